Background: an optimization exercise with open tools, aiming at small area. Do not read the settings as production practice. Only simulation tests tie the RTL to the original design; equivalence was not proved. The runs stand in the order in which they began. Some may have run side by side, so a run need not build on the results above it, and the first need not be the original design. The series may have gaps, and a smaller design here may also do less where the tests do not look. Power and IR drop assume default switching activity.

==> flow/design.v <==
module twiddle_rom #(
    parameter DATA_WIDTH = 12,
    parameter ADDR_WIDTH = 8
)(
    input  wire                      clk,
    input  wire [ADDR_WIDTH-1:0]     addr_forward,
    input  wire [ADDR_WIDTH-1:0]     addr_backward,
    input  wire [6:0]                addr_pwm,
    output reg  [DATA_WIDTH-1:0]     data_forward,
    output reg  [DATA_WIDTH-1:0]     data_backward,
    output reg  [DATA_WIDTH-1:0]     data_pwm
);
    function [DATA_WIDTH-1:0] rom_forward_lo(input [6:0] a);
        case (a)
            7'd0: rom_forward_lo = 12'd1;
            7'd1: rom_forward_lo = 12'd3328;
            7'd2: rom_forward_lo = 12'd1729;
            7'd3: rom_forward_lo = 12'd1600;
            7'd4: rom_forward_lo = 12'd2580;
            7'd5: rom_forward_lo = 12'd749;
            7'd6: rom_forward_lo = 12'd3289;
            7'd7: rom_forward_lo = 12'd40;
            7'd8: rom_forward_lo = 12'd2642;
            7'd9: rom_forward_lo = 12'd687;
            7'd10: rom_forward_lo = 12'd630;
            7'd11: rom_forward_lo = 12'd2699;
            7'd12: rom_forward_lo = 12'd1897;
            7'd13: rom_forward_lo = 12'd1432;
            7'd14: rom_forward_lo = 12'd848;
            7'd15: rom_forward_lo = 12'd2481;
            7'd16: rom_forward_lo = 12'd1062;
            7'd17: rom_forward_lo = 12'd2267;
            7'd18: rom_forward_lo = 12'd1919;
            7'd19: rom_forward_lo = 12'd1410;
            7'd20: rom_forward_lo = 12'd193;
            7'd21: rom_forward_lo = 12'd3136;
            7'd22: rom_forward_lo = 12'd797;
            7'd23: rom_forward_lo = 12'd2532;
            7'd24: rom_forward_lo = 12'd2786;
            7'd25: rom_forward_lo = 12'd543;
            7'd26: rom_forward_lo = 12'd3260;
            7'd27: rom_forward_lo = 12'd69;
            7'd28: rom_forward_lo = 12'd569;
            7'd29: rom_forward_lo = 12'd2760;
            7'd30: rom_forward_lo = 12'd1746;
            7'd31: rom_forward_lo = 12'd1583;
            7'd32: rom_forward_lo = 12'd296;
            7'd33: rom_forward_lo = 12'd3033;
            7'd34: rom_forward_lo = 12'd2447;
            7'd35: rom_forward_lo = 12'd882;
            7'd36: rom_forward_lo = 12'd1339;
            7'd37: rom_forward_lo = 12'd1990;
            7'd38: rom_forward_lo = 12'd1476;
            7'd39: rom_forward_lo = 12'd1853;
            7'd40: rom_forward_lo = 12'd3046;
            7'd41: rom_forward_lo = 12'd283;
            7'd42: rom_forward_lo = 12'd56;
            7'd43: rom_forward_lo = 12'd3273;
            7'd44: rom_forward_lo = 12'd2240;
            7'd45: rom_forward_lo = 12'd1089;
            7'd46: rom_forward_lo = 12'd1333;
            7'd47: rom_forward_lo = 12'd1996;
            7'd48: rom_forward_lo = 12'd1426;
            7'd49: rom_forward_lo = 12'd1903;
            7'd50: rom_forward_lo = 12'd2094;
            7'd51: rom_forward_lo = 12'd1235;
            7'd52: rom_forward_lo = 12'd535;
            7'd53: rom_forward_lo = 12'd2794;
            7'd54: rom_forward_lo = 12'd2882;
            7'd55: rom_forward_lo = 12'd447;
            7'd56: rom_forward_lo = 12'd2393;
            7'd57: rom_forward_lo = 12'd936;
            7'd58: rom_forward_lo = 12'd2879;
            7'd59: rom_forward_lo = 12'd450;
            7'd60: rom_forward_lo = 12'd1974;
            7'd61: rom_forward_lo = 12'd1355;
            7'd62: rom_forward_lo = 12'd821;
            7'd63: rom_forward_lo = 12'd2508;
            7'd64: rom_forward_lo = 12'd289;
            7'd65: rom_forward_lo = 12'd3040;
            7'd66: rom_forward_lo = 12'd331;
            7'd67: rom_forward_lo = 12'd2998;
            7'd68: rom_forward_lo = 12'd3253;
            7'd69: rom_forward_lo = 12'd76;
            7'd70: rom_forward_lo = 12'd1756;
            7'd71: rom_forward_lo = 12'd1573;
            7'd72: rom_forward_lo = 12'd1197;
            7'd73: rom_forward_lo = 12'd2132;
            7'd74: rom_forward_lo = 12'd2304;
            7'd75: rom_forward_lo = 12'd1025;
            7'd76: rom_forward_lo = 12'd2277;
            7'd77: rom_forward_lo = 12'd1052;
            7'd78: rom_forward_lo = 12'd2055;
            7'd79: rom_forward_lo = 12'd1274;
            7'd80: rom_forward_lo = 12'd650;
            7'd81: rom_forward_lo = 12'd2679;
            7'd82: rom_forward_lo = 12'd1977;
            7'd83: rom_forward_lo = 12'd1352;
            7'd84: rom_forward_lo = 12'd2513;
            7'd85: rom_forward_lo = 12'd816;
            7'd86: rom_forward_lo = 12'd632;
            7'd87: rom_forward_lo = 12'd2697;
            7'd88: rom_forward_lo = 12'd2865;
            7'd89: rom_forward_lo = 12'd464;
            7'd90: rom_forward_lo = 12'd33;
            7'd91: rom_forward_lo = 12'd3296;
            7'd92: rom_forward_lo = 12'd1320;
            7'd93: rom_forward_lo = 12'd2009;
            7'd94: rom_forward_lo = 12'd1915;
            7'd95: rom_forward_lo = 12'd1414;
            7'd96: rom_forward_lo = 12'd2319;
            7'd97: rom_forward_lo = 12'd1010;
            7'd98: rom_forward_lo = 12'd1435;
            7'd99: rom_forward_lo = 12'd1894;
            7'd100: rom_forward_lo = 12'd807;
            7'd101: rom_forward_lo = 12'd2522;
            7'd102: rom_forward_lo = 12'd452;
            7'd103: rom_forward_lo = 12'd2877;
            7'd104: rom_forward_lo = 12'd1438;
            7'd105: rom_forward_lo = 12'd1891;
            7'd106: rom_forward_lo = 12'd2868;
            7'd107: rom_forward_lo = 12'd461;
            7'd108: rom_forward_lo = 12'd1534;
            7'd109: rom_forward_lo = 12'd1795;
            7'd110: rom_forward_lo = 12'd2402;
            7'd111: rom_forward_lo = 12'd927;
            7'd112: rom_forward_lo = 12'd2647;
            7'd113: rom_forward_lo = 12'd682;
            7'd114: rom_forward_lo = 12'd2617;
            7'd115: rom_forward_lo = 12'd712;
            7'd116: rom_forward_lo = 12'd1481;
            7'd117: rom_forward_lo = 12'd1848;
            7'd118: rom_forward_lo = 12'd648;
            7'd119: rom_forward_lo = 12'd2681;
            7'd120: rom_forward_lo = 12'd2474;
            7'd121: rom_forward_lo = 12'd855;
            7'd122: rom_forward_lo = 12'd3110;
            7'd123: rom_forward_lo = 12'd219;
            7'd124: rom_forward_lo = 12'd1227;
            7'd125: rom_forward_lo = 12'd2102;
            7'd126: rom_forward_lo = 12'd910;
            7'd127: rom_forward_lo = 12'd2419;
            default: rom_forward_lo = 12'd0;
        endcase
    endfunction
    function [DATA_WIDTH-1:0] rom_forward_hi(input [6:0] a);
        case (a)
            7'd0: rom_forward_hi = 12'd17;
            7'd1: rom_forward_hi = 12'd3312;
            7'd2: rom_forward_hi = 12'd2761;
            7'd3: rom_forward_hi = 12'd568;
            7'd4: rom_forward_hi = 12'd583;
            7'd5: rom_forward_hi = 12'd2746;
            7'd6: rom_forward_hi = 12'd2649;
            7'd7: rom_forward_hi = 12'd680;
            7'd8: rom_forward_hi = 12'd1637;
            7'd9: rom_forward_hi = 12'd1692;
            7'd10: rom_forward_hi = 12'd723;
            7'd11: rom_forward_hi = 12'd2606;
            7'd12: rom_forward_hi = 12'd2288;
            7'd13: rom_forward_hi = 12'd1041;
            7'd14: rom_forward_hi = 12'd1100;
            7'd15: rom_forward_hi = 12'd2229;
            7'd16: rom_forward_hi = 12'd1409;
            7'd17: rom_forward_hi = 12'd1920;
            7'd18: rom_forward_hi = 12'd2662;
            7'd19: rom_forward_hi = 12'd667;
            7'd20: rom_forward_hi = 12'd3281;
            7'd21: rom_forward_hi = 12'd48;
            7'd22: rom_forward_hi = 12'd233;
            7'd23: rom_forward_hi = 12'd3096;
            7'd24: rom_forward_hi = 12'd756;
            7'd25: rom_forward_hi = 12'd2573;
            7'd26: rom_forward_hi = 12'd2156;
            7'd27: rom_forward_hi = 12'd1173;
            7'd28: rom_forward_hi = 12'd3015;
            7'd29: rom_forward_hi = 12'd314;
            7'd30: rom_forward_hi = 12'd3050;
            7'd31: rom_forward_hi = 12'd279;
            7'd32: rom_forward_hi = 12'd1703;
            7'd33: rom_forward_hi = 12'd1626;
            7'd34: rom_forward_hi = 12'd1651;
            7'd35: rom_forward_hi = 12'd1678;
            7'd36: rom_forward_hi = 12'd2789;
            7'd37: rom_forward_hi = 12'd540;
            7'd38: rom_forward_hi = 12'd1789;
            7'd39: rom_forward_hi = 12'd1540;
            7'd40: rom_forward_hi = 12'd1847;
            7'd41: rom_forward_hi = 12'd1482;
            7'd42: rom_forward_hi = 12'd952;
            7'd43: rom_forward_hi = 12'd2377;
            7'd44: rom_forward_hi = 12'd1461;
            7'd45: rom_forward_hi = 12'd1868;
            7'd46: rom_forward_hi = 12'd2687;
            7'd47: rom_forward_hi = 12'd642;
            7'd48: rom_forward_hi = 12'd939;
            7'd49: rom_forward_hi = 12'd2390;
            7'd50: rom_forward_hi = 12'd2308;
            7'd51: rom_forward_hi = 12'd1021;
            7'd52: rom_forward_hi = 12'd2437;
            7'd53: rom_forward_hi = 12'd892;
            7'd54: rom_forward_hi = 12'd2388;
            7'd55: rom_forward_hi = 12'd941;
            7'd56: rom_forward_hi = 12'd733;
            7'd57: rom_forward_hi = 12'd2596;
            7'd58: rom_forward_hi = 12'd2337;
            7'd59: rom_forward_hi = 12'd992;
            7'd60: rom_forward_hi = 12'd268;
            7'd61: rom_forward_hi = 12'd3061;
            7'd62: rom_forward_hi = 12'd641;
            7'd63: rom_forward_hi = 12'd2688;
            7'd64: rom_forward_hi = 12'd1584;
            7'd65: rom_forward_hi = 12'd1745;
            7'd66: rom_forward_hi = 12'd2298;
            7'd67: rom_forward_hi = 12'd1031;
            7'd68: rom_forward_hi = 12'd2037;
            7'd69: rom_forward_hi = 12'd1292;
            7'd70: rom_forward_hi = 12'd3220;
            7'd71: rom_forward_hi = 12'd109;
            7'd72: rom_forward_hi = 12'd375;
            7'd73: rom_forward_hi = 12'd2954;
            7'd74: rom_forward_hi = 12'd2549;
            7'd75: rom_forward_hi = 12'd780;
            7'd76: rom_forward_hi = 12'd2090;
            7'd77: rom_forward_hi = 12'd1239;
            7'd78: rom_forward_hi = 12'd1645;
            7'd79: rom_forward_hi = 12'd1684;
            7'd80: rom_forward_hi = 12'd1063;
            7'd81: rom_forward_hi = 12'd2266;
            7'd82: rom_forward_hi = 12'd319;
            7'd83: rom_forward_hi = 12'd3010;
            7'd84: rom_forward_hi = 12'd2773;
            7'd85: rom_forward_hi = 12'd556;
            7'd86: rom_forward_hi = 12'd757;
            7'd87: rom_forward_hi = 12'd2572;
            7'd88: rom_forward_hi = 12'd2099;
            7'd89: rom_forward_hi = 12'd1230;
            7'd90: rom_forward_hi = 12'd561;
            7'd91: rom_forward_hi = 12'd2768;
            7'd92: rom_forward_hi = 12'd2466;
            7'd93: rom_forward_hi = 12'd863;
            7'd94: rom_forward_hi = 12'd2594;
            7'd95: rom_forward_hi = 12'd735;
            7'd96: rom_forward_hi = 12'd2804;
            7'd97: rom_forward_hi = 12'd525;
            7'd98: rom_forward_hi = 12'd1092;
            7'd99: rom_forward_hi = 12'd2237;
            7'd100: rom_forward_hi = 12'd403;
            7'd101: rom_forward_hi = 12'd2926;
            7'd102: rom_forward_hi = 12'd1026;
            7'd103: rom_forward_hi = 12'd2303;
            7'd104: rom_forward_hi = 12'd1143;
            7'd105: rom_forward_hi = 12'd2186;
            7'd106: rom_forward_hi = 12'd2150;
            7'd107: rom_forward_hi = 12'd1179;
            7'd108: rom_forward_hi = 12'd2775;
            7'd109: rom_forward_hi = 12'd554;
            7'd110: rom_forward_hi = 12'd886;
            7'd111: rom_forward_hi = 12'd2443;
            7'd112: rom_forward_hi = 12'd1722;
            7'd113: rom_forward_hi = 12'd1607;
            7'd114: rom_forward_hi = 12'd1212;
            7'd115: rom_forward_hi = 12'd2117;
            7'd116: rom_forward_hi = 12'd1874;
            7'd117: rom_forward_hi = 12'd1455;
            7'd118: rom_forward_hi = 12'd1029;
            7'd119: rom_forward_hi = 12'd2300;
            7'd120: rom_forward_hi = 12'd2110;
            7'd121: rom_forward_hi = 12'd1219;
            7'd122: rom_forward_hi = 12'd2935;
            7'd123: rom_forward_hi = 12'd394;
            7'd124: rom_forward_hi = 12'd885;
            7'd125: rom_forward_hi = 12'd2444;
            7'd126: rom_forward_hi = 12'd2154;
            7'd127: rom_forward_hi = 12'd1175;
            default: rom_forward_hi = 12'd0;
        endcase
    endfunction
    function [DATA_WIDTH-1:0] rom_backward_lo(input [6:0] a);
        case (a)
            7'd0: rom_backward_lo = 12'd1;
            7'd1: rom_backward_lo = 12'd3328;
            7'd2: rom_backward_lo = 12'd1600;
            7'd3: rom_backward_lo = 12'd1729;
            7'd4: rom_backward_lo = 12'd40;
            7'd5: rom_backward_lo = 12'd3289;
            7'd6: rom_backward_lo = 12'd749;
            7'd7: rom_backward_lo = 12'd2580;
            7'd8: rom_backward_lo = 12'd2481;
            7'd9: rom_backward_lo = 12'd848;
            7'd10: rom_backward_lo = 12'd1432;
            7'd11: rom_backward_lo = 12'd1897;
            7'd12: rom_backward_lo = 12'd2699;
            7'd13: rom_backward_lo = 12'd630;
            7'd14: rom_backward_lo = 12'd687;
            7'd15: rom_backward_lo = 12'd2642;
            7'd16: rom_backward_lo = 12'd1583;
            7'd17: rom_backward_lo = 12'd1746;
            7'd18: rom_backward_lo = 12'd2760;
            7'd19: rom_backward_lo = 12'd569;
            7'd20: rom_backward_lo = 12'd69;
            7'd21: rom_backward_lo = 12'd3260;
            7'd22: rom_backward_lo = 12'd543;
            7'd23: rom_backward_lo = 12'd2786;
            7'd24: rom_backward_lo = 12'd2532;
            7'd25: rom_backward_lo = 12'd797;
            7'd26: rom_backward_lo = 12'd3136;
            7'd27: rom_backward_lo = 12'd193;
            7'd28: rom_backward_lo = 12'd1410;
            7'd29: rom_backward_lo = 12'd1919;
            7'd30: rom_backward_lo = 12'd2267;
            7'd31: rom_backward_lo = 12'd1062;
            7'd32: rom_backward_lo = 12'd2508;
            7'd33: rom_backward_lo = 12'd821;
            7'd34: rom_backward_lo = 12'd1355;
            7'd35: rom_backward_lo = 12'd1974;
            7'd36: rom_backward_lo = 12'd450;
            7'd37: rom_backward_lo = 12'd2879;
            7'd38: rom_backward_lo = 12'd936;
            7'd39: rom_backward_lo = 12'd2393;
            7'd40: rom_backward_lo = 12'd447;
            7'd41: rom_backward_lo = 12'd2882;
            7'd42: rom_backward_lo = 12'd2794;
            7'd43: rom_backward_lo = 12'd535;
            7'd44: rom_backward_lo = 12'd1235;
            7'd45: rom_backward_lo = 12'd2094;
            7'd46: rom_backward_lo = 12'd1903;
            7'd47: rom_backward_lo = 12'd1426;
            7'd48: rom_backward_lo = 12'd1996;
            7'd49: rom_backward_lo = 12'd1333;
            7'd50: rom_backward_lo = 12'd1089;
            7'd51: rom_backward_lo = 12'd2240;
            7'd52: rom_backward_lo = 12'd3273;
            7'd53: rom_backward_lo = 12'd56;
            7'd54: rom_backward_lo = 12'd283;
            7'd55: rom_backward_lo = 12'd3046;
            7'd56: rom_backward_lo = 12'd1853;
            7'd57: rom_backward_lo = 12'd1476;
            7'd58: rom_backward_lo = 12'd1990;
            7'd59: rom_backward_lo = 12'd1339;
            7'd60: rom_backward_lo = 12'd882;
            7'd61: rom_backward_lo = 12'd2447;
            7'd62: rom_backward_lo = 12'd3033;
            7'd63: rom_backward_lo = 12'd296;
            7'd64: rom_backward_lo = 12'd2419;
            7'd65: rom_backward_lo = 12'd910;
            7'd66: rom_backward_lo = 12'd2102;
            7'd67: rom_backward_lo = 12'd1227;
            7'd68: rom_backward_lo = 12'd219;
            7'd69: rom_backward_lo = 12'd3110;
            7'd70: rom_backward_lo = 12'd855;
            7'd71: rom_backward_lo = 12'd2474;
            7'd72: rom_backward_lo = 12'd2681;
            7'd73: rom_backward_lo = 12'd648;
            7'd74: rom_backward_lo = 12'd1848;
            7'd75: rom_backward_lo = 12'd1481;
            7'd76: rom_backward_lo = 12'd712;
            7'd77: rom_backward_lo = 12'd2617;
            7'd78: rom_backward_lo = 12'd682;
            7'd79: rom_backward_lo = 12'd2647;
            7'd80: rom_backward_lo = 12'd927;
            7'd81: rom_backward_lo = 12'd2402;
            7'd82: rom_backward_lo = 12'd1795;
            7'd83: rom_backward_lo = 12'd1534;
            7'd84: rom_backward_lo = 12'd461;
            7'd85: rom_backward_lo = 12'd2868;
            7'd86: rom_backward_lo = 12'd1891;
            7'd87: rom_backward_lo = 12'd1438;
            7'd88: rom_backward_lo = 12'd2877;
            7'd89: rom_backward_lo = 12'd452;
            7'd90: rom_backward_lo = 12'd2522;
            7'd91: rom_backward_lo = 12'd807;
            7'd92: rom_backward_lo = 12'd1894;
            7'd93: rom_backward_lo = 12'd1435;
            7'd94: rom_backward_lo = 12'd1010;
            7'd95: rom_backward_lo = 12'd2319;
            7'd96: rom_backward_lo = 12'd1414;
            7'd97: rom_backward_lo = 12'd1915;
            7'd98: rom_backward_lo = 12'd2009;
            7'd99: rom_backward_lo = 12'd1320;
            7'd100: rom_backward_lo = 12'd3296;
            7'd101: rom_backward_lo = 12'd33;
            7'd102: rom_backward_lo = 12'd464;
            7'd103: rom_backward_lo = 12'd2865;
            7'd104: rom_backward_lo = 12'd2697;
            7'd105: rom_backward_lo = 12'd632;
            7'd106: rom_backward_lo = 12'd816;
            7'd107: rom_backward_lo = 12'd2513;
            7'd108: rom_backward_lo = 12'd1352;
            7'd109: rom_backward_lo = 12'd1977;
            7'd110: rom_backward_lo = 12'd2679;
            7'd111: rom_backward_lo = 12'd650;
            7'd112: rom_backward_lo = 12'd1274;
            7'd113: rom_backward_lo = 12'd2055;
            7'd114: rom_backward_lo = 12'd1052;
            7'd115: rom_backward_lo = 12'd2277;
            7'd116: rom_backward_lo = 12'd1025;
            7'd117: rom_backward_lo = 12'd2304;
            7'd118: rom_backward_lo = 12'd2132;
            7'd119: rom_backward_lo = 12'd1197;
            7'd120: rom_backward_lo = 12'd1573;
            7'd121: rom_backward_lo = 12'd1756;
            7'd122: rom_backward_lo = 12'd76;
            7'd123: rom_backward_lo = 12'd3253;
            7'd124: rom_backward_lo = 12'd2998;
            7'd125: rom_backward_lo = 12'd331;
            7'd126: rom_backward_lo = 12'd3040;
            7'd127: rom_backward_lo = 12'd289;
            default: rom_backward_lo = 12'd0;
        endcase
    endfunction
    function [DATA_WIDTH-1:0] rom_backward_hi(input [6:0] a);
        case (a)
            7'd0: rom_backward_hi = 12'd1175;
            7'd1: rom_backward_hi = 12'd2154;
            7'd2: rom_backward_hi = 12'd2444;
            7'd3: rom_backward_hi = 12'd885;
            7'd4: rom_backward_hi = 12'd394;
            7'd5: rom_backward_hi = 12'd2935;
            7'd6: rom_backward_hi = 12'd1219;
            7'd7: rom_backward_hi = 12'd2110;
            7'd8: rom_backward_hi = 12'd2300;
            7'd9: rom_backward_hi = 12'd1029;
            7'd10: rom_backward_hi = 12'd1455;
            7'd11: rom_backward_hi = 12'd1874;
            7'd12: rom_backward_hi = 12'd2117;
            7'd13: rom_backward_hi = 12'd1212;
            7'd14: rom_backward_hi = 12'd1607;
            7'd15: rom_backward_hi = 12'd1722;
            7'd16: rom_backward_hi = 12'd2443;
            7'd17: rom_backward_hi = 12'd886;
            7'd18: rom_backward_hi = 12'd554;
            7'd19: rom_backward_hi = 12'd2775;
            7'd20: rom_backward_hi = 12'd1179;
            7'd21: rom_backward_hi = 12'd2150;
            7'd22: rom_backward_hi = 12'd2186;
            7'd23: rom_backward_hi = 12'd1143;
            7'd24: rom_backward_hi = 12'd2303;
            7'd25: rom_backward_hi = 12'd1026;
            7'd26: rom_backward_hi = 12'd2926;
            7'd27: rom_backward_hi = 12'd403;
            7'd28: rom_backward_hi = 12'd2237;
            7'd29: rom_backward_hi = 12'd1092;
            7'd30: rom_backward_hi = 12'd525;
            7'd31: rom_backward_hi = 12'd2804;
            7'd32: rom_backward_hi = 12'd735;
            7'd33: rom_backward_hi = 12'd2594;
            7'd34: rom_backward_hi = 12'd863;
            7'd35: rom_backward_hi = 12'd2466;
            7'd36: rom_backward_hi = 12'd2768;
            7'd37: rom_backward_hi = 12'd561;
            7'd38: rom_backward_hi = 12'd1230;
            7'd39: rom_backward_hi = 12'd2099;
            7'd40: rom_backward_hi = 12'd2572;
            7'd41: rom_backward_hi = 12'd757;
            7'd42: rom_backward_hi = 12'd556;
            7'd43: rom_backward_hi = 12'd2773;
            7'd44: rom_backward_hi = 12'd3010;
            7'd45: rom_backward_hi = 12'd319;
            7'd46: rom_backward_hi = 12'd2266;
            7'd47: rom_backward_hi = 12'd1063;
            7'd48: rom_backward_hi = 12'd1684;
            7'd49: rom_backward_hi = 12'd1645;
            7'd50: rom_backward_hi = 12'd1239;
            7'd51: rom_backward_hi = 12'd2090;
            7'd52: rom_backward_hi = 12'd780;
            7'd53: rom_backward_hi = 12'd2549;
            7'd54: rom_backward_hi = 12'd2954;
            7'd55: rom_backward_hi = 12'd375;
            7'd56: rom_backward_hi = 12'd109;
            7'd57: rom_backward_hi = 12'd3220;
            7'd58: rom_backward_hi = 12'd1292;
            7'd59: rom_backward_hi = 12'd2037;
            7'd60: rom_backward_hi = 12'd1031;
            7'd61: rom_backward_hi = 12'd2298;
            7'd62: rom_backward_hi = 12'd1745;
            7'd63: rom_backward_hi = 12'd1584;
            7'd64: rom_backward_hi = 12'd2688;
            7'd65: rom_backward_hi = 12'd641;
            7'd66: rom_backward_hi = 12'd3061;
            7'd67: rom_backward_hi = 12'd268;
            7'd68: rom_backward_hi = 12'd992;
            7'd69: rom_backward_hi = 12'd2337;
            7'd70: rom_backward_hi = 12'd2596;
            7'd71: rom_backward_hi = 12'd733;
            7'd72: rom_backward_hi = 12'd941;
            7'd73: rom_backward_hi = 12'd2388;
            7'd74: rom_backward_hi = 12'd892;
            7'd75: rom_backward_hi = 12'd2437;
            7'd76: rom_backward_hi = 12'd1021;
            7'd77: rom_backward_hi = 12'd2308;
            7'd78: rom_backward_hi = 12'd2390;
            7'd79: rom_backward_hi = 12'd939;
            7'd80: rom_backward_hi = 12'd642;
            7'd81: rom_backward_hi = 12'd2687;
            7'd82: rom_backward_hi = 12'd1868;
            7'd83: rom_backward_hi = 12'd1461;
            7'd84: rom_backward_hi = 12'd2377;
            7'd85: rom_backward_hi = 12'd952;
            7'd86: rom_backward_hi = 12'd1482;
            7'd87: rom_backward_hi = 12'd1847;
            7'd88: rom_backward_hi = 12'd1540;
            7'd89: rom_backward_hi = 12'd1789;
            7'd90: rom_backward_hi = 12'd540;
            7'd91: rom_backward_hi = 12'd2789;
            7'd92: rom_backward_hi = 12'd1678;
            7'd93: rom_backward_hi = 12'd1651;
            7'd94: rom_backward_hi = 12'd1626;
            7'd95: rom_backward_hi = 12'd1703;
            7'd96: rom_backward_hi = 12'd279;
            7'd97: rom_backward_hi = 12'd3050;
            7'd98: rom_backward_hi = 12'd314;
            7'd99: rom_backward_hi = 12'd3015;
            7'd100: rom_backward_hi = 12'd1173;
            7'd101: rom_backward_hi = 12'd2156;
            7'd102: rom_backward_hi = 12'd2573;
            7'd103: rom_backward_hi = 12'd756;
            7'd104: rom_backward_hi = 12'd3096;
            7'd105: rom_backward_hi = 12'd233;
            7'd106: rom_backward_hi = 12'd48;
            7'd107: rom_backward_hi = 12'd3281;
            7'd108: rom_backward_hi = 12'd667;
            7'd109: rom_backward_hi = 12'd2662;
            7'd110: rom_backward_hi = 12'd1920;
            7'd111: rom_backward_hi = 12'd1409;
            7'd112: rom_backward_hi = 12'd2229;
            7'd113: rom_backward_hi = 12'd1100;
            7'd114: rom_backward_hi = 12'd1041;
            7'd115: rom_backward_hi = 12'd2288;
            7'd116: rom_backward_hi = 12'd2606;
            7'd117: rom_backward_hi = 12'd723;
            7'd118: rom_backward_hi = 12'd1692;
            7'd119: rom_backward_hi = 12'd1637;
            7'd120: rom_backward_hi = 12'd680;
            7'd121: rom_backward_hi = 12'd2649;
            7'd122: rom_backward_hi = 12'd2746;
            7'd123: rom_backward_hi = 12'd583;
            7'd124: rom_backward_hi = 12'd568;
            7'd125: rom_backward_hi = 12'd2761;
            7'd126: rom_backward_hi = 12'd3312;
            7'd127: rom_backward_hi = 12'd17;
            default: rom_backward_hi = 12'd0;
        endcase
    endfunction
    function [DATA_WIDTH-1:0] rom_pwm_lo(input [5:0] a);
        case (a)
            6'd0: rom_pwm_lo = 12'd17;
            6'd1: rom_pwm_lo = 12'd3312;
            6'd2: rom_pwm_lo = 12'd2761;
            6'd3: rom_pwm_lo = 12'd568;
            6'd4: rom_pwm_lo = 12'd583;
            6'd5: rom_pwm_lo = 12'd2746;
            6'd6: rom_pwm_lo = 12'd2649;
            6'd7: rom_pwm_lo = 12'd680;
            6'd8: rom_pwm_lo = 12'd1637;
            6'd9: rom_pwm_lo = 12'd1692;
            6'd10: rom_pwm_lo = 12'd723;
            6'd11: rom_pwm_lo = 12'd2606;
            6'd12: rom_pwm_lo = 12'd2288;
            6'd13: rom_pwm_lo = 12'd1041;
            6'd14: rom_pwm_lo = 12'd1100;
            6'd15: rom_pwm_lo = 12'd2229;
            6'd16: rom_pwm_lo = 12'd1409;
            6'd17: rom_pwm_lo = 12'd1920;
            6'd18: rom_pwm_lo = 12'd2662;
            6'd19: rom_pwm_lo = 12'd667;
            6'd20: rom_pwm_lo = 12'd3281;
            6'd21: rom_pwm_lo = 12'd48;
            6'd22: rom_pwm_lo = 12'd233;
            6'd23: rom_pwm_lo = 12'd3096;
            6'd24: rom_pwm_lo = 12'd756;
            6'd25: rom_pwm_lo = 12'd2573;
            6'd26: rom_pwm_lo = 12'd2156;
            6'd27: rom_pwm_lo = 12'd1173;
            6'd28: rom_pwm_lo = 12'd3015;
            6'd29: rom_pwm_lo = 12'd314;
            6'd30: rom_pwm_lo = 12'd3050;
            6'd31: rom_pwm_lo = 12'd279;
            6'd32: rom_pwm_lo = 12'd1703;
            6'd33: rom_pwm_lo = 12'd1626;
            6'd34: rom_pwm_lo = 12'd1651;
            6'd35: rom_pwm_lo = 12'd1678;
            6'd36: rom_pwm_lo = 12'd2789;
            6'd37: rom_pwm_lo = 12'd540;
            6'd38: rom_pwm_lo = 12'd1789;
            6'd39: rom_pwm_lo = 12'd1540;
            6'd40: rom_pwm_lo = 12'd1847;
            6'd41: rom_pwm_lo = 12'd1482;
            6'd42: rom_pwm_lo = 12'd952;
            6'd43: rom_pwm_lo = 12'd2377;
            6'd44: rom_pwm_lo = 12'd1461;
            6'd45: rom_pwm_lo = 12'd1868;
            6'd46: rom_pwm_lo = 12'd2687;
            6'd47: rom_pwm_lo = 12'd642;
            6'd48: rom_pwm_lo = 12'd939;
            6'd49: rom_pwm_lo = 12'd2390;
            6'd50: rom_pwm_lo = 12'd2308;
            6'd51: rom_pwm_lo = 12'd1021;
            6'd52: rom_pwm_lo = 12'd2437;
            6'd53: rom_pwm_lo = 12'd892;
            6'd54: rom_pwm_lo = 12'd2388;
            6'd55: rom_pwm_lo = 12'd941;
            6'd56: rom_pwm_lo = 12'd733;
            6'd57: rom_pwm_lo = 12'd2596;
            6'd58: rom_pwm_lo = 12'd2337;
            6'd59: rom_pwm_lo = 12'd992;
            6'd60: rom_pwm_lo = 12'd268;
            6'd61: rom_pwm_lo = 12'd3061;
            6'd62: rom_pwm_lo = 12'd641;
            6'd63: rom_pwm_lo = 12'd2688;
            default: rom_pwm_lo = 12'd0;
        endcase
    endfunction
    function [DATA_WIDTH-1:0] rom_pwm_hi(input [5:0] a);
        case (a)
            6'd0: rom_pwm_hi = 12'd1584;
            6'd1: rom_pwm_hi = 12'd1745;
            6'd2: rom_pwm_hi = 12'd2298;
            6'd3: rom_pwm_hi = 12'd1031;
            6'd4: rom_pwm_hi = 12'd2037;
            6'd5: rom_pwm_hi = 12'd1292;
            6'd6: rom_pwm_hi = 12'd3220;
            6'd7: rom_pwm_hi = 12'd109;
            6'd8: rom_pwm_hi = 12'd375;
            6'd9: rom_pwm_hi = 12'd2954;
            6'd10: rom_pwm_hi = 12'd2549;
            6'd11: rom_pwm_hi = 12'd780;
            6'd12: rom_pwm_hi = 12'd2090;
            6'd13: rom_pwm_hi = 12'd1239;
            6'd14: rom_pwm_hi = 12'd1645;
            6'd15: rom_pwm_hi = 12'd1684;
            6'd16: rom_pwm_hi = 12'd1063;
            6'd17: rom_pwm_hi = 12'd2266;
            6'd18: rom_pwm_hi = 12'd319;
            6'd19: rom_pwm_hi = 12'd3010;
            6'd20: rom_pwm_hi = 12'd2773;
            6'd21: rom_pwm_hi = 12'd556;
            6'd22: rom_pwm_hi = 12'd757;
            6'd23: rom_pwm_hi = 12'd2572;
            6'd24: rom_pwm_hi = 12'd2099;
            6'd25: rom_pwm_hi = 12'd1230;
            6'd26: rom_pwm_hi = 12'd561;
            6'd27: rom_pwm_hi = 12'd2768;
            6'd28: rom_pwm_hi = 12'd2466;
            6'd29: rom_pwm_hi = 12'd863;
            6'd30: rom_pwm_hi = 12'd2594;
            6'd31: rom_pwm_hi = 12'd735;
            6'd32: rom_pwm_hi = 12'd2804;
            6'd33: rom_pwm_hi = 12'd525;
            6'd34: rom_pwm_hi = 12'd1092;
            6'd35: rom_pwm_hi = 12'd2237;
            6'd36: rom_pwm_hi = 12'd403;
            6'd37: rom_pwm_hi = 12'd2926;
            6'd38: rom_pwm_hi = 12'd1026;
            6'd39: rom_pwm_hi = 12'd2303;
            6'd40: rom_pwm_hi = 12'd1143;
            6'd41: rom_pwm_hi = 12'd2186;
            6'd42: rom_pwm_hi = 12'd2150;
            6'd43: rom_pwm_hi = 12'd1179;
            6'd44: rom_pwm_hi = 12'd2775;
            6'd45: rom_pwm_hi = 12'd554;
            6'd46: rom_pwm_hi = 12'd886;
            6'd47: rom_pwm_hi = 12'd2443;
            6'd48: rom_pwm_hi = 12'd1722;
            6'd49: rom_pwm_hi = 12'd1607;
            6'd50: rom_pwm_hi = 12'd1212;
            6'd51: rom_pwm_hi = 12'd2117;
            6'd52: rom_pwm_hi = 12'd1874;
            6'd53: rom_pwm_hi = 12'd1455;
            6'd54: rom_pwm_hi = 12'd1029;
            6'd55: rom_pwm_hi = 12'd2300;
            6'd56: rom_pwm_hi = 12'd2110;
            6'd57: rom_pwm_hi = 12'd1219;
            6'd58: rom_pwm_hi = 12'd2935;
            6'd59: rom_pwm_hi = 12'd394;
            6'd60: rom_pwm_hi = 12'd885;
            6'd61: rom_pwm_hi = 12'd2444;
            6'd62: rom_pwm_hi = 12'd2154;
            6'd63: rom_pwm_hi = 12'd1175;
            default: rom_pwm_hi = 12'd0;
        endcase
    endfunction
    wire [DATA_WIDTH-1:0] fwd_lo = rom_forward_lo(addr_forward[6:0]);
    wire [DATA_WIDTH-1:0] fwd_hi = rom_forward_hi(addr_forward[6:0]);
    wire [DATA_WIDTH-1:0] bwd_lo = rom_backward_lo(addr_backward[6:0]);
    wire [DATA_WIDTH-1:0] bwd_hi = rom_backward_hi(addr_backward[6:0]);
    wire [DATA_WIDTH-1:0] pwm_lo = rom_pwm_lo(addr_pwm[5:0]);
    wire [DATA_WIDTH-1:0] pwm_hi = rom_pwm_hi(addr_pwm[5:0]);
    always @(posedge clk) begin
        data_forward  <= addr_forward[7] ? fwd_hi : fwd_lo;
        data_backward <= addr_backward[7] ? bwd_hi : bwd_lo;
        data_pwm      <= addr_pwm[6] ? pwm_hi : pwm_lo;
    end
endmodule
==> flow/run.sh <==
#!/bin/bash
# synth_recipe.tcl (not shown) runs the flow's synth.tcl, then flattens the netlist and writes it again
# the make line also repeats each setting of config.mk as NAME=value (left out here)
make -C /OpenROAD-flow-scripts/flow DESIGN_CONFIG=/design/flow/config.mk WORK_HOME=/design/flow/orfs CLKGATE_MAP_FILE= SYNTH_SCRIPT=/design/flow/synth_recipe.tcl finish
==> flow/config.mk <==
export PLATFORM = sky130hd
export DESIGN_NAME = twiddle_rom
export DESIGN_NICKNAME = twiddle_rom
export VERILOG_FILES = /design/flow/design.v
export SDC_FILE = /design/flow/constraint.sdc
export NUM_CORES = 4
export LEC_CHECK = 0
export CAP_MARGIN = 20
export CORE_MARGIN = 2
export CORE_UTILIZATION = 25
export SLEW_MARGIN = 20
==> flow/constraint.sdc <==
create_clock -name core_clock -period 5.0 [get_ports {clk}]
set_input_delay 1.0000 -clock core_clock [delete_from_list [all_inputs] [get_ports {clk}]]
set_output_delay 1.0000 -clock core_clock [all_outputs]
set_load 0.01 [all_outputs]
==> results of run 1 <==
## report_power, final
group          internal [mW]  switching (mW)
Clock                  0.201           0.191
Combinational          0.453           0.870
Sequential             0.329          0.0177
## registers in the layout (all words and copies together) (netlist names)
name,flops
data_backward,12
data_forward,12
data_pwm,12
## critical path: cells and delay by family
family                     cells  cell delay [ps]
and+or+nand+nor                2              710
AOI/OAI and AO/OA              4             1190
adders and majority gates      1              340
buffers and inverters          3              980
## layout make-up
cell class | count | area (sq um) | share of cell area [%]
Multi-Input combinational cell | 1471 | 9160 | 76.6
Sequential cell | 36 | 721 | 6.02
Clock buffer | 7 | 143 | 1.19
Timing Repair Buffer | 129 | 1090 | 9.14
Antenna cell | 1 | 2.50 | 0.0209
Clock inverter | 1 | 7.51 | 0.0627
Tap cell | 585 | 732 | 6.12
Inverter | 27 | 101 | 0.847
## layer usage
metal | track usage, % | part of all wire (%) | vias up
met2 | 36.3 | 42 | 1410
met5 | 0 | 0 | -
met4 | 12.6 | 6.6 | 0
li1 | - | - | 6489
met3 | 5.73 | 13 | 332
met1 | 32.8 | 38 | 6982
## cells in the mapped netlist (all sizes together) (13+ instances only)
| cell | n |
|---|---|
| o21ai | 173 |
| a21oi | 169 |
| nand2 | 162 |
| nor2 | 162 |
| buf | 116 |
| clkbuf | 99 |
| nand3 | 71 |
| nor3 | 66 |
| ha | 60 |
| nand2b | 52 |
| a211oi | 47 |
| o211ai | 45 |
| a31oi | 41 |
| dfxtp | 36 |
| nor2b | 33 |
| o311ai | 28 |
| o31ai | 26 |
| a311oi | 24 |
| o221ai | 22 |
| inv | 20 |
| a211o | 19 |
| o22ai | 18 |
| a221oi | 17 |
| and2 | 15 |
| o2111ai | 14 |
| mux2i | 13 |
## metrics by stage
| stage | setup slack (ps) | instance area (sq um) | hold WS (ps) |
|---|---|---|---|
| 2_1_floorplan | 1670 | 11000 | 1230 |
| 3_3_place_gp | 954 | 11800 | 1620 |
| 3_5_place_dp | 998 | 11800 | 1620 |
| 4_1_cts | 1340 | 12000 | 1260 |
| 5_1_grt | 975 | 12000 | 1310 |
| 6_report | 1000 | 12000 | 1310 |
## path summary, 6_finish.rpt
check	startpoint	slack, ps	endpoint
setup / recovery	addr_forward[0]	1000	data_forward[11]
hold / removal	addr_forward[4]	1310	data_forward[5]
## logic make-up after synthesis
| family | count (synthesis) | share of synthesized area (%) |
|---|---|---|
| compound gates | 754 | 46.1 |
| simple gates | 626 | 27.1 |
| buf+inv | 242 | 9.85 |
| fa+ha+maj | 60 | 6.85 |
| flops | 36 | 6.57 |
| mux | 22 | 2.73 |
| xor+xnor | 9 | 0.787 |
==> notes.md, run 1 <==
vias per cell=6.74; RSZ-0062 raised after global routing=no; hold crit path type=in -> reg; Hold-fix buffers, CTS=0; Core Util, Final=between 20 and 30%; area share of the largest cell type after synthesis=7.81%; H-tree levels=2; die footprint=0.0455 sq mm; final setup violation count=0; Clk Tree Root Cell=clkbuf_16; Clock Pin Slew Worst Setup and Hold Paths=~80 ps; Mapped Cells=1749; antenna violations before repair=1; cts repair resizes=0; Worst Setup End Kind=register; dpl hpwl=roughly 39000 um; DRT antenna net count=0; Worst EP arrival=4250 ps; Post-synth top flop=dfxtp_1; status=complete, no violations; Avg Cell Area, Syn=~6.3 sq um; power after layout=2.06 mW; period utilization=about four fifths; WS Path Type=in -> reg; CORE AREA=0.0432 sq mm; first-pass GRT wire length=86300 um; Syn-to-layout area delta=9.12%; largest cells by area after synthesis=o21ai_0 7.8%, a21oi_1 7.7%, ha_1 6.8%; asr flop ratio synth=0%; Yosys top cell by area=o21ai_0; Initial Util=25.4%; gr ovfl total=0; Worst path slowest cell=a2111oi_0; cell row count=76; initial DRC count=about 2700; Final Max Slew Viols=0; synth unique cells=81; most frequent cells in the layout=171 x o21ai_0, 168 x a21oi_1, 162 x nand2_1; max capacitance violation total=0; Placed Cells incl. Taps=roughly 2200; Worst Path Required=5250 ps; Mapped Area=0.0110 sq mm; vias in the first global route=13600; final hold vios=0; final net count=1754; CTS tree=done; drt drc=0; WL/cell=25.5 um; setup tns final=0 ps; Final min period=approximately 4000 ps; largest net degree at the start of global routing=131; Seq cells post-synth=36; Syn Nets=1833; Slew headroom=34.3%; CTS Buf Count=5; final cell count without fillers=roughly 2300; Max IR drop VDD=0.117 mV; Tot GR Track Use=24.5%; RePlAce Congestion=around 1.1; fmax=250 MHz; Worst Setup Start Kind=input port; number of fill cells=roughly 4900; commonest non-fill, non-tap cell in the layout=o21ai_0; Critical Path Fanout Max=29; sequential area share after synthesis=6.57%; WL final=57600 um; Worst path max stage delay=820 ps; die height=between 200 and 250 um; routed vias=approximately 15000; WHS Path Cells=3; PortBufs=59; number of enable flip-flop cells after synthesis=0; clk sink count=36; first-pass iteration count of the detailed router=9; CTS max path bufs=2; P per Cell Area=approximately 170 mW/mm^2; Ys Warns=1; Slew @ Worst Pin=a little under 1000 ps; I/O pins=60; worst path cell trace=clkdlybuf4s50_1 > inv_1 > ha_1 > buf_4 > nand2b_1 > nor2_1 > a211oi_1 > a2111oi_0 > a31oi_1 > a2bb2oi_1; leak pwr=4.17 nW; DIE WIDTH=around 210 um; Post-CTS Setup Inserts=0; share of post-route cells with drive strength above 1=7.42%
==> run 2: changes to the inputs <==
==> flow/design.v (replaced) <==
module twiddle_rom #(
    parameter DATA_WIDTH = 12,
    parameter ADDR_WIDTH = 8
)(
    input  wire                      clk,
    input  wire [ADDR_WIDTH-1:0]     addr_forward,
    input  wire [ADDR_WIDTH-1:0]     addr_backward,
    input  wire [6:0]                addr_pwm,
    output wire [DATA_WIDTH-1:0]     data_forward,
    output wire [DATA_WIDTH-1:0]     data_backward,
    output wire [DATA_WIDTH-1:0]     data_pwm
);
    reg [7:0] ra_f, ra_b;
    reg [6:0] ra_p;
    always @(posedge clk) begin
        ra_f <= addr_forward;
        ra_b <= addr_backward;
        ra_p <= addr_pwm;
    end
    wire [11:0] xf, xb, xp;
    wire tf_new_n100, tf_new_n101, tf_new_n102, tf_new_n103, tf_new_n104, tf_new_n105, tf_new_n106, tf_new_n107;
    wire tf_new_n108, tf_new_n109, tf_new_n110, tf_new_n111, tf_new_n112, tf_new_n113, tf_new_n114, tf_new_n115;
    wire tf_new_n116, tf_new_n117, tf_new_n118, tf_new_n119, tf_new_n120, tf_new_n121, tf_new_n122, tf_new_n123;
    wire tf_new_n124, tf_new_n125, tf_new_n126, tf_new_n127, tf_new_n128, tf_new_n129, tf_new_n130, tf_new_n131;
    wire tf_new_n132, tf_new_n133, tf_new_n134, tf_new_n135, tf_new_n136, tf_new_n138, tf_new_n139, tf_new_n140;
    wire tf_new_n141, tf_new_n142, tf_new_n143, tf_new_n144, tf_new_n145, tf_new_n146, tf_new_n147, tf_new_n148;
    wire tf_new_n149, tf_new_n150, tf_new_n151, tf_new_n152, tf_new_n153, tf_new_n154, tf_new_n155, tf_new_n156;
    wire tf_new_n157, tf_new_n158, tf_new_n159, tf_new_n160, tf_new_n161, tf_new_n162, tf_new_n163, tf_new_n164;
    wire tf_new_n165, tf_new_n166, tf_new_n167, tf_new_n168, tf_new_n169, tf_new_n170, tf_new_n171, tf_new_n172;
    wire tf_new_n173, tf_new_n174, tf_new_n176, tf_new_n177, tf_new_n178, tf_new_n179, tf_new_n180, tf_new_n181;
    wire tf_new_n182, tf_new_n183, tf_new_n184, tf_new_n185, tf_new_n186, tf_new_n187, tf_new_n188, tf_new_n189;
    wire tf_new_n190, tf_new_n191, tf_new_n192, tf_new_n193, tf_new_n194, tf_new_n195, tf_new_n196, tf_new_n197;
    wire tf_new_n198, tf_new_n199, tf_new_n20, tf_new_n200, tf_new_n201, tf_new_n203, tf_new_n204, tf_new_n205;
    wire tf_new_n206, tf_new_n207, tf_new_n208, tf_new_n209, tf_new_n21, tf_new_n210, tf_new_n211, tf_new_n212;
    wire tf_new_n213, tf_new_n214, tf_new_n215, tf_new_n216, tf_new_n217, tf_new_n218, tf_new_n219, tf_new_n22;
    wire tf_new_n220, tf_new_n221, tf_new_n222, tf_new_n223, tf_new_n224, tf_new_n225, tf_new_n226, tf_new_n228;
    wire tf_new_n229, tf_new_n23, tf_new_n230, tf_new_n231, tf_new_n232, tf_new_n233, tf_new_n234, tf_new_n235;
    wire tf_new_n236, tf_new_n237, tf_new_n238, tf_new_n239, tf_new_n24, tf_new_n240, tf_new_n241, tf_new_n242;
    wire tf_new_n243, tf_new_n244, tf_new_n245, tf_new_n247, tf_new_n248, tf_new_n249, tf_new_n25, tf_new_n250;
    wire tf_new_n251, tf_new_n252, tf_new_n253, tf_new_n254, tf_new_n255, tf_new_n256, tf_new_n257, tf_new_n258;
    wire tf_new_n259, tf_new_n26, tf_new_n260, tf_new_n261, tf_new_n262, tf_new_n263, tf_new_n265, tf_new_n266;
    wire tf_new_n267, tf_new_n268, tf_new_n269, tf_new_n27, tf_new_n270, tf_new_n271, tf_new_n272, tf_new_n273;
    wire tf_new_n274, tf_new_n275, tf_new_n276, tf_new_n278, tf_new_n279, tf_new_n28, tf_new_n280, tf_new_n281;
    wire tf_new_n282, tf_new_n283, tf_new_n284, tf_new_n285, tf_new_n286, tf_new_n287, tf_new_n288, tf_new_n289;
    wire tf_new_n29, tf_new_n290, tf_new_n291, tf_new_n292, tf_new_n293, tf_new_n294, tf_new_n295, tf_new_n297;
    wire tf_new_n298, tf_new_n299, tf_new_n30, tf_new_n300, tf_new_n301, tf_new_n302, tf_new_n303, tf_new_n304;
    wire tf_new_n305, tf_new_n306, tf_new_n307, tf_new_n308, tf_new_n309, tf_new_n31, tf_new_n310, tf_new_n311;
    wire tf_new_n312, tf_new_n314, tf_new_n315, tf_new_n316, tf_new_n317, tf_new_n318, tf_new_n319, tf_new_n32;
    wire tf_new_n320, tf_new_n321, tf_new_n322, tf_new_n323, tf_new_n324, tf_new_n326, tf_new_n327, tf_new_n328;
    wire tf_new_n329, tf_new_n33, tf_new_n330, tf_new_n331, tf_new_n332, tf_new_n333, tf_new_n334, tf_new_n335;
    wire tf_new_n336, tf_new_n337, tf_new_n338, tf_new_n339, tf_new_n34, tf_new_n35, tf_new_n36, tf_new_n37;
    wire tf_new_n38, tf_new_n39, tf_new_n40, tf_new_n41, tf_new_n42, tf_new_n43, tf_new_n44, tf_new_n45;
    wire tf_new_n46, tf_new_n47, tf_new_n48, tf_new_n49, tf_new_n50, tf_new_n51, tf_new_n52, tf_new_n53;
    wire tf_new_n54, tf_new_n55, tf_new_n56, tf_new_n57, tf_new_n58, tf_new_n59, tf_new_n60, tf_new_n61;
    wire tf_new_n62, tf_new_n63, tf_new_n64, tf_new_n65, tf_new_n66, tf_new_n67, tf_new_n68, tf_new_n69;
    wire tf_new_n70, tf_new_n71, tf_new_n72, tf_new_n73, tf_new_n74, tf_new_n75, tf_new_n76, tf_new_n77;
    wire tf_new_n78, tf_new_n79, tf_new_n80, tf_new_n81, tf_new_n82, tf_new_n83, tf_new_n84, tf_new_n85;
    wire tf_new_n86, tf_new_n87, tf_new_n88, tf_new_n89, tf_new_n90, tf_new_n91, tf_new_n93, tf_new_n94;
    wire tf_new_n95, tf_new_n96, tf_new_n97, tf_new_n98, tf_new_n99, tb_new_n100, tb_new_n101, tb_new_n102;
    wire tb_new_n103, tb_new_n104, tb_new_n105, tb_new_n106, tb_new_n107, tb_new_n108, tb_new_n109, tb_new_n110;
    wire tb_new_n111, tb_new_n112, tb_new_n113, tb_new_n114, tb_new_n115, tb_new_n116, tb_new_n117, tb_new_n118;
    wire tb_new_n119, tb_new_n120, tb_new_n121, tb_new_n122, tb_new_n123, tb_new_n124, tb_new_n125, tb_new_n126;
    wire tb_new_n127, tb_new_n128, tb_new_n129, tb_new_n130, tb_new_n131, tb_new_n132, tb_new_n133, tb_new_n134;
    wire tb_new_n135, tb_new_n137, tb_new_n138, tb_new_n139, tb_new_n140, tb_new_n141, tb_new_n142, tb_new_n143;
    wire tb_new_n144, tb_new_n145, tb_new_n146, tb_new_n147, tb_new_n148, tb_new_n149, tb_new_n150, tb_new_n151;
    wire tb_new_n152, tb_new_n153, tb_new_n154, tb_new_n155, tb_new_n156, tb_new_n157, tb_new_n158, tb_new_n159;
    wire tb_new_n160, tb_new_n161, tb_new_n162, tb_new_n163, tb_new_n164, tb_new_n165, tb_new_n167, tb_new_n168;
    wire tb_new_n169, tb_new_n170, tb_new_n171, tb_new_n172, tb_new_n173, tb_new_n174, tb_new_n175, tb_new_n176;
    wire tb_new_n177, tb_new_n178, tb_new_n179, tb_new_n180, tb_new_n181, tb_new_n182, tb_new_n183, tb_new_n184;
    wire tb_new_n185, tb_new_n186, tb_new_n187, tb_new_n188, tb_new_n189, tb_new_n190, tb_new_n192, tb_new_n193;
    wire tb_new_n194, tb_new_n195, tb_new_n196, tb_new_n197, tb_new_n198, tb_new_n199, tb_new_n20, tb_new_n200;
    wire tb_new_n201, tb_new_n202, tb_new_n203, tb_new_n204, tb_new_n205, tb_new_n206, tb_new_n207, tb_new_n208;
    wire tb_new_n209, tb_new_n21, tb_new_n210, tb_new_n211, tb_new_n212, tb_new_n213, tb_new_n215, tb_new_n216;
    wire tb_new_n217, tb_new_n218, tb_new_n219, tb_new_n22, tb_new_n220, tb_new_n221, tb_new_n222, tb_new_n223;
    wire tb_new_n224, tb_new_n225, tb_new_n226, tb_new_n227, tb_new_n228, tb_new_n229, tb_new_n23, tb_new_n230;
    wire tb_new_n231, tb_new_n232, tb_new_n233, tb_new_n234, tb_new_n235, tb_new_n237, tb_new_n238, tb_new_n239;
    wire tb_new_n24, tb_new_n240, tb_new_n241, tb_new_n242, tb_new_n243, tb_new_n244, tb_new_n245, tb_new_n246;
    wire tb_new_n247, tb_new_n248, tb_new_n249, tb_new_n25, tb_new_n250, tb_new_n251, tb_new_n252, tb_new_n253;
    wire tb_new_n254, tb_new_n255, tb_new_n256, tb_new_n257, tb_new_n258, tb_new_n26, tb_new_n260, tb_new_n261;
    wire tb_new_n262, tb_new_n263, tb_new_n264, tb_new_n265, tb_new_n266, tb_new_n267, tb_new_n268, tb_new_n269;
    wire tb_new_n27, tb_new_n270, tb_new_n271, tb_new_n272, tb_new_n273, tb_new_n274, tb_new_n276, tb_new_n277;
    wire tb_new_n278, tb_new_n279, tb_new_n28, tb_new_n280, tb_new_n281, tb_new_n282, tb_new_n283, tb_new_n284;
    wire tb_new_n285, tb_new_n286, tb_new_n287, tb_new_n288, tb_new_n289, tb_new_n29, tb_new_n290, tb_new_n291;
    wire tb_new_n292, tb_new_n293, tb_new_n294, tb_new_n295, tb_new_n296, tb_new_n298, tb_new_n299, tb_new_n30;
    wire tb_new_n300, tb_new_n301, tb_new_n302, tb_new_n303, tb_new_n304, tb_new_n305, tb_new_n306, tb_new_n307;
    wire tb_new_n308, tb_new_n309, tb_new_n31, tb_new_n310, tb_new_n311, tb_new_n312, tb_new_n314, tb_new_n315;
    wire tb_new_n316, tb_new_n317, tb_new_n318, tb_new_n319, tb_new_n32, tb_new_n320, tb_new_n321, tb_new_n322;
    wire tb_new_n323, tb_new_n324, tb_new_n325, tb_new_n326, tb_new_n327, tb_new_n329, tb_new_n33, tb_new_n330;
    wire tb_new_n331, tb_new_n332, tb_new_n333, tb_new_n334, tb_new_n335, tb_new_n336, tb_new_n337, tb_new_n338;
    wire tb_new_n339, tb_new_n34, tb_new_n340, tb_new_n341, tb_new_n342, tb_new_n35, tb_new_n36, tb_new_n37;
    wire tb_new_n38, tb_new_n39, tb_new_n40, tb_new_n41, tb_new_n42, tb_new_n43, tb_new_n44, tb_new_n45;
    wire tb_new_n46, tb_new_n47, tb_new_n48, tb_new_n49, tb_new_n50, tb_new_n51, tb_new_n52, tb_new_n53;
    wire tb_new_n54, tb_new_n55, tb_new_n56, tb_new_n57, tb_new_n58, tb_new_n59, tb_new_n60, tb_new_n61;
    wire tb_new_n62, tb_new_n63, tb_new_n64, tb_new_n65, tb_new_n66, tb_new_n67, tb_new_n68, tb_new_n69;
    wire tb_new_n70, tb_new_n71, tb_new_n72, tb_new_n73, tb_new_n74, tb_new_n75, tb_new_n76, tb_new_n77;
    wire tb_new_n78, tb_new_n79, tb_new_n80, tb_new_n81, tb_new_n82, tb_new_n83, tb_new_n84, tb_new_n85;
    wire tb_new_n86, tb_new_n87, tb_new_n88, tb_new_n89, tb_new_n90, tb_new_n91, tb_new_n92, tb_new_n93;
    wire tb_new_n94, tb_new_n95, tb_new_n97, tb_new_n98, tb_new_n99, tp_new_n100, tp_new_n101, tp_new_n102;
    wire tp_new_n103, tp_new_n104, tp_new_n105, tp_new_n106, tp_new_n107, tp_new_n108, tp_new_n109, tp_new_n110;
    wire tp_new_n112, tp_new_n113, tp_new_n114, tp_new_n115, tp_new_n116, tp_new_n117, tp_new_n118, tp_new_n119;
    wire tp_new_n120, tp_new_n121, tp_new_n122, tp_new_n123, tp_new_n124, tp_new_n125, tp_new_n127, tp_new_n128;
    wire tp_new_n129, tp_new_n130, tp_new_n131, tp_new_n132, tp_new_n133, tp_new_n134, tp_new_n135, tp_new_n136;
    wire tp_new_n137, tp_new_n139, tp_new_n140, tp_new_n141, tp_new_n142, tp_new_n143, tp_new_n144, tp_new_n145;
    wire tp_new_n146, tp_new_n147, tp_new_n148, tp_new_n149, tp_new_n150, tp_new_n151, tp_new_n152, tp_new_n154;
    wire tp_new_n155, tp_new_n156, tp_new_n157, tp_new_n158, tp_new_n159, tp_new_n160, tp_new_n161, tp_new_n162;
    wire tp_new_n164, tp_new_n165, tp_new_n166, tp_new_n167, tp_new_n169, tp_new_n170, tp_new_n171, tp_new_n172;
    wire tp_new_n173, tp_new_n174, tp_new_n175, tp_new_n176, tp_new_n178, tp_new_n179, tp_new_n180, tp_new_n181;
    wire tp_new_n182, tp_new_n183, tp_new_n185, tp_new_n186, tp_new_n187, tp_new_n188, tp_new_n189, tp_new_n19;
    wire tp_new_n190, tp_new_n191, tp_new_n192, tp_new_n20, tp_new_n21, tp_new_n22, tp_new_n23, tp_new_n24;
    wire tp_new_n25, tp_new_n26, tp_new_n27, tp_new_n28, tp_new_n29, tp_new_n30, tp_new_n31, tp_new_n32;
    wire tp_new_n33, tp_new_n34, tp_new_n35, tp_new_n36, tp_new_n37, tp_new_n38, tp_new_n39, tp_new_n40;
    wire tp_new_n41, tp_new_n42, tp_new_n43, tp_new_n44, tp_new_n45, tp_new_n46, tp_new_n47, tp_new_n48;
    wire tp_new_n49, tp_new_n50, tp_new_n51, tp_new_n52, tp_new_n53, tp_new_n54, tp_new_n55, tp_new_n57;
    wire tp_new_n58, tp_new_n59, tp_new_n60, tp_new_n61, tp_new_n62, tp_new_n63, tp_new_n64, tp_new_n65;
    wire tp_new_n66, tp_new_n67, tp_new_n68, tp_new_n69, tp_new_n70, tp_new_n71, tp_new_n72, tp_new_n73;
    wire tp_new_n74, tp_new_n75, tp_new_n76, tp_new_n77, tp_new_n78, tp_new_n79, tp_new_n80, tp_new_n81;
    wire tp_new_n82, tp_new_n83, tp_new_n84, tp_new_n85, tp_new_n86, tp_new_n87, tp_new_n88, tp_new_n90;
    wire tp_new_n91, tp_new_n92, tp_new_n93, tp_new_n94, tp_new_n95, tp_new_n96, tp_new_n97, tp_new_n98;
    assign tf_new_n20 = (~(ra_f[6]));
    assign tf_new_n21 = (~(ra_f[2]));
    assign tf_new_n22 = (~(ra_f[1])&~(tf_new_n21));
    assign tf_new_n23 = (~(ra_f[3])&~(tf_new_n20)&~(tf_new_n22));
    assign tf_new_n24 = (~(ra_f[1]));
    assign tf_new_n25 = (~(ra_f[5]));
    assign tf_new_n26 = (~(tf_new_n24)&~(tf_new_n25));
    assign tf_new_n27 = (~(ra_f[2])&~(tf_new_n26));
    assign tf_new_n28 = (~(tf_new_n27));
    assign tf_new_n29 = (~(ra_f[5])&~(tf_new_n20));
    assign tf_new_n30 = (~(tf_new_n29));
    assign tf_new_n31 = (~(tf_new_n24)&~(tf_new_n20)) | (~(ra_f[5]));
    assign tf_new_n32 = (~(tf_new_n30)) | (~(tf_new_n31));
    assign tf_new_n33 = (~(ra_f[1])&~(ra_f[5]));
    assign tf_new_n34 = (~(tf_new_n33));
    assign tf_new_n35 = (~(tf_new_n32)) | (~(ra_f[2])) | (~(tf_new_n34));
    assign tf_new_n36 = (~(tf_new_n35)&~(tf_new_n23)) | (~(ra_f[3])&~(tf_new_n23)) | (~(tf_new_n28)&~(tf_new_n23));
    assign tf_new_n37 = (~(tf_new_n25)&~(tf_new_n20));
    assign tf_new_n38 = (~(tf_new_n37)&~(ra_f[3])) | (~(tf_new_n21)&~(ra_f[3]));
    assign tf_new_n39 = (~(tf_new_n24)&~(tf_new_n20));
    assign tf_new_n40 = (~(ra_f[1])&~(ra_f[6]));
    assign tf_new_n41 = (~(tf_new_n40)&~(tf_new_n39));
    assign tf_new_n42 = (~(tf_new_n41)&~(tf_new_n21)) | (~(ra_f[5])&~(tf_new_n21));
    assign tf_new_n43 = (~(ra_f[6])&~(tf_new_n24));
    assign tf_new_n44 = (~(ra_f[2])&~(tf_new_n43));
    assign tf_new_n45 = (~(tf_new_n44)&~(tf_new_n42)) | (~(tf_new_n38));
    assign tf_new_n46 = (~(tf_new_n40));
    assign tf_new_n47 = (~(ra_f[5])&~(tf_new_n46));
    assign tf_new_n48 = (~(tf_new_n47));
    assign tf_new_n49 = (~(tf_new_n42)) | (~(tf_new_n48));
    assign tf_new_n50 = (~(ra_f[5])&~(ra_f[6]));
    assign tf_new_n51 = (~(tf_new_n50)&~(tf_new_n37));
    assign tf_new_n52 = (~(tf_new_n51));
    assign tf_new_n53 = (~(ra_f[2])&~(tf_new_n39));
    assign tf_new_n54 = (~(tf_new_n52)) | (~(tf_new_n53));
    assign tf_new_n55 = (~(tf_new_n49)) | (~(ra_f[3])) | (~(tf_new_n54));
    assign tf_new_n56 = (~(tf_new_n55)) | (~(ra_f[4])) | (~(tf_new_n45));
    assign tf_new_n57 = (~(ra_f[4])&~(tf_new_n36)) | (~(tf_new_n56));
    assign tf_new_n58 = (~(ra_f[3]));
    assign tf_new_n59 = (~(tf_new_n52)&~(tf_new_n58)) | (~(tf_new_n22)&~(tf_new_n58));
    assign tf_new_n60 = (~(tf_new_n22)&~(tf_new_n52)) | (~(tf_new_n59));
    assign tf_new_n61 = (~(ra_f[4]));
    assign tf_new_n62 = (~(tf_new_n37));
    assign tf_new_n63 = (~(tf_new_n21)&~(tf_new_n20));
    assign tf_new_n64 = (~(ra_f[5])&~(tf_new_n24));
    assign tf_new_n65 = (~(tf_new_n64));
    assign tf_new_n66 = (~(tf_new_n62)&~(tf_new_n63)) | (~(tf_new_n65)&~(tf_new_n63));
    assign tf_new_n67 = (~(tf_new_n22)&~(tf_new_n66));
    assign tf_new_n68 = (~(tf_new_n67)&~(tf_new_n61)) | (~(tf_new_n58)&~(tf_new_n61));
    assign tf_new_n69 = (~(ra_f[7]));
    assign tf_new_n70 = (~(tf_new_n50));
    assign tf_new_n71 = (~(tf_new_n24)&~(tf_new_n21));
    assign tf_new_n72 = (~(tf_new_n71));
    assign tf_new_n73 = (~(tf_new_n70)&~(tf_new_n72));
    assign tf_new_n74 = (~(tf_new_n25)&~(tf_new_n43));
    assign tf_new_n75 = (~(tf_new_n74)&~(tf_new_n73)) | (~(ra_f[2])&~(tf_new_n73));
    assign tf_new_n76 = (~(ra_f[2])&~(tf_new_n24));
    assign tf_new_n77 = (~(ra_f[2])&~(tf_new_n25));
    assign tf_new_n78 = (~(ra_f[2])&~(ra_f[6]));
    assign tf_new_n79 = (~(tf_new_n78)&~(tf_new_n77));
    assign tf_new_n80 = (~(tf_new_n79));
    assign tf_new_n81 = (~(tf_new_n76)&~(tf_new_n80));
    assign tf_new_n82 = (~(ra_f[4])&~(tf_new_n58));
    assign tf_new_n83 = (~(tf_new_n75)) | (~(tf_new_n81)) | (~(tf_new_n82));
    assign tf_new_n84 = (~(tf_new_n21)&~(tf_new_n25));
    assign tf_new_n85 = (~(ra_f[2])&~(ra_f[5]));
    assign tf_new_n86 = (~(tf_new_n85)&~(tf_new_n46)&~(tf_new_n84));
    assign tf_new_n87 = (~(tf_new_n50)&~(tf_new_n72));
    assign tf_new_n88 = (~(ra_f[3])&~(ra_f[4]));
    assign tf_new_n89 = (~(tf_new_n88));
    assign tf_new_n90 = (~(tf_new_n86)&~(tf_new_n87)&~(tf_new_n89)) | (~(tf_new_n69)) | (~(tf_new_n83));
    assign tf_new_n91 = (~(tf_new_n60)&~(tf_new_n90)) | (~(tf_new_n68)&~(tf_new_n90));
    assign xf[0] = (~(tf_new_n57)&~(tf_new_n91)) | (~(ra_f[7])&~(tf_new_n91));
    assign tf_new_n93 = (~(tf_new_n21)&~(tf_new_n37));
    assign tf_new_n94 = (~(tf_new_n93));
    assign tf_new_n95 = (~(ra_f[3])&~(tf_new_n71));
    assign tf_new_n96 = (~(tf_new_n33)&~(tf_new_n26));
    assign tf_new_n97 = (~(tf_new_n96));
    assign tf_new_n98 = (~(tf_new_n97)) | (~(tf_new_n80));
    assign tf_new_n99 = (~(ra_f[3])&~(tf_new_n61));
    assign tf_new_n100 = (~(tf_new_n31)&~(tf_new_n61)) | (~(ra_f[2])&~(tf_new_n61));
    assign tf_new_n101 = (~(ra_f[2])&~(tf_new_n20));
    assign tf_new_n102 = (~(tf_new_n65)) | (~(tf_new_n101));
    assign tf_new_n103 = (~(tf_new_n100)&~(tf_new_n99)) | (~(tf_new_n102)&~(tf_new_n99));
    assign tf_new_n104 = (~(tf_new_n98)&~(tf_new_n103)) | (~(tf_new_n94)&~(tf_new_n103)) | (~(tf_new_n95)&~(tf_new_n103));
    assign tf_new_n105 = (~(tf_new_n78)&~(tf_new_n85));
    assign tf_new_n106 = (~(tf_new_n50)&~(tf_new_n105));
    assign tf_new_n107 = (~(tf_new_n21)&~(tf_new_n43)&~(tf_new_n51));
    assign tf_new_n108 = (~(tf_new_n34)&~(tf_new_n89)&~(tf_new_n107)) | (~(tf_new_n106)&~(tf_new_n89)&~(tf_new_n107));
    assign tf_new_n109 = (~(tf_new_n82));
    assign tf_new_n110 = (~(tf_new_n26));
    assign tf_new_n111 = (~(ra_f[1])&~(tf_new_n50));
    assign tf_new_n112 = (~(tf_new_n77)&~(tf_new_n44));
    assign tf_new_n113 = (~(ra_f[1])&~(tf_new_n112)) | (~(tf_new_n37)&~(tf_new_n112));
    assign tf_new_n114 = (~(tf_new_n113));
    assign tf_new_n115 = (~(tf_new_n111)&~(tf_new_n114));
    assign tf_new_n116 = (~(ra_f[1])&~(tf_new_n20));
    assign tf_new_n117 = (~(tf_new_n116));
    assign tf_new_n118 = (~(ra_f[2])&~(tf_new_n115)) | (~(tf_new_n110)&~(tf_new_n115)) | (~(tf_new_n117)&~(tf_new_n115));
    assign tf_new_n119 = (~(tf_new_n109)&~(tf_new_n118)) | (~(ra_f[7]));
    assign tf_new_n120 = (~(tf_new_n63));
    assign tf_new_n121 = (~(tf_new_n29)&~(tf_new_n28)) | (~(tf_new_n33)&~(tf_new_n120));
    assign tf_new_n122 = (~(tf_new_n121)) | (~(ra_f[3]));
    assign tf_new_n123 = (~(tf_new_n78));
    assign tf_new_n124 = (~(tf_new_n26)&~(tf_new_n123)) | (~(tf_new_n34)) | (~(tf_new_n95));
    assign tf_new_n125 = (~(tf_new_n122)) | (~(tf_new_n61)) | (~(tf_new_n124));
    assign tf_new_n126 = (~(tf_new_n25)&~(tf_new_n40));
    assign tf_new_n127 = (~(tf_new_n126));
    assign tf_new_n128 = (~(tf_new_n48)&~(tf_new_n93)) | (~(tf_new_n48)&~(tf_new_n97)) | (~(tf_new_n21)&~(tf_new_n93)) | (~(tf_new_n127)&~(tf_new_n93)) | (~(tf_new_n21)&~(tf_new_n97)) | (~(tf_new_n127)&~(tf_new_n97));
    assign tf_new_n129 = (~(tf_new_n58)&~(tf_new_n61));
    assign tf_new_n130 = (~(tf_new_n129));
    assign tf_new_n131 = (~(tf_new_n99));
    assign tf_new_n132 = (~(tf_new_n84));
    assign tf_new_n133 = (~(ra_f[6])&~(tf_new_n132));
    assign tf_new_n134 = (~(tf_new_n53)&~(tf_new_n131)&~(tf_new_n133));
    assign tf_new_n135 = (~(ra_f[7])&~(tf_new_n134));
    assign tf_new_n136 = (~(tf_new_n130)&~(tf_new_n128)) | (~(tf_new_n135)) | (~(tf_new_n125));
    assign xf[1] = (~(tf_new_n108)&~(tf_new_n104)&~(tf_new_n119)) | (~(tf_new_n136));
    assign tf_new_n138 = (~(tf_new_n21)&~(tf_new_n34));
    assign tf_new_n139 = (~(tf_new_n63)&~(tf_new_n138));
    assign tf_new_n140 = (~(tf_new_n95));
    assign tf_new_n141 = (~(tf_new_n58)) | (~(tf_new_n25));
    assign tf_new_n142 = (~(tf_new_n140)) | (~(tf_new_n141));
    assign tf_new_n143 = (~(tf_new_n142)) | (~(tf_new_n139));
    assign tf_new_n144 = (~(tf_new_n41));
    assign tf_new_n145 = (~(tf_new_n77));
    assign tf_new_n146 = (~(tf_new_n145)&~(tf_new_n144));
    assign tf_new_n147 = (~(tf_new_n30)&~(tf_new_n115)) | (~(tf_new_n42)&~(tf_new_n115));
    assign tf_new_n148 = (~(tf_new_n58)&~(tf_new_n147)) | (~(tf_new_n143)&~(tf_new_n146));
    assign tf_new_n149 = (~(tf_new_n148)) | (~(tf_new_n61));
    assign tf_new_n150 = (~(tf_new_n41)) | (~(ra_f[5]));
    assign tf_new_n151 = (~(tf_new_n21)&~(tf_new_n143)) | (~(tf_new_n70)&~(tf_new_n143)) | (~(tf_new_n150)&~(tf_new_n143));
    assign tf_new_n152 = (~(tf_new_n76));
    assign tf_new_n153 = (~(tf_new_n29)&~(tf_new_n152));
    assign tf_new_n154 = (~(tf_new_n116)&~(tf_new_n132));
    assign tf_new_n155 = (~(tf_new_n153)&~(tf_new_n154)) | (~(ra_f[3]));
    assign tf_new_n156 = (~(tf_new_n155)) | (~(ra_f[4]));
    assign tf_new_n157 = (~(tf_new_n151)&~(tf_new_n156)) | (~(tf_new_n149));
    assign tf_new_n158 = (~(tf_new_n30)&~(tf_new_n21)) | (~(tf_new_n24)&~(tf_new_n21));
    assign tf_new_n159 = (~(tf_new_n158));
    assign tf_new_n160 = (~(ra_f[2])&~(tf_new_n74));
    assign tf_new_n161 = (~(tf_new_n160)) | (~(tf_new_n70));
    assign tf_new_n162 = (~(tf_new_n159)&~(tf_new_n58)) | (~(tf_new_n161)&~(tf_new_n58));
    assign tf_new_n163 = (~(tf_new_n71)&~(tf_new_n93));
    assign tf_new_n164 = (~(tf_new_n50)&~(tf_new_n163));
    assign tf_new_n165 = (~(tf_new_n30)&~(ra_f[2])) | (~(tf_new_n24)&~(ra_f[2]));
    assign tf_new_n166 = (~(ra_f[3])&~(tf_new_n165)&~(tf_new_n164));
    assign tf_new_n167 = (~(tf_new_n61)&~(tf_new_n162)&~(tf_new_n166));
    assign tf_new_n168 = (~(tf_new_n21)&~(tf_new_n40)&~(tf_new_n51));
    assign tf_new_n169 = (~(tf_new_n89)&~(tf_new_n160)&~(tf_new_n168));
    assign tf_new_n170 = (~(tf_new_n22)&~(tf_new_n76));
    assign tf_new_n171 = (~(tf_new_n170));
    assign tf_new_n172 = (~(tf_new_n39)&~(tf_new_n84));
    assign tf_new_n173 = (~(tf_new_n171)&~(tf_new_n109)) | (~(tf_new_n172)&~(tf_new_n109));
    assign tf_new_n174 = (~(tf_new_n69)&~(tf_new_n169)&~(tf_new_n173)&~(tf_new_n167));
    assign xf[2] = (~(tf_new_n157)&~(tf_new_n174)) | (~(tf_new_n69)&~(tf_new_n174));
    assign tf_new_n176 = (~(tf_new_n62)&~(tf_new_n21)) | (~(tf_new_n65)&~(tf_new_n21));
    assign tf_new_n177 = (~(tf_new_n53));
    assign tf_new_n178 = (~(tf_new_n33)&~(tf_new_n177)) | (~(ra_f[3])) | (~(tf_new_n139));
    assign tf_new_n179 = (~(ra_f[3])&~(tf_new_n165)&~(tf_new_n176)) | (~(ra_f[4])) | (~(tf_new_n178));
    assign tf_new_n180 = (~(tf_new_n25)&~(tf_new_n120));
    assign tf_new_n181 = (~(tf_new_n97)&~(tf_new_n180)) | (~(ra_f[2])&~(tf_new_n180));
    assign tf_new_n182 = (~(tf_new_n181)) | (~(tf_new_n61));
    assign tf_new_n183 = (~(tf_new_n182)) | (~(tf_new_n109));
    assign tf_new_n184 = (~(tf_new_n116)&~(tf_new_n26)) | (~(tf_new_n21));
    assign tf_new_n185 = (~(tf_new_n39)&~(tf_new_n184)) | (~(tf_new_n59));
    assign tf_new_n186 = (~(tf_new_n177)&~(tf_new_n141)) | (~(tf_new_n185)) | (~(tf_new_n183));
    assign tf_new_n187 = (~(tf_new_n40)&~(tf_new_n85)&~(tf_new_n37));
    assign tf_new_n188 = (~(tf_new_n64)&~(tf_new_n140));
    assign tf_new_n189 = (~(tf_new_n188));
    assign tf_new_n190 = (~(ra_f[3])&~(tf_new_n20));
    assign tf_new_n191 = (~(ra_f[2])&~(tf_new_n65)) | (~(tf_new_n190));
    assign tf_new_n192 = (~(tf_new_n58)&~(tf_new_n187)) | (~(tf_new_n61)) | (~(tf_new_n191)) | (~(tf_new_n189));
    assign tf_new_n193 = (~(tf_new_n21)&~(tf_new_n41));
    assign tf_new_n194 = (~(tf_new_n193));
    assign tf_new_n195 = (~(tf_new_n79)&~(tf_new_n97));
    assign tf_new_n196 = (~(tf_new_n195));
    assign tf_new_n197 = (~(tf_new_n25)&~(tf_new_n194)) | (~(tf_new_n196));
    assign tf_new_n198 = (~(tf_new_n44)) | (~(tf_new_n34));
    assign tf_new_n199 = (~(tf_new_n73)&~(tf_new_n69)) | (~(ra_f[4])&~(tf_new_n69));
    assign tf_new_n200 = (~(tf_new_n131)&~(tf_new_n198)) | (~(tf_new_n199));
    assign tf_new_n201 = (~(tf_new_n197)&~(tf_new_n200)) | (~(tf_new_n129)&~(tf_new_n200));
    assign xf[3] = (~(tf_new_n186)&~(tf_new_n192)) | (~(tf_new_n186)&~(tf_new_n201)) | (~(tf_new_n69)&~(tf_new_n192)) | (~(tf_new_n179)&~(tf_new_n192)) | (~(tf_new_n69)&~(tf_new_n201)) | (~(tf_new_n179)&~(tf_new_n201));
    assign tf_new_n203 = (~(tf_new_n116)&~(tf_new_n94)) | (~(tf_new_n129));
    assign tf_new_n204 = (~(tf_new_n62)&~(tf_new_n203)) | (~(tf_new_n48)&~(tf_new_n203)) | (~(tf_new_n53)&~(tf_new_n203));
    assign tf_new_n205 = (~(tf_new_n58)&~(tf_new_n138));
    assign tf_new_n206 = (~(tf_new_n51)) | (~(tf_new_n44));
    assign tf_new_n207 = (~(tf_new_n194)) | (~(tf_new_n205)) | (~(tf_new_n206));
    assign tf_new_n208 = (~(tf_new_n40)&~(tf_new_n132));
    assign tf_new_n209 = (~(tf_new_n78)&~(tf_new_n208));
    assign tf_new_n210 = (~(tf_new_n209)) | (~(tf_new_n58)) | (~(tf_new_n28));
    assign tf_new_n211 = (~(tf_new_n207)) | (~(tf_new_n210)) | (~(tf_new_n61));
    assign tf_new_n212 = (~(tf_new_n105)&~(tf_new_n96));
    assign tf_new_n213 = (~(tf_new_n48)&~(tf_new_n21)) | (~(tf_new_n127)&~(tf_new_n21));
    assign tf_new_n214 = (~(tf_new_n212)&~(tf_new_n213)) | (~(tf_new_n99));
    assign tf_new_n215 = (~(tf_new_n211)) | (~(tf_new_n69)) | (~(tf_new_n214));
    assign tf_new_n216 = (~(tf_new_n132)&~(tf_new_n41));
    assign tf_new_n217 = (~(ra_f[3])&~(tf_new_n73)&~(tf_new_n216));
    assign tf_new_n218 = (~(tf_new_n217));
    assign tf_new_n219 = (~(tf_new_n62)&~(tf_new_n218)) | (~(tf_new_n53)&~(tf_new_n218));
    assign tf_new_n220 = (~(tf_new_n58)&~(tf_new_n43)&~(tf_new_n71)&~(tf_new_n93));
    assign tf_new_n221 = (~(tf_new_n21)&~(tf_new_n29));
    assign tf_new_n222 = (~(tf_new_n46)&~(tf_new_n221)) | (~(tf_new_n46)&~(tf_new_n65)) | (~(tf_new_n85)&~(tf_new_n221)) | (~(tf_new_n85)&~(tf_new_n65));
    assign tf_new_n223 = (~(tf_new_n222)) | (~(tf_new_n31)) | (~(tf_new_n82));
    assign tf_new_n224 = (~(tf_new_n70)&~(tf_new_n170)) | (~(tf_new_n25)&~(tf_new_n41));
    assign tf_new_n225 = (~(tf_new_n224)&~(tf_new_n69)) | (~(tf_new_n88)&~(tf_new_n69));
    assign tf_new_n226 = (~(tf_new_n61)&~(tf_new_n220)&~(tf_new_n219)) | (~(tf_new_n223)) | (~(tf_new_n225));
    assign xf[4] = (~(tf_new_n204)&~(tf_new_n215)) | (~(tf_new_n226));
    assign tf_new_n228 = (~(tf_new_n38));
    assign tf_new_n229 = (~(tf_new_n111));
    assign tf_new_n230 = (~(tf_new_n25)&~(tf_new_n116));
    assign tf_new_n231 = (~(tf_new_n230));
    assign tf_new_n232 = (~(ra_f[5])&~(tf_new_n144)) | (~(tf_new_n231));
    assign tf_new_n233 = (~(tf_new_n21)&(tf_new_n181)) | (~(tf_new_n232)&(tf_new_n181));
    assign tf_new_n234 = (~(tf_new_n58)&~(tf_new_n233)) | (~(tf_new_n228)&~(tf_new_n229)) | (~(tf_new_n69));
    assign tf_new_n235 = (~(tf_new_n43)&~(tf_new_n180)) | (~(tf_new_n110));
    assign tf_new_n236 = (~(tf_new_n63)&~(ra_f[3])) | (~(tf_new_n34)&~(ra_f[3]));
    assign tf_new_n237 = (~(tf_new_n32)&~(tf_new_n235)&~(tf_new_n69)) | (~(tf_new_n32)&~(ra_f[3])&~(tf_new_n69)) | (~(tf_new_n236)&~(tf_new_n235)&~(tf_new_n69)) | (~(tf_new_n236)&~(ra_f[3])&~(tf_new_n69));
    assign tf_new_n238 = (~(ra_f[4])&~(tf_new_n237));
    assign tf_new_n239 = (~(tf_new_n234)) | (~(tf_new_n238));
    assign tf_new_n240 = (~(tf_new_n168)) | (~(tf_new_n69));
    assign tf_new_n241 = (~(tf_new_n65)) | (~(ra_f[2])) | (~(tf_new_n20)) | (~(ra_f[7]));
    assign tf_new_n242 = (~(tf_new_n46)&~(tf_new_n145)) | (~(tf_new_n129)) | (~(tf_new_n241)) | (~(tf_new_n240));
    assign tf_new_n243 = (~(tf_new_n44)&~(tf_new_n69)&~(tf_new_n64)) | (~(tf_new_n70)&~(tf_new_n69)&~(tf_new_n64));
    assign tf_new_n244 = (~(tf_new_n221));
    assign tf_new_n245 = (~(tf_new_n244)&~(ra_f[7])) | (~(tf_new_n229)&~(ra_f[7]));
    assign xf[5] = (~(tf_new_n131)&~(tf_new_n243)&~(tf_new_n245)) | (~(tf_new_n242)) | (~(tf_new_n239));
    assign tf_new_n247 = (~(tf_new_n112));
    assign tf_new_n248 = (~(ra_f[2])&~(tf_new_n41));
    assign tf_new_n249 = (~(tf_new_n25)&~(tf_new_n63)&~(tf_new_n248)) | (~(ra_f[3])) | (~(tf_new_n30));
    assign tf_new_n250 = (~(ra_f[3])&~(tf_new_n247)&~(tf_new_n216)) | (~(ra_f[7])) | (~(tf_new_n249));
    assign tf_new_n251 = (~(tf_new_n231)&~(ra_f[2])) | (~(tf_new_n30)&~(ra_f[2])) | (~(tf_new_n34)&~(ra_f[2]));
    assign tf_new_n252 = (~(tf_new_n76)&~(tf_new_n101)&~(tf_new_n154));
    assign tf_new_n253 = (~(tf_new_n252)&~(ra_f[7])) | (~(tf_new_n205)&~(ra_f[7]));
    assign tf_new_n254 = (~(tf_new_n251)&~(tf_new_n218)) | (~(tf_new_n253));
    assign tf_new_n255 = (~(tf_new_n254)) | (~(ra_f[4])) | (~(tf_new_n250));
    assign tf_new_n256 = (~(tf_new_n101));
    assign tf_new_n257 = (~(tf_new_n24)&~(tf_new_n52)) | (~(tf_new_n256));
    assign tf_new_n258 = (~(tf_new_n257)) | (~(ra_f[3]));
    assign tf_new_n259 = (~(tf_new_n258)&~(ra_f[7])) | (~(tf_new_n189)&~(ra_f[7]));
    assign tf_new_n260 = (~(tf_new_n20)&~(tf_new_n51)&~(tf_new_n58)) | (~(tf_new_n20)&~(tf_new_n22)&~(tf_new_n58)) | (~(tf_new_n77)&~(tf_new_n51)&~(tf_new_n58)) | (~(tf_new_n77)&~(tf_new_n22)&~(tf_new_n58));
    assign tf_new_n261 = (~(tf_new_n105));
    assign tf_new_n262 = (~(tf_new_n261)) | (~(tf_new_n24));
    assign tf_new_n263 = (~(tf_new_n236)&~(tf_new_n69)&~(tf_new_n260)) | (~(tf_new_n262)&~(tf_new_n69)&~(tf_new_n260));
    assign xf[6] = (~(ra_f[4])&~(tf_new_n259)&~(tf_new_n263)) | (~(tf_new_n255));
    assign tf_new_n265 = (~(tf_new_n206)) | (~(tf_new_n99));
    assign tf_new_n266 = (~(tf_new_n75)) | (~(tf_new_n54)) | (~(tf_new_n129));
    assign tf_new_n267 = (~(tf_new_n89)&~(tf_new_n153)&~(tf_new_n158));
    assign tf_new_n268 = (~(tf_new_n82)&~(tf_new_n267)) | (~(tf_new_n229)&~(tf_new_n267));
    assign tf_new_n269 = (~(tf_new_n138)&~(tf_new_n180)&~(tf_new_n265)) | (~(tf_new_n266)) | (~(tf_new_n268));
    assign tf_new_n270 = (~(ra_f[6])&~(tf_new_n171)) | (~(tf_new_n205));
    assign tf_new_n271 = (~(tf_new_n84)&~(tf_new_n261)) | (~(tf_new_n58)) | (~(tf_new_n46));
    assign tf_new_n272 = (~(tf_new_n270)) | (~(ra_f[4])) | (~(tf_new_n271));
    assign tf_new_n273 = (~(tf_new_n221)&~(tf_new_n89)) | (~(tf_new_n31)&~(tf_new_n89));
    assign tf_new_n274 = (~(ra_f[2])&~(tf_new_n96)) | (~(tf_new_n273));
    assign tf_new_n275 = (~(tf_new_n44)&~(tf_new_n109)) | (~(tf_new_n65)&~(tf_new_n109));
    assign tf_new_n276 = (~(tf_new_n159)&~(tf_new_n69)) | (~(tf_new_n275)&~(tf_new_n69));
    assign xf[7] = (~(tf_new_n276)&~(tf_new_n269)) | (~(tf_new_n276)&~(tf_new_n69)) | (~(tf_new_n272)&~(tf_new_n269)) | (~(tf_new_n274)&~(tf_new_n269)) | (~(tf_new_n272)&~(tf_new_n69)) | (~(tf_new_n274)&~(tf_new_n69));
    assign tf_new_n278 = (~(tf_new_n97)&~(tf_new_n193)&~(tf_new_n228)) | (~(tf_new_n21)&~(tf_new_n193)&~(tf_new_n228));
    assign tf_new_n279 = (~(tf_new_n70)) | (~(ra_f[3]));
    assign tf_new_n280 = (~(tf_new_n163)&~(tf_new_n279)) | (~(tf_new_n177)&~(tf_new_n279));
    assign tf_new_n281 = (~(ra_f[7])&~(tf_new_n280)&~(tf_new_n278));
    assign tf_new_n282 = (~(tf_new_n77)&~(tf_new_n53));
    assign tf_new_n283 = (~(tf_new_n20)&~(tf_new_n282)) | (~(tf_new_n65)&~(tf_new_n282));
    assign tf_new_n284 = (~(ra_f[2])&~(ra_f[3])&~(tf_new_n283)) | (~(tf_new_n31)&~(ra_f[3])&~(tf_new_n283));
    assign tf_new_n285 = (~(tf_new_n58)&~(tf_new_n27)&~(tf_new_n87));
    assign tf_new_n286 = (~(tf_new_n69)&~(tf_new_n285)&~(tf_new_n284));
    assign tf_new_n287 = (~(tf_new_n256)) | (~(tf_new_n58)) | (~(tf_new_n25));
    assign tf_new_n288 = (~(tf_new_n21)&~(tf_new_n70));
    assign tf_new_n289 = (~(tf_new_n58)&~(tf_new_n288)&~(tf_new_n208));
    assign tf_new_n290 = (~(tf_new_n289)) | (~(tf_new_n198));
    assign tf_new_n291 = (~(tf_new_n290)&~(ra_f[7])) | (~(tf_new_n287)&~(ra_f[7]));
    assign tf_new_n292 = (~(tf_new_n106)&~(tf_new_n216)) | (~(ra_f[3]));
    assign tf_new_n293 = (~(tf_new_n22)&~(tf_new_n69)) | (~(tf_new_n190)&~(tf_new_n69));
    assign tf_new_n294 = (~(tf_new_n292)) | (~(tf_new_n293));
    assign tf_new_n295 = (~(tf_new_n294)) | (~(tf_new_n61));
    assign xf[8] = (~(tf_new_n61)&~(tf_new_n281)&~(tf_new_n286)) | (~(tf_new_n291)&~(tf_new_n295));
    assign tf_new_n297 = (~(tf_new_n229)) | (~(tf_new_n44));
    assign tf_new_n298 = (~(tf_new_n297)) | (~(tf_new_n236));
    assign tf_new_n299 = (~(tf_new_n24)&~(tf_new_n120)) | (~(tf_new_n209));
    assign tf_new_n300 = (~(tf_new_n299)&~(tf_new_n69)) | (~(ra_f[3])&~(tf_new_n69));
    assign tf_new_n301 = (~(tf_new_n232)&~(tf_new_n247)) | (~(ra_f[2])&~(tf_new_n247));
    assign tf_new_n302 = (~(tf_new_n145)&~(tf_new_n41));
    assign tf_new_n303 = (~(ra_f[3])&~(tf_new_n301)) | (~(tf_new_n279)&~(tf_new_n302));
    assign tf_new_n304 = ((tf_new_n303)&(tf_new_n69)) | ((tf_new_n298)&(tf_new_n300));
    assign tf_new_n305 = (~(ra_f[2])&~(tf_new_n58)&~(tf_new_n212)) | (~(tf_new_n117)&~(tf_new_n58)&~(tf_new_n212));
    assign tf_new_n306 = (~(tf_new_n101)&~(tf_new_n133)&~(tf_new_n189));
    assign tf_new_n307 = (~(ra_f[7])&~(tf_new_n305)&~(tf_new_n306));
    assign tf_new_n308 = (~(tf_new_n25)&~(tf_new_n41)) | (~(tf_new_n71)&~(tf_new_n221));
    assign tf_new_n309 = (~(tf_new_n58)&~(tf_new_n248));
    assign tf_new_n310 = (~(tf_new_n110)&~(ra_f[3])) | (~(tf_new_n63)&~(ra_f[3]));
    assign tf_new_n311 = (~(tf_new_n308)&~(tf_new_n196)&~(tf_new_n69)) | (~(tf_new_n308)&~(tf_new_n310)&~(tf_new_n69)) | (~(tf_new_n309)&~(tf_new_n196)&~(tf_new_n69)) | (~(tf_new_n309)&~(tf_new_n310)&~(tf_new_n69));
    assign tf_new_n312 = (~(tf_new_n61)&~(tf_new_n311)&~(tf_new_n307));
    assign xf[9] = (~(tf_new_n304)&~(tf_new_n312)) | (~(tf_new_n61)&~(tf_new_n312));
    assign tf_new_n314 = (~(tf_new_n165)&~(tf_new_n182)) | (~(ra_f[3]));
    assign tf_new_n315 = (~(tf_new_n230)&~(tf_new_n81)) | (~(tf_new_n26)&~(tf_new_n244));
    assign tf_new_n316 = (~(tf_new_n315)) | (~(tf_new_n88));
    assign tf_new_n317 = (~(tf_new_n34)&~(tf_new_n63)) | (~(ra_f[4]));
    assign tf_new_n318 = (~(tf_new_n37)&~(tf_new_n317)) | (~(ra_f[7])) | (~(tf_new_n316)) | (~(tf_new_n314));
    assign tf_new_n319 = (~(tf_new_n49)) | (~(ra_f[3])) | (~(tf_new_n152)) | (~(tf_new_n123));
    assign tf_new_n320 = (~(ra_f[3])&~(tf_new_n107)&~(tf_new_n113)) | (~(tf_new_n61)) | (~(tf_new_n319));
    assign tf_new_n321 = (~(tf_new_n96)&~(tf_new_n244)) | (~(ra_f[3]));
    assign tf_new_n322 = (~(tf_new_n94)&~(tf_new_n61)) | (~(tf_new_n95)&~(tf_new_n61)) | (~(tf_new_n184)&~(tf_new_n61));
    assign tf_new_n323 = (~(tf_new_n113)&~(tf_new_n321)) | (~(tf_new_n322));
    assign tf_new_n324 = (~(tf_new_n320)) | (~(tf_new_n69)) | (~(tf_new_n323));
    assign xf[10] = (~(tf_new_n318)) | (~(tf_new_n324));
    assign tf_new_n326 = (~(tf_new_n172)&~(tf_new_n193));
    assign tf_new_n327 = (~(tf_new_n40)&~(tf_new_n282)) | (~(tf_new_n100));
    assign tf_new_n328 = (~(ra_f[4])&~(tf_new_n138)&~(tf_new_n326)) | (~(ra_f[3])) | (~(tf_new_n327));
    assign tf_new_n329 = (~(tf_new_n96)&~(ra_f[2])) | (~(tf_new_n46)&~(ra_f[2]));
    assign tf_new_n330 = (~(tf_new_n61)&~(tf_new_n44)&~(tf_new_n176)) | (~(tf_new_n329)&~(tf_new_n182));
    assign tf_new_n331 = (~(tf_new_n330)&~(tf_new_n69)) | (~(tf_new_n58)&~(tf_new_n69));
    assign tf_new_n332 = (~(tf_new_n248)&~(tf_new_n42));
    assign tf_new_n333 = (~(tf_new_n288)&~(tf_new_n109)&~(tf_new_n332));
    assign tf_new_n334 = (~(tf_new_n120)&~(tf_new_n138)) | (~(ra_f[5])&~(tf_new_n138));
    assign tf_new_n335 = (~(tf_new_n46)) | (~(tf_new_n58)) | (~(ra_f[4]));
    assign tf_new_n336 = (~(tf_new_n335)&~(tf_new_n334)) | (~(tf_new_n130)&~(tf_new_n282));
    assign tf_new_n337 = (~(ra_f[2])&~(tf_new_n126)) | (~(tf_new_n172));
    assign tf_new_n338 = (~(tf_new_n89)&~(tf_new_n337)) | (~(tf_new_n69));
    assign tf_new_n339 = (~(tf_new_n336)&~(tf_new_n338)&~(tf_new_n333));
    assign xf[11] = (~(tf_new_n331)&~(tf_new_n339)) | (~(tf_new_n328)&~(tf_new_n339));
    assign tb_new_n20 = (~(ra_b[4]));
    assign tb_new_n21 = (~(ra_b[3]));
    assign tb_new_n22 = (~(ra_b[6]));
    assign tb_new_n23 = (~(ra_b[5]));
    assign tb_new_n24 = (~(ra_b[7]));
    assign tb_new_n25 = (~(ra_b[1])&~(tb_new_n24));
    assign tb_new_n26 = (~(tb_new_n25));
    assign tb_new_n27 = (~(ra_b[2])&~(ra_b[7]));
    assign tb_new_n28 = (~(ra_b[2]));
    assign tb_new_n29 = (~(tb_new_n28)&~(tb_new_n24));
    assign tb_new_n30 = (~(tb_new_n27)&~(tb_new_n29));
    assign tb_new_n31 = (~(tb_new_n30));
    assign tb_new_n32 = (~(tb_new_n31)) | (~(ra_b[1]));
    assign tb_new_n33 = (~(tb_new_n32)) | (~(tb_new_n23)) | (~(tb_new_n26));
    assign tb_new_n34 = (~(ra_b[1]));
    assign tb_new_n35 = (~(tb_new_n34)&~(tb_new_n31));
    assign tb_new_n36 = (~(ra_b[1])&~(ra_b[7]));
    assign tb_new_n37 = (~(tb_new_n23)&~(tb_new_n36));
    assign tb_new_n38 = (~(tb_new_n37));
    assign tb_new_n39 = (~(tb_new_n38)&~(tb_new_n35));
    assign tb_new_n40 = (~(tb_new_n39));
    assign tb_new_n41 = (~(tb_new_n40)&~(tb_new_n22)) | (~(tb_new_n33)&~(tb_new_n22));
    assign tb_new_n42 = (~(ra_b[2])&~(tb_new_n24));
    assign tb_new_n43 = (~(ra_b[2])&~(tb_new_n34));
    assign tb_new_n44 = (~(tb_new_n23)&~(tb_new_n43));
    assign tb_new_n45 = (~(tb_new_n44));
    assign tb_new_n46 = (~(tb_new_n42)&~(tb_new_n45));
    assign tb_new_n47 = (~(tb_new_n34)&~(tb_new_n28));
    assign tb_new_n48 = (~(ra_b[1])&~(ra_b[2]));
    assign tb_new_n49 = (~(ra_b[5])&~(tb_new_n48));
    assign tb_new_n50 = (~(tb_new_n49));
    assign tb_new_n51 = (~(tb_new_n47)&~(tb_new_n50)) | (~(tb_new_n22));
    assign tb_new_n52 = (~(tb_new_n51)&~(tb_new_n46)) | (~(tb_new_n21));
    assign tb_new_n53 = (~(tb_new_n48)&~(tb_new_n25));
    assign tb_new_n54 = (~(tb_new_n42)&~(tb_new_n53));
    assign tb_new_n55 = (~(ra_b[7])&~(tb_new_n28));
    assign tb_new_n56 = (~(tb_new_n55)&~(tb_new_n23)) | (~(ra_b[1])&~(tb_new_n23));
    assign tb_new_n57 = (~(tb_new_n56));
    assign tb_new_n58 = (~(tb_new_n54)&~(tb_new_n57));
    assign tb_new_n59 = (~(tb_new_n26)&~(tb_new_n22)&~(tb_new_n58)) | (~(tb_new_n49)&~(tb_new_n22)&~(tb_new_n58));
    assign tb_new_n60 = (~(tb_new_n36));
    assign tb_new_n61 = (~(ra_b[2])&~(ra_b[5]));
    assign tb_new_n62 = (~(tb_new_n34)&~(tb_new_n24)) | (~(tb_new_n61));
    assign tb_new_n63 = (~(tb_new_n23)&~(tb_new_n55));
    assign tb_new_n64 = (~(tb_new_n63));
    assign tb_new_n65 = (~(tb_new_n64)) | (~(tb_new_n62));
    assign tb_new_n66 = (~(tb_new_n65)&~(ra_b[6])) | (~(tb_new_n60)&~(ra_b[6]));
    assign tb_new_n67 = (~(tb_new_n21)&~(tb_new_n66)&~(tb_new_n59)) | (~(tb_new_n52)&~(tb_new_n41));
    assign tb_new_n68 = (~(tb_new_n48));
    assign tb_new_n69 = (~(tb_new_n23)&~(tb_new_n68));
    assign tb_new_n70 = (~(tb_new_n69));
    assign tb_new_n71 = (~(tb_new_n28)&~(tb_new_n23));
    assign tb_new_n72 = (~(tb_new_n71));
    assign tb_new_n73 = (~(tb_new_n24)&~(tb_new_n72));
    assign tb_new_n74 = (~(tb_new_n73));
    assign tb_new_n75 = (~(tb_new_n74)) | (~(tb_new_n22)) | (~(tb_new_n70));
    assign tb_new_n76 = (~(ra_b[5])&~(tb_new_n34));
    assign tb_new_n77 = (~(tb_new_n76));
    assign tb_new_n78 = (~(tb_new_n55)&~(tb_new_n77));
    assign tb_new_n79 = (~(ra_b[1])&~(tb_new_n28));
    assign tb_new_n80 = (~(ra_b[5])&~(tb_new_n24));
    assign tb_new_n81 = (~(tb_new_n80));
    assign tb_new_n82 = (~(tb_new_n34)&~(tb_new_n23));
    assign tb_new_n83 = (~(tb_new_n82));
    assign tb_new_n84 = (~(tb_new_n42)&~(tb_new_n83));
    assign tb_new_n85 = (~(tb_new_n84));
    assign tb_new_n86 = (~(tb_new_n54)) | (~(ra_b[5]));
    assign tb_new_n87 = (~(tb_new_n79)&~(tb_new_n81)) | (~(ra_b[6])) | (~(tb_new_n86)) | (~(tb_new_n85));
    assign tb_new_n88 = (~(tb_new_n78)&~(tb_new_n75)) | (~(tb_new_n87));
    assign tb_new_n89 = (~(tb_new_n88)) | (~(tb_new_n21));
    assign tb_new_n90 = (~(tb_new_n47));
    assign tb_new_n91 = (~(ra_b[6])&~(tb_new_n25));
    assign tb_new_n92 = (~(tb_new_n70)) | (~(tb_new_n90)) | (~(tb_new_n91));
    assign tb_new_n93 = (~(tb_new_n36)) | (~(tb_new_n28));
    assign tb_new_n94 = (~(tb_new_n93)&~(tb_new_n21)) | (~(ra_b[6])&~(tb_new_n21));
    assign tb_new_n95 = (~(tb_new_n92)&~(tb_new_n20)) | (~(tb_new_n94)&~(tb_new_n20));
    assign xb[0] = (~(tb_new_n89)&~(tb_new_n67)) | (~(tb_new_n89)&~(tb_new_n20)) | (~(tb_new_n95)&~(tb_new_n67)) | (~(tb_new_n95)&~(tb_new_n20));
    assign tb_new_n97 = (~(tb_new_n34)&~(tb_new_n42));
    assign tb_new_n98 = (~(ra_b[5])&~(tb_new_n79));
    assign tb_new_n99 = (~(tb_new_n98));
    assign tb_new_n100 = (~(tb_new_n97)&~(tb_new_n99));
    assign tb_new_n101 = (~(tb_new_n42)) | (~(ra_b[1]));
    assign tb_new_n102 = (~(tb_new_n101)&~(tb_new_n22)) | (~(tb_new_n37)&~(tb_new_n22));
    assign tb_new_n103 = (~(tb_new_n102)) | (~(tb_new_n70));
    assign tb_new_n104 = (~(tb_new_n100)&~(tb_new_n103));
    assign tb_new_n105 = (~(tb_new_n34)&~(tb_new_n24));
    assign tb_new_n106 = (~(tb_new_n23)&~(tb_new_n48)&~(tb_new_n105));
    assign tb_new_n107 = (~(tb_new_n30)&~(tb_new_n106)) | (~(tb_new_n30)&~(tb_new_n90)) | (~(tb_new_n23)&~(tb_new_n106)) | (~(tb_new_n23)&~(tb_new_n90));
    assign tb_new_n108 = (~(ra_b[6])&~(tb_new_n107)) | (~(ra_b[3]));
    assign tb_new_n109 = (~(tb_new_n27));
    assign tb_new_n110 = (~(tb_new_n82)) | (~(tb_new_n109));
    assign tb_new_n111 = (~(tb_new_n68)) | (~(tb_new_n24));
    assign tb_new_n112 = (~(tb_new_n47)&~(tb_new_n111)) | (~(tb_new_n23));
    assign tb_new_n113 = (~(tb_new_n23)&~(tb_new_n54)) | (~(tb_new_n50));
    assign tb_new_n114 = (~(tb_new_n42)&~(tb_new_n77));
    assign tb_new_n115 = (~(tb_new_n22)&~(tb_new_n114));
    assign tb_new_n116 = (~(tb_new_n22)&~(tb_new_n113)) | (~(tb_new_n22)&~(tb_new_n115)) | (~(tb_new_n110)&~(tb_new_n113)) | (~(tb_new_n112)&~(tb_new_n113)) | (~(tb_new_n110)&~(tb_new_n115)) | (~(tb_new_n112)&~(tb_new_n115));
    assign tb_new_n117 = (~(ra_b[3])&~(tb_new_n116)) | (~(tb_new_n104)&~(tb_new_n108));
    assign tb_new_n118 = (~(tb_new_n23)&~(tb_new_n42));
    assign tb_new_n119 = (~(tb_new_n26)&~(tb_new_n118)) | (~(tb_new_n23)&~(tb_new_n118)) | (~(tb_new_n109)&~(tb_new_n118));
    assign tb_new_n120 = (~(ra_b[5])&~(tb_new_n28));
    assign tb_new_n121 = (~(tb_new_n36)&~(tb_new_n105));
    assign tb_new_n122 = (~(tb_new_n121));
    assign tb_new_n123 = (~(tb_new_n28)&~(tb_new_n122));
    assign tb_new_n124 = (~(ra_b[1])&~(ra_b[5]));
    assign tb_new_n125 = (~(tb_new_n22)&~(tb_new_n124));
    assign tb_new_n126 = (~(tb_new_n120)&~(tb_new_n123)) | (~(tb_new_n125));
    assign tb_new_n127 = (~(ra_b[6])&~(tb_new_n119)) | (~(ra_b[3])) | (~(tb_new_n126));
    assign tb_new_n128 = (~(tb_new_n42));
    assign tb_new_n129 = (~(tb_new_n23)&~(tb_new_n48));
    assign tb_new_n130 = (~(tb_new_n128)) | (~(tb_new_n129));
    assign tb_new_n131 = (~(tb_new_n130)&~(tb_new_n22)) | (~(tb_new_n81)&~(tb_new_n22));
    assign tb_new_n132 = (~(tb_new_n43)&~(tb_new_n81));
    assign tb_new_n133 = (~(ra_b[6])&~(tb_new_n132)&~(tb_new_n58));
    assign tb_new_n134 = (~(tb_new_n131)&~(tb_new_n133)) | (~(tb_new_n21));
    assign tb_new_n135 = (~(tb_new_n134)&~(ra_b[4])) | (~(tb_new_n127)&~(ra_b[4]));
    assign xb[1] = (~(ra_b[4])&~(tb_new_n135)) | (~(tb_new_n117)&~(tb_new_n135));
    assign tb_new_n137 = (~(tb_new_n61));
    assign tb_new_n138 = (~(ra_b[5])&~(ra_b[7]));
    assign tb_new_n139 = (~(tb_new_n138));
    assign tb_new_n140 = (~(tb_new_n137)) | (~(tb_new_n139));
    assign tb_new_n141 = (~(tb_new_n122)) | (~(tb_new_n140));
    assign tb_new_n142 = (~(tb_new_n80)&~(tb_new_n78));
    assign tb_new_n143 = (~(tb_new_n25)&~(tb_new_n130)) | (~(tb_new_n142));
    assign tb_new_n144 = (~(tb_new_n141)&~(tb_new_n143)) | (~(tb_new_n141)&~(tb_new_n22)) | (~(tb_new_n102)&~(tb_new_n143)) | (~(tb_new_n102)&~(tb_new_n22));
    assign tb_new_n145 = (~(tb_new_n72)) | (~(tb_new_n139));
    assign tb_new_n146 = (~(tb_new_n145)&~(ra_b[6])) | (~(tb_new_n53)&~(ra_b[6]));
    assign tb_new_n147 = (~(tb_new_n27)&~(tb_new_n38)) | (~(tb_new_n115));
    assign tb_new_n148 = (~(tb_new_n147)) | (~(ra_b[3]));
    assign tb_new_n149 = (~(ra_b[3])&~(tb_new_n144)) | (~(tb_new_n146)&~(tb_new_n148));
    assign tb_new_n150 = (~(tb_new_n109)) | (~(tb_new_n23));
    assign tb_new_n151 = (~(tb_new_n36)&~(tb_new_n150));
    assign tb_new_n152 = (~(ra_b[6])&~(tb_new_n151));
    assign tb_new_n153 = (~(tb_new_n23)&~(tb_new_n79));
    assign tb_new_n154 = (~(tb_new_n32)) | (~(tb_new_n153));
    assign tb_new_n155 = (~(tb_new_n154)&~(tb_new_n21)) | (~(tb_new_n152)&~(tb_new_n21));
    assign tb_new_n156 = (~(tb_new_n55));
    assign tb_new_n157 = (~(tb_new_n22)&~(tb_new_n80));
    assign tb_new_n158 = (~(tb_new_n156)&~(tb_new_n83)) | (~(tb_new_n157));
    assign tb_new_n159 = (~(tb_new_n155)) | (~(tb_new_n158));
    assign tb_new_n160 = (~(tb_new_n30)&~(ra_b[5])) | (~(tb_new_n60)&~(ra_b[5]));
    assign tb_new_n161 = (~(tb_new_n106)&~(tb_new_n160));
    assign tb_new_n162 = (~(ra_b[6])&~(tb_new_n161));
    assign tb_new_n163 = (~(tb_new_n22)&~(tb_new_n73));
    assign tb_new_n164 = (~(tb_new_n77)&~(tb_new_n162)) | (~(tb_new_n70)&~(tb_new_n162)) | (~(tb_new_n163)&~(tb_new_n162));
    assign tb_new_n165 = (~(tb_new_n164)&~(ra_b[4])) | (~(tb_new_n21)&~(ra_b[4]));
    assign xb[2] = (~(ra_b[4])&~(tb_new_n165)) | (~(ra_b[4])&~(tb_new_n159)) | (~(tb_new_n149)&~(tb_new_n165)) | (~(tb_new_n149)&~(tb_new_n159));
    assign tb_new_n167 = (~(tb_new_n34)&~(tb_new_n55));
    assign tb_new_n168 = (~(tb_new_n167));
    assign tb_new_n169 = (~(tb_new_n168)) | (~(tb_new_n23));
    assign tb_new_n170 = (~(tb_new_n54)&~(tb_new_n169));
    assign tb_new_n171 = (~(tb_new_n26)&~(tb_new_n170)) | (~(tb_new_n44)&~(tb_new_n170));
    assign tb_new_n172 = (~(tb_new_n22)&~(tb_new_n171)) | (~(tb_new_n155));
    assign tb_new_n173 = (~(tb_new_n99)&~(tb_new_n122));
    assign tb_new_n174 = (~(tb_new_n173));
    assign tb_new_n175 = (~(tb_new_n23)&~(tb_new_n31));
    assign tb_new_n176 = (~(tb_new_n22)&~(tb_new_n175));
    assign tb_new_n177 = (~(tb_new_n176)) | (~(tb_new_n174));
    assign tb_new_n178 = (~(tb_new_n80)&~(tb_new_n98)&~(tb_new_n46));
    assign tb_new_n179 = (~(ra_b[6])&~(tb_new_n178)) | (~(tb_new_n177));
    assign tb_new_n180 = (~(tb_new_n179)&~(tb_new_n20)) | (~(tb_new_n21)&~(tb_new_n20));
    assign tb_new_n181 = (~(tb_new_n153));
    assign tb_new_n182 = (~(tb_new_n32)) | (~(tb_new_n21)) | (~(tb_new_n23)) | (~(tb_new_n68));
    assign tb_new_n183 = (~(tb_new_n140)) | (~(ra_b[3])) | (~(tb_new_n93));
    assign tb_new_n184 = (~(tb_new_n182)) | (~(tb_new_n181)) | (~(tb_new_n183));
    assign tb_new_n185 = (~(ra_b[5])&~(tb_new_n55));
    assign tb_new_n186 = (~(tb_new_n124)&~(tb_new_n167));
    assign tb_new_n187 = (~(tb_new_n185)&~(tb_new_n186)) | (~(tb_new_n21));
    assign tb_new_n188 = (~(tb_new_n140));
    assign tb_new_n189 = (~(tb_new_n188)&~(tb_new_n22)) | (~(ra_b[1])&~(tb_new_n22)) | (~(ra_b[3])&~(tb_new_n22));
    assign tb_new_n190 = (~(tb_new_n187)&~(tb_new_n184)&~(ra_b[4])) | (~(tb_new_n187)&~(tb_new_n22)&~(ra_b[4])) | (~(tb_new_n189)&~(tb_new_n184)&~(ra_b[4])) | (~(tb_new_n189)&~(tb_new_n22)&~(ra_b[4]));
    assign xb[3] = (~(tb_new_n180)&~(tb_new_n190)) | (~(tb_new_n172)&~(tb_new_n190));
    assign tb_new_n192 = (~(tb_new_n56)&~(ra_b[6])) | (~(tb_new_n128)&~(ra_b[6]));
    assign tb_new_n193 = (~(ra_b[5])&~(tb_new_n123)) | (~(tb_new_n192));
    assign tb_new_n194 = (~(tb_new_n22)&~(tb_new_n79));
    assign tb_new_n195 = (~(ra_b[5])&~(tb_new_n36)) | (~(tb_new_n194));
    assign tb_new_n196 = (~(tb_new_n193)) | (~(tb_new_n21)) | (~(tb_new_n195));
    assign tb_new_n197 = (~(tb_new_n124));
    assign tb_new_n198 = (~(tb_new_n105)&~(tb_new_n181)) | (~(tb_new_n27)&~(tb_new_n197));
    assign tb_new_n199 = (~(tb_new_n150)&~(tb_new_n122)) | (~(tb_new_n25)&~(tb_new_n45));
    assign tb_new_n200 = (~(tb_new_n199)&~(tb_new_n21)) | (~(tb_new_n22)&~(tb_new_n21));
    assign tb_new_n201 = (~(tb_new_n22)&~(tb_new_n198)) | (~(tb_new_n200));
    assign tb_new_n202 = (~(tb_new_n201)&~(tb_new_n20)) | (~(tb_new_n196)&~(tb_new_n20));
    assign tb_new_n203 = (~(tb_new_n138)&~(tb_new_n49));
    assign tb_new_n204 = (~(tb_new_n203)) | (~(tb_new_n22));
    assign tb_new_n205 = (~(tb_new_n26)&~(tb_new_n204)) | (~(tb_new_n118)&~(tb_new_n204));
    assign tb_new_n206 = (~(tb_new_n118));
    assign tb_new_n207 = (~(tb_new_n121)&~(tb_new_n206));
    assign tb_new_n208 = (~(tb_new_n22)&~(tb_new_n132)&~(tb_new_n207));
    assign tb_new_n209 = (~(tb_new_n205)&~(tb_new_n208)) | (~(tb_new_n21));
    assign tb_new_n210 = (~(tb_new_n207)&~(tb_new_n170)) | (~(ra_b[6]));
    assign tb_new_n211 = (~(tb_new_n207));
    assign tb_new_n212 = (~(tb_new_n211)) | (~(tb_new_n22)) | (~(tb_new_n62));
    assign tb_new_n213 = (~(tb_new_n210)&~(ra_b[4])) | (~(tb_new_n212)&~(ra_b[4])) | (~(ra_b[3])&~(ra_b[4]));
    assign xb[4] = (~(tb_new_n213)&~(tb_new_n202)) | (~(tb_new_n209)&~(tb_new_n202));
    assign tb_new_n215 = (~(tb_new_n32)) | (~(tb_new_n98));
    assign tb_new_n216 = (~(tb_new_n29));
    assign tb_new_n217 = (~(tb_new_n109)) | (~(tb_new_n34));
    assign tb_new_n218 = (~(tb_new_n216)) | (~(tb_new_n217)) | (~(ra_b[5]));
    assign tb_new_n219 = (~(tb_new_n215)&~(ra_b[6])) | (~(tb_new_n218)&~(ra_b[6]));
    assign tb_new_n220 = (~(tb_new_n34)&~(tb_new_n29));
    assign tb_new_n221 = (~(tb_new_n23)&~(tb_new_n220));
    assign tb_new_n222 = (~(tb_new_n221));
    assign tb_new_n223 = (~(tb_new_n122)) | (~(tb_new_n120));
    assign tb_new_n224 = (~(ra_b[6])&~(ra_b[4])&~(tb_new_n219)) | (~(tb_new_n222)&~(ra_b[4])&~(tb_new_n219)) | (~(tb_new_n223)&~(ra_b[4])&~(tb_new_n219));
    assign tb_new_n225 = (~(tb_new_n25)&~(tb_new_n42)&~(tb_new_n50));
    assign tb_new_n226 = (~(ra_b[6])&~(tb_new_n82)&~(tb_new_n73)&~(tb_new_n225));
    assign tb_new_n227 = (~(tb_new_n157));
    assign tb_new_n228 = (~(ra_b[1])&~(tb_new_n227)) | (~(tb_new_n27)&~(tb_new_n227));
    assign tb_new_n229 = (~(tb_new_n20)&~(tb_new_n228)&~(tb_new_n226));
    assign tb_new_n230 = (~(ra_b[6])&~(tb_new_n56));
    assign tb_new_n231 = (~(tb_new_n230));
    assign tb_new_n232 = (~(tb_new_n103)&~(tb_new_n170)) | (~(tb_new_n185)&~(tb_new_n231)) | (~(tb_new_n20));
    assign tb_new_n233 = (~(tb_new_n76)&~(tb_new_n63)) | (~(ra_b[6])) | (~(tb_new_n168));
    assign tb_new_n234 = (~(ra_b[6])&~(tb_new_n137)&~(tb_new_n121)) | (~(ra_b[4])) | (~(tb_new_n233));
    assign tb_new_n235 = (~(tb_new_n232)) | (~(tb_new_n21)) | (~(tb_new_n234));
    assign xb[5] = (~(tb_new_n21)&~(tb_new_n229)&~(tb_new_n224)) | (~(tb_new_n235));
    assign tb_new_n237 = (~(tb_new_n35));
    assign tb_new_n238 = (~(tb_new_n237)) | (~(tb_new_n60)) | (~(tb_new_n98));
    assign tb_new_n239 = (~(tb_new_n111)) | (~(ra_b[5]));
    assign tb_new_n240 = (~(tb_new_n238)&~(tb_new_n22)) | (~(tb_new_n239)&~(tb_new_n22));
    assign tb_new_n241 = (~(tb_new_n114)&~(tb_new_n231)) | (~(tb_new_n21));
    assign tb_new_n242 = (~(tb_new_n174)&~(tb_new_n22)) | (~(tb_new_n64)&~(tb_new_n22));
    assign tb_new_n243 = (~(ra_b[6])&~(tb_new_n132));
    assign tb_new_n244 = (~(tb_new_n243)) | (~(tb_new_n130));
    assign tb_new_n245 = (~(tb_new_n244)) | (~(ra_b[3]));
    assign tb_new_n246 = (~(tb_new_n241)&~(tb_new_n240)) | (~(tb_new_n242)&~(tb_new_n245));
    assign tb_new_n247 = (~(tb_new_n246)) | (~(tb_new_n20));
    assign tb_new_n248 = (~(tb_new_n29)&~(tb_new_n99));
    assign tb_new_n249 = (~(tb_new_n175)&~(tb_new_n248)) | (~(tb_new_n34)&~(tb_new_n248));
    assign tb_new_n250 = (~(ra_b[6])&~(tb_new_n249));
    assign tb_new_n251 = (~(ra_b[6])&~(tb_new_n21)&~(tb_new_n84)&~(tb_new_n250)) | (~(tb_new_n225)&~(tb_new_n21)&~(tb_new_n84)&~(tb_new_n250));
    assign tb_new_n252 = (~(tb_new_n43));
    assign tb_new_n253 = (~(tb_new_n112)) | (~(tb_new_n22));
    assign tb_new_n254 = (~(tb_new_n252)&~(tb_new_n253)) | (~(tb_new_n37)&~(tb_new_n253));
    assign tb_new_n255 = (~(tb_new_n56)) | (~(tb_new_n93));
    assign tb_new_n256 = (~(tb_new_n255)) | (~(ra_b[6])) | (~(tb_new_n62));
    assign tb_new_n257 = (~(tb_new_n256)) | (~(tb_new_n21));
    assign tb_new_n258 = (~(tb_new_n257)&~(tb_new_n254)) | (~(ra_b[4]));
    assign xb[6] = (~(tb_new_n251)&~(tb_new_n258)) | (~(tb_new_n247));
    assign tb_new_n260 = (~(tb_new_n192)) | (~(tb_new_n188));
    assign tb_new_n261 = (~(tb_new_n30)&~(tb_new_n45)) | (~(tb_new_n105)&~(tb_new_n150)) | (~(ra_b[6]));
    assign tb_new_n262 = (~(tb_new_n261)) | (~(tb_new_n260)) | (~(ra_b[3]));
    assign tb_new_n263 = (~(ra_b[7])&~(tb_new_n23));
    assign tb_new_n264 = (~(ra_b[7])&~(tb_new_n263)) | (~(tb_new_n61)&~(tb_new_n263));
    assign tb_new_n265 = (~(tb_new_n194)&~(tb_new_n152)&~(ra_b[3])) | (~(tb_new_n194)&~(tb_new_n45)&~(ra_b[3])) | (~(tb_new_n264)&~(tb_new_n152)&~(ra_b[3])) | (~(tb_new_n264)&~(tb_new_n45)&~(ra_b[3]));
    assign tb_new_n266 = (~(ra_b[4])&~(tb_new_n265));
    assign tb_new_n267 = (~(tb_new_n220));
    assign tb_new_n268 = (~(tb_new_n121)&~(ra_b[6])) | (~(tb_new_n129)&~(ra_b[6]));
    assign tb_new_n269 = (~(tb_new_n139)) | (~(tb_new_n79));
    assign tb_new_n270 = ((ra_b[6])&(tb_new_n267)&(tb_new_n269)) | ((tb_new_n33)&(tb_new_n268));
    assign tb_new_n271 = (~(tb_new_n270)) | (~(tb_new_n21));
    assign tb_new_n272 = (~(tb_new_n50)&~(tb_new_n122)) | (~(tb_new_n110)) | (~(tb_new_n176));
    assign tb_new_n273 = (~(tb_new_n169)) | (~(tb_new_n22));
    assign tb_new_n274 = (~(tb_new_n84)&~(tb_new_n273)) | (~(ra_b[3])) | (~(tb_new_n272));
    assign xb[7] = (~(tb_new_n271)&~(tb_new_n262)) | (~(tb_new_n271)&~(tb_new_n266)) | (~(tb_new_n274)&~(tb_new_n262)) | (~(ra_b[4])&~(tb_new_n262)) | (~(tb_new_n274)&~(tb_new_n266)) | (~(ra_b[4])&~(tb_new_n266));
    assign tb_new_n276 = (~(tb_new_n54));
    assign tb_new_n277 = (~(tb_new_n237)) | (~(tb_new_n276)) | (~(tb_new_n23));
    assign tb_new_n278 = (~(tb_new_n163));
    assign tb_new_n279 = (~(tb_new_n71)&~(tb_new_n278)) | (~(tb_new_n34)&~(tb_new_n278));
    assign tb_new_n280 = (~(tb_new_n124)&~(tb_new_n216)) | (~(ra_b[2])&~(tb_new_n26));
    assign tb_new_n281 = (~(ra_b[6])&~(tb_new_n138)&~(tb_new_n280));
    assign tb_new_n282 = (~(tb_new_n279)&~(tb_new_n281)) | (~(tb_new_n277)&~(tb_new_n281));
    assign tb_new_n283 = (~(tb_new_n25)) | (~(tb_new_n23));
    assign tb_new_n284 = (~(tb_new_n28)&~(ra_b[5])) | (~(tb_new_n283));
    assign tb_new_n285 = (~(tb_new_n284)&~(tb_new_n58)) | (~(tb_new_n22));
    assign tb_new_n286 = (~(tb_new_n83)&~(tb_new_n30));
    assign tb_new_n287 = (~(tb_new_n22)&~(tb_new_n286));
    assign tb_new_n288 = (~(tb_new_n60)&~(tb_new_n72)) | (~(tb_new_n142)) | (~(tb_new_n287));
    assign tb_new_n289 = (~(tb_new_n285)) | (~(ra_b[3])) | (~(tb_new_n288));
    assign tb_new_n290 = (~(ra_b[3])&~(tb_new_n282)) | (~(tb_new_n289));
    assign tb_new_n291 = (~(tb_new_n290)) | (~(tb_new_n20));
    assign tb_new_n292 = (~(tb_new_n276)&~(tb_new_n204)) | (~(ra_b[5])&~(tb_new_n204)) | (~(tb_new_n90)&~(tb_new_n204));
    assign tb_new_n293 = (~(tb_new_n22)&~(tb_new_n203)) | (~(tb_new_n21));
    assign tb_new_n294 = (~(tb_new_n74)) | (~(tb_new_n91));
    assign tb_new_n295 = (~(tb_new_n114)&~(tb_new_n294)) | (~(tb_new_n63)&~(tb_new_n227)) | (~(ra_b[3]));
    assign tb_new_n296 = (~(tb_new_n292)&~(tb_new_n293)) | (~(tb_new_n295));
    assign xb[8] = (~(tb_new_n20)&~(tb_new_n296)) | (~(tb_new_n291));
    assign tb_new_n298 = (~(tb_new_n109)&~(tb_new_n188)) | (~(tb_new_n34)&~(tb_new_n188));
    assign tb_new_n299 = (~(tb_new_n248)&~(tb_new_n278)) | (~(tb_new_n298)&~(tb_new_n75));
    assign tb_new_n300 = (~(tb_new_n299)) | (~(tb_new_n21));
    assign tb_new_n301 = (~(tb_new_n76)) | (~(tb_new_n27));
    assign tb_new_n302 = (~(tb_new_n287)) | (~(tb_new_n301));
    assign tb_new_n303 = (~(tb_new_n80)&~(tb_new_n118)) | (~(tb_new_n91));
    assign tb_new_n304 = (~(tb_new_n302)) | (~(ra_b[3])) | (~(tb_new_n303));
    assign tb_new_n305 = (~(tb_new_n300)&~(tb_new_n20)) | (~(tb_new_n304)&~(tb_new_n20));
    assign tb_new_n306 = (~(tb_new_n85)&~(tb_new_n22)) | (~(tb_new_n86)&~(tb_new_n22)) | (~(tb_new_n197)&~(tb_new_n22));
    assign tb_new_n307 = (~(tb_new_n140)) | (~(ra_b[6]));
    assign tb_new_n308 = (~(tb_new_n211)) | (~(tb_new_n22)) | (~(tb_new_n137)) | (~(tb_new_n283));
    assign tb_new_n309 = (~(tb_new_n308)) | (~(tb_new_n307));
    assign tb_new_n310 = (~(tb_new_n306)&~(tb_new_n309)) | (~(ra_b[3]));
    assign tb_new_n311 = (~(tb_new_n36)&~(tb_new_n80)&~(tb_new_n286)) | (~(tb_new_n22));
    assign tb_new_n312 = (~(tb_new_n22)&~(tb_new_n151)&~(tb_new_n286)) | (~(tb_new_n21)) | (~(tb_new_n311));
    assign xb[9] = (~(tb_new_n20)&~(tb_new_n305)) | (~(tb_new_n310)&~(tb_new_n305)) | (~(tb_new_n312)&~(tb_new_n305));
    assign tb_new_n314 = (~(tb_new_n47)&~(tb_new_n206)) | (~(ra_b[6]));
    assign tb_new_n315 = (~(tb_new_n23)&~(tb_new_n32)) | (~(tb_new_n22)) | (~(tb_new_n238));
    assign tb_new_n316 = (~(tb_new_n315)&~(ra_b[4])) | (~(tb_new_n314)&~(ra_b[4]));
    assign tb_new_n317 = (~(ra_b[5])&~(tb_new_n54)) | (~(tb_new_n36)&~(tb_new_n72)) | (~(tb_new_n22));
    assign tb_new_n318 = (~(tb_new_n156)&~(tb_new_n83)) | (~(tb_new_n26)) | (~(tb_new_n125));
    assign tb_new_n319 = (~(tb_new_n317)) | (~(ra_b[4])) | (~(tb_new_n318));
    assign tb_new_n320 = (~(tb_new_n319)) | (~(tb_new_n21));
    assign tb_new_n321 = (~(tb_new_n222)) | (~(tb_new_n301));
    assign tb_new_n322 = (~(tb_new_n63)&~(tb_new_n273)) | (~(tb_new_n20));
    assign tb_new_n323 = (~(ra_b[6])&~(tb_new_n322)) | (~(tb_new_n86)&~(tb_new_n322)) | (~(tb_new_n321)&~(tb_new_n322));
    assign tb_new_n324 = (~(tb_new_n175)&~(tb_new_n253)) | (~(tb_new_n252)&~(tb_new_n253));
    assign tb_new_n325 = (~(tb_new_n267)) | (~(tb_new_n217));
    assign tb_new_n326 = (~(tb_new_n325)&~(tb_new_n22)&~(tb_new_n298)) | (~(ra_b[5])&~(tb_new_n22)&~(tb_new_n298));
    assign tb_new_n327 = (~(tb_new_n20)&~(tb_new_n324)&~(tb_new_n326));
    assign xb[10] = (~(tb_new_n21)&~(tb_new_n323)&~(tb_new_n327)) | (~(tb_new_n320)&~(tb_new_n316));
    assign tb_new_n329 = (~(tb_new_n122)) | (~(tb_new_n71));
    assign tb_new_n330 = (~(tb_new_n55)&~(tb_new_n99)) | (~(tb_new_n329));
    assign tb_new_n331 = (~(tb_new_n330)) | (~(ra_b[6]));
    assign tb_new_n332 = (~(ra_b[6])&~(tb_new_n97)&~(tb_new_n124)&~(tb_new_n175)) | (~(tb_new_n331));
    assign tb_new_n333 = (~(ra_b[5])&~(tb_new_n325)) | (~(ra_b[6]));
    assign tb_new_n334 = (~(tb_new_n153)&~(tb_new_n333)) | (~(tb_new_n168)&~(tb_new_n333));
    assign tb_new_n335 = (~(tb_new_n40)&~(tb_new_n21)&~(tb_new_n334)) | (~(tb_new_n22)&~(tb_new_n21)&~(tb_new_n334)) | (~(tb_new_n197)&~(tb_new_n21)&~(tb_new_n334));
    assign tb_new_n336 = (~(tb_new_n21)&~(tb_new_n335)) | (~(tb_new_n332)&~(tb_new_n335));
    assign tb_new_n337 = (~(tb_new_n238)) | (~(tb_new_n22)) | (~(tb_new_n329));
    assign tb_new_n338 = (~(tb_new_n337)&~(ra_b[3])) | (~(tb_new_n307)&~(ra_b[3])) | (~(tb_new_n318)&~(ra_b[3]));
    assign tb_new_n339 = (~(tb_new_n223)) | (~(tb_new_n230));
    assign tb_new_n340 = (~(tb_new_n105)&~(tb_new_n64)) | (~(ra_b[6])) | (~(tb_new_n150));
    assign tb_new_n341 = (~(tb_new_n339)) | (~(tb_new_n340)) | (~(ra_b[3]));
    assign tb_new_n342 = (~(tb_new_n341)) | (~(ra_b[4]));
    assign xb[11] = (~(ra_b[4])&~(tb_new_n336)) | (~(tb_new_n338)&~(tb_new_n342));
    assign tp_new_n19 = (~(ra_p[4]));
    assign tp_new_n20 = (~(ra_p[2]));
    assign tp_new_n21 = (~(ra_p[1]));
    assign tp_new_n22 = (~(ra_p[6]));
    assign tp_new_n23 = (~(tp_new_n21)&~(tp_new_n22));
    assign tp_new_n24 = (~(tp_new_n23));
    assign tp_new_n25 = (~(tp_new_n20)&~(tp_new_n24));
    assign tp_new_n26 = (~(tp_new_n25));
    assign tp_new_n27 = (~(tp_new_n20)&~(tp_new_n22));
    assign tp_new_n28 = (~(ra_p[2])&~(ra_p[6]));
    assign tp_new_n29 = (~(tp_new_n28)&~(tp_new_n27));
    assign tp_new_n30 = (~(ra_p[5]));
    assign tp_new_n31 = (~(tp_new_n21)&~(tp_new_n30));
    assign tp_new_n32 = (~(tp_new_n31));
    assign tp_new_n33 = (~(tp_new_n29));
    assign tp_new_n34 = (~(tp_new_n33)) | (~(ra_p[5]));
    assign tp_new_n35 = (~(tp_new_n34)) | (~(tp_new_n32));
    assign tp_new_n36 = (~(ra_p[6])&~(tp_new_n21));
    assign tp_new_n37 = (~(ra_p[5])&~(tp_new_n36));
    assign tp_new_n38 = (~(tp_new_n29)&~(tp_new_n35)&~(tp_new_n19)) | (~(tp_new_n29)&~(tp_new_n26)&~(tp_new_n19)) | (~(tp_new_n37)&~(tp_new_n35)&~(tp_new_n19)) | (~(tp_new_n37)&~(tp_new_n26)&~(tp_new_n19));
    assign tp_new_n39 = (~(ra_p[6])&~(tp_new_n20));
    assign tp_new_n40 = (~(tp_new_n39));
    assign tp_new_n41 = (~(ra_p[5])&~(tp_new_n20));
    assign tp_new_n42 = (~(tp_new_n41));
    assign tp_new_n43 = (~(tp_new_n23)&~(tp_new_n42));
    assign tp_new_n44 = (~(tp_new_n31)&~(tp_new_n43)) | (~(tp_new_n40)&~(tp_new_n43));
    assign tp_new_n45 = (~(ra_p[4])&~(tp_new_n44)) | (~(ra_p[3]));
    assign tp_new_n46 = (~(tp_new_n30)&~(tp_new_n22));
    assign tp_new_n47 = (~(tp_new_n31)&~(tp_new_n46)) | (~(tp_new_n26));
    assign tp_new_n48 = (~(ra_p[2])&~(ra_p[5]));
    assign tp_new_n49 = (~(tp_new_n36)) | (~(tp_new_n48));
    assign tp_new_n50 = (~(ra_p[3])&~(tp_new_n19));
    assign tp_new_n51 = (~(ra_p[3])&~(ra_p[4]));
    assign tp_new_n52 = (~(tp_new_n51));
    assign tp_new_n53 = (~(ra_p[2])&~(tp_new_n22));
    assign tp_new_n54 = (~(tp_new_n53)&~(tp_new_n23)&~(tp_new_n52));
    assign tp_new_n55 = (~(tp_new_n47)&~(tp_new_n54)) | (~(tp_new_n49)&~(tp_new_n54)) | (~(tp_new_n50)&~(tp_new_n54));
    assign xp[0] = (~(tp_new_n45)&~(tp_new_n38)) | (~(tp_new_n55));
    assign tp_new_n57 = (~(ra_p[1])&~(tp_new_n22));
    assign tp_new_n58 = (~(ra_p[1])&~(ra_p[2]));
    assign tp_new_n59 = (~(tp_new_n30)&~(tp_new_n58));
    assign tp_new_n60 = (~(tp_new_n59));
    assign tp_new_n61 = (~(tp_new_n57)&~(tp_new_n60)) | (~(tp_new_n50));
    assign tp_new_n62 = (~(ra_p[1])&~(ra_p[6]));
    assign tp_new_n63 = (~(tp_new_n62));
    assign tp_new_n64 = (~(tp_new_n63)&~(ra_p[5])) | (~(tp_new_n20)&~(ra_p[5]));
    assign tp_new_n65 = (~(tp_new_n57));
    assign tp_new_n66 = (~(tp_new_n37));
    assign tp_new_n67 = (~(tp_new_n21)&~(tp_new_n20));
    assign tp_new_n68 = (~(tp_new_n58)&~(tp_new_n67));
    assign tp_new_n69 = (~(tp_new_n68));
    assign tp_new_n70 = (~(tp_new_n66)&~(tp_new_n69));
    assign tp_new_n71 = (~(tp_new_n70)) | (~(tp_new_n65));
    assign tp_new_n72 = (~(tp_new_n71)&~(tp_new_n52)) | (~(tp_new_n34)&~(tp_new_n52));
    assign tp_new_n73 = (~(tp_new_n67)&~(ra_p[4])) | (~(ra_p[5])&~(ra_p[4]));
    assign tp_new_n74 = (~(ra_p[5])&~(tp_new_n62)&~(tp_new_n39));
    assign tp_new_n75 = (~(tp_new_n74)) | (~(tp_new_n24));
    assign tp_new_n76 = (~(tp_new_n58));
    assign tp_new_n77 = (~(tp_new_n76)) | (~(tp_new_n22));
    assign tp_new_n78 = (~(tp_new_n77)) | (~(ra_p[5]));
    assign tp_new_n79 = (~(tp_new_n75)) | (~(tp_new_n73)) | (~(tp_new_n78));
    assign tp_new_n80 = (~(ra_p[3]));
    assign tp_new_n81 = (~(ra_p[1])&~(tp_new_n20));
    assign tp_new_n82 = (~(tp_new_n81));
    assign tp_new_n83 = (~(ra_p[1])&~(ra_p[5]));
    assign tp_new_n84 = (~(tp_new_n83));
    assign tp_new_n85 = (~(tp_new_n22)&~(tp_new_n84));
    assign tp_new_n86 = (~(tp_new_n82)&~(tp_new_n85)) | (~(tp_new_n46)&~(tp_new_n85));
    assign tp_new_n87 = (~(tp_new_n86)&~(tp_new_n80)) | (~(ra_p[4])&~(tp_new_n80)) | (~(tp_new_n42)&~(tp_new_n80));
    assign tp_new_n88 = (~(tp_new_n79)&~(tp_new_n72)) | (~(tp_new_n87)&~(tp_new_n72));
    assign xp[1] = (~(tp_new_n61)&~(tp_new_n64)) | (~(tp_new_n88));
    assign tp_new_n90 = (~(ra_p[6])&~(tp_new_n31));
    assign tp_new_n91 = (~(tp_new_n19)&~(tp_new_n67));
    assign tp_new_n92 = (~(tp_new_n46)&~(tp_new_n90)) | (~(tp_new_n91));
    assign tp_new_n93 = (~(tp_new_n28)&~(tp_new_n83)) | (~(tp_new_n76));
    assign tp_new_n94 = (~(tp_new_n93)&~(tp_new_n80)) | (~(tp_new_n19)&~(tp_new_n80));
    assign tp_new_n95 = (~(tp_new_n74)&~(tp_new_n61));
    assign tp_new_n96 = (~(ra_p[5])&~(tp_new_n81));
    assign tp_new_n97 = (~(tp_new_n96));
    assign tp_new_n98 = (~(tp_new_n97)&~(tp_new_n25)) | (~(tp_new_n29)&~(tp_new_n60));
    assign xp[2] = (~(tp_new_n92)&~(tp_new_n98)&~(tp_new_n95)) | (~(tp_new_n92)&~(tp_new_n51)&~(tp_new_n95)) | (~(tp_new_n94)&~(tp_new_n98)&~(tp_new_n95)) | (~(tp_new_n94)&~(tp_new_n51)&~(tp_new_n95));
    assign tp_new_n100 = (~(tp_new_n80)&~(tp_new_n19));
    assign tp_new_n101 = (~(tp_new_n63)) | (~(ra_p[5]));
    assign tp_new_n102 = (~(tp_new_n58)&~(tp_new_n101));
    assign tp_new_n103 = (~(tp_new_n26)&~(tp_new_n37)) | (~(tp_new_n102)&~(tp_new_n37));
    assign tp_new_n104 = (~(tp_new_n80)&~(tp_new_n62)&~(tp_new_n48)&~(tp_new_n46));
    assign tp_new_n105 = (~(tp_new_n19)&~(tp_new_n103)) | (~(tp_new_n100)&~(tp_new_n104));
    assign tp_new_n106 = (~(tp_new_n48)&~(tp_new_n39)) | (~(ra_p[1])) | (~(tp_new_n51));
    assign tp_new_n107 = (~(tp_new_n53));
    assign tp_new_n108 = (~(ra_p[5])&~(tp_new_n39));
    assign tp_new_n109 = (~(tp_new_n59)&~(tp_new_n108)) | (~(tp_new_n107));
    assign tp_new_n110 = (~(tp_new_n109)) | (~(tp_new_n50)) | (~(tp_new_n84));
    assign xp[3] = (~(tp_new_n105)) | (~(tp_new_n106)) | (~(tp_new_n110));
    assign tp_new_n112 = (~(tp_new_n21)) | (~(ra_p[5]));
    assign tp_new_n113 = (~(tp_new_n34)) | (~(tp_new_n112));
    assign tp_new_n114 = (~(tp_new_n24)&~(tp_new_n113)&~(tp_new_n19)) | (~(tp_new_n24)&~(tp_new_n65)&~(tp_new_n19)) | (~(tp_new_n96)&~(tp_new_n113)&~(tp_new_n19)) | (~(tp_new_n96)&~(tp_new_n65)&~(tp_new_n19));
    assign tp_new_n115 = (~(tp_new_n48)&~(tp_new_n83));
    assign tp_new_n116 = (~(tp_new_n36)&~(tp_new_n57));
    assign tp_new_n117 = (~(tp_new_n116)) | (~(ra_p[5]));
    assign tp_new_n118 = (~(tp_new_n115)&~(tp_new_n77)) | (~(tp_new_n117));
    assign tp_new_n119 = (~(ra_p[4])&~(tp_new_n118)) | (~(tp_new_n80));
    assign tp_new_n120 = (~(tp_new_n119)&~(tp_new_n114));
    assign tp_new_n121 = (~(tp_new_n91)) | (~(tp_new_n42)) | (~(tp_new_n77));
    assign tp_new_n122 = (~(ra_p[1])&~(tp_new_n29));
    assign tp_new_n123 = (~(tp_new_n107)) | (~(tp_new_n31));
    assign tp_new_n124 = (~(tp_new_n115)&~(tp_new_n122)) | (~(tp_new_n112)) | (~(tp_new_n123));
    assign tp_new_n125 = (~(tp_new_n124)&~(tp_new_n80)) | (~(tp_new_n19)&~(tp_new_n80));
    assign xp[4] = (~(tp_new_n121)&~(tp_new_n120)) | (~(tp_new_n125)&~(tp_new_n120));
    assign tp_new_n127 = (~(tp_new_n39)&~(tp_new_n62)) | (~(tp_new_n97));
    assign tp_new_n128 = (~(tp_new_n22)&~(tp_new_n82)) | (~(ra_p[5]));
    assign tp_new_n129 = (~(tp_new_n128)&~(tp_new_n80)) | (~(tp_new_n66)&~(tp_new_n80)) | (~(tp_new_n19)&~(tp_new_n80));
    assign tp_new_n130 = (~(tp_new_n19)&~(tp_new_n127)) | (~(tp_new_n129));
    assign tp_new_n131 = (~(tp_new_n65)) | (~(tp_new_n30));
    assign tp_new_n132 = (~(tp_new_n131)&~(tp_new_n53)) | (~(tp_new_n19)&~(tp_new_n53));
    assign tp_new_n133 = (~(tp_new_n46));
    assign tp_new_n134 = (~(tp_new_n58)&~(tp_new_n133));
    assign tp_new_n135 = (~(tp_new_n32)) | (~(tp_new_n84));
    assign tp_new_n136 = (~(tp_new_n81)&~(tp_new_n135)) | (~(tp_new_n107));
    assign tp_new_n137 = (~(tp_new_n136)) | (~(tp_new_n50));
    assign xp[5] = (~(ra_p[3])&~(tp_new_n132)&~(tp_new_n134)) | (~(tp_new_n137)) | (~(tp_new_n130));
    assign tp_new_n139 = (~(tp_new_n21)&~(tp_new_n39)) | (~(tp_new_n102));
    assign tp_new_n140 = (~(ra_p[5])&~(tp_new_n58)&~(tp_new_n53));
    assign tp_new_n141 = (~(tp_new_n140));
    assign tp_new_n142 = (~(tp_new_n139)) | (~(ra_p[4])) | (~(tp_new_n141));
    assign tp_new_n143 = (~(tp_new_n27)) | (~(tp_new_n84));
    assign tp_new_n144 = (~(tp_new_n46)&~(tp_new_n76)) | (~(tp_new_n143));
    assign tp_new_n145 = (~(tp_new_n144)) | (~(tp_new_n19));
    assign tp_new_n146 = (~(tp_new_n22)&~(tp_new_n82));
    assign tp_new_n147 = (~(ra_p[5])&~(tp_new_n146));
    assign tp_new_n148 = (~(tp_new_n46)&~(tp_new_n147));
    assign tp_new_n149 = (~(tp_new_n148)) | (~(tp_new_n73));
    assign tp_new_n150 = (~(tp_new_n134));
    assign tp_new_n151 = (~(tp_new_n60)&~(tp_new_n19)) | (~(tp_new_n22)&~(tp_new_n19));
    assign tp_new_n152 = (~(tp_new_n150)&~(tp_new_n80)) | (~(tp_new_n151)&~(tp_new_n80));
    assign xp[6] = ((tp_new_n80)&(tp_new_n142)&(tp_new_n145)) | ((tp_new_n149)&(tp_new_n152));
    assign tp_new_n154 = (~(tp_new_n30)&~(tp_new_n146));
    assign tp_new_n155 = (~(tp_new_n64)&~(tp_new_n154)) | (~(tp_new_n50)) | (~(tp_new_n123));
    assign tp_new_n156 = (~(tp_new_n21)&~(tp_new_n39)) | (~(tp_new_n147));
    assign tp_new_n157 = (~(tp_new_n32)&~(tp_new_n39)) | (~(tp_new_n51)) | (~(tp_new_n156));
    assign tp_new_n158 = (~(tp_new_n135)&~(tp_new_n69)) | (~(ra_p[6])&~(tp_new_n69));
    assign tp_new_n159 = (~(ra_p[5])&~(tp_new_n82));
    assign tp_new_n160 = (~(tp_new_n69)&~(tp_new_n159)) | (~(tp_new_n22)&~(tp_new_n159));
    assign tp_new_n161 = (~(tp_new_n160)&~(tp_new_n80)) | (~(ra_p[4])&~(tp_new_n80));
    assign tp_new_n162 = (~(ra_p[4])&~(tp_new_n158)) | (~(tp_new_n161));
    assign xp[7] = (~(tp_new_n162)) | (~(tp_new_n155)) | (~(tp_new_n157));
    assign tp_new_n164 = (~(tp_new_n30)&~(tp_new_n113)&~(ra_p[4])) | (~(tp_new_n30)&~(tp_new_n65)&~(ra_p[4])) | (~(tp_new_n53)&~(tp_new_n113)&~(ra_p[4])) | (~(tp_new_n53)&~(tp_new_n65)&~(ra_p[4]));
    assign tp_new_n165 = (~(tp_new_n67)&~(tp_new_n60)) | (~(ra_p[4]));
    assign tp_new_n166 = (~(tp_new_n43)&~(tp_new_n165)) | (~(ra_p[3]));
    assign tp_new_n167 = (~(tp_new_n86)&~(tp_new_n51)) | (~(tp_new_n86)&~(tp_new_n146)) | (~(tp_new_n141)&~(tp_new_n51)) | (~(tp_new_n50)&~(tp_new_n51)) | (~(tp_new_n141)&~(tp_new_n146)) | (~(tp_new_n50)&~(tp_new_n146));
    assign xp[8] = (~(tp_new_n166)&~(tp_new_n164)) | (~(tp_new_n167));
    assign tp_new_n169 = (~(ra_p[1])&~(tp_new_n29)) | (~(tp_new_n113));
    assign tp_new_n170 = (~(tp_new_n169)) | (~(tp_new_n75)) | (~(tp_new_n100));
    assign tp_new_n171 = (~(tp_new_n116)&~(tp_new_n52)) | (~(tp_new_n96)&~(tp_new_n52));
    assign tp_new_n172 = (~(tp_new_n150)) | (~(tp_new_n171));
    assign tp_new_n173 = (~(tp_new_n141)) | (~(tp_new_n112));
    assign tp_new_n174 = (~(tp_new_n173)) | (~(tp_new_n40)) | (~(tp_new_n50));
    assign tp_new_n175 = (~(tp_new_n39)&~(tp_new_n81)) | (~(tp_new_n101));
    assign tp_new_n176 = (~(tp_new_n175)) | (~(ra_p[3])) | (~(tp_new_n19)) | (~(tp_new_n107));
    assign xp[9] = (~(tp_new_n170)) | (~(tp_new_n172)) | (~(tp_new_n174)) | (~(tp_new_n176));
    assign tp_new_n178 = (~(tp_new_n27)&~(tp_new_n131)) | (~(tp_new_n28)&~(tp_new_n112));
    assign tp_new_n179 = (~(tp_new_n102));
    assign tp_new_n180 = (~(tp_new_n63)&~(tp_new_n159)) | (~(tp_new_n48)&~(tp_new_n159));
    assign tp_new_n181 = (~(tp_new_n180)&~(tp_new_n80)) | (~(tp_new_n179)&~(tp_new_n80));
    assign tp_new_n182 = (~(tp_new_n84)&~(tp_new_n27));
    assign tp_new_n183 = (~(tp_new_n19)&~(tp_new_n46)&~(tp_new_n182));
    assign xp[10] = (~(tp_new_n51)&~(tp_new_n100)&~(tp_new_n183)&~(tp_new_n181)) | (~(tp_new_n178)&~(tp_new_n100)&~(tp_new_n183)&~(tp_new_n181));
    assign tp_new_n185 = (~(tp_new_n49)) | (~(ra_p[4]));
    assign tp_new_n186 = (~(tp_new_n97)&~(tp_new_n185)) | (~(tp_new_n78)&~(tp_new_n185));
    assign tp_new_n187 = (~(tp_new_n135)&~(tp_new_n122)) | (~(tp_new_n19));
    assign tp_new_n188 = (~(tp_new_n187)) | (~(tp_new_n80));
    assign tp_new_n189 = (~(ra_p[1])&~(tp_new_n179)) | (~(tp_new_n33)&~(tp_new_n179));
    assign tp_new_n190 = (~(ra_p[4])&~(tp_new_n70)&~(tp_new_n189));
    assign tp_new_n191 = (~(tp_new_n39)&~(tp_new_n81)&~(tp_new_n101));
    assign tp_new_n192 = (~(tp_new_n19)&~(tp_new_n85)&~(tp_new_n140)&~(tp_new_n191));
    assign xp[11] = (~(tp_new_n80)&~(tp_new_n192)&~(tp_new_n190)) | (~(tp_new_n186)&~(tp_new_n188));
    function [11:0] cneg(input [11:0] x, input j);
        reg [11:0] c;
        integer i;
        begin
            c = 12'd0;
            c[2] = ~x[1];
            for (i = 3; i < 9; i = i + 1) c[i] = c[i-1] & ~x[i-1];
            c[9]  = ~x[8] | c[8];
            c[10] = ~x[9] & c[9];
            c[11] = ~x[10] | c[10];
            cneg[0] = x[0] ^ j;
            cneg[1] = x[1];
            for (i = 2; i < 8; i = i + 1) cneg[i] = x[i] ^ (j & ~c[i]);
            cneg[8]  = x[8] ^ (j & c[8]);
            cneg[9]  = x[9] ^ (j & ~c[9]);
            cneg[10] = x[10] ^ (j & c[10]);
            cneg[11] = x[11] ^ (j & c[11]);
        end
    endfunction
    assign data_forward  = cneg(xf, ra_f[0]);
    assign data_backward = cneg(xb, ra_b[0]);
    assign data_pwm      = cneg(xp, ra_p[0]);
endmodule
--- a/flow/config.mk
+++ b/flow/config.mk
@@ -5,6 +5,7 @@
 export SDC_FILE = /design/flow/constraint.sdc
 export NUM_CORES = 4
 export LEC_CHECK = 0
+export ABC_AREA = 1
 export CAP_MARGIN = 20
 export CORE_MARGIN = 2
 export CORE_UTILIZATION = 25
==> run 2 against run 1 <==
  * Flip-flop and latch count decreased by 13
  * Clock power fell by 51%
  * Die area decreased by 47%
  * Synthesized cell count down 39%
  * Total power decreased by 40%
  * Sequential share of layout area grew 0.67 points
  * Final area shrank 42%
  * Non-clock buffer count is 23 lower
  * Largest power group unchanged
==> notes.md, run 2 <==
status=complete, no violations; fmax=218 MHz (-13%); Slew headroom=56.0% (+22 points); I/O pins=60 (unchanged); cts repair resizes=0 (unchanged); commonest non-fill, non-tap cell in the layout=nand2_1; Worst Path Required=4000 ps (-1250 ps); net load switching power=0.614 mW (-43%); Max IR drop VDD=0.111 mV (-5.0%); Yosys top cell by area=nand2_1; Initial Util=25.5% (+0.074 points); asr flop ratio synth=0% (unchanged); final setup violation count=0 (unchanged); Mapped Area=0.00577 sq mm (-47%); RePlAce Congestion=1.10 (+1.5%); routed wire length on met3=3140 um (-59%); wl on met1=10800 um (-51%); PortBufs=59 (unchanged); most common cell in the netlist=nand2_1; Placed Cells incl. Taps=1407 (-37%); sw frac=49.7% (-2.6 points); initial DRC count=1217 (-55%); Min-Delay Endpoint=ra_b[1]; Worst EP arrival=3590 ps (-660 ps); WS Path Type=reg -> out; Avg Cell Area, Syn=5.45 sq um (-13%); Clk pwr share=15.8% (-3.2 points); WL/cell=20.4 um (-20%); Post-synth top flop=dfxtp_1; most frequent cells in the layout=268 x nand2_1, 117 x nor2_1, 111 x nand3_1; Reg area=463 sq um (-36%); Slew @ Worst Pin=655 ps (-326 ps); Final Max Slew Viols=0 (unchanged); antenna violations before repair=1 (unchanged); routed vias=8311 (-45%); Synth top cells by count=268 x nand2_1, 117 x nor2_1, 111 x nand3_1; setup tns final=0 ps (unchanged); dpl hpwl=22300 um (-42%); Post-CTS Setup Inserts=0 (unchanged); Tot GR Track Use=23.6% (-0.89 points); period utilization=91.8% (+12 points); WL final=28900 um (-50%); worst hold path startpoint=addr_backward[1]; H-tree levels=1 (-1); die footprint=0.0243 sq mm (-47%); Clock Pin Slew Worst Setup and Hold Paths=70 ps (about the same); cell row count=55 (-28%); number of fill cells=2560 (-47%); CORE AREA=0.0226 sq mm (-48%); max capacitance violation total=0 (unchanged); Worst path slowest cell=clkdlybuf4s50_1; number of enable flip-flop cells after synthesis=0 (unchanged); Hold-fix buffers, CTS=0 (unchanged); sequential area share after synthesis=7.98% (+1.4 points); leak pwr=3.25 nW (-22%); synth unique cells=53 (-35%); CTS max path bufs=2 (unchanged); Seq pwr share=16.7% (about the same); worst path cell trace=inv_2 > ha_1 > inv_1 > nand3_1 > nand2_1 > inv_1 > o21ai_0 > nand2_1 > nand2_1 > nand2_1 > nand2_2 > nand4_1 > nor2_2 > nand3_1 > nor2_1 > xor2_1 > clkdlybuf4s50_1; final cell count without fillers=1412 (-37%); RSZ-0062 raised after global routing=no; Seq cells post-synth=23 (-36%); largest net degree at the start of global routing=39 (-70%); vias per cell=5.89 (-13%); Pint=0.620 mW (-37%); gr ovfl total=0 (unchanged); DR WL met2=12600 um (-47%); Syn-to-layout area delta=20.0%; P per Cell Area=178 mW/mm^2 (+3.4%); Final min period=4590 ps (+594 ps); vias in the first global route=7895 (-42%); delay-heaviest family, CP=simple AND/OR/NAND/NOR gates; Mapped Cells=1059 (-39%); CTS Buf Count=3 (-2); Ys Warns=1 (unchanged); first-pass GRT wire length=45000 um (-48%); share of post-route cells with drive strength above 1=7.73% (+0.31 points); CP Buf/Inv Count=4 (+1); combinational power share=67.5% (+3.3 points); Top Metal Used=met4; top flop regs=ra_b x8, ra_f x8, ra_p x7; DRT antenna net count=0 (unchanged); CP dominant cell by count=nand2_1; hold crit path type=in -> reg; Syn Nets=1124 (-39%); clk sink count=23 (-36%); die height=156 um (-27%); first-pass iteration count of the detailed router=8 (-1); Worst Setup End Kind=primary output; drt drc=0 (unchanged); final hold vios=0 (unchanged); Clk Tree Root Cell=clkbuf_16; Worst path max stage delay=570 ps (-250 ps); Worst Setup Start Kind=register; largest cells by area after synthesis=nand2_1 17%, nand3_1 9.6%, o21ai_0 8.9%; area share of the largest cell type after synthesis=17.4% (+9.6 points); multi-input logic area=0.00460 sq mm (-50%); WHS Path Cells=1 (-2); Critical Path Fanout Max=10 (-66%); final net count=1192 (-32%); DIE WIDTH=156 um (-27%); CTS tree=done
## run 2: cell count changes in the layout (fill, tap and decap cells not counted), sizes merged, moves of 43 or more
cell	delta
a211oi	-43
a21oi	-105
inv	+101
nand2	+110
o21ai	-69
nand2b	-52
nor3	-52
## run 2: cell families (layout without fill, tap and decap cells)
logic type	count (synthesis)	after routing	share of synthesized area, %
simple gates	545	545	40.4
compound gates	253	253	25.9
buf+inv	168	235	12.3
fa+ha+maj	41	41	9.03
xor+xnor	29	29	4.40
flops	23	23	7.98
other cells	0	1	0
## run 2: per-layer routing
layer / up-vias / global-route usage (%)
li1: 3719 / -
met1: 3729 / 30.0
met2: 678 / 37.4
met3: 185 / 3.36
met4: 0 / 15.0
met5: - / 0
## run 2: power groups by stage
| stage | Clock (mW) | Combinational [mW] | Sequential, mW |
|---|---|---|---|
| after floorplan | 0 | 0.476 | 0.209 |
| after global placement | 0 | 0.839 | 0.210 |
| after detailed placement | 0 | 0.803 | 0.210 |
| after CTS | 0.211 | 0.806 | 0.206 |
| after global routing | 0.220 | 0.894 | 0.209 |
| final | 0.194 | 0.833 | 0.207 |
## run 2: per-stage QoR
| step | power [mW] | hold slack, ps | util [%] | worst slack (ps) | instance area (sq um) |
|---|---|---|---|---|---|
| final | 1.23 | 1160 | 30.6 | 408 | 6920 |
| after global routing | 1.32 | 1150 | 30.6 | 101 | 6920 |
| after CTS | 1.22 | 1150 | 30.5 | 275 | 6910 |
| after detailed placement | 1.01 | 1450 | 30.2 | 588 | 6830 |
| after global placement | 1.05 | 1450 | 30.2 | 413 | 6830 |
| after floorplan | 0.684 | 1030 | - | 1640 | 5770 |
## run 2: area by class of cell
| class | instances | share of cell area [%] |
|---|---|---|
| Tap cell | 285 | 5.15 |
| Inverter | 125 | 6.82 |
| Antenna cell | 1 | 0.0362 |
| Timing Repair Buffer | 106 | 13.6 |
| Clock buffer | 3 | 1.08 |
| Sequential cell | 23 | 6.69 |
| Clock inverter | 1 | 0.108 |
| Multi-Input combinational cell | 868 | 66.5 |
## run 2: how the worst max path moves through the flow
stage	slack (ps)	cells past startpoint	endpoint	from
floorplan	1640	15	data_forward[10]	ra_f[6]
global placement	410	17	data_backward[8]	ra_b[1]
detailed placement	590	17	data_backward[8]	ra_b[1]
CTS	270	17	data_backward[8]	ra_b[1]
global route	100	20	data_backward[11]	ra_b[2]
finish	410	17	data_backward[8]	ra_b[2]
==> run 3: changes to the inputs <==
==> flow/flow/run.sh (new file) <==
#!/bin/bash
# Own flow: the standard layout (standard.sh) with two changes:
#  1. Yosys's ABC call maps the logic for area (abc_map.script: strash; dch; map -a) instead
#     of ORFS's script, which also buffers and resizes; OpenROAD repairs timing later.
#  2. Port buffers are sky130_fd_sc_hd__buf_1 (every port still gets one).
# Everything else, including the synthesis script itself, is the standard flow's.
set -euo pipefail
W=$(pwd)
{
  echo "proc abc {args} {"
  echo "  set i [lsearch -exact \$args -script]"
  echo "  if {\$i >= 0} { lset args [expr {\$i + 1}] $W/flow/abc_map.script }"
  echo "  yosys abc {*}\$args"
  echo "}"
  cat "$W/synth_recipe.tcl"
} > "$W/flow_synth.tcl"
bash "$W/standard.sh" "SYNTH_SCRIPT=$W/flow_synth.tcl" \
  "BUFFER_PORTS_ARGS=-buffer_cell sky130_fd_sc_hd__buf_1" finish > "$W/orfs_make.log" 2>&1
==> flow/flow/abc_map.script (new file) <==
strash
dch
map -a
topo
==> flow/standard.sh (new file) <==
#!/bin/bash
# synth_recipe.tcl (not shown) runs the flow's synth.tcl, then flattens the netlist and writes it again
# the make line also repeats each setting of config.mk as NAME=value (left out here)
make -C /OpenROAD-flow-scripts/flow DESIGN_CONFIG=/design/flow/config.mk WORK_HOME=/design/flow/orfs CLKGATE_MAP_FILE= SYNTH_SCRIPT=/design/flow/synth_recipe.tcl "${@:-finish}"
--- a/flow/config.mk
+++ b/flow/config.mk
@@ -8,5 +8,5 @@
 export ABC_AREA = 1
 export CAP_MARGIN = 20
 export CORE_MARGIN = 2
-export CORE_UTILIZATION = 25
+export CORE_UTILIZATION = 40
 export SLEW_MARGIN = 20
removed: flow/run.sh
==> run 3 against run 2 <==
  * Global-route usage rose by 13 points
  * Sequential share of layout area rose by 0.65 points
  * Largest power group unchanged
  * Combinational power fell by 9.2%
  * First-iteration DRC count rose by 34%
  * Synthesized area fell by 8.7%
  * Still clean on timing, DRC and antenna
==> notes.md, run 3 <==
dpl hpwl=20600 um (-7.5%); Worst EP arrival=3750 ps (+160 ps); sequential area share after synthesis=8.74% (+0.76 points); Initial Util=41.4% (+16 points); DRT antenna net count=0 (unchanged); number of enable flip-flop cells after synthesis=0 (unchanged); DIE WIDTH=119 um (-24%); antenna violations before repair=0 (-1); final setup violation count=0 (unchanged); most common cell in the netlist=nor2_1; cell row count=41 (-25%); # diodes=0 (-1); P per Cell Area=183 mW/mm^2 (+2.4%); synth unique cells=37 (-30%); Worst path max stage delay=430 ps (-140 ps); vias per cell=6.65 (+13%); Worst Setup End Kind=primary output; Ys Warns=1 (unchanged); share of post-route cells with drive strength above 1=8.90% (+1.2 points); Slew @ Worst Pin=725 ps (+69.2 ps); Avg Cell Area, Syn=5.67 sq um (+4.2%); Syn Nets=993 (-12%); WS Path Type=reg -> out; Max IR drop VDD=0.160 mV (+44%); Yosys top cell by area=nor2_1; Final Max Slew Viols=0 (unchanged); clk sink count=23 (unchanged); leak pwr=2.41 nW (-26%); commonest non-fill, non-tap cell in the layout=nor2_1; CORE AREA=0.0127 sq mm (-44%); worst hold path startpoint=addr_forward[6]; Slew headroom=51.2% (-4.8 points); gr ovfl total=0 (unchanged); period utilization=95.0% (+3.1 points); H-tree levels=1 (unchanged); Mapped Cells=928 (-12%); CTS Buf Count=3 (unchanged); Post-synth top flop=dfxtp_1; multi-input logic area=0.00433 sq mm (-5.8%); Worst Path Required=4000 ps (about the same); Worst Setup Start Kind=register; asr flop ratio synth=0% (unchanged); Adder-Cell Fraction of Synth Area=9.88% (+0.86 points); die height=119 um (-24%); status=complete, no violations; Synth top cells by count=185 x nor2_1, 135 x clkinv_1, 111 x nand2_1; number of fill cells=1353 (-47%); routed vias=8167 (-1.7%); Compound-Gate Fraction of Synth Area=36.9% (+11 points); die footprint=0.0141 sq mm (-42%); WL/cell=21.8 um (+6.9%); initial DRC count=1631 (+34%); Finished Cell Area=0.00632 sq mm (-8.6%); Critical Path Fanout Max=8 (-2); PortBufs=59 (unchanged); Final min period=4750 ps (+156 ps); area share of the largest cell type after synthesis=13.2% (-4.3 points); Syn-to-layout area delta=20.1% (about the same); Hold-fix buffers, CTS=0 (unchanged); Min-Delay Endpoint=ra_f[6]; Placed Area=0.00612 sq mm (-10%); Mapped Area=0.00527 sq mm (-8.7%); largest cells by area after synthesis=nor2_1 13%, clkinv_1 9.6%, ha_1 9.5%; fraction of the mapped netlist area in simple logic gates=29.3% (-11 points); setup tns final=0 ps (unchanged); top flop regs=ra_b x8, ra_f x8, ra_p x7; CP dominant cell by count=nand2_1; Seq cells post-synth=23 (unchanged); final hold vios=0 (unchanged); Clock Pin Slew Worst Setup and Hold Paths=80 ps (about the same); CTS tree=done; vias in the first global route=7262 (-8.0%); WL final=26800 um (-7.0%); drt drc=0 (unchanged); RSZ-0062 raised after global routing=no; first-pass GRT wire length=40600 um (-9.7%); final net count=1122 (-5.9%); CTS max path bufs=2 (unchanged); Worst path slowest cell=dfxtp_2; fmax=211 MHz (-3.3%); Tot GR Track Use=36.1% (+13 points); max capacitance violation total=0 (unchanged); I/O pins=60 (unchanged); first-pass iteration count of the detailed router=8 (unchanged); largest net degree at the start of global routing=31 (-21%); Synth Area in XOR/XNOR=5.49% (+1.1 points); most frequent cells in the layout=180 x nor2_1, 129 x clkinv_1, 111 x nand2_1; Clk Tree Root Cell=clkbuf_16; worst path cell trace=clkinvlp_4 > buf_4 > ha_1 > clkinv_1 > o21ai_0 > a21oi_1 > o21ai_0 > o21ai_0 > nand2_1 > nor2_1 > nand2_1 > nor3b_2 > nand2_1 > nand2_1 > nand2_1 > nor2_1 > a21oi_1 > xnor2_1 > buf_1; Reg area=464 sq um (+0.27%); fraction of synthesized area in multiplexers=0% (unchanged); main combinational cell family by area after synthesis=compound AO/OA/AOI/OAI gates; hold crit path type=in -> reg; WHS Path Cells=1 (unchanged); RePlAce Congestion=1.11 (+0.58%)
==> run 3: through the flow <==
step	total power, mW	setup WS (ps)	utilization (%)	hold slack (ps)	cells
finish	1.16	252	49.7	815	1228
global route	1.21	1.60	49.7	804	1228
floorplan	0.656	522	-	1030	928
detailed placement	0.912	343	48.1	1090	1214
global placement	0.934	447	48.1	1090	1214
CTS	1.11	30.6	48.7	806	1218
==> run 3: power breakdown <==
group	internal (mW)	total (mW)	leakage [nW]	switching, mW
Sequential	0.194	0.209	0.194	0.0152
Combinational	0.247	0.756	2.18	0.510
Clock	0.109	0.190	0.0371	0.0811
==> run 3: area by class of cell <==
type | count | share of cell area [%]
Clock buffer | 3 | 1.19
Multi-Input combinational cell | 770 | 68.5
Sequential cell | 23 | 7.34
Timing Repair Buffer | 124 | 11.2
Tap cell | 172 | 3.40
Inverter | 135 | 8.19
Clock inverter | 1 | 0.119
==> run 3: how the worst max path moves through the flow <==
stage	startpoint	cells after the start	slack, ps	end
after floorplan	ra_b[6]	16	520	data_backward[11]
after global placement	ra_p[1]	17	450	data_pwm[11]
after detailed placement	ra_b[2]	19	340	data_backward[11]
after CTS	ra_b[7]	19	30	data_backward[11]
after global routing	ra_f[5]	18	2	data_forward[11]
final	ra_b[7]	19	250	data_backward[11]
==> run 3: critical path: cells and delay by family, from the launching register on <==
family,cells,cell delay (ps)
and+or+nand+nor,8,970
AOI/OAI and AO/OA,5,910
buffers and inverters,4,660
DFF,1,430
adders and majority gates,1,350
xor gates and xnor gates,1,160
==> run 3: per-layer routing <==
metal  vias up  GRT usage (%)  wire length [um]
met1      3555           48.5             10200
li1       3575              -                 -
met5         -           3.68                65
met2       842           51.7             10500
met3       193           15.7              4660
met4         2           10.7              1410
==> run 3: logic make-up after synthesis <==
kind of cell / after synthesis
AND/OR/NAND/NOR: 379
AO/OA/AOI/OAI: 317
buffers and inverters: 135
adder cells (fa/ha/maj): 41
XOR/XNOR: 33
flip-flops: 23
==> run 3: timing repair <==
action,CTS,global route
resized for setup,0,21
buffers inserted,0,10
endpoints found under the setup margin,0,8
==> run 4: too many edits to list; what changed since run 3 <==
flow/design.v: 961 -> 911 lines; modules unchanged: 0
  twiddle_rom: edited, 961 -> 911 lines, shown in part
==> module twiddle_rom, changes in run 4, first 19 of 1760 lines <==
@@ -18,924 +18,874 @@
         ra_p <= addr_pwm;
     end
     wire [11:0] xf, xb, xp;
-    wire tf_new_n100, tf_new_n101, tf_new_n102, tf_new_n103, tf_new_n104, tf_new_n105, tf_new_n106, tf_new_n107;
-    wire tf_new_n108, tf_new_n109, tf_new_n110, tf_new_n111, tf_new_n112, tf_new_n113, tf_new_n114, tf_new_n115;
-    wire tf_new_n116, tf_new_n117, tf_new_n118, tf_new_n119, tf_new_n120, tf_new_n121, tf_new_n122, tf_new_n123;
-    wire tf_new_n124, tf_new_n125, tf_new_n126, tf_new_n127, tf_new_n128, tf_new_n129, tf_new_n130, tf_new_n131;
-    wire tf_new_n132, tf_new_n133, tf_new_n134, tf_new_n135, tf_new_n136, tf_new_n138, tf_new_n139, tf_new_n140;
+    wire tf_new_n100, tf_new_n101, tf_new_n102, tf_new_n103, tf_new_n105, tf_new_n106, tf_new_n107, tf_new_n108;
+    wire tf_new_n109, tf_new_n110, tf_new_n111, tf_new_n112, tf_new_n113, tf_new_n114, tf_new_n115, tf_new_n116;
+    wire tf_new_n117, tf_new_n118, tf_new_n119, tf_new_n120, tf_new_n121, tf_new_n122, tf_new_n123, tf_new_n124;
+    wire tf_new_n125, tf_new_n126, tf_new_n127, tf_new_n128, tf_new_n129, tf_new_n130, tf_new_n131, tf_new_n132;
+    wire tf_new_n133, tf_new_n134, tf_new_n135, tf_new_n136, tf_new_n137, tf_new_n138, tf_new_n139, tf_new_n140;
     wire tf_new_n141, tf_new_n142, tf_new_n143, tf_new_n144, tf_new_n145, tf_new_n146, tf_new_n147, tf_new_n148;
-    wire tf_new_n149, tf_new_n150, tf_new_n151, tf_new_n152, tf_new_n153, tf_new_n154, tf_new_n155, tf_new_n156;
-    wire tf_new_n157, tf_new_n158, tf_new_n159, tf_new_n160, tf_new_n161, tf_new_n162, tf_new_n163, tf_new_n164;
-    wire tf_new_n165, tf_new_n166, tf_new_n167, tf_new_n168, tf_new_n169, tf_new_n170, tf_new_n171, tf_new_n172;
-    wire tf_new_n173, tf_new_n174, tf_new_n176, tf_new_n177, tf_new_n178, tf_new_n179, tf_new_n180, tf_new_n181;
==> flow/flow/run.sh (replaced) <==
#!/bin/bash
# Own flow: the standard layout (standard.sh) with these changes:
#  1. Yosys's ABC call maps the logic with flow/abc_map.script (strash; dch; map -D 1500)
#     instead of ORFS's script, which also buffers and resizes; OpenROAD repairs timing later.
#  2. ADDER_MAP_FILE is empty, so synthesis does not extract half/full adders ahead of ABC.
#  3. Port buffers are sky130_fd_sc_hd__buf_1 (every port still gets one).
# Everything else, including the synthesis script itself, is the standard flow's.
set -euo pipefail
W=$(pwd)
{
  echo "proc abc {args} {"
  echo "  set i [lsearch -exact \$args -script]"
  echo "  if {\$i >= 0} { lset args [expr {\$i + 1}] $W/flow/abc_map.script }"
  echo "  yosys abc {*}\$args"
  echo "}"
  cat "$W/synth_recipe.tcl"
} > "$W/flow_synth.tcl"
bash "$W/standard.sh" "SYNTH_SCRIPT=$W/flow_synth.tcl" "ADDER_MAP_FILE=" \
  "BUFFER_PORTS_ARGS=-buffer_cell sky130_fd_sc_hd__buf_1" finish > "$W/orfs_make.log" 2>&1
==> flow/flow/abc_map.script (replaced) <==
strash
dch
map -D 1500
topo
--- a/flow/config.mk
+++ b/flow/config.mk
@@ -9,4 +9,6 @@
 export CAP_MARGIN = 20
 export CORE_MARGIN = 2
 export CORE_UTILIZATION = 40
+export GPL_TIMING_DRIVEN = 0
+export SETUP_SLACK_MARGIN = 0.05
 export SLEW_MARGIN = 20
==> run 4 against run 3 <==
  * Critical path type unchanged
  * Largest cell class unchanged
  * Combinational power decreased by about 20%
  * Total power decreased by 11%
  * Sequential share of layout area increased by 1.6 points
  * Die area decreased by 10%
==> notes.md, run 4 <==
DRT antenna net count=0 (unchanged); Seq cells post-synth=23 (unchanged); Syn-to-layout area delta=12.3%; final hold vios=0 (unchanged); Worst path max stage delay=620 ps (+190 ps); sw frac=52.4% (about the same); sequential area share after synthesis=9.75% (+1.0 points); worst hold path startpoint=addr_forward[6]; H-tree levels=1 (unchanged); I/O pins=60 (unchanged); wl on met1=8190 um (-19%); Avg Cell Area, Syn=5.27 sq um (-7.1%); die footprint=0.0127 sq mm (-10%); final cell count without fillers=1106 (-9.9%); clk sink count=23 (unchanged); most frequent cells in the layout=189 x nand2_1, 149 x nor2_1, 110 x clkinv_1; Mapped Cells=896 (-3.4%); first-pass iteration count of the detailed router=12 (+4); CP Buf/Inv Count=2 (-2); first-pass GRT wire length=36600 um (-9.9%); Seq pwr share=23.5% (+5.4 points); WS Path Type=reg -> out; RSZ-0062 raised after global routing=no; Pint=0.488 mW (-11%); Syn Nets=920 (-7.4%); most common cell in the netlist=nand2_1; WL/cell=21.2 um (-2.9%); Worst EP arrival=3780 ps (+30 ps); status=complete, no violations; combinational power share=59.1% (-6.4 points); largest net degree at the start of global routing=30 (-3.2%); largest cells by area after synthesis=nand2_1 15%, nor2_1 12%, dfxtp_1 9.8%; Final min period=4780 ps (+30.5 ps); Yosys top cell by area=nand2_1; Worst Path Required=4000 ps (about the same); Core Util, Final=46.3% (-3.5 points); Slew @ Worst Pin=829 ps (+105 ps); fraction of synthesized area in multiplexers=0% (unchanged); DR WL met2=10500 um (about the same); main combinational cell family by area after synthesis=simple AND/OR/NAND/NOR gates; CP dominant cell by count=nand2_1; Ys Warns=1 (unchanged); Worst Setup Start Kind=register; PortBufs=59 (unchanged); dpl hpwl=17400 um (-15%); Max IR drop VDD=0.148 mV (-7.5%); gr ovfl total=0 (unchanged); vias in the first global route=6761 (-6.9%); Tot GR Track Use=36.0% (-0.12 points); leak pwr=1.99 nW (-17%); CTS max path bufs=2 (unchanged); Critical Path Fanout Max=11 (+3); # diodes=0 (unchanged); Clock Pin Slew Worst Setup and Hold Paths=70 ps (about the same); CTS tree=done; net load switching power=0.538 mW (-11%); delay-heaviest family, CP=simple AND/OR/NAND/NOR gates; die height=113 um (-5.1%); Worst path slowest cell=dfxtp_1; antenna violations before repair=0 (unchanged); CORE AREA=0.0115 sq mm (-9.9%); synth unique cells=39 (+5.4%); Adder-Cell Fraction of Synth Area=0% (-9.9 points); P per Cell Area=194 mW/mm^2 (+6.0%); Placed Cells incl. Taps=1098 (-9.6%); RePlAce Congestion=1.09 (-1.8%); fmax=209 MHz (-0.64%); Worst Setup End Kind=primary output; Slew headroom=44.6% (-6.6 points); routed wire length on met3=3040 um (-35%); Synth top cells by count=191 x nand2_1, 151 x nor2_1, 117 x clkinv_1; fraction of the mapped netlist area in simple logic gates=40.7% (+11 points); Initial Util=41.2% (-0.22 points); DIE WIDTH=113 um (-5.1%); vias per cell=6.73 (+1.2%); Synth Area in XOR/XNOR=5.38% (-0.11 points); hold crit path type=in -> reg; top flop regs=ra_b x8, ra_f x8, ra_p x7; Final Max Slew Viols=0 (unchanged); Clk Tree Root Cell=clkbuf_16; cell row count=39 (-4.9%); Compound-Gate Fraction of Synth Area=34.9% (-2.1 points); number of enable flip-flop cells after synthesis=0 (unchanged); commonest non-fill, non-tap cell in the layout=nand2_1; Crit. Startpoint=ra_b[1]; Post-synth top flop=dfxtp_1; CTS Buf Count=3 (unchanged); final setup violation count=0 (unchanged); routed vias=7441 (-8.9%); share of post-route cells with drive strength above 1=3.53% (-5.4 points); worst path cell trace=clkinv_1 > nand2_1 > nand2_1 > nor2_1 > a211oi_1 > nand3_1 > o311ai_0 > nand4_1 > nand2_1 > nor2_1 > nand3_1 > o31ai_1 > buf_1; asr flop ratio synth=0% (unchanged); max capacitance violation total=0 (unchanged); area share of the largest cell type after synthesis=15.2% (+2.0 points); Mapped Area=0.00472 sq mm (-10%); Top Metal Used=met4; drt drc=0 (unchanged); final net count=988 (-12%); period utilization=95.6% (+0.61 points); Clk pwr share=17.4% (+0.9 points); WL final=23500 um (-13%); initial DRC count=1356 (-17%)
==> run 4: cell types whose count changed after synthesis, moves of 6 or more <==
cell	before	now
o21ai_0	92	71
nand4_1	6	14
nand3_1	44	75
nand2_1	111	191
a21oi_1	99	74
nor2_1	185	151
clkinv_1	135	117
ha_1	40	0
xnor2_1	19	13
==> run 4: power groups by stage <==
stage	registers [mW]	clock network (mW)	logic [mW]
after floorplan	0.223	0	0.395
after global placement	0.242	0	0.589
after detailed placement	0.240	0	0.570
after CTS	0.236	0.183	0.572
after global routing	0.242	0.189	0.655
final	0.241	0.179	0.607
==> run 4: through the flow <==
step                setup TNS, ps  hold WS [ps]  power, mW  area, sq um  setup WS (ps)
global route                    0           816       1.09         5300           45.8
detailed placement          -1220          1090      0.809         5120           -342
floorplan                       0          1030      0.619         4720           1050
CTS                             0           821      0.991         5220           39.3
finish                          0           824       1.03         5300            222
global placement            -2570          1090      0.831         5120           -496
==> run 4: layout make-up <==
class                           instances  area, sq um
Multi-Input combinational cell        756         3860
Tap cell                              143          179
Clock buffer                            4         78.8
Sequential cell                        23          477
Fill cell                            1223         6160
Inverter                              117          457
Timing Repair Buffer                   63          251
==> run 4: kinds of logic (layout without fill, tap and decap cells) <==
family	Yosys count	count (layout)
AO/OA/AOI/OAI	263	263
AND/OR/NAND/NOR	464	464
XOR/XNOR	29	29
buffers and inverters	117	184
flip-flops	23	23
==> run 4: final timing paths <==
kind	slack, ps	cells past startpoint	endpoint
max	220	13	data_backward[8]
min	820	1	ra_f[6]
==> run 4: metal layers <==
| metal | vias up | track usage [%] |
|---|---|---|
| met4 | 0 | 17.6 |
| met1 | 3217 | 44.9 |
| met2 | 709 | 58.9 |
| met5 | - | 0 |
| met3 | 190 | 7.56 |
| li1 | 3325 | - |
==> run 4: what timing repair did <==
item / in CTS / in global routing
setup buffers: 0 / 4
hold buffers: 0 / 0
resized for setup: 8 / 19
setup endpoints to repair: 15 / 14
==> run 5: changes to the inputs <==
--- a/flow/config.mk
+++ b/flow/config.mk
@@ -8,7 +8,7 @@
 export ABC_AREA = 1
 export CAP_MARGIN = 20
 export CORE_MARGIN = 2
-export CORE_UTILIZATION = 40
+export CORE_UTILIZATION = 55
 export GPL_TIMING_DRIVEN = 0
 export SETUP_SLACK_MARGIN = 0.05
 export SLEW_MARGIN = 20
==> run 5 against run 4 <==
  * Still clean on timing, DRC and antenna
  * Sequential power about the same
  * Final area shrank 2.0%
  * Maximum frequency fell by 1.1%
  * Synthesized cell count unchanged
  * Critical endpoint is now data_forward[11]
==> notes.md, run 5 <==
RePlAce Congestion=1.22 (+12%); antenna violations before repair=0 (unchanged); max capacitance violation total=0 (unchanged); Tot GR Track Use=43.8% (+7.7 points); Slew headroom=40.3% (-4.3 points); most common cell in the netlist=nand2_1; setup tns final=0 ps (unchanged); Final Max Slew Viols=0 (unchanged); Ys Warns=1 (unchanged); WS Path Type=reg -> out; largest net degree at the start of global routing=30 (unchanged); die footprint=0.00934 sq mm (-26%); Initial Util=57.2% (+16 points); cell row count=33 (-15%); area share of the largest cell type after synthesis=15.2% (unchanged); Worst path slowest cell=dfxtp_1; Placed Area=0.00507 sq mm (-0.93%); fmax=207 MHz (-1.1%); Fin Hold WS=799 ps (-25.0 ps); CP dominant cell by count=nand2_1; most frequent cells in the layout=188 x nand2_1, 150 x nor2_1, 107 x clkinv_1; vias in the first global route=6829 (+1.0%); Finished Cell Area=0.00520 sq mm (-2.0%); multi-input logic area=0.00385 sq mm (-0.36%); Syn Nets=920 (unchanged); CORE AREA=0.00826 sq mm (-28%); Worst Setup End Kind=primary output; Final min period=4830 ps (+52.6 ps); Synth top cells by count=191 x nand2_1, 151 x nor2_1, 117 x clkinv_1; commonest non-fill, non-tap cell in the layout=nand2_1; final net count=985 (-0.30%); Reg area=478 sq um (+0.26%); final setup violation count=0 (unchanged); period utilization=96.6% (+1.1 points); gr ovfl total=0 (unchanged); Max IR drop VDD=0.146 mV (-0.72%); Hold-fix buffers, CTS=0 (unchanged); hold crit path type=in -> reg; CP Buf/Inv Count=2 (unchanged); Yosys top cell by area=nand2_1; CTS Buf Count=3 (unchanged); PortBufs=59 (unchanged); status=complete, no violations; Critical Path Fanout Max=21 (+10); dpl hpwl=15700 um (-9.8%); number of fill cells=855 (-30%); Worst Setup Start Kind=register; Mapped Cells=896 (unchanged); power after layout=0.963 mW (-6.2%); synth unique cells=39 (unchanged); vias per cell=7.17 (+6.6%); leak pwr=1.95 nW (-2.2%); DRT antenna net count=0 (unchanged); CTS max path bufs=2 (unchanged); first-pass iteration count of the detailed router=14 (+2); # diodes=0 (unchanged); Clk Tree Root Cell=clkbuf_8; drt drc=0 (unchanged); Slew @ Worst Pin=894 ps (+65.0 ps); Post-CTS Setup Inserts=0 (unchanged); Worst EP arrival=3830 ps (+50 ps); Syn-to-layout area delta=10.1%; Avg Cell Area, Syn=5.27 sq um (unchanged); I/O pins=60 (unchanged); H-tree levels=1 (unchanged); P per Cell Area=185 mW/mm^2 (-4.3%); delay-heaviest family, CP=simple AND/OR/NAND/NOR gates; die height=96.7 um (-14%); Seq cells post-synth=23 (unchanged); sequential area share after synthesis=9.75% (unchanged); first-pass GRT wire length=34300 um (-6.2%); DIE WIDTH=96.7 um (-14%); top flop regs=ra_b x8, ra_f x8, ra_p x7; share of post-route cells with drive strength above 1=3.96% (+0.43 points); routed vias=7639 (+2.7%); CTS tree=done; worst path cell trace=clkinv_1 > nor2_1 > nand2_1 > a22oi_1 > o21a_1 > nor3b_1 > nand4_1 > a21oi_1 > o21bai_1 > nand2_1 > buf_1; largest cells by area after synthesis=nand2_1 15%, nor2_1 12%, dfxtp_1 9.8%; Worst path max stage delay=920 ps (+300 ps); number of enable flip-flop cells after synthesis=0 (unchanged); asr flop ratio synth=0% (unchanged); Worst Path Required=4000 ps (about the same); RSZ-0062 raised after global routing=yes; final hold vios=0 (unchanged); Post-synth top flop=dfxtp_1; Clock Pin Slew Worst Setup and Hold Paths=110 ps (+40 ps); WL final=21400 um (-8.8%); WL/cell=20.1 um (-5.3%); initial DRC count=1834 (+35%); clk sink count=23 (unchanged); Mapped Area=0.00472 sq mm (unchanged)
## run 5: cell counts after synthesis
No cell type changed its count.
## run 5: through the flow
stage | util (%) | instances | worst slack (ps)
after detailed placement | 61.5 | 1060 | -92.2
final | 63.0 | 1065 | 169
after floorplan | - | 896 | 1050
after CTS | 62.2 | 1064 | 57.2
after global routing | 63.0 | 1065 | 6.25
after global placement | 61.5 | 1060 | -153
## run 5: path summary, 6_finish.rpt
path | from | to | slack [ps] | depth (start not counted)
setup / recovery | ra_f[4] | data_forward[11] | 170 | 11
hold / removal | addr_backward[5] | ra_b[5] | 800 | 1
## run 5: what timing repair did
action                     CTS  global route
gates resized for setup      8            23
hold endpoints to repair     0             0
setup endpoints to repair   13            17
cloned                       0             1
## run 5: report_power, final
group | total [mW] | switching, mW | internal, mW
clock network | 0.130 | 0.0731 | 0.0566
logic | 0.593 | 0.408 | 0.184
registers | 0.241 | 0.0476 | 0.193
## run 5: final cells by class
| class | instances | area share, % |
|---|---|---|
| Clock buffer | 3 | 0.794 |
| Clock inverter | 1 | 0.144 |
| Inverter | 117 | 8.98 |
| Multi-Input combinational cell | 756 | 74.0 |
| Sequential cell | 23 | 9.19 |
| Tap cell | 105 | 2.53 |
| Timing Repair Buffer | 59 | 4.26 |
| Timing Repair inverter | 1 | 0.0963 |
## run 5: cells by family after synthesis
kind of cell | Yosys count | synth area share (%)
AO/OA/AOI/OAI | 263 | 34.9
XOR/XNOR | 29 | 5.38
buffers and inverters | 117 | 9.30
flip-flops | 23 | 9.75
AND/OR/NAND/NOR | 464 | 40.7
## run 5: per-layer routing
| metal | global-route usage, % | routed length [um] | vias to the layer above | share of wire, % |
|---|---|---|---|---|
| li1 | - | - | 3309 | - |
| met1 | 57.6 | 7460 | 3250 | 35 |
| met2 | 63.1 | 8250 | 829 | 39 |
| met3 | 17.8 | 4040 | 247 | 19 |
| met4 | 17.2 | 1560 | 4 | 7.3 |
| met5 | 4.95 | 90 | - | 0.42 |
==> run 6: changes to the inputs <==
==> flow/design.v (replaced) <==
module twiddle_rom #(
    parameter DATA_WIDTH = 12,
    parameter ADDR_WIDTH = 8
)(
    input  wire                      clk,
    input  wire [ADDR_WIDTH-1:0]     addr_forward,
    input  wire [ADDR_WIDTH-1:0]     addr_backward,
    input  wire [6:0]                addr_pwm,
    output wire [DATA_WIDTH-1:0]     data_forward,
    output wire [DATA_WIDTH-1:0]     data_backward,
    output wire [DATA_WIDTH-1:0]     data_pwm
);
    reg [7:0] ra_f, ra_b;
    reg [6:0] ra_p;
    always @(posedge clk) begin
        ra_f <= addr_forward;
        ra_b <= addr_backward;
        ra_p <= addr_pwm;
    end
    wire [11:0] xf, xb, xp;
    wire tf_new_n100, tf_new_n101, tf_new_n102, tf_new_n103, tf_new_n104, tf_new_n105, tf_new_n106, tf_new_n107;
    wire tf_new_n108, tf_new_n109, tf_new_n110, tf_new_n111, tf_new_n112, tf_new_n113, tf_new_n114, tf_new_n115;
    wire tf_new_n116, tf_new_n117, tf_new_n118, tf_new_n119, tf_new_n120, tf_new_n121, tf_new_n122, tf_new_n123;
    wire tf_new_n124, tf_new_n125, tf_new_n126, tf_new_n127, tf_new_n128, tf_new_n129, tf_new_n130, tf_new_n131;
    wire tf_new_n132, tf_new_n133, tf_new_n134, tf_new_n135, tf_new_n136, tf_new_n137, tf_new_n138, tf_new_n139;
    wire tf_new_n140, tf_new_n142, tf_new_n143, tf_new_n144, tf_new_n145, tf_new_n146, tf_new_n147, tf_new_n148;
    wire tf_new_n149, tf_new_n150, tf_new_n151, tf_new_n152, tf_new_n153, tf_new_n154, tf_new_n155, tf_new_n156;
    wire tf_new_n157, tf_new_n158, tf_new_n159, tf_new_n160, tf_new_n161, tf_new_n162, tf_new_n163, tf_new_n164;
    wire tf_new_n165, tf_new_n166, tf_new_n167, tf_new_n168, tf_new_n169, tf_new_n170, tf_new_n171, tf_new_n172;
    wire tf_new_n173, tf_new_n175, tf_new_n176, tf_new_n177, tf_new_n178, tf_new_n179, tf_new_n180, tf_new_n181;
    wire tf_new_n182, tf_new_n183, tf_new_n184, tf_new_n185, tf_new_n186, tf_new_n187, tf_new_n188, tf_new_n189;
    wire tf_new_n190, tf_new_n191, tf_new_n192, tf_new_n193, tf_new_n194, tf_new_n195, tf_new_n196, tf_new_n197;
    wire tf_new_n199, tf_new_n20, tf_new_n200, tf_new_n201, tf_new_n202, tf_new_n203, tf_new_n204, tf_new_n205;
    wire tf_new_n206, tf_new_n207, tf_new_n208, tf_new_n209, tf_new_n21, tf_new_n210, tf_new_n211, tf_new_n212;
    wire tf_new_n213, tf_new_n215, tf_new_n216, tf_new_n217, tf_new_n218, tf_new_n219, tf_new_n22, tf_new_n220;
    wire tf_new_n221, tf_new_n222, tf_new_n223, tf_new_n224, tf_new_n225, tf_new_n226, tf_new_n227, tf_new_n228;
    wire tf_new_n229, tf_new_n23, tf_new_n231, tf_new_n232, tf_new_n233, tf_new_n234, tf_new_n235, tf_new_n236;
    wire tf_new_n237, tf_new_n238, tf_new_n239, tf_new_n24, tf_new_n240, tf_new_n241, tf_new_n242, tf_new_n243;
    wire tf_new_n244, tf_new_n245, tf_new_n246, tf_new_n247, tf_new_n248, tf_new_n249, tf_new_n25, tf_new_n250;
    wire tf_new_n251, tf_new_n252, tf_new_n254, tf_new_n255, tf_new_n256, tf_new_n257, tf_new_n258, tf_new_n259;
    wire tf_new_n26, tf_new_n260, tf_new_n261, tf_new_n262, tf_new_n263, tf_new_n264, tf_new_n265, tf_new_n266;
    wire tf_new_n268, tf_new_n269, tf_new_n27, tf_new_n270, tf_new_n271, tf_new_n272, tf_new_n273, tf_new_n274;
    wire tf_new_n275, tf_new_n276, tf_new_n277, tf_new_n278, tf_new_n279, tf_new_n28, tf_new_n281, tf_new_n282;
    wire tf_new_n283, tf_new_n284, tf_new_n285, tf_new_n286, tf_new_n287, tf_new_n288, tf_new_n289, tf_new_n29;
    wire tf_new_n290, tf_new_n291, tf_new_n293, tf_new_n294, tf_new_n295, tf_new_n296, tf_new_n297, tf_new_n298;
    wire tf_new_n299, tf_new_n30, tf_new_n300, tf_new_n301, tf_new_n302, tf_new_n303, tf_new_n305, tf_new_n306;
    wire tf_new_n307, tf_new_n308, tf_new_n309, tf_new_n31, tf_new_n310, tf_new_n311, tf_new_n312, tf_new_n313;
    wire tf_new_n314, tf_new_n315, tf_new_n316, tf_new_n317, tf_new_n32, tf_new_n33, tf_new_n34, tf_new_n35;
    wire tf_new_n36, tf_new_n37, tf_new_n38, tf_new_n39, tf_new_n40, tf_new_n41, tf_new_n42, tf_new_n43;
    wire tf_new_n44, tf_new_n45, tf_new_n46, tf_new_n47, tf_new_n48, tf_new_n49, tf_new_n50, tf_new_n51;
    wire tf_new_n52, tf_new_n53, tf_new_n54, tf_new_n55, tf_new_n56, tf_new_n57, tf_new_n58, tf_new_n59;
    wire tf_new_n60, tf_new_n61, tf_new_n62, tf_new_n63, tf_new_n64, tf_new_n65, tf_new_n66, tf_new_n67;
    wire tf_new_n68, tf_new_n69, tf_new_n70, tf_new_n71, tf_new_n72, tf_new_n73, tf_new_n74, tf_new_n75;
    wire tf_new_n76, tf_new_n77, tf_new_n78, tf_new_n79, tf_new_n80, tf_new_n81, tf_new_n82, tf_new_n83;
    wire tf_new_n84, tf_new_n85, tf_new_n86, tf_new_n87, tf_new_n88, tf_new_n89, tf_new_n90, tf_new_n91;
    wire tf_new_n92, tf_new_n93, tf_new_n94, tf_new_n95, tf_new_n96, tf_new_n97, tf_new_n99, tb_new_n100;
    wire tb_new_n101, tb_new_n102, tb_new_n103, tb_new_n104, tb_new_n105, tb_new_n106, tb_new_n107, tb_new_n108;
    wire tb_new_n109, tb_new_n110, tb_new_n111, tb_new_n112, tb_new_n113, tb_new_n114, tb_new_n115, tb_new_n116;
    wire tb_new_n117, tb_new_n118, tb_new_n119, tb_new_n120, tb_new_n121, tb_new_n122, tb_new_n123, tb_new_n124;
    wire tb_new_n125, tb_new_n126, tb_new_n127, tb_new_n128, tb_new_n129, tb_new_n130, tb_new_n131, tb_new_n132;
    wire tb_new_n133, tb_new_n134, tb_new_n135, tb_new_n136, tb_new_n137, tb_new_n138, tb_new_n139, tb_new_n140;
    wire tb_new_n141, tb_new_n142, tb_new_n143, tb_new_n144, tb_new_n145, tb_new_n146, tb_new_n147, tb_new_n148;
    wire tb_new_n149, tb_new_n151, tb_new_n152, tb_new_n153, tb_new_n154, tb_new_n155, tb_new_n156, tb_new_n157;
    wire tb_new_n158, tb_new_n159, tb_new_n160, tb_new_n161, tb_new_n162, tb_new_n163, tb_new_n164, tb_new_n165;
    wire tb_new_n166, tb_new_n167, tb_new_n168, tb_new_n169, tb_new_n170, tb_new_n171, tb_new_n172, tb_new_n173;
    wire tb_new_n174, tb_new_n175, tb_new_n177, tb_new_n178, tb_new_n179, tb_new_n180, tb_new_n181, tb_new_n182;
    wire tb_new_n183, tb_new_n184, tb_new_n185, tb_new_n186, tb_new_n187, tb_new_n188, tb_new_n189, tb_new_n190;
    wire tb_new_n191, tb_new_n192, tb_new_n193, tb_new_n194, tb_new_n195, tb_new_n197, tb_new_n198, tb_new_n199;
    wire tb_new_n20, tb_new_n200, tb_new_n201, tb_new_n202, tb_new_n203, tb_new_n204, tb_new_n205, tb_new_n206;
    wire tb_new_n207, tb_new_n208, tb_new_n209, tb_new_n21, tb_new_n210, tb_new_n211, tb_new_n212, tb_new_n213;
    wire tb_new_n214, tb_new_n215, tb_new_n216, tb_new_n217, tb_new_n218, tb_new_n219, tb_new_n22, tb_new_n220;
    wire tb_new_n222, tb_new_n223, tb_new_n224, tb_new_n225, tb_new_n226, tb_new_n227, tb_new_n228, tb_new_n229;
    wire tb_new_n23, tb_new_n230, tb_new_n231, tb_new_n232, tb_new_n233, tb_new_n234, tb_new_n235, tb_new_n236;
    wire tb_new_n237, tb_new_n239, tb_new_n24, tb_new_n240, tb_new_n241, tb_new_n242, tb_new_n243, tb_new_n244;
    wire tb_new_n245, tb_new_n246, tb_new_n247, tb_new_n248, tb_new_n249, tb_new_n25, tb_new_n250, tb_new_n251;
    wire tb_new_n252, tb_new_n253, tb_new_n254, tb_new_n255, tb_new_n256, tb_new_n257, tb_new_n258, tb_new_n26;
    wire tb_new_n260, tb_new_n261, tb_new_n262, tb_new_n263, tb_new_n264, tb_new_n265, tb_new_n266, tb_new_n267;
    wire tb_new_n268, tb_new_n269, tb_new_n27, tb_new_n270, tb_new_n271, tb_new_n272, tb_new_n273, tb_new_n274;
    wire tb_new_n275, tb_new_n277, tb_new_n278, tb_new_n279, tb_new_n28, tb_new_n280, tb_new_n281, tb_new_n282;
    wire tb_new_n283, tb_new_n284, tb_new_n285, tb_new_n286, tb_new_n287, tb_new_n288, tb_new_n289, tb_new_n29;
    wire tb_new_n291, tb_new_n292, tb_new_n293, tb_new_n294, tb_new_n295, tb_new_n296, tb_new_n297, tb_new_n298;
    wire tb_new_n299, tb_new_n30, tb_new_n300, tb_new_n301, tb_new_n302, tb_new_n304, tb_new_n305, tb_new_n306;
    wire tb_new_n307, tb_new_n308, tb_new_n309, tb_new_n31, tb_new_n310, tb_new_n311, tb_new_n312, tb_new_n313;
    wire tb_new_n314, tb_new_n316, tb_new_n317, tb_new_n318, tb_new_n319, tb_new_n32, tb_new_n320, tb_new_n321;
    wire tb_new_n322, tb_new_n323, tb_new_n324, tb_new_n325, tb_new_n326, tb_new_n33, tb_new_n34, tb_new_n35;
    wire tb_new_n36, tb_new_n37, tb_new_n38, tb_new_n39, tb_new_n40, tb_new_n41, tb_new_n42, tb_new_n43;
    wire tb_new_n44, tb_new_n45, tb_new_n46, tb_new_n47, tb_new_n48, tb_new_n49, tb_new_n50, tb_new_n51;
    wire tb_new_n52, tb_new_n53, tb_new_n54, tb_new_n55, tb_new_n56, tb_new_n57, tb_new_n58, tb_new_n59;
    wire tb_new_n60, tb_new_n61, tb_new_n62, tb_new_n63, tb_new_n64, tb_new_n65, tb_new_n66, tb_new_n67;
    wire tb_new_n68, tb_new_n69, tb_new_n70, tb_new_n71, tb_new_n72, tb_new_n73, tb_new_n74, tb_new_n75;
    wire tb_new_n76, tb_new_n77, tb_new_n78, tb_new_n79, tb_new_n80, tb_new_n81, tb_new_n82, tb_new_n83;
    wire tb_new_n84, tb_new_n85, tb_new_n86, tb_new_n87, tb_new_n88, tb_new_n89, tb_new_n90, tb_new_n91;
    wire tb_new_n92, tb_new_n93, tb_new_n94, tb_new_n95, tb_new_n96, tb_new_n97, tb_new_n99, tp_new_n100;
    wire tp_new_n101, tp_new_n102, tp_new_n103, tp_new_n104, tp_new_n105, tp_new_n106, tp_new_n107, tp_new_n108;
    wire tp_new_n110, tp_new_n111, tp_new_n112, tp_new_n113, tp_new_n114, tp_new_n115, tp_new_n116, tp_new_n117;
    wire tp_new_n118, tp_new_n119, tp_new_n120, tp_new_n121, tp_new_n122, tp_new_n123, tp_new_n125, tp_new_n126;
    wire tp_new_n127, tp_new_n128, tp_new_n129, tp_new_n130, tp_new_n131, tp_new_n133, tp_new_n134, tp_new_n135;
    wire tp_new_n136, tp_new_n137, tp_new_n138, tp_new_n139, tp_new_n140, tp_new_n142, tp_new_n143, tp_new_n144;
    wire tp_new_n145, tp_new_n146, tp_new_n147, tp_new_n149, tp_new_n150, tp_new_n151, tp_new_n152, tp_new_n154;
    wire tp_new_n155, tp_new_n157, tp_new_n158, tp_new_n159, tp_new_n160, tp_new_n161, tp_new_n162, tp_new_n163;
    wire tp_new_n165, tp_new_n166, tp_new_n167, tp_new_n168, tp_new_n169, tp_new_n171, tp_new_n172, tp_new_n173;
    wire tp_new_n174, tp_new_n175, tp_new_n176, tp_new_n177, tp_new_n19, tp_new_n20, tp_new_n21, tp_new_n22;
    wire tp_new_n23, tp_new_n24, tp_new_n25, tp_new_n26, tp_new_n27, tp_new_n28, tp_new_n29, tp_new_n30;
    wire tp_new_n31, tp_new_n32, tp_new_n33, tp_new_n34, tp_new_n35, tp_new_n36, tp_new_n37, tp_new_n38;
    wire tp_new_n39, tp_new_n40, tp_new_n41, tp_new_n42, tp_new_n43, tp_new_n44, tp_new_n45, tp_new_n46;
    wire tp_new_n47, tp_new_n48, tp_new_n49, tp_new_n50, tp_new_n51, tp_new_n52, tp_new_n53, tp_new_n54;
    wire tp_new_n55, tp_new_n56, tp_new_n57, tp_new_n58, tp_new_n59, tp_new_n60, tp_new_n61, tp_new_n62;
    wire tp_new_n63, tp_new_n64, tp_new_n65, tp_new_n66, tp_new_n67, tp_new_n68, tp_new_n69, tp_new_n70;
    wire tp_new_n71, tp_new_n73, tp_new_n74, tp_new_n75, tp_new_n76, tp_new_n77, tp_new_n78, tp_new_n79;
    wire tp_new_n80, tp_new_n81, tp_new_n82, tp_new_n83, tp_new_n84, tp_new_n85, tp_new_n86, tp_new_n87;
    wire tp_new_n88, tp_new_n89, tp_new_n90, tp_new_n91, tp_new_n92, tp_new_n93, tp_new_n95, tp_new_n96;
    wire tp_new_n97, tp_new_n98, tp_new_n99;
    assign tf_new_n20 = (~(ra_f[4]));
    assign tf_new_n21 = (~(ra_f[7]));
    assign tf_new_n22 = (~(ra_f[5])&~(ra_f[6]));
    assign tf_new_n23 = (~(ra_f[5]));
    assign tf_new_n24 = (~(ra_f[6]));
    assign tf_new_n25 = (~(tf_new_n23)&~(tf_new_n24));
    assign tf_new_n26 = (~(tf_new_n22)&~(tf_new_n25));
    assign tf_new_n27 = (~(tf_new_n26));
    assign tf_new_n28 = (~(ra_f[2]));
    assign tf_new_n29 = (~(ra_f[1])&~(tf_new_n28));
    assign tf_new_n30 = (~(ra_f[3]));
    assign tf_new_n31 = (~(tf_new_n27)&~(tf_new_n30)) | (~(tf_new_n29)&~(tf_new_n30));
    assign tf_new_n32 = (~(tf_new_n27)&~(tf_new_n29)) | (~(tf_new_n31));
    assign tf_new_n33 = (~(ra_f[3])&~(tf_new_n29));
    assign tf_new_n34 = (~(tf_new_n28)&~(tf_new_n24));
    assign tf_new_n35 = (~(ra_f[1]));
    assign tf_new_n36 = (~(ra_f[5])&~(tf_new_n35));
    assign tf_new_n37 = (~(tf_new_n36)&~(tf_new_n25));
    assign tf_new_n38 = (~(tf_new_n34)&~(tf_new_n37)) | (~(tf_new_n33));
    assign tf_new_n39 = (~(tf_new_n35)&~(tf_new_n24));
    assign tf_new_n40 = (~(ra_f[2])&~(tf_new_n39));
    assign tf_new_n41 = (~(tf_new_n27)&~(tf_new_n30)) | (~(tf_new_n40)&~(tf_new_n30));
    assign tf_new_n42 = (~(ra_f[1])&~(ra_f[6]));
    assign tf_new_n43 = (~(tf_new_n42)&~(tf_new_n39));
    assign tf_new_n44 = (~(tf_new_n28)&~(tf_new_n23));
    assign tf_new_n45 = (~(tf_new_n44));
    assign tf_new_n46 = (~(tf_new_n45)&~(tf_new_n43));
    assign tf_new_n47 = (~(tf_new_n46));
    assign tf_new_n48 = (~(tf_new_n42));
    assign tf_new_n49 = (~(ra_f[5])&~(tf_new_n28));
    assign tf_new_n50 = (~(tf_new_n48)) | (~(tf_new_n49));
    assign tf_new_n51 = (~(tf_new_n42)&~(tf_new_n45));
    assign tf_new_n52 = (~(tf_new_n51));
    assign tf_new_n53 = (~(ra_f[2])&~(ra_f[6])) | (~(tf_new_n52));
    assign tf_new_n54 = (~(ra_f[2])&~(tf_new_n24));
    assign tf_new_n55 = (~(tf_new_n54));
    assign tf_new_n56 = (~(tf_new_n23)&~(tf_new_n55)) | (~(tf_new_n30));
    assign tf_new_n57 = (~(tf_new_n53)&~(tf_new_n56)) | (~(tf_new_n43)&~(tf_new_n56));
    assign tf_new_n58 = (~(tf_new_n41)&~(tf_new_n57)) | (~(tf_new_n47)&~(tf_new_n57)) | (~(tf_new_n50)&~(tf_new_n57));
    assign tf_new_n59 = (~(tf_new_n21)&~(tf_new_n58));
    assign tf_new_n60 = (~(tf_new_n21)&~(tf_new_n59)) | (~(tf_new_n32)&~(tf_new_n59)) | (~(tf_new_n38)&~(tf_new_n59));
    assign tf_new_n61 = (~(ra_f[1])&~(tf_new_n24));
    assign tf_new_n62 = (~(ra_f[1])&~(tf_new_n23));
    assign tf_new_n63 = (~(tf_new_n61)&~(tf_new_n62));
    assign tf_new_n64 = (~(tf_new_n63));
    assign tf_new_n65 = (~(tf_new_n36)&~(tf_new_n64));
    assign tf_new_n66 = (~(tf_new_n65));
    assign tf_new_n67 = (~(tf_new_n28)&~(tf_new_n66));
    assign tf_new_n68 = (~(ra_f[2])&~(tf_new_n23)&~(tf_new_n48));
    assign tf_new_n69 = (~(tf_new_n35)&~(tf_new_n28));
    assign tf_new_n70 = (~(tf_new_n69));
    assign tf_new_n71 = (~(tf_new_n22)&~(tf_new_n70));
    assign tf_new_n72 = (~(ra_f[3])&~(tf_new_n68)&~(tf_new_n71)&~(tf_new_n67));
    assign tf_new_n73 = (~(ra_f[6])&~(tf_new_n45));
    assign tf_new_n74 = (~(tf_new_n24)&~(tf_new_n45));
    assign tf_new_n75 = (~(tf_new_n49));
    assign tf_new_n76 = (~(tf_new_n35)&~(ra_f[6])&~(tf_new_n75));
    assign tf_new_n77 = (~(tf_new_n74)&~(tf_new_n76));
    assign tf_new_n78 = (~(tf_new_n77));
    assign tf_new_n79 = (~(tf_new_n35)&~(tf_new_n78)) | (~(tf_new_n73)&~(tf_new_n78));
    assign tf_new_n80 = (~(ra_f[1])&~(ra_f[5]));
    assign tf_new_n81 = (~(ra_f[6])&~(tf_new_n35));
    assign tf_new_n82 = (~(ra_f[2])&~(tf_new_n81));
    assign tf_new_n83 = (~(tf_new_n82));
    assign tf_new_n84 = (~(tf_new_n80)&~(tf_new_n83));
    assign tf_new_n85 = (~(tf_new_n84));
    assign tf_new_n86 = (~(tf_new_n61));
    assign tf_new_n87 = (~(tf_new_n86)&~(tf_new_n30)) | (~(tf_new_n28)&~(tf_new_n30));
    assign tf_new_n88 = (~(tf_new_n79)&~(ra_f[7])&~(tf_new_n72)) | (~(tf_new_n85)&~(ra_f[7])&~(tf_new_n72)) | (~(tf_new_n87)&~(ra_f[7])&~(tf_new_n72));
    assign tf_new_n89 = (~(tf_new_n23)&~(tf_new_n39));
    assign tf_new_n90 = (~(tf_new_n36));
    assign tf_new_n91 = (~(tf_new_n24)&~(tf_new_n90));
    assign tf_new_n92 = (~(tf_new_n89)&~(tf_new_n91)) | (~(ra_f[2]));
    assign tf_new_n93 = (~(tf_new_n35)&~(tf_new_n23));
    assign tf_new_n94 = (~(ra_f[2])&~(tf_new_n93));
    assign tf_new_n95 = (~(tf_new_n30)&~(tf_new_n94));
    assign tf_new_n96 = (~(ra_f[6])&~(tf_new_n92)) | (~(ra_f[6])&~(tf_new_n95)) | (~(tf_new_n33)&~(tf_new_n92)) | (~(tf_new_n33)&~(tf_new_n95));
    assign tf_new_n97 = (~(tf_new_n21)&~(tf_new_n96)) | (~(tf_new_n20));
    assign xf[0] = (~(tf_new_n20)&~(tf_new_n60)) | (~(tf_new_n97)&~(tf_new_n88));
    assign tf_new_n99 = (~(tf_new_n29)&~(tf_new_n34));
    assign tf_new_n100 = (~(tf_new_n99)&~(tf_new_n26));
    assign tf_new_n101 = (~(ra_f[2])&~(tf_new_n27));
    assign tf_new_n102 = (~(tf_new_n101)&~(tf_new_n100)) | (~(tf_new_n86)&~(tf_new_n100));
    assign tf_new_n103 = (~(tf_new_n35)&~(tf_new_n26));
    assign tf_new_n104 = (~(tf_new_n63)) | (~(tf_new_n28));
    assign tf_new_n105 = (~(tf_new_n42)&~(tf_new_n36));
    assign tf_new_n106 = (~(tf_new_n105));
    assign tf_new_n107 = (~(tf_new_n106)&~(tf_new_n30)) | (~(ra_f[2])&~(tf_new_n30));
    assign tf_new_n108 = (~(tf_new_n103)&~(tf_new_n104)) | (~(tf_new_n107));
    assign tf_new_n109 = (~(ra_f[3])&~(tf_new_n102)) | (~(tf_new_n20)) | (~(tf_new_n108));
    assign tf_new_n110 = (~(tf_new_n61)) | (~(ra_f[5]));
    assign tf_new_n111 = (~(tf_new_n110)) | (~(ra_f[2]));
    assign tf_new_n112 = (~(tf_new_n66)) | (~(tf_new_n30)) | (~(tf_new_n111));
    assign tf_new_n113 = (~(ra_f[3])&~(tf_new_n20));
    assign tf_new_n114 = (~(tf_new_n90)&~(tf_new_n20)) | (~(tf_new_n54)&~(tf_new_n20));
    assign tf_new_n115 = ((tf_new_n28)&(tf_new_n114)) | ((tf_new_n89)&(tf_new_n114));
    assign tf_new_n116 = (~(tf_new_n113)&~(tf_new_n115)) | (~(tf_new_n112));
    assign tf_new_n117 = (~(tf_new_n109)) | (~(ra_f[7])) | (~(tf_new_n116));
    assign tf_new_n118 = (~(tf_new_n36)) | (~(ra_f[2]));
    assign tf_new_n119 = (~(tf_new_n47)) | (~(tf_new_n118));
    assign tf_new_n120 = (~(tf_new_n43));
    assign tf_new_n121 = (~(tf_new_n34)&~(tf_new_n40));
    assign tf_new_n122 = (~(tf_new_n30)&~(tf_new_n121));
    assign tf_new_n123 = (~(tf_new_n27)&~(tf_new_n120)) | (~(tf_new_n122));
    assign tf_new_n124 = (~(tf_new_n25));
    assign tf_new_n125 = (~(tf_new_n40)) | (~(tf_new_n124));
    assign tf_new_n126 = (~(ra_f[1])&~(tf_new_n125));
    assign tf_new_n127 = (~(ra_f[3])&~(ra_f[5]));
    assign tf_new_n128 = (~(tf_new_n127));
    assign tf_new_n129 = (~(tf_new_n54)&~(tf_new_n128));
    assign tf_new_n130 = (~(ra_f[3])&~(tf_new_n69));
    assign tf_new_n131 = (~(tf_new_n130));
    assign tf_new_n132 = (~(tf_new_n129)&~(tf_new_n131)&~(tf_new_n126)) | (~(tf_new_n20)) | (~(tf_new_n123));
    assign tf_new_n133 = (~(tf_new_n110)) | (~(ra_f[3]));
    assign tf_new_n134 = (~(tf_new_n133));
    assign tf_new_n135 = (~(tf_new_n65)) | (~(tf_new_n28));
    assign tf_new_n136 = (~(tf_new_n135)) | (~(tf_new_n134));
    assign tf_new_n137 = (~(tf_new_n40));
    assign tf_new_n138 = (~(tf_new_n73));
    assign tf_new_n139 = (~(tf_new_n138)) | (~(tf_new_n137)) | (~(tf_new_n113));
    assign tf_new_n140 = (~(tf_new_n20)&~(tf_new_n119)&~(tf_new_n136)) | (~(tf_new_n139)) | (~(tf_new_n132));
    assign xf[1] = (~(ra_f[7])&~(tf_new_n140)) | (~(tf_new_n117));
    assign tf_new_n142 = (~(tf_new_n34));
    assign tf_new_n143 = (~(tf_new_n93)&~(tf_new_n142)) | (~(tf_new_n30));
    assign tf_new_n144 = (~(tf_new_n83)&~(tf_new_n27));
    assign tf_new_n145 = (~(ra_f[2])&~(tf_new_n42));
    assign tf_new_n146 = (~(tf_new_n81)) | (~(tf_new_n28));
    assign tf_new_n147 = (~(tf_new_n89)) | (~(tf_new_n146));
    assign tf_new_n148 = (~(tf_new_n147)) | (~(tf_new_n145));
    assign tf_new_n149 = (~(tf_new_n148)&~(tf_new_n144));
    assign tf_new_n150 = (~(tf_new_n44)&~(tf_new_n149)) | (~(tf_new_n134));
    assign tf_new_n151 = (~(tf_new_n35)&~(tf_new_n83));
    assign tf_new_n152 = (~(tf_new_n143)&~(tf_new_n144)&~(tf_new_n151)&~(tf_new_n67)) | (~(tf_new_n150));
    assign tf_new_n153 = (~(tf_new_n152)) | (~(ra_f[4]));
    assign tf_new_n154 = (~(tf_new_n23)&~(tf_new_n120));
    assign tf_new_n155 = (~(tf_new_n42)&~(tf_new_n103));
    assign tf_new_n156 = (~(tf_new_n28)&~(tf_new_n155)) | (~(tf_new_n103)&~(tf_new_n104));
    assign tf_new_n157 = (~(tf_new_n156)&~(ra_f[4])) | (~(ra_f[3])&~(ra_f[4]));
    assign tf_new_n158 = (~(tf_new_n143)&~(tf_new_n154)&~(tf_new_n67)) | (~(tf_new_n157));
    assign tf_new_n159 = (~(tf_new_n22)&~(tf_new_n111)) | (~(tf_new_n30)) | (~(tf_new_n148));
    assign tf_new_n160 = (~(tf_new_n30)&~(tf_new_n68));
    assign tf_new_n161 = (~(tf_new_n24)&~(tf_new_n75));
    assign tf_new_n162 = (~(tf_new_n69)&~(tf_new_n161));
    assign tf_new_n163 = (~(tf_new_n162));
    assign tf_new_n164 = (~(tf_new_n101)&~(tf_new_n163)) | (~(tf_new_n160));
    assign tf_new_n165 = (~(ra_f[2])&~(ra_f[5]));
    assign tf_new_n166 = (~(ra_f[3])&~(ra_f[4]));
    assign tf_new_n167 = (~(tf_new_n166));
    assign tf_new_n168 = (~(tf_new_n165)&~(tf_new_n167)&~(tf_new_n78));
    assign tf_new_n169 = (~(ra_f[1])&~(tf_new_n75));
    assign tf_new_n170 = (~(tf_new_n30)&~(ra_f[4])&~(tf_new_n169));
    assign tf_new_n171 = (~(tf_new_n170)&~(tf_new_n168)) | (~(tf_new_n146));
    assign tf_new_n172 = (~(tf_new_n171)) | (~(ra_f[7]));
    assign tf_new_n173 = (~(ra_f[4])&~(tf_new_n172)) | (~(tf_new_n159)&~(tf_new_n172)) | (~(tf_new_n164)&~(tf_new_n172));
    assign xf[2] = (~(tf_new_n21)&~(tf_new_n173)) | (~(tf_new_n153)&~(tf_new_n173)) | (~(tf_new_n158)&~(tf_new_n173));
    assign tf_new_n175 = (~(tf_new_n165));
    assign tf_new_n176 = (~(ra_f[1])&~(tf_new_n175));
    assign tf_new_n177 = (~(tf_new_n176));
    assign tf_new_n178 = (~(tf_new_n65)) | (~(tf_new_n55));
    assign tf_new_n179 = (~(tf_new_n178)) | (~(tf_new_n177));
    assign tf_new_n180 = (~(tf_new_n137)&~(tf_new_n179));
    assign tf_new_n181 = (~(ra_f[3])&~(tf_new_n76));
    assign tf_new_n182 = (~(tf_new_n85)&~(tf_new_n20)) | (~(tf_new_n181)&~(tf_new_n20));
    assign tf_new_n183 = (~(tf_new_n30)&~(tf_new_n46)&~(tf_new_n76)&~(tf_new_n180)) | (~(tf_new_n182));
    assign tf_new_n184 = (~(tf_new_n165)) | (~(ra_f[1]));
    assign tf_new_n185 = (~(tf_new_n24)&~(ra_f[3])) | (~(ra_f[1])&~(ra_f[3])) | (~(ra_f[2])&~(ra_f[3]));
    assign tf_new_n186 = (~(tf_new_n124)) | (~(tf_new_n48)) | (~(tf_new_n175));
    assign tf_new_n187 = (~(tf_new_n184)&~(tf_new_n186)&~(ra_f[4])) | (~(tf_new_n184)&~(ra_f[3])&~(ra_f[4])) | (~(tf_new_n185)&~(tf_new_n186)&~(ra_f[4])) | (~(tf_new_n185)&~(ra_f[3])&~(ra_f[4]));
    assign tf_new_n188 = (~(tf_new_n21)&~(tf_new_n187));
    assign tf_new_n189 = (~(tf_new_n137)&~(tf_new_n106)) | (~(tf_new_n31));
    assign tf_new_n190 = (~(ra_f[4])&~(tf_new_n30));
    assign tf_new_n191 = (~(ra_f[4])&~(tf_new_n169)&~(tf_new_n51));
    assign tf_new_n192 = (~(tf_new_n190)&~(tf_new_n191)) | (~(tf_new_n137)&~(tf_new_n128)) | (~(tf_new_n189));
    assign tf_new_n193 = (~(tf_new_n74));
    assign tf_new_n194 = (~(tf_new_n193)) | (~(tf_new_n148)) | (~(tf_new_n30)) | (~(tf_new_n118));
    assign tf_new_n195 = (~(tf_new_n30)&~(tf_new_n169));
    assign tf_new_n196 = (~(tf_new_n80)&~(tf_new_n121)) | (~(tf_new_n195));
    assign tf_new_n197 = (~(tf_new_n194)) | (~(ra_f[4])) | (~(tf_new_n196));
    assign xf[3] = (~(tf_new_n197)&~(tf_new_n183)) | (~(tf_new_n197)&~(tf_new_n188)) | (~(tf_new_n21)&~(tf_new_n183)) | (~(tf_new_n192)&~(tf_new_n183)) | (~(tf_new_n21)&~(tf_new_n188)) | (~(tf_new_n192)&~(tf_new_n188));
    assign tf_new_n199 = (~(tf_new_n178)) | (~(tf_new_n193)) | (~(tf_new_n177));
    assign tf_new_n200 = (~(tf_new_n63)) | (~(tf_new_n82));
    assign tf_new_n201 = (~(tf_new_n200)) | (~(tf_new_n124)) | (~(tf_new_n142));
    assign tf_new_n202 = (~(tf_new_n107)&~(tf_new_n199)&~(tf_new_n20)) | (~(tf_new_n107)&~(tf_new_n181)&~(tf_new_n20)) | (~(tf_new_n201)&~(tf_new_n199)&~(tf_new_n20)) | (~(tf_new_n201)&~(tf_new_n181)&~(tf_new_n20));
    assign tf_new_n203 = (~(tf_new_n28)&~(tf_new_n43));
    assign tf_new_n204 = (~(tf_new_n190));
    assign tf_new_n205 = (~(tf_new_n203)&~(tf_new_n169)&~(tf_new_n204)&~(tf_new_n144));
    assign tf_new_n206 = (~(tf_new_n94)&~(tf_new_n167)&~(tf_new_n53));
    assign tf_new_n207 = (~(tf_new_n205)&~(tf_new_n206)&~(tf_new_n202));
    assign tf_new_n208 = (~(tf_new_n83)&~(tf_new_n113)) | (~(ra_f[4])&~(tf_new_n113)) | (~(tf_new_n110)&~(tf_new_n113));
    assign tf_new_n209 = (~(tf_new_n181)&~(tf_new_n208)) | (~(tf_new_n47)&~(tf_new_n208)) | (~(tf_new_n125)&~(tf_new_n208));
    assign tf_new_n210 = (~(tf_new_n177)) | (~(tf_new_n118)) | (~(tf_new_n166));
    assign tf_new_n211 = (~(tf_new_n83)&~(tf_new_n66)) | (~(tf_new_n50));
    assign tf_new_n212 = (~(tf_new_n211)) | (~(tf_new_n190));
    assign tf_new_n213 = (~(tf_new_n155)&~(tf_new_n210)) | (~(ra_f[7])) | (~(tf_new_n212));
    assign xf[4] = (~(ra_f[7])&~(tf_new_n207)) | (~(tf_new_n209)&~(tf_new_n213));
    assign tf_new_n215 = (~(tf_new_n135)&~(tf_new_n95)) | (~(tf_new_n134)&~(tf_new_n95));
    assign tf_new_n216 = (~(tf_new_n48)&~(tf_new_n45)) | (~(tf_new_n118));
    assign tf_new_n217 = (~(tf_new_n56));
    assign tf_new_n218 = (~(tf_new_n217)) | (~(tf_new_n64));
    assign tf_new_n219 = (~(tf_new_n91)&~(tf_new_n216)&~(tf_new_n215)) | (~(tf_new_n21)) | (~(tf_new_n218));
    assign tf_new_n220 = (~(tf_new_n120)) | (~(ra_f[3]));
    assign tf_new_n221 = (~(tf_new_n45)&~(tf_new_n21)) | (~(tf_new_n61)&~(tf_new_n21));
    assign tf_new_n222 = (~(tf_new_n220)) | (~(tf_new_n221));
    assign tf_new_n223 = (~(tf_new_n73)&~(tf_new_n101)&~(tf_new_n222)) | (~(tf_new_n20)) | (~(tf_new_n219));
    assign tf_new_n224 = (~(tf_new_n36)&~(tf_new_n111));
    assign tf_new_n225 = (~(tf_new_n224)) | (~(tf_new_n121));
    assign tf_new_n226 = (~(tf_new_n160)&~(tf_new_n178)&~(tf_new_n21)) | (~(tf_new_n160)&~(tf_new_n33)&~(tf_new_n21)) | (~(tf_new_n225)&~(tf_new_n178)&~(tf_new_n21)) | (~(tf_new_n225)&~(tf_new_n33)&~(tf_new_n21));
    assign tf_new_n227 = (~(tf_new_n91));
    assign tf_new_n228 = (~(tf_new_n227)) | (~(tf_new_n21)) | (~(tf_new_n104));
    assign tf_new_n229 = (~(tf_new_n77)&~(tf_new_n228)) | (~(tf_new_n160)&~(tf_new_n228));
    assign xf[5] = (~(tf_new_n20)&~(tf_new_n226)&~(tf_new_n229)) | (~(tf_new_n223));
    assign tf_new_n231 = (~(ra_f[2])&~(tf_new_n43));
    assign tf_new_n232 = (~(tf_new_n126));
    assign tf_new_n233 = (~(tf_new_n232)) | (~(tf_new_n135)) | (~(tf_new_n47)) | (~(tf_new_n181));
    assign tf_new_n234 = (~(tf_new_n231)&~(tf_new_n233));
    assign tf_new_n235 = (~(tf_new_n30)&~(tf_new_n145)&~(tf_new_n224));
    assign tf_new_n236 = (~(tf_new_n30)&~(tf_new_n44)&~(tf_new_n155));
    assign tf_new_n237 = (~(tf_new_n27)&~(tf_new_n30)) | (~(ra_f[2])&~(tf_new_n30));
    assign tf_new_n238 = (~(tf_new_n237));
    assign tf_new_n239 = (~(tf_new_n46)&~(tf_new_n82)&~(tf_new_n101));
    assign tf_new_n240 = (~(tf_new_n238)&~(tf_new_n236)) | (~(ra_f[3])&~(tf_new_n239));
    assign tf_new_n241 = (~(tf_new_n240)) | (~(ra_f[7]));
    assign tf_new_n242 = (~(ra_f[7])&~(tf_new_n235)&~(tf_new_n234)) | (~(ra_f[4])) | (~(tf_new_n241));
    assign tf_new_n243 = (~(tf_new_n70)) | (~(tf_new_n55));
    assign tf_new_n244 = (~(tf_new_n93)&~(tf_new_n243)) | (~(tf_new_n237));
    assign tf_new_n245 = (~(tf_new_n36)&~(tf_new_n131));
    assign tf_new_n246 = (~(ra_f[7])&~(tf_new_n245));
    assign tf_new_n247 = (~(tf_new_n80)&~(tf_new_n142));
    assign tf_new_n248 = (~(ra_f[3])&~(tf_new_n247));
    assign tf_new_n249 = (~(tf_new_n232)) | (~(tf_new_n248));
    assign tf_new_n250 = (~(tf_new_n243)&~(tf_new_n27)) | (~(ra_f[3]));
    assign tf_new_n251 = (~(tf_new_n249)&~(tf_new_n21)) | (~(tf_new_n250)&~(tf_new_n21));
    assign tf_new_n252 = (~(tf_new_n244)&~(tf_new_n251)) | (~(tf_new_n246)&~(tf_new_n251));
    assign xf[6] = (~(ra_f[4])&~(tf_new_n252)) | (~(tf_new_n242));
    assign tf_new_n254 = (~(tf_new_n169)&~(tf_new_n144));
    assign tf_new_n255 = (~(ra_f[3])&~(tf_new_n100));
    assign tf_new_n256 = (~(tf_new_n254)&~(tf_new_n79)) | (~(tf_new_n254)&~(tf_new_n41)) | (~(tf_new_n255)&~(tf_new_n79)) | (~(tf_new_n255)&~(tf_new_n41));
    assign tf_new_n257 = (~(tf_new_n20)&~(tf_new_n256));
    assign tf_new_n258 = (~(tf_new_n52)) | (~(tf_new_n148));
    assign tf_new_n259 = (~(ra_f[2])&~(tf_new_n42)) | (~(tf_new_n99));
    assign tf_new_n260 = (~(tf_new_n195)&~(tf_new_n258)&~(tf_new_n20)) | (~(tf_new_n195)&~(tf_new_n217)&~(tf_new_n20)) | (~(tf_new_n259)&~(tf_new_n258)&~(tf_new_n20)) | (~(tf_new_n259)&~(tf_new_n217)&~(tf_new_n20));
    assign tf_new_n261 = (~(tf_new_n90)&~(tf_new_n204)&~(tf_new_n163)) | (~(tf_new_n82)&~(tf_new_n204)&~(tf_new_n163));
    assign tf_new_n262 = (~(tf_new_n36)&~(tf_new_n161)) | (~(tf_new_n28)&~(tf_new_n161));
    assign tf_new_n263 = (~(tf_new_n262)&~(tf_new_n167)) | (~(tf_new_n147)&~(tf_new_n167));
    assign tf_new_n264 = (~(tf_new_n261)&~(tf_new_n263)&~(tf_new_n260));
    assign tf_new_n265 = (~(tf_new_n162)) | (~(tf_new_n166));
    assign tf_new_n266 = (~(tf_new_n265)&~(tf_new_n149)) | (~(tf_new_n64)&~(tf_new_n204)) | (~(tf_new_n21));
    assign xf[7] = (~(tf_new_n266)&~(tf_new_n257)) | (~(tf_new_n21)&~(tf_new_n264));
    assign tf_new_n268 = (~(tf_new_n179)&~(tf_new_n203)&~(tf_new_n56)) | (~(tf_new_n28)&~(tf_new_n203)&~(tf_new_n56));
    assign tf_new_n269 = (~(tf_new_n22)&~(tf_new_n151));
    assign tf_new_n270 = (~(tf_new_n31)&~(tf_new_n20)&~(tf_new_n268)) | (~(tf_new_n269)&~(tf_new_n20)&~(tf_new_n268));
    assign tf_new_n271 = (~(tf_new_n51)&~(tf_new_n84)&~(tf_new_n238));
    assign tf_new_n272 = (~(tf_new_n129)&~(tf_new_n271)) | (~(tf_new_n20));
    assign tf_new_n273 = (~(tf_new_n272)) | (~(tf_new_n21));
    assign tf_new_n274 = (~(tf_new_n89)&~(tf_new_n231)) | (~(tf_new_n217));
    assign tf_new_n275 = (~(tf_new_n30)&~(tf_new_n94)&~(tf_new_n71)) | (~(ra_f[4])) | (~(tf_new_n274));
    assign tf_new_n276 = (~(tf_new_n46)&~(tf_new_n101));
    assign tf_new_n277 = (~(ra_f[3])&~(tf_new_n276));
    assign tf_new_n278 = (~(tf_new_n218)&~(tf_new_n277)) | (~(tf_new_n276)&~(tf_new_n277));
    assign tf_new_n279 = (~(ra_f[4])&~(tf_new_n278)) | (~(tf_new_n275));
    assign xf[8] = (~(tf_new_n273)&~(tf_new_n270)) | (~(tf_new_n21)&~(tf_new_n279));
    assign tf_new_n281 = (~(tf_new_n71)&~(tf_new_n53)) | (~(ra_f[3]));
    assign tf_new_n282 = (~(tf_new_n248)&~(tf_new_n21)) | (~(tf_new_n200)&~(tf_new_n21));
    assign tf_new_n283 = (~(tf_new_n80)) | (~(ra_f[6]));
    assign tf_new_n284 = (~(tf_new_n239)&~(tf_new_n236)) | (~(tf_new_n185)&~(tf_new_n236)) | (~(tf_new_n283)&~(tf_new_n236));
    assign tf_new_n285 = (~(tf_new_n281)&~(tf_new_n284)) | (~(tf_new_n281)&~(tf_new_n21)) | (~(tf_new_n282)&~(tf_new_n284)) | (~(tf_new_n282)&~(tf_new_n21));
    assign tf_new_n286 = (~(ra_f[4])&~(tf_new_n285));
    assign tf_new_n287 = (~(tf_new_n47)) | (~(tf_new_n146)) | (~(tf_new_n221));
    assign tf_new_n288 = (~(ra_f[3])&~(tf_new_n21)) | (~(tf_new_n287));
    assign tf_new_n289 = (~(tf_new_n143)&~(tf_new_n180)) | (~(tf_new_n288));
    assign tf_new_n290 = (~(tf_new_n245)) | (~(tf_new_n138)) | (~(tf_new_n55));
    assign tf_new_n291 = (~(tf_new_n30)&~(tf_new_n216)&~(tf_new_n179)) | (~(tf_new_n21)) | (~(tf_new_n290));
    assign xf[9] = (~(ra_f[4])&~(tf_new_n286)) | (~(tf_new_n289)&~(tf_new_n286)) | (~(tf_new_n291)&~(tf_new_n286));
    assign tf_new_n293 = ((tf_new_n47)&(tf_new_n50)&(tf_new_n87));
    assign tf_new_n294 = (~(ra_f[2])&~(tf_new_n103));
    assign tf_new_n295 = (~(ra_f[3])&~(tf_new_n100)&~(tf_new_n294));
    assign tf_new_n296 = (~(ra_f[2])&~(tf_new_n106)) | (~(tf_new_n30)) | (~(tf_new_n111));
    assign tf_new_n297 = (~(tf_new_n30)&~(tf_new_n294)&~(tf_new_n67)) | (~(ra_f[4])) | (~(tf_new_n296));
    assign tf_new_n298 = (~(ra_f[4])&~(tf_new_n293)&~(tf_new_n295)) | (~(tf_new_n21)) | (~(tf_new_n297));
    assign tf_new_n299 = (~(tf_new_n191)&~(tf_new_n30)) | (~(tf_new_n148)&~(tf_new_n30));
    assign tf_new_n300 = (~(tf_new_n68)&~(tf_new_n167)&~(tf_new_n71));
    assign tf_new_n301 = (~(tf_new_n62)&~(tf_new_n106)) | (~(tf_new_n300));
    assign tf_new_n302 = (~(tf_new_n114)) | (~(tf_new_n177));
    assign tf_new_n303 = (~(tf_new_n100)&~(tf_new_n302)) | (~(ra_f[7])) | (~(tf_new_n301));
    assign xf[10] = (~(tf_new_n299)&~(tf_new_n303)) | (~(tf_new_n298));
    assign tf_new_n305 = (~(tf_new_n232)) | (~(tf_new_n135)) | (~(tf_new_n191));
    assign tf_new_n306 = (~(tf_new_n193)) | (~(tf_new_n118)) | (~(ra_f[4])) | (~(tf_new_n83));
    assign tf_new_n307 = (~(tf_new_n305)) | (~(tf_new_n30)) | (~(tf_new_n306));
    assign tf_new_n308 = (~(tf_new_n40)&~(tf_new_n119)) | (~(tf_new_n190));
    assign tf_new_n309 = (~(tf_new_n115)) | (~(ra_f[3]));
    assign tf_new_n310 = (~(tf_new_n149)&~(tf_new_n309)) | (~(tf_new_n308)) | (~(tf_new_n307));
    assign tf_new_n311 = (~(tf_new_n255)) | (~(tf_new_n105)) | (~(tf_new_n175));
    assign tf_new_n312 = (~(tf_new_n227)) | (~(tf_new_n28)) | (~(ra_f[3]));
    assign tf_new_n313 = (~(tf_new_n311)&~(tf_new_n20)) | (~(tf_new_n312)&~(tf_new_n20));
    assign tf_new_n314 = (~(ra_f[5])&~(tf_new_n201)) | (~(tf_new_n190));
    assign tf_new_n315 = (~(tf_new_n49)&~(tf_new_n154)) | (~(tf_new_n166)) | (~(tf_new_n92));
    assign tf_new_n316 = (~(tf_new_n154)&~(tf_new_n314)) | (~(tf_new_n21)) | (~(tf_new_n315));
    assign tf_new_n317 = (~(tf_new_n313)&~(tf_new_n316));
    assign xf[11] = (~(tf_new_n310)&~(tf_new_n317)) | (~(ra_f[7])&~(tf_new_n317));
    assign tb_new_n20 = (~(ra_b[4]));
    assign tb_new_n21 = (~(ra_b[3]));
    assign tb_new_n22 = (~(ra_b[5]));
    assign tb_new_n23 = (~(ra_b[1]));
    assign tb_new_n24 = (~(ra_b[2]));
    assign tb_new_n25 = (~(tb_new_n23)) | (~(tb_new_n24));
    assign tb_new_n26 = (~(tb_new_n22)&~(tb_new_n25));
    assign tb_new_n27 = (~(tb_new_n26));
    assign tb_new_n28 = (~(ra_b[7]));
    assign tb_new_n29 = (~(tb_new_n24)&~(tb_new_n28));
    assign tb_new_n30 = (~(tb_new_n29));
    assign tb_new_n31 = (~(tb_new_n22)&~(tb_new_n30));
    assign tb_new_n32 = (~(ra_b[6])&~(tb_new_n31));
    assign tb_new_n33 = (~(tb_new_n32)) | (~(tb_new_n27));
    assign tb_new_n34 = (~(ra_b[7])&~(tb_new_n24));
    assign tb_new_n35 = (~(ra_b[5])&~(tb_new_n23));
    assign tb_new_n36 = (~(tb_new_n35));
    assign tb_new_n37 = (~(tb_new_n34)&~(tb_new_n36));
    assign tb_new_n38 = (~(ra_b[2])&~(ra_b[7]));
    assign tb_new_n39 = (~(tb_new_n38)&~(tb_new_n29));
    assign tb_new_n40 = (~(tb_new_n39));
    assign tb_new_n41 = (~(ra_b[2])&~(tb_new_n23));
    assign tb_new_n42 = (~(tb_new_n22)&~(tb_new_n41));
    assign tb_new_n43 = (~(tb_new_n40)) | (~(tb_new_n42));
    assign tb_new_n44 = (~(ra_b[2])&~(tb_new_n28));
    assign tb_new_n45 = (~(tb_new_n23)&~(tb_new_n44));
    assign tb_new_n46 = (~(tb_new_n45));
    assign tb_new_n47 = (~(tb_new_n22)&~(tb_new_n46));
    assign tb_new_n48 = (~(tb_new_n47));
    assign tb_new_n49 = (~(tb_new_n48)) | (~(tb_new_n43));
    assign tb_new_n50 = (~(ra_b[6]));
    assign tb_new_n51 = (~(ra_b[5])&~(tb_new_n28));
    assign tb_new_n52 = (~(tb_new_n50)&~(tb_new_n51));
    assign tb_new_n53 = (~(ra_b[1])&~(tb_new_n24));
    assign tb_new_n54 = (~(ra_b[6])&~(tb_new_n52)) | (~(tb_new_n53)&~(tb_new_n52));
    assign tb_new_n55 = (~(tb_new_n54)&~(tb_new_n49)) | (~(tb_new_n33)&~(tb_new_n37));
    assign tb_new_n56 = (~(ra_b[1])&~(tb_new_n28));
    assign tb_new_n57 = (~(tb_new_n56));
    assign tb_new_n58 = (~(tb_new_n23)&~(tb_new_n24));
    assign tb_new_n59 = (~(tb_new_n58));
    assign tb_new_n60 = (~(tb_new_n27)&~(ra_b[6])) | (~(tb_new_n57)&~(ra_b[6])) | (~(tb_new_n59)&~(ra_b[6]));
    assign tb_new_n61 = (~(ra_b[1])&~(tb_new_n39));
    assign tb_new_n62 = (~(tb_new_n61));
    assign tb_new_n63 = (~(tb_new_n50)&~(tb_new_n53));
    assign tb_new_n64 = (~(tb_new_n63));
    assign tb_new_n65 = (~(tb_new_n64)&~(tb_new_n62));
    assign tb_new_n66 = (~(tb_new_n60)&~(tb_new_n65)) | (~(ra_b[3]));
    assign tb_new_n67 = (~(tb_new_n66)) | (~(ra_b[4]));
    assign tb_new_n68 = (~(tb_new_n21)&~(tb_new_n67)) | (~(tb_new_n55)&~(tb_new_n67));
    assign tb_new_n69 = (~(tb_new_n23)&~(tb_new_n39));
    assign tb_new_n70 = (~(tb_new_n56)&~(tb_new_n69)) | (~(ra_b[5]));
    assign tb_new_n71 = (~(tb_new_n69));
    assign tb_new_n72 = (~(tb_new_n71)) | (~(tb_new_n22)) | (~(tb_new_n57));
    assign tb_new_n73 = (~(tb_new_n72)) | (~(tb_new_n21)) | (~(tb_new_n70));
    assign tb_new_n74 = (~(tb_new_n23)&~(tb_new_n28));
    assign tb_new_n75 = (~(tb_new_n41)&~(tb_new_n74));
    assign tb_new_n76 = (~(ra_b[1])&~(ra_b[5]));
    assign tb_new_n77 = (~(tb_new_n76));
    assign tb_new_n78 = (~(ra_b[5])&~(tb_new_n34));
    assign tb_new_n79 = (~(tb_new_n75)&~(tb_new_n78)) | (~(tb_new_n77)&~(tb_new_n78));
    assign tb_new_n80 = (~(tb_new_n76)&~(tb_new_n49)) | (~(ra_b[6]));
    assign tb_new_n81 = (~(tb_new_n79)&~(tb_new_n80)) | (~(ra_b[3])&~(tb_new_n50));
    assign tb_new_n82 = (~(tb_new_n81)) | (~(tb_new_n73));
    assign tb_new_n83 = (~(tb_new_n53));
    assign tb_new_n84 = (~(tb_new_n83)) | (~(tb_new_n22));
    assign tb_new_n85 = (~(tb_new_n41)&~(tb_new_n84));
    assign tb_new_n86 = (~(ra_b[2])&~(tb_new_n22));
    assign tb_new_n87 = (~(ra_b[1])&~(ra_b[7]));
    assign tb_new_n88 = (~(tb_new_n87));
    assign tb_new_n89 = (~(tb_new_n88)) | (~(tb_new_n86));
    assign tb_new_n90 = (~(tb_new_n89)) | (~(tb_new_n21));
    assign tb_new_n91 = (~(tb_new_n22)&~(tb_new_n28));
    assign tb_new_n92 = (~(tb_new_n86)&~(tb_new_n91));
    assign tb_new_n93 = (~(ra_b[2])&~(ra_b[5])&~(tb_new_n74));
    assign tb_new_n94 = (~(tb_new_n93));
    assign tb_new_n95 = (~(tb_new_n94)) | (~(tb_new_n92));
    assign tb_new_n96 = (~(tb_new_n95)&~(ra_b[6])) | (~(ra_b[3])&~(ra_b[6])) | (~(tb_new_n88)&~(ra_b[6]));
    assign tb_new_n97 = (~(tb_new_n85)&~(tb_new_n90)) | (~(tb_new_n96));
    assign xb[0] = (~(tb_new_n82)&~(tb_new_n68)) | (~(tb_new_n20)&~(tb_new_n68)) | (~(tb_new_n97)&~(tb_new_n68));
    assign tb_new_n99 = (~(tb_new_n38));
    assign tb_new_n100 = (~(tb_new_n23)&~(tb_new_n22));
    assign tb_new_n101 = (~(tb_new_n100)) | (~(tb_new_n99));
    assign tb_new_n102 = (~(tb_new_n85));
    assign tb_new_n103 = (~(ra_b[6])&~(tb_new_n51));
    assign tb_new_n104 = (~(tb_new_n102)) | (~(tb_new_n103));
    assign tb_new_n105 = (~(tb_new_n104));
    assign tb_new_n106 = (~(tb_new_n105)) | (~(tb_new_n101));
    assign tb_new_n107 = (~(tb_new_n44)&~(tb_new_n36));
    assign tb_new_n108 = (~(tb_new_n50)&~(tb_new_n107));
    assign tb_new_n109 = (~(tb_new_n62)) | (~(ra_b[5]));
    assign tb_new_n110 = (~(tb_new_n109)) | (~(tb_new_n95));
    assign tb_new_n111 = (~(tb_new_n110)&~(tb_new_n20)) | (~(tb_new_n108)&~(tb_new_n20));
    assign tb_new_n112 = (~(tb_new_n51));
    assign tb_new_n113 = (~(tb_new_n41)&~(tb_new_n112));
    assign tb_new_n114 = (~(ra_b[6])&~(tb_new_n113));
    assign tb_new_n115 = (~(ra_b[7])&~(tb_new_n59)) | (~(ra_b[5]));
    assign tb_new_n116 = (~(tb_new_n61)&~(tb_new_n115)) | (~(tb_new_n114));
    assign tb_new_n117 = (~(tb_new_n22)&~(tb_new_n44));
    assign tb_new_n118 = (~(tb_new_n117));
    assign tb_new_n119 = (~(tb_new_n118)) | (~(tb_new_n112));
    assign tb_new_n120 = (~(tb_new_n50)&~(tb_new_n26));
    assign tb_new_n121 = (~(tb_new_n119)&~(ra_b[4])) | (~(tb_new_n120)&~(ra_b[4]));
    assign tb_new_n122 = (~(tb_new_n116)&~(tb_new_n106)) | (~(tb_new_n116)&~(tb_new_n111)) | (~(tb_new_n121)&~(tb_new_n106)) | (~(tb_new_n121)&~(tb_new_n111));
    assign tb_new_n123 = (~(tb_new_n59)&~(ra_b[6])) | (~(tb_new_n78)&~(ra_b[6]));
    assign tb_new_n124 = (~(tb_new_n50)&~(tb_new_n76));
    assign tb_new_n125 = (~(tb_new_n34));
    assign tb_new_n126 = (~(tb_new_n125)) | (~(tb_new_n23));
    assign tb_new_n127 = (~(tb_new_n126));
    assign tb_new_n128 = (~(tb_new_n23)&~(tb_new_n29));
    assign tb_new_n129 = (~(tb_new_n128));
    assign tb_new_n130 = (~(tb_new_n129)) | (~(ra_b[5]));
    assign tb_new_n131 = (~(tb_new_n127)&~(tb_new_n130));
    assign tb_new_n132 = (~(tb_new_n131));
    assign tb_new_n133 = (~(tb_new_n132)&~(tb_new_n123)) | (~(tb_new_n124)&~(tb_new_n123));
    assign tb_new_n134 = (~(ra_b[6])&~(tb_new_n56));
    assign tb_new_n135 = (~(tb_new_n119)) | (~(tb_new_n134));
    assign tb_new_n136 = (~(tb_new_n24)&~(tb_new_n133)) | (~(tb_new_n20)) | (~(tb_new_n135));
    assign tb_new_n137 = (~(tb_new_n99)) | (~(tb_new_n23));
    assign tb_new_n138 = (~(tb_new_n129)) | (~(tb_new_n137));
    assign tb_new_n139 = (~(tb_new_n138)) | (~(ra_b[5]));
    assign tb_new_n140 = (~(tb_new_n139)) | (~(tb_new_n40));
    assign tb_new_n141 = (~(tb_new_n86)&~(tb_new_n100));
    assign tb_new_n142 = (~(tb_new_n141)&~(tb_new_n69));
    assign tb_new_n143 = (~(tb_new_n142));
    assign tb_new_n144 = (~(tb_new_n140)) | (~(tb_new_n50)) | (~(tb_new_n143));
    assign tb_new_n145 = (~(tb_new_n45)&~(tb_new_n84));
    assign tb_new_n146 = (~(tb_new_n56)&~(tb_new_n45)) | (~(ra_b[5]));
    assign tb_new_n147 = (~(tb_new_n146)) | (~(tb_new_n120));
    assign tb_new_n148 = (~(tb_new_n145)&~(tb_new_n147)) | (~(ra_b[4])) | (~(tb_new_n144));
    assign tb_new_n149 = (~(tb_new_n136)) | (~(ra_b[3])) | (~(tb_new_n148));
    assign xb[1] = (~(ra_b[3])&~(tb_new_n122)) | (~(tb_new_n149));
    assign tb_new_n151 = (~(tb_new_n87)&~(tb_new_n74));
    assign tb_new_n152 = (~(ra_b[5])&~(tb_new_n29));
    assign tb_new_n153 = (~(tb_new_n152));
    assign tb_new_n154 = (~(tb_new_n151)&~(tb_new_n153)) | (~(ra_b[6])) | (~(tb_new_n146));
    assign tb_new_n155 = (~(tb_new_n78)&~(tb_new_n126)) | (~(tb_new_n78)&~(tb_new_n117)) | (~(tb_new_n88)&~(tb_new_n126)) | (~(tb_new_n88)&~(tb_new_n117));
    assign tb_new_n156 = (~(ra_b[6])&~(tb_new_n155)) | (~(tb_new_n154));
    assign tb_new_n157 = (~(tb_new_n156)) | (~(tb_new_n21));
    assign tb_new_n158 = (~(tb_new_n86)&~(tb_new_n51));
    assign tb_new_n159 = (~(tb_new_n126)&~(ra_b[6])) | (~(tb_new_n158)&~(ra_b[6]));
    assign tb_new_n160 = (~(tb_new_n22)&~(tb_new_n28)) | (~(tb_new_n101)) | (~(tb_new_n108));
    assign tb_new_n161 = (~(tb_new_n160)) | (~(ra_b[3]));
    assign tb_new_n162 = (~(tb_new_n159)&~(tb_new_n161)) | (~(tb_new_n157));
    assign tb_new_n163 = (~(tb_new_n100)) | (~(tb_new_n34));
    assign tb_new_n164 = (~(ra_b[5])&~(tb_new_n138)) | (~(tb_new_n163));
    assign tb_new_n165 = (~(tb_new_n23)&~(tb_new_n99));
    assign tb_new_n166 = (~(tb_new_n53)&~(tb_new_n165)&~(tb_new_n164)) | (~(tb_new_n50));
    assign tb_new_n167 = (~(tb_new_n31));
    assign tb_new_n168 = (~(tb_new_n167)) | (~(tb_new_n36)) | (~(tb_new_n120));
    assign tb_new_n169 = (~(tb_new_n166)) | (~(tb_new_n21)) | (~(tb_new_n168));
    assign tb_new_n170 = (~(tb_new_n52)) | (~(tb_new_n163));
    assign tb_new_n171 = (~(tb_new_n99)) | (~(tb_new_n22));
    assign tb_new_n172 = (~(tb_new_n87)&~(tb_new_n171)) | (~(tb_new_n50));
    assign tb_new_n173 = (~(tb_new_n172));
    assign tb_new_n174 = (~(tb_new_n143)&~(tb_new_n21)) | (~(tb_new_n173)&~(tb_new_n21));
    assign tb_new_n175 = (~(tb_new_n174)&~(ra_b[4])) | (~(tb_new_n170)&~(ra_b[4]));
    assign xb[2] = (~(ra_b[4])&~(tb_new_n169)) | (~(ra_b[4])&~(tb_new_n175)) | (~(tb_new_n162)&~(tb_new_n169)) | (~(tb_new_n162)&~(tb_new_n175));
    assign tb_new_n177 = (~(tb_new_n41));
    assign tb_new_n178 = (~(tb_new_n71)&~(ra_b[3])) | (~(tb_new_n25)&~(ra_b[3]));
    assign tb_new_n179 = (~(ra_b[3])&~(ra_b[5])&~(tb_new_n178)) | (~(tb_new_n177)&~(ra_b[5])&~(tb_new_n178)) | (~(tb_new_n40)&~(ra_b[5])&~(tb_new_n178));
    assign tb_new_n180 = (~(tb_new_n141)) | (~(tb_new_n50));
    assign tb_new_n181 = (~(ra_b[3])&~(tb_new_n50)&~(tb_new_n79));
    assign tb_new_n182 = (~(ra_b[1])&~(tb_new_n181)) | (~(ra_b[3])&~(tb_new_n181)) | (~(ra_b[6])&~(tb_new_n181)) | (~(tb_new_n153)&~(tb_new_n181));
    assign tb_new_n183 = (~(tb_new_n180)&~(tb_new_n179)) | (~(tb_new_n182));
    assign tb_new_n184 = (~(tb_new_n42));
    assign tb_new_n185 = (~(tb_new_n56)&~(tb_new_n184));
    assign tb_new_n186 = (~(tb_new_n75)) | (~(tb_new_n22));
    assign tb_new_n187 = (~(tb_new_n186)&~(tb_new_n61));
    assign tb_new_n188 = (~(tb_new_n185)&~(tb_new_n187)) | (~(ra_b[6]));
    assign tb_new_n189 = (~(tb_new_n174)) | (~(tb_new_n188));
    assign tb_new_n190 = (~(tb_new_n39)&~(tb_new_n50)) | (~(ra_b[5])&~(tb_new_n50));
    assign tb_new_n191 = (~(tb_new_n151)) | (~(tb_new_n22)) | (~(tb_new_n83));
    assign tb_new_n192 = (~(tb_new_n34)&~(ra_b[6])) | (~(tb_new_n76)&~(ra_b[6]));
    assign tb_new_n193 = (~(tb_new_n192));
    assign tb_new_n194 = (~(tb_new_n90)&~(tb_new_n193)) | (~(ra_b[4]));
    assign tb_new_n195 = (~(tb_new_n191)&~(tb_new_n194)) | (~(tb_new_n21)&~(tb_new_n194)) | (~(tb_new_n190)&~(tb_new_n194));
    assign xb[3] = (~(tb_new_n189)&~(tb_new_n183)) | (~(tb_new_n189)&~(tb_new_n20)) | (~(tb_new_n195)&~(tb_new_n183)) | (~(tb_new_n195)&~(tb_new_n20));
    assign tb_new_n197 = (~(tb_new_n124)&~(tb_new_n65)) | (~(tb_new_n74)&~(tb_new_n141));
    assign tb_new_n198 = (~(tb_new_n74)&~(tb_new_n171));
    assign tb_new_n199 = (~(tb_new_n198)&~(tb_new_n185)) | (~(tb_new_n192));
    assign tb_new_n200 = (~(ra_b[5])&~(tb_new_n61));
    assign tb_new_n201 = (~(tb_new_n200));
    assign tb_new_n202 = (~(tb_new_n32));
    assign tb_new_n203 = (~(tb_new_n58)&~(tb_new_n118));
    assign tb_new_n204 = (~(tb_new_n203)&~(tb_new_n202));
    assign tb_new_n205 = (~(tb_new_n77)&~(tb_new_n40));
    assign tb_new_n206 = (~(tb_new_n34)&~(tb_new_n84));
    assign tb_new_n207 = (~(tb_new_n206)&~(tb_new_n205));
    assign tb_new_n208 = (~(tb_new_n63)&~(tb_new_n204)&~(ra_b[3])) | (~(tb_new_n63)&~(tb_new_n207)&~(ra_b[3])) | (~(tb_new_n201)&~(tb_new_n204)&~(ra_b[3])) | (~(tb_new_n201)&~(tb_new_n207)&~(ra_b[3]));
    assign tb_new_n209 = (~(ra_b[3])&~(tb_new_n20)&~(tb_new_n208)) | (~(tb_new_n197)&~(tb_new_n20)&~(tb_new_n208)) | (~(tb_new_n199)&~(tb_new_n20)&~(tb_new_n208));
    assign tb_new_n210 = (~(tb_new_n74)&~(tb_new_n87)) | (~(tb_new_n117));
    assign tb_new_n211 = (~(tb_new_n50)&~(tb_new_n113));
    assign tb_new_n212 = (~(ra_b[5])&~(tb_new_n44));
    assign tb_new_n213 = (~(tb_new_n212));
    assign tb_new_n214 = (~(tb_new_n213)) | (~(tb_new_n36));
    assign tb_new_n215 = (~(ra_b[6])&~(tb_new_n214));
    assign tb_new_n216 = (~(tb_new_n210)&~(tb_new_n215)&~(ra_b[3])) | (~(tb_new_n210)&~(tb_new_n135)&~(ra_b[3])) | (~(tb_new_n211)&~(tb_new_n215)&~(ra_b[3])) | (~(tb_new_n211)&~(tb_new_n135)&~(ra_b[3]));
    assign tb_new_n217 = (~(tb_new_n186)&~(tb_new_n61)) | (~(ra_b[6])) | (~(tb_new_n210));
    assign tb_new_n218 = (~(tb_new_n94)) | (~(tb_new_n210));
    assign tb_new_n219 = (~(tb_new_n218)&~(tb_new_n21)) | (~(tb_new_n50)&~(tb_new_n21));
    assign tb_new_n220 = (~(tb_new_n217)&~(ra_b[4])&~(tb_new_n216)) | (~(tb_new_n219)&~(ra_b[4])&~(tb_new_n216));
    assign xb[4] = ((tb_new_n220)) | ((tb_new_n209));
    assign tb_new_n222 = (~(tb_new_n35)) | (~(tb_new_n38));
    assign tb_new_n223 = (~(tb_new_n130)&~(tb_new_n61)) | (~(tb_new_n222)&~(tb_new_n61));
    assign tb_new_n224 = (~(tb_new_n24)&~(tb_new_n151));
    assign tb_new_n225 = (~(tb_new_n224));
    assign tb_new_n226 = (~(tb_new_n225)) | (~(ra_b[6])) | (~(tb_new_n130));
    assign tb_new_n227 = (~(tb_new_n29)&~(tb_new_n193)&~(tb_new_n223)) | (~(ra_b[3])) | (~(tb_new_n226));
    assign tb_new_n228 = (~(tb_new_n115)) | (~(tb_new_n50));
    assign tb_new_n229 = (~(tb_new_n147)&~(tb_new_n187)) | (~(tb_new_n78)&~(tb_new_n228)) | (~(tb_new_n21));
    assign tb_new_n230 = (~(tb_new_n227)) | (~(tb_new_n20)) | (~(tb_new_n229));
    assign tb_new_n231 = (~(tb_new_n168)) | (~(ra_b[6])) | (~(tb_new_n75));
    assign tb_new_n232 = (~(tb_new_n145)&~(ra_b[3])) | (~(tb_new_n134)&~(ra_b[3]));
    assign tb_new_n233 = (~(tb_new_n231)) | (~(tb_new_n232));
    assign tb_new_n234 = (~(tb_new_n52));
    assign tb_new_n235 = (~(tb_new_n213)&~(tb_new_n127));
    assign tb_new_n236 = (~(tb_new_n100)&~(tb_new_n235)&~(tb_new_n202)) | (~(tb_new_n234)&~(tb_new_n165));
    assign tb_new_n237 = (~(tb_new_n236)) | (~(ra_b[4])) | (~(tb_new_n233));
    assign xb[5] = (~(tb_new_n230)) | (~(tb_new_n237));
    assign tb_new_n239 = (~(tb_new_n177)&~(tb_new_n104)) | (~(tb_new_n88)&~(tb_new_n104));
    assign tb_new_n240 = (~(tb_new_n50)&~(tb_new_n31));
    assign tb_new_n241 = (~(tb_new_n61)&~(tb_new_n115)) | (~(tb_new_n240));
    assign tb_new_n242 = (~(tb_new_n93)&~(tb_new_n241));
    assign tb_new_n243 = (~(tb_new_n242)&~(tb_new_n239)) | (~(tb_new_n21));
    assign tb_new_n244 = (~(tb_new_n152)) | (~(tb_new_n83));
    assign tb_new_n245 = (~(tb_new_n39)) | (~(tb_new_n42));
    assign tb_new_n246 = (~(tb_new_n244)&~(ra_b[6])) | (~(tb_new_n245)&~(ra_b[6]));
    assign tb_new_n247 = (~(tb_new_n50)&~(tb_new_n213)&~(tb_new_n127));
    assign tb_new_n248 = (~(tb_new_n47)&~(tb_new_n246)&~(tb_new_n247)) | (~(ra_b[3]));
    assign tb_new_n249 = (~(tb_new_n35)&~(tb_new_n205)) | (~(tb_new_n40)&~(tb_new_n205));
    assign tb_new_n250 = (~(tb_new_n87)&~(tb_new_n249));
    assign tb_new_n251 = (~(tb_new_n26)&~(tb_new_n91)&~(tb_new_n250));
    assign tb_new_n252 = (~(ra_b[6])&~(tb_new_n107));
    assign tb_new_n253 = (~(tb_new_n252)&~(ra_b[3])) | (~(tb_new_n115)&~(ra_b[3]));
    assign tb_new_n254 = (~(tb_new_n50)&~(tb_new_n251)) | (~(tb_new_n253));
    assign tb_new_n255 = (~(tb_new_n117)) | (~(tb_new_n25));
    assign tb_new_n256 = (~(tb_new_n191)&~(tb_new_n50)) | (~(tb_new_n92)&~(tb_new_n50));
    assign tb_new_n257 = (~(tb_new_n114)&~(tb_new_n21)&~(tb_new_n256)) | (~(tb_new_n255)&~(tb_new_n21)&~(tb_new_n256));
    assign tb_new_n258 = (~(ra_b[4])&~(tb_new_n257));
    assign xb[6] = (~(ra_b[4])&~(tb_new_n254)) | (~(ra_b[4])&~(tb_new_n258)) | (~(tb_new_n243)&~(tb_new_n254)) | (~(tb_new_n248)&~(tb_new_n254)) | (~(tb_new_n243)&~(tb_new_n258)) | (~(tb_new_n248)&~(tb_new_n258));
    assign tb_new_n260 = (~(tb_new_n204)) | (~(tb_new_n153));
    assign tb_new_n261 = (~(tb_new_n50)&~(tb_new_n198));
    assign tb_new_n262 = (~(tb_new_n261)&~(tb_new_n21)) | (~(tb_new_n43)&~(tb_new_n21));
    assign tb_new_n263 = (~(tb_new_n91)&~(tb_new_n212)) | (~(tb_new_n63));
    assign tb_new_n264 = (~(tb_new_n173)&~(ra_b[3])) | (~(tb_new_n184)&~(ra_b[3]));
    assign tb_new_n265 = (~(tb_new_n263)&~(tb_new_n260)&~(ra_b[4])) | (~(tb_new_n263)&~(tb_new_n262)&~(ra_b[4])) | (~(tb_new_n264)&~(tb_new_n260)&~(ra_b[4])) | (~(tb_new_n264)&~(tb_new_n262)&~(ra_b[4]));
    assign tb_new_n266 = (~(tb_new_n152)) | (~(ra_b[6]));
    assign tb_new_n267 = (~(tb_new_n266)&~(tb_new_n128)) | (~(tb_new_n64)&~(tb_new_n128));
    assign tb_new_n268 = (~(tb_new_n151)) | (~(tb_new_n117));
    assign tb_new_n269 = ((tb_new_n72)&(tb_new_n50)&(tb_new_n268)) | ((tb_new_n267));
    assign tb_new_n270 = (~(tb_new_n269)) | (~(tb_new_n21));
    assign tb_new_n271 = (~(tb_new_n151)) | (~(tb_new_n212));
    assign tb_new_n272 = (~(tb_new_n190)) | (~(tb_new_n101)) | (~(tb_new_n271));
    assign tb_new_n273 = (~(tb_new_n75)&~(ra_b[6])) | (~(tb_new_n22)&~(ra_b[6]));
    assign tb_new_n274 = (~(tb_new_n48)&~(tb_new_n21)) | (~(tb_new_n273)&~(tb_new_n21));
    assign tb_new_n275 = (~(tb_new_n274)&~(tb_new_n20)) | (~(tb_new_n272)&~(tb_new_n20));
    assign xb[7] = (~(tb_new_n270)&~(tb_new_n265)) | (~(tb_new_n275)&~(tb_new_n265));
    assign tb_new_n277 = (~(tb_new_n92)) | (~(tb_new_n52));
    assign tb_new_n278 = (~(tb_new_n167)) | (~(tb_new_n252)) | (~(tb_new_n57));
    assign tb_new_n279 = (~(tb_new_n278)&~(tb_new_n21)) | (~(tb_new_n277)&~(tb_new_n21));
    assign tb_new_n280 = (~(tb_new_n214)) | (~(ra_b[6]));
    assign tb_new_n281 = (~(tb_new_n58)&~(tb_new_n109)) | (~(tb_new_n215));
    assign tb_new_n282 = (~(tb_new_n281)&~(ra_b[3])) | (~(tb_new_n280)&~(ra_b[3]));
    assign tb_new_n283 = (~(tb_new_n20)&~(tb_new_n279)&~(tb_new_n282));
    assign tb_new_n284 = (~(tb_new_n198)&~(tb_new_n116)) | (~(tb_new_n50));
    assign tb_new_n285 = (~(tb_new_n234)&~(tb_new_n165)&~(tb_new_n131)) | (~(ra_b[3])) | (~(tb_new_n284));
    assign tb_new_n286 = (~(tb_new_n249)) | (~(tb_new_n225)) | (~(tb_new_n240));
    assign tb_new_n287 = (~(tb_new_n100)&~(tb_new_n119)) | (~(tb_new_n32)) | (~(tb_new_n102));
    assign tb_new_n288 = (~(tb_new_n286)) | (~(tb_new_n287));
    assign tb_new_n289 = (~(tb_new_n288)&~(ra_b[4])) | (~(tb_new_n21)&~(ra_b[4]));
    assign xb[8] = (~(tb_new_n285)&~(tb_new_n283)) | (~(tb_new_n289)&~(tb_new_n283));
    assign tb_new_n291 = (~(tb_new_n137)&~(tb_new_n33)) | (~(tb_new_n152)&~(tb_new_n33));
    assign tb_new_n292 = (~(tb_new_n83)&~(tb_new_n50)&~(tb_new_n31)) | (~(tb_new_n152)&~(tb_new_n50)&~(tb_new_n31));
    assign tb_new_n293 = (~(tb_new_n292)&~(tb_new_n291)) | (~(tb_new_n21));
    assign tb_new_n294 = (~(tb_new_n40)) | (~(tb_new_n100));
    assign tb_new_n295 = (~(tb_new_n294)) | (~(ra_b[6])) | (~(tb_new_n222));
    assign tb_new_n296 = (~(tb_new_n295)) | (~(ra_b[3])) | (~(tb_new_n135));
    assign tb_new_n297 = (~(tb_new_n123)) | (~(tb_new_n210));
    assign tb_new_n298 = (~(tb_new_n80)) | (~(ra_b[3])) | (~(tb_new_n266)) | (~(tb_new_n297));
    assign tb_new_n299 = (~(tb_new_n294)) | (~(tb_new_n88)) | (~(tb_new_n103));
    assign tb_new_n300 = (~(tb_new_n87)&~(tb_new_n171)) | (~(tb_new_n294));
    assign tb_new_n301 = (~(tb_new_n300)&~(ra_b[3])) | (~(ra_b[6])&~(ra_b[3]));
    assign tb_new_n302 = (~(tb_new_n301)&~(ra_b[4])) | (~(tb_new_n299)&~(ra_b[4]));
    assign xb[9] = ((tb_new_n293)&(ra_b[4])&(tb_new_n296)) | ((tb_new_n298)&(tb_new_n302));
    assign tb_new_n304 = (~(tb_new_n153)&~(tb_new_n205)) | (~(ra_b[6])) | (~(tb_new_n139));
    assign tb_new_n305 = (~(tb_new_n105)&~(tb_new_n21)) | (~(tb_new_n245)&~(tb_new_n21));
    assign tb_new_n306 = (~(tb_new_n201)) | (~(tb_new_n32)) | (~(tb_new_n163));
    assign tb_new_n307 = (~(tb_new_n163)) | (~(tb_new_n57)) | (~(tb_new_n124));
    assign tb_new_n308 = ((tb_new_n21)&(tb_new_n306)&(tb_new_n307)) | ((tb_new_n305)&(tb_new_n304));
    assign tb_new_n309 = (~(tb_new_n92)&~(tb_new_n223)&~(tb_new_n21)) | (~(tb_new_n92)&~(ra_b[6])&~(tb_new_n21)) | (~(tb_new_n273)&~(tb_new_n223)&~(tb_new_n21)) | (~(tb_new_n273)&~(ra_b[6])&~(tb_new_n21));
    assign tb_new_n310 = (~(ra_b[6])&~(tb_new_n250));
    assign tb_new_n311 = (~(tb_new_n310)) | (~(tb_new_n294));
    assign tb_new_n312 = (~(tb_new_n50)&~(tb_new_n203)) | (~(tb_new_n311));
    assign tb_new_n313 = (~(tb_new_n312)&~(tb_new_n309)) | (~(tb_new_n21)&~(tb_new_n309));
    assign tb_new_n314 = (~(ra_b[4])&~(tb_new_n313));
    assign xb[10] = (~(ra_b[4])&~(tb_new_n314)) | (~(tb_new_n308)&~(tb_new_n314));
    assign tb_new_n316 = (~(tb_new_n310)) | (~(tb_new_n132));
    assign tb_new_n317 = (~(tb_new_n316)&~(ra_b[3])) | (~(tb_new_n266)&~(ra_b[3])) | (~(tb_new_n307)&~(ra_b[3]));
    assign tb_new_n318 = (~(tb_new_n277)&~(tb_new_n50)&~(tb_new_n198)) | (~(tb_new_n101)&~(tb_new_n50)&~(tb_new_n198));
    assign tb_new_n319 = (~(tb_new_n224)&~(tb_new_n228)) | (~(ra_b[3]));
    assign tb_new_n320 = (~(tb_new_n318)&~(tb_new_n319)) | (~(ra_b[4]));
    assign tb_new_n321 = (~(tb_new_n50)&~(tb_new_n26)&~(tb_new_n164));
    assign tb_new_n322 = (~(tb_new_n77)&~(tb_new_n321)) | (~(tb_new_n134)&~(tb_new_n321)) | (~(tb_new_n294)&~(tb_new_n321));
    assign tb_new_n323 = (~(tb_new_n206)&~(tb_new_n131)) | (~(ra_b[6]));
    assign tb_new_n324 = (~(tb_new_n109)) | (~(tb_new_n77)) | (~(tb_new_n252));
    assign tb_new_n325 = (~(tb_new_n323)) | (~(tb_new_n21)) | (~(tb_new_n324));
    assign tb_new_n326 = (~(tb_new_n21)&~(tb_new_n322)) | (~(tb_new_n325));
    assign xb[11] = (~(tb_new_n320)&~(tb_new_n317)) | (~(ra_b[4])&~(tb_new_n326));
    assign tp_new_n19 = (~(ra_p[3]));
    assign tp_new_n20 = (~(ra_p[1])&~(ra_p[6]));
    assign tp_new_n21 = (~(ra_p[2]));
    assign tp_new_n22 = (~(ra_p[5])&~(ra_p[6]));
    assign tp_new_n23 = (~(tp_new_n22));
    assign tp_new_n24 = (~(tp_new_n21)&~(tp_new_n23));
    assign tp_new_n25 = (~(tp_new_n20)&~(tp_new_n24));
    assign tp_new_n26 = (~(ra_p[4]));
    assign tp_new_n27 = (~(ra_p[1]));
    assign tp_new_n28 = (~(tp_new_n27)&~(tp_new_n21));
    assign tp_new_n29 = (~(tp_new_n28));
    assign tp_new_n30 = (~(ra_p[5]));
    assign tp_new_n31 = (~(ra_p[6]));
    assign tp_new_n32 = (~(tp_new_n30)&~(tp_new_n31));
    assign tp_new_n33 = (~(tp_new_n29)&~(tp_new_n26)) | (~(tp_new_n32)&~(tp_new_n26));
    assign tp_new_n34 = (~(tp_new_n33)) | (~(tp_new_n25));
    assign tp_new_n35 = (~(ra_p[1])&~(tp_new_n21));
    assign tp_new_n36 = (~(tp_new_n35));
    assign tp_new_n37 = (~(tp_new_n31)&~(tp_new_n36));
    assign tp_new_n38 = (~(tp_new_n37)&~(ra_p[3])) | (~(tp_new_n26)&~(ra_p[3]));
    assign tp_new_n39 = (~(tp_new_n38)) | (~(tp_new_n34));
    assign tp_new_n40 = (~(ra_p[1])&~(ra_p[5]));
    assign tp_new_n41 = (~(tp_new_n40));
    assign tp_new_n42 = (~(tp_new_n41)) | (~(tp_new_n21));
    assign tp_new_n43 = (~(tp_new_n42)) | (~(ra_p[6]));
    assign tp_new_n44 = (~(tp_new_n43)) | (~(ra_p[4]));
    assign tp_new_n45 = (~(tp_new_n44));
    assign tp_new_n46 = (~(ra_p[6])&~(tp_new_n28));
    assign tp_new_n47 = (~(tp_new_n27)&~(tp_new_n30));
    assign tp_new_n48 = (~(tp_new_n47));
    assign tp_new_n49 = (~(tp_new_n46)) | (~(tp_new_n48));
    assign tp_new_n50 = (~(tp_new_n45)) | (~(tp_new_n49));
    assign tp_new_n51 = (~(tp_new_n21)&~(tp_new_n30));
    assign tp_new_n52 = (~(tp_new_n46));
    assign tp_new_n53 = (~(tp_new_n27)&~(tp_new_n52));
    assign tp_new_n54 = (~(tp_new_n20)&~(tp_new_n26)&~(tp_new_n53)) | (~(tp_new_n51)&~(tp_new_n26)&~(tp_new_n53));
    assign tp_new_n55 = (~(tp_new_n54));
    assign tp_new_n56 = (~(tp_new_n55)) | (~(tp_new_n50));
    assign tp_new_n57 = (~(tp_new_n21)&~(tp_new_n31));
    assign tp_new_n58 = (~(tp_new_n57));
    assign tp_new_n59 = (~(ra_p[2])&~(ra_p[5]));
    assign tp_new_n60 = (~(tp_new_n59)&~(tp_new_n51));
    assign tp_new_n61 = (~(tp_new_n60));
    assign tp_new_n62 = (~(ra_p[1])&~(ra_p[2]));
    assign tp_new_n63 = (~(tp_new_n28)&~(tp_new_n62)) | (~(tp_new_n21)&~(tp_new_n23));
    assign tp_new_n64 = (~(tp_new_n52)&~(tp_new_n27)) | (~(tp_new_n52)&~(tp_new_n61)) | (~(tp_new_n58)&~(tp_new_n27)) | (~(tp_new_n63)&~(tp_new_n27)) | (~(tp_new_n58)&~(tp_new_n61)) | (~(tp_new_n63)&~(tp_new_n61));
    assign tp_new_n65 = (~(tp_new_n20)) | (~(ra_p[5]));
    assign tp_new_n66 = (~(tp_new_n61)) | (~(tp_new_n31));
    assign tp_new_n67 = (~(tp_new_n31)&~(tp_new_n48)) | (~(tp_new_n65)) | (~(tp_new_n66));
    assign tp_new_n68 = (~(tp_new_n41)&~(tp_new_n58));
    assign tp_new_n69 = (~(tp_new_n68)&~(tp_new_n67));
    assign tp_new_n70 = (~(ra_p[4])&~(tp_new_n69));
    assign tp_new_n71 = (~(tp_new_n56)&~(tp_new_n70)) | (~(tp_new_n64)&~(tp_new_n70));
    assign xp[0] = (~(tp_new_n19)&~(tp_new_n71)) | (~(tp_new_n39));
    assign tp_new_n73 = (~(tp_new_n25));
    assign tp_new_n74 = (~(tp_new_n73)&~(tp_new_n37)) | (~(tp_new_n36)&~(tp_new_n37));
    assign tp_new_n75 = (~(tp_new_n22)&~(tp_new_n74));
    assign tp_new_n76 = (~(tp_new_n27)&~(tp_new_n66));
    assign tp_new_n77 = (~(tp_new_n62));
    assign tp_new_n78 = (~(tp_new_n31)&~(tp_new_n77));
    assign tp_new_n79 = (~(ra_p[4])&~(tp_new_n78));
    assign tp_new_n80 = (~(tp_new_n79));
    assign tp_new_n81 = (~(tp_new_n32)&~(tp_new_n76)&~(tp_new_n80)&~(tp_new_n75));
    assign tp_new_n82 = (~(ra_p[5])&~(tp_new_n21));
    assign tp_new_n83 = (~(tp_new_n62)&~(tp_new_n28));
    assign tp_new_n84 = (~(tp_new_n40)&~(tp_new_n47));
    assign tp_new_n85 = (~(tp_new_n83)&~(tp_new_n31)) | (~(tp_new_n84)&~(tp_new_n31));
    assign tp_new_n86 = (~(tp_new_n26)&~(tp_new_n82)&~(tp_new_n85)) | (~(ra_p[3]));
    assign tp_new_n87 = (~(tp_new_n47)&~(tp_new_n42));
    assign tp_new_n88 = (~(ra_p[6])&~(tp_new_n62));
    assign tp_new_n89 = (~(tp_new_n88)&~(tp_new_n78));
    assign tp_new_n90 = (~(tp_new_n33)) | (~(tp_new_n89));
    assign tp_new_n91 = (~(tp_new_n90)&~(tp_new_n87)) | (~(tp_new_n44)&~(tp_new_n87));
    assign tp_new_n92 = (~(tp_new_n31)&~(tp_new_n60));
    assign tp_new_n93 = (~(tp_new_n46)&~(tp_new_n92)&~(ra_p[4])) | (~(tp_new_n46)&~(tp_new_n77)&~(ra_p[4])) | (~(tp_new_n60)&~(tp_new_n92)&~(ra_p[4])) | (~(tp_new_n60)&~(tp_new_n77)&~(ra_p[4]));
    assign xp[1] = (~(ra_p[3])&~(tp_new_n91)&~(tp_new_n93)) | (~(tp_new_n86)&~(tp_new_n81));
    assign tp_new_n95 = (~(tp_new_n77)&~(tp_new_n31)) | (~(tp_new_n30)&~(tp_new_n31));
    assign tp_new_n96 = (~(tp_new_n64)) | (~(tp_new_n88));
    assign tp_new_n97 = (~(tp_new_n51)&~(tp_new_n96));
    assign tp_new_n98 = (~(tp_new_n95)&~(tp_new_n97)) | (~(tp_new_n26));
    assign tp_new_n99 = (~(tp_new_n98)) | (~(tp_new_n50));
    assign tp_new_n100 = (~(ra_p[4])&~(tp_new_n88));
    assign tp_new_n101 = (~(tp_new_n43)&~(tp_new_n68)) | (~(tp_new_n100));
    assign tp_new_n102 = (~(tp_new_n101)) | (~(tp_new_n80));
    assign tp_new_n103 = (~(tp_new_n22)&~(tp_new_n53)) | (~(tp_new_n36));
    assign tp_new_n104 = (~(tp_new_n26)&~(tp_new_n87));
    assign tp_new_n105 = (~(tp_new_n104));
    assign tp_new_n106 = (~(tp_new_n30)&~(tp_new_n105));
    assign tp_new_n107 = (~(tp_new_n26)&~(tp_new_n92)&~(tp_new_n73)) | (~(tp_new_n19));
    assign tp_new_n108 = (~(tp_new_n102)&~(tp_new_n106)&~(tp_new_n107)) | (~(tp_new_n103)&~(tp_new_n106)&~(tp_new_n107));
    assign xp[2] = (~(tp_new_n99)&~(tp_new_n108)) | (~(ra_p[3])&~(tp_new_n108));
    assign tp_new_n110 = (~(tp_new_n35)&~(tp_new_n59)&~(tp_new_n25)) | (~(tp_new_n45));
    assign tp_new_n111 = (~(tp_new_n22)&~(tp_new_n32));
    assign tp_new_n112 = (~(tp_new_n111));
    assign tp_new_n113 = (~(ra_p[2])&~(tp_new_n112));
    assign tp_new_n114 = (~(tp_new_n20)&~(tp_new_n113)) | (~(tp_new_n26));
    assign tp_new_n115 = (~(tp_new_n114)&~(ra_p[3])) | (~(tp_new_n110)&~(ra_p[3]));
    assign tp_new_n116 = (~(tp_new_n31)&~(tp_new_n28));
    assign tp_new_n117 = (~(tp_new_n35)&~(tp_new_n51));
    assign tp_new_n118 = (~(ra_p[2])&~(tp_new_n84)) | (~(tp_new_n31));
    assign tp_new_n119 = (~(tp_new_n118)) | (~(tp_new_n117));
    assign tp_new_n120 = ((ra_p[6])&(ra_p[4])&(tp_new_n119)) | ((tp_new_n117)&(ra_p[4])&(tp_new_n119));
    assign tp_new_n121 = (~(tp_new_n104)&~(tp_new_n120)) | (~(tp_new_n84)&~(tp_new_n116));
    assign tp_new_n122 = (~(tp_new_n82)&~(ra_p[4])) | (~(ra_p[6])&~(ra_p[4]));
    assign tp_new_n123 = (~(tp_new_n49)&~(tp_new_n19)) | (~(tp_new_n122)&~(tp_new_n19));
    assign xp[3] = (~(tp_new_n121)&~(tp_new_n115)) | (~(tp_new_n123)&~(tp_new_n115));
    assign tp_new_n125 = (~(tp_new_n28)&~(tp_new_n78)) | (~(tp_new_n32)&~(tp_new_n78));
    assign tp_new_n126 = (~(tp_new_n21)&~(tp_new_n96)) | (~(tp_new_n125));
    assign tp_new_n127 = (~(tp_new_n126)) | (~(tp_new_n33));
    assign tp_new_n128 = (~(tp_new_n35)&~(tp_new_n87));
    assign tp_new_n129 = (~(tp_new_n128)&~(ra_p[3])) | (~(tp_new_n122)&~(ra_p[3]));
    assign tp_new_n130 = (~(tp_new_n92)&~(tp_new_n80));
    assign tp_new_n131 = (~(tp_new_n23)&~(tp_new_n83)) | (~(tp_new_n130));
    assign xp[4] = (~(ra_p[3])&~(tp_new_n127)) | (~(ra_p[3])&~(tp_new_n129)) | (~(tp_new_n90)&~(tp_new_n127)) | (~(tp_new_n131)&~(tp_new_n127)) | (~(tp_new_n90)&~(tp_new_n129)) | (~(tp_new_n131)&~(tp_new_n129));
    assign tp_new_n133 = (~(tp_new_n120));
    assign tp_new_n134 = (~(tp_new_n85));
    assign tp_new_n135 = (~(tp_new_n134)&~(ra_p[4])) | (~(ra_p[5])&~(ra_p[4]));
    assign tp_new_n136 = (~(ra_p[1])&~(ra_p[6])) | (~(tp_new_n135));
    assign tp_new_n137 = (~(tp_new_n103)) | (~(ra_p[4]));
    assign tp_new_n138 = (~(tp_new_n136)&~(tp_new_n19)) | (~(tp_new_n137)&~(tp_new_n19));
    assign tp_new_n139 = (~(tp_new_n31)&~(tp_new_n29));
    assign tp_new_n140 = (~(ra_p[5])&~(tp_new_n139)) | (~(tp_new_n79));
    assign xp[5] = (~(tp_new_n19)&~(tp_new_n138)) | (~(tp_new_n133)&~(tp_new_n138)) | (~(tp_new_n140)&~(tp_new_n138));
    assign tp_new_n142 = (~(tp_new_n27)&~(tp_new_n111));
    assign tp_new_n143 = (~(tp_new_n26)&~(tp_new_n24)&~(tp_new_n142));
    assign tp_new_n144 = (~(tp_new_n57)&~(tp_new_n46)) | (~(tp_new_n143));
    assign tp_new_n145 = (~(ra_p[2])&~(tp_new_n112)) | (~(tp_new_n58)&~(tp_new_n48)) | (~(tp_new_n65));
    assign tp_new_n146 = (~(tp_new_n145)&~(tp_new_n19)) | (~(tp_new_n26)&~(tp_new_n19));
    assign tp_new_n147 = (~(tp_new_n41)&~(tp_new_n106)) | (~(tp_new_n100)&~(tp_new_n106));
    assign xp[6] = ((tp_new_n19)&(tp_new_n101)&(tp_new_n144)) | ((tp_new_n147)&(tp_new_n146));
    assign tp_new_n149 = (~(tp_new_n80)&~(tp_new_n67)) | (~(tp_new_n80)&~(tp_new_n41)) | (~(tp_new_n101)&~(tp_new_n67)) | (~(tp_new_n101)&~(tp_new_n41));
    assign tp_new_n150 = (~(tp_new_n31)&~(tp_new_n85)) | (~(tp_new_n83)&~(tp_new_n85));
    assign tp_new_n151 = (~(tp_new_n68)&~(tp_new_n55)) | (~(ra_p[4])&~(tp_new_n150));
    assign tp_new_n152 = (~(tp_new_n151)) | (~(ra_p[3]));
    assign xp[7] = (~(tp_new_n107)&~(tp_new_n149)) | (~(tp_new_n152));
    assign tp_new_n154 = (~(tp_new_n104)) | (~(tp_new_n63));
    assign tp_new_n155 = (~(tp_new_n134)) | (~(tp_new_n143));
    assign xp[8] = (~(tp_new_n38)&~(tp_new_n146)) | (~(tp_new_n38)&~(tp_new_n154)) | (~(tp_new_n155)&~(tp_new_n146)) | (~(tp_new_n155)&~(tp_new_n154));
    assign tp_new_n157 = (~(tp_new_n95)&~(tp_new_n55));
    assign tp_new_n158 = (~(tp_new_n21)&~(tp_new_n25)) | (~(tp_new_n26));
    assign tp_new_n159 = (~(tp_new_n32)&~(tp_new_n68)&~(tp_new_n158)) | (~(tp_new_n36)&~(tp_new_n68)&~(tp_new_n158));
    assign tp_new_n160 = (~(tp_new_n159)&~(tp_new_n157)) | (~(ra_p[3]));
    assign tp_new_n161 = (~(tp_new_n135)) | (~(tp_new_n89));
    assign tp_new_n162 = (~(ra_p[5])&~(tp_new_n58)) | (~(tp_new_n104));
    assign tp_new_n163 = (~(tp_new_n161)) | (~(tp_new_n19)) | (~(tp_new_n162));
    assign xp[9] = (~(tp_new_n160)) | (~(tp_new_n163));
    assign tp_new_n165 = (~(tp_new_n96)) | (~(tp_new_n130));
    assign tp_new_n166 = (~(tp_new_n26)&~(tp_new_n125));
    assign tp_new_n167 = (~(tp_new_n19)&~(tp_new_n166));
    assign tp_new_n168 = (~(tp_new_n112)&~(tp_new_n139)&~(tp_new_n158));
    assign tp_new_n169 = (~(tp_new_n27)&~(ra_p[3])&~(tp_new_n168)) | (~(ra_p[4])&~(ra_p[3])&~(tp_new_n168)) | (~(tp_new_n112)&~(ra_p[3])&~(tp_new_n168));
    assign xp[10] = (~(tp_new_n165)&~(tp_new_n169)) | (~(tp_new_n167)&~(tp_new_n169));
    assign tp_new_n171 = (~(tp_new_n126)) | (~(tp_new_n26));
    assign tp_new_n172 = (~(tp_new_n27)&~(tp_new_n52)) | (~(tp_new_n67));
    assign tp_new_n173 = (~(tp_new_n172)) | (~(ra_p[4])) | (~(tp_new_n134));
    assign tp_new_n174 = (~(tp_new_n33)&~(tp_new_n104)) | (~(tp_new_n74));
    assign tp_new_n175 = (~(ra_p[5])&~(tp_new_n142)) | (~(tp_new_n35)&~(tp_new_n142));
    assign tp_new_n176 = (~(ra_p[4])&~(tp_new_n175));
    assign tp_new_n177 = (~(ra_p[3])&~(tp_new_n176));
    assign xp[11] = (~(tp_new_n171)&~(tp_new_n174)) | (~(tp_new_n171)&~(tp_new_n177)) | (~(ra_p[3])&~(tp_new_n174)) | (~(tp_new_n173)&~(tp_new_n174)) | (~(ra_p[3])&~(tp_new_n177)) | (~(tp_new_n173)&~(tp_new_n177));
    function [11:0] cneg(input [11:0] x, input j);
        reg [11:0] c;
        integer i;
        begin
            c = 12'd0;
            c[2] = ~x[1];
            for (i = 3; i < 9; i = i + 1) c[i] = c[i-1] & ~x[i-1];
            c[9]  = ~x[8] | c[8];
            c[10] = ~x[9] & c[9];
            c[11] = ~x[10] | c[10];
            cneg[0] = x[0] ^ j;
            cneg[1] = x[1];
            for (i = 2; i < 8; i = i + 1) cneg[i] = x[i] ^ (j & ~c[i]);
            cneg[8]  = x[8] ^ (j & c[8]);
            cneg[9]  = x[9] ^ (j & ~c[9]);
            cneg[10] = x[10] ^ (j & c[10]);
            cneg[11] = x[11] ^ (j & c[11]);
        end
    endfunction
    assign data_forward  = cneg(xf, ra_f[0]);
    assign data_backward = cneg(xb, ra_b[0]);
    assign data_pwm      = cneg(xp, ra_p[0] ^ ra_p[6]);
endmodule
==> run 6 against run 5 <==
  * Still clean
  * Maximum frequency down 0.52%
  * Die area down 0.74%
  * Clock power up about 10%
  * Clock-buffer cell count unchanged
  * Non-clock buffer count up 3
  * Sequential share of layout area down 0.055 points
  * Combinational power up 6.6%
  * Setup slack worse by 25 ps
  * Critical path type unchanged
  * Critical endpoint unchanged
==> notes.md, run 6 <==
Slew @ Worst Pin=786 ps (-108 ps); Compound-Gate Fraction of Synth Area=38.5% (+3.6 points); final net count=986 (+0.10%); delay-heaviest family, CP=simple AND/OR/NAND/NOR gates; H-tree levels=1 (unchanged); Tot GR Track Use=51.3% (+7.5 points); routed vias=7742 (+1.3%); most common cell in the netlist=nand2_1; status=complete, no violations; largest net degree at the start of global routing=29 (-3.3%); cell row count=33 (unchanged); Adder-Cell Fraction of Synth Area=0% (unchanged); hold crit path type=in -> reg; Hold-fix buffers, CTS=0 (unchanged); fraction of synthesized area in multiplexers=0% (unchanged); sequential area share after synthesis=9.83% (+0.076 points); Worst Setup Start Kind=register; drt drc=0 (unchanged); DRT antenna net count=0 (unchanged); Clock Pin Slew Worst Setup and Hold Paths=110 ps (about the same); setup ws final=144 ps (-25.3 ps); Finished Cell Area=0.00523 sq mm (+0.60%); WL/cell=21.9 um (+9.2%); worst path cell trace=nand2_1 > clkinv_1 > nor2_1 > clkinv_1 > a211oi_1 > o21ai_0 > nand3_1 > o21ai_2 > nand4_1 > nor2_1 > nand4_1 > nand2_1 > a311o_2 > nand2_1 > buf_1; first-pass iteration count of the detailed router=22 (+8); share of post-route cells with drive strength above 1=5.20% (+1.2 points); Ys Warns=1 (unchanged); most frequent cells in the layout=185 x nand2_1, 160 x nor2_1, 107 x clkinv_1; Avg Cell Area, Syn=5.24 sq um (-0.66%); initial DRC count=1806 (-1.5%); Syn-to-layout area delta=11.6%; PortBufs=59 (unchanged); Seq cells post-synth=23 (unchanged); period utilization=97.1% (+0.51 points); CTS tree=done; max capacitance violation total=0 (unchanged); final hold vios=0 (unchanged); Worst EP arrival=3860 ps (+30 ps); WL final=23400 um (+9.3%); synth unique cells=35 (-10%); DIE WIDTH=96.3 um (-0.37%); antenna violations before repair=1 (+1); Mapped Area=0.00469 sq mm (-0.77%); CTS Buf Count=3 (unchanged); CP dominant cell by count=nand2_1; commonest non-fill, non-tap cell in the layout=nand2_1; RSZ-0062 raised after global routing=no; CORE AREA=0.00826 sq mm (unchanged); first-pass GRT wire length=36000 um (+4.9%); Final Max Slew Viols=0 (unchanged); Mapped Cells=895 (-0.11%); dpl hpwl=15800 um (+0.26%); area share of the largest cell type after synthesis=15.1% (-0.043 points); final setup violation count=0 (unchanged); die footprint=0.00927 sq mm (-0.74%); CP Buf/Inv Count=3 (+1); Critical Path Fanout Max=16 (-24%); largest cells by area after synthesis=nand2_1 15%, nor2_1 13%, dfxtp_1 9.8%; asr flop ratio synth=0% (unchanged); WHS Path Cells=1 (unchanged); I/O pins=60 (unchanged); Max IR drop VDD=0.130 mV (-11%); Syn Nets=919 (-0.11%); Worst path max stage delay=500 ps (-420 ps); Worst Path Required=4000 ps (about the same); Synth Area in XOR/XNOR=5.42% (+0.042 points); CTS max path bufs=2 (unchanged); main combinational cell family by area after synthesis=compound AO/OA/AOI/OAI gates; top flop regs=ra_b x8, ra_f x8, ra_p x7; WS Path Type=reg -> out; P per Cell Area=194 mW/mm^2 (+4.7%); Placed Area=0.00504 sq mm (-0.72%); DP Worst Slack=-130 ps (-37.4 ps); Post-synth top flop=dfxtp_1; vias per cell=7.26 (+1.3%); Yosys top cell by area=nand2_1; Initial Util=56.7% (-0.44 points); worst hold path startpoint=addr_backward[5]; die height=96.3 um (-0.37%); fraction of the mapped netlist area in simple logic gates=37.2% (-3.5 points); leak pwr=1.95 nW (+0.30%); Clk Tree Root Cell=clkbuf_8; Final min period=4860 ps (+25.3 ps); Slew headroom=47.6% (+7.3 points); vias in the first global route=6623 (-3.0%); clk sink count=23 (unchanged); Min-Delay Endpoint=ra_b[5]; Worst path slowest cell=nor2_1; # diodes=0 (unchanged); number of enable flip-flop cells after synthesis=0 (unchanged); fmax=206 MHz (-0.52%); Synth top cells by count=189 x nand2_1, 164 x nor2_1, 114 x clkinv_1; Worst Setup End Kind=primary output; gr ovfl total=0 (unchanged); RePlAce Congestion=1.20 (-1.5%)
==> run 6: cell count changes after synthesis, sizes merged, moves of 4 or more <==
cell    previous run  this run
a21oi             74        86
xor2              16        10
nor2             151       164
o21ai             71        90
a311oi             6         2
nor3              27        15
o211ai            17        13
nand4             14         6
xnor2             13        19
nand3             75        57
o221ai             4         9
a31oi             19        29
o22ai             10         5
a211oi             9         4
==> run 6: kinds of logic after synthesis <==
family,Yosys count
AO/OA/AOI/OAI,295
AND/OR/NAND/NOR,434
flip-flops,23
buffers and inverters,114
XOR/XNOR,29
==> run 6: power by group <==
| group | internal, mW | switching (mW) | total, mW |
|---|---|---|---|
| clock network | 0.0571 | 0.0858 | 0.143 |
| registers | 0.194 | 0.0458 | 0.240 |
| logic | 0.191 | 0.441 | 0.632 |
==> run 6: worst max path at each step <==
stage	slack, ps	startpoint	cells after the start	to
finish	140	ra_f[1]	15	data_forward[11]
global route	60	ra_p[1]	16	data_pwm[6]
global placement	-130	ra_f[3]	14	data_forward[11]
detailed placement	-130	ra_f[3]	14	data_forward[11]
CTS	50	ra_f[6]	15	data_forward[11]
floorplan	1100	ra_f[3]	13	data_forward[11]
==> run 6: metrics by stage <==
| stage | instances | power (mW) | setup TNS [ps] | hold WS [ps] | utilization [%] |
|---|---|---|---|---|---|
| final | 1066 | 1.01 | 0 | 784 | 63.3 |
| after global routing | 1066 | 1.07 | 0 | 783 | 63.3 |
| after CTS | 1063 | 0.939 | 0 | 789 | 61.7 |
| after detailed placement | 1059 | 0.798 | -238 | 1090 | 61.0 |
| after global placement | 1059 | 0.798 | -196 | 1090 | 61.0 |
| after floorplan | 895 | 0.623 | 0 | 1030 | - |
==> run 6: routing by layer <==
| metal | up-vias | global-route usage [%] | routed length (um) |
|---|---|---|---|
| met5 | - | 9.52 | 42 |
| met4 | 2 | 29.6 | 2410 |
| met3 | 313 | 34.7 | 4500 |
| met2 | 901 | 71.1 | 8960 |
| met1 | 3219 | 57.1 | 7480 |
| li1 | 3307 | - | - |
==> run 6: cell type report <==
type,count,area [sq um]
Clock buffer,3,41.3
Clock inverter,1,7.51
Fill cell,815,3030
Inverter,114,448
Multi-Input combinational cell,758,3880
Sequential cell,23,478
Tap cell,105,131
Timing Repair Buffer,62,244
==> run 6: what timing repair did <==
item	CTS	global route
setup buffers	0	3
cloned	0	0
endpoints found under the hold margin	0	0
gates resized for setup	7	36
endpoints found under the setup margin	13	16
==> run 7: changes to the inputs <==
--- a/flow/design.v
+++ b/flow/design.v
@@ -877,13 +877,14 @@
     assign tp_new_n176 = (~(ra_p[4])&~(tp_new_n175));
     assign tp_new_n177 = (~(ra_p[3])&~(tp_new_n176));
     assign xp[11] = (~(tp_new_n171)&~(tp_new_n174)) | (~(tp_new_n171)&~(tp_new_n177)) | (~(ra_p[3])&~(tp_new_n174)) | (~(tp_new_n173)&~(tp_new_n174)) | (~(ra_p[3])&~(tp_new_n177)) | (~(tp_new_n173)&~(tp_new_n177));
-    function [11:0] cneg(input [11:0] x, input j);
+    function [11:0] cneg(input [11:0] x, input j, input c8);
         reg [11:0] c;
         integer i;
         begin
             c = 12'd0;
             c[2] = ~x[1];
-            for (i = 3; i < 9; i = i + 1) c[i] = c[i-1] & ~x[i-1];
+            for (i = 3; i < 8; i = i + 1) c[i] = c[i-1] & ~x[i-1];
+            c[8]  = c8;
             c[9]  = ~x[8] | c[8];
             c[10] = ~x[9] & c[9];
             c[11] = ~x[10] | c[10];
@@ -896,7 +897,7 @@
             cneg[11] = x[11] ^ (j & c[11]);
         end
     endfunction
-    assign data_forward  = cneg(xf, ra_f[0]);
-    assign data_backward = cneg(xb, ra_b[0]);
-    assign data_pwm      = cneg(xp, ra_p[0] ^ ra_p[6]);
+    assign data_forward  = cneg(xf, ra_f[0], ra_f[7:1] == 7'd0 || ra_f[7:1] == 7'd37);
+    assign data_backward = cneg(xb, ra_b[0], ra_b[7:1] == 7'd0 || ra_b[7:1] == 7'd58);
+    assign data_pwm      = cneg(xp, ra_p[0] ^ ra_p[6], 1'b0);
 endmodule
==> run 7 against run 6 <==
  * Flip-flop and latch count is the same
  * Non-clock buffer count shrank 3
  * Setup slack gained 47 ps
  * Clock power shrank about 20%
  * Via count shrank 2.1%
  * Synthesized cell count shrank 0.45%
  * Core utilization shrank 1.0 points
  * Hold slack gained 36 ps
  * Critical path depth is the same
  * Die area grew 0.49%
  * Combinational power shrank 4.1%
  * Critical path type unchanged
  * Largest cell class unchanged
  * Largest power group unchanged
==> notes.md, run 7 <==
final net count=979 (-0.71%); RePlAce Congestion=1.24 (+3.4%); I/O pins=60 (unchanged); hold crit path type=in -> reg; commonest non-fill, non-tap cell in the layout=nand2_1; Worst EP arrival=3810 ps (-50 ps); power after layout=0.961 mW (-5.3%); H-tree levels=1 (unchanged); clk sink count=23 (unchanged); wl on met1=7460 um (-0.25%); first-pass iteration count of the detailed router=15 (-32%); Ys Warns=1 (unchanged); top flop regs=ra_b x8, ra_f x8, ra_p x7; Final Max Slew Viols=0 (unchanged); share of post-route cells with drive strength above 1=2.83% (-2.4 points); Placed Cells incl. Taps=1055 (-0.38%); # diodes=0 (unchanged); cell row count=33 (unchanged); CTS max path bufs=2 (unchanged); Final min period=4810 ps (-46.8 ps); Worst Path Required=4000 ps (about the same); gr ovfl total=0 (unchanged); vias in the first global route=6638 (+0.23%); DRT antenna net count=0 (unchanged); Slew @ Worst Pin=775 ps (-10.5 ps); die footprint=0.00932 sq mm (+0.49%); Clock Pin Slew Worst Setup and Hold Paths=80 ps (-30 ps); number of enable flip-flop cells after synthesis=0 (unchanged); PortBufs=59 (unchanged); CTS tree=done; routed vias=7577 (-2.1%); DIE WIDTH=96.5 um (+0.24%); period utilization=96.2% (-0.94 points); Syn Nets=915 (-0.44%); cts repair resizes=6 (-1); Yosys top cell by area=nand2_1; Post-CTS Setup Inserts=0 (unchanged); max capacitance violation total=0 (unchanged); first-pass GRT wire length=33300 um (-7.7%); RSZ-0062 raised after global routing=no; status=complete, no violations; fmax=208 MHz (+0.97%); Worst Setup End Kind=primary output; die height=96.5 um (+0.24%); Crit. Startpoint=ra_f[2]; P per Cell Area=187 mW/mm^2 (-3.7%); Hold-fix buffers, CTS=0 (unchanged); Critical Path Fanout Max=23 (+7); Top Metal Used=met4; Mapped Area=0.00471 sq mm (+0.51%); synth unique cells=39 (+11%); vias per cell=7.15 (-1.5%); largest net degree at the start of global routing=31 (+6.9%); Worst setup endpoint=data_forward[7]; dpl hpwl=15600 um (-1.0%); most common cell in the netlist=nand2_1; WS Path Type=reg -> out; Syn-to-layout area delta=9.22%; CTS Buf Count=3 (unchanged); DR WL met2=7740 um (-14%); Initial Util=57.0% (+0.29 points); area share of the largest cell type after synthesis=15.3% (+0.16 points); antenna violations before repair=0 (-1); largest cells by area after synthesis=nand2_1 15%, nor2_1 12%, clkinv_1 9.9%; Slew headroom=47.9% (+0.33 points); Worst Setup Start Kind=register; final cell count without fillers=1059 (-0.66%); setup ws final=191 ps (+46.8 ps); asr flop ratio synth=0% (unchanged); routed wire length on met3=4100 um (-8.9%); Tot GR Track Use=45.8% (-5.5 points); final setup violation count=0 (unchanged); Avg Cell Area, Syn=5.29 sq um (+0.96%); Clk Tree Root Cell=clkbuf_8; most frequent cells in the layout=192 x nand2_1, 147 x nor2_1, 118 x clkinv_1; WL/cell=19.9 um (-9.5%); Fin Hold WS=820 ps (+36.3 ps); Post-synth top flop=dfxtp_1; Max IR drop VDD=0.247 mV (+91%); sequential area share after synthesis=9.78% (-0.050 points); final hold vios=0 (unchanged); Seq cells post-synth=23 (unchanged); Synth top cells by count=192 x nand2_1, 149 x nor2_1, 124 x clkinv_1; WL final=21000 um (-10%); leak pwr=1.92 nW (-1.5%); initial DRC count=1943 (+7.6%); CORE AREA=0.00826 sq mm (unchanged); drt drc=0 (unchanged); Mapped Cells=891 (-0.45%); DP Worst Slack=-265 ps (-135 ps)
## run 7: cell families after synthesis
| group | synth area share (%) |
|---|---|
| flip-flops | 9.78 |
| buffers and inverters | 9.88 |
| AND/OR/NAND/NOR | 36.1 |
| XOR/XNOR | 5.02 |
| AO/OA/AOI/OAI | 39.2 |
## run 7: worst min path at each step
stage / from / to / slack (ps) / cells after the start
6_report: addr_pwm[6] / ra_p[6] / 820 / 1
5_1_grt: addr_forward[0] / ra_f[0] / 810 / 1
4_1_cts: addr_backward[4] / ra_b[4] / 820 / 1
3_5_place_dp: addr_backward[4] / ra_b[4] / 1090 / 1
3_3_place_gp: addr_backward[0] / ra_b[0] / 1090 / 1
2_1_floorplan: addr_backward[0] / ra_b[0] / 1030 / 0
## run 7: metrics by stage
stage	utilization (%)	setup TNS [ps]	instance area, sq um
after floorplan	-	0	4710
after global placement	61.3	-1420	5060
after detailed placement	61.3	-687	5060
after global routing	62.3	0	5140
after CTS	62.0	0	5120
final	62.3	0	5140
## run 7: area by class of cell
cell class	count	area (sq um)
clock inverters	1	7.51
inverters	124	478
repair buffers	59	221
flip-flops and latches	23	475
well taps	105	131
clock buffers	3	41.3
multi-input cells	744	3790
fillers	841	3110
## run 7: power by group
group,internal [mW],switching (mW),leakage [nW],total [mW]
combinational,0.190,0.416,1.71,0.606
sequential,0.193,0.0466,0.195,0.240
clock,0.0563,0.0586,0.0217,0.115
## run 7: per-layer routing
| metal | GRT usage, % | vias to the layer above |
|---|---|---|
| li1 | - | 3297 |
| met1 | 58.5 | 3200 |
| met2 | 62.0 | 835 |
| met3 | 24.4 | 245 |
| met4 | 21.8 | 0 |
| met5 | 2.38 | - |
## run 7: worst max-delay path, cell delays in order (launching register included)
cell and delay (ps):
dfxtp_4 520, clkinv_2 310, nor2_2 390, clkinv_1 200, o21ai_1 410, o32ai_1 130
nand2_1 70, o311ai_0 210, o31ai_1 240, nand2_1 140, nor2_1 110, nor2_1 70
a21oi_1 310, o2111ai_1 160, nand2_1 100, buf_1 150
==> run 8: changes to the inputs <==
--- a/flow/config.mk
+++ b/flow/config.mk
@@ -8,7 +8,7 @@
 export ABC_AREA = 1
 export CAP_MARGIN = 20
 export CORE_MARGIN = 2
-export CORE_UTILIZATION = 55
+export CORE_UTILIZATION = 45
 export GPL_TIMING_DRIVEN = 0
 export SETUP_SLACK_MARGIN = 0.05
 export SLEW_MARGIN = 20
==> run 8 against run 7 <==
  * Sequential share of layout area down 0.16 points
  * Critical endpoint unchanged
  * Critical path depth decreased by 1
  * Combinational power rose by 1%
  * Largest cell class unchanged
==> notes.md, run 8 <==
status=complete, no violations; DIE WIDTH=106 um (+10%); Seq cells post-synth=23 (unchanged); WL/cell=20.1 um (+1.0%); Seq pwr share=24.6% (-0.4 points); final net count=979 (unchanged); Clock Pin Slew Worst Setup and Hold Paths=90 ps (about the same); Final min period=4890 ps (+77.0 ps); Post-CTS Setup Inserts=0 (unchanged); Slew @ Worst Pin=914 ps (+139 ps); CTS tree=done; synth unique cells=39 (unchanged); first-pass GRT wire length=34100 um (+2.4%); largest cells by area after synthesis=nand2_1 15%, nor2_1 12%, clkinv_1 9.9%; top flop regs=ra_b x8, ra_f x8, ra_p x7; RSZ-0062 raised after global routing=yes; number of fill cells=1101 (+31%); WL final=21900 um (+4.0%); share of post-route cells with drive strength above 1=3.56% (+0.73 points); Initial Util=46.0% (-11 points); setup tns final=0 ps (unchanged); sw frac=54.8% (+0.58 points); Max IR drop VDD=0.145 mV (-42%); Avg Cell Area, Syn=5.29 sq um (unchanged); Hold-fix buffers, CTS=0 (unchanged); hold crit path type=in -> reg; Critical Path Fanout Max=18 (-22%); Final Max Slew Viols=0 (unchanged); clk sink count=23 (unchanged); PortBufs=59 (unchanged); routed vias=7412 (-2.2%); CTS max path bufs=2 (unchanged); period utilization=97.7% (+1.5 points); Ys Warns=1 (unchanged); Worst Setup Start Kind=register; leak pwr=1.93 nW (+0.23%); worst hold path startpoint=addr_backward[4]; Clk pwr share=12.6% (+0.6 points); RePlAce Congestion=1.10 (-11%); Min-Delay Endpoint=ra_b[4]; DRT antenna net count=0 (unchanged); gr ovfl total=0 (unchanged); Mapped Area=0.00471 sq mm (unchanged); drt drc=0 (unchanged); Pint=0.442 mW (+0.46%); largest net degree at the start of global routing=31 (unchanged); most common cell in the netlist=nand2_1; Worst Path Required=4000 ps (about the same); initial DRC count=1229 (-37%); Mapped Cells=891 (unchanged); combinational power share=62.8% (-0.3 points); Syn-to-layout area delta=10.6%; CORE AREA=0.0102 sq mm (+24%); Slew headroom=39.0% (-9.0 points); I/O pins=60 (unchanged); Syn Nets=915 (unchanged); dpl hpwl=16200 um (+3.7%); Yosys top cell by area=nand2_1; # diodes=0 (unchanged); first-pass iteration count of the detailed router=11 (-4); Worst EP arrival=3890 ps (+80 ps); final hold vios=0 (unchanged); WS Path Type=reg -> out; most frequent cells in the layout=190 x nand2_1, 143 x nor2_1, 119 x clkinv_1; P per Cell Area=188 mW/mm^2 (+0.48%); vias in the first global route=6555 (-1.3%); Clk Tree Root Cell=clkbuf_8; die footprint=0.0113 sq mm (+21%); power after layout=0.978 mW (+1.8%); CTS Buf Count=3 (unchanged); max capacitance violation total=0 (unchanged); number of enable flip-flop cells after synthesis=0 (unchanged); final setup violation count=0 (unchanged); cell row count=37 (+12%); net load switching power=0.536 mW (+2.8%); Tot GR Track Use=37.5% (-8.3 points); die height=106 um (+10%); Synth top cells by count=192 x nand2_1, 149 x nor2_1, 124 x clkinv_1; Post-synth top flop=dfxtp_1; fmax=205 MHz (-1.6%); vias per cell=6.80 (-5.0%); H-tree levels=1 (unchanged); commonest non-fill, non-tap cell in the layout=nand2_1; antenna violations before repair=0 (unchanged); sequential area share after synthesis=9.78% (unchanged); WHS Path Cells=1 (unchanged); asr flop ratio synth=0% (unchanged); Worst Setup End Kind=primary output; area share of the largest cell type after synthesis=15.3% (unchanged)
[run 8: cell type report]
| type | count | area (sq um) | share of cell area [%] |
|---|---|---|---|
| Clock buffer | 3 | 41.3 | 0.793 |
| Clock inverter | 1 | 7.51 | 0.144 |
| Timing Repair Buffer | 59 | 221 | 4.25 |
| Tap cell | 136 | 170 | 3.27 |
| Inverter | 124 | 475 | 9.13 |
| Multi-Input combinational cell | 744 | 3820 | 73.3 |
| Sequential cell | 23 | 473 | 9.08 |
[run 8: per-layer routing]
layer | GRT usage [%] | wire length [um] | part of all wire [%] | vias to the layer above
li1 | - | - | - | 3299
met1 | 49.8 | 8050 | 37 | 3142
met2 | 52.0 | 8300 | 38 | 776
met3 | 15.9 | 4060 | 19 | 195
met4 | 16.7 | 1470 | 6.7 | 0
met5 | 2.38 | 0 | 0 | -
[run 8: how the worst max path moves through the flow]
| stage | start | slack [ps] | endpoint |
|---|---|---|---|
| after floorplan | ra_f[2] | 990 | data_forward[7] |
| after global placement | ra_f[2] | -610 | data_forward[7] |
| after detailed placement | ra_f[2] | -420 | data_forward[7] |
| after CTS | ra_f[1] | 100 | data_forward[7] |
| after global routing | ra_f[5] | 50 | data_forward[7] |
| final | ra_f[5] | 110 | data_forward[7] |
[run 8: critical path, cell delays in order, from the launching register on]
cell      delay (ps)
dfxtp_2          590
nor2_1           240
o21ai_1          500
nor2_1           110
nor2_1           350
clkinv_1         210
nor2_1           220
o21ai_0          140
a32oi_1          440
nor2_1           100
nor2_1           190
a21oi_2           90
a31o_2           220
nand2_1           50
buf_1            150
[run 8: through the flow]
| step | instances | worst slack (ps) | instance area (sq um) | utilization [%] | hold WS, ps |
|---|---|---|---|---|---|
| final | 1090 | 114 | 5210 | 50.9 | 805 |
| after global routing | 1090 | 47.8 | 5210 | 50.9 | 801 |
| after CTS | 1090 | 99.3 | 5160 | 50.5 | 804 |
| after detailed placement | 1086 | -423 | 5100 | 49.9 | 1090 |
| after global placement | 1086 | -610 | 5100 | 49.9 | 1090 |
| after floorplan | 891 | 988 | 4710 | - | 1030 |
[run 8: timing repair]
| item | in CTS | in global routing |
|---|---|---|
| cloned | 0 | 0 |
| gates resized for setup | 9 | 19 |
| setup endpoints to repair | 16 | 12 |
[run 8: kinds of logic (layout without fill, tap and decap cells)]
group	after synthesis	count (layout)	share of synthesized area, %
flops	23	23	9.78
buf+inv	124	187	9.88
simple gates	423	423	36.1
xor+xnor	27	27	5.02
compound gates	294	294	39.2
[run 8: power by group through the flow]
stage,Sequential [mW],Combinational (mW),Clock (mW)
2_1_floorplan,0.223,0.407,0
3_3_place_gp,0.241,0.590,0
3_5_place_dp,0.238,0.575,0
4_1_cts,0.235,0.579,0.126
5_1_grt,0.241,0.661,0.132
6_report,0.240,0.614,0.124
==> run 9: changes to the inputs <==
--- a/flow/config.mk
+++ b/flow/config.mk
@@ -8,7 +8,8 @@
 export ABC_AREA = 1
 export CAP_MARGIN = 20
 export CORE_MARGIN = 2
-export CORE_UTILIZATION = 45
+export CORE_UTILIZATION = 55
+export CTS_BUF_LIST = sky130_fd_sc_hd__clkbuf_4
 export GPL_TIMING_DRIVEN = 0
 export SETUP_SLACK_MARGIN = 0.05
 export SLEW_MARGIN = 20
==> run 9 against run 8 <==
  * Critical endpoint is now data_backward[7]
  * Synthesized area unchanged
  * Maximum frequency up 2.2%
  * Synthesized cell count unchanged
  * Routed wire length down 3.9%
  * Hold slack worse by 50 ps
  * Clock-buffer cell count unchanged
  * First-iteration DRC count up 48%
  * Core utilization up 11 points
  * Sequential share of layout area up 0.15 points
  * Final area down 1.1%
  * Still clean on timing, DRC and antenna
  * Sequential power about the same
  * Non-clock buffer count unchanged
==> notes.md, run 9 <==
Worst path slowest cell=dfxtp_1; dpl hpwl=15600 um (-3.6%); Mapped Area=0.00471 sq mm (unchanged); most frequent cells in the layout=192 x nand2_1, 145 x nor2_1, 117 x clkinv_1; largest net degree at the start of global routing=31 (unchanged); first-pass GRT wire length=33200 um (-2.6%); final setup violation count=0 (unchanged); share of post-route cells with drive strength above 1=3.35% (-0.21 points); worst path cell trace=clkinv_1 > nand2_1 > clkinv_1 > a21oi_1 > a21oi_1 > o2bb2ai_1 > a22o_2 > nand2_1 > nor2_1 > nand2_1 > nand2_1 > o21ai_0 > nor2_1 > nand2_1 > nand2_1 > buf_1; Worst path max stage delay=650 ps (+60 ps); vias in the first global route=6650 (+1.4%); Clk pwr share=9.5% (-3.1 points); multi-input logic area=0.00381 sq mm (-0.23%); antenna violations before repair=0 (unchanged); CTS Buf Count=3 (unchanged); routed vias=7573 (+2.2%); PortBufs=59 (unchanged); CP dominant cell by count=nand2_1; cell row count=33 (-11%); Pint=0.416 mW (-5.9%); final hold vios=0 (unchanged); CORE AREA=0.00826 sq mm (-19%); Worst Setup Start Kind=register; vias per cell=7.15 (+5.2%); Seq cells post-synth=23 (unchanged); status=complete, no violations; Initial Util=57.0% (+11 points); Finished Cell Area=0.00515 sq mm (-1.1%); setup ws final=217 ps (+103 ps); Yosys top cell by area=nand2_1; DIE WIDTH=96.5 um (-9.2%); WS Path Type=reg -> out; Synth top cells by count=192 x nand2_1, 149 x nor2_1, 124 x clkinv_1; CTS tree=done; Post-synth top flop=dfxtp_1; sw frac=55.6% (+0.82 points); number of enable flip-flop cells after synthesis=0 (unchanged); Worst Path Required=4000 ps (about the same); DP Worst Slack=-265 ps (+158 ps); I/O pins=60 (unchanged); RSZ-0062 raised after global routing=no; area share of the largest cell type after synthesis=15.3% (unchanged); Tot GR Track Use=45.7% (+8.2 points); largest cells by area after synthesis=nand2_1 15%, nor2_1 12%, clkinv_1 9.9%; die footprint=0.00932 sq mm (-18%); # diodes=0 (unchanged); Max IR drop VDD=0.242 mV (+67%); Avg Cell Area, Syn=5.29 sq um (unchanged); DRT antenna net count=0 (unchanged); fmax=209 MHz (+2.2%); clk sink count=23 (unchanged); Seq pwr share=25.7% (+1.1 points); die height=96.5 um (-9.2%); P per Cell Area=182 mW/mm^2 (-3.1%); WL/cell=19.8 um (-1.1%); Syn Nets=915 (unchanged); hold crit path type=in -> reg; Worst Setup End Kind=primary output; CTS max path bufs=2 (unchanged); Placed Area=0.00506 sq mm (-0.76%); Slew headroom=47.3% (+8.4 points); H-tree levels=1 (unchanged); period utilization=95.7% (-2.1 points); Worst EP arrival=3780 ps (-110 ps); RePlAce Congestion=1.24 (+12%); final net count=979 (unchanged); leak pwr=1.92 nW (-0.53%); initial DRC count=1824 (+48%); final cell count without fillers=1059 (-2.8%); CP Buf/Inv Count=3 (+1); Slew @ Worst Pin=789 ps (-126 ps); net load switching power=0.521 mW (-2.8%); power after layout=0.937 mW (-4.2%); Syn-to-layout area delta=9.40%; max capacitance violation total=0 (unchanged); drt drc=0 (unchanged); synth unique cells=39 (unchanged); Reg area=475 sq um (+0.53%); first-pass iteration count of the detailed router=17 (+6); Hold-fix buffers, CTS=0 (unchanged); WL final=21000 um (-3.9%); Placed Cells incl. Taps=1055 (-2.9%); Critical Path Fanout Max=13 (-5); top flop regs=ra_b x8, ra_f x8, ra_p x7; combinational power share=64.9% (+2.1 points); gr ovfl total=0 (unchanged); Core Util, Final=62.4% (+11 points); Clk Tree Root Cell=clkbuf_4; most common cell in the netlist=nand2_1; Clock Pin Slew Worst Setup and Hold Paths=120 ps (+30 ps); sequential area share after synthesis=9.78% (unchanged); delay-heaviest family, CP=compound AO/OA/AOI/OAI gates; number of fill cells=847 (-23%); Ys Warns=1 (unchanged); Final Max Slew Viols=0 (unchanged); commonest non-fill, non-tap cell in the layout=nand2_1; Final min period=4780 ps (-103 ps); Mapped Cells=891 (unchanged); asr flop ratio synth=0% (unchanged)
[run 9: cell counts after synthesis]
No cell type changed its count.
[run 9: final cells by class]
cell class | count | area share [%]
clock inverter | 1 | 0.146
sequential | 23 | 9.23
timing repair buffer | 59 | 4.30
multi-input combinational | 744 | 74.0
tap | 105 | 2.55
inverter | 124 | 9.37
clock buffer | 3 | 0.437
[run 9: path summary, 6_finish.rpt]
| path | endpoint | start | cells past startpoint |
|---|---|---|---|
| min | ra_b[4] | addr_backward[4] | 1 |
| max | data_backward[7] | ra_b[1] | 16 |
[run 9: what timing repair did]
item,CTS,global route
endpoints found under the setup margin,16,13
buffers inserted,0,0
resized for setup,7,19
endpoints found under the hold margin,0,0
[run 9: power by group through the flow]
stage               clock (mW)  combinational [mW]  sequential, mW
floorplan                    0               0.407           0.223
detailed placement           0               0.567           0.238
finish                  0.0887               0.608           0.240
CTS                     0.0910               0.571           0.235
global route            0.0985               0.662           0.241
global placement             0               0.568           0.239
[run 9: logic make-up after synthesis]
logic type | count (synthesis) | share of synthesized area, %
AND/OR/NAND/NOR | 423 | 36.1
AO/OA/AOI/OAI | 294 | 39.2
buffers and inverters | 124 | 9.88
XOR/XNOR | 27 | 5.02
flip-flops | 23 | 9.78
[run 9: per-layer routing]
layer | part of all wire (%) | vias up | global-route usage [%] | wire length, um
met4 | 7.5 | 2 | 22.8 | 1570
met2 | 38 | 822 | 61.3 | 7920
met1 | 36 | 3211 | 58.2 | 7570
met5 | 0.024 | - | 2.38 | 5
met3 | 19 | 249 | 24.7 | 3950
li1 | - | 3289 | - | -
[run 9: metrics by stage]
| step | TNS (ps) | hold slack [ps] |
|---|---|---|
| after floorplan | 0 | 1030 |
| after global placement | -1420 | 1090 |
| after detailed placement | -687 | 1090 |
| after CTS | 0 | 752 |
| after global routing | 0 | 737 |
| final | 0 | 755 |

[static timing again, ports no longer ideal]
How much do the figures lean on ideal ports? The routed layouts below were timed once more, with nothing changed but the port constraints. Step 1: set_driving_cell puts a clkbuf_16 on clk and a buf_2 on each other input, an assumption about the parent block. Step 2, shift: input delay + t, output delay - t, t = (earliest + latest rising clock arrival at the registers) / 2. This alone moves slack from input paths to output paths. Slacks: no drivers / after step 1 / after step 2; pairs: no drivers / after step 1.
run | t, ns | slack for setup (ns) | clock arrival spread, ns
run 1 | 0.376 | 1.003 / 1.035 / 0.659 | 0.025 / 0.024
run 2 | 0.315 | 0.408 / 0.363 / 0.677 | 0.006 / 0.007
run 3 | 0.299 | 0.252 / 0.218 / 0.517 | 0.014 / 0.014
run 4 | 0.293 | 0.222 / 0.185 / 0.478 | 0.011 / 0.011
run 5 | 0.303 | 0.169 / 0.137 / 0.440 | 0.019 / 0.019
run 6 | 0.332 | 0.144 / 0.104 / 0.436 | 0.006 / 0.007
run 7 | 0.289 | 0.191 / 0.163 / 0.453 | 0.001 / 0.001
run 8 | 0.301 | 0.114 / 0.085 / 0.386 | 0.008 / 0.008
run 9 | 0.344 | 0.217 / 0.195 / 0.538 | 0.003 / 0.003
After both steps setup and hold are still met in every run listed. For run 1, which loses most, drivers alone change the setup slack by +0.032 ns; drivers and shift together by -0.344 ns.
